Source: an optimization exercise on an open RTL-to-GDS flow (aim: small area, a short achievable clock period and few clock cycles per item). Production flows keep margins and buffers that such runs may drop. RTL that was checked went through simulation tests only; none was proved equivalent to the original. Order is by start time. A run may have started before the one above it ended, and the first run may already hold edits. Not every run is shown, and edits may drop behaviour that the tests do not exercise. The RTL of runs 3 to 9, 11, 15, 20, 22, 27 and 30 was laid out without a check of its function. Power figures rest on the tool's default switching activity, not on a simulated workload.

`design/flow/run.sh`:
```
#!/bin/bash
# synth_recipe.tcl (not shown) runs the flow's synth.tcl, then flattens the netlist and writes it again
# the make line also repeats each setting of config.mk as NAME=value (left out here)
make -C /OpenROAD-flow-scripts/flow DESIGN_CONFIG=/design/flow/config.mk WORK_HOME=/design/flow/orfs CLKGATE_MAP_FILE= SYNTH_SCRIPT=/design/flow/synth_recipe.tcl finish
```
`design/flow/config.mk`:
```
export PLATFORM = sky130hd
export DESIGN_NAME = k_nn
export DESIGN_NICKNAME = k_nn
export VERILOG_FILES = /design/flow/design.v
export SDC_FILE = /design/flow/constraint.sdc
export NUM_CORES = 4
export LEC_CHECK = 0
export CAP_MARGIN = 20
export CORE_MARGIN = 2
export CORE_UTILIZATION = 40
export SLEW_MARGIN = 20
```
`design/flow/constraint.sdc`:
```
create_clock -name core_clock -period 9.0 [get_ports {clk}]
set_input_delay 1.8000 -clock core_clock [delete_from_list [all_inputs] [get_ports {clk}]]
set_output_delay 1.8000 -clock core_clock [all_outputs]
set_load 0.01 [all_outputs]
```
`design/flow/design.v`:
```
module knn_sqrt_pipeline #(parameter data_with=32)(
    input  wire        clk,       
    input  wire        rst,       
    input  wire        en,        
    input  wire [32:0] data_in,   
    output reg  [16:0] data_out   
);
reg [34:0] rem [0:17];
reg [16:0] quo [0:17];
reg [33:0] rad [0:17];
reg [36:0] trial;
integer i;
always @(posedge clk) begin
    if (rst) begin
        for (i = 0; i <= 17; i = i + 1) begin
            rem[i] <= 0;
            quo[i] <= 0;
            rad[i] <= 0;
        end
        data_out <= 0;
    end else if (en) begin
        rem[0] <= 0;
        quo[0] <= 0;
        rad[0] <= {1'b0, data_in};
        for (i = 0; i < 17; i = i + 1) begin
            if (rem[i][34] == 0) begin   
                trial = {rem[i], rad[i][33:32]} - {18'b0, quo[i], 2'b01};
            end else begin                
                trial = {rem[i], rad[i][33:32]} + {18'b0, quo[i], 2'b11};
            end
            rem[i+1] <= trial[34:0];
            quo[i+1] <= {quo[i][15:0], ~trial[34]};
            rad[i+1] <= {rad[i][31:0], 2'b00};
        end
        data_out <= quo[17];
    end
end
endmodule
module knn_distance #(
	parameter data_with=32
)(
    input clk,
    input rst,
    input en,
    input [data_with-1:0] x_data_df,
    input [data_with-1:0] y_data_df,
    input [data_with-1:0] new_x_data_point,
    input [data_with-1:0] new_y_data_point,
    output reg [data_with-1:0] distance 
);
reg [data_with-1:0] dx_reg, dy_reg;        
reg [data_with*2-1:0] dx_sq, dy_sq;         
reg [data_with*2-1:0] sum_sq;               
wire [16:0] sqrt_out;                       
knn_sqrt_pipeline knn_sqrt_pipeline_inst(
    .clk(clk),
    .rst(rst),
    .en(en),
    .data_in(sum_sq[32:0]), 
    .data_out(sqrt_out)
);
always @(posedge clk) begin
    if (rst) begin
        dx_reg <= 0;
        dy_reg <= 0;
    end else if (en) begin
        dx_reg <= new_x_data_point - x_data_df;
        dy_reg <= new_y_data_point - y_data_df;
    end
end
always @(posedge clk) begin
    if (rst) begin
        dx_sq <= 0;
        dy_sq <= 0;
    end else if (en) begin
        dx_sq <= dx_reg * dx_reg;
        dy_sq <= dy_reg * dy_reg;
    end
end
always @(posedge clk) begin
    if (rst) begin
        sum_sq <= 0;
    end else if (en) begin
        sum_sq <= dx_sq + dy_sq;
    end
end
always @(posedge clk) begin
    if (rst) begin
        distance <= 0;
    end else if (en) begin
        distance <= {15'b0, sqrt_out};
    end
end
endmodule
module k_nn #( 
    parameter NUMBER_ELEMENTS = 6,
    parameter DATA_WIDTH = 32,
    parameter CLASS_WIDTH = 8
)(
    input  wire                     clk,
    input  wire                     rst,  
    output reg                      m_axis_tvalid,
    input  wire                     m_axis_tready,
    output reg  [DATA_WIDTH-1:0]    m_axis_tdata,
    output reg                      m_axis_tlast,
    input  wire                     s_axis_tvalid,
    output wire                     s_axis_tready,
    input  wire [DATA_WIDTH-1:0]    s_axis_tdata,
    input  wire                     s_axis_tlast,
    output reg  [DATA_WIDTH-1:0]    distance_result
);
    localparam LAT = 23;    
    function [DATA_WIDTH-1:0] ref_x (input [2:0] k);
        case (k)
            3'd0: ref_x = 5100;  3'd1: ref_x = 4900;  3'd2: ref_x = 4700;
            3'd3: ref_x = 7000;  3'd4: ref_x = 6400;  default: ref_x = 6900;
        endcase
    endfunction
    function [DATA_WIDTH-1:0] ref_y (input [2:0] k);
        case (k)
            3'd0: ref_y = 3500;  3'd1: ref_y = 3000;  3'd2: ref_y = 3200;
            3'd3: ref_y = 3200;  3'd4: ref_y = 3200;  default: ref_y = 3100;
        endcase
    endfunction
    function [CLASS_WIDTH-1:0] ref_class (input [2:0] k);
        ref_class = (k >= 3) ? 1 : 0;
    endfunction
    wire adv = !m_axis_tvalid || m_axis_tready;
    reg                  busy;
    reg [2:0]            idx;
    reg [DATA_WIDTH-1:0] new_x_data_point;
    reg [DATA_WIDTH-1:0] new_y_data_point;
    reg [DATA_WIDTH-1:0] x_data;
    reg [DATA_WIDTH-1:0] y_data;
    assign s_axis_tready = adv && (!busy || idx == NUMBER_ELEMENTS-1);
    always @(posedge clk) begin
        if (!rst) begin
            busy <= 0;
            idx  <= 0;
        end else if (adv) begin
            if (s_axis_tvalid && s_axis_tready) begin
                busy <= 1;
                idx  <= 0;
                new_x_data_point <= {{(DATA_WIDTH-16){1'b0}}, s_axis_tdata[15:0]};
                new_y_data_point <= {{(DATA_WIDTH-16){1'b0}}, s_axis_tdata[31:16]};
            end else if (busy) begin
                if (idx == NUMBER_ELEMENTS-1)
                    busy <= 0;
                else
                    idx <= idx + 1;
            end
        end
    end
    always @(*) begin
        x_data = ref_x(idx);
        y_data = ref_y(idx);
    end
    reg [LAT-1:0] tag_v;
    reg [2:0]     tag_i [0:LAT-1];
    integer k;
    always @(posedge clk) begin
        if (!rst) begin
            tag_v <= 0;
        end else if (adv) begin
            tag_v <= {tag_v[LAT-2:0], busy};
        end
    end
    always @(posedge clk) begin
        if (adv) begin
            tag_i[0] <= idx;
            for (k = 1; k < LAT; k = k + 1)
                tag_i[k] <= tag_i[k-1];
        end
    end
    wire [DATA_WIDTH-1:0] distance_result_parallel;
    knn_distance dist_calc (
        .clk(clk),
        .rst(~rst),
        .en(adv),
        .new_x_data_point(new_x_data_point),
        .new_y_data_point(new_y_data_point),
        .x_data_df(x_data),
        .y_data_df(y_data),
        .distance(distance_result_parallel)
    );
    wire                  p_valid = tag_v[LAT-1];
    wire [2:0]            p_idx   = tag_i[LAT-1];
    wire [16:0]           p_dist  = distance_result_parallel[16:0];
    reg  [16:0]           nd0, nd1, nd2;
    reg  [CLASS_WIDTH-1:0] nc0, nc1, nc2;
    reg  [16:0]           td0, td1, td2;
    reg  [CLASS_WIDTH-1:0] tc0, tc1, tc2;
    reg  [CLASS_WIDTH-1:0] p_class;
    reg  [CLASS_WIDTH-1:0] vote;
    always @(*) begin
        p_class = ref_class(p_idx);
        if (p_idx == 0) begin
            td0 = 17'h1ffff; td1 = 17'h1ffff; td2 = 17'h1ffff;
            tc0 = 0; tc1 = 0; tc2 = 0;
        end else begin
            td0 = nd0; td1 = nd1; td2 = nd2;
            tc0 = nc0; tc1 = nc1; tc2 = nc2;
        end
        if (p_dist < td0 || p_idx == 0) begin
            td2 = td1; tc2 = tc1;
            td1 = td0; tc1 = tc0;
            td0 = p_dist; tc0 = p_class;
        end else if (p_dist < td1 || p_idx == 1) begin
            td2 = td1; tc2 = tc1;
            td1 = p_dist; tc1 = p_class;
        end else if (p_dist < td2 || p_idx == 2) begin
            td2 = p_dist; tc2 = p_class;
        end
        if (tc0 == tc1 || tc0 == tc2)
            vote = tc0;
        else if (tc1 == tc2)
            vote = tc1;
        else
            vote = tc0;
    end
    always @(posedge clk) begin
        if (adv && p_valid) begin
            nd0 <= td0; nd1 <= td1; nd2 <= td2;
            nc0 <= tc0; nc1 <= tc1; nc2 <= tc2;
        end
    end
    always @(posedge clk) begin
        if (!rst) begin
            m_axis_tvalid <= 0;
        end else if (adv) begin
            m_axis_tvalid <= p_valid;
        end
    end
    always @(posedge clk) begin
        if (adv && p_valid) begin
            m_axis_tdata <= {{(DATA_WIDTH-17){1'b0}}, p_dist};
            m_axis_tlast <= (p_idx == NUMBER_ELEMENTS-1);
            if (p_idx == NUMBER_ELEMENTS-1)
                distance_result <= {vote, {(DATA_WIDTH-CLASS_WIDTH-17){1'b0}}, td0};
        end
    end
endmodule
```
==> results of run 1 <==
## cell type report
| cell class | count | area, µm² |
|---|---|---|
| well taps | 3167 | 3960 |
| clock inverters | 68 | 1090 |
| diodes | 1 | 2.50 |
| fillers | 23300 | 133000 |
| clock buffers | 209 | 4320 |
| inverters | 1128 | 4250 |
| repair buffers | 163 | 1550 |
| multi-input cells | 8295 | 60500 |
| flip-flops and latches | 1352 | 29300 |
## cell families after synthesis
| logic type | after synthesis | synth area share [%] |
|---|---|---|
| AO/OA/AOI/OAI | 2638 | 16.6 |
| adder cells (fa/ha/maj) | 1491 | 24.5 |
| flip-flops | 1352 | 30.5 |
| AND/OR/NAND/NOR | 3440 | 15.4 |
| buffers and inverters | 1635 | 6.50 |
| multiplexers | 45 | 0.541 |
| XOR/XNOR | 659 | 6.02 |
| other | 1 | 0.00391 |
## Yosys cell counts (160+ instances only)
cell,n,share of area [%]
a21oi_1,1245,6.5
xnor2_1,479,4.4
ha_1,848,11
fa_1,643,13
edfxtp_1,219,6.9
and2_1,160,1.0
xor2_1,180,1.6
nor2_1,510,2.0
o21ai_0,451,2.4
inv_1,1126,4.4
dfxtp_1,1133,24
nand2_1,2105,8.2
clkbuf_1,442,1.7
a21o_1,245,1.9
## where the power goes
group	internal [mW]	switching, mW
Combinational	8.56	10.7
Sequential	7.38	0.855
Clock	3.88	2.72
## routing by layer
metal | vias up | part of all wire (%) | track usage [%]
met2 | 1194 | 46 | 30.3
met5 | - | 0 | 0
met1 | 35100 | 48 | 25.3
li1 | 37200 | - | -
met3 | 291 | 3.8 | 2.35
met4 | 0 | 2.6 | 5.27
## final timing paths
kind | start | to | slack, ns
worst max-delay path | dist_calc.dy_reg[7]$_SDFFE_PN0N_ | dist_calc.dy_sq[32]$_SDFFE_PN0N_ | 0.66
worst min-delay path | tag_i[10][2]$_DFFE_PN_ | tag_i[11][2]$_DFFE_PN_ | 0.39
worst max register to register | dist_calc.dy_reg[7]$_SDFFE_PN0N_ | dist_calc.dy_sq[32]$_SDFFE_PN0N_ | 0.66
worst min register to register | tag_i[10][2]$_DFFE_PN_ | tag_i[11][2]$_DFFE_PN_ | 0.39
## metrics by stage
stage          power, mW  area [µm²]  worst slack, ns  util, %
3_3_place_gp        27.0       99600            0.796     41.8
2_1_floorplan       23.5       96000             1.41        -
5_1_grt             37.3      105000            0.186     44.1
3_5_place_dp        27.5       99600            0.693     41.8
6_report            34.1      105000            0.665     44.1
4_1_cts             34.3      105000            0.675     44.1
==> flow_metrics.py, run 1 <==
metrics = {
    "clocking": {
        "cts.clk_slew.worst_paths_ns": 0.06,
        "cts_tree": "yes",
        "cts_hold_repair.buffers": 0,
        "clock_path_buffers": 3,
        "clkLatencyLatePin_ns": 0.86,
        "cts_made_buffers": 154,
        "cts_root_buf": "clkbuf_16",
        "clock_sink_count": 1352,
        "cts_resized": 0,
        "htreeDepth": 4,
        "postCtsSetupBuffers": 0,
    },
    "synthesis": {
        "synth.cell_area_um2": 95900,
        "seq_area_frac_synth_pct": 30.5,
        "synthCells": 11300,
        "synth_edf_count": 219,
        "async_flop_share_pct": 0,
        "ys_types": 96,
        "ys_ff_latch": 1352,
        "synthFlopType": "dfxtp_1",
        "ys_warn_count": 7,
        "avgSynthCellArea_um2": 8.52,
    },
    "floorplan": {
        "core-area_um2": 238000,
        "start_util_pct": 40.3,
        "io_pins": 104,
        "row_count": 179,
        "die-area_um2": 244000,
        "die_w_um": 494,
        "die_y_um": 494,
    },
    "critical_path": {
        "cp-start-kind": "flip-flop",
        "cp_data_arrival_time_ns": 9.00,
        "critPathKind": "reg2reg",
        "crit_path_max_fanout": 15,
        "cpLargestDelayFamily": "adder cells",
        "cpMostUsedCell": "fa_1",
        "required_ns": 9.66,
        "cp.depth": 25,
        "cpPeakStageDelay_ns": 0.77,
        "cp_slowest_cell": "dfxtp_1",
        "critPathCaptureType": "flip-flop",
        "cp_num_buf_inv": 4,
        "rr_worst_depth": 25,
    },
    "sta": {
        "max_slew.worst_pin.slew_ns": 1.09,
        "slew_headroom_pct": 27.1,
        "fmax_mhz": 120,
        "hold_viol": 0,
        "finClkSkew_ns": 0.0624,
        "holdWs_ns": 0.386,
        "rsz0062_at_grt": "false",
        "final-max-slew-violation-count": 0,
        "min_period_over_period_pct": 92.6,
        "setup_violations": 0,
        "min_period_ns": 8.34,
        "setup_tns_ns": 0,
    },
    "route": {
        "drt_iter0_markers": 4349,
        "wl_per_cell_um": 15.7,
        "first_pass_iters": 6,
        "finalWirelength_um": 226000,
        "vias": 73800,
        "ant_nets": 0,
        "drc_errors": 0,
        "routed_via_density": 5.13,
    },
    "grt": {
        "grt_pass1_wl_um": 377000,
        "grt_max_degree": 217,
        "first_global_vias": 73700,
        "grt_util_all_layers_pct": 18.4,
        "antenna_found_initial": 5,
        "grt_overflow": 0,
    },
    "finish": {
        "layout_commonest_cell": "nand2_1",
        "syn_to_final_growth_pct": 9.47,
        "final_cells": 14400,
        "nNetsFinal": 12600,
        "layout_common_cells": "nand2_1, a21oi_1, dfxtp_1",
        "largest_reg_flops": 482,
        "layout-drive-gt1-share_pct": 3.79,
        "top_regs": "dist_calc.knn_sqrt_pipeline_inst.rem x482, dist_calc.knn_sqrt_pipeline_inst.rad x305, dist_calc.knn_sqrt_pipeline_inst.quo x153",
        "top_register": "dist_calc.knn_sqrt_pipeline_inst.rem",
    },
    "power": {
        "worst_ir_drop_vdd_mv": 0.167,
        "p_leak_nw": 45.8,
        "power_density_nw_per_um2": 325,
    },
    "placement": {
        "numPortBuffers": 80,
        "hpwl_um": 164000,
        "placed_cells": 14100,
        "gp_congestion": 0.880,
    },
    "job": {
        "drv_cap": 0,
    },
    "worst_hold_path": {
        "holdPathStages": 0,
        "hold_path.class": "reg2reg",
    },
    "run_status": {
        "outcome": "timing/DRC/antenna clean",
    },
}
Testbench counts, summed over its fixed seeds: cycles 7,880, queries 1,280.
==> run 2, diff against run 1 <==
==> design/flow/design.v (replaced) <==
module knn_sqrt_pipeline #(
    parameter [16:0] CUT = 17'b1_0010_0100_1001_0010
)(
    input  wire        clk,
    input  wire        rst,       
    input  wire        en,        
    input  wire        vin,
    input  wire [32:0] data_in,
    output wire        vout,
    output wire [16:0] data_out
);
    wire [35:0] rem_w [0:17];
    wire [35:0] quo_w [0:17];
    wire [35:0] rad_w [0:17];
    wire        v_w   [0:17];
    assign rem_w[0] = 36'd0;
    assign quo_w[0] = 36'd0;
    assign rad_w[0] = {3'b000, data_in};
    assign v_w[0]   = vin;
    genvar j;
    generate
        for (j = 0; j < 17; j = j + 1) begin : step
            wire [j+2:0] r2 = {rem_w[j][j:0], rad_w[j][33-2*j:32-2*j]};
            wire [j+2:0] d  = {quo_w[j][j:0], 2'b01};
            wire [j+3:0] t  = {1'b0, r2} - {1'b0, d};
            wire         ok = !t[j+3];
            wire [j+1:0] rn = ok ? t[j+1:0] : r2[j+1:0];
            wire [j:0]   qn = {quo_w[j][j:0], ok};
            if (CUT[j]) begin : reg_s
                reg [j+1:0]      rr;
                reg [j:0]        qr;
                reg [35:0]       sr;
                reg              vr;
                always @(posedge clk) begin
                    if (!rst) vr <= 1'b0;
                    else if (en) vr <= v_w[j];
                end
                always @(posedge clk) begin
                    if (en) begin
                        rr <= rn;
                        qr <= qn;
                        sr <= rad_w[j];
                    end
                end
                assign rem_w[j+1] = rr;
                assign quo_w[j+1] = qr;
                assign rad_w[j+1] = sr;
                assign v_w[j+1]   = vr;
            end else begin : wire_s
                assign rem_w[j+1] = rn;
                assign quo_w[j+1] = qn;
                assign rad_w[j+1] = rad_w[j];
                assign v_w[j+1]   = v_w[j];
            end
        end
    endgenerate
    assign data_out = quo_w[17][16:0];
    assign vout     = v_w[17];
endmodule
module knn_distance (
    input  wire        clk,
    input  wire        rst,       
    input  wire        en,        
    input  wire        vin,
    input  wire [2:0]  k,
    input  wire [15:0] qx,
    input  wire [15:0] qy,
    output reg         vout,
    output reg  [32:0] sum_sq
);
    reg [15:0] rx, ry;
    always @(*) begin
        case (k)
            3'd0: begin rx = 16'd5100; ry = 16'd3500; end
            3'd1: begin rx = 16'd4900; ry = 16'd3000; end
            3'd2: begin rx = 16'd4700; ry = 16'd3200; end
            3'd3: begin rx = 16'd7000; ry = 16'd3200; end
            3'd4: begin rx = 16'd6400; ry = 16'd3200; end
            default: begin rx = 16'd6900; ry = 16'd3100; end
        endcase
    end
    wire [16:0] dx = {1'b0, qx} - {1'b0, rx};
    wire [16:0] dy = {1'b0, qy} - {1'b0, ry};
    wire [15:0] adx = dx[16] ? (rx - qx) : dx[15:0];
    wire [15:0] ady = dy[16] ? (ry - qy) : dy[15:0];
    reg        v1;
    reg [15:0] ax, ay;
    always @(posedge clk) begin
        if (!rst) begin
            v1   <= 1'b0;
            vout <= 1'b0;
        end else if (en) begin
            v1   <= vin;
            vout <= v1;
        end
    end
    always @(posedge clk) begin
        if (en) begin
            ax     <= adx;
            ay     <= ady;
            sum_sq <= ax * ax + ay * ay;
        end
    end
endmodule
module k_nn #(
    parameter NUMBER_ELEMENTS = 6,
    parameter DATA_WIDTH = 32,
    parameter CLASS_WIDTH = 8
)(
    input  wire                     clk,
    input  wire                     rst,  
    output reg                      m_axis_tvalid,
    input  wire                     m_axis_tready,
    output wire [DATA_WIDTH-1:0]    m_axis_tdata,
    output reg                      m_axis_tlast,
    input  wire                     s_axis_tvalid,
    output wire                     s_axis_tready,
    input  wire [DATA_WIDTH-1:0]    s_axis_tdata,
    input  wire                     s_axis_tlast,
    output wire [DATA_WIDTH-1:0]    distance_result
);
    reg         sk_v;
    wire        en = !sk_v;
    reg         busy;
    reg  [2:0]  idx;
    reg  [15:0] qx, qy;
    assign s_axis_tready = en && (!busy || idx == NUMBER_ELEMENTS-1);
    wire accept = s_axis_tvalid && s_axis_tready;
    always @(posedge clk) begin
        if (!rst) begin
            busy <= 1'b0;
            idx  <= 3'd0;
        end else if (accept) begin
            busy <= 1'b1;
            idx  <= 3'd0;
        end else if (en && busy) begin
            if (idx == NUMBER_ELEMENTS-1)
                busy <= 1'b0;
            else
                idx <= idx + 3'd1;
        end
    end
    always @(posedge clk) begin
        if (accept) begin
            qx <= s_axis_tdata[15:0];
            qy <= s_axis_tdata[31:16];
        end
    end
    wire        sq_v;
    wire [32:0] sum_sq;
    knn_distance dist_calc (
        .clk(clk), .rst(rst), .en(en),
        .vin(busy), .k(idx), .qx(qx), .qy(qy),
        .vout(sq_v), .sum_sq(sum_sq)
    );
    wire        p_v;
    wire [16:0] p_d;
    knn_sqrt_pipeline sqrt_calc (
        .clk(clk), .rst(rst), .en(en),
        .vin(sq_v), .data_in(sum_sq),
        .vout(p_v), .data_out(p_d)
    );
    reg  [16:0] m_d, sk_d;
    wire        take     = en && p_v;
    wire        out_free = !m_axis_tvalid || m_axis_tready;
    wire        load_m   = out_free && (sk_v || take);
    wire [16:0] din      = sk_v ? sk_d : p_d;
    always @(posedge clk) begin
        if (!rst) begin
            m_axis_tvalid <= 1'b0;
            sk_v          <= 1'b0;
        end else begin
            if (out_free)
                m_axis_tvalid <= sk_v || take;
            if (out_free)
                sk_v <= 1'b0;
            else if (take)
                sk_v <= 1'b1;
        end
    end
    always @(posedge clk) begin
        if (take && !out_free)
            sk_d <= p_d;
        if (load_m)
            m_d <= din;
    end
    assign m_axis_tdata = {{(DATA_WIDTH-17){1'b0}}, m_d};
    reg  [2:0]  ko;
    reg  [16:0] nd, sd;
    reg  [1:0]  cnt;
    wire        lt_n = din < nd;
    wire        lt_s = din < sd;
    always @(posedge clk) begin
        if (!rst)
            ko <= 3'd0;
        else if (load_m)
            ko <= (ko == NUMBER_ELEMENTS-1) ? 3'd0 : ko + 3'd1;
    end
    always @(posedge clk) begin
        if (load_m) begin
            m_axis_tlast <= (ko == NUMBER_ELEMENTS-1);
            if (ko == 3'd0) begin
                nd  <= din;
                sd  <= 17'h1ffff;
                cnt <= 2'd0;
            end else if (ko < 3'd3) begin
                if (lt_n) begin
                    nd <= din;
                    sd <= nd;
                end else if (lt_s) begin
                    sd <= din;
                end
            end else begin
                if (lt_n)
                    nd <= din;
                if (lt_s)
                    cnt <= cnt + 2'd1;
            end
        end
    end
    assign distance_result = {{(CLASS_WIDTH-1){1'b0}}, cnt[1],
                              {(DATA_WIDTH-CLASS_WIDTH-17){1'b0}}, nd};
endmodule
==> run 2 against run 1 <==
Wire length is 64% lower. Highest routed layer is now met5. First-iteration DRC count is 68% lower. Sequential cell count is 975 lower. Hold slack better by 0.0071 ns. Clock skew is 0.036 ns lower. Sequential share of layout area is 1.7 points lower. Largest cell class unchanged. Final area is 59% lower. Clock-buffer cell count is 158 lower. Critical endpoint is now dist_calc.sum_sq[31]$_DFFE_PN_. Synthesized cell count is 65% lower. Critical path depth is 6 higher. Non-clock buffer count is 38 lower. Register-to-register slack worse by 0.29 ns.
==> flow_metrics.py, run 2 <==
metrics = {
    "run_status": {
        "outcome": "timing/DRC/antenna clean",
    },
    "sta": {
        "max_slew.worst_pin.slew_ns": 1.07,
        "min_period_over_period_pct": 95.8,
        "setup_tns_ns": 0,
        "rsz0062_at_grt": "false",
        "hold_viol": 0,
        "slew_headroom_pct": 29.0,
        "final-max-slew-violation-count": 0,
        "fmax_mhz": 116,
        "min_period_ns": 8.62,
        "setup_violations": 0,
        "layout_setup_ws_ns": 0.378,
        "finClkSkew_ns": 0.0260,
    },
    "synthesis": {
        "yosysMostFrequentCell": "inv_1",
        "yosysTopAreaCellShare_pct": 27.9,
        "seq_area_frac_synth_pct": 28.7,
        "synthTopCellsByCount": "inv_1, ha_1, edfxtp_1, fa_1, nand2_1",
        "avgSynthCellArea_um2": 9.86,
        "synth.cell_area_um2": 38800,
        "yosys-top-cells-area": "edfxtp_1, fa_1, ha_1",
        "ys_types": 88,
        "synthFlopType": "edfxtp_1",
        "synth_edf_count": 360,
        "ys_warn_count": 3,
        "synthCells": 3936,
        "ys_ff_latch": 377,
        "synth_top_area_cell": "edfxtp_1",
        "async_flop_share_pct": 0,
    },
    "worst_hold_path": {
        "hold-path-endpoint": "sqrt_calc.step[1].reg_s.sr[26]$_DFFE_PN_",
        "min_from": "dist_calc.sum_sq[26]$_DFFE_PN_",
        "hold_path.class": "reg2reg",
        "holdPathStages": 0,
    },
    "critical_path": {
        "cp_num_buf_inv": 5,
        "cp-startpoint": "dist_calc.ax[8]$_DFFE_PN_",
        "rrSetupSlack_ns": 0.38,
        "rr_worst_depth": 31,
        "critPathCaptureType": "flip-flop",
        "crit_path_max_fanout": 6,
        "cp-start-kind": "flip-flop",
        "cpLargestDelayFamily": "adder cells",
        "required_ns": 9.35,
        "cpMostUsedCell": "fa_1",
        "cp_data_arrival_time_ns": 8.97,
        "cpPeakStageDelay_ns": 0.55,
        "worstReg2RegStart": "dist_calc.ax[8]$_DFFE_PN_",
        "cp_slowest_cell": "fa_1",
        "r2r-end": "dist_calc.sum_sq[31]$_DFFE_PN_",
        "critPathKind": "reg2reg",
    },
    "route": {
        "drc_errors": 0,
        "drt_iter0_markers": 1371,
        "finalWirelength_um": 81700,
        "first_pass_iters": 5,
        "routed_via_density": 4.99,
        "vias": 26600,
        "wl_per_cell_um": 15.3,
        "ant_nets": 0,
    },
    "job": {
        "drv_cap": 0,
    },
    "clocking": {
        "cts_made_buffers": 43,
        "cts.clk_slew.worst_paths_ns": 0.07,
        "cts_tree": "yes",
        "cts_root_buf": "clkbuf_16",
        "clkLatencyLatePin_ns": 0.60,
        "htreeDepth": 2,
        "clock_sink_count": 377,
        "clock_path_buffers": 3,
    },
    "floorplan": {
        "io_pins": 104,
        "die_w_um": 315,
        "die-area_um2": 99500,
        "die_y_um": 315,
        "core-area_um2": 96400,
        "row_count": 114,
        "start_util_pct": 40.2,
    },
    "grt": {
        "met3_usage_pct": 1.97,
        "met1_usage_pct": 21.9,
        "grt_pass1_wl_um": 136000,
        "grt_util_all_layers_pct": 16.8,
        "grt_max_degree": 119,
        "antenna_found_initial": 1,
        "grt_use_met2_pct": 29.7,
        "grt_overflow": 0,
        "first_global_vias": 26900,
        "grt.busiest_layer": "met2",
    },
    "finish": {
        "layout_commonest_cell": "inv_1",
        "fillers": 9375,
        "layout_common_cells": "inv_1, ha_1, edfxtp_1",
        "register_area_um2": 11200,
        "top_regs": "sqrt_calc.step.reg_s.sr x90, sqrt_calc.step.reg_s.qr x57, sqrt_calc.step.reg_s.rr x45",
        "layout-drive-gt1-share_pct": 5.84,
        "syn_to_final_growth_pct": 9.79,
        "nNetsFinal": 4849,
        "final_cells": 5335,
        "n_antenna_cell": 0,
        "top_register": "sqrt_calc.step.reg_s.sr",
        "multi_input_area_um2": 24700,
        "largest_reg_flops": 90,
    },
    "placement": {
        "pre_cts_ws_ns": 0.352,
        "numPortBuffers": 73,
        "gp_congestion": 0.849,
        "hpwl_um": 66400,
        "placed_cells": 5249,
    },
}
run 2: changes by cell type after synthesis, moves of 141 or more:
cell      delta
nor2_1     -303
o21ai_0    -312
nand2_1   -1797
clkbuf_1   -379
ha_1       -386
a21oi_1   -1028
xnor2_1    -323
edfxtp_1   +141
inv_1      -452
fa_1       -318
a21o_1     -170
dfxtp_1   -1116
run 2: logic make-up (layout without fill, tap and decap cells):
group / Yosys count / after routing / synth area share (%)
adders and majority gates: 787 / 787 / 31.7
other: 1 / 29 / 0.00966
and+or+nand+nor: 952 / 952 / 11.9
xor gates and xnor gates: 231 / 231 / 5.21
buffers and inverters: 788 / 883 / 7.97
AOI/OAI and AO/OA: 701 / 701 / 11.7
DFF: 377 / 377 / 28.7
muxes: 99 / 99 / 2.82
run 2: worst register-to-register path, delay by kind of cell, from the launching register on:
family | cells | cell delay (ns)
fa+ha+maj | 8 | 3.80
simple gates | 2 | 0.45
compound gates | 14 | 3.05
xor+xnor | 2 | 0.31
buf+inv | 5 | 0.29
flops | 1 | 0.50
run 2: layout make-up:
cell class / count / area share [%]
inverter: 679 / 6.00
clock inverter: 28 / 0.822
tap: 1276 / 3.75
multi-input combinational: 2799 / 57.9
clock buffer: 51 / 2.64
timing repair buffer: 125 / 2.69
sequential: 377 / 26.2
run 2: layer usage:
| metal | vias up | share of wire [%] |
|---|---|---|
| li1 | 13400 | - |
| met1 | 12800 | 46 |
| met2 | 392 | 49 |
| met3 | 100 | 3.4 |
| met4 | 2 | 2.2 |
| met5 | - | 0.016 |
run 2: worst max-delay path by stage:
stage / end / cells after the start
after floorplan: dist_calc.sum_sq[31]$_DFFE_PN_ / 34
after global placement: dist_calc.sum_sq[31]$_DFFE_PN_ / 31
after detailed placement: dist_calc.sum_sq[31]$_DFFE_PN_ / 31
after CTS: dist_calc.sum_sq[31]$_DFFE_PN_ / 31
after global routing: dist_calc.sum_sq[31]$_DFFE_PN_ / 31
final: dist_calc.sum_sq[31]$_DFFE_PN_ / 31
run 2: timing repair:
item                       CTS  global route
setup endpoints to repair    0             2
hold buffers                 0             0
resized for setup            0             1
setup buffers                0             7
run 2: per-stage QoR:
stage	util [%]	cell area [µm²]	hold slack (ns)
after CTS	44.1	42500	0.391
after floorplan	-	38900	0.400
after global placement	42.6	41000	0.401
after detailed placement	42.6	41000	0.405
final	44.2	42600	0.393
after global routing	44.2	42600	0.404
Testbench counts for the RTL of run 2, summed over its fixed seeds: cycles 7,760, queries 1,280.
Power of run 2 is left out: the tool's default activity adds up to more than one toggle a clock period on the data nets, which glitch-free logic cannot reach.
==> run 3, diff against run 2 <==
==> design/flow/design.v (replaced) <==
module knn_sqrt_pipeline #(
    parameter [16:0] CUT = 17'b11111111111101010
)(
    input  wire        clk,
    input  wire        rst,       
    input  wire        en,        
    input  wire        vin,
    input  wire [32:0] data_in,
    output wire        vout,
    output wire [16:0] data_out
);
    wire [35:0] rem_w [0:17];
    wire [35:0] quo_w [0:17];
    wire [35:0] rad_w [0:17];
    wire        v_w   [0:17];
    assign rem_w[0] = 36'd0;
    assign quo_w[0] = 36'd0;
    assign rad_w[0] = {3'b000, data_in};
    assign v_w[0]   = vin;
    genvar j;
    generate
        for (j = 0; j < 17; j = j + 1) begin : step
            wire [j+2:0] r2 = {rem_w[j][j:0], rad_w[j][33-2*j:32-2*j]};
            wire [j+2:0] d  = {quo_w[j][j:0], 2'b01};
            wire [j+3:0] t  = {1'b0, r2} - {1'b0, d};
            wire         ok = !t[j+3];
            wire [j+1:0] rn = ok ? t[j+1:0] : r2[j+1:0];
            wire [j:0]   qn = {quo_w[j][j:0], ok};
            if (CUT[j]) begin : reg_s
                reg [j+1:0]      rr;
                reg [j:0]        qr;
                reg [35:0]       sr;
                reg              vr;
                always @(posedge clk) begin
                    if (!rst) vr <= 1'b0;
                    else if (en) vr <= v_w[j];
                end
                always @(posedge clk) begin
                    if (en) begin
                        rr <= rn;
                        qr <= qn;
                        sr <= rad_w[j];
                    end
                end
                assign rem_w[j+1] = rr;
                assign quo_w[j+1] = qr;
                assign rad_w[j+1] = sr;
                assign v_w[j+1]   = vr;
            end else begin : wire_s
                assign rem_w[j+1] = rn;
                assign quo_w[j+1] = qn;
                assign rad_w[j+1] = rad_w[j];
                assign v_w[j+1]   = v_w[j];
            end
        end
    endgenerate
    assign data_out = quo_w[17][16:0];
    assign vout     = v_w[17];
endmodule
module knn_distance (
    input  wire        clk,
    input  wire        rst,       
    input  wire        en,        
    input  wire        vin,
    input  wire [2:0]  k,
    input  wire [15:0] qx,
    input  wire [15:0] qy,
    output wire        vout,
    output wire [32:0] sum_sq
);
    reg [15:0] rx, ry;
    always @(*) begin
        case (k)
            3'd0: begin rx = 16'd5100; ry = 16'd3500; end
            3'd1: begin rx = 16'd4900; ry = 16'd3000; end
            3'd2: begin rx = 16'd4700; ry = 16'd3200; end
            3'd3: begin rx = 16'd7000; ry = 16'd3200; end
            3'd4: begin rx = 16'd6400; ry = 16'd3200; end
            default: begin rx = 16'd6900; ry = 16'd3100; end
        endcase
    end
    wire [16:0] dx = {1'b0, qx} - {1'b0, rx};
    wire [16:0] dy = {1'b0, qy} - {1'b0, ry};
    wire [15:0] nx = rx - qx;
    wire [15:0] ny = ry - qy;
    reg        v1;
    reg [15:0] ax, ay;
    always @(posedge clk) begin
        if (!rst) v1 <= 1'b0;
        else if (en) v1 <= vin;
    end
    always @(posedge clk) begin
        if (en) begin
            ax <= dx[16] ? nx : dx[15:0];
            ay <= dy[16] ? ny : dy[15:0];
        end
    end
    wire [115:0] t4_d;
    reg  [115:0] t4;
    reg        t4_v;
    always @(posedge clk) begin
        if (!rst) t4_v <= 1'b0;
        else if (en) t4_v <= v1;
    end
    always @(posedge clk) begin
        if (en) t4 <= t4_d;
    end
    wire [61:0] t6_d;
    reg  [61:0] t6;
    reg        t6_v;
    always @(posedge clk) begin
        if (!rst) t6_v <= 1'b0;
        else if (en) t6_v <= t4_v;
    end
    always @(posedge clk) begin
        if (en) t6 <= t6_d;
    end
    wire p1;
    wire p2;
    wire p3;
    wire p4;
    wire p5;
    wire p6;
    wire p7;
    wire p8;
    wire p9;
    wire p10;
    wire p11;
    wire p12;
    wire p13;
    wire p14;
    wire p15;
    wire p16;
    wire p17;
    wire p18;
    wire p19;
    wire p20;
    wire p21;
    wire p22;
    wire p23;
    wire p24;
    wire p25;
    wire p26;
    wire p27;
    wire p28;
    wire p29;
    wire p30;
    wire p31;
    wire p32;
    wire p33;
    wire p34;
    wire p35;
    wire p36;
    wire p37;
    wire p38;
    wire p39;
    wire p40;
    wire p41;
    wire p42;
    wire p43;
    wire p44;
    wire p45;
    wire p46;
    wire p47;
    wire p48;
    wire p49;
    wire p50;
    wire p51;
    wire p52;
    wire p53;
    wire p54;
    wire p55;
    wire p56;
    wire p57;
    wire p58;
    wire p59;
    wire p60;
    wire p61;
    wire p62;
    wire p63;
    wire p64;
    wire p65;
    wire p66;
    wire p67;
    wire p68;
    wire p69;
    wire p70;
    wire p71;
    wire p72;
    wire p73;
    wire p74;
    wire p75;
    wire p76;
    wire p77;
    wire p78;
    wire p79;
    wire p80;
    wire p81;
    wire p82;
    wire p83;
    wire p84;
    wire p85;
    wire p86;
    wire p87;
    wire p88;
    wire p89;
    wire p90;
    wire p91;
    wire p92;
    wire p93;
    wire p94;
    wire p95;
    wire p96;
    wire p97;
    wire p98;
    wire p99;
    wire p100;
    wire p101;
    wire p102;
    wire p103;
    wire p104;
    wire p105;
    wire p106;
    wire p107;
    wire p108;
    wire p109;
    wire p110;
    wire p111;
    wire p112;
    wire p113;
    wire p114;
    wire p115;
    wire p116;
    wire p117;
    wire p118;
    wire p119;
    wire p120;
    wire p121;
    wire p122;
    wire p123;
    wire p124;
    wire p125;
    wire p126;
    wire p127;
    wire p128;
    wire p129;
    wire p130;
    wire p131;
    wire p132;
    wire p133;
    wire p134;
    wire p135;
    wire p136;
    wire p137;
    wire p138;
    wire p139;
    wire p140;
    wire p141;
    wire p142;
    wire p143;
    wire p144;
    wire p145;
    wire p146;
    wire p147;
    wire p148;
    wire p149;
    wire p150;
    wire p151;
    wire p152;
    wire p153;
    wire p154;
    wire p155;
    wire p156;
    wire p157;
    wire p158;
    wire p159;
    wire p160;
    wire p161;
    wire p162;
    wire p163;
    wire p164;
    wire p165;
    wire p166;
    wire p167;
    wire p168;
    wire p169;
    wire p170;
    wire p171;
    wire p172;
    wire p173;
    wire p174;
    wire p175;
    wire p176;
    wire p177;
    wire p178;
    wire p179;
    wire p180;
    wire p181;
    wire p182;
    wire p183;
    wire p184;
    wire p185;
    wire p186;
    wire p187;
    wire p188;
    wire p189;
    wire p190;
    wire p191;
    wire p192;
    wire p193;
    wire p194;
    wire p195;
    wire p196;
    wire p197;
    wire p198;
    wire p199;
    wire p200;
    wire p201;
    wire p202;
    wire p203;
    wire p204;
    wire p205;
    wire p206;
    wire p207;
    wire p208;
    wire p209;
    wire p210;
    wire p211;
    wire p212;
    wire p213;
    wire p214;
    wire p215;
    wire p216;
    wire p217;
    wire p218;
    wire p219;
    wire p220;
    wire p221;
    wire p222;
    wire p223;
    wire p224;
    wire p225;
    wire p226;
    wire p227;
    wire p228;
    wire p229;
    wire p230;
    wire p231;
    wire p232;
    wire p233;
    wire p234;
    wire p235;
    wire p236;
    wire p237;
    wire p238;
    wire p239;
    wire p240;
    wire s241;
    wire c242;
    wire s243;
    wire c244;
    wire s245;
    wire c246;
    wire s247;
    wire c248;
    wire s249;
    wire c250;
    wire s251;
    wire c252;
    wire s253;
    wire c254;
    wire s255;
    wire c256;
    wire s257;
    wire c258;
    wire s259;
    wire c260;
    wire s261;
    wire c262;
    wire s263;
    wire c264;
    wire s265;
    wire c266;
    wire s267;
    wire c268;
    wire s269;
    wire c270;
    wire s271;
    wire c272;
    wire s273;
    wire c274;
    wire s275;
    wire c276;
    wire s277;
    wire c278;
    wire s279;
    wire c280;
    wire s281;
    wire c282;
    wire s283;
    wire c284;
    wire s285;
    wire c286;
    wire s287;
    wire c288;
    wire s289;
    wire c290;
    wire s291;
    wire c292;
    wire s293;
    wire c294;
    wire s295;
    wire c296;
    wire s297;
    wire c298;
    wire s299;
    wire c300;
    wire s301;
    wire c302;
    wire s303;
    wire c304;
    wire s305;
    wire c306;
    wire s307;
    wire c308;
    wire s309;
    wire c310;
    wire s311;
    wire c312;
    wire s313;
    wire c314;
    wire s315;
    wire c316;
    wire s317;
    wire c318;
    wire s319;
    wire c320;
    wire s321;
    wire c322;
    wire s323;
    wire c324;
    wire s325;
    wire c326;
    wire s327;
    wire c328;
    wire s329;
    wire c330;
    wire s331;
    wire c332;
    wire s333;
    wire c334;
    wire s335;
    wire c336;
    wire s337;
    wire c338;
    wire s339;
    wire c340;
    wire s341;
    wire c342;
    wire s343;
    wire c344;
    wire s345;
    wire c346;
    wire s347;
    wire c348;
    wire s349;
    wire c350;
    wire s351;
    wire c352;
    wire s353;
    wire c354;
    wire s355;
    wire c356;
    wire s357;
    wire c358;
    wire s359;
    wire c360;
    wire s361;
    wire c362;
    wire s363;
    wire c364;
    wire s365;
    wire c366;
    wire s367;
    wire c368;
    wire s369;
    wire c370;
    wire s371;
    wire c372;
    wire s373;
    wire c374;
    wire s375;
    wire c376;
    wire s377;
    wire c378;
    wire s379;
    wire c380;
    wire s381;
    wire c382;
    wire s383;
    wire c384;
    wire s385;
    wire c386;
    wire s387;
    wire c388;
    wire s389;
    wire c390;
    wire s391;
    wire c392;
    wire s393;
    wire c394;
    wire s395;
    wire c396;
    wire s397;
    wire c398;
    wire s399;
    wire c400;
    wire s401;
    wire c402;
    wire s403;
    wire c404;
    wire s405;
    wire c406;
    wire s407;
    wire c408;
    wire s409;
    wire c410;
    wire s411;
    wire c412;
    wire s413;
    wire c414;
    wire s415;
    wire c416;
    wire s417;
    wire c418;
    wire s419;
    wire c420;
    wire s421;
    wire c422;
    wire s423;
    wire c424;
    wire s425;
    wire c426;
    wire s427;
    wire c428;
    wire s429;
    wire c430;
    wire s431;
    wire c432;
    wire s433;
    wire c434;
    wire s435;
    wire c436;
    wire s437;
    wire c438;
    wire s439;
    wire c440;
    wire s441;
    wire c442;
    wire s443;
    wire c444;
    wire s445;
    wire c446;
    wire s447;
    wire c448;
    wire s449;
    wire c450;
    wire s451;
    wire c452;
    wire s453;
    wire c454;
    wire s455;
    wire c456;
    wire s457;
    wire c458;
    wire s459;
    wire c460;
    wire s461;
    wire c462;
    wire s463;
    wire c464;
    wire s465;
    wire c466;
    wire s467;
    wire c468;
    wire s469;
    wire c470;
    wire s471;
    wire c472;
    wire s473;
    wire c474;
    wire s475;
    wire c476;
    wire s477;
    wire c478;
    wire s479;
    wire c480;
    wire s481;
    wire c482;
    wire s483;
    wire c484;
    wire s485;
    wire c486;
    wire s487;
    wire c488;
    wire s489;
    wire c490;
    wire s491;
    wire c492;
    wire s493;
    wire c494;
    wire s495;
    wire c496;
    wire s497;
    wire c498;
    wire s499;
    wire c500;
    wire s501;
    wire c502;
    wire s503;
    wire c504;
    wire s505;
    wire c506;
    wire s507;
    wire c508;
    wire s509;
    wire c510;
    wire s511;
    wire c512;
    wire s513;
    wire c514;
    wire s515;
    wire c516;
    wire s517;
    wire c518;
    wire s519;
    wire c520;
    wire s521;
    wire c522;
    wire s523;
    wire c524;
    wire s525;
    wire c526;
    wire s527;
    wire c528;
    wire s529;
    wire c530;
    wire s531;
    wire c532;
    wire s533;
    wire c534;
    wire s535;
    wire c536;
    wire s537;
    wire c538;
    wire s539;
    wire c540;
    wire s541;
    wire c542;
    wire s543;
    wire c544;
    wire s545;
    wire c546;
    wire s547;
    wire c548;
    wire s549;
    wire c550;
    wire s551;
    wire c552;
    wire s553;
    wire c554;
    wire s555;
    wire c556;
    wire s557;
    wire c558;
    wire s559;
    wire c560;
    wire s561;
    wire c562;
    wire s563;
    wire c564;
    wire s565;
    wire c566;
    wire s567;
    wire c568;
    wire s569;
    wire c570;
    wire s571;
    wire c572;
    wire s573;
    wire c574;
    wire s575;
    wire c576;
    wire s577;
    wire c578;
    wire s579;
    wire c580;
    wire s581;
    wire c582;
    wire s583;
    wire c584;
    wire s585;
    wire c586;
    wire s587;
    wire c588;
    wire s589;
    wire c590;
    wire s591;
    wire c592;
    wire s593;
    wire c594;
    wire s595;
    wire c596;
    wire s597;
    wire c598;
    wire s599;
    wire c600;
    wire s601;
    wire c602;
    wire s603;
    wire c604;
    wire s605;
    wire c606;
    wire s607;
    wire c608;
    wire s609;
    wire c610;
    wire s611;
    wire c612;
    wire s613;
    wire c614;
    wire s615;
    wire c616;
    wire s617;
    wire c618;
    wire s619;
    wire c620;
    wire s621;
    wire c622;
    wire s623;
    wire c624;
    wire s625;
    wire c626;
    wire s627;
    wire c628;
    wire s629;
    wire c630;
    wire s631;
    wire c632;
    wire s633;
    wire c634;
    wire s635;
    wire c636;
    wire s637;
    wire c638;
    wire s639;
    wire c640;
    wire s641;
    wire c642;
    wire s643;
    wire c644;
    wire s645;
    wire c646;
    wire s647;
    wire c648;
    wire s649;
    wire c650;
    wire s651;
    wire c652;
    wire s653;
    wire c654;
    wire s655;
    wire c656;
    wire s657;
    wire c658;
    wire s659;
    wire c660;
    wire s661;
    wire c662;
    wire s663;
    wire c664;
    wire s665;
    wire c666;
    wire s667;
    wire c668;
    wire s669;
    wire c670;
    wire s671;
    wire c672;
    wire s673;
    wire c674;
    wire s675;
    wire c676;
    wire s677;
    wire c678;
    wire s679;
    wire c680;
    wire s681;
    wire c682;
    wire s683;
    wire c684;
    wire s685;
    wire c686;
    wire s687;
    wire c688;
    wire s689;
    wire c690;
    wire s691;
    wire c692;
    assign p1 = ax[0] & ax[1];
    assign p2 = ax[0] & ax[2];
    assign p3 = ax[0] & ax[3];
    assign p4 = ax[0] & ax[4];
    assign p5 = ax[0] & ax[5];
    assign p6 = ax[0] & ax[6];
    assign p7 = ax[0] & ax[7];
    assign p8 = ax[0] & ax[8];
    assign p9 = ax[0] & ax[9];
    assign p10 = ax[0] & ax[10];
    assign p11 = ax[0] & ax[11];
    assign p12 = ax[0] & ax[12];
    assign p13 = ax[0] & ax[13];
    assign p14 = ax[0] & ax[14];
    assign p15 = ax[0] & ax[15];
    assign p16 = ax[1] & ax[2];
    assign p17 = ax[1] & ax[3];
    assign p18 = ax[1] & ax[4];
    assign p19 = ax[1] & ax[5];
    assign p20 = ax[1] & ax[6];
    assign p21 = ax[1] & ax[7];
    assign p22 = ax[1] & ax[8];
    assign p23 = ax[1] & ax[9];
    assign p24 = ax[1] & ax[10];
    assign p25 = ax[1] & ax[11];
    assign p26 = ax[1] & ax[12];
    assign p27 = ax[1] & ax[13];
    assign p28 = ax[1] & ax[14];
    assign p29 = ax[1] & ax[15];
    assign p30 = ax[2] & ax[3];
    assign p31 = ax[2] & ax[4];
    assign p32 = ax[2] & ax[5];
    assign p33 = ax[2] & ax[6];
    assign p34 = ax[2] & ax[7];
    assign p35 = ax[2] & ax[8];
    assign p36 = ax[2] & ax[9];
    assign p37 = ax[2] & ax[10];
    assign p38 = ax[2] & ax[11];
    assign p39 = ax[2] & ax[12];
    assign p40 = ax[2] & ax[13];
    assign p41 = ax[2] & ax[14];
    assign p42 = ax[2] & ax[15];
    assign p43 = ax[3] & ax[4];
    assign p44 = ax[3] & ax[5];
    assign p45 = ax[3] & ax[6];
    assign p46 = ax[3] & ax[7];
    assign p47 = ax[3] & ax[8];
    assign p48 = ax[3] & ax[9];
    assign p49 = ax[3] & ax[10];
    assign p50 = ax[3] & ax[11];
    assign p51 = ax[3] & ax[12];
    assign p52 = ax[3] & ax[13];
    assign p53 = ax[3] & ax[14];
    assign p54 = ax[3] & ax[15];
    assign p55 = ax[4] & ax[5];
    assign p56 = ax[4] & ax[6];
    assign p57 = ax[4] & ax[7];
    assign p58 = ax[4] & ax[8];
    assign p59 = ax[4] & ax[9];
    assign p60 = ax[4] & ax[10];
    assign p61 = ax[4] & ax[11];
    assign p62 = ax[4] & ax[12];
    assign p63 = ax[4] & ax[13];
    assign p64 = ax[4] & ax[14];
    assign p65 = ax[4] & ax[15];
    assign p66 = ax[5] & ax[6];
    assign p67 = ax[5] & ax[7];
    assign p68 = ax[5] & ax[8];
    assign p69 = ax[5] & ax[9];
    assign p70 = ax[5] & ax[10];
    assign p71 = ax[5] & ax[11];
    assign p72 = ax[5] & ax[12];
    assign p73 = ax[5] & ax[13];
    assign p74 = ax[5] & ax[14];
    assign p75 = ax[5] & ax[15];
    assign p76 = ax[6] & ax[7];
    assign p77 = ax[6] & ax[8];
    assign p78 = ax[6] & ax[9];
    assign p79 = ax[6] & ax[10];
    assign p80 = ax[6] & ax[11];
    assign p81 = ax[6] & ax[12];
    assign p82 = ax[6] & ax[13];
    assign p83 = ax[6] & ax[14];
    assign p84 = ax[6] & ax[15];
    assign p85 = ax[7] & ax[8];
    assign p86 = ax[7] & ax[9];
    assign p87 = ax[7] & ax[10];
    assign p88 = ax[7] & ax[11];
    assign p89 = ax[7] & ax[12];
    assign p90 = ax[7] & ax[13];
    assign p91 = ax[7] & ax[14];
    assign p92 = ax[7] & ax[15];
    assign p93 = ax[8] & ax[9];
    assign p94 = ax[8] & ax[10];
    assign p95 = ax[8] & ax[11];
    assign p96 = ax[8] & ax[12];
    assign p97 = ax[8] & ax[13];
    assign p98 = ax[8] & ax[14];
    assign p99 = ax[8] & ax[15];
    assign p100 = ax[9] & ax[10];
    assign p101 = ax[9] & ax[11];
    assign p102 = ax[9] & ax[12];
    assign p103 = ax[9] & ax[13];
    assign p104 = ax[9] & ax[14];
    assign p105 = ax[9] & ax[15];
    assign p106 = ax[10] & ax[11];
    assign p107 = ax[10] & ax[12];
    assign p108 = ax[10] & ax[13];
    assign p109 = ax[10] & ax[14];
    assign p110 = ax[10] & ax[15];
    assign p111 = ax[11] & ax[12];
    assign p112 = ax[11] & ax[13];
    assign p113 = ax[11] & ax[14];
    assign p114 = ax[11] & ax[15];
    assign p115 = ax[12] & ax[13];
    assign p116 = ax[12] & ax[14];
    assign p117 = ax[12] & ax[15];
    assign p118 = ax[13] & ax[14];
    assign p119 = ax[13] & ax[15];
    assign p120 = ax[14] & ax[15];
    assign p121 = ay[0] & ay[1];
    assign p122 = ay[0] & ay[2];
    assign p123 = ay[0] & ay[3];
    assign p124 = ay[0] & ay[4];
    assign p125 = ay[0] & ay[5];
    assign p126 = ay[0] & ay[6];
    assign p127 = ay[0] & ay[7];
    assign p128 = ay[0] & ay[8];
    assign p129 = ay[0] & ay[9];
    assign p130 = ay[0] & ay[10];
    assign p131 = ay[0] & ay[11];
    assign p132 = ay[0] & ay[12];
    assign p133 = ay[0] & ay[13];
    assign p134 = ay[0] & ay[14];
    assign p135 = ay[0] & ay[15];
    assign p136 = ay[1] & ay[2];
    assign p137 = ay[1] & ay[3];
    assign p138 = ay[1] & ay[4];
    assign p139 = ay[1] & ay[5];
    assign p140 = ay[1] & ay[6];
    assign p141 = ay[1] & ay[7];
    assign p142 = ay[1] & ay[8];
    assign p143 = ay[1] & ay[9];
    assign p144 = ay[1] & ay[10];
    assign p145 = ay[1] & ay[11];
    assign p146 = ay[1] & ay[12];
    assign p147 = ay[1] & ay[13];
    assign p148 = ay[1] & ay[14];
    assign p149 = ay[1] & ay[15];
    assign p150 = ay[2] & ay[3];
    assign p151 = ay[2] & ay[4];
    assign p152 = ay[2] & ay[5];
    assign p153 = ay[2] & ay[6];
    assign p154 = ay[2] & ay[7];
    assign p155 = ay[2] & ay[8];
    assign p156 = ay[2] & ay[9];
    assign p157 = ay[2] & ay[10];
    assign p158 = ay[2] & ay[11];
    assign p159 = ay[2] & ay[12];
    assign p160 = ay[2] & ay[13];
    assign p161 = ay[2] & ay[14];
    assign p162 = ay[2] & ay[15];
    assign p163 = ay[3] & ay[4];
    assign p164 = ay[3] & ay[5];
    assign p165 = ay[3] & ay[6];
    assign p166 = ay[3] & ay[7];
    assign p167 = ay[3] & ay[8];
    assign p168 = ay[3] & ay[9];
    assign p169 = ay[3] & ay[10];
    assign p170 = ay[3] & ay[11];
    assign p171 = ay[3] & ay[12];
    assign p172 = ay[3] & ay[13];
    assign p173 = ay[3] & ay[14];
    assign p174 = ay[3] & ay[15];
    assign p175 = ay[4] & ay[5];
    assign p176 = ay[4] & ay[6];
    assign p177 = ay[4] & ay[7];
    assign p178 = ay[4] & ay[8];
    assign p179 = ay[4] & ay[9];
    assign p180 = ay[4] & ay[10];
    assign p181 = ay[4] & ay[11];
    assign p182 = ay[4] & ay[12];
    assign p183 = ay[4] & ay[13];
    assign p184 = ay[4] & ay[14];
    assign p185 = ay[4] & ay[15];
    assign p186 = ay[5] & ay[6];
    assign p187 = ay[5] & ay[7];
    assign p188 = ay[5] & ay[8];
    assign p189 = ay[5] & ay[9];
    assign p190 = ay[5] & ay[10];
    assign p191 = ay[5] & ay[11];
    assign p192 = ay[5] & ay[12];
    assign p193 = ay[5] & ay[13];
    assign p194 = ay[5] & ay[14];
    assign p195 = ay[5] & ay[15];
    assign p196 = ay[6] & ay[7];
    assign p197 = ay[6] & ay[8];
    assign p198 = ay[6] & ay[9];
    assign p199 = ay[6] & ay[10];
    assign p200 = ay[6] & ay[11];
    assign p201 = ay[6] & ay[12];
    assign p202 = ay[6] & ay[13];
    assign p203 = ay[6] & ay[14];
    assign p204 = ay[6] & ay[15];
    assign p205 = ay[7] & ay[8];
    assign p206 = ay[7] & ay[9];
    assign p207 = ay[7] & ay[10];
    assign p208 = ay[7] & ay[11];
    assign p209 = ay[7] & ay[12];
    assign p210 = ay[7] & ay[13];
    assign p211 = ay[7] & ay[14];
    assign p212 = ay[7] & ay[15];
    assign p213 = ay[8] & ay[9];
    assign p214 = ay[8] & ay[10];
    assign p215 = ay[8] & ay[11];
    assign p216 = ay[8] & ay[12];
    assign p217 = ay[8] & ay[13];
    assign p218 = ay[8] & ay[14];
    assign p219 = ay[8] & ay[15];
    assign p220 = ay[9] & ay[10];
    assign p221 = ay[9] & ay[11];
    assign p222 = ay[9] & ay[12];
    assign p223 = ay[9] & ay[13];
    assign p224 = ay[9] & ay[14];
    assign p225 = ay[9] & ay[15];
    assign p226 = ay[10] & ay[11];
    assign p227 = ay[10] & ay[12];
    assign p228 = ay[10] & ay[13];
    assign p229 = ay[10] & ay[14];
    assign p230 = ay[10] & ay[15];
    assign p231 = ay[11] & ay[12];
    assign p232 = ay[11] & ay[13];
    assign p233 = ay[11] & ay[14];
    assign p234 = ay[11] & ay[15];
    assign p235 = ay[12] & ay[13];
    assign p236 = ay[12] & ay[14];
    assign p237 = ay[12] & ay[15];
    assign p238 = ay[13] & ay[14];
    assign p239 = ay[13] & ay[15];
    assign p240 = ay[14] & ay[15];
    assign s241 = p11 ^ p24;
    assign c242 = p11 & p24;
    assign s243 = p13 ^ p26 ^ p38;
    assign c244 = (p13 & p26) | (p13 & p38) | (p26 & p38);
    assign s245 = p49 ^ p59;
    assign c246 = p49 & p59;
    assign s247 = p14 ^ p27 ^ p39;
    assign c248 = (p14 & p27) | (p14 & p39) | (p27 & p39);
    assign s249 = p50 ^ p60;
    assign c250 = p50 & p60;
    assign s251 = p15 ^ p28 ^ p40;
    assign c252 = (p15 & p28) | (p15 & p40) | (p28 & p40);
    assign s253 = p51 ^ p61 ^ p70;
    assign c254 = (p51 & p61) | (p51 & p70) | (p61 & p70);
    assign s255 = p78 ^ p85 ^ ax[8];
    assign c256 = (p78 & p85) | (p78 & ax[8]) | (p85 & ax[8]);
    assign s257 = p135 ^ p148;
    assign c258 = p135 & p148;
    assign s259 = p29 ^ p41 ^ p52;
    assign c260 = (p29 & p41) | (p29 & p52) | (p41 & p52);
    assign s261 = p62 ^ p71 ^ p79;
    assign c262 = (p62 & p71) | (p62 & p79) | (p71 & p79);
    assign s263 = p86 ^ p149;
    assign c264 = p86 & p149;
    assign s265 = p42 ^ p53 ^ p63;
    assign c266 = (p42 & p53) | (p42 & p63) | (p53 & p63);
    assign s267 = p72 ^ p80 ^ p87;
    assign c268 = (p72 & p80) | (p72 & p87) | (p80 & p87);
    assign s269 = p93 ^ ax[9] ^ p162;
    assign c270 = (p93 & ax[9]) | (p93 & p162) | (ax[9] & p162);
    assign s271 = p54 ^ p64 ^ p73;
    assign c272 = (p54 & p64) | (p54 & p73) | (p64 & p73);
    assign s273 = p65 ^ p74 ^ p82;
    assign c274 = (p65 & p74) | (p65 & p82) | (p74 & p82);
    assign s275 = p7 ^ p20;
    assign c276 = p7 & p20;
    assign s277 = p9 ^ p22 ^ p34;
    assign c278 = (p9 & p22) | (p9 & p34) | (p22 & p34);
    assign s279 = p45 ^ p55;
    assign c280 = p45 & p55;
    assign s281 = p10 ^ p23 ^ p35;
    assign c282 = (p10 & p23) | (p10 & p35) | (p23 & p35);
    assign s283 = p46 ^ p56;
    assign c284 = p46 & p56;
    assign s285 = p36 ^ p47 ^ p57;
    assign c286 = (p36 & p47) | (p36 & p57) | (p47 & p57);
    assign s287 = p66 ^ ax[6] ^ p131;
    assign c288 = (p66 & ax[6]) | (p66 & p131) | (ax[6] & p131);
    assign s289 = p144 ^ p156 ^ p167;
    assign c290 = (p144 & p156) | (p144 & p167) | (p156 & p167);
    assign s291 = p12 ^ p25 ^ p37;
    assign c292 = (p12 & p25) | (p12 & p37) | (p25 & p37);
    assign s293 = p48 ^ p58 ^ p67;
    assign c294 = (p48 & p58) | (p48 & p67) | (p58 & p67);
    assign s295 = p132 ^ p145 ^ p157;
    assign c296 = (p132 & p145) | (p132 & p157) | (p145 & p157);
    assign s297 = p168 ^ p178;
    assign c298 = p168 & p178;
    assign s299 = p68 ^ p76 ^ ax[7];
    assign c300 = (p68 & p76) | (p68 & ax[7]) | (p76 & ax[7]);
    assign s301 = p133 ^ p146 ^ p158;
    assign c302 = (p133 & p146) | (p133 & p158) | (p146 & p158);
    assign s303 = p169 ^ p179 ^ p188;
    assign c304 = (p169 & p179) | (p169 & p188) | (p179 & p188);
    assign s305 = p196 ^ ay[7] ^ s243;
    assign c306 = (p196 & ay[7]) | (p196 & s243) | (ay[7] & s243);
    assign s307 = p69 ^ p77 ^ p134;
    assign c308 = (p69 & p77) | (p69 & p134) | (p77 & p134);
    assign s309 = p147 ^ p159 ^ p170;
    assign c310 = (p147 & p159) | (p147 & p170) | (p159 & p170);
    assign s311 = p180 ^ p189 ^ p197;
    assign c312 = (p180 & p189) | (p180 & p197) | (p189 & p197);
    assign s313 = s247 ^ s249 ^ c244;
    assign c314 = (s247 & s249) | (s247 & c244) | (s249 & c244);
    assign s315 = p160 ^ p171 ^ p181;
    assign c316 = (p160 & p171) | (p160 & p181) | (p171 & p181);
    assign s317 = p190 ^ p198 ^ p205;
    assign c318 = (p190 & p198) | (p190 & p205) | (p198 & p205);
    assign s319 = ay[8] ^ s251 ^ s253;
    assign c320 = (ay[8] & s251) | (ay[8] & s253) | (s251 & s253);
    assign s321 = s255 ^ s257 ^ c248;
    assign c322 = (s255 & s257) | (s255 & c248) | (s257 & c248);
    assign s323 = p161 ^ p172 ^ p182;
    assign c324 = (p161 & p172) | (p161 & p182) | (p172 & p182);
    assign s325 = p191 ^ p199 ^ p206;
    assign c326 = (p191 & p199) | (p191 & p206) | (p199 & p206);
    assign s327 = s259 ^ s261 ^ s263;
    assign c328 = (s259 & s261) | (s259 & s263) | (s261 & s263);
    assign s329 = c252 ^ c254 ^ c256;
    assign c330 = (c252 & c254) | (c252 & c256) | (c254 & c256);
    assign s331 = p173 ^ p183 ^ p192;
    assign c332 = (p173 & p183) | (p173 & p192) | (p183 & p192);
    assign s333 = p200 ^ p207 ^ p213;
    assign c334 = (p200 & p207) | (p200 & p213) | (p207 & p213);
    assign s335 = ay[9] ^ s265 ^ s267;
    assign c336 = (ay[9] & s265) | (ay[9] & s267) | (s265 & s267);
    assign s337 = s269 ^ c260 ^ c262;
    assign c338 = (s269 & c260) | (s269 & c262) | (c260 & c262);
    assign s339 = p81 ^ p88 ^ p94;
    assign c340 = (p81 & p88) | (p81 & p94) | (p88 & p94);
    assign s341 = p174 ^ p184 ^ p193;
    assign c342 = (p174 & p184) | (p174 & p193) | (p184 & p193);
    assign s343 = p201 ^ p208 ^ p214;
    assign c344 = (p201 & p208) | (p201 & p214) | (p208 & p214);
    assign s345 = s271 ^ c266 ^ c268;
    assign c346 = (s271 & c266) | (s271 & c268) | (c266 & c268);
    assign s347 = p89 ^ p95 ^ p100;
    assign c348 = (p89 & p95) | (p89 & p100) | (p95 & p100);
    assign s349 = ax[10] ^ p185 ^ p194;
    assign c350 = (ax[10] & p185) | (ax[10] & p194) | (p185 & p194);
    assign s351 = p202 ^ p209 ^ p215;
    assign c352 = (p202 & p209) | (p202 & p215) | (p209 & p215);
    assign s353 = p220 ^ ay[10] ^ s273;
    assign c354 = (p220 & ay[10]) | (p220 & s273) | (ay[10] & s273);
    assign s355 = p75 ^ p83 ^ p90;
    assign c356 = (p75 & p83) | (p75 & p90) | (p83 & p90);
    assign s357 = p96 ^ p101 ^ p195;
    assign c358 = (p96 & p101) | (p96 & p195) | (p101 & p195);
    assign s359 = p203 ^ p210 ^ p216;
    assign c360 = (p203 & p210) | (p203 & p216) | (p210 & p216);
    assign s361 = p84 ^ p91 ^ p97;
    assign c362 = (p84 & p91) | (p84 & p97) | (p91 & p97);
    assign s363 = p102 ^ p106 ^ ax[11];
    assign c364 = (p102 & p106) | (p102 & ax[11]) | (p106 & ax[11]);
    assign s365 = p204 ^ p211 ^ p217;
    assign c366 = (p204 & p211) | (p204 & p217) | (p211 & p217);
    assign s367 = p92 ^ p98 ^ p103;
    assign c368 = (p92 & p98) | (p92 & p103) | (p98 & p103);
    assign s369 = p99 ^ p104 ^ p108;
    assign c370 = (p99 & p104) | (p99 & p108) | (p104 & p108);
    assign s371 = p5 ^ p18 ^ p30;
    assign c372 = (p5 & p18) | (p5 & p30) | (p18 & p30);
    assign s373 = p6 ^ p19;
    assign c374 = p6 & p19;
    assign s375 = p32 ^ p43 ^ ax[4];
    assign c376 = (p32 & p43) | (p32 & ax[4]) | (p43 & ax[4]);
    assign s377 = p127 ^ p140 ^ p152;
    assign c378 = (p127 & p140) | (p127 & p152) | (p140 & p152);
    assign s379 = p8 ^ p21 ^ p33;
    assign c380 = (p8 & p21) | (p8 & p33) | (p21 & p33);
    assign s381 = p44 ^ p128 ^ p141;
    assign c382 = (p44 & p128) | (p44 & p141) | (p128 & p141);
    assign s383 = p153 ^ p164;
    assign c384 = p153 & p164;
    assign s385 = ax[5] ^ p129 ^ p142;
    assign c386 = (ax[5] & p129) | (ax[5] & p142) | (p129 & p142);
    assign s387 = p154 ^ p165 ^ p175;
    assign c388 = (p154 & p165) | (p154 & p175) | (p165 & p175);
    assign s389 = ay[5] ^ s277 ^ s279;
    assign c390 = (ay[5] & s277) | (ay[5] & s279) | (s277 & s279);
    assign s391 = p130 ^ p143 ^ p155;
    assign c392 = (p130 & p143) | (p130 & p155) | (p143 & p155);
    assign s393 = p166 ^ p176 ^ s281;
    assign c394 = (p166 & p176) | (p166 & s281) | (p176 & s281);
    assign s395 = s283 ^ c278 ^ c280;
    assign c396 = (s283 & c278) | (s283 & c280) | (c278 & c280);
    assign s397 = p177 ^ p186 ^ ay[6];
    assign c398 = (p177 & p186) | (p177 & ay[6]) | (p186 & ay[6]);
    assign s399 = s241 ^ s285 ^ s287;
    assign c400 = (s241 & s285) | (s241 & s287) | (s285 & s287);
    assign s401 = s289 ^ c282 ^ c284;
    assign c402 = (s289 & c282) | (s289 & c284) | (c282 & c284);
    assign s403 = p187 ^ c242 ^ s291;
    assign c404 = (p187 & c242) | (p187 & s291) | (c242 & s291);
    assign s405 = s293 ^ s295 ^ s297;
    assign c406 = (s293 & s295) | (s293 & s297) | (s295 & s297);
    assign s407 = c286 ^ c288 ^ c290;
    assign c408 = (c286 & c288) | (c286 & c290) | (c288 & c290);
    assign s409 = s245 ^ s299 ^ s301;
    assign c410 = (s245 & s299) | (s245 & s301) | (s299 & s301);
    assign s411 = s303 ^ s305 ^ c292;
    assign c412 = (s303 & s305) | (s303 & c292) | (s305 & c292);
    assign s413 = c294 ^ c296 ^ c298;
    assign c414 = (c294 & c296) | (c294 & c298) | (c296 & c298);
    assign s415 = c246 ^ s307 ^ s309;
    assign c416 = (c246 & s307) | (c246 & s309) | (s307 & s309);
    assign s417 = s311 ^ s313 ^ c300;
    assign c418 = (s311 & s313) | (s311 & c300) | (s313 & c300);
    assign s419 = c302 ^ c304 ^ c306;
    assign c420 = (c302 & c304) | (c302 & c306) | (c304 & c306);
    assign s421 = c250 ^ s315 ^ s317;
    assign c422 = (c250 & s315) | (c250 & s317) | (s315 & s317);
    assign s423 = s319 ^ s321 ^ c308;
    assign c424 = (s319 & s321) | (s319 & c308) | (s321 & c308);
    assign s425 = c310 ^ c312 ^ c314;
    assign c426 = (c310 & c312) | (c310 & c314) | (c312 & c314);
    assign s427 = c258 ^ s323 ^ s325;
    assign c428 = (c258 & s323) | (c258 & s325) | (s323 & s325);
    assign s429 = s327 ^ s329 ^ c316;
    assign c430 = (s327 & s329) | (s327 & c316) | (s329 & c316);
    assign s431 = c318 ^ c320 ^ c322;
    assign c432 = (c318 & c320) | (c318 & c322) | (c320 & c322);
    assign s433 = c264 ^ s331 ^ s333;
    assign c434 = (c264 & s331) | (c264 & s333) | (s331 & s333);
    assign s435 = s335 ^ s337 ^ c324;
    assign c436 = (s335 & s337) | (s335 & c324) | (s337 & c324);
    assign s437 = c326 ^ c328 ^ c330;
    assign c438 = (c326 & c328) | (c326 & c330) | (c328 & c330);
    assign s439 = c270 ^ s339 ^ s341;
    assign c440 = (c270 & s339) | (c270 & s341) | (s339 & s341);
    assign s441 = s343 ^ s345 ^ c332;
    assign c442 = (s343 & s345) | (s343 & c332) | (s345 & c332);
    assign s443 = c334 ^ c336 ^ c338;
    assign c444 = (c334 & c336) | (c334 & c338) | (c336 & c338);
    assign s445 = c272 ^ s347 ^ s349;
    assign c446 = (c272 & s347) | (c272 & s349) | (s347 & s349);
    assign s447 = s351 ^ s353 ^ c340;
    assign c448 = (s351 & s353) | (s351 & c340) | (s353 & c340);
    assign s449 = c342 ^ c344 ^ c346;
    assign c450 = (c342 & c344) | (c342 & c346) | (c344 & c346);
    assign s451 = p221 ^ c274 ^ s355;
    assign c452 = (p221 & c274) | (p221 & s355) | (c274 & s355);
    assign s453 = s357 ^ s359 ^ c348;
    assign c454 = (s357 & s359) | (s357 & c348) | (s359 & c348);
    assign s455 = c350 ^ c352 ^ c354;
    assign c456 = (c350 & c352) | (c350 & c354) | (c352 & c354);
    assign s457 = p222 ^ p226 ^ ay[11];
    assign c458 = (p222 & p226) | (p222 & ay[11]) | (p226 & ay[11]);
    assign s459 = s361 ^ s363 ^ s365;
    assign c460 = (s361 & s363) | (s361 & s365) | (s363 & s365);
    assign s461 = c356 ^ c358 ^ c360;
    assign c462 = (c356 & c358) | (c356 & c360) | (c358 & c360);
    assign s463 = p107 ^ p212 ^ p218;
    assign c464 = (p107 & p212) | (p107 & p218) | (p212 & p218);
    assign s465 = p223 ^ p227 ^ s367;
    assign c466 = (p223 & p227) | (p223 & s367) | (p227 & s367);
    assign s467 = c362 ^ c364 ^ c366;
    assign c468 = (c362 & c364) | (c362 & c366) | (c364 & c366);
    assign s469 = p111 ^ ax[12] ^ p219;
    assign c470 = (p111 & ax[12]) | (p111 & p219) | (ax[12] & p219);
    assign s471 = p224 ^ p228 ^ p231;
    assign c472 = (p224 & p228) | (p224 & p231) | (p228 & p231);
    assign s473 = ay[12] ^ s369 ^ c368;
    assign c474 = (ay[12] & s369) | (ay[12] & c368) | (s369 & c368);
    assign s475 = p105 ^ p109 ^ p112;
    assign c476 = (p105 & p109) | (p105 & p112) | (p109 & p112);
    assign s477 = p225 ^ p229 ^ p232;
    assign c478 = (p225 & p229) | (p225 & p232) | (p229 & p232);
    assign s479 = p110 ^ p113 ^ p115;
    assign c480 = (p110 & p113) | (p110 & p115) | (p113 & p115);
    assign s481 = ax[13] ^ p230 ^ p233;
    assign c482 = (ax[13] & p230) | (ax[13] & p233) | (p230 & p233);
    assign s483 = p3 ^ p16 ^ ax[2];
    assign c484 = (p3 & p16) | (p3 & ax[2]) | (p16 & ax[2]);
    assign s485 = p4 ^ p17;
    assign c486 = p4 & p17;
    assign s487 = ax[3] ^ p125 ^ p138;
    assign c488 = (ax[3] & p125) | (ax[3] & p138) | (p125 & p138);
    assign s489 = p150 ^ ay[3];
    assign c490 = p150 & ay[3];
    assign s491 = p31 ^ p126 ^ p139;
    assign c492 = (p31 & p126) | (p31 & p139) | (p126 & p139);
    assign s493 = p151 ^ s373 ^ c372;
    assign c494 = (p151 & s373) | (p151 & c372) | (s373 & c372);
    assign s495 = p163 ^ ay[4] ^ s275;
    assign c496 = (p163 & ay[4]) | (p163 & s275) | (ay[4] & s275);
    assign s497 = s375 ^ s377 ^ c374;
    assign c498 = (s375 & s377) | (s375 & c374) | (s377 & c374);
    assign s499 = c276 ^ s379 ^ s381;
    assign c500 = (c276 & s379) | (c276 & s381) | (s379 & s381);
    assign s501 = s383 ^ c376 ^ c378;
    assign c502 = (s383 & c376) | (s383 & c378) | (c376 & c378);
    assign s503 = s385 ^ s387 ^ s389;
    assign c504 = (s385 & s387) | (s385 & s389) | (s387 & s389);
    assign s505 = c380 ^ c382 ^ c384;
    assign c506 = (c380 & c382) | (c380 & c384) | (c382 & c384);
    assign s507 = s391 ^ s393 ^ s395;
    assign c508 = (s391 & s393) | (s391 & s395) | (s393 & s395);
    assign s509 = c386 ^ c388 ^ c390;
    assign c510 = (c386 & c388) | (c386 & c390) | (c388 & c390);
    assign s511 = s397 ^ s399 ^ s401;
    assign c512 = (s397 & s399) | (s397 & s401) | (s399 & s401);
    assign s513 = c392 ^ c394 ^ c396;
    assign c514 = (c392 & c394) | (c392 & c396) | (c394 & c396);
    assign s515 = s403 ^ s405 ^ s407;
    assign c516 = (s403 & s405) | (s403 & s407) | (s405 & s407);
    assign s517 = c398 ^ c400 ^ c402;
    assign c518 = (c398 & c400) | (c398 & c402) | (c400 & c402);
    assign s519 = s409 ^ s411 ^ s413;
    assign c520 = (s409 & s411) | (s409 & s413) | (s411 & s413);
    assign s521 = c404 ^ c406 ^ c408;
    assign c522 = (c404 & c406) | (c404 & c408) | (c406 & c408);
    assign s523 = s415 ^ s417 ^ s419;
    assign c524 = (s415 & s417) | (s415 & s419) | (s417 & s419);
    assign s525 = c410 ^ c412 ^ c414;
    assign c526 = (c410 & c412) | (c410 & c414) | (c412 & c414);
    assign s527 = s421 ^ s423 ^ s425;
    assign c528 = (s421 & s423) | (s421 & s425) | (s423 & s425);
    assign s529 = c416 ^ c418 ^ c420;
    assign c530 = (c416 & c418) | (c416 & c420) | (c418 & c420);
    assign s531 = s427 ^ s429 ^ s431;
    assign c532 = (s427 & s429) | (s427 & s431) | (s429 & s431);
    assign s533 = c422 ^ c424 ^ c426;
    assign c534 = (c422 & c424) | (c422 & c426) | (c424 & c426);
    assign s535 = s433 ^ s435 ^ s437;
    assign c536 = (s433 & s435) | (s433 & s437) | (s435 & s437);
    assign s537 = c428 ^ c430 ^ c432;
    assign c538 = (c428 & c430) | (c428 & c432) | (c430 & c432);
    assign s539 = s439 ^ s441 ^ s443;
    assign c540 = (s439 & s441) | (s439 & s443) | (s441 & s443);
    assign s541 = c434 ^ c436 ^ c438;
    assign c542 = (c434 & c436) | (c434 & c438) | (c436 & c438);
    assign s543 = s445 ^ s447 ^ s449;
    assign c544 = (s445 & s447) | (s445 & s449) | (s447 & s449);
    assign s545 = c440 ^ c442 ^ c444;
    assign c546 = (c440 & c442) | (c440 & c444) | (c442 & c444);
    assign s547 = s451 ^ s453 ^ s455;
    assign c548 = (s451 & s453) | (s451 & s455) | (s453 & s455);
    assign s549 = c446 ^ c448 ^ c450;
    assign c550 = (c446 & c448) | (c446 & c450) | (c448 & c450);
    assign s551 = s457 ^ s459 ^ s461;
    assign c552 = (s457 & s459) | (s457 & s461) | (s459 & s461);
    assign s553 = c452 ^ c454 ^ c456;
    assign c554 = (c452 & c454) | (c452 & c456) | (c454 & c456);
    assign s555 = s463 ^ s465 ^ s467;
    assign c556 = (s463 & s465) | (s463 & s467) | (s465 & s467);
    assign s557 = c458 ^ c460 ^ c462;
    assign c558 = (c458 & c460) | (c458 & c462) | (c460 & c462);
    assign s559 = s469 ^ s471 ^ s473;
    assign c560 = (s469 & s471) | (s469 & s473) | (s471 & s473);
    assign s561 = c464 ^ c466 ^ c468;
    assign c562 = (c464 & c466) | (c464 & c468) | (c466 & c468);
    assign s563 = c370 ^ s475 ^ s477;
    assign c564 = (c370 & s475) | (c370 & s477) | (s475 & s477);
    assign s565 = c470 ^ c472 ^ c474;
    assign c566 = (c470 & c472) | (c470 & c474) | (c472 & c474);
    assign s567 = p235 ^ ay[13] ^ s479;
    assign c568 = (p235 & ay[13]) | (p235 & s479) | (ay[13] & s479);
    assign s569 = s481 ^ c476 ^ c478;
    assign c570 = (s481 & c476) | (s481 & c478) | (c476 & c478);
    assign s571 = p114 ^ p116 ^ p234;
    assign c572 = (p114 & p116) | (p114 & p234) | (p116 & p234);
    assign s573 = p236 ^ c480 ^ c482;
    assign c574 = (p236 & c480) | (p236 & c482) | (c480 & c482);
    assign s575 = p117 ^ p118 ^ ax[14];
    assign c576 = (p117 & p118) | (p117 & ax[14]) | (p118 & ax[14]);
    assign s577 = p237 ^ p238 ^ ay[14];
    assign c578 = (p237 & p238) | (p237 & ay[14]) | (p238 & ay[14]);
    assign t4_d[0] = ax[0];
    assign t4_d[1] = ay[0];
    assign t4_d[2] = p1;
    assign t4_d[3] = ax[1];
    assign t4_d[4] = p121;
    assign t4_d[5] = ay[1];
    assign t4_d[6] = p2;
    assign t4_d[7] = p122;
    assign t4_d[8] = p123;
    assign t4_d[9] = p136;
    assign t4_d[10] = ay[2];
    assign t4_d[11] = s483;
    assign t4_d[12] = p124;
    assign t4_d[13] = p137;
    assign t4_d[14] = s485;
    assign t4_d[15] = c484;
    assign t4_d[16] = s371;
    assign t4_d[17] = s487;
    assign t4_d[18] = s489;
    assign t4_d[19] = c486;
    assign t4_d[20] = s491;
    assign t4_d[21] = s493;
    assign t4_d[22] = c488;
    assign t4_d[23] = c490;
    assign t4_d[24] = s495;
    assign t4_d[25] = s497;
    assign t4_d[26] = c492;
    assign t4_d[27] = c494;
    assign t4_d[28] = s499;
    assign t4_d[29] = s501;
    assign t4_d[30] = c496;
    assign t4_d[31] = c498;
    assign t4_d[32] = s503;
    assign t4_d[33] = s505;
    assign t4_d[34] = c500;
    assign t4_d[35] = c502;
    assign t4_d[36] = s507;
    assign t4_d[37] = s509;
    assign t4_d[38] = c504;
    assign t4_d[39] = c506;
    assign t4_d[40] = s511;
    assign t4_d[41] = s513;
    assign t4_d[42] = c508;
    assign t4_d[43] = c510;
    assign t4_d[44] = s515;
    assign t4_d[45] = s517;
    assign t4_d[46] = c512;
    assign t4_d[47] = c514;
    assign t4_d[48] = s519;
    assign t4_d[49] = s521;
    assign t4_d[50] = c516;
    assign t4_d[51] = c518;
    assign t4_d[52] = s523;
    assign t4_d[53] = s525;
    assign t4_d[54] = c520;
    assign t4_d[55] = c522;
    assign t4_d[56] = s527;
    assign t4_d[57] = s529;
    assign t4_d[58] = c524;
    assign t4_d[59] = c526;
    assign t4_d[60] = s531;
    assign t4_d[61] = s533;
    assign t4_d[62] = c528;
    assign t4_d[63] = c530;
    assign t4_d[64] = s535;
    assign t4_d[65] = s537;
    assign t4_d[66] = c532;
    assign t4_d[67] = c534;
    assign t4_d[68] = s539;
    assign t4_d[69] = s541;
    assign t4_d[70] = c536;
    assign t4_d[71] = c538;
    assign t4_d[72] = s543;
    assign t4_d[73] = s545;
    assign t4_d[74] = c540;
    assign t4_d[75] = c542;
    assign t4_d[76] = s547;
    assign t4_d[77] = s549;
    assign t4_d[78] = c544;
    assign t4_d[79] = c546;
    assign t4_d[80] = s551;
    assign t4_d[81] = s553;
    assign t4_d[82] = c548;
    assign t4_d[83] = c550;
    assign t4_d[84] = s555;
    assign t4_d[85] = s557;
    assign t4_d[86] = c552;
    assign t4_d[87] = c554;
    assign t4_d[88] = s559;
    assign t4_d[89] = s561;
    assign t4_d[90] = c556;
    assign t4_d[91] = c558;
    assign t4_d[92] = s563;
    assign t4_d[93] = s565;
    assign t4_d[94] = c560;
    assign t4_d[95] = c562;
    assign t4_d[96] = s567;
    assign t4_d[97] = s569;
    assign t4_d[98] = c564;
    assign t4_d[99] = c566;
    assign t4_d[100] = s571;
    assign t4_d[101] = s573;
    assign t4_d[102] = c568;
    assign t4_d[103] = c570;
    assign t4_d[104] = s575;
    assign t4_d[105] = s577;
    assign t4_d[106] = c572;
    assign t4_d[107] = c574;
    assign t4_d[108] = p119;
    assign t4_d[109] = p239;
    assign t4_d[110] = c576;
    assign t4_d[111] = c578;
    assign t4_d[112] = p120;
    assign t4_d[113] = ax[15];
    assign t4_d[114] = p240;
    assign t4_d[115] = ay[15];
    assign s579 = t4[2] ^ t4[3];
    assign c580 = t4[2] & t4[3];
    assign s581 = t4[8] ^ t4[9];
    assign c582 = t4[8] & t4[9];
    assign s583 = t4[12] ^ t4[13] ^ t4[14];
    assign c584 = (t4[12] & t4[13]) | (t4[12] & t4[14]) | (t4[13] & t4[14]);
    assign s585 = t4[16] ^ t4[17] ^ t4[18];
    assign c586 = (t4[16] & t4[17]) | (t4[16] & t4[18]) | (t4[17] & t4[18]);
    assign s587 = t4[20] ^ t4[21] ^ t4[22];
    assign c588 = (t4[20] & t4[21]) | (t4[20] & t4[22]) | (t4[21] & t4[22]);
    assign s589 = t4[24] ^ t4[25] ^ t4[26];
    assign c590 = (t4[24] & t4[25]) | (t4[24] & t4[26]) | (t4[25] & t4[26]);
    assign s591 = t4[28] ^ t4[29] ^ t4[30];
    assign c592 = (t4[28] & t4[29]) | (t4[28] & t4[30]) | (t4[29] & t4[30]);
    assign s593 = t4[32] ^ t4[33] ^ t4[34];
    assign c594 = (t4[32] & t4[33]) | (t4[32] & t4[34]) | (t4[33] & t4[34]);
    assign s595 = t4[36] ^ t4[37] ^ t4[38];
    assign c596 = (t4[36] & t4[37]) | (t4[36] & t4[38]) | (t4[37] & t4[38]);
    assign s597 = t4[40] ^ t4[41] ^ t4[42];
    assign c598 = (t4[40] & t4[41]) | (t4[40] & t4[42]) | (t4[41] & t4[42]);
    assign s599 = t4[44] ^ t4[45] ^ t4[46];
    assign c600 = (t4[44] & t4[45]) | (t4[44] & t4[46]) | (t4[45] & t4[46]);
    assign s601 = t4[48] ^ t4[49] ^ t4[50];
    assign c602 = (t4[48] & t4[49]) | (t4[48] & t4[50]) | (t4[49] & t4[50]);
    assign s603 = t4[52] ^ t4[53] ^ t4[54];
    assign c604 = (t4[52] & t4[53]) | (t4[52] & t4[54]) | (t4[53] & t4[54]);
    assign s605 = t4[56] ^ t4[57] ^ t4[58];
    assign c606 = (t4[56] & t4[57]) | (t4[56] & t4[58]) | (t4[57] & t4[58]);
    assign s607 = t4[60] ^ t4[61] ^ t4[62];
    assign c608 = (t4[60] & t4[61]) | (t4[60] & t4[62]) | (t4[61] & t4[62]);
    assign s609 = t4[64] ^ t4[65] ^ t4[66];
    assign c610 = (t4[64] & t4[65]) | (t4[64] & t4[66]) | (t4[65] & t4[66]);
    assign s611 = t4[68] ^ t4[69] ^ t4[70];
    assign c612 = (t4[68] & t4[69]) | (t4[68] & t4[70]) | (t4[69] & t4[70]);
    assign s613 = t4[72] ^ t4[73] ^ t4[74];
    assign c614 = (t4[72] & t4[73]) | (t4[72] & t4[74]) | (t4[73] & t4[74]);
    assign s615 = t4[76] ^ t4[77] ^ t4[78];
    assign c616 = (t4[76] & t4[77]) | (t4[76] & t4[78]) | (t4[77] & t4[78]);
    assign s617 = t4[80] ^ t4[81] ^ t4[82];
    assign c618 = (t4[80] & t4[81]) | (t4[80] & t4[82]) | (t4[81] & t4[82]);
    assign s619 = t4[84] ^ t4[85] ^ t4[86];
    assign c620 = (t4[84] & t4[85]) | (t4[84] & t4[86]) | (t4[85] & t4[86]);
    assign s621 = t4[88] ^ t4[89] ^ t4[90];
    assign c622 = (t4[88] & t4[89]) | (t4[88] & t4[90]) | (t4[89] & t4[90]);
    assign s623 = t4[92] ^ t4[93] ^ t4[94];
    assign c624 = (t4[92] & t4[93]) | (t4[92] & t4[94]) | (t4[93] & t4[94]);
    assign s625 = t4[96] ^ t4[97] ^ t4[98];
    assign c626 = (t4[96] & t4[97]) | (t4[96] & t4[98]) | (t4[97] & t4[98]);
    assign s627 = t4[100] ^ t4[101] ^ t4[102];
    assign c628 = (t4[100] & t4[101]) | (t4[100] & t4[102]) | (t4[101] & t4[102]);
    assign s629 = t4[104] ^ t4[105] ^ t4[106];
    assign c630 = (t4[104] & t4[105]) | (t4[104] & t4[106]) | (t4[105] & t4[106]);
    assign s631 = t4[108] ^ t4[109] ^ t4[110];
    assign c632 = (t4[108] & t4[109]) | (t4[108] & t4[110]) | (t4[109] & t4[110]);
    assign s633 = t4[112] ^ t4[113] ^ t4[114];
    assign c634 = (t4[112] & t4[113]) | (t4[112] & t4[114]) | (t4[113] & t4[114]);
    assign s635 = t4[4] ^ t4[5];
    assign c636 = t4[4] & t4[5];
    assign s637 = t4[6] ^ t4[7] ^ c580;
    assign c638 = (t4[6] & t4[7]) | (t4[6] & c580) | (t4[7] & c580);
    assign s639 = t4[10] ^ t4[11] ^ s581;
    assign c640 = (t4[10] & t4[11]) | (t4[10] & s581) | (t4[11] & s581);
    assign s641 = t4[15] ^ s583 ^ c582;
    assign c642 = (t4[15] & s583) | (t4[15] & c582) | (s583 & c582);
    assign s643 = t4[19] ^ s585 ^ c584;
    assign c644 = (t4[19] & s585) | (t4[19] & c584) | (s585 & c584);
    assign s645 = t4[23] ^ s587 ^ c586;
    assign c646 = (t4[23] & s587) | (t4[23] & c586) | (s587 & c586);
    assign s647 = t4[27] ^ s589 ^ c588;
    assign c648 = (t4[27] & s589) | (t4[27] & c588) | (s589 & c588);
    assign s649 = t4[31] ^ s591 ^ c590;
    assign c650 = (t4[31] & s591) | (t4[31] & c590) | (s591 & c590);
    assign s651 = t4[35] ^ s593 ^ c592;
    assign c652 = (t4[35] & s593) | (t4[35] & c592) | (s593 & c592);
    assign s653 = t4[39] ^ s595 ^ c594;
    assign c654 = (t4[39] & s595) | (t4[39] & c594) | (s595 & c594);
    assign s655 = t4[43] ^ s597 ^ c596;
    assign c656 = (t4[43] & s597) | (t4[43] & c596) | (s597 & c596);
    assign s657 = t4[47] ^ s599 ^ c598;
    assign c658 = (t4[47] & s599) | (t4[47] & c598) | (s599 & c598);
    assign s659 = t4[51] ^ s601 ^ c600;
    assign c660 = (t4[51] & s601) | (t4[51] & c600) | (s601 & c600);
    assign s661 = t4[55] ^ s603 ^ c602;
    assign c662 = (t4[55] & s603) | (t4[55] & c602) | (s603 & c602);
    assign s663 = t4[59] ^ s605 ^ c604;
    assign c664 = (t4[59] & s605) | (t4[59] & c604) | (s605 & c604);
    assign s665 = t4[63] ^ s607 ^ c606;
    assign c666 = (t4[63] & s607) | (t4[63] & c606) | (s607 & c606);
    assign s667 = t4[67] ^ s609 ^ c608;
    assign c668 = (t4[67] & s609) | (t4[67] & c608) | (s609 & c608);
    assign s669 = t4[71] ^ s611 ^ c610;
    assign c670 = (t4[71] & s611) | (t4[71] & c610) | (s611 & c610);
    assign s671 = t4[75] ^ s613 ^ c612;
    assign c672 = (t4[75] & s613) | (t4[75] & c612) | (s613 & c612);
    assign s673 = t4[79] ^ s615 ^ c614;
    assign c674 = (t4[79] & s615) | (t4[79] & c614) | (s615 & c614);
    assign s675 = t4[83] ^ s617 ^ c616;
    assign c676 = (t4[83] & s617) | (t4[83] & c616) | (s617 & c616);
    assign s677 = t4[87] ^ s619 ^ c618;
    assign c678 = (t4[87] & s619) | (t4[87] & c618) | (s619 & c618);
    assign s679 = t4[91] ^ s621 ^ c620;
    assign c680 = (t4[91] & s621) | (t4[91] & c620) | (s621 & c620);
    assign s681 = t4[95] ^ s623 ^ c622;
    assign c682 = (t4[95] & s623) | (t4[95] & c622) | (s623 & c622);
    assign s683 = t4[99] ^ s625 ^ c624;
    assign c684 = (t4[99] & s625) | (t4[99] & c624) | (s625 & c624);
    assign s685 = t4[103] ^ s627 ^ c626;
    assign c686 = (t4[103] & s627) | (t4[103] & c626) | (s627 & c626);
    assign s687 = t4[107] ^ s629 ^ c628;
    assign c688 = (t4[107] & s629) | (t4[107] & c628) | (s629 & c628);
    assign s689 = t4[111] ^ s631 ^ c630;
    assign c690 = (t4[111] & s631) | (t4[111] & c630) | (s631 & c630);
    assign s691 = t4[115] ^ s633 ^ c632;
    assign c692 = (t4[115] & s633) | (t4[115] & c632) | (s633 & c632);
    assign t6_d[0] = t4[0];
    assign t6_d[1] = t4[1];
    assign t6_d[2] = s579;
    assign t6_d[3] = s635;
    assign t6_d[4] = s637;
    assign t6_d[5] = c636;
    assign t6_d[6] = s639;
    assign t6_d[7] = c638;
    assign t6_d[8] = s641;
    assign t6_d[9] = c640;
    assign t6_d[10] = s643;
    assign t6_d[11] = c642;
    assign t6_d[12] = s645;
    assign t6_d[13] = c644;
    assign t6_d[14] = s647;
    assign t6_d[15] = c646;
    assign t6_d[16] = s649;
    assign t6_d[17] = c648;
    assign t6_d[18] = s651;
    assign t6_d[19] = c650;
    assign t6_d[20] = s653;
    assign t6_d[21] = c652;
    assign t6_d[22] = s655;
    assign t6_d[23] = c654;
    assign t6_d[24] = s657;
    assign t6_d[25] = c656;
    assign t6_d[26] = s659;
    assign t6_d[27] = c658;
    assign t6_d[28] = s661;
    assign t6_d[29] = c660;
    assign t6_d[30] = s663;
    assign t6_d[31] = c662;
    assign t6_d[32] = s665;
    assign t6_d[33] = c664;
    assign t6_d[34] = s667;
    assign t6_d[35] = c666;
    assign t6_d[36] = s669;
    assign t6_d[37] = c668;
    assign t6_d[38] = s671;
    assign t6_d[39] = c670;
    assign t6_d[40] = s673;
    assign t6_d[41] = c672;
    assign t6_d[42] = s675;
    assign t6_d[43] = c674;
    assign t6_d[44] = s677;
    assign t6_d[45] = c676;
    assign t6_d[46] = s679;
    assign t6_d[47] = c678;
    assign t6_d[48] = s681;
    assign t6_d[49] = c680;
    assign t6_d[50] = s683;
    assign t6_d[51] = c682;
    assign t6_d[52] = s685;
    assign t6_d[53] = c684;
    assign t6_d[54] = s687;
    assign t6_d[55] = c686;
    assign t6_d[56] = s689;
    assign t6_d[57] = c688;
    assign t6_d[58] = s691;
    assign t6_d[59] = c690;
    assign t6_d[60] = c634;
    assign t6_d[61] = c692;
    wire [32:0] row_a = {1'b0, t6[60], t6[58], t6[56], t6[54], t6[52], t6[50], t6[48], t6[46], t6[44], t6[42], t6[40], t6[38], t6[36], t6[34], t6[32], t6[30], t6[28], t6[26], t6[24], t6[22], t6[20], t6[18], t6[16], t6[14], t6[12], t6[10], t6[8], t6[6], t6[4], t6[2], 1'b0, t6[0]};
    wire [32:0] row_b = {1'b0, t6[61], t6[59], t6[57], t6[55], t6[53], t6[51], t6[49], t6[47], t6[45], t6[43], t6[41], t6[39], t6[37], t6[35], t6[33], t6[31], t6[29], t6[27], t6[25], t6[23], t6[21], t6[19], t6[17], t6[15], t6[13], t6[11], t6[9], t6[7], t6[5], t6[3], 1'b0, t6[1]};
    wire [32:0] sum = row_a + row_b;
    assign sum_sq = sum;
    assign vout = t6_v;
endmodule
module k_nn #(
    parameter NUMBER_ELEMENTS = 6,
    parameter DATA_WIDTH = 32,
    parameter CLASS_WIDTH = 8
)(
    input  wire                     clk,
    input  wire                     rst,  
    output reg                      m_axis_tvalid,
    input  wire                     m_axis_tready,
    output wire [DATA_WIDTH-1:0]    m_axis_tdata,
    output wire                     m_axis_tlast,
    input  wire                     s_axis_tvalid,
    output wire                     s_axis_tready,
    input  wire [DATA_WIDTH-1:0]    s_axis_tdata,
    input  wire                     s_axis_tlast,
    output wire [DATA_WIDTH-1:0]    distance_result
);
    reg         full;
    wire        en = !full;
    reg         busy;
    reg  [2:0]  idx;
    reg  [15:0] qx, qy;
    assign s_axis_tready = en && (!busy || idx == NUMBER_ELEMENTS-1);
    wire accept = s_axis_tvalid && s_axis_tready;
    always @(posedge clk) begin
        if (!rst) begin
            busy <= 1'b0;
            idx  <= 3'd0;
        end else if (accept) begin
            busy <= 1'b1;
            idx  <= 3'd0;
        end else if (en && busy) begin
            if (idx == NUMBER_ELEMENTS-1)
                busy <= 1'b0;
            else
                idx <= idx + 3'd1;
        end
    end
    always @(posedge clk) begin
        if (s_axis_tready) begin
            qx <= s_axis_tdata[15:0];
            qy <= s_axis_tdata[31:16];
        end
    end
    wire        sq_v;
    wire [32:0] sum_sq;
    knn_distance dist_calc (
        .clk(clk), .rst(rst), .en(en),
        .vin(busy), .k(idx), .qx(qx), .qy(qy),
        .vout(sq_v), .sum_sq(sum_sq)
    );
    wire        p_v;
    wire [16:0] p_d;
    knn_sqrt_pipeline sqrt_calc (
        .clk(clk), .rst(rst), .en(en),
        .vin(sq_v), .data_in(sum_sq),
        .vout(p_v), .data_out(p_d)
    );
    wire take = en && p_v;
    reg  [2:0]  ko;
    reg  [16:0] nd, sd;
    reg  [1:0]  cnt;
    reg  [16:0] res_d;
    reg         res_c;
    wire        lt_n = p_d < nd;
    wire        lt_s = p_d < sd;
    wire        last = (ko == NUMBER_ELEMENTS-1);
    always @(posedge clk) begin
        if (!rst)
            ko <= 3'd0;
        else if (take)
            ko <= last ? 3'd0 : ko + 3'd1;
    end
    always @(posedge clk) begin
        if (take) begin
            if (ko == 3'd0) begin
                nd  <= p_d;
                sd  <= 17'h1ffff;
                cnt <= 2'd0;
            end else if (ko < 3'd3) begin
                if (lt_n) begin
                    nd <= p_d;
                    sd <= nd;
                end else if (lt_s) begin
                    sd <= p_d;
                end
            end else begin
                if (lt_n)
                    nd <= p_d;
                if (lt_s)
                    cnt <= cnt + 2'd1;
            end
            if (last) begin
                res_d <= lt_n ? p_d : nd;
                res_c <= (cnt + lt_s) >= 2'd2;
            end
        end
    end
    assign distance_result = {{(CLASS_WIDTH-1){1'b0}}, res_c,
                              {(DATA_WIDTH-CLASS_WIDTH-17){1'b0}}, res_d};
    reg  [16:0] q0_d, q1_d;
    reg         q0_l, q1_l;
    reg         wp;
    reg         rd0, rd1;
    reg  [1:0]  qn;
    wire        pop = m_axis_tvalid && m_axis_tready;
    wire [1:0]  qn_next = qn + {1'b0, take} - {1'b0, pop};
    always @(posedge clk) begin
        if (!rst) begin
            wp            <= 1'b0;
            rd0           <= 1'b1;
            rd1           <= 1'b0;
            qn            <= 2'd0;
            full          <= 1'b0;
            m_axis_tvalid <= 1'b0;
        end else begin
            if (take)
                wp <= !wp;
            if (pop) begin
                rd0 <= !rd0;
                rd1 <= !rd1;
            end
            qn            <= qn_next;
            full          <= qn_next[1];
            m_axis_tvalid <= qn_next != 2'd0;
        end
    end
    always @(posedge clk) begin
        if (take && !wp) begin
            q0_d <= p_d;
            q0_l <= last;
        end
        if (take && wp) begin
            q1_d <= p_d;
            q1_l <= last;
        end
    end
    assign m_axis_tdata = {{(DATA_WIDTH-17){1'b0}},
                           ({17{rd0}} & q0_d) | ({17{rd1}} & q1_d)};
    assign m_axis_tlast = (rd0 & q0_l) | (rd1 & q1_l);
endmodule
--- a/design/flow/config.mk
+++ b/design/flow/config.mk
@@ -5,6 +5,7 @@
 export SDC_FILE = /design/flow/constraint.sdc
 export NUM_CORES = 4
 export LEC_CHECK = 0
+export ABC_CLOCK_PERIOD_IN_PS = 1900
 export CAP_MARGIN = 20
 export CORE_MARGIN = 2
 export CORE_UTILIZATION = 40
==> run 3 against run 2 <==
Still clean. Sequential share of layout area is 23 points higher. Clock skew is 0.025 ns higher. Maximum frequency grew 84%. Synthesized area is 17% higher. Register-to-register slack improved by 4.2 ns. Clock-buffer cell count grew 61. Worst setup slack improved by 3.9 ns. Final area up 19%. Critical endpoint is now s_axis_tready.
==> flow_metrics.py, run 3 <==
metrics = {
    "run_status": {
        "outcome": "timing/DRC/antenna clean",
    },
    "grt": {
        "grt_overflow": 0,
        "grt_util_all_layers_pct": 13.9,
        "grt_pass1_wl_um": 132000,
        "antenna_found_initial": 0,
        "first_global_vias": 26200,
        "grt_max_degree": 144,
    },
    "worst_hold_path": {
        "hold_path.class": "reg2reg",
    },
    "synthesis": {
        "synth.area.mux_share_pct": 2.93,
        "synthFlopType": "edfxtp_1",
        "synthTopCellsByCount": "edfxtp_1, inv_1, ha_1, and2_1, fa_1",
        "synthAdderAreaFrac_pct": 16.4,
        "ys_ff_latch": 834,
        "synth_edf_count": 804,
        "ys_warn_count": 3,
        "yosysMostFrequentCell": "edfxtp_1",
        "synthCells": 3545,
        "async_flop_share_pct": 0,
        "synth-simple-area-share_pct": 8.93,
        "yosysTopAreaCellShare_pct": 53.3,
        "synth_xor_area_share_pct": 3.25,
        "synth.cell_area_um2": 45300,
        "synth-compound-area-share_pct": 9.02,
        "ys_types": 83,
        "seq_area_frac_synth_pct": 54.7,
        "yosys-top-cells-area": "edfxtp_1, fa_1, ha_1",
        "synth_top_family_by_area": "adder cells",
        "synth_top_area_cell": "edfxtp_1",
        "avgSynthCellArea_um2": 12.8,
    },
    "critical_path": {
        "cp_data_arrival_time_ns": 2.88,
        "worstReg2RegStart": "idx[1]$_SDFFE_PP0P_",
        "cp.depth": 6,
        "critPathCaptureType": "output port",
        "endpoint": "s_axis_tready",
        "cp_num_buf_inv": 3,
        "cp_slowest_cell": "clkdlybuf4s50_1",
        "critPathKind": "reg2out",
        "cpLargestDelayFamily": "buffers and inverters",
        "cp-startpoint": "idx[1]$_SDFFE_PP0P_",
        "r2r-end": "dist_calc.ax[5]$_DFFE_PN_",
        "cp-start-kind": "flip-flop",
        "crit_path_max_fanout": 34,
        "crit_chain": "inv_1 > ha_1 > nand2_1 > a21oi_4 > buf_4 > clkdlybuf4s50_1",
        "required_ns": 7.20,
        "cpPeakStageDelay_ns": 0.62,
        "rr_worst_depth": 17,
        "rrSetupSlack_ns": 4.53,
    },
    "route": {
        "drt_iter0_markers": 1310,
        "drc_errors": 0,
        "wl_per_cell_um": 15.3,
        "routed_via_density": 4.93,
        "vias": 25700,
        "first_pass_iters": 6,
        "finalWirelength_um": 79800,
        "ant_nets": 0,
    },
    "sta": {
        "max_slew.worst_pin.slew_ns": 1.02,
        "setup_violations": 0,
        "rsz0062_at_grt": "false",
        "final-max-slew-violation-count": 0,
        "finClkSkew_ns": 0.0513,
        "min_period_over_period_pct": 52.0,
        "fmax_mhz": 214,
        "hold_viol": 0,
        "slew_headroom_pct": 32.0,
        "min_period_ns": 4.68,
        "setup_tns_ns": 0,
    },
    "finish": {
        "register_area_um2": 24700,
        "top_regs": "sqrt_calc.step.reg_s.sr x188, sqrt_calc.step.reg_s.qr x144, sqrt_calc.step.reg_s.rr x140",
        "utilization_pct": 45.0,
        "layout_commonest_cell": "edfxtp_1",
        "largest_reg_flops": 188,
        "top_register": "sqrt_calc.step.reg_s.sr",
        "layout_common_cells": "edfxtp_1, inv_1, ha_1",
        "n_antenna_cell": 0,
        "nNetsFinal": 4155,
        "multi_input_area_um2": 18500,
        "syn_to_final_growth_pct": 11.7,
        "fillers": 10200,
        "layout-drive-gt1-share_pct": 6.89,
    },
    "floorplan": {
        "core-area_um2": 112000,
        "die_w_um": 340,
        "row_count": 123,
        "start_util_pct": 40.3,
        "die_y_um": 340,
        "io_pins": 104,
        "die-area_um2": 116000,
    },
    "clocking": {
        "htreeDepth": 3,
        "cts_tree": "yes",
        "cts_resized": 0,
        "cts_made_buffers": 89,
        "cts_root_buf": "clkbuf_16",
        "clock_sink_count": 834,
        "clkLatencyLatePin_ns": 0.67,
        "cts.clk_slew.worst_paths_ns": 0.06,
        "cts_hold_repair.buffers": 0,
        "postCtsSetupBuffers": 0,
        "clock_path_buffers": 3,
    },
    "placement": {
        "gp_congestion": 0.848,
        "hpwl_um": 55900,
        "numPortBuffers": 73,
    },
    "job": {
        "drv_cap": 0,
    },
}
[run 3: changes by cell type in the layout (fill, tap and decap cells not counted), moves of 23 or more]
cell and delta:
edfxtp_1 +444, inv_1 -252, ha_1 -182, nand2_1 -140
fa_1 -128, and2_1 +86, xnor2_1 -47, clkbuf_16 +46
a21oi_1 -39, nor2_1 -37, buf_4 -34, mux2_2 +28
o21ai_0 -28, nand3_1 -23
[run 3: kinds of logic (layout without fill, tap and decap cells)]
| family | Yosys count | after routing |
|---|---|---|
| flops | 834 | 834 |
| fa+ha+maj | 477 | 477 |
| buf+inv | 534 | 674 |
| simple gates | 787 | 787 |
| xor+xnor | 167 | 167 |
| mux | 122 | 122 |
| compound gates | 623 | 623 |
| other cells | 1 | 29 |
[run 3: layout make-up]
class / instances / area share (%)
clock inverter: 51 / 1.25
inverter: 421 / 3.13
timing repair buffer: 90 / 1.72
sequential: 834 / 48.9
tap: 1500 / 3.71
multi-input combinational: 2205 / 36.6
clock buffer: 112 / 4.67
[run 3: how the worst min path moves through the flow]
stage                                                   startpoint  depth (start not counted)                                        to
final                     sqrt_calc.step[1].reg_s.sr[12]$_DFFE_PN_                          0  sqrt_calc.step[3].reg_s.sr[12]$_DFFE_PN_
after global routing      sqrt_calc.step[1].reg_s.sr[12]$_DFFE_PN_                          0  sqrt_calc.step[3].reg_s.sr[12]$_DFFE_PN_
after CTS                  sqrt_calc.step[3].reg_s.sr[1]$_DFFE_PN_                          0   sqrt_calc.step[5].reg_s.sr[1]$_DFFE_PN_
after detailed placement   sqrt_calc.step[9].reg_s.sr[4]$_DFFE_PN_                          0  sqrt_calc.step[10].reg_s.sr[4]$_DFFE_PN_
after global placement     sqrt_calc.step[3].reg_s.sr[6]$_DFFE_PN_                          0   sqrt_calc.step[5].reg_s.sr[6]$_DFFE_PN_
after floorplan                          dist_calc.t4[0]$_DFFE_PN_                          0                 dist_calc.t6[0]$_DFFE_PN_
[run 3: per-stage QoR]
step | cell area, µm² | std cells | setup WS (ns) | hold WS [ns]
final | 50600 | 5213 | 4.32 | 0.367
after global placement | 47600 | 5050 | 4.67 | 0.400
after floorplan | 45400 | 3573 | -2.92 | 0.400
after CTS | 50600 | 5213 | 4.24 | 0.364
after detailed placement | 47600 | 5050 | 4.61 | 0.405
after global routing | 50600 | 5213 | 4.09 | 0.374
[run 3: metal layers]
| layer | GRT usage [%] | up-vias | part of all wire (%) |
|---|---|---|---|
| met4 | 4.86 | 0 | 3.2 |
| met2 | 25.0 | 413 | 51 |
| met5 | 0 | - | 0 |
| met3 | 2.36 | 181 | 3.6 |
| met1 | 16.7 | 12500 | 42 |
| li1 | - | 12600 | - |
Power of run 3 is not shown: the default activity estimate is doubtful for this run.
==> run 4, diff against run 3 <==
--- a/design/flow/config.mk
+++ b/design/flow/config.mk
@@ -8,5 +8,6 @@
 export ABC_CLOCK_PERIOD_IN_PS = 1900
 export CAP_MARGIN = 20
 export CORE_MARGIN = 2
-export CORE_UTILIZATION = 40
+export CORE_UTILIZATION = 60
+export PLACE_DENSITY = 0.7
 export SLEW_MARGIN = 20
==> run 4 against run 3 <==
Highest routed layer unchanged. Cell count shrank 10%. Critical path type unchanged. Via count grew 2.8%. Still clean. Sequential cell count is the same. Largest cell class unchanged. Critical path depth shrank 1. Synthesized area is the same.
==> flow_metrics.py, run 4 <==
metrics = {
    "route": {
        "drc_errors": 0,
        "wl_per_cell_um": 18.0,
        "first_pass_iters": 8,
        "ant_nets": 0,
        "finalWirelength_um": 84200,
        "routed_via_density": 5.65,
        "drt_iter0_markers": 1772,
        "vias": 26400,
    },
    "finish": {
        "top_regs": "sqrt_calc.step.reg_s.sr x188, sqrt_calc.step.reg_s.qr x144, sqrt_calc.step.reg_s.rr x140",
        "fillers": 5375,
        "multi_input_area_um2": 18500,
        "nNetsFinal": 4156,
        "register_area_um2": 24700,
        "utilization_pct": 66.8,
        "n_antenna_cell": 0,
        "syn_to_final_growth_pct": 9.96,
        "layout_common_cells": "edfxtp_1, inv_1, ha_1",
        "layout-drive-gt1-share_pct": 7.11,
        "layout_commonest_cell": "edfxtp_1",
        "largest_reg_flops": 188,
        "top_register": "sqrt_calc.step.reg_s.sr",
    },
    "critical_path": {
        "critPathCaptureType": "output port",
        "crit_path_max_fanout": 34,
        "cp-start-kind": "flip-flop",
        "cp_data_arrival_time_ns": 2.88,
        "required_ns": 7.20,
        "critPathKind": "reg2out",
    },
    "sta": {
        "final-max-slew-violation-count": 0,
        "min_period_ns": 4.68,
        "finClkSkew_ns": 0.0211,
        "max_slew.worst_pin.slew_ns": 1.02,
        "rsz0062_at_grt": "false",
        "layout_setup_ws_ns": 4.32,
        "setup_tns_ns": 0,
        "hold_viol": 0,
        "slew_headroom_pct": 31.4,
        "fmax_mhz": 214,
        "min_period_over_period_pct": 52.0,
        "setup_violations": 0,
    },
    "placement": {
        "pre_cts_ws_ns": 4.60,
        "hpwl_um": 60400,
        "gp_congestion": 0.891,
        "numPortBuffers": 73,
    },
    "clocking": {
        "clock_path_buffers": 3,
        "cts_tree": "yes",
        "postCtsSetupBuffers": 0,
        "cts_made_buffers": 89,
        "clkLatencyLatePin_ns": 0.62,
        "cts.clk_slew.worst_paths_ns": 0.06,
        "cts_root_buf": "clkbuf_16",
        "htreeDepth": 3,
        "cts_resized": 0,
        "clock_sink_count": 834,
        "cts_hold_repair.buffers": 0,
    },
    "synthesis": {
        "synth.area.mux_share_pct": 2.93,
        "seq_area_frac_synth_pct": 54.7,
        "yosysTopAreaCellShare_pct": 53.3,
        "synthTopCellsByCount": "edfxtp_1, inv_1, ha_1, and2_1, fa_1",
        "synth_xor_area_share_pct": 3.25,
        "ys_ff_latch": 834,
        "synthCells": 3545,
        "synth_top_area_cell": "edfxtp_1",
        "synth-compound-area-share_pct": 9.02,
        "ys_warn_count": 3,
        "yosys-top-cells-area": "edfxtp_1, fa_1, ha_1",
        "avgSynthCellArea_um2": 12.8,
        "synth.cell_area_um2": 45300,
        "yosysMostFrequentCell": "edfxtp_1",
        "synth-simple-area-share_pct": 8.93,
        "ys_types": 83,
        "synthFlopType": "edfxtp_1",
        "async_flop_share_pct": 0,
        "synth_top_family_by_area": "adder cells",
        "synthAdderAreaFrac_pct": 16.4,
        "synth_edf_count": 804,
    },
    "floorplan": {
        "core-area_um2": 74600,
        "die_w_um": 279,
        "start_util_pct": 60.7,
        "io_pins": 104,
        "die_y_um": 279,
        "die-area_um2": 77700,
        "row_count": 100,
    },
    "run_status": {
        "outcome": "timing/DRC/antenna clean",
    },
    "grt": {
        "grt_max_degree": 177,
        "grt_util_all_layers_pct": 22.2,
        "antenna_found_initial": 0,
        "grt_overflow": 0,
        "grt_pass1_wl_um": 139000,
        "first_global_vias": 27900,
    },
    "worst_hold_path": {
        "hold_path.class": "reg2reg",
    },
    "job": {
        "drv_cap": 0,
    },
}
[run 4: changes by cell type in the layout (fill, tap and decap cells not counted), sizes merged]
cell and change:
bufinv -6, clkinvlp +3, inv -1, buf +1
clkbuf +5, clkinv -3
[run 4: critical path: stages (launching register included)]
cell             delay [ns]
dfxtp_1                0.45
ha_1                   0.37
nand2_1                0.21
a21oi_4                0.19
buf_4                  0.39
clkdlybuf4s50_1        0.62
[run 4: cells by family after synthesis]
logic type                 after synthesis
buffers and inverters                  534
and+or+nand+nor                        787
other                                    1
muxes                                  122
AOI/OAI and AO/OA                      623
adders and majority gates              477
DFF                                    834
xor gates and xnor gates               167
[run 4: worst paths after layout]
path / end / start / slack (ns) / cells past startpoint
setup / recovery: s_axis_tready / idx[0]$_SDFFE_PP0P_ / 4.32 / 5
setup reg to reg: dist_calc.ax[5]$_DFFE_PN_ / idx[0]$_SDFFE_PP0P_ / 4.50 / 17
hold / removal: sqrt_calc.step[7].reg_s.sr[10]$_DFFE_PN_ / sqrt_calc.step[6].reg_s.sr[10]$_DFFE_PN_ / 0.41 / 0
hold reg to reg: sqrt_calc.step[7].reg_s.sr[10]$_DFFE_PN_ / sqrt_calc.step[6].reg_s.sr[10]$_DFFE_PN_ / 0.41 / 0
[run 4: area by class of cell]
cell class / instances / share of cell area [%]
Inverter: 421 / 3.18
Tap cell: 969 / 2.44
Multi-Input combinational cell: 2205 / 37.2
Sequential cell: 834 / 49.7
Timing Repair Buffer: 91 / 1.81
Clock inverter: 44 / 0.684
Clock buffer: 117 / 5.02
[run 4: layer usage]
layer / GRT usage, % / vias up / part of all wire [%] / routed length (µm)
li1: - / 12600 / - / -
met2: 41.3 / 547 / 53 / 44700
met1: 25.8 / 13000 / 40 / 33300
met5: 0 / - / 0 / 0
met4: 8.95 / 0 / 3.9 / 3290
met3: 3.12 / 214 / 3.4 / 2900
[run 4: stage by stage]
stage                     instances  hold slack (ns)  cell area [µm²]
after floorplan                3573            0.400            45400
after global placement         4519            0.400            46900
after detailed placement       4519            0.405            46900
after CTS                      4680            0.409            49800
after global routing           4681            0.416            49800
final                          4681            0.412            49800
Power of run 4 is left out: the tool's default activity adds up to more than one toggle a clock period on the data nets, which glitch-free logic cannot reach.
==> run 5, diff against run 4 <==
--- a/design/flow/config.mk
+++ b/design/flow/config.mk
@@ -8,6 +8,6 @@
 export ABC_CLOCK_PERIOD_IN_PS = 1900
 export CAP_MARGIN = 20
 export CORE_MARGIN = 2
-export CORE_UTILIZATION = 60
-export PLACE_DENSITY = 0.7
+export CORE_UTILIZATION = 40
+export SETUP_SLACK_MARGIN = 5
 export SLEW_MARGIN = 20
==> run 5 against run 4 <==
First-iteration DRC count is 29% lower. Critical path depth is 3 lower. Critical path type unchanged. Wire length is 5.6% lower. Highest routed layer unchanged. Via count is 2.9% lower. Clock-buffer cell count is 12 lower. Synthesized cell count stayed put.
==> flow_metrics.py, run 5 <==
metrics = {
    "finish": {
        "top_regs": "sqrt_calc.step.reg_s.sr x188, sqrt_calc.step.reg_s.qr x144, sqrt_calc.step.reg_s.rr x140",
        "syn_to_final_growth_pct": 11.7,
        "n_antenna_cell": 0,
        "layout_common_cells": "edfxtp_1, inv_1, ha_1",
        "layout_commonest_cell": "edfxtp_1",
        "top_register": "sqrt_calc.step.reg_s.sr",
        "layout-drive-gt1-share_pct": 7.62,
        "utilization_pct": 45.0,
        "largest_reg_flops": 188,
        "nNetsFinal": 4164,
    },
    "placement": {
        "numPortBuffers": 73,
        "hpwl_um": 55100,
        "pre_cts_ws_ns": 4.58,
        "gp_congestion": 0.837,
    },
    "floorplan": {
        "die-area_um2": 116000,
        "io_pins": 104,
        "start_util_pct": 40.3,
        "die_y_um": 340,
        "row_count": 123,
        "die_w_um": 340,
        "core-area_um2": 112000,
    },
    "clocking": {
        "clkLatencyLatePin_ns": 0.65,
        "clock_sink_count": 834,
        "cts_tree": "yes",
        "cts_hold_repair.buffers": 0,
        "cts.clk_slew.worst_paths_ns": 0.06,
        "cts_made_buffers": 89,
        "clock_path_buffers": 3,
        "cts_root_buf": "clkbuf_16",
        "htreeDepth": 3,
    },
    "route": {
        "wl_per_cell_um": 15.2,
        "drt_iter0_markers": 1258,
        "ant_nets": 0,
        "drc_errors": 0,
        "vias": 25600,
        "first_pass_iters": 5,
        "finalWirelength_um": 79500,
        "routed_via_density": 4.92,
    },
    "synthesis": {
        "yosysTopAreaCellShare_pct": 53.3,
        "ys_types": 83,
        "synthCells": 3545,
        "synth.area.mux_share_pct": 2.93,
        "async_flop_share_pct": 0,
        "synth-compound-area-share_pct": 9.02,
        "seq_area_frac_synth_pct": 54.7,
        "ys_ff_latch": 834,
        "synthTopCellsByCount": "edfxtp_1, inv_1, ha_1, and2_1, fa_1",
        "synth_xor_area_share_pct": 3.25,
        "ys_warn_count": 3,
        "synthFlopType": "edfxtp_1",
        "synthAdderAreaFrac_pct": 16.4,
        "synth_top_area_cell": "edfxtp_1",
        "yosys-top-cells-area": "edfxtp_1, fa_1, ha_1",
        "synth.cell_area_um2": 45300,
        "synth-simple-area-share_pct": 8.93,
        "avgSynthCellArea_um2": 12.8,
        "synth_top_family_by_area": "adder cells",
        "synth_edf_count": 804,
        "yosysMostFrequentCell": "edfxtp_1",
    },
    "critical_path": {
        "cp_slowest_cell": "dfxtp_2",
        "cp-start-kind": "flip-flop",
        "cp_data_arrival_time_ns": 2.01,
        "cp_num_buf_inv": 1,
        "cpPeakStageDelay_ns": 0.57,
        "cpLargestDelayFamily": "flip-flops",
        "crit_chain": "a22o_1 > clkdlybuf4s50_1",
        "crit_path_max_fanout": 19,
        "required_ns": 7.20,
        "critPathKind": "reg2out",
        "critPathCaptureType": "output port",
    },
    "sta": {
        "min_period_over_period_pct": 42.4,
        "final-max-slew-violation-count": 0,
        "setup_violations": 0,
        "fmax_mhz": 262,
        "finClkSkew_ns": 0.0277,
        "max_slew.worst_pin.slew_ns": 0.981,
        "min_period_ns": 3.81,
        "layout_setup_ws_ns": 5.19,
        "slew_headroom_pct": 34.6,
        "rsz0062_at_grt": "true",
        "hold_viol": 0,
    },
    "grt": {
        "grt_max_degree": 215,
        "grt_overflow": 0,
        "grt_pass1_wl_um": 131000,
        "first_global_vias": 26200,
        "antenna_found_initial": 0,
        "grt_util_all_layers_pct": 13.8,
    },
    "run_status": {
        "outcome": "timing/DRC/antenna clean",
    },
    "job": {
        "drv_cap": 0,
    },
    "worst_hold_path": {
        "hold_path.class": "reg2reg",
    },
}
run 5: cell types whose count changed in the layout (fill, tap and decap cells not counted), moves of 4 or more:
cell       change
clkbuf_16      -5
clkbuf_8       -4
dfxtp_2        +4
dfxtp_1        -4
clkinv_1       +5
ha_1           -4
buf_4          +6
run 5: area by class of cell:
type / instances / area, µm²
fillers: 10100 / 61800
repair buffers: 98 / 978
clock inverters: 52 / 489
inverters: 421 / 1580
well taps: 1500 / 1880
multi-input cells: 2206 / 18600
flip-flops and latches: 834 / 24800
clock buffers: 105 / 2310
run 5: path summary, 6_finish.rpt:
check / from / to / slack (ns) / depth (start not counted)
setup reg to reg: dist_calc.t6[3]$_DFFE_PN_ / sqrt_calc.step[1].reg_s.rr[2]$_DFFE_PN_ / 5.21 / 14
setup / recovery: rd0$_SDFFE_PN1P_ / m_axis_tdata[1] / 5.19 / 2
hold / removal: sqrt_calc.step[3].reg_s.sr[1]$_DFFE_PN_ / sqrt_calc.step[5].reg_s.sr[1]$_DFFE_PN_ / 0.41 / 0
hold reg to reg: sqrt_calc.step[3].reg_s.sr[1]$_DFFE_PN_ / sqrt_calc.step[5].reg_s.sr[1]$_DFFE_PN_ / 0.41 / 0
run 5: what timing repair did:
action | in CTS | in global routing
buffers inserted | 5 | 3
pin swaps | 2 | 3
resized for setup | 9 | 17
endpoints found under the setup margin | 35 | 27
gates cloned | 1 | 0
run 5: cells by family after synthesis:
group / count (synthesis)
AO/OA/AOI/OAI: 623
XOR/XNOR: 167
adder cells (fa/ha/maj): 477
buffers and inverters: 534
flip-flops: 834
multiplexers: 122
other: 1
AND/OR/NAND/NOR: 787
run 5: per-layer routing:
layer	up-vias	global-route usage (%)	routed length [µm]	share of wire [%]
li1	12700	-	-	-
met1	12400	16.7	33800	42
met2	408	24.9	40700	51
met3	182	2.26	2610	3.3
met4	0	4.99	2480	3.1
met5	-	0	0	0
run 5: per-stage QoR:
stage | hold slack [ns] | cell area [µm²] | TNS, ns | cells
after floorplan | 0.400 | 45400 | -1601.48 | 3573
after global placement | 0.400 | 47600 | 0 | 5049
after detailed placement | 0.405 | 47600 | 0 | 5049
after CTS | 0.408 | 50500 | 0 | 5212
after global routing | 0.419 | 50600 | 0 | 5216
final | 0.405 | 50600 | 0 | 5216
Power of run 5 is not shown: the default activity estimate is doubtful for this run.
==> run 6, diff against run 5 <==
--- a/design/flow/design.v
+++ b/design/flow/design.v
@@ -1,5 +1,5 @@
 module knn_sqrt_pipeline #(
-    parameter [16:0] CUT = 17'b11111111111101010
+    parameter [16:0] CUT = 17'b10101010101010100
 )(
     input  wire        clk,
     input  wire        rst,       
@@ -95,22 +95,12 @@
             ay <= dy[16] ? ny : dy[15:0];
         end
     end
-    wire [115:0] t4_d;
-    reg  [115:0] t4;
-    reg        t4_v;
-    always @(posedge clk) begin
-        if (!rst) t4_v <= 1'b0;
-        else if (en) t4_v <= v1;
-    end
-    always @(posedge clk) begin
-        if (en) t4 <= t4_d;
-    end
     wire [61:0] t6_d;
     reg  [61:0] t6;
     reg        t6_v;
     always @(posedge clk) begin
         if (!rst) t6_v <= 1'b0;
-        else if (en) t6_v <= t4_v;
+        else if (en) t6_v <= v1;
     end
     always @(posedge clk) begin
         if (en) t6 <= t6_d;
@@ -1385,238 +1375,122 @@
     assign c576 = (p117 & p118) | (p117 & ax[14]) | (p118 & ax[14]);
     assign s577 = p237 ^ p238 ^ ay[14];
     assign c578 = (p237 & p238) | (p237 & ay[14]) | (p238 & ay[14]);
-    assign t4_d[0] = ax[0];
-    assign t4_d[1] = ay[0];
-    assign t4_d[2] = p1;
-    assign t4_d[3] = ax[1];
-    assign t4_d[4] = p121;
-    assign t4_d[5] = ay[1];
-    assign t4_d[6] = p2;
-    assign t4_d[7] = p122;
-    assign t4_d[8] = p123;
-    assign t4_d[9] = p136;
-    assign t4_d[10] = ay[2];
-    assign t4_d[11] = s483;
-    assign t4_d[12] = p124;
-    assign t4_d[13] = p137;
-    assign t4_d[14] = s485;
-    assign t4_d[15] = c484;
-    assign t4_d[16] = s371;
-    assign t4_d[17] = s487;
-    assign t4_d[18] = s489;
-    assign t4_d[19] = c486;
-    assign t4_d[20] = s491;
-    assign t4_d[21] = s493;
-    assign t4_d[22] = c488;
-    assign t4_d[23] = c490;
-    assign t4_d[24] = s495;
-    assign t4_d[25] = s497;
-    assign t4_d[26] = c492;
-    assign t4_d[27] = c494;
-    assign t4_d[28] = s499;
-    assign t4_d[29] = s501;
-    assign t4_d[30] = c496;
-    assign t4_d[31] = c498;
-    assign t4_d[32] = s503;
-    assign t4_d[33] = s505;
-    assign t4_d[34] = c500;
-    assign t4_d[35] = c502;
-    assign t4_d[36] = s507;
-    assign t4_d[37] = s509;
-    assign t4_d[38] = c504;
-    assign t4_d[39] = c506;
-    assign t4_d[40] = s511;
-    assign t4_d[41] = s513;
-    assign t4_d[42] = c508;
-    assign t4_d[43] = c510;
-    assign t4_d[44] = s515;
-    assign t4_d[45] = s517;
-    assign t4_d[46] = c512;
-    assign t4_d[47] = c514;
-    assign t4_d[48] = s519;
-    assign t4_d[49] = s521;
-    assign t4_d[50] = c516;
-    assign t4_d[51] = c518;
-    assign t4_d[52] = s523;
-    assign t4_d[53] = s525;
-    assign t4_d[54] = c520;
-    assign t4_d[55] = c522;
-    assign t4_d[56] = s527;
-    assign t4_d[57] = s529;
-    assign t4_d[58] = c524;
-    assign t4_d[59] = c526;
-    assign t4_d[60] = s531;
-    assign t4_d[61] = s533;
-    assign t4_d[62] = c528;
-    assign t4_d[63] = c530;
-    assign t4_d[64] = s535;
-    assign t4_d[65] = s537;
-    assign t4_d[66] = c532;
-    assign t4_d[67] = c534;
-    assign t4_d[68] = s539;
-    assign t4_d[69] = s541;
-    assign t4_d[70] = c536;
-    assign t4_d[71] = c538;
-    assign t4_d[72] = s543;
-    assign t4_d[73] = s545;
-    assign t4_d[74] = c540;
-    assign t4_d[75] = c542;
-    assign t4_d[76] = s547;
-    assign t4_d[77] = s549;
-    assign t4_d[78] = c544;
-    assign t4_d[79] = c546;
-    assign t4_d[80] = s551;
-    assign t4_d[81] = s553;
-    assign t4_d[82] = c548;
-    assign t4_d[83] = c550;
-    assign t4_d[84] = s555;
-    assign t4_d[85] = s557;
-    assign t4_d[86] = c552;
-    assign t4_d[87] = c554;
-    assign t4_d[88] = s559;
-    assign t4_d[89] = s561;
-    assign t4_d[90] = c556;
-    assign t4_d[91] = c558;
-    assign t4_d[92] = s563;
-    assign t4_d[93] = s565;
-    assign t4_d[94] = c560;
-    assign t4_d[95] = c562;
-    assign t4_d[96] = s567;
-    assign t4_d[97] = s569;
-    assign t4_d[98] = c564;
-    assign t4_d[99] = c566;
-    assign t4_d[100] = s571;
-    assign t4_d[101] = s573;
-    assign t4_d[102] = c568;
-    assign t4_d[103] = c570;
-    assign t4_d[104] = s575;
-    assign t4_d[105] = s577;
-    assign t4_d[106] = c572;
-    assign t4_d[107] = c574;
-    assign t4_d[108] = p119;
-    assign t4_d[109] = p239;
-    assign t4_d[110] = c576;
-    assign t4_d[111] = c578;
-    assign t4_d[112] = p120;
-    assign t4_d[113] = ax[15];
-    assign t4_d[114] = p240;
-    assign t4_d[115] = ay[15];
-    assign s579 = t4[2] ^ t4[3];
-    assign c580 = t4[2] & t4[3];
-    assign s581 = t4[8] ^ t4[9];
-    assign c582 = t4[8] & t4[9];
-    assign s583 = t4[12] ^ t4[13] ^ t4[14];
-    assign c584 = (t4[12] & t4[13]) | (t4[12] & t4[14]) | (t4[13] & t4[14]);
-    assign s585 = t4[16] ^ t4[17] ^ t4[18];
-    assign c586 = (t4[16] & t4[17]) | (t4[16] & t4[18]) | (t4[17] & t4[18]);
-    assign s587 = t4[20] ^ t4[21] ^ t4[22];
-    assign c588 = (t4[20] & t4[21]) | (t4[20] & t4[22]) | (t4[21] & t4[22]);
-    assign s589 = t4[24] ^ t4[25] ^ t4[26];
-    assign c590 = (t4[24] & t4[25]) | (t4[24] & t4[26]) | (t4[25] & t4[26]);
-    assign s591 = t4[28] ^ t4[29] ^ t4[30];
-    assign c592 = (t4[28] & t4[29]) | (t4[28] & t4[30]) | (t4[29] & t4[30]);
-    assign s593 = t4[32] ^ t4[33] ^ t4[34];
-    assign c594 = (t4[32] & t4[33]) | (t4[32] & t4[34]) | (t4[33] & t4[34]);
-    assign s595 = t4[36] ^ t4[37] ^ t4[38];
-    assign c596 = (t4[36] & t4[37]) | (t4[36] & t4[38]) | (t4[37] & t4[38]);
-    assign s597 = t4[40] ^ t4[41] ^ t4[42];
-    assign c598 = (t4[40] & t4[41]) | (t4[40] & t4[42]) | (t4[41] & t4[42]);
-    assign s599 = t4[44] ^ t4[45] ^ t4[46];
-    assign c600 = (t4[44] & t4[45]) | (t4[44] & t4[46]) | (t4[45] & t4[46]);
-    assign s601 = t4[48] ^ t4[49] ^ t4[50];
-    assign c602 = (t4[48] & t4[49]) | (t4[48] & t4[50]) | (t4[49] & t4[50]);
-    assign s603 = t4[52] ^ t4[53] ^ t4[54];
-    assign c604 = (t4[52] & t4[53]) | (t4[52] & t4[54]) | (t4[53] & t4[54]);
-    assign s605 = t4[56] ^ t4[57] ^ t4[58];
-    assign c606 = (t4[56] & t4[57]) | (t4[56] & t4[58]) | (t4[57] & t4[58]);
-    assign s607 = t4[60] ^ t4[61] ^ t4[62];
-    assign c608 = (t4[60] & t4[61]) | (t4[60] & t4[62]) | (t4[61] & t4[62]);
-    assign s609 = t4[64] ^ t4[65] ^ t4[66];
-    assign c610 = (t4[64] & t4[65]) | (t4[64] & t4[66]) | (t4[65] & t4[66]);
-    assign s611 = t4[68] ^ t4[69] ^ t4[70];
-    assign c612 = (t4[68] & t4[69]) | (t4[68] & t4[70]) | (t4[69] & t4[70]);
-    assign s613 = t4[72] ^ t4[73] ^ t4[74];
-    assign c614 = (t4[72] & t4[73]) | (t4[72] & t4[74]) | (t4[73] & t4[74]);
-    assign s615 = t4[76] ^ t4[77] ^ t4[78];
-    assign c616 = (t4[76] & t4[77]) | (t4[76] & t4[78]) | (t4[77] & t4[78]);
-    assign s617 = t4[80] ^ t4[81] ^ t4[82];
-    assign c618 = (t4[80] & t4[81]) | (t4[80] & t4[82]) | (t4[81] & t4[82]);
-    assign s619 = t4[84] ^ t4[85] ^ t4[86];
-    assign c620 = (t4[84] & t4[85]) | (t4[84] & t4[86]) | (t4[85] & t4[86]);
-    assign s621 = t4[88] ^ t4[89] ^ t4[90];
-    assign c622 = (t4[88] & t4[89]) | (t4[88] & t4[90]) | (t4[89] & t4[90]);
-    assign s623 = t4[92] ^ t4[93] ^ t4[94];
-    assign c624 = (t4[92] & t4[93]) | (t4[92] & t4[94]) | (t4[93] & t4[94]);
-    assign s625 = t4[96] ^ t4[97] ^ t4[98];
-    assign c626 = (t4[96] & t4[97]) | (t4[96] & t4[98]) | (t4[97] & t4[98]);
-    assign s627 = t4[100] ^ t4[101] ^ t4[102];
-    assign c628 = (t4[100] & t4[101]) | (t4[100] & t4[102]) | (t4[101] & t4[102]);
-    assign s629 = t4[104] ^ t4[105] ^ t4[106];
-    assign c630 = (t4[104] & t4[105]) | (t4[104] & t4[106]) | (t4[105] & t4[106]);
-    assign s631 = t4[108] ^ t4[109] ^ t4[110];
-    assign c632 = (t4[108] & t4[109]) | (t4[108] & t4[110]) | (t4[109] & t4[110]);
-    assign s633 = t4[112] ^ t4[113] ^ t4[114];
-    assign c634 = (t4[112] & t4[113]) | (t4[112] & t4[114]) | (t4[113] & t4[114]);
-    assign s635 = t4[4] ^ t4[5];
-    assign c636 = t4[4] & t4[5];
-    assign s637 = t4[6] ^ t4[7] ^ c580;
-    assign c638 = (t4[6] & t4[7]) | (t4[6] & c580) | (t4[7] & c580);
-    assign s639 = t4[10] ^ t4[11] ^ s581;
-    assign c640 = (t4[10] & t4[11]) | (t4[10] & s581) | (t4[11] & s581);
-    assign s641 = t4[15] ^ s583 ^ c582;
-    assign c642 = (t4[15] & s583) | (t4[15] & c582) | (s583 & c582);
-    assign s643 = t4[19] ^ s585 ^ c584;
-    assign c644 = (t4[19] & s585) | (t4[19] & c584) | (s585 & c584);
-    assign s645 = t4[23] ^ s587 ^ c586;
-    assign c646 = (t4[23] & s587) | (t4[23] & c586) | (s587 & c586);
-    assign s647 = t4[27] ^ s589 ^ c588;
-    assign c648 = (t4[27] & s589) | (t4[27] & c588) | (s589 & c588);
-    assign s649 = t4[31] ^ s591 ^ c590;
-    assign c650 = (t4[31] & s591) | (t4[31] & c590) | (s591 & c590);
-    assign s651 = t4[35] ^ s593 ^ c592;
-    assign c652 = (t4[35] & s593) | (t4[35] & c592) | (s593 & c592);
-    assign s653 = t4[39] ^ s595 ^ c594;
-    assign c654 = (t4[39] & s595) | (t4[39] & c594) | (s595 & c594);
-    assign s655 = t4[43] ^ s597 ^ c596;
-    assign c656 = (t4[43] & s597) | (t4[43] & c596) | (s597 & c596);
-    assign s657 = t4[47] ^ s599 ^ c598;
-    assign c658 = (t4[47] & s599) | (t4[47] & c598) | (s599 & c598);
-    assign s659 = t4[51] ^ s601 ^ c600;
-    assign c660 = (t4[51] & s601) | (t4[51] & c600) | (s601 & c600);
-    assign s661 = t4[55] ^ s603 ^ c602;
-    assign c662 = (t4[55] & s603) | (t4[55] & c602) | (s603 & c602);
-    assign s663 = t4[59] ^ s605 ^ c604;
-    assign c664 = (t4[59] & s605) | (t4[59] & c604) | (s605 & c604);
-    assign s665 = t4[63] ^ s607 ^ c606;
-    assign c666 = (t4[63] & s607) | (t4[63] & c606) | (s607 & c606);
-    assign s667 = t4[67] ^ s609 ^ c608;
-    assign c668 = (t4[67] & s609) | (t4[67] & c608) | (s609 & c608);
-    assign s669 = t4[71] ^ s611 ^ c610;
-    assign c670 = (t4[71] & s611) | (t4[71] & c610) | (s611 & c610);
-    assign s671 = t4[75] ^ s613 ^ c612;
-    assign c672 = (t4[75] & s613) | (t4[75] & c612) | (s613 & c612);
-    assign s673 = t4[79] ^ s615 ^ c614;
-    assign c674 = (t4[79] & s615) | (t4[79] & c614) | (s615 & c614);
-    assign s675 = t4[83] ^ s617 ^ c616;
-    assign c676 = (t4[83] & s617) | (t4[83] & c616) | (s617 & c616);
-    assign s677 = t4[87] ^ s619 ^ c618;
-    assign c678 = (t4[87] & s619) | (t4[87] & c618) | (s619 & c618);
-    assign s679 = t4[91] ^ s621 ^ c620;
-    assign c680 = (t4[91] & s621) | (t4[91] & c620) | (s621 & c620);
-    assign s681 = t4[95] ^ s623 ^ c622;
-    assign c682 = (t4[95] & s623) | (t4[95] & c622) | (s623 & c622);
-    assign s683 = t4[99] ^ s625 ^ c624;
-    assign c684 = (t4[99] & s625) | (t4[99] & c624) | (s625 & c624);
-    assign s685 = t4[103] ^ s627 ^ c626;
-    assign c686 = (t4[103] & s627) | (t4[103] & c626) | (s627 & c626);
-    assign s687 = t4[107] ^ s629 ^ c628;
-    assign c688 = (t4[107] & s629) | (t4[107] & c628) | (s629 & c628);
-    assign s689 = t4[111] ^ s631 ^ c630;
-    assign c690 = (t4[111] & s631) | (t4[111] & c630) | (s631 & c630);
-    assign s691 = t4[115] ^ s633 ^ c632;
-    assign c692 = (t4[115] & s633) | (t4[115] & c632) | (s633 & c632);
-    assign t6_d[0] = t4[0];
-    assign t6_d[1] = t4[1];
+    assign s579 = p1 ^ ax[1];
+    assign c580 = p1 & ax[1];
+    assign s581 = p123 ^ p136;
+    assign c582 = p123 & p136;
+    assign s583 = p124 ^ p137 ^ s485;
+    assign c584 = (p124 & p137) | (p124 & s485) | (p137 & s485);
+    assign s585 = s371 ^ s487 ^ s489;
+    assign c586 = (s371 & s487) | (s371 & s489) | (s487 & s489);
+    assign s587 = s491 ^ s493 ^ c488;
+    assign c588 = (s491 & s493) | (s491 & c488) | (s493 & c488);
+    assign s589 = s495 ^ s497 ^ c492;
+    assign c590 = (s495 & s497) | (s495 & c492) | (s497 & c492);
+    assign s591 = s499 ^ s501 ^ c496;
+    assign c592 = (s499 & s501) | (s499 & c496) | (s501 & c496);
+    assign s593 = s503 ^ s505 ^ c500;
+    assign c594 = (s503 & s505) | (s503 & c500) | (s505 & c500);
+    assign s595 = s507 ^ s509 ^ c504;
+    assign c596 = (s507 & s509) | (s507 & c504) | (s509 & c504);
+    assign s597 = s511 ^ s513 ^ c508;
+    assign c598 = (s511 & s513) | (s511 & c508) | (s513 & c508);
+    assign s599 = s515 ^ s517 ^ c512;
+    assign c600 = (s515 & s517) | (s515 & c512) | (s517 & c512);
+    assign s601 = s519 ^ s521 ^ c516;
+    assign c602 = (s519 & s521) | (s519 & c516) | (s521 & c516);
+    assign s603 = s523 ^ s525 ^ c520;
+    assign c604 = (s523 & s525) | (s523 & c520) | (s525 & c520);
+    assign s605 = s527 ^ s529 ^ c524;
+    assign c606 = (s527 & s529) | (s527 & c524) | (s529 & c524);
+    assign s607 = s531 ^ s533 ^ c528;
+    assign c608 = (s531 & s533) | (s531 & c528) | (s533 & c528);
+    assign s609 = s535 ^ s537 ^ c532;
+    assign c610 = (s535 & s537) | (s535 & c532) | (s537 & c532);
+    assign s611 = s539 ^ s541 ^ c536;
+    assign c612 = (s539 & s541) | (s539 & c536) | (s541 & c536);
+    assign s613 = s543 ^ s545 ^ c540;
+    assign c614 = (s543 & s545) | (s543 & c540) | (s545 & c540);
+    assign s615 = s547 ^ s549 ^ c544;
+    assign c616 = (s547 & s549) | (s547 & c544) | (s549 & c544);
+    assign s617 = s551 ^ s553 ^ c548;
+    assign c618 = (s551 & s553) | (s551 & c548) | (s553 & c548);
+    assign s619 = s555 ^ s557 ^ c552;
+    assign c620 = (s555 & s557) | (s555 & c552) | (s557 & c552);
+    assign s621 = s559 ^ s561 ^ c556;
+    assign c622 = (s559 & s561) | (s559 & c556) | (s561 & c556);
+    assign s623 = s563 ^ s565 ^ c560;
+    assign c624 = (s563 & s565) | (s563 & c560) | (s565 & c560);
+    assign s625 = s567 ^ s569 ^ c564;
+    assign c626 = (s567 & s569) | (s567 & c564) | (s569 & c564);
+    assign s627 = s571 ^ s573 ^ c568;
+    assign c628 = (s571 & s573) | (s571 & c568) | (s573 & c568);
+    assign s629 = s575 ^ s577 ^ c572;
+    assign c630 = (s575 & s577) | (s575 & c572) | (s577 & c572);
+    assign s631 = p119 ^ p239 ^ c576;
+    assign c632 = (p119 & p239) | (p119 & c576) | (p239 & c576);
+    assign s633 = p120 ^ ax[15] ^ p240;
+    assign c634 = (p120 & ax[15]) | (p120 & p240) | (ax[15] & p240);
+    assign s635 = p121 ^ ay[1];
+    assign c636 = p121 & ay[1];
+    assign s637 = p2 ^ p122 ^ c580;
+    assign c638 = (p2 & p122) | (p2 & c580) | (p122 & c580);
+    assign s639 = ay[2] ^ s483 ^ s581;
+    assign c640 = (ay[2] & s483) | (ay[2] & s581) | (s483 & s581);
+    assign s641 = c484 ^ s583 ^ c582;
+    assign c642 = (c484 & s583) | (c484 & c582) | (s583 & c582);
+    assign s643 = c486 ^ s585 ^ c584;
+    assign c644 = (c486 & s585) | (c486 & c584) | (s585 & c584);
+    assign s645 = c490 ^ s587 ^ c586;
+    assign c646 = (c490 & s587) | (c490 & c586) | (s587 & c586);
+    assign s647 = c494 ^ s589 ^ c588;
+    assign c648 = (c494 & s589) | (c494 & c588) | (s589 & c588);
+    assign s649 = c498 ^ s591 ^ c590;
+    assign c650 = (c498 & s591) | (c498 & c590) | (s591 & c590);
+    assign s651 = c502 ^ s593 ^ c592;
+    assign c652 = (c502 & s593) | (c502 & c592) | (s593 & c592);
+    assign s653 = c506 ^ s595 ^ c594;
+    assign c654 = (c506 & s595) | (c506 & c594) | (s595 & c594);
+    assign s655 = c510 ^ s597 ^ c596;
+    assign c656 = (c510 & s597) | (c510 & c596) | (s597 & c596);
+    assign s657 = c514 ^ s599 ^ c598;
+    assign c658 = (c514 & s599) | (c514 & c598) | (s599 & c598);
+    assign s659 = c518 ^ s601 ^ c600;
+    assign c660 = (c518 & s601) | (c518 & c600) | (s601 & c600);
+    assign s661 = c522 ^ s603 ^ c602;
+    assign c662 = (c522 & s603) | (c522 & c602) | (s603 & c602);
+    assign s663 = c526 ^ s605 ^ c604;
+    assign c664 = (c526 & s605) | (c526 & c604) | (s605 & c604);
+    assign s665 = c530 ^ s607 ^ c606;
+    assign c666 = (c530 & s607) | (c530 & c606) | (s607 & c606);
+    assign s667 = c534 ^ s609 ^ c608;
+    assign c668 = (c534 & s609) | (c534 & c608) | (s609 & c608);
+    assign s669 = c538 ^ s611 ^ c610;
+    assign c670 = (c538 & s611) | (c538 & c610) | (s611 & c610);
+    assign s671 = c542 ^ s613 ^ c612;
+    assign c672 = (c542 & s613) | (c542 & c612) | (s613 & c612);
+    assign s673 = c546 ^ s615 ^ c614;
+    assign c674 = (c546 & s615) | (c546 & c614) | (s615 & c614);
+    assign s675 = c550 ^ s617 ^ c616;
+    assign c676 = (c550 & s617) | (c550 & c616) | (s617 & c616);
+    assign s677 = c554 ^ s619 ^ c618;
+    assign c678 = (c554 & s619) | (c554 & c618) | (s619 & c618);
+    assign s679 = c558 ^ s621 ^ c620;
+    assign c680 = (c558 & s621) | (c558 & c620) | (s621 & c620);
+    assign s681 = c562 ^ s623 ^ c622;
+    assign c682 = (c562 & s623) | (c562 & c622) | (s623 & c622);
+    assign s683 = c566 ^ s625 ^ c624;
+    assign c684 = (c566 & s625) | (c566 & c624) | (s625 & c624);
+    assign s685 = c570 ^ s627 ^ c626;
+    assign c686 = (c570 & s627) | (c570 & c626) | (s627 & c626);
+    assign s687 = c574 ^ s629 ^ c628;
+    assign c688 = (c574 & s629) | (c574 & c628) | (s629 & c628);
+    assign s689 = c578 ^ s631 ^ c630;
+    assign c690 = (c578 & s631) | (c578 & c630) | (s631 & c630);
+    assign s691 = ay[15] ^ s633 ^ c632;
+    assign c692 = (ay[15] & s633) | (ay[15] & c632) | (s633 & c632);
+    assign t6_d[0] = ax[0];
+    assign t6_d[1] = ay[0];
     assign t6_d[2] = s579;
     assign t6_d[3] = s635;
     assign t6_d[4] = s637;
@@ -1693,36 +1567,74 @@
     output reg                      m_axis_tvalid,
     input  wire                     m_axis_tready,
     output wire [DATA_WIDTH-1:0]    m_axis_tdata,
-    output wire                     m_axis_tlast,
+    output reg                      m_axis_tlast,
     input  wire                     s_axis_tvalid,
     output wire                     s_axis_tready,
     input  wire [DATA_WIDTH-1:0]    s_axis_tdata,
     input  wire                     s_axis_tlast,
     output wire [DATA_WIDTH-1:0]    distance_result
 );
-    reg         full;
-    wire        en = !full;
+    reg         sk_v;
+    wire        en = !sk_v;
+    wire        p_v;
+    wire [16:0] p_d;
+    reg  [16:0] m_d, sk_d;
+    wire        take     = en && p_v;
+    wire        out_free = !m_axis_tvalid || m_axis_tready;
+    wire        load_m   = out_free && (sk_v || take);
+    wire [16:0] din      = sk_v ? sk_d : p_d;
+    wire        sk_v_n   = out_free ? 1'b0 : (sk_v || take);
+    always @(posedge clk) begin
+        if (!rst) begin
+            m_axis_tvalid <= 1'b0;
+            sk_v          <= 1'b0;
+        end else begin
+            if (out_free)
+                m_axis_tvalid <= sk_v || take;
+            sk_v <= sk_v_n;
+        end
+    end
+    always @(posedge clk) begin
+        if (take && !out_free)
+            sk_d <= p_d;
+        if (load_m)
+            m_d <= din;
+    end
+    assign m_axis_tdata = {{(DATA_WIDTH-17){1'b0}}, m_d};
     reg         busy;
     reg  [2:0]  idx;
     reg  [15:0] qx, qy;
-    assign s_axis_tready = en && (!busy || idx == NUMBER_ELEMENTS-1);
-    wire accept = s_axis_tvalid && s_axis_tready;
-    always @(posedge clk) begin
-        if (!rst) begin
-            busy <= 1'b0;
-            idx  <= 3'd0;
-        end else if (accept) begin
-            busy <= 1'b1;
-            idx  <= 3'd0;
+    reg         s_rdy;
+    wire        accept = s_axis_tvalid && s_rdy;
+    reg         busy_n;
+    reg  [2:0]  idx_n;
+    always @(*) begin
+        busy_n = busy;
+        idx_n  = idx;
+        if (accept) begin
+            busy_n = 1'b1;
+            idx_n  = 3'd0;
         end else if (en && busy) begin
             if (idx == NUMBER_ELEMENTS-1)
-                busy <= 1'b0;
+                busy_n = 1'b0;
             else
-                idx <= idx + 3'd1;
+                idx_n = idx + 3'd1;
+        end
+    end
+    always @(posedge clk) begin
+        if (!rst) begin
+            busy  <= 1'b0;
+            idx   <= 3'd0;
+            s_rdy <= 1'b0;
+        end else begin
+            busy  <= busy_n;
+            idx   <= idx_n;
+            s_rdy <= !sk_v_n && (!busy_n || idx_n == NUMBER_ELEMENTS-1);
         end
     end
+    assign s_axis_tready = s_rdy;
     always @(posedge clk) begin
-        if (s_axis_tready) begin
+        if (s_rdy) begin
             qx <= s_axis_tdata[15:0];
             qy <= s_axis_tdata[31:16];
         end
@@ -1734,93 +1646,44 @@
         .vin(busy), .k(idx), .qx(qx), .qy(qy),
         .vout(sq_v), .sum_sq(sum_sq)
     );
-    wire        p_v;
-    wire [16:0] p_d;
     knn_sqrt_pipeline sqrt_calc (
         .clk(clk), .rst(rst), .en(en),
         .vin(sq_v), .data_in(sum_sq),
         .vout(p_v), .data_out(p_d)
     );
-    wire take = en && p_v;
     reg  [2:0]  ko;
     reg  [16:0] nd, sd;
     reg  [1:0]  cnt;
-    reg  [16:0] res_d;
-    reg         res_c;
-    wire        lt_n = p_d < nd;
-    wire        lt_s = p_d < sd;
-    wire        last = (ko == NUMBER_ELEMENTS-1);
+    wire        lt_n = din < nd;
+    wire        lt_s = din < sd;
     always @(posedge clk) begin
         if (!rst)
             ko <= 3'd0;
-        else if (take)
-            ko <= last ? 3'd0 : ko + 3'd1;
+        else if (load_m)
+            ko <= (ko == NUMBER_ELEMENTS-1) ? 3'd0 : ko + 3'd1;
     end
     always @(posedge clk) begin
-        if (take) begin
+        if (load_m) begin
+            m_axis_tlast <= (ko == NUMBER_ELEMENTS-1);
             if (ko == 3'd0) begin
-                nd  <= p_d;
+                nd  <= din;
                 sd  <= 17'h1ffff;
                 cnt <= 2'd0;
             end else if (ko < 3'd3) begin
                 if (lt_n) begin
-                    nd <= p_d;
+                    nd <= din;
                     sd <= nd;
                 end else if (lt_s) begin
-                    sd <= p_d;
+                    sd <= din;
                 end
             end else begin
                 if (lt_n)
-                    nd <= p_d;
+                    nd <= din;
                 if (lt_s)
                     cnt <= cnt + 2'd1;
             end
-            if (last) begin
-                res_d <= lt_n ? p_d : nd;
-                res_c <= (cnt + lt_s) >= 2'd2;
-            end
-        end
-    end
-    assign distance_result = {{(CLASS_WIDTH-1){1'b0}}, res_c,
-                              {(DATA_WIDTH-CLASS_WIDTH-17){1'b0}}, res_d};
-    reg  [16:0] q0_d, q1_d;
-    reg         q0_l, q1_l;
-    reg         wp;
-    reg         rd0, rd1;
-    reg  [1:0]  qn;
-    wire        pop = m_axis_tvalid && m_axis_tready;
-    wire [1:0]  qn_next = qn + {1'b0, take} - {1'b0, pop};
-    always @(posedge clk) begin
-        if (!rst) begin
-            wp            <= 1'b0;
-            rd0           <= 1'b1;
-            rd1           <= 1'b0;
-            qn            <= 2'd0;
-            full          <= 1'b0;
-            m_axis_tvalid <= 1'b0;
-        end else begin
-            if (take)
-                wp <= !wp;
-            if (pop) begin
-                rd0 <= !rd0;
-                rd1 <= !rd1;
-            end
-            qn            <= qn_next;
-            full          <= qn_next[1];
-            m_axis_tvalid <= qn_next != 2'd0;
-        end
-    end
-    always @(posedge clk) begin
-        if (take && !wp) begin
-            q0_d <= p_d;
-            q0_l <= last;
-        end
-        if (take && wp) begin
-            q1_d <= p_d;
-            q1_l <= last;
         end
     end
-    assign m_axis_tdata = {{(DATA_WIDTH-17){1'b0}},
-                           ({17{rd0}} & q0_d) | ({17{rd1}} & q1_d)};
-    assign m_axis_tlast = (rd0 & q0_l) | (rd1 & q1_l);
+    assign distance_result = {{(CLASS_WIDTH-1){1'b0}}, cnt[1],
+                              {(DATA_WIDTH-CLASS_WIDTH-17){1'b0}}, nd};
 endmodule
--- a/design/flow/config.mk
+++ b/design/flow/config.mk
@@ -5,7 +5,7 @@
 export SDC_FILE = /design/flow/constraint.sdc
 export NUM_CORES = 4
 export LEC_CHECK = 0
-export ABC_CLOCK_PERIOD_IN_PS = 1900
+export ABC_CLOCK_PERIOD_IN_PS = 3000
 export CAP_MARGIN = 20
 export CORE_MARGIN = 2
 export CORE_UTILIZATION = 40
==> run 6 against run 5 <==
Still clean. Critical path depth is 18 higher. First-iteration DRC count is 11% lower. Global-route usage is 3.0 points higher. Wire length is 7.4% lower. Clock-buffer cell count is 48 lower. Non-clock buffer count is 242 higher. Synthesized area is 25% lower. Cell count is 12% lower. Core utilization is 4.8 points higher. Sequential share of layout area is 15 points lower. Via count is 9.7% lower. Hold slack worse by 0.0065 ns. Highest routed layer unchanged.
==> flow_metrics.py, run 6 <==
metrics = {
    "clocking": {
        "cts_hold_repair.buffers": 0,
        "clock_sink_count": 479,
        "htreeDepth": 2,
        "cts_made_buffers": 54,
        "cts.clk_slew.worst_paths_ns": 0.06,
        "clock_path_buffers": 3,
        "cts_root_buf": "clkbuf_16",
        "clkLatencyLatePin_ns": 0.63,
        "cts_tree": "yes",
    },
    "run_status": {
        "outcome": "timing/DRC/antenna clean",
    },
    "grt": {
        "grt_pass1_wl_um": 119000,
        "first_global_vias": 23500,
        "grt_max_degree": 171,
        "grt_overflow": 0,
        "antenna_found_initial": 0,
        "grt_util_all_layers_pct": 16.8,
    },
    "synthesis": {
        "yosysMostFrequentCell": "edfxtp_1",
        "synth_edf_count": 459,
        "synth_top_area_cell": "edfxtp_1",
        "ys_warn_count": 3,
        "ys_types": 91,
        "avgSynthCellArea_um2": 10.9,
        "async_flop_share_pct": 0,
        "synthTopCellsByCount": "edfxtp_1, inv_1, ha_1, nand2_1, fa_1",
        "synth.cell_area_um2": 34000,
        "synthFlopType": "edfxtp_1",
        "synthCells": 3108,
        "seq_area_frac_synth_pct": 41.7,
        "yosysTopAreaCellShare_pct": 40.5,
        "yosys-top-cells-area": "edfxtp_1, fa_1, ha_1",
        "ys_ff_latch": 479,
    },
    "route": {
        "drt_iter0_markers": 1123,
        "routed_via_density": 5.02,
        "wl_per_cell_um": 15.9,
        "first_pass_iters": 5,
        "ant_nets": 0,
        "finalWirelength_um": 73600,
        "drc_errors": 0,
        "vias": 23200,
    },
    "floorplan": {
        "io_pins": 104,
        "row_count": 106,
        "start_util_pct": 40.5,
        "die_w_um": 296,
        "core-area_um2": 84000,
        "die_y_um": 296,
        "die-area_um2": 87400,
    },
    "critical_path": {
        "cp_data_arrival_time_ns": 5.10,
        "cpPeakStageDelay_ns": 0.54,
        "cp_slowest_cell": "or4_4",
        "critPathCaptureType": "flip-flop",
        "required_ns": 9.38,
        "critPathKind": "reg2reg",
        "crit_path_max_fanout": 6,
        "cp_num_buf_inv": 3,
        "crit_chain": "ha_4 > or4_4 > o21ai_4 > a2111oi_4 > or3b_4 > inv_12 > nand2_4 > o21ai_4 > ha_4 > a21oi_4 > o21bai_1 > a21o_1 > a211o_1 > a2111oi_4 > nor3_2 > o21a_1 > a21boi_2 > buf_6 > inv_8 > mux2_4",
        "cp-start-kind": "flip-flop",
        "cpLargestDelayFamily": "compound AO/OA/AOI/OAI gates",
    },
    "sta": {
        "slew_headroom_pct": 19.3,
        "finClkSkew_ns": 0.0359,
        "hold_viol": 0,
        "final-max-slew-violation-count": 0,
        "setup_tns_ns": 0,
        "fmax_mhz": 212,
        "min_period_ns": 4.72,
        "rsz0062_at_grt": "true",
        "min_period_over_period_pct": 52.4,
        "setup_violations": 0,
        "max_slew.worst_pin.slew_ns": 1.20,
    },
    "job": {
        "drv_cap": 0,
    },
    "placement": {
        "numPortBuffers": 73,
        "placed_cells": 4257,
        "gp_congestion": 0.827,
        "hpwl_um": 50300,
    },
    "finish": {
        "final_cells": 4616,
        "n_antenna_cell": 0,
        "syn_to_final_growth_pct": 22.9,
        "top_register": "sqrt_calc.step.reg_s.sr",
        "fillers": 7406,
        "layout_common_cells": "edfxtp_1, inv_1, ha_1",
        "layout-drive-gt1-share_pct": 20.7,
        "largest_reg_flops": 112,
        "nNetsFinal": 3944,
        "top_regs": "sqrt_calc.step.reg_s.sr x112, sqrt_calc.step.reg_s.qr x80, sqrt_calc.step.reg_s.rr x70",
        "layout_commonest_cell": "edfxtp_1",
    },
    "worst_hold_path": {
        "hold_path.class": "reg2reg",
    },
}
[run 6: cell count changes after synthesis, moves of 12 or more]
cell      change
mux2_2       -19
a21oi_1      -35
edfxtp_1    -345
a22o_1       -18
buf_2        -12
nand2_1      +47
nor2_1       -27
o21ai_0      +28
o21a_1       -15
a21o_1       -13
[run 6: worst reg2reg max path, cell delays in order (launching register included)]
cell,delay [ns]
edfxtp_1,0.43
ha_4,0.26
or4_4,0.54
o21ai_4,0.10
a2111oi_4,0.07
or3b_4,0.49
inv_12,0.12
nand2_4,0.06
o21ai_4,0.07
ha_4,0.23
a21oi_4,0.13
o21bai_1,0.09
a21o_1,0.15
a211o_1,0.36
a2111oi_4,0.36
nor3_2,0.10
o21a_1,0.23
a21boi_2,0.17
buf_6,0.17
inv_8,0.05
mux2_4,0.29
[run 6: final timing paths]
check	startpoint	endpoint	cells after the start	slack (ns)
hold reg to reg	sqrt_calc.step[2].reg_s.sr[0]$_DFFE_PN_	sqrt_calc.step[4].reg_s.sr[0]$_DFFE_PN_	0	0.40
hold / removal	sqrt_calc.step[2].reg_s.sr[0]$_DFFE_PN_	sqrt_calc.step[4].reg_s.sr[0]$_DFFE_PN_	0	0.40
setup / recovery	sqrt_calc.step[12].reg_s.rr[3]$_DFFE_PN_	sqrt_calc.step[14].reg_s.rr[8]$_DFFE_PN_	20	4.28
setup reg to reg	sqrt_calc.step[12].reg_s.rr[3]$_DFFE_PN_	sqrt_calc.step[14].reg_s.rr[8]$_DFFE_PN_	20	4.28
[run 6: final cells by class]
type                       count  area (µm²)  share of cell area, %
clock buffer                  57        1360                   3.26
sequential                   479       14200                   33.9
tap                         1134        1420                   3.39
clock inverter                44         537                   1.28
multi-input combinational   2145       19700                   47.0
timing repair buffer         340        3040                   7.28
timing repair inverter         3        22.5                 0.0538
inverter                     414        1600                   3.82
[run 6: layer usage]
layer  share of wire (%)  vias up  global-route usage, %
met5                   0        -                      0
met4                 4.1        0                   7.07
met3                 2.9      179                   2.04
met2                  51      364                   30.9
met1                  42    11300                   19.7
li1                    -    11300                      -
[run 6: repair_timing]
action / CTS / global route
pin swaps: 119 / 116
buffers inserted: 167 / 84
gates resized for setup: 202 / 173
setup endpoints to repair: 142 / 233
cloned: 6 / 1
[run 6: cells by family after synthesis]
family / count (synthesis) / synth area share [%]
adders and majority gates: 470 / 21.6
DFF: 479 / 41.7
xor gates and xnor gates: 168 / 4.40
muxes: 103 / 3.25
AOI/OAI and AO/OA: 568 / 10.9
buffers and inverters: 514 / 6.10
other: 1 / 0.0110
and+or+nand+nor: 805 / 12.0
[run 6: per-stage QoR]
step | cell area [µm²] | hold slack [ns] | utilization (%) | setup slack [ns]
CTS | 40400 | 0.385 | 48.1 | 4.31
floorplan | 34600 | 0.400 | - | 2.81
finish | 41800 | 0.399 | 49.8 | 4.28
global placement | 36200 | 0.400 | 43.1 | 3.28
global route | 41800 | 0.416 | 49.8 | 4.17
detailed placement | 36200 | 0.405 | 43.2 | 3.24
Power of run 6 is not shown: default switching activity piles up to over one toggle a cycle in this logic, so the estimate is an artifact.
==> run 7, diff against run 6 <==
==> design/flow/design.v: back to that of run 3 <==
==> design/flow/flow/run.sh (new file) <==
#!/bin/bash
# Standard ORFS layout (standard.sh, unchanged synthesis), with the
# resizer's setup repair aimed below the 9 ns clock: repair_timing keeps
# working until setup slack reaches SETUP_SLACK_MARGIN.
set -euo pipefail
bash standard.sh SETUP_SLACK_MARGIN=${MARGIN:-6.2} finish > standard.log 2>&1
==> design/flow/standard.sh (new file) <==
#!/bin/bash
# synth_recipe.tcl (not shown) runs the flow's synth.tcl, then flattens the netlist and writes it again
# the make line also repeats each setting of config.mk as NAME=value (left out here)
make -C /OpenROAD-flow-scripts/flow DESIGN_CONFIG=/design/flow/config.mk WORK_HOME=/design/flow/orfs CLKGATE_MAP_FILE= SYNTH_SCRIPT=/design/flow/synth_recipe.tcl "${@:-finish}"
==> design/flow/config.mk (replaced) <==
export PLATFORM = sky130hd
export DESIGN_NAME = k_nn
export DESIGN_NICKNAME = k_nn
export VERILOG_FILES = /design/flow/design.v
export SDC_FILE = /design/flow/constraint.sdc
export NUM_CORES = 4
export LEC_CHECK = 0
export ABC_CLOCK_PERIOD_IN_PS = 1900
export CAP_MARGIN = 20
export CORE_MARGIN = 2
export CORE_UTILIZATION = 40
export SLEW_MARGIN = 20
removed: design/flow/run.sh
==> run 7 against run 6 <==
Worst setup slack improved by 1.3 ns. Sequential cell count increased by 355. First-iteration DRC count increased by 19%. Synthesized cell count increased by 14%. Global-route usage decreased by 2.0 points. Core utilization decreased by 1.7 points. Cell count increased by 18%. Final area increased by 29%. Die area increased by 33%. Synthesized area increased by 33%. Critical path type unchanged. Critical endpoint is now dist_calc.ax[10]$_DFFE_PN_.
==> flow_metrics.py, run 7 <==
metrics = {
    "finish": {
        "fillers": 9793,
        "nNetsFinal": 4393,
        "final_cells": 5453,
        "layout-drive-gt1-share_pct": 19.6,
        "largest_reg_flops": 188,
        "layout_common_cells": "edfxtp_1, inv_1, ha_1",
        "syn_to_final_growth_pct": 19.5,
        "layout_commonest_cell": "edfxtp_1",
        "top_regs": "sqrt_calc.step.reg_s.sr x188, sqrt_calc.step.reg_s.qr x144, sqrt_calc.step.reg_s.rr x140",
        "top_register": "sqrt_calc.step.reg_s.sr",
        "utilization_pct": 48.2,
        "n_antenna_cell": 0,
    },
    "synthesis": {
        "synthCells": 3545,
        "yosysMostFrequentCell": "edfxtp_1",
        "seq_area_frac_synth_pct": 54.7,
        "synth.cell_area_um2": 45300,
        "synthFlopType": "edfxtp_1",
        "async_flop_share_pct": 0,
        "synth_edf_count": 804,
        "yosysTopAreaCellShare_pct": 53.3,
        "ys_warn_count": 3,
        "yosys-top-cells-area": "edfxtp_1, fa_1, ha_1",
        "ys_types": 83,
        "synth_top_area_cell": "edfxtp_1",
        "ys_ff_latch": 834,
        "synthTopCellsByCount": "edfxtp_1, inv_1, ha_1, and2_1, fa_1",
        "avgSynthCellArea_um2": 12.8,
    },
    "sta": {
        "fmax_mhz": 291,
        "finClkSkew_ns": 0.0280,
        "slew_headroom_pct": 18.6,
        "setup_violations": 0,
        "min_period_over_period_pct": 38.2,
        "final-max-slew-violation-count": 0,
        "layout_setup_ws_ns": 5.56,
        "max_slew.worst_pin.slew_ns": 1.22,
        "min_period_ns": 3.44,
        "rsz0062_at_grt": "true",
        "hold_viol": 0,
    },
    "route": {
        "routed_via_density": 4.96,
        "finalWirelength_um": 88100,
        "m1WireLength_um": 36000,
        "vias": 27000,
        "wl_met3_um": 2860,
        "wl_per_cell_um": 16.2,
        "first_pass_iters": 6,
        "topRoutingLayerUsed": "met4",
        "met2_wirelength_um": 46100,
        "drt_iter0_markers": 1339,
        "drc_errors": 0,
        "ant_nets": 0,
    },
    "grt": {
        "grt_util_all_layers_pct": 14.9,
        "first_global_vias": 27600,
        "antenna_found_initial": 0,
        "grt_max_degree": 173,
        "grt_pass1_wl_um": 140000,
        "grt_overflow": 0,
    },
    "clocking": {
        "cts_made_buffers": 87,
        "clock_path_buffers": 3,
        "cts_root_buf": "clkbuf_16",
        "cts_tree": "yes",
        "clkLatencyLatePin_ns": 0.67,
        "htreeDepth": 3,
        "cts.clk_slew.worst_paths_ns": 0.06,
        "clock_sink_count": 834,
    },
    "floorplan": {
        "row_count": 123,
        "io_pins": 104,
        "core-area_um2": 112000,
        "die_y_um": 340,
        "die-area_um2": 116000,
        "start_util_pct": 40.3,
        "die_w_um": 340,
    },
    "placement": {
        "pre_cts_ws_ns": 4.83,
        "gp_congestion": 0.852,
        "placed_cells": 5051,
        "numPortBuffers": 73,
        "hpwl_um": 56000,
    },
    "critical_path": {
        "crit_path_max_fanout": 5,
        "critPathCaptureType": "flip-flop",
        "cp_data_arrival_time_ns": 3.83,
        "cp-start-kind": "flip-flop",
        "required_ns": 9.39,
        "critPathKind": "reg2reg",
    },
    "job": {
        "drv_cap": 0,
    },
    "run_status": {
        "outcome": "timing/DRC/antenna clean",
    },
    "worst_hold_path": {
        "hold_path.class": "reg2reg",
    },
}
## run 7: cell types whose count changed in the layout (fill, tap and decap cells not counted), sizes merged, moves of 28 or more
cell           delta
a21oi            +37
clkbuf           +54
clkdlybuf4s50    -40
edfxtp          +345
mux2             +28
nand2            -43
nor2             +29
## run 7: what timing repair did
item | CTS | global route
resized for setup | 402 | 160
hold buffers | 0 | 0
gates cloned | 12 | 7
endpoints found under the setup margin | 762 | 625
pin swaps | 96 | 76
buffers inserted | 175 | 45
## run 7: critical path, stage by stage (launching register included)
cell and delay (ns):
dfxtp_4 0.36, buf_6 0.12, ha_4 0.18, nor3_4 0.18, nor3_2 0.06, a21oi_2 0.18
inv_2 0.08, o21ai_2 0.07, ha_2 0.21, fa_2 0.21, nor2b_2 0.05, o21ai_2 0.16
a21oi_2 0.09, o31a_1 0.28, o221a_4 0.25, buf_4 0.14, or3_1 0.31, o31a_1 0.12
xnor2_1 0.12
## run 7: routing by layer
layer	vias up	global-route usage [%]
met4	0	6.00
met1	13300	17.6
met5	-	0
met3	179	2.07
met2	446	27.0
li1	13100	-
## run 7: area by class of cell
class	instances	area [µm²]	share of cell area, %
clock buffers	109	2290	4.23
flip-flops and latches	834	24800	45.8
clock inverters	54	706	1.30
repair inverters	2	10.0	0.0185
repair buffers	322	3120	5.77
multi-input cells	2211	19800	36.5
well taps	1500	1880	3.47
inverters	421	1600	2.95
## run 7: path summary, 6_finish.rpt
| kind | from | to | slack (ns) | cells after the start |
|---|---|---|---|---|
| worst max-delay path | idx[1]$_SDFFE_PP0P_ | dist_calc.ax[10]$_DFFE_PN_ | 5.56 | 18 |
| worst min-delay path | sqrt_calc.step[5].reg_s.sr[17]$_DFFE_PN_ | sqrt_calc.step[6].reg_s.sr[17]$_DFFE_PN_ | 0.39 | 0 |
| worst min register to register | sqrt_calc.step[5].reg_s.sr[17]$_DFFE_PN_ | sqrt_calc.step[6].reg_s.sr[17]$_DFFE_PN_ | 0.39 | 0 |
| worst max register to register | idx[1]$_SDFFE_PP0P_ | dist_calc.ax[10]$_DFFE_PN_ | 5.56 | 18 |
## run 7: cell families (layout without fill, tap and decap cells)
logic type      after synthesis  in the layout  share of synthesized area (%)
buf+inv                     534            908                           4.76
simple gates                787            791                           8.93
fa+ha+maj                   477            477                           16.4
compound gates              623            625                           9.02
flops                       834            834                           54.7
mux                         122            122                           2.93
other cells                   1             29                        0.00828
xor+xnor                    167            167                           3.25
## run 7: through the flow
stage | hold WS (ns) | TNS [ns] | area (µm²)
after floorplan | 0.400 | -1601.48 | 45500
after global placement | 0.400 | 0 | 47700
after detailed placement | 0.405 | 0 | 47700
after CTS | 0.391 | 0 | 53100
after global routing | 0.406 | 0 | 54100
final | 0.389 | 0 | 54100
Power of run 7 is not shown: the default activity estimate is doubtful for this run.
==> run 8, diff against run 7 <==
--- a/design/flow/design.v
+++ b/design/flow/design.v
@@ -1693,36 +1693,74 @@
     output reg                      m_axis_tvalid,
     input  wire                     m_axis_tready,
     output wire [DATA_WIDTH-1:0]    m_axis_tdata,
-    output wire                     m_axis_tlast,
+    output reg                      m_axis_tlast,
     input  wire                     s_axis_tvalid,
     output wire                     s_axis_tready,
     input  wire [DATA_WIDTH-1:0]    s_axis_tdata,
     input  wire                     s_axis_tlast,
     output wire [DATA_WIDTH-1:0]    distance_result
 );
-    reg         full;
-    wire        en = !full;
+    reg         sk_v;
+    wire        en = !sk_v;
+    wire        p_v;
+    wire [16:0] p_d;
+    reg  [16:0] m_d, sk_d;
+    wire        take     = en && p_v;
+    wire        out_free = !m_axis_tvalid || m_axis_tready;
+    wire        load_m   = out_free && (sk_v || take);
+    wire [16:0] din      = sk_v ? sk_d : p_d;
+    wire        sk_v_n   = out_free ? 1'b0 : (sk_v || take);
+    always @(posedge clk) begin
+        if (!rst) begin
+            m_axis_tvalid <= 1'b0;
+            sk_v          <= 1'b0;
+        end else begin
+            if (out_free)
+                m_axis_tvalid <= sk_v || take;
+            sk_v <= sk_v_n;
+        end
+    end
+    always @(posedge clk) begin
+        if (take && !out_free)
+            sk_d <= p_d;
+        if (load_m)
+            m_d <= din;
+    end
+    assign m_axis_tdata = {{(DATA_WIDTH-17){1'b0}}, m_d};
     reg         busy;
     reg  [2:0]  idx;
     reg  [15:0] qx, qy;
-    assign s_axis_tready = en && (!busy || idx == NUMBER_ELEMENTS-1);
-    wire accept = s_axis_tvalid && s_axis_tready;
-    always @(posedge clk) begin
-        if (!rst) begin
-            busy <= 1'b0;
-            idx  <= 3'd0;
-        end else if (accept) begin
-            busy <= 1'b1;
-            idx  <= 3'd0;
+    reg         s_rdy;
+    wire        accept = s_axis_tvalid && s_rdy;
+    reg         busy_n;
+    reg  [2:0]  idx_n;
+    always @(*) begin
+        busy_n = busy;
+        idx_n  = idx;
+        if (accept) begin
+            busy_n = 1'b1;
+            idx_n  = 3'd0;
         end else if (en && busy) begin
             if (idx == NUMBER_ELEMENTS-1)
-                busy <= 1'b0;
+                busy_n = 1'b0;
             else
-                idx <= idx + 3'd1;
+                idx_n = idx + 3'd1;
         end
     end
     always @(posedge clk) begin
-        if (s_axis_tready) begin
+        if (!rst) begin
+            busy  <= 1'b0;
+            idx   <= 3'd0;
+            s_rdy <= 1'b0;
+        end else begin
+            busy  <= busy_n;
+            idx   <= idx_n;
+            s_rdy <= !sk_v_n && (!busy_n || idx_n == NUMBER_ELEMENTS-1);
+        end
+    end
+    assign s_axis_tready = s_rdy;
+    always @(posedge clk) begin
+        if (s_rdy) begin
             qx <= s_axis_tdata[15:0];
             qy <= s_axis_tdata[31:16];
         end
@@ -1734,93 +1772,44 @@
         .vin(busy), .k(idx), .qx(qx), .qy(qy),
         .vout(sq_v), .sum_sq(sum_sq)
     );
-    wire        p_v;
-    wire [16:0] p_d;
     knn_sqrt_pipeline sqrt_calc (
         .clk(clk), .rst(rst), .en(en),
         .vin(sq_v), .data_in(sum_sq),
         .vout(p_v), .data_out(p_d)
     );
-    wire take = en && p_v;
     reg  [2:0]  ko;
     reg  [16:0] nd, sd;
     reg  [1:0]  cnt;
-    reg  [16:0] res_d;
-    reg         res_c;
-    wire        lt_n = p_d < nd;
-    wire        lt_s = p_d < sd;
-    wire        last = (ko == NUMBER_ELEMENTS-1);
+    wire        lt_n = din < nd;
+    wire        lt_s = din < sd;
     always @(posedge clk) begin
         if (!rst)
             ko <= 3'd0;
-        else if (take)
-            ko <= last ? 3'd0 : ko + 3'd1;
+        else if (load_m)
+            ko <= (ko == NUMBER_ELEMENTS-1) ? 3'd0 : ko + 3'd1;
     end
     always @(posedge clk) begin
-        if (take) begin
+        if (load_m) begin
+            m_axis_tlast <= (ko == NUMBER_ELEMENTS-1);
             if (ko == 3'd0) begin
-                nd  <= p_d;
+                nd  <= din;
                 sd  <= 17'h1ffff;
                 cnt <= 2'd0;
             end else if (ko < 3'd3) begin
                 if (lt_n) begin
-                    nd <= p_d;
+                    nd <= din;
                     sd <= nd;
                 end else if (lt_s) begin
-                    sd <= p_d;
+                    sd <= din;
                 end
             end else begin
                 if (lt_n)
-                    nd <= p_d;
+                    nd <= din;
                 if (lt_s)
                     cnt <= cnt + 2'd1;
             end
-            if (last) begin
-                res_d <= lt_n ? p_d : nd;
-                res_c <= (cnt + lt_s) >= 2'd2;
-            end
-        end
-    end
-    assign distance_result = {{(CLASS_WIDTH-1){1'b0}}, res_c,
-                              {(DATA_WIDTH-CLASS_WIDTH-17){1'b0}}, res_d};
-    reg  [16:0] q0_d, q1_d;
-    reg         q0_l, q1_l;
-    reg         wp;
-    reg         rd0, rd1;
-    reg  [1:0]  qn;
-    wire        pop = m_axis_tvalid && m_axis_tready;
-    wire [1:0]  qn_next = qn + {1'b0, take} - {1'b0, pop};
-    always @(posedge clk) begin
-        if (!rst) begin
-            wp            <= 1'b0;
-            rd0           <= 1'b1;
-            rd1           <= 1'b0;
-            qn            <= 2'd0;
-            full          <= 1'b0;
-            m_axis_tvalid <= 1'b0;
-        end else begin
-            if (take)
-                wp <= !wp;
-            if (pop) begin
-                rd0 <= !rd0;
-                rd1 <= !rd1;
-            end
-            qn            <= qn_next;
-            full          <= qn_next[1];
-            m_axis_tvalid <= qn_next != 2'd0;
-        end
-    end
-    always @(posedge clk) begin
-        if (take && !wp) begin
-            q0_d <= p_d;
-            q0_l <= last;
-        end
-        if (take && wp) begin
-            q1_d <= p_d;
-            q1_l <= last;
         end
     end
-    assign m_axis_tdata = {{(DATA_WIDTH-17){1'b0}},
-                           ({17{rd0}} & q0_d) | ({17{rd1}} & q1_d)};
-    assign m_axis_tlast = (rd0 & q0_l) | (rd1 & q1_l);
+    assign distance_result = {{(CLASS_WIDTH-1){1'b0}}, cnt[1],
+                              {(DATA_WIDTH-CLASS_WIDTH-17){1'b0}}, nd};
 endmodule
==> run 8 against run 7 <==
Register-to-register slack improved by 0.02 ns. First-iteration DRC count rose by 21%. Sequential cell count decreased by 22. Critical path depth is 2 higher. Core utilization grew 1.6 points. Maximum frequency up 0.46%. Hold slack improved by 0.022 ns. Largest cell class unchanged. Synthesized area fell by 2.4%. Clock skew decreased by 0.0029 ns. Sequential share of layout area decreased by 1.3 points.
==> flow_metrics.py, run 8 <==
metrics = {
    "run_status": {
        "outcome": "timing/DRC/antenna clean",
    },
    "finish": {
        "utilization_pct": 49.8,
        "top_regs": "sqrt_calc.step.reg_s.sr x188, sqrt_calc.step.reg_s.qr x144, sqrt_calc.step.reg_s.rr x140",
        "n_antenna_cell": 0,
        "top_register": "sqrt_calc.step.reg_s.sr",
        "layout_commonest_cell": "edfxtp_1",
        "fillers": 9275,
        "layout-drive-gt1-share_pct": 22.9,
        "layout_common_cells": "edfxtp_1, inv_1, ha_1",
        "syn_to_final_growth_pct": 23.0,
        "largest_reg_flops": 188,
        "nNetsFinal": 4389,
    },
    "clocking": {
        "htreeDepth": 3,
        "cts_tree": "yes",
        "cts_hold_repair.buffers": 0,
        "clock_sink_count": 812,
        "clkLatencyLatePin_ns": 0.65,
        "clock_path_buffers": 3,
        "cts.clk_slew.worst_paths_ns": 0.06,
        "cts_root_buf": "clkbuf_16",
        "cts_made_buffers": 85,
    },
    "synthesis": {
        "yosys-top-cells-area": "edfxtp_1, fa_1, ha_1",
        "ys_warn_count": 3,
        "synth_edf_count": 785,
        "ys_ff_latch": 812,
        "synth_top_area_cell": "edfxtp_1",
        "yosysMostFrequentCell": "edfxtp_1",
        "async_flop_share_pct": 0,
        "synthCells": 3489,
        "synthFlopType": "edfxtp_1",
        "synth.cell_area_um2": 44200,
        "avgSynthCellArea_um2": 12.7,
        "seq_area_frac_synth_pct": 54.6,
        "synthTopCellsByCount": "edfxtp_1, inv_1, ha_1, and2_1, fa_1",
        "yosysTopAreaCellShare_pct": 53.3,
        "ys_types": 79,
    },
    "floorplan": {
        "die_w_um": 336,
        "die-area_um2": 113000,
        "row_count": 121,
        "start_util_pct": 40.5,
        "die_y_um": 336,
        "io_pins": 104,
        "core-area_um2": 109000,
    },
    "grt": {
        "first_global_vias": 27700,
        "grt_max_degree": 195,
        "grt_pass1_wl_um": 144000,
        "antenna_found_initial": 0,
        "grt_util_all_layers_pct": 16.1,
        "grt_overflow": 0,
    },
    "sta": {
        "min_period_over_period_pct": 38.1,
        "setup_violations": 0,
        "finClkSkew_ns": 0.0250,
        "slew_headroom_pct": 28.9,
        "holdWs_ns": 0.411,
        "setup_tns_ns": 0,
        "layout_setup_ws_ns": 5.58,
        "max_slew.worst_pin.slew_ns": 1.07,
        "rsz0062_at_grt": "true",
        "min_period_ns": 3.42,
        "fmax_mhz": 292,
        "final-max-slew-violation-count": 0,
        "hold_viol": 0,
    },
    "job": {
        "drv_cap": 0,
    },
    "placement": {
        "hpwl_um": 58000,
        "numPortBuffers": 73,
        "gp_congestion": 0.828,
        "pre_cts_ws_ns": 4.36,
    },
    "critical_path": {
        "crit_path_max_fanout": 5,
        "worstReg2RegStart": "idx[0]$_SDFF_PN0_",
        "rrSetupSlack_ns": 5.58,
        "cp_data_arrival_time_ns": 3.92,
        "cp-start-kind": "flip-flop",
        "critPathCaptureType": "flip-flop",
        "required_ns": 9.50,
        "cp-startpoint": "idx[0]$_SDFF_PN0_",
        "critPathKind": "reg2reg",
    },
    "worst_hold_path": {
        "min_from": "sqrt_calc.step[8].reg_s.sr[0]$_DFFE_PN_",
        "hold_path.class": "reg2reg",
    },
    "route": {
        "drt_iter0_markers": 1615,
        "wl_per_cell_um": 17.1,
        "routed_via_density": 5.01,
        "vias": 27200,
        "first_pass_iters": 5,
        "finalWirelength_um": 92900,
        "drc_errors": 0,
        "ant_nets": 0,
    },
}
[run 8: worst max-delay path, cell delays in order, from the launching register on]
cell and delay, ns:
dfxtp_4 0.40, inv_4 0.06, ha_4 0.17, nor2_4 0.14, nor2_4 0.06, nor2_1 0.09, nor2_1 0.07, nor2_2 0.14
inv_2 0.07, o21ai_4 0.10, ha_4 0.18, fa_2 0.20, nor2b_1 0.05, o21a_1 0.19, o21ai_2 0.21, a21oi_4 0.11
o41ai_4 0.24, buf_6 0.19, buf_8 0.13, or3b_1 0.36, o21ai_2 0.08
[run 8: final cells by class]
cell class	instances	area, µm²	area share [%]
inverters	423	1610	2.96
well taps	1476	1850	3.40
repair inverters	1	7.51	0.0138
clock inverters	54	691	1.27
flip-flops and latches	812	24100	44.4
clock buffers	103	2220	4.08
multi-input cells	2174	20100	37.0
repair buffers	380	3730	6.87
[run 8: final timing paths]
| check | to | cells after the start |
|---|---|---|
| worst min-delay path | sqrt_calc.step[9].reg_s.sr[0]$_DFFE_PN_ | 0 |
| worst max-delay path | dist_calc.ax[3]$_DFFE_PN_ | 20 |
| worst min register to register | sqrt_calc.step[9].reg_s.sr[0]$_DFFE_PN_ | 0 |
| worst max register to register | dist_calc.ax[3]$_DFFE_PN_ | 20 |
[run 8: stage by stage]
stage	cell area (µm²)	std cells
after global placement	46600	4979
after floorplan	44300	3517
after CTS	53000	5364
final	54300	5423
after global routing	54300	5423
after detailed placement	46600	4979
[run 8: repair_timing]
action                     in CTS  in global routing
setup endpoints to repair     295                268
gates cloned                   16                  4
buffers inserted              212                 55
resized for setup             553                215
pin swaps                     183                139
[run 8: logic make-up after synthesis]
| group | synth area share [%] |
|---|---|
| flops | 54.6 |
| other cells | 0.00849 |
| compound gates | 9.18 |
| fa+ha+maj | 16.8 |
| xor+xnor | 3.29 |
| buf+inv | 4.88 |
| simple gates | 9.12 |
| mux | 2.16 |
[run 8: per-layer routing]
layer | vias to the layer above | track usage [%] | wire length (µm) | share of wire, %
li1 | 13000 | - | - | -
met2 | 532 | 29.4 | 48800 | 53
met4 | 0 | 5.14 | 2890 | 3.1
met5 | - | 0 | 0 | 0
met3 | 209 | 2.68 | 3930 | 4.2
met1 | 13400 | 19.2 | 37300 | 40
Power of run 8 is not shown: the default activity estimate is doubtful for this run.
==> run 9, diff against run 8 <==
--- a/design/flow/design.v
+++ b/design/flow/design.v
@@ -1,5 +1,5 @@
 module knn_sqrt_pipeline #(
-    parameter [16:0] CUT = 17'b11111111111101010
+    parameter [16:0] CUT = 17'b11111111111111101
 )(
     input  wire        clk,
     input  wire        rst,       
@@ -62,23 +62,26 @@
     input  wire        rst,       
     input  wire        en,        
     input  wire        vin,
-    input  wire [2:0]  k,
+    input  wire [5:0]  k,         
     input  wire [15:0] qx,
     input  wire [15:0] qy,
     output wire        vout,
     output wire [32:0] sum_sq
 );
-    reg [15:0] rx, ry;
-    always @(*) begin
-        case (k)
-            3'd0: begin rx = 16'd5100; ry = 16'd3500; end
-            3'd1: begin rx = 16'd4900; ry = 16'd3000; end
-            3'd2: begin rx = 16'd4700; ry = 16'd3200; end
-            3'd3: begin rx = 16'd7000; ry = 16'd3200; end
-            3'd4: begin rx = 16'd6400; ry = 16'd3200; end
-            default: begin rx = 16'd6900; ry = 16'd3100; end
-        endcase
-    end
+    wire [15:0] rx =
+        ({16{k[0]}} & 16'd5100) |
+        ({16{k[1]}} & 16'd4900) |
+        ({16{k[2]}} & 16'd4700) |
+        ({16{k[3]}} & 16'd7000) |
+        ({16{k[4]}} & 16'd6400) |
+        ({16{k[5]}} & 16'd6900);
+    wire [15:0] ry =
+        ({16{k[0]}} & 16'd3500) |
+        ({16{k[1]}} & 16'd3000) |
+        ({16{k[2]}} & 16'd3200) |
+        ({16{k[3]}} & 16'd3200) |
+        ({16{k[4]}} & 16'd3200) |
+        ({16{k[5]}} & 16'd3100);
     wire [16:0] dx = {1'b0, qx} - {1'b0, rx};
     wire [16:0] dy = {1'b0, qy} - {1'b0, ry};
     wire [15:0] nx = rx - qx;
@@ -1704,11 +1707,11 @@
     wire        en = !sk_v;
     wire        p_v;
     wire [16:0] p_d;
+    reg  [5:0]  ko;           
     reg  [16:0] m_d, sk_d;
+    reg         sk_l;
     wire        take     = en && p_v;
     wire        out_free = !m_axis_tvalid || m_axis_tready;
-    wire        load_m   = out_free && (sk_v || take);
-    wire [16:0] din      = sk_v ? sk_d : p_d;
     wire        sk_v_n   = out_free ? 1'b0 : (sk_v || take);
     always @(posedge clk) begin
         if (!rst) begin
@@ -1721,41 +1724,50 @@
         end
     end
     always @(posedge clk) begin
-        if (take && !out_free)
+        if (take && !out_free) begin
             sk_d <= p_d;
-        if (load_m)
-            m_d <= din;
+            sk_l <= ko[5];
+        end
+        if (out_free) begin
+            if (sk_v) begin
+                m_d          <= sk_d;
+                m_axis_tlast <= sk_l;
+            end else if (take) begin
+                m_d          <= p_d;
+                m_axis_tlast <= ko[5];
+            end
+        end
     end
     assign m_axis_tdata = {{(DATA_WIDTH-17){1'b0}}, m_d};
     reg         busy;
-    reg  [2:0]  idx;
+    reg  [5:0]  kx;
     reg  [15:0] qx, qy;
     reg         s_rdy;
     wire        accept = s_axis_tvalid && s_rdy;
     reg         busy_n;
-    reg  [2:0]  idx_n;
+    reg  [5:0]  kx_n;
     always @(*) begin
         busy_n = busy;
-        idx_n  = idx;
+        kx_n   = kx;
         if (accept) begin
             busy_n = 1'b1;
-            idx_n  = 3'd0;
+            kx_n   = 6'b000001;
         end else if (en && busy) begin
-            if (idx == NUMBER_ELEMENTS-1)
+            if (kx[5])
                 busy_n = 1'b0;
             else
-                idx_n = idx + 3'd1;
+                kx_n = {kx[4:0], 1'b0};
         end
     end
     always @(posedge clk) begin
         if (!rst) begin
             busy  <= 1'b0;
-            idx   <= 3'd0;
+            kx    <= 6'b000001;
             s_rdy <= 1'b0;
         end else begin
             busy  <= busy_n;
-            idx   <= idx_n;
-            s_rdy <= !sk_v_n && (!busy_n || idx_n == NUMBER_ELEMENTS-1);
+            kx    <= kx_n;
+            s_rdy <= !sk_v_n && (!busy_n || kx_n[5]);
         end
     end
     assign s_axis_tready = s_rdy;
@@ -1769,7 +1781,7 @@
     wire [32:0] sum_sq;
     knn_distance dist_calc (
         .clk(clk), .rst(rst), .en(en),
-        .vin(busy), .k(idx), .qx(qx), .qy(qy),
+        .vin(busy), .k(kx), .qx(qx), .qy(qy),
         .vout(sq_v), .sum_sq(sum_sq)
     );
     knn_sqrt_pipeline sqrt_calc (
@@ -1777,39 +1789,43 @@
         .vin(sq_v), .data_in(sum_sq),
         .vout(p_v), .data_out(p_d)
     );
-    reg  [2:0]  ko;
     reg  [16:0] nd, sd;
     reg  [1:0]  cnt;
-    wire        lt_n = din < nd;
-    wire        lt_s = din < sd;
+    reg  [16:0] res_d;
+    reg         res_c;
+    wire        lt_n = p_d < nd;
+    wire        lt_s = p_d < sd;
     always @(posedge clk) begin
         if (!rst)
-            ko <= 3'd0;
-        else if (load_m)
-            ko <= (ko == NUMBER_ELEMENTS-1) ? 3'd0 : ko + 3'd1;
+            ko <= 6'b000001;
+        else if (take)
+            ko <= {ko[4:0], ko[5]};
     end
     always @(posedge clk) begin
-        if (load_m) begin
-            m_axis_tlast <= (ko == NUMBER_ELEMENTS-1);
-            if (ko == 3'd0) begin
-                nd  <= din;
+        if (take) begin
+            if (ko[0]) begin
+                nd  <= p_d;
                 sd  <= 17'h1ffff;
                 cnt <= 2'd0;
-            end else if (ko < 3'd3) begin
+            end else if (ko[1] || ko[2]) begin
                 if (lt_n) begin
-                    nd <= din;
+                    nd <= p_d;
                     sd <= nd;
                 end else if (lt_s) begin
-                    sd <= din;
+                    sd <= p_d;
                 end
             end else begin
                 if (lt_n)
-                    nd <= din;
+                    nd <= p_d;
                 if (lt_s)
                     cnt <= cnt + 2'd1;
             end
+            if (ko[5]) begin
+                res_d <= lt_n ? p_d : nd;
+                res_c <= cnt[1] || (cnt[0] && lt_s);
+            end
         end
     end
-    assign distance_result = {{(CLASS_WIDTH-1){1'b0}}, cnt[1],
-                              {(DATA_WIDTH-CLASS_WIDTH-17){1'b0}}, nd};
+    assign distance_result = {{(CLASS_WIDTH-1){1'b0}}, res_c,
+                              {(DATA_WIDTH-CLASS_WIDTH-17){1'b0}}, res_d};
 endmodule
==> run 9 against run 8 <==
Synthesized area rose by 7.4%. Die area rose by 7.3%. Worst setup slack improved by 0.15 ns. Largest cell class unchanged.
==> flow_metrics.py, run 9 <==
metrics = {
    "synthesis": {
        "async_flop_share_pct": 0,
        "synth_top_area_cell": "edfxtp_1",
        "synth.cell_area_um2": 47400,
        "ys_types": 93,
        "ys_warn_count": 3,
        "yosysTopAreaCellShare_pct": 55.2,
        "synthCells": 3591,
        "synth_edf_count": 873,
        "ys_ff_latch": 908,
        "yosysMostFrequentCell": "edfxtp_1",
        "avgSynthCellArea_um2": 13.2,
        "synthFlopType": "edfxtp_1",
        "synthTopCellsByCount": "edfxtp_1, inv_1, ha_1, fa_1, and2_1",
        "seq_area_frac_synth_pct": 56.7,
        "yosys-top-cells-area": "edfxtp_1, fa_1, ha_1",
    },
    "finish": {
        "final_cells": 5529,
        "top_register": "sqrt_calc.step.reg_s.sr",
        "multi_input_area_um2": 19800,
        "register_area_um2": 26900,
        "largest_reg_flops": 242,
        "syn_to_final_growth_pct": 18.7,
        "top_regs": "sqrt_calc.step.reg_s.sr x242, sqrt_calc.step.reg_s.qr x151, sqrt_calc.step.reg_s.rr x148",
        "nNetsFinal": 4422,
        "layout-drive-gt1-share_pct": 19.7,
        "utilization_pct": 47.8,
        "layout_common_cells": "edfxtp_1, inv_1, ha_1",
        "layout_commonest_cell": "edfxtp_1",
        "n_antenna_cell": 0,
        "fillers": 10200,
    },
    "sta": {
        "layout_setup_ws_ns": 5.73,
        "min_period_over_period_pct": 36.4,
        "rsz0062_at_grt": "true",
        "min_period_ns": 3.27,
        "finClkSkew_ns": 0.0374,
        "setup_violations": 0,
        "hold_viol": 0,
        "slew_headroom_pct": 31.6,
        "max_slew.worst_pin.slew_ns": 1.03,
        "fmax_mhz": 306,
        "final-max-slew-violation-count": 0,
    },
    "grt": {
        "met1_usage_pct": 17.2,
        "first_global_vias": 28600,
        "grt_max_degree": 102,
        "grt.busiest_layer": "met2",
        "grt_overflow": 0,
        "grt_pass1_wl_um": 144000,
        "grt_use_met2_pct": 26.4,
        "met3_usage_pct": 2.03,
        "grt_util_all_layers_pct": 14.5,
        "antenna_found_initial": 0,
    },
    "route": {
        "vias": 27500,
        "first_pass_iters": 5,
        "drt_iter0_markers": 1515,
        "drc_errors": 0,
        "ant_nets": 0,
        "finalWirelength_um": 88700,
        "routed_via_density": 4.97,
        "wl_per_cell_um": 16.0,
    },
    "power": {
        "p_leak_nw": 23.3,
        "power_density_nw_per_um2": 377,
        "worst_ir_drop_vdd_mv": 0.179,
    },
    "critical_path": {
        "worstReg2RegStart": "kx[5]$_SDFF_PN0_",
        "cpLargestDelayFamily": "compound AO/OA/AOI/OAI gates",
        "crit_path_max_fanout": 4,
        "rrSetupSlack_ns": 5.73,
        "crit_chain": "or4_4 > or2_4 > nor2_4 > ha_4 > a2111oi_4 > o21a_4 > mux2_4 > o211a_1 > o21ai_2 > o31ai_1",
        "cpPeakStageDelay_ns": 0.55,
        "cp_data_arrival_time_ns": 3.68,
        "required_ns": 9.41,
        "cp-start-kind": "flip-flop",
        "critPathCaptureType": "flip-flop",
        "rr_worst_depth": 10,
        "cp_num_buf_inv": 0,
        "cp_slowest_cell": "or4_4",
        "critPathKind": "reg2reg",
        "r2r-end": "dist_calc.ay[15]$_DFFE_PN_",
    },
    "clocking": {
        "clkLatencyLatePin_ns": 0.66,
        "cts_hold_repair.buffers": 0,
        "clock_path_buffers": 3,
        "cts_root_buf": "clkbuf_16",
        "htreeDepth": 3,
        "cts_made_buffers": 95,
        "cts.clk_slew.worst_paths_ns": 0.06,
        "cts_tree": "yes",
        "clock_sink_count": 908,
    },
    "floorplan": {
        "die-area_um2": 121000,
        "core-area_um2": 118000,
        "start_util_pct": 40.2,
        "row_count": 126,
        "die_w_um": 348,
        "die_y_um": 348,
        "io_pins": 104,
    },
    "worst_hold_path": {
        "hold_path.class": "reg2reg",
        "holdPathStages": 0,
        "hold-path-endpoint": "sqrt_calc.step[5].reg_s.sr[13]$_DFFE_PN_",
        "min_from": "sqrt_calc.step[4].reg_s.sr[13]$_DFFE_PN_",
    },
    "placement": {
        "gp_congestion": 0.815,
        "placed_cells": 5130,
        "hpwl_um": 55300,
        "numPortBuffers": 73,
        "pre_cts_ws_ns": 5.16,
    },
    "run_status": {
        "outcome": "timing/DRC/antenna clean",
    },
    "job": {
        "drv_cap": 0,
    },
}
run 9: cell types whose count changed after synthesis, moves of 16 or more:
cell / previous run / this run
edfxtp_1: 785 / 873
a211o_1: 6 / 29
a31oi_1: 39 / 17
and2_1: 204 / 187
nand2_1: 161 / 182
mux2_4: 0 / 16
nor2b_1: 55 / 79
o21ai_0: 149 / 126
mux2_2: 50 / 87
run 9: worst max path at each step:
stage | startpoint | end | cells past startpoint
detailed placement | kx[2]$_SDFFE_PP0P_ | dist_calc.ay[15]$_DFFE_PN_ | 10
floorplan | sk_v$_SDFF_PN0_ | ko[0]$_SDFFE_PN1P_ | 6
finish | kx[5]$_SDFF_PN0_ | dist_calc.ay[15]$_DFFE_PN_ | 10
global placement | kx[2]$_SDFFE_PP0P_ | dist_calc.ay[15]$_DFFE_PN_ | 10
global route | kx[5]$_SDFF_PN0_ | dist_calc.ay[15]$_DFFE_PN_ | 12
CTS | kx[5]$_SDFF_PN0_ | dist_calc.ay[15]$_DFFE_PN_ | 10
run 9: where the power goes:
group	internal [mW]	switching (mW)	total (mW)
combinational	4.60	4.78	9.38
clock	2.31	1.65	3.96
sequential	7.17	0.746	7.92
run 9: layout make-up:
type                            count  share of cell area (%)
Sequential cell                   908                    47.8
Multi-Input combinational cell   2174                    35.1
Timing Repair Buffer              310                    5.21
Clock buffer                      111                    4.37
Tap cell                         1536                    3.41
Inverter                          425                    2.86
Clock inverter                     65                    1.27
run 9: metal layers:
metal / part of all wire (%) / wire [µm]
met4: 3.6 / 3210
met3: 3.3 / 2910
met5: 0 / 0
met2: 52 / 46000
met1: 41 / 36700
run 9: cell families after synthesis:
group,share of synthesized area [%]
xor+xnor,3.05
compound gates,8.13
simple gates,8.45
flops,56.7
fa+ha+maj,15.5
buf+inv,4.68
mux,3.43
other cells,0.00790
run 9: stage by stage:
step	hold WS [ns]	TNS [ns]	cell area, µm²	power [mW]
after detailed placement	0.405	0	49900	16.2
after global routing	0.409	0	56300	22.9
after floorplan	0.400	-2719.47	47800	14.2
after global placement	0.401	0	49900	15.9
after CTS	0.394	0	55200	21.0
final	0.396	0	56300	21.3
run 9: what timing repair did:
action                     4_1_cts  5_1_grt
pin swaps                       97       91
gates resized for setup        360      151
buffers inserted               153       58
gates cloned                     9        3
setup endpoints to repair      689      254
==> run 10, diff against run 9 <==
--- a/design/flow/design.v
+++ b/design/flow/design.v
@@ -1,5 +1,5 @@
 module knn_sqrt_pipeline #(
-    parameter [16:0] CUT = 17'b11111111111111101
+    parameter [16:0] CUT = 17'b11111111111110101
 )(
     input  wire        clk,
     input  wire        rst,       
==> run 10 against run 9 <==
Global-route usage is 0.65 points higher. Final area is 0.72% lower. Worst setup slack improved by 0.16 ns. Core utilization rose by 0.55 points. Via count fell by 0.20%. Sequential share of layout area down 1.5 points. Register-to-register slack improved by 0.16 ns. Critical path type unchanged. Critical endpoint is now dist_calc.ax[11]$_DFFE_PN_.
==> flow_metrics.py, run 10 <==
metrics = {
    "clocking": {
        "cts_root_buf": "clkbuf_16",
        "cts_hold_repair.buffers": 0,
        "cts_tree": "yes",
        "clkLatencyLatePin_ns": 0.70,
        "clock_sink_count": 872,
        "clock_path_buffers": 3,
        "cts_made_buffers": 97,
        "htreeDepth": 3,
        "cts.clk_slew.worst_paths_ns": 0.06,
    },
    "grt": {
        "grt_util_all_layers_pct": 15.1,
        "grt_pass1_wl_um": 145000,
        "grt_overflow": 0,
        "first_global_vias": 27600,
        "grt_max_degree": 179,
        "antenna_found_initial": 0,
    },
    "finish": {
        "layout_commonest_cell": "edfxtp_1",
        "n_antenna_cell": 0,
        "layout_common_cells": "edfxtp_1, inv_1, ha_1",
        "top_register": "sqrt_calc.step.reg_s.sr",
        "layout-drive-gt1-share_pct": 21.5,
        "largest_reg_flops": 216,
        "final_area_um2": 55900,
        "register_area_um2": 25900,
        "top_regs": "sqrt_calc.step.reg_s.sr x216, sqrt_calc.step.reg_s.qr x147, sqrt_calc.step.reg_s.rr x143",
        "syn_to_final_growth_pct": 20.4,
        "multi_input_area_um2": 20000,
        "fillers": 10000,
        "nNetsFinal": 4442,
    },
    "placement": {
        "hpwl_um": 58100,
        "placed_area_um2": 49000,
        "gp_congestion": 0.827,
        "pre_cts_ws_ns": 5.05,
        "numPortBuffers": 73,
    },
    "synthesis": {
        "seq_area_frac_synth_pct": 55.6,
        "synth_top_area_cell": "edfxtp_1",
        "ys_warn_count": 3,
        "synthCells": 3560,
        "yosys-top-cells-area": "edfxtp_1, fa_1, ha_1",
        "synth_edf_count": 838,
        "yosysMostFrequentCell": "edfxtp_1",
        "synth.cell_area_um2": 46500,
        "ys_ff_latch": 872,
        "avgSynthCellArea_um2": 13.0,
        "synthFlopType": "edfxtp_1",
        "synthTopCellsByCount": "edfxtp_1, inv_1, ha_1, fa_1, and2_1",
        "ys_types": 105,
        "async_flop_share_pct": 0,
        "yosysTopAreaCellShare_pct": 54.2,
    },
    "sta": {
        "hold_viol": 0,
        "holdWs_ns": 0.367,
        "final-max-slew-violation-count": 0,
        "layout_setup_ws_ns": 5.89,
        "fmax_mhz": 321,
        "min_period_ns": 3.11,
        "finClkSkew_ns": 0.0843,
        "slew_headroom_pct": 34.1,
        "max_slew.worst_pin.slew_ns": 0.989,
        "setup_violations": 0,
        "rsz0062_at_grt": "true",
        "min_period_over_period_pct": 34.6,
    },
    "floorplan": {
        "die_y_um": 345,
        "start_util_pct": 40.1,
        "core-area_um2": 116000,
        "die-area_um2": 119000,
        "die_w_um": 345,
        "io_pins": 104,
        "row_count": 125,
    },
    "route": {
        "finalWirelength_um": 90400,
        "routed_via_density": 4.95,
        "vias": 27400,
        "wl_per_cell_um": 16.3,
        "first_pass_iters": 5,
        "ant_nets": 0,
        "drt_iter0_markers": 1443,
        "drc_errors": 0,
    },
    "job": {
        "drv_cap": 0,
    },
    "critical_path": {
        "cp_data_arrival_time_ns": 3.55,
        "critPathKind": "reg2reg",
        "critPathCaptureType": "flip-flop",
        "crit_path_max_fanout": 5,
        "required_ns": 9.44,
        "cp-start-kind": "flip-flop",
    },
    "run_status": {
        "outcome": "timing/DRC/antenna clean",
    },
    "worst_hold_path": {
        "hold_path.class": "reg2reg",
    },
}
[run 10: changes by cell type in the layout (fill, tap and decap cells not counted), moves of 12 or more]
cell      previous run  this run
a211o_1             28         8
buf_4              162       204
clkinv_1            29        15
edfxtp_1           873       838
mux2_4              29        12
nand2_1            166       143
nand3_1             22        60
nor2b_1             72        50
o21ai_0            108       121
xor2_1              59        47
[run 10: path summary, 6_finish.rpt]
path                                           start                                       to  slack, ns  depth (start not counted)
max                               kx[1]$_SDFFE_PP0P_               dist_calc.ax[11]$_DFFE_PN_       5.89                         16
min          sqrt_calc.step[2].reg_s.sr[6]$_DFFE_PN_  sqrt_calc.step[4].reg_s.sr[6]$_DFFE_PN_       0.37                          0
max reg2reg                       kx[1]$_SDFFE_PP0P_               dist_calc.ax[11]$_DFFE_PN_       5.89                         16
min reg2reg  sqrt_calc.step[2].reg_s.sr[6]$_DFFE_PN_  sqrt_calc.step[4].reg_s.sr[6]$_DFFE_PN_       0.37                          0
[run 10: cell type report]
type | count | area share, %
multi-input combinational | 2183 | 35.7
clock inverter | 54 | 1.18
sequential | 872 | 46.3
tap | 1524 | 3.41
clock buffer | 125 | 4.64
timing repair buffer | 356 | 5.91
inverter | 424 | 2.91
[run 10: per-stage QoR]
stage | utilization, % | TNS (ns) | cells
2_1_floorplan | - | -2209.76 | 3589
3_3_place_gp | 42.4 | 0 | 5090
3_5_place_dp | 42.4 | 0 | 5090
4_1_cts | 47.2 | 0 | 5462
5_1_grt | 48.3 | 0 | 5538
6_report | 48.3 | 0 | 5538
[run 10: routing by layer]
| layer | vias to the layer above | track usage [%] | part of all wire [%] |
|---|---|---|---|
| li1 | 13300 | - | - |
| met1 | 13500 | 18.9 | 43 |
| met2 | 484 | 26.7 | 50 |
| met3 | 188 | 2.52 | 3.8 |
| met4 | 0 | 5.02 | 3.1 |
| met5 | - | 0 | 0 |
[run 10: timing repair]
action                                  in CTS  in global routing
resized for setup                          343                160
setup buffers                              184                 74
endpoints found under the setup margin     443                353
pin swaps                                   91                105
cloned                                       9                  2
[run 10: worst max-delay path, stage by stage, from the launching register on]
cell and delay, ns:
dfxtp_4 0.37, nor2_4 0.14, nand2_4 0.08, or2_4 0.25
ha_4 0.17, fa_2 0.35, nor2b_2 0.14, o21ai_2 0.08
o21ai_4 0.20, a311oi_4 0.14, buf_6 0.17, buf_6 0.11
buf_6 0.11, nand2_4 0.06, o31ai_4 0.07, o221ai_2 0.20
xor2_1 0.23
[run 10: logic make-up after synthesis]
kind of cell             count (synthesis)  synth area share [%]
flip-flops                             872                  55.6
AND/OR/NAND/NOR                        775                  8.63
AO/OA/AOI/OAI                          596                  8.60
buffers and inverters                  537                  4.70
adder cells (fa/ha/maj)                471                  15.9
XOR/XNOR                               162                  3.05
multiplexers                           146                  3.49
other                                    1               0.00807
Testbench counts for the RTL of run 10, summed over its fixed seeds: cycles 7,840, queries 1,280.
Power of run 10 is not shown: the default activity estimate is doubtful for this run.
==> run 11, diff against run 10 <==
--- a/design/flow/design.v
+++ b/design/flow/design.v
@@ -1,5 +1,5 @@
 module knn_sqrt_pipeline #(
-    parameter [16:0] CUT = 17'b11111111111110101
+    parameter [16:0] CUT = 17'b11111111111110100
 )(
     input  wire        clk,
     input  wire        rst,       
@@ -108,16 +108,6 @@
     always @(posedge clk) begin
         if (en) t4 <= t4_d;
     end
-    wire [61:0] t6_d;
-    reg  [61:0] t6;
-    reg        t6_v;
-    always @(posedge clk) begin
-        if (!rst) t6_v <= 1'b0;
-        else if (en) t6_v <= t4_v;
-    end
-    always @(posedge clk) begin
-        if (en) t6 <= t6_d;
-    end
     wire p1;
     wire p2;
     wire p3;
@@ -1618,73 +1608,20 @@
     assign c690 = (t4[111] & s631) | (t4[111] & c630) | (s631 & c630);
     assign s691 = t4[115] ^ s633 ^ c632;
     assign c692 = (t4[115] & s633) | (t4[115] & c632) | (s633 & c632);
-    assign t6_d[0] = t4[0];
-    assign t6_d[1] = t4[1];
-    assign t6_d[2] = s579;
-    assign t6_d[3] = s635;
-    assign t6_d[4] = s637;
-    assign t6_d[5] = c636;
-    assign t6_d[6] = s639;
-    assign t6_d[7] = c638;
-    assign t6_d[8] = s641;
-    assign t6_d[9] = c640;
-    assign t6_d[10] = s643;
-    assign t6_d[11] = c642;
-    assign t6_d[12] = s645;
-    assign t6_d[13] = c644;
-    assign t6_d[14] = s647;
-    assign t6_d[15] = c646;
-    assign t6_d[16] = s649;
-    assign t6_d[17] = c648;
-    assign t6_d[18] = s651;
-    assign t6_d[19] = c650;
-    assign t6_d[20] = s653;
-    assign t6_d[21] = c652;
-    assign t6_d[22] = s655;
-    assign t6_d[23] = c654;
-    assign t6_d[24] = s657;
-    assign t6_d[25] = c656;
-    assign t6_d[26] = s659;
-    assign t6_d[27] = c658;
-    assign t6_d[28] = s661;
-    assign t6_d[29] = c660;
-    assign t6_d[30] = s663;
-    assign t6_d[31] = c662;
-    assign t6_d[32] = s665;
-    assign t6_d[33] = c664;
-    assign t6_d[34] = s667;
-    assign t6_d[35] = c666;
-    assign t6_d[36] = s669;
-    assign t6_d[37] = c668;
-    assign t6_d[38] = s671;
-    assign t6_d[39] = c670;
-    assign t6_d[40] = s673;
-    assign t6_d[41] = c672;
-    assign t6_d[42] = s675;
-    assign t6_d[43] = c674;
-    assign t6_d[44] = s677;
-    assign t6_d[45] = c676;
-    assign t6_d[46] = s679;
-    assign t6_d[47] = c678;
-    assign t6_d[48] = s681;
-    assign t6_d[49] = c680;
-    assign t6_d[50] = s683;
-    assign t6_d[51] = c682;
-    assign t6_d[52] = s685;
-    assign t6_d[53] = c684;
-    assign t6_d[54] = s687;
-    assign t6_d[55] = c686;
-    assign t6_d[56] = s689;
-    assign t6_d[57] = c688;
-    assign t6_d[58] = s691;
-    assign t6_d[59] = c690;
-    assign t6_d[60] = c634;
-    assign t6_d[61] = c692;
-    wire [32:0] row_a = {1'b0, t6[60], t6[58], t6[56], t6[54], t6[52], t6[50], t6[48], t6[46], t6[44], t6[42], t6[40], t6[38], t6[36], t6[34], t6[32], t6[30], t6[28], t6[26], t6[24], t6[22], t6[20], t6[18], t6[16], t6[14], t6[12], t6[10], t6[8], t6[6], t6[4], t6[2], 1'b0, t6[0]};
-    wire [32:0] row_b = {1'b0, t6[61], t6[59], t6[57], t6[55], t6[53], t6[51], t6[49], t6[47], t6[45], t6[43], t6[41], t6[39], t6[37], t6[35], t6[33], t6[31], t6[29], t6[27], t6[25], t6[23], t6[21], t6[19], t6[17], t6[15], t6[13], t6[11], t6[9], t6[7], t6[5], t6[3], 1'b0, t6[1]};
+    wire [32:0] row_a = {1'b0, c634, s691, s689, s687, s685, s683, s681, s679, s677, s675, s673, s671, s669, s667, s665, s663, s661, s659, s657, s655, s653, s651, s649, s647, s645, s643, s641, s639, s637, s579, 1'b0, t4[0]};
+    wire [32:0] row_b = {1'b0, c692, c690, c688, c686, c684, c682, c680, c678, c676, c674, c672, c670, c668, c666, c664, c662, c660, c658, c656, c654, c652, c650, c648, c646, c644, c642, c640, c638, c636, s635, 1'b0, t4[1]};
     wire [32:0] sum = row_a + row_b;
-    assign sum_sq = sum;
-    assign vout = t6_v;
+    reg  [32:0] sum_r;
+    reg         sum_v;
+    always @(posedge clk) begin
+        if (!rst) sum_v <= 1'b0;
+        else if (en) sum_v <= t4_v;
+    end
+    always @(posedge clk) begin
+        if (en) sum_r <= sum;
+    end
+    assign sum_sq = sum_r;
+    assign vout = sum_v;
 endmodule
 module k_nn #(
     parameter NUMBER_ELEMENTS = 6,
==> design/flow/flow/run.sh (replaced) <==
#!/bin/bash
# Standard ORFS layout (standard.sh, unchanged synthesis), with the
# resizer's setup repair aimed below the 9 ns clock: repair_timing keeps
# working until setup slack reaches SETUP_SLACK_MARGIN.
set -euo pipefail
bash standard.sh SETUP_SLACK_MARGIN=${MARGIN:-5.9} finish > standard.log 2>&1
==> run 11 against run 10 <==
First-iteration DRC count grew 6.9%. Synthesized area decreased by 1.1%. Cell count up 0.54%. Global-route usage is essentially flat. Core utilization decreased by 1.5 points. Clock-buffer cell count decreased by 11. Hold slack better by 0.041 ns. Critical endpoint is now dist_calc.sum_r[31]$_DFFE_PN_.
==> flow_metrics.py, run 11 <==
metrics = {
    "synthesis": {
        "synthFlopType": "edfxtp_1",
        "async_flop_share_pct": 0,
        "synth.area.mux_share_pct": 4.23,
        "synthAdderAreaFrac_pct": 16.1,
        "ys_warn_count": 3,
        "synthTopCellsByCount": "edfxtp_1, inv_1, ha_1, and2_1, fa_1",
        "yosys-top-cells-area": "edfxtp_1, fa_1, ha_1",
        "synth_top_family_by_area": "adder cells",
        "synth-compound-area-share_pct": 9.38,
        "ys_ff_latch": 808,
        "synth.cell_area_um2": 45900,
        "yosysMostFrequentCell": "edfxtp_1",
        "synth-simple-area-share_pct": 9.32,
        "synth_top_area_cell": "edfxtp_1",
        "ys_types": 89,
        "synth_edf_count": 775,
        "yosysTopAreaCellShare_pct": 50.7,
        "synth_xor_area_share_pct": 2.95,
        "synthCells": 3755,
        "seq_area_frac_synth_pct": 52.1,
        "avgSynthCellArea_um2": 12.2,
    },
    "grt": {
        "grt_pass1_wl_um": 144000,
        "first_global_vias": 28400,
        "grt.busiest_layer": "met2",
        "grt_overflow": 0,
        "grt_util_all_layers_pct": 15.1,
        "met1_usage_pct": 18.4,
        "grt_max_degree": 193,
        "antenna_found_initial": 0,
        "met3_usage_pct": 2.61,
        "grt_use_met2_pct": 27.0,
    },
    "placement": {
        "hpwl_um": 59600,
        "gp_congestion": 0.850,
        "numPortBuffers": 73,
    },
    "sta": {
        "rsz0062_at_grt": "true",
        "fmax_mhz": 275,
        "finClkSkew_ns": 0.0340,
        "final-max-slew-violation-count": 0,
        "max_slew.worst_pin.slew_ns": 0.930,
        "min_period_ns": 3.64,
        "hold_viol": 0,
        "slew_headroom_pct": 37.9,
        "min_period_over_period_pct": 40.4,
        "setup_violations": 0,
        "holdWs_ns": 0.408,
    },
    "floorplan": {
        "die-area_um2": 118000,
        "core-area_um2": 114000,
        "row_count": 124,
        "die_y_um": 343,
        "start_util_pct": 40.2,
        "io_pins": 104,
        "die_w_um": 343,
    },
    "critical_path": {
        "rrSetupSlack_ns": 5.36,
        "critPathKind": "reg2reg",
        "cp_data_arrival_time_ns": 4.16,
        "r2r-end": "dist_calc.sum_r[31]$_DFFE_PN_",
        "worstReg2RegStart": "dist_calc.t4[12]$_DFFE_PN_",
        "required_ns": 9.52,
        "critPathCaptureType": "flip-flop",
        "crit_path_max_fanout": 2,
        "rr_worst_depth": 13,
        "cp-start-kind": "flip-flop",
    },
    "finish": {
        "top_regs": "sqrt_calc.step.reg_s.sr x184, sqrt_calc.step.reg_s.qr x146, sqrt_calc.step.reg_s.rr x142",
        "n_antenna_cell": 0,
        "nNetsFinal": 4497,
        "layout-drive-gt1-share_pct": 16.9,
        "largest_reg_flops": 184,
        "layout_common_cells": "edfxtp_1, inv_1, ha_1",
        "syn_to_final_growth_pct": 16.5,
        "top_register": "sqrt_calc.step.reg_s.sr",
        "layout_commonest_cell": "edfxtp_1",
    },
    "clocking": {
        "cts_tree": "yes",
        "cts.clk_slew.worst_paths_ns": 0.06,
        "cts_root_buf": "clkbuf_16",
        "cts_made_buffers": 89,
        "clkLatencyLatePin_ns": 0.66,
        "clock_path_buffers": 3,
        "htreeDepth": 3,
        "clock_sink_count": 808,
    },
    "route": {
        "drt_iter0_markers": 1543,
        "finalWirelength_um": 88800,
        "vias": 27600,
        "routed_via_density": 4.95,
        "wl_per_cell_um": 15.9,
        "first_pass_iters": 5,
        "ant_nets": 0,
        "drc_errors": 0,
    },
    "worst_hold_path": {
        "hold_path.class": "reg2reg",
        "min_from": "sqrt_calc.step[5].reg_s.sr[14]$_DFFE_PN_",
        "hold-path-endpoint": "sqrt_calc.step[6].reg_s.sr[14]$_DFFE_PN_",
        "holdPathStages": 0,
    },
    "run_status": {
        "outcome": "timing/DRC/antenna clean",
    },
    "job": {
        "drv_cap": 0,
    },
}
run 11: area by class of cell:
cell class / instances / area [µm²]
multi-input cells: 2292 / 20600
repair buffers: 232 / 1910
clock buffers: 114 / 2390
fillers: 10300 / 60700
well taps: 1512 / 1890
flip-flops and latches: 808 / 23900
inverters: 564 / 2130
clock inverters: 46 / 583
run 11: critical path: stages (launching register included):
cell and delay (ns):
edfxtp_1 0.38, inv_2 0.07, fa_1 0.43, fa_1 0.51, inv_2 0.04, ha_4 0.28, o21ai_4 0.07, nor4_4 0.36
nor3_4 0.10, a2111oi_4 0.30, buf_4 0.20, o2111ai_4 0.14, or4b_1 0.54, nand3b_1 0.09
run 11: worst max path at each step:
stage / start / end / slack, ns / cells after the start
after floorplan: sk_v$_SDFF_PN0_ / sk_d[0]$_DFFE_PP_ / -3.11 / 3
after detailed placement: dist_calc.t4[22]$_DFFE_PN_ / dist_calc.sum_r[31]$_DFFE_PN_ / 4.84 / 12
final: dist_calc.t4[12]$_DFFE_PN_ / dist_calc.sum_r[31]$_DFFE_PN_ / 5.36 / 13
after global routing: dist_calc.t4[12]$_DFFE_PN_ / dist_calc.sum_r[31]$_DFFE_PN_ / 5.21 / 13
after global placement: dist_calc.t4[22]$_DFFE_PN_ / dist_calc.sum_r[31]$_DFFE_PN_ / 4.86 / 12
after CTS: dist_calc.t4[13]$_DFFE_PN_ / dist_calc.sum_r[31]$_DFFE_PN_ / 5.38 / 13
run 11: metal layers:
metal  share of wire, %  up-vias
met3                3.7      183
met4                3.2        0
met2                 51      464
met5                  0        -
li1                   -    13500
met1                 43    13400
run 11: what timing repair did:
item,4_1_cts,5_1_grt
pin swaps,63,62
setup buffers,90,42
resized for setup,273,120
endpoints found under the setup margin,296,290
hold buffers,0,0
gates cloned,1,1
run 11: through the flow:
| stage | setup slack, ns | setup TNS [ns] | cell area, µm² | std cells | utilization (%) |
|---|---|---|---|---|---|
| 3_3_place_gp | 4.86 | 0 | 48600 | 5274 | 42.6 |
| 6_report | 5.36 | 0 | 53500 | 5568 | 46.9 |
| 3_5_place_dp | 4.84 | 0 | 48600 | 5274 | 42.6 |
| 5_1_grt | 5.21 | 0 | 53500 | 5568 | 46.9 |
| 2_1_floorplan | -3.11 | -1263.36 | 46400 | 3783 | - |
| 4_1_cts | 5.38 | 0 | 52800 | 5525 | 46.2 |
run 11: cells by family (layout without fill, tap and decap cells):
group	Yosys count	count (layout)
simple gates	815	815
flops	808	808
buf+inv	683	956
compound gates	643	643
fa+ha+maj	473	473
mux	177	177
xor+xnor	155	155
other cells	1	29
Power of run 11 is not shown: the default activity estimate is doubtful for this run.
==> run 12, diff against run 11 <==
==> design/flow/design.v: back to that of run 10 <==
==> design/flow/flow/run.sh (replaced) <==
#!/bin/bash
# Standard ORFS layout (standard.sh, unchanged synthesis), with the
# resizer's setup repair aimed below the 9 ns clock: repair_timing keeps
# working until setup slack reaches SETUP_SLACK_MARGIN.
set -euo pipefail
bash standard.sh SETUP_SLACK_MARGIN=${MARGIN:-5.5} finish > standard.log 2>&1
==> run 12 against run 11 <==
Still clean. Maximum frequency increased by 6.7%. Via count fell by 6.0%. Synthesized area up 1.1%. Global-route usage shrank 1.2 points. Die area up 1.1%. Cell count fell by 5.3%. Wire length is 8.0% lower. Worst setup slack gained 0.23 ns. Core utilization is 2.0 points lower. Critical path depth unchanged. Clock-buffer cell count is 7 higher. Hold slack worse by 0.0013 ns.
==> flow_metrics.py, run 12 <==
metrics = {
    "synthesis": {
        "seq_area_frac_synth_pct": 55.6,
        "synth.cell_area_um2": 46500,
        "synthTopCellsByCount": "edfxtp_1, inv_1, ha_1, fa_1, and2_1",
        "yosys-top-cells-area": "edfxtp_1, fa_1, ha_1",
        "avgSynthCellArea_um2": 13.0,
        "async_flop_share_pct": 0,
        "synth_edf_count": 838,
        "ys_types": 105,
        "synth_top_area_cell": "edfxtp_1",
        "ys_warn_count": 3,
        "yosysTopAreaCellShare_pct": 54.2,
        "synthFlopType": "edfxtp_1",
        "ys_ff_latch": 872,
        "yosysMostFrequentCell": "edfxtp_1",
        "synthCells": 3560,
    },
    "floorplan": {
        "row_count": 125,
        "io_pins": 104,
        "die-area_um2": 119000,
        "core-area_um2": 116000,
        "die_w_um": 345,
        "start_util_pct": 40.1,
        "die_y_um": 345,
    },
    "route": {
        "routed_via_density": 4.92,
        "wl_per_cell_um": 15.5,
        "first_pass_iters": 5,
        "vias": 25900,
        "drt_iter0_markers": 1340,
        "finalWirelength_um": 81700,
        "ant_nets": 0,
        "drc_errors": 0,
    },
    "clocking": {
        "cts.clk_slew.worst_paths_ns": 0.06,
        "cts_hold_repair.buffers": 0,
        "cts_root_buf": "clkbuf_16",
        "cts_tree": "yes",
        "cts_made_buffers": 93,
        "htreeDepth": 3,
        "clock_path_buffers": 3,
        "clkLatencyLatePin_ns": 0.64,
        "clock_sink_count": 872,
    },
    "finish": {
        "n_antenna_cell": 0,
        "top_register": "sqrt_calc.step.reg_s.sr",
        "register_area_um2": 25900,
        "syn_to_final_growth_pct": 11.9,
        "layout-drive-gt1-share_pct": 9.30,
        "layout_common_cells": "edfxtp_1, inv_1, ha_1",
        "top_regs": "sqrt_calc.step.reg_s.sr x216, sqrt_calc.step.reg_s.qr x147, sqrt_calc.step.reg_s.rr x143",
        "multi_input_area_um2": 18700,
        "largest_reg_flops": 216,
        "layout_commonest_cell": "edfxtp_1",
        "nNetsFinal": 4188,
        "fillers": 10400,
    },
    "critical_path": {
        "cpPeakStageDelay_ns": 0.46,
        "cp.depth": 13,
        "r2r-end": "dist_calc.ax[13]$_DFFE_PN_",
        "cp_slowest_cell": "fa_1",
        "required_ns": 9.37,
        "endpoint": "dist_calc.ax[13]$_DFFE_PN_",
        "cp-start-kind": "flip-flop",
        "critPathCaptureType": "flip-flop",
        "cp_data_arrival_time_ns": 3.79,
        "cp-startpoint": "kx[2]$_SDFFE_PP0P_",
        "critPathKind": "reg2reg",
        "crit_path_max_fanout": 7,
        "crit_chain": "or2_2 > nor2_1 > inv_1 > fa_1 > nor2b_1 > o21ai_0 > o21ai_2 > a311oi_4 > buf_6 > nand3b_1 > a31oi_4 > o21ai_1 > xnor2_1",
        "cp_num_buf_inv": 2,
        "rr_worst_depth": 13,
        "cpLargestDelayFamily": "simple AND/OR/NAND/NOR gates",
        "rrSetupSlack_ns": 5.59,
        "worstReg2RegStart": "kx[2]$_SDFFE_PP0P_",
    },
    "sta": {
        "final-max-slew-violation-count": 0,
        "max_slew.worst_pin.slew_ns": 1.22,
        "hold_viol": 0,
        "fmax_mhz": 293,
        "min_period_over_period_pct": 37.9,
        "setup_tns_ns": 0,
        "slew_headroom_pct": 18.5,
        "finClkSkew_ns": 0.0285,
        "min_period_ns": 3.41,
        "setup_violations": 0,
        "rsz0062_at_grt": "true",
    },
    "run_status": {
        "outcome": "timing/DRC/antenna clean",
    },
    "grt": {
        "first_global_vias": 26600,
        "grt_overflow": 0,
        "grt_pass1_wl_um": 134000,
        "grt_util_all_layers_pct": 13.9,
        "antenna_found_initial": 1,
        "grt_max_degree": 192,
    },
    "placement": {
        "gp_congestion": 0.843,
        "numPortBuffers": 73,
        "hpwl_um": 56700,
    },
    "worst_hold_path": {
        "hold_path.class": "reg2reg",
    },
    "job": {
        "drv_cap": 0,
    },
}
## run 12: area by class of cell
type,instances,area share (%)
clock buffer,121,4.80
tap,1524,3.67
timing repair buffer,109,2.11
clock inverter,45,0.667
multi-input combinational,2180,35.9
inverter,424,3.08
sequential,872,49.7
## run 12: how the worst min path moves through the flow
| stage | start | cells after the start | to |
|---|---|---|---|
| after floorplan | dist_calc.t4[0]$_DFFE_PN_ | 0 | dist_calc.t6[0]$_DFFE_PN_ |
| after global placement | sqrt_calc.step[0].reg_s.sr[10]$_DFFE_PN_ | 0 | sqrt_calc.step[2].reg_s.sr[10]$_DFFE_PN_ |
| after detailed placement | sqrt_calc.step[9].reg_s.sr[10]$_DFFE_PN_ | 0 | sqrt_calc.step[10].reg_s.sr[10]$_DFFE_PN_ |
| after CTS | dist_calc.t4[1]$_DFFE_PN_ | 0 | dist_calc.t6[1]$_DFFE_PN_ |
| after global routing | dist_calc.t4[1]$_DFFE_PN_ | 0 | dist_calc.t6[1]$_DFFE_PN_ |
| final | sqrt_calc.step[12].reg_s.sr[5]$_DFFE_PN_ | 0 | sqrt_calc.step[13].reg_s.sr[5]$_DFFE_PN_ |
## run 12: worst reg2reg max path: cells and delay by family, from the launching register on
kind | cells | cell delay (ns)
fa+ha+maj | 1 | 0.46
flops | 1 | 0.36
simple gates | 4 | 0.99
compound gates | 5 | 0.90
buf+inv | 2 | 0.34
xor+xnor | 1 | 0.13
## run 12: per-stage QoR
stage	hold WS, ns	setup WS [ns]	utilization [%]	instance area (µm²)	cells
3_3_place_gp	0.400	5.06	42.1	48800	5085
6_report	0.407	5.59	44.9	52000	5275
4_1_cts	0.404	5.53	44.7	51700	5258
3_5_place_dp	0.405	5.06	42.1	48800	5085
5_1_grt	0.416	5.41	44.9	52000	5275
2_1_floorplan	0.400	-4.19	-	46600	3589
## run 12: cells by family after synthesis
kind of cell	count (synthesis)	synth area share [%]
AOI/OAI and AO/OA	596	8.60
xor gates and xnor gates	162	3.05
adders and majority gates	471	15.9
buffers and inverters	537	4.70
DFF	872	55.6
muxes	146	3.49
other	1	0.00807
and+or+nand+nor	775	8.63
## run 12: routing by layer
layer / wire length, µm / vias up / track usage (%)
met3: 2720 / 175 / 1.99
met1: 34600 / 12600 / 16.9
met4: 2990 / 0 / 5.59
met5: 0 / - / 0
li1: - / 12800 / -
met2: 41300 / 411 / 24.9
## run 12: what timing repair did
item / 4_1_cts / 5_1_grt
pin swaps: 3 / 6
resized for setup: 18 / 15
setup buffers: 7 / 17
endpoints found under the hold margin: 0 / 0
endpoints found under the setup margin: 57 / 99
Testbench counts for the RTL of run 12, summed over its fixed seeds: cycles 7,840, queries 1,280.
Power of run 12 is not shown: the default activity estimate is doubtful for this run.
==> run 13, diff against run 12 <==
==> design/flow/flow/run.sh (replaced) <==
#!/bin/bash
# Standard ORFS layout (standard.sh, unchanged synthesis), with the
# resizer's setup repair aimed below the 9 ns clock: repair_timing keeps
# working until setup slack reaches SETUP_SLACK_MARGIN.
set -euo pipefail
bash standard.sh SETUP_SLACK_MARGIN=${MARGIN:-5.9} finish > standard.log 2>&1
==> run 13 against run 12 <==
Synthesized cell count stayed put. Final area is 2.2% higher. Hold slack better by 0.0056 ns. First-iteration DRC count is 8.9% higher. Wire length is 4.2% higher. Critical path type unchanged. Largest cell class unchanged.
==> flow_metrics.py, run 13 <==
metrics = {
    "run_status": {
        "outcome": "timing/DRC/antenna clean",
    },
    "sta": {
        "min_period_over_period_pct": 34.6,
        "min_period_ns": 3.11,
        "max_slew.worst_pin.slew_ns": 1.05,
        "rsz0062_at_grt": "true",
        "fmax_mhz": 321,
        "slew_headroom_pct": 30.0,
        "layout_setup_ws_ns": 5.89,
        "setup_violations": 0,
        "hold_viol": 0,
        "final-max-slew-violation-count": 0,
        "finClkSkew_ns": 0.0264,
    },
    "floorplan": {
        "die_w_um": 345,
        "row_count": 125,
        "core-area_um2": 116000,
        "die_y_um": 345,
        "die-area_um2": 119000,
        "io_pins": 104,
        "start_util_pct": 40.1,
    },
    "placement": {
        "numPortBuffers": 73,
        "gp_congestion": 0.850,
        "hpwl_um": 58000,
        "placed_cells": 5090,
        "pre_cts_ws_ns": 4.79,
    },
    "worst_hold_path": {
        "hold-path-endpoint": "sqrt_calc.step[6].reg_s.sr[13]$_DFFE_PN_",
        "min_from": "sqrt_calc.step[5].reg_s.sr[13]$_DFFE_PN_",
        "holdPathStages": 0,
        "hold_path.class": "reg2reg",
    },
    "finish": {
        "layout-drive-gt1-share_pct": 13.8,
        "utilization_pct": 45.9,
        "syn_to_final_growth_pct": 14.3,
        "layout_common_cells": "edfxtp_1, inv_1, ha_1",
        "largest_reg_flops": 216,
        "nNetsFinal": 4277,
        "final_cells": 5364,
        "layout_commonest_cell": "edfxtp_1",
        "top_regs": "sqrt_calc.step.reg_s.sr x216, sqrt_calc.step.reg_s.qr x147, sqrt_calc.step.reg_s.rr x143",
        "top_register": "sqrt_calc.step.reg_s.sr",
        "n_antenna_cell": 0,
    },
    "grt": {
        "first_global_vias": 26800,
        "grt_util_all_layers_pct": 14.4,
        "grt_pass1_wl_um": 138000,
        "antenna_found_initial": 0,
        "grt_max_degree": 87,
        "grt_overflow": 0,
    },
    "clocking": {
        "htreeDepth": 3,
        "cts.clk_slew.worst_paths_ns": 0.06,
        "cts_root_buf": "clkbuf_16",
        "clock_sink_count": 872,
        "cts_tree": "yes",
        "cts_made_buffers": 92,
        "clkLatencyLatePin_ns": 0.65,
        "clock_path_buffers": 3,
    },
    "synthesis": {
        "seq_area_frac_synth_pct": 55.6,
        "synth_top_area_cell": "edfxtp_1",
        "synthFlopType": "edfxtp_1",
        "avgSynthCellArea_um2": 13.0,
        "yosysTopAreaCellShare_pct": 54.2,
        "ys_types": 105,
        "synth_edf_count": 838,
        "synthCells": 3560,
        "yosys-top-cells-area": "edfxtp_1, fa_1, ha_1",
        "synth.cell_area_um2": 46500,
        "synthTopCellsByCount": "edfxtp_1, inv_1, ha_1, fa_1, and2_1",
        "ys_warn_count": 3,
        "ys_ff_latch": 872,
        "yosysMostFrequentCell": "edfxtp_1",
        "async_flop_share_pct": 0,
    },
    "route": {
        "routed_via_density": 4.90,
        "finalWirelength_um": 85100,
        "vias": 26300,
        "drc_errors": 0,
        "wl_per_cell_um": 15.9,
        "ant_nets": 0,
        "drt_iter0_markers": 1459,
        "first_pass_iters": 5,
    },
    "critical_path": {
        "critPathKind": "reg2reg",
        "cp_data_arrival_time_ns": 3.50,
        "rrSetupSlack_ns": 5.89,
        "crit_path_max_fanout": 8,
        "r2r-end": "dist_calc.ax[13]$_DFFE_PN_",
        "rr_worst_depth": 14,
        "cp-start-kind": "flip-flop",
        "worstReg2RegStart": "kx[5]$_SDFF_PN0_",
        "required_ns": 9.39,
        "critPathCaptureType": "flip-flop",
    },
    "job": {
        "drv_cap": 0,
    },
}
-- run 13: cell types whose count changed in the layout (fill, tap and decap cells not counted), moves of 9 or more --
| cell | delta |
|---|---|
| clkbuf_1 | -17 |
| clkdlybuf4s50_1 | -38 |
| clkinv_1 | +17 |
| bufinv_16 | +10 |
| buf_4 | +78 |
| ha_1 | -10 |
| clkbuf_2 | +9 |
| buf_2 | +29 |
-- run 13: kinds of logic after synthesis --
logic type	after synthesis	share of synthesized area (%)
mux	146	3.49
buf+inv	537	4.70
fa+ha+maj	471	15.9
simple gates	775	8.63
xor+xnor	162	3.05
flops	872	55.6
other cells	1	0.00807
compound gates	596	8.60
-- run 13: worst max path at each step --
stage,cells after the start,to,slack [ns],startpoint
2_1_floorplan,6,ko[0]$_SDFFE_PN1P_,-4.19,sk_v$_SDFF_PN0_
3_3_place_gp,5,sqrt_calc.step[13].reg_s.rr[12]$_DFFE_PN_,4.86,sk_v$_SDFF_PN0_
3_5_place_dp,5,sqrt_calc.step[13].reg_s.qr[11]$_DFFE_PN_,4.79,sk_v$_SDFF_PN0_
4_1_cts,11,sd[8]$_SDFFCE_PP1P_,5.88,sqrt_calc.step[16].reg_s.qr[14]$_DFFE_PN_
5_1_grt,14,dist_calc.ax[14]$_DFFE_PN_,5.78,kx[5]$_SDFF_PN0_
6_report,14,dist_calc.ax[13]$_DFFE_PN_,5.89,kx[5]$_SDFF_PN0_
-- run 13: final cells by class --
cell class                 count  area, µm²
multi-input combinational   2181      19000
sequential                   872      25900
clock inverter                65        701
timing repair inverter         1       5.00
inverter                     424       1610
fill                       10300      62600
timing repair buffer         197       1690
tap                         1524       1910
clock buffer                 100       2370
-- run 13: metal layers --
layer,global-route usage (%),wire [µm],up-vias
met5,0,0,-
met4,5.10,2740,0
met3,2.44,3350,178
met2,25.5,42800,466
met1,17.6,36200,12700
li1,-,-,12900
-- run 13: critical path, cell delays in order, from the launching register on --
cell      delay (ns)
dfxtp_4         0.37
nor2_4          0.15
nand2_4         0.08
or2_4           0.30
ha_4            0.18
fa_2            0.35
nor2b_2         0.13
o21ai_2         0.08
o21ai_2         0.21
a311oi_2        0.14
buf_6           0.18
mux2_4          0.31
a31oi_4         0.17
o21ai_2         0.07
xnor2_1         0.13
-- run 13: stage by stage --
| step | TNS, ns | area, µm² | hold WS, ns |
|---|---|---|---|
| after floorplan | -2209.75 | 46600 | 0.400 |
| after global routing | 0 | 53100 | 0.423 |
| final | 0 | 53100 | 0.412 |
| after detailed placement | 0 | 48800 | 0.405 |
| after global placement | 0 | 48800 | 0.400 |
| after CTS | 0 | 52700 | 0.408 |
-- run 13: repair_timing --
item	in CTS	in global routing
gates resized for setup	203	55
setup buffers	62	42
hold buffers	0	0
cloned	5	0
pin swaps	17	41
endpoints found under the hold margin	0	0
setup endpoints to repair	732	509
Power of run 13 is not shown: the default activity estimate is doubtful for this run.
==> run 14, diff against run 13 <==
--- a/design/flow/config.mk
+++ b/design/flow/config.mk
@@ -5,7 +5,7 @@
 export SDC_FILE = /design/flow/constraint.sdc
 export NUM_CORES = 4
 export LEC_CHECK = 0
-export ABC_CLOCK_PERIOD_IN_PS = 1900
+export ABC_CLOCK_PERIOD_IN_PS = 2500
 export CAP_MARGIN = 20
 export CORE_MARGIN = 2
 export CORE_UTILIZATION = 40
==> run 14 against run 13 <==
Clock-buffer cell count unchanged. First-iteration DRC count did not move. Non-clock buffer count unchanged. Cell count unchanged. Global-route usage unchanged. Die area stayed put. Clock skew unchanged. Register-to-register slack about the same. Synthesized cell count did not move. Synthesized area unchanged. Via count is the same. Sequential cell count stayed put.
==> flow_metrics.py, run 14 <==
metrics = {
    "sta": {
        "rsz0062_at_grt": "true",
        "max_slew.worst_pin.slew_ns": 1.05,
        "hold_viol": 0,
        "fmax_mhz": 321,
        "final-max-slew-violation-count": 0,
        "min_period_ns": 3.11,
        "finClkSkew_ns": 0.0264,
        "setup_violations": 0,
        "min_period_over_period_pct": 34.6,
        "slew_headroom_pct": 30.0,
    },
    "clocking": {
        "cts.clk_slew.worst_paths_ns": 0.06,
        "htreeDepth": 3,
        "clock_path_buffers": 3,
        "clkLatencyLatePin_ns": 0.65,
        "clock_sink_count": 872,
        "cts_tree": "yes",
        "cts_made_buffers": 92,
        "cts_root_buf": "clkbuf_16",
    },
    "job": {
        "drv_cap": 0,
    },
    "route": {
        "routed_via_density": 4.90,
        "ant_nets": 0,
        "wl_per_cell_um": 15.9,
        "vias": 26300,
        "first_pass_iters": 5,
        "drc_errors": 0,
        "drt_iter0_markers": 1459,
        "finalWirelength_um": 85100,
    },
    "synthesis": {
        "synthFlopType": "edfxtp_1",
        "synthCells": 3560,
        "seq_area_frac_synth_pct": 55.6,
        "yosysMostFrequentCell": "edfxtp_1",
        "async_flop_share_pct": 0,
        "synthTopCellsByCount": "edfxtp_1, inv_1, ha_1, fa_1, and2_1",
        "ys_warn_count": 3,
        "avgSynthCellArea_um2": 13.0,
        "ys_ff_latch": 872,
        "yosysTopAreaCellShare_pct": 54.2,
        "synth.cell_area_um2": 46500,
        "synth_edf_count": 838,
        "synth_top_area_cell": "edfxtp_1",
        "ys_types": 105,
        "yosys-top-cells-area": "edfxtp_1, fa_1, ha_1",
    },
    "grt": {
        "first_global_vias": 26800,
        "met1_usage_pct": 17.6,
        "grt_use_met2_pct": 25.5,
        "grt_util_all_layers_pct": 14.4,
        "grt_max_degree": 87,
        "grt.busiest_layer": "met2",
        "grt_overflow": 0,
        "grt_pass1_wl_um": 138000,
        "met3_usage_pct": 2.44,
        "antenna_found_initial": 0,
    },
    "critical_path": {
        "critPathCaptureType": "flip-flop",
        "critPathKind": "reg2reg",
        "cp-start-kind": "flip-flop",
        "rr_worst_depth": 14,
        "cp_data_arrival_time_ns": 3.50,
        "required_ns": 9.39,
        "crit_path_max_fanout": 8,
    },
    "finish": {
        "layout_common_cells": "edfxtp_1, inv_1, ha_1",
        "top_regs": "sqrt_calc.step.reg_s.sr x216, sqrt_calc.step.reg_s.qr x147, sqrt_calc.step.reg_s.rr x143",
        "largest_reg_flops": 216,
        "nNetsFinal": 4277,
        "layout-drive-gt1-share_pct": 13.8,
        "top_register": "sqrt_calc.step.reg_s.sr",
        "utilization_pct": 45.9,
        "layout_commonest_cell": "edfxtp_1",
        "n_antenna_cell": 0,
        "syn_to_final_growth_pct": 14.3,
    },
    "placement": {
        "hpwl_um": 58000,
        "numPortBuffers": 73,
        "gp_congestion": 0.850,
    },
    "run_status": {
        "outcome": "timing/DRC/antenna clean",
    },
    "floorplan": {
        "io_pins": 104,
        "die_y_um": 345,
        "row_count": 125,
        "start_util_pct": 40.1,
        "core-area_um2": 116000,
        "die-area_um2": 119000,
        "die_w_um": 345,
    },
    "worst_hold_path": {
        "hold_path.class": "reg2reg",
        "holdPathStages": 0,
    },
}
## run 14: cell counts after synthesis
Identical to the previous run, type by type.
## run 14: through the flow
| step | hold WS (ns) | instance area [µm²] | TNS (ns) | setup slack, ns | instances |
|---|---|---|---|---|---|
| after floorplan | 0.400 | 46600 | -2209.75 | -4.19 | 3589 |
| after global placement | 0.400 | 48800 | 0 | 4.86 | 5090 |
| after detailed placement | 0.405 | 48800 | 0 | 4.79 | 5090 |
| after CTS | 0.408 | 52700 | 0 | 5.88 | 5322 |
| after global routing | 0.423 | 53100 | 0 | 5.78 | 5364 |
| final | 0.412 | 53100 | 0 | 5.89 | 5364 |
## run 14: cell families after synthesis
kind of cell	after synthesis	share of synthesized area, %
adder cells (fa/ha/maj)	471	15.9
other	1	0.00807
multiplexers	146	3.49
buffers and inverters	537	4.70
flip-flops	872	55.6
AND/OR/NAND/NOR	775	8.63
XOR/XNOR	162	3.05
AO/OA/AOI/OAI	596	8.60
## run 14: worst paths after layout
kind | end | slack (ns) | from
max | dist_calc.ax[13]$_DFFE_PN_ | 5.89 | kx[5]$_SDFF_PN0_
min | sqrt_calc.step[6].reg_s.sr[13]$_DFFE_PN_ | 0.41 | sqrt_calc.step[5].reg_s.sr[13]$_DFFE_PN_
max reg2reg | dist_calc.ax[13]$_DFFE_PN_ | 5.89 | kx[5]$_SDFF_PN0_
min reg2reg | sqrt_calc.step[6].reg_s.sr[13]$_DFFE_PN_ | 0.41 | sqrt_calc.step[5].reg_s.sr[13]$_DFFE_PN_
## run 14: cell type report
class,instances,area (µm²)
Clock buffer,100,2370
Multi-Input combinational cell,2181,19000
Fill cell,10300,62600
Sequential cell,872,25900
Clock inverter,65,701
Timing Repair Buffer,197,1690
Tap cell,1524,1910
Timing Repair inverter,1,5.00
Inverter,424,1610
## run 14: worst max-delay path, stage by stage (launching register included)
cell and delay, ns:
dfxtp_4 0.37, nor2_4 0.15, nand2_4 0.08, or2_4 0.30
ha_4 0.18, fa_2 0.35, nor2b_2 0.13, o21ai_2 0.08
o21ai_2 0.21, a311oi_2 0.14, buf_6 0.18, mux2_4 0.31
a31oi_4 0.17, o21ai_2 0.07, xnor2_1 0.13
## run 14: per-layer routing
metal,share of wire [%],vias up,wire length (µm)
met3,3.9,178,3350
met5,0,-,0
met2,50,466,42800
met4,3.2,0,2740
met1,43,12700,36200
li1,-,12900,-
## run 14: timing repair
action	CTS	global route
resized for setup	203	55
buffers inserted	62	42
setup endpoints to repair	732	509
gates cloned	5	0
hold buffers	0	0
pin swaps	17	41
Power of run 14 is not shown: the default activity estimate is doubtful for this run.
## Run 15: large edit since run 14, in outline
design/flow/design.v: 1831 -> 2027 lines; modules unchanged: 2
  knn_distance: edited, 1629 -> 1825 lines, shown in part
==> module knn_distance, changes in run 15, first 85 of 1856 lines <==
@@ -25,22 +25,20 @@
         ({16{k[5]}} & 16'd3100);
     wire [16:0] dx = {1'b0, qx} - {1'b0, rx};
     wire [16:0] dy = {1'b0, qy} - {1'b0, ry};
-    wire [15:0] nx = rx - qx;
-    wire [15:0] ny = ry - qy;
     reg        v1;
-    reg [15:0] ax, ay;
+    reg [16:0] ax, ay;      
     always @(posedge clk) begin
         if (!rst) v1 <= 1'b0;
         else if (en) v1 <= vin;
     end
     always @(posedge clk) begin
         if (en) begin
-            ax <= dx[16] ? nx : dx[15:0];
-            ay <= dy[16] ? ny : dy[15:0];
+            ax <= dx;
+            ay <= dy;
         end
     end
-    wire [115:0] t4_d;
-    reg  [115:0] t4;
+    wire [123:0] t4_d;
+    reg  [123:0] t4;
     reg        t4_v;
     always @(posedge clk) begin
         if (!rst) t4_v <= 1'b0;
@@ -49,8 +47,8 @@
     always @(posedge clk) begin
         if (en) t4 <= t4_d;
     end
-    wire [61:0] t6_d;
-    reg  [61:0] t6;
+    wire [63:0] t6_d;
+    reg  [63:0] t6;
     reg        t6_v;
     always @(posedge clk) begin
         if (!rst) t6_v <= 1'b0;
@@ -179,22 +177,22 @@
     wire p118;
     wire p119;
     wire p120;
-    wire p121;
-    wire p122;
-    wire p123;
-    wire p124;
-    wire p125;
-    wire p126;
-    wire p127;
-    wire p128;
-    wire p129;
-    wire p130;
-    wire p131;
-    wire p132;
-    wire p133;
-    wire p134;
-    wire p135;
-    wire p136;
+    wire n121;
+    wire n122;
+    wire n123;
+    wire n124;
+    wire n125;
+    wire n126;
+    wire n127;
+    wire n128;
+    wire n129;
+    wire n130;
+    wire n131;
+    wire n132;
+    wire n133;
+    wire n134;
+    wire n135;
+    wire n136;
     wire p137;
     wire p138;
     wire p139;
@@ -299,38 +297,38 @@
     wire p238;
     wire p239;
     wire p240;
-    wire s241;
-    wire c242;
-    wire s243;
--- a/design/flow/config.mk
+++ b/design/flow/config.mk
@@ -5,7 +5,7 @@
 export SDC_FILE = /design/flow/constraint.sdc
 export NUM_CORES = 4
 export LEC_CHECK = 0
-export ABC_CLOCK_PERIOD_IN_PS = 2500
+export ABC_CLOCK_PERIOD_IN_PS = 1900
 export CAP_MARGIN = 20
 export CORE_MARGIN = 2
 export CORE_UTILIZATION = 40
==> run 15 against run 14 <==
Still clean on timing, DRC and antenna. Sequential cell count rose by 12. Synthesized cell count down 0.51%. Sequential share of layout area is 0.24 points higher. Final area grew 0.85%. Maximum frequency down 0.23%. First-iteration DRC count up 0.34%. Worst setup slack got worse by 0.0070 ns. Cell count increased by 0.19%. Wire length increased by 1.7%. Clock-buffer cell count is 18 higher. Global-route usage up 0.23 points. Critical path type unchanged. Largest cell class unchanged.
==> flow_metrics.py, run 15 <==
metrics = {
    "sta": {
        "max_slew.worst_pin.slew_ns": 1.12,
        "finClkSkew_ns": 0.0347,
        "hold_viol": 0,
        "slew_headroom_pct": 25.5,
        "min_period_over_period_pct": 34.7,
        "setup_violations": 0,
        "layout_setup_ws_ns": 5.88,
        "rsz0062_at_grt": "true",
        "min_period_ns": 3.12,
        "fmax_mhz": 320,
        "final-max-slew-violation-count": 0,
    },
    "route": {
        "first_pass_iters": 5,
        "routed_via_density": 4.97,
        "ant_nets": 0,
        "drt_iter0_markers": 1464,
        "drc_errors": 0,
        "vias": 26700,
        "wl_per_cell_um": 16.1,
        "finalWirelength_um": 86600,
    },
    "clocking": {
        "clock_sink_count": 884,
        "cts_root_buf": "clkbuf_16",
        "cts_made_buffers": 94,
        "clock_path_buffers": 3,
        "cts.clk_slew.worst_paths_ns": 0.06,
        "htreeDepth": 3,
        "cts_tree": "yes",
        "clkLatencyLatePin_ns": 0.67,
        "cts_hold_repair.buffers": 0,
    },
    "synthesis": {
        "ys_types": 84,
        "synthFlopType": "edfxtp_1",
        "ys_ff_latch": 884,
        "yosys-top-cells-area": "edfxtp_1, fa_1, ha_1",
        "synth_top_area_cell": "edfxtp_1",
        "avgSynthCellArea_um2": 13.2,
        "yosysMostFrequentCell": "edfxtp_1",
        "synthCells": 3542,
        "synthTopCellsByCount": "edfxtp_1, inv_1, ha_1, fa_1, nand2_1",
        "yosysTopAreaCellShare_pct": 54.6,
        "ys_warn_count": 3,
        "synth_edf_count": 850,
        "seq_area_frac_synth_pct": 56.0,
        "async_flop_share_pct": 0,
        "synth.cell_area_um2": 46800,
    },
    "critical_path": {
        "crit_path_max_fanout": 4,
        "critPathCaptureType": "flip-flop",
        "critPathKind": "reg2reg",
        "cp_data_arrival_time_ns": 3.51,
        "required_ns": 9.39,
        "cp-start-kind": "flip-flop",
    },
    "finish": {
        "nNetsFinal": 4287,
        "largest_reg_flops": 216,
        "top_register": "sqrt_calc.step.reg_s.sr",
        "layout_commonest_cell": "edfxtp_1",
        "fillers": 10300,
        "top_regs": "sqrt_calc.step.reg_s.sr x216, sqrt_calc.step.reg_s.qr x147, sqrt_calc.step.reg_s.rr x143",
        "layout_common_cells": "edfxtp_1, inv_1, ha_1",
        "n_antenna_cell": 0,
        "layout-drive-gt1-share_pct": 14.2,
        "syn_to_final_growth_pct": 14.5,
    },
    "job": {
        "drv_cap": 0,
    },
    "run_status": {
        "outcome": "timing/DRC/antenna clean",
    },
    "grt": {
        "grt_max_degree": 202,
        "first_global_vias": 27800,
        "grt_pass1_wl_um": 142000,
        "grt_util_all_layers_pct": 14.6,
        "grt_overflow": 0,
        "antenna_found_initial": 1,
    },
    "floorplan": {
        "start_util_pct": 40.3,
        "die_y_um": 346,
        "core-area_um2": 116000,
        "io_pins": 104,
        "die_w_um": 346,
        "row_count": 125,
        "die-area_um2": 120000,
    },
    "placement": {
        "gp_congestion": 0.805,
        "hpwl_um": 57600,
        "numPortBuffers": 73,
        "pre_cts_ws_ns": 5.15,
    },
    "worst_hold_path": {
        "hold_path.class": "reg2reg",
    },
}
[run 15: cell types whose count changed in the layout (fill, tap and decap cells not counted), moves of 14 or more]
cell	delta
nand2_1	+27
buf_4	+15
a211o_1	+16
mux2_2	+28
nand3_1	-32
a211oi_1	+14
o21ai_0	-22
clkinv_1	-14
a21o_1	-18
fa_1	+25
[run 15: cells by family (layout without fill, tap and decap cells)]
family | after synthesis | after routing | share of synthesized area (%)
buf+inv | 526 | 804 | 4.51
other cells | 1 | 30 | 0.00802
xor+xnor | 153 | 153 | 2.86
simple gates | 781 | 781 | 8.50
mux | 154 | 154 | 3.70
compound gates | 564 | 565 | 8.00
flops | 884 | 884 | 56.0
fa+ha+maj | 479 | 479 | 16.4
[run 15: path summary, 6_finish.rpt]
path	startpoint	end	slack, ns	depth (start not counted)
worst min register to register	sqrt_calc.step[5].reg_s.sr[12]$_DFFE_PN_	sqrt_calc.step[6].reg_s.sr[12]$_DFFE_PN_	0.40	0
worst max register to register	dist_calc.ax[10]$_DFFE_PN_	dist_calc.t4[68]$_DFFE_PN_	5.88	8
worst max-delay path	dist_calc.ax[10]$_DFFE_PN_	dist_calc.t4[68]$_DFFE_PN_	5.88	8
worst min-delay path	sqrt_calc.step[5].reg_s.sr[12]$_DFFE_PN_	sqrt_calc.step[6].reg_s.sr[12]$_DFFE_PN_	0.40	0
[run 15: metal layers]
metal  routed length [µm]  vias to the layer above  GRT usage, %
met2                44600                      380          26.5
met4                 2910                        0          5.45
met1                36500                    13200          17.6
met3                 2550                      182          2.08
met5                    0                        -             0
li1                     -                    13000             -
[run 15: critical path, stage by stage, from the launching register on]
cell and delay, ns:
edfxtp_1 0.45, buf_4 0.17, and2_1 0.16, fa_1 0.48, inv_1 0.05, fa_1 0.47, fa_1 0.55, inv_1 0.06
fa_1 0.45
[run 15: what timing repair did]
action | CTS | global route
setup buffers | 96 | 23
gates resized for setup | 200 | 60
gates cloned | 2 | 1
setup endpoints to repair | 664 | 467
pin swaps | 30 | 28
[run 15: final cells by class]
| cell class | count | area, µm² | area share, % |
|---|---|---|---|
| clock buffer | 118 | 2510 | 4.70 |
| clock inverter | 57 | 642 | 1.20 |
| inverter | 414 | 1570 | 2.93 |
| multi-input combinational | 2162 | 18900 | 35.3 |
| sequential | 884 | 26200 | 48.9 |
| tap | 1524 | 1910 | 3.56 |
| timing repair buffer | 213 | 1770 | 3.30 |
| timing repair inverter | 2 | 10.0 | 0.0187 |
[run 15: metrics by stage]
stage | utilization, % | setup TNS (ns) | hold WS, ns | instances | area, µm²
finish | 46.1 | 0 | 0.395 | 5374 | 53500
global route | 46.1 | 0 | 0.394 | 5374 | 53500
CTS | 45.8 | 0 | 0.389 | 5350 | 53200
detailed placement | 42.4 | 0 | 0.405 | 5077 | 49200
global placement | 42.4 | 0 | 0.401 | 5077 | 49200
floorplan | - | -2366.02 | 0.400 | 3571 | 46900
Power of run 15 is not shown: the default activity estimate is doubtful for this run.
==> run 16, diff against run 15 <==
==> design/flow/design.v: back to that of run 10 <==
--- a/design/flow/config.mk
+++ b/design/flow/config.mk
@@ -8,5 +8,6 @@
 export ABC_CLOCK_PERIOD_IN_PS = 1900
 export CAP_MARGIN = 20
 export CORE_MARGIN = 2
-export CORE_UTILIZATION = 40
+export CORE_UTILIZATION = 60
+export PLACE_DENSITY = 0.75
 export SLEW_MARGIN = 20
==> run 16 against run 15 <==
Maximum frequency is 0.26% lower. Sequential share of layout area rose by 0.26 points. Final area fell by 1.8%. Non-clock buffer count is 27 lower. Via count rose by 0.97%. First-iteration DRC count increased by 7.2%. Wire length shrank 0.86%. Cell count shrank 9.3%. Clock skew shrank 0.019 ns. Synthesized area fell by 0.68%. Register-to-register slack barely moved. Core utilization up 22 points. Highest routed layer unchanged.
==> flow_metrics.py, run 16 <==
metrics = {
    "run_status": {
        "outcome": "timing/DRC/antenna clean",
    },
    "finish": {
        "syn_to_final_growth_pct": 13.1,
        "top_regs": "sqrt_calc.step.reg_s.sr x216, sqrt_calc.step.reg_s.qr x147, sqrt_calc.step.reg_s.rr x143",
        "largest_reg_flops": 216,
        "nNetsFinal": 4265,
        "layout-drive-gt1-share_pct": 14.0,
        "layout_commonest_cell": "edfxtp_1",
        "top_register": "sqrt_calc.step.reg_s.sr",
        "final_area_um2": 52600,
        "layout_common_cells": "edfxtp_1, inv_1, ha_1",
        "fillers": 5467,
    },
    "grt": {
        "grt_pass1_wl_um": 137000,
        "met3_usage_pct": 3.11,
        "grt_max_degree": 194,
        "grt_util_all_layers_pct": 21.8,
        "antenna_found_initial": 0,
        "first_global_vias": 27400,
        "grt_use_met2_pct": 39.9,
        "met1_usage_pct": 25.8,
        "grt.busiest_layer": "met2",
        "grt_overflow": 0,
    },
    "sta": {
        "min_period_over_period_pct": 34.8,
        "fmax_mhz": 320,
        "rsz0062_at_grt": "true",
        "slew_headroom_pct": 36.1,
        "final-max-slew-violation-count": 0,
        "max_slew.worst_pin.slew_ns": 0.958,
        "min_period_ns": 3.13,
        "setup_tns_ns": 0,
        "layout_setup_ws_ns": 5.87,
        "finClkSkew_ns": 0.0160,
        "hold_viol": 0,
        "setup_violations": 0,
    },
    "synthesis": {
        "yosysMostFrequentCell": "edfxtp_1",
        "synthCells": 3560,
        "synth_edf_count": 838,
        "synth.cell_area_um2": 46500,
        "yosysTopAreaCellShare_pct": 54.2,
        "yosys-top-cells-area": "edfxtp_1, fa_1, ha_1",
        "ys_ff_latch": 872,
        "ys_warn_count": 3,
        "synthFlopType": "edfxtp_1",
        "avgSynthCellArea_um2": 13.0,
        "seq_area_frac_synth_pct": 55.6,
        "synthTopCellsByCount": "edfxtp_1, inv_1, ha_1, fa_1, and2_1",
        "async_flop_share_pct": 0,
        "ys_types": 105,
        "synth_top_area_cell": "edfxtp_1",
    },
    "route": {
        "ant_nets": 0,
        "finalWirelength_um": 85800,
        "routed_via_density": 5.54,
        "first_pass_iters": 5,
        "drt_iter0_markers": 1570,
        "drc_errors": 0,
        "vias": 27000,
        "wl_per_cell_um": 17.6,
    },
    "critical_path": {
        "cpLargestDelayFamily": "adder cells",
        "cp_num_buf_inv": 2,
        "critPathCaptureType": "flip-flop",
        "cp_slowest_cell": "fa_1",
        "rrSetupSlack_ns": 5.87,
        "cp_data_arrival_time_ns": 3.51,
        "crit_path_max_fanout": 6,
        "cp-start-kind": "flip-flop",
        "cpPeakStageDelay_ns": 0.59,
        "critPathKind": "reg2reg",
        "crit_chain": "and2_4 > fa_1 > inv_2 > fa_1 > fa_1 > inv_2 > fa_2",
        "required_ns": 9.38,
        "cpMostUsedCell": "fa_1",
    },
    "clocking": {
        "htreeDepth": 3,
        "cts_root_buf": "clkbuf_16",
        "cts_made_buffers": 92,
        "clock_sink_count": 872,
        "cts_hold_repair.buffers": 0,
        "cts_tree": "yes",
        "clock_path_buffers": 3,
        "cts.clk_slew.worst_paths_ns": 0.06,
        "clkLatencyLatePin_ns": 0.65,
    },
    "floorplan": {
        "io_pins": 104,
        "start_util_pct": 60.3,
        "die-area_um2": 79700,
        "row_count": 102,
        "die_w_um": 282,
        "core-area_um2": 77100,
        "die_y_um": 282,
    },
    "placement": {
        "gp_congestion": 0.861,
        "hpwl_um": 56900,
        "placed_area_um2": 48200,
        "numPortBuffers": 73,
        "pre_cts_ws_ns": 4.88,
    },
    "worst_hold_path": {
        "hold_path.class": "reg2reg",
    },
    "job": {
        "drv_cap": 0,
    },
}
[run 16: changes by cell type after synthesis, moves of 14 or more]
| cell | before | now |
|---|---|---|
| a211o_1 | 25 | 10 |
| a211oi_1 | 29 | 14 |
| a21o_1 | 46 | 64 |
| fa_1 | 223 | 197 |
| ha_1 | 256 | 274 |
| mux2_2 | 111 | 85 |
| nand2_1 | 193 | 166 |
| nand3_1 | 29 | 61 |
| o21ai_0 | 109 | 130 |
| o21ai_1 | 1 | 15 |
[run 16: metal layers]
layer / part of all wire [%] / vias up / routed length (µm)
li1: - / 12900 / -
met1: 40 / 13200 / 34400
met2: 52 / 595 / 45000
met3: 3.6 / 206 / 3080
met4: 3.9 / 0 / 3360
met5: 0 / - / 0
[run 16: logic make-up (layout without fill, tap and decap cells)]
group | count (synthesis) | count (layout) | synth area share [%]
XOR/XNOR | 162 | 162 | 3.05
other | 1 | 31 | 0.00807
adder cells (fa/ha/maj) | 471 | 471 | 15.9
flip-flops | 872 | 872 | 55.6
AO/OA/AOI/OAI | 596 | 597 | 8.60
AND/OR/NAND/NOR | 775 | 775 | 8.63
multiplexers | 146 | 146 | 3.49
buffers and inverters | 537 | 779 | 4.70
[run 16: repair_timing]
| action | in CTS | in global routing |
|---|---|---|
| resized for setup | 161 | 108 |
| endpoints found under the setup margin | 350 | 295 |
| pin swaps | 22 | 52 |
| buffers inserted | 58 | 36 |
| cloned | 4 | 1 |
[run 16: area by class of cell]
type	count	area (µm²)	share of cell area (%)
clock inverter	52	568	1.08
sequential	872	25900	49.2
multi-input combinational	2181	19100	36.3
tap	1040	1300	2.48
inverter	424	1610	3.06
timing repair buffer	186	1660	3.17
antenna	1	2.50	0.00476
clock buffer	117	2480	4.72
[run 16: path summary, 6_finish.rpt]
check                                                               from                                       end  cells after the start
worst max-delay path                          dist_calc.ax[12]$_DFFE_PN_                dist_calc.t4[52]$_DFFE_PN_                      7
worst min-delay path            sqrt_calc.step[10].reg_s.sr[8]$_DFFE_PN_  sqrt_calc.step[11].reg_s.sr[8]$_DFFE_PN_                      0
worst max register to register                dist_calc.ax[12]$_DFFE_PN_                dist_calc.t4[52]$_DFFE_PN_                      7
worst min register to register  sqrt_calc.step[10].reg_s.sr[8]$_DFFE_PN_  sqrt_calc.step[11].reg_s.sr[8]$_DFFE_PN_                      0
[run 16: stage by stage]
stage               hold slack [ns]  std cells  utilization (%)
finish                        0.412       4873             68.2
global route                  0.418       4872             68.2
CTS                           0.412       4835             67.5
detailed placement            0.405       4604             62.5
global placement              0.401       4604             62.5
floorplan                     0.400       3589                -
Testbench counts for the RTL of run 16, summed over its fixed seeds: cycles 7,840, queries 1,280.
Power of run 16 is not shown: the default activity estimate is doubtful for this run.
==> run 17, diff against run 16 <==
--- a/design/flow/config.mk
+++ b/design/flow/config.mk
@@ -8,6 +8,7 @@
 export ABC_CLOCK_PERIOD_IN_PS = 1900
 export CAP_MARGIN = 20
 export CORE_MARGIN = 2
-export CORE_UTILIZATION = 60
-export PLACE_DENSITY = 0.75
+export CORE_UTILIZATION = 40
+export CTS_CLUSTER_DIAMETER = 120
+export CTS_CLUSTER_SIZE = 26
 export SLEW_MARGIN = 20
==> run 17 against run 16 <==
Largest cell class unchanged. Maximum frequency increased by 0.84%. Critical endpoint is now dist_calc.ax[13]$_DFFE_PN_. Via count decreased by 3.8%. Register-to-register slack improved by 0.03 ns. First-iteration DRC count decreased by 2.7%. Highest routed layer unchanged. Core utilization decreased by 24 points. Hold slack about the same. Final area decreased by 2.7%. Clock-buffer cell count decreased by 63. Sequential share of layout area increased by 1.3 points. Sequential cell count unchanged. Clock skew increased by 0.0053 ns.
==> flow_metrics.py, run 17 <==
metrics = {
    "finish": {
        "n_antenna_cell": 0,
        "nNetsFinal": 4221,
        "final_area_um2": 51200,
        "largest_reg_flops": 216,
        "layout-drive-gt1-share_pct": 11.7,
        "syn_to_final_growth_pct": 10.1,
        "top_register": "sqrt_calc.step.reg_s.sr",
        "layout_common_cells": "edfxtp_1, inv_1, ha_1",
        "top_regs": "sqrt_calc.step.reg_s.sr x216, sqrt_calc.step.reg_s.qr x147, sqrt_calc.step.reg_s.rr x143",
        "final_cells": 5254,
        "layout_commonest_cell": "edfxtp_1",
    },
    "synthesis": {
        "ys_warn_count": 3,
        "synthFlopType": "edfxtp_1",
        "ys_types": 105,
        "synthCells": 3560,
        "yosysMostFrequentCell": "edfxtp_1",
        "synth_top_area_cell": "edfxtp_1",
        "yosysTopAreaCellShare_pct": 54.2,
        "avgSynthCellArea_um2": 13.0,
        "yosys-top-cells-area": "edfxtp_1, fa_1, ha_1",
        "synth_edf_count": 838,
        "async_flop_share_pct": 0,
        "ys_ff_latch": 872,
        "seq_area_frac_synth_pct": 55.6,
        "synth.cell_area_um2": 46500,
        "synthTopCellsByCount": "edfxtp_1, inv_1, ha_1, fa_1, and2_1",
    },
    "worst_hold_path": {
        "hold-path-endpoint": "sqrt_calc.step[5].reg_s.sr[4]$_DFFE_PN_",
        "hold_path.class": "reg2reg",
        "min_from": "sqrt_calc.step[4].reg_s.sr[4]$_DFFE_PN_",
        "holdPathStages": 0,
    },
    "critical_path": {
        "rrSetupSlack_ns": 5.90,
        "r2r-end": "dist_calc.ax[13]$_DFFE_PN_",
        "critPathCaptureType": "flip-flop",
        "cp-startpoint": "kx[5]$_SDFF_PN0_",
        "cp-start-kind": "flip-flop",
        "cp_data_arrival_time_ns": 3.46,
        "crit_path_max_fanout": 8,
        "required_ns": 9.36,
        "worstReg2RegStart": "kx[5]$_SDFF_PN0_",
        "rr_worst_depth": 14,
        "critPathKind": "reg2reg",
    },
    "floorplan": {
        "die-area_um2": 119000,
        "start_util_pct": 40.1,
        "core-area_um2": 116000,
        "io_pins": 104,
        "die_y_um": 345,
        "row_count": 125,
        "die_w_um": 345,
    },
    "sta": {
        "fmax_mhz": 322,
        "min_period_over_period_pct": 34.5,
        "max_slew.worst_pin.slew_ns": 1.04,
        "setup_violations": 0,
        "final-max-slew-violation-count": 0,
        "slew_headroom_pct": 30.8,
        "hold_viol": 0,
        "min_period_ns": 3.10,
        "rsz0062_at_grt": "true",
        "finClkSkew_ns": 0.0212,
    },
    "clocking": {
        "cts_root_buf": "clkbuf_16",
        "clock_path_buffers": 3,
        "htreeDepth": 2,
        "cts_tree": "yes",
        "cts_hold_repair.buffers": 0,
        "cts_made_buffers": 40,
        "clock_sink_count": 872,
        "cts.clk_slew.worst_paths_ns": 0.10,
        "clkLatencyLatePin_ns": 0.61,
    },
    "run_status": {
        "outcome": "timing/DRC/antenna clean",
    },
    "route": {
        "wl_per_cell_um": 16.0,
        "ant_nets": 0,
        "finalWirelength_um": 83900,
        "drc_errors": 0,
        "routed_via_density": 4.94,
        "drt_iter0_markers": 1527,
        "vias": 26000,
        "first_pass_iters": 6,
    },
    "grt": {
        "grt_util_all_layers_pct": 14.1,
        "first_global_vias": 26200,
        "grt_overflow": 0,
        "grt_max_degree": 87,
        "antenna_found_initial": 0,
        "grt_pass1_wl_um": 136000,
    },
    "placement": {
        "placed_area_um2": 48800,
        "placed_cells": 5090,
        "gp_congestion": 0.850,
        "hpwl_um": 58000,
        "numPortBuffers": 73,
    },
    "job": {
        "drv_cap": 0,
    },
}
run 17: cell types whose count changed in the layout (fill, tap and decap cells not counted), sizes merged:
| cell | delta |
|---|---|
| nor3 | +1 |
| clkbuf | -68 |
| buf | +9 |
| clkdlybuf4s15 | +2 |
| clkinv | -33 |
| inv | -2 |
| bufinv | -11 |
| diode | -1 |
run 17: worst max path at each step:
stage,to,slack [ns],depth (start not counted)
floorplan,ko[0]$_SDFFE_PN1P_,-4.19,6
global placement,sqrt_calc.step[13].reg_s.rr[12]$_DFFE_PN_,4.86,5
detailed placement,sqrt_calc.step[13].reg_s.qr[11]$_DFFE_PN_,4.79,5
CTS,sd[9]$_SDFFCE_PP1P_,5.89,10
global route,dist_calc.ax[13]$_DFFE_PN_,5.76,14
finish,dist_calc.ax[13]$_DFFE_PN_,5.90,14
run 17: stage by stage:
step / utilization [%] / setup slack, ns / setup TNS, ns / hold slack (ns)
2_1_floorplan: - / -4.19 / -2209.75 / 0.400
3_3_place_gp: 42.2 / 4.86 / 0 / 0.400
4_1_cts: 43.9 / 5.89 / 0 / 0.418
3_5_place_dp: 42.2 / 4.79 / 0 / 0.405
6_report: 44.2 / 5.90 / 0 / 0.412
5_1_grt: 44.2 / 5.76 / 0 / 0.428
run 17: final cells by class:
cell class | count | area (µm²)
Fill cell | 10500 | 64600
Clock buffer | 54 | 1050
Timing Repair Buffer | 192 | 1670
Multi-Input combinational cell | 2182 | 19000
Timing Repair inverter | 1 | 5.00
Inverter | 424 | 1610
Sequential cell | 872 | 25900
Tap cell | 1524 | 1910
Clock inverter | 5 | 66.3
run 17: repair_timing:
| item | in CTS | in global routing |
|---|---|---|
| gates cloned | 6 | 0 |
| gates resized for setup | 172 | 66 |
| pin swaps | 22 | 49 |
| endpoints found under the setup margin | 734 | 111 |
| buffers inserted | 67 | 32 |
run 17: critical path: stages (launching register included):
cell and delay [ns]:
dfxtp_4 0.38, nor2_4 0.14, nand2_4 0.08, or2_4 0.27
ha_2 0.21, fa_2 0.36, nor2b_2 0.13, o21ai_2 0.08
o21ai_2 0.21, a311oi_2 0.14, buf_6 0.18, mux2_2 0.29
a31oi_4 0.16, o21ai_1 0.09, xnor2_1 0.13
run 17: cell families (layout without fill, tap and decap cells):
kind of cell             count (synthesis)  after routing  share of synthesized area [%]
AO/OA/AOI/OAI                          596            597                           8.60
XOR/XNOR                               162            162                           3.05
adder cells (fa/ha/maj)                471            471                           15.9
buffers and inverters                  537            676                           4.70
flip-flops                             872            872                           55.6
multiplexers                           146            146                           3.49
other                                    1             30                        0.00807
AND/OR/NAND/NOR                        775            776                           8.63
run 17: routing by layer:
metal / track usage [%] / up-vias / wire, µm
met1: 17.7 / 12700 / 36300
li1: - / 12700 / -
met4: 4.44 / 0 / 2400
met5: 0 / - / 0
met3: 1.65 / 116 / 2770
met2: 25.4 / 385 / 42400
Power of run 17 is not shown: the default activity estimate is doubtful for this run.
==> run 18, diff against run 17 <==
==> design/flow/flow/run.sh (replaced) <==
#!/bin/bash
# Standard ORFS layout (standard.sh, unchanged synthesis), with the
# resizer's setup repair aimed below the 9 ns clock: repair_timing keeps
# working until setup slack reaches SETUP_SLACK_MARGIN.
set -euo pipefail
bash standard.sh SETUP_SLACK_MARGIN=${MARGIN:-6.05} finish > standard.log 2>&1
==> run 18 against run 17 <==
Hold slack lost 0.0071 ns. Register-to-register slack about the same. Critical path depth did not move. Die area is the same. Via count rose by 0.76%. Maximum frequency barely moved. Non-clock buffer count up 37. Sequential cell count unchanged. Final area is 1.4% higher. Critical path type unchanged. Core utilization increased by 0.61 points. Clock skew grew 0.016 ns. Synthesized cell count stayed put. Critical endpoint unchanged.
==> flow_metrics.py, run 18 <==
metrics = {
    "run_status": {
        "outcome": "timing/DRC/antenna clean",
    },
    "finish": {
        "layout_common_cells": "edfxtp_1, inv_1, ha_1",
        "syn_to_final_growth_pct": 11.7,
        "top_register": "sqrt_calc.step.reg_s.sr",
        "largest_reg_flops": 216,
        "n_antenna_cell": 0,
        "top_regs": "sqrt_calc.step.reg_s.sr x216, sqrt_calc.step.reg_s.qr x147, sqrt_calc.step.reg_s.rr x143",
        "layout_commonest_cell": "edfxtp_1",
        "final_area_um2": 51900,
        "nNetsFinal": 4257,
        "final_cells": 5292,
        "utilization_pct": 44.8,
        "layout-drive-gt1-share_pct": 14.4,
    },
    "sta": {
        "holdWs_ns": 0.405,
        "min_period_over_period_pct": 34.5,
        "rsz0062_at_grt": "true",
        "setup_violations": 0,
        "fmax_mhz": 322,
        "max_slew.worst_pin.slew_ns": 1.10,
        "slew_headroom_pct": 26.3,
        "final-max-slew-violation-count": 0,
        "finClkSkew_ns": 0.0373,
        "hold_viol": 0,
        "min_period_ns": 3.10,
    },
    "clocking": {
        "cts_made_buffers": 40,
        "clock_sink_count": 872,
        "clock_path_buffers": 3,
        "clkLatencyLatePin_ns": 0.62,
        "htreeDepth": 2,
        "cts_root_buf": "clkbuf_16",
        "cts_tree": "yes",
        "cts.clk_slew.worst_paths_ns": 0.11,
    },
    "synthesis": {
        "synth_edf_count": 838,
        "synthCells": 3560,
        "synthAdderAreaFrac_pct": 15.9,
        "synth-simple-area-share_pct": 8.63,
        "async_flop_share_pct": 0,
        "ys_types": 105,
        "ys_ff_latch": 872,
        "yosys-top-cells-area": "edfxtp_1, fa_1, ha_1",
        "avgSynthCellArea_um2": 13.0,
        "yosysTopAreaCellShare_pct": 54.2,
        "synthTopCellsByCount": "edfxtp_1, inv_1, ha_1, fa_1, and2_1",
        "yosysMostFrequentCell": "edfxtp_1",
        "synth_top_area_cell": "edfxtp_1",
        "synth.cell_area_um2": 46500,
        "synth-compound-area-share_pct": 8.60,
        "synth_xor_area_share_pct": 3.05,
        "synthFlopType": "edfxtp_1",
        "synth_top_family_by_area": "adder cells",
        "synth.area.mux_share_pct": 3.49,
        "seq_area_frac_synth_pct": 55.6,
        "ys_warn_count": 3,
    },
    "floorplan": {
        "row_count": 125,
        "io_pins": 104,
        "die-area_um2": 119000,
        "die_y_um": 345,
        "start_util_pct": 40.1,
        "die_w_um": 345,
        "core-area_um2": 116000,
    },
    "grt": {
        "grt_overflow": 0,
        "first_global_vias": 26700,
        "grt_max_degree": 190,
        "grt_util_all_layers_pct": 14.1,
        "grt_pass1_wl_um": 137000,
        "antenna_found_initial": 1,
    },
    "critical_path": {
        "required_ns": 9.37,
        "critPathKind": "reg2reg",
        "rrSetupSlack_ns": 5.90,
        "critPathCaptureType": "flip-flop",
        "rr_worst_depth": 14,
        "cp-start-kind": "flip-flop",
        "crit_path_max_fanout": 7,
        "r2r-end": "dist_calc.ax[13]$_DFFE_PN_",
        "worstReg2RegStart": "kx[1]$_SDFFE_PP0P_",
        "cp_data_arrival_time_ns": 3.47,
    },
    "route": {
        "ant_nets": 0,
        "first_pass_iters": 7,
        "routed_via_density": 4.94,
        "vias": 26100,
        "drt_iter0_markers": 1477,
        "finalWirelength_um": 84100,
        "wl_per_cell_um": 15.9,
        "drc_errors": 0,
    },
    "job": {
        "drv_cap": 0,
    },
    "placement": {
        "gp_congestion": 0.847,
        "numPortBuffers": 73,
        "placed_cells": 5088,
        "hpwl_um": 58300,
        "placed_area_um2": 48900,
    },
    "worst_hold_path": {
        "min_from": "sqrt_calc.step[5].reg_s.sr[0]$_DFFE_PN_",
        "holdPathStages": 0,
        "hold-path-endpoint": "sqrt_calc.step[6].reg_s.sr[0]$_DFFE_PN_",
        "hold_path.class": "reg2reg",
    },
}
[run 18: cell counts after synthesis]
No cell type changed its count.
[run 18: how the worst max path moves through the flow]
stage / from / end / slack, ns / cells past startpoint
floorplan: sk_v$_SDFF_PN0_ / ko[0]$_SDFFE_PN1P_ / -4.19 / 6
global placement: sqrt_calc.step[16].reg_s.qr[14]$_DFFE_PN_ / sd[9]$_SDFFCE_PP1P_ / 5.09 / 9
detailed placement: sqrt_calc.step[16].reg_s.qr[14]$_DFFE_PN_ / sd[10]$_SDFFCE_PP1P_ / 5.02 / 9
CTS: kx[5]$_SDFF_PN0_ / dist_calc.ax[13]$_DFFE_PN_ / 5.87 / 14
global route: kx[1]$_SDFFE_PP0P_ / dist_calc.ax[13]$_DFFE_PN_ / 5.78 / 14
finish: kx[1]$_SDFFE_PP0P_ / dist_calc.ax[13]$_DFFE_PN_ / 5.90 / 14
[run 18: critical path, cell delays in order, from the launching register on]
cell and delay (ns):
dfxtp_4 0.38, nor2_4 0.15, nand2_4 0.06, or2_4 0.28, ha_4 0.17, fa_2 0.37
nor2b_4 0.14, o21ai_4 0.08, o21ai_4 0.18, a311oi_2 0.14, buf_6 0.18, mux2_4 0.32
a31oi_4 0.19, o21ai_2 0.09, xnor2_1 0.13
[run 18: cells by family after synthesis]
family / after synthesis
flip-flops: 872
AND/OR/NAND/NOR: 775
AO/OA/AOI/OAI: 596
buffers and inverters: 537
adder cells (fa/ha/maj): 471
XOR/XNOR: 162
multiplexers: 146
other: 1
[run 18: repair_timing]
action	CTS	global route
hold buffers	0	0
setup buffers	93	46
resized for setup	249	109
gates cloned	2	2
endpoints found under the setup margin	379	369
hold endpoints to repair	0	0
pin swaps	43	52
[run 18: routing by layer]
layer	GRT usage, %	routed length [µm]
met1	17.4	35900
met2	25.6	43200
met3	1.53	2630
met4	4.70	2350
met5	0	0
[run 18: cell type report]
cell class / count / area [µm²]
flip-flops and latches: 872 / 25900
well taps: 1524 / 1910
clock buffers: 55 / 1080
repair buffers: 229 / 2000
multi-input cells: 2182 / 19300
clock inverters: 6 / 67.6
fillers: 10300 / 63900
inverters: 424 / 1610
[run 18: metrics by stage]
stage | setup slack, ns | setup TNS (ns)
2_1_floorplan | -4.19 | -2209.75
4_1_cts | 5.87 | 0
3_5_place_dp | 5.02 | 0
6_report | 5.90 | 0
5_1_grt | 5.78 | 0
3_3_place_gp | 5.09 | 0
Power of run 18 is not shown: the default activity estimate is doubtful for this run.
==> run 19, diff against run 18 <==
--- a/design/flow/design.v
+++ b/design/flow/design.v
@@ -3,7 +3,7 @@
 )(
     input  wire        clk,
     input  wire        rst,       
-    input  wire        en,        
+    input  wire        flush,     
     input  wire        vin,
     input  wire [32:0] data_in,
     output wire        vout,
@@ -33,14 +33,12 @@
                 reg              vr;
                 always @(posedge clk) begin
                     if (!rst) vr <= 1'b0;
-                    else if (en) vr <= v_w[j];
+                    else vr <= v_w[j] & !flush;
                 end
                 always @(posedge clk) begin
-                    if (en) begin
-                        rr <= rn;
-                        qr <= qn;
-                        sr <= rad_w[j];
-                    end
+                    rr <= rn;
+                    qr <= qn;
+                    sr <= rad_w[j];
                 end
                 assign rem_w[j+1] = rr;
                 assign quo_w[j+1] = qr;
@@ -60,7 +58,7 @@
 module knn_distance (
     input  wire        clk,
     input  wire        rst,       
-    input  wire        en,        
+    input  wire        flush,     
     input  wire        vin,
     input  wire [5:0]  k,         
     input  wire [15:0] qx,
@@ -90,10 +88,10 @@
     reg [15:0] ax, ay;
     always @(posedge clk) begin
         if (!rst) v1 <= 1'b0;
-        else if (en) v1 <= vin;
+        else v1 <= vin & !flush;
     end
     always @(posedge clk) begin
-        if (en) begin
+        begin
             ax <= dx[16] ? nx : dx[15:0];
             ay <= dy[16] ? ny : dy[15:0];
         end
@@ -103,20 +101,20 @@
     reg        t4_v;
     always @(posedge clk) begin
         if (!rst) t4_v <= 1'b0;
-        else if (en) t4_v <= v1;
+        else t4_v <= v1 & !flush;
     end
     always @(posedge clk) begin
-        if (en) t4 <= t4_d;
+        t4 <= t4_d;
     end
     wire [61:0] t6_d;
     reg  [61:0] t6;
     reg        t6_v;
     always @(posedge clk) begin
         if (!rst) t6_v <= 1'b0;
-        else if (en) t6_v <= t4_v;
+        else t6_v <= t4_v & !flush;
     end
     always @(posedge clk) begin
-        if (en) t6 <= t6_d;
+        t6 <= t6_d;
     end
     wire p1;
     wire p2;
@@ -1689,7 +1687,8 @@
 module k_nn #(
     parameter NUMBER_ELEMENTS = 6,
     parameter DATA_WIDTH = 32,
-    parameter CLASS_WIDTH = 8
+    parameter CLASS_WIDTH = 8,
+    parameter NS = 5
 )(
     input  wire                     clk,
     input  wire                     rst,  
@@ -1703,106 +1702,119 @@
     input  wire                     s_axis_tlast,
     output wire [DATA_WIDTH-1:0]    distance_result
 );
-    reg         sk_v;
-    wire        en = !sk_v;
+    function [2:0] inc (input [2:0] p);
+        inc = (p == NS-1) ? 3'd0 : p + 3'd1;
+    endfunction
     wire        p_v;
     wire [16:0] p_d;
+    reg  [16:0] m_d;
     reg  [5:0]  ko;           
-    reg  [16:0] m_d, sk_d;
-    reg         sk_l;
-    wire        take     = en && p_v;
     wire        out_free = !m_axis_tvalid || m_axis_tready;
-    wire        sk_v_n   = out_free ? 1'b0 : (sk_v || take);
+    wire        commit   = p_v && out_free;
+    wire        flush    = p_v && !out_free;
     always @(posedge clk) begin
-        if (!rst) begin
+        if (!rst)
             m_axis_tvalid <= 1'b0;
-            sk_v          <= 1'b0;
-        end else begin
-            if (out_free)
-                m_axis_tvalid <= sk_v || take;
-            sk_v <= sk_v_n;
-        end
+        else if (out_free)
+            m_axis_tvalid <= p_v;
     end
     always @(posedge clk) begin
-        if (take && !out_free) begin
-            sk_d <= p_d;
-            sk_l <= ko[5];
-        end
-        if (out_free) begin
-            if (sk_v) begin
-                m_d          <= sk_d;
-                m_axis_tlast <= sk_l;
-            end else if (take) begin
-                m_d          <= p_d;
-                m_axis_tlast <= ko[5];
-            end
+        if (commit) begin
+            m_d          <= p_d;
+            m_axis_tlast <= ko[5];
         end
     end
     assign m_axis_tdata = {{(DATA_WIDTH-17){1'b0}}, m_d};
-    reg         busy;
-    reg  [5:0]  kx;
-    reg  [15:0] qx, qy;
+    reg  [31:0] slot [0:NS-1];
+    reg  [2:0]  wr, com, iss, ia, used;
+    reg  [5:0]  ik;
     reg         s_rdy;
-    wire        accept = s_axis_tvalid && s_rdy;
-    reg         busy_n;
-    reg  [5:0]  kx_n;
+    reg  [31:0] cur;          
+    wire        accept   = s_axis_tvalid && s_rdy;
+    wire        can_iss  = ia < used;
+    wire        issue    = can_iss && !flush;
+    wire        q_done   = commit && ko[5];
+    reg  [2:0]  iss_n, ia_n, used_n;
+    wire [2:0]  iss_nf = (can_iss && ik[5]) ? inc(iss) : iss;
+    reg  [5:0]  ik_n;
     always @(*) begin
-        busy_n = busy;
-        kx_n   = kx;
-        if (accept) begin
-            busy_n = 1'b1;
-            kx_n   = 6'b000001;
-        end else if (en && busy) begin
-            if (kx[5])
-                busy_n = 1'b0;
-            else
-                kx_n = {kx[4:0], 1'b0};
+        iss_n  = iss;
+        ia_n   = ia;
+        ik_n   = ik;
+        if (flush) begin
+            iss_n = com;
+            ia_n  = 3'd0;
+            ik_n  = ko;
+        end else begin
+            if (issue) begin
+                if (ik[5]) begin
+                    iss_n = inc(iss);
+                    ia_n  = ia + 3'd1;
+                    ik_n  = 6'b000001;
+                end else begin
+                    ik_n  = {ik[4:0], 1'b0};
+                end
+            end
+            if (q_done)
+                ia_n = ia_n - 3'd1;
         end
+        used_n = used + {2'b00, accept} - {2'b00, q_done};
     end
     always @(posedge clk) begin
         if (!rst) begin
-            busy  <= 1'b0;
-            kx    <= 6'b000001;
+            wr    <= 3'd0;
+            com   <= 3'd0;
+            iss   <= 3'd0;
+            ia    <= 3'd0;
+            used  <= 3'd0;
+            ik    <= 6'b000001;
+            ko    <= 6'b000001;
             s_rdy <= 1'b0;
         end else begin
-            busy  <= busy_n;
-            kx    <= kx_n;
-            s_rdy <= !sk_v_n && (!busy_n || kx_n[5]);
+            if (accept)
+                wr <= inc(wr);
+            if (q_done)
+                com <= inc(com);
+            if (commit)
+                ko <= {ko[4:0], ko[5]};
+            iss   <= iss_n;
+            ia    <= ia_n;
+            ik    <= ik_n;
+            used  <= used_n;
+            s_rdy <= q_done || (accept ? (used < NS-1) : (used < NS));
         end
     end
     assign s_axis_tready = s_rdy;
+    integer i;
     always @(posedge clk) begin
-        if (s_rdy) begin
-            qx <= s_axis_tdata[15:0];
-            qy <= s_axis_tdata[31:16];
-        end
+        for (i = 0; i < NS; i = i + 1)
+            if (s_rdy && wr == i)
+                slot[i] <= s_axis_tdata;
+        if (flush)
+            cur <= slot[com];
+        else if (s_rdy && iss_nf == wr)
+            cur <= s_axis_tdata;
+        else
+            cur <= slot[iss_nf];
     end
     wire        sq_v;
     wire [32:0] sum_sq;
     knn_distance dist_calc (
-        .clk(clk), .rst(rst), .en(en),
-        .vin(busy), .k(kx), .qx(qx), .qy(qy),
+        .clk(clk), .rst(rst), .flush(flush),
+        .vin(issue), .k(ik), .qx(cur[15:0]), .qy(cur[31:16]),
         .vout(sq_v), .sum_sq(sum_sq)
     );
     knn_sqrt_pipeline sqrt_calc (
-        .clk(clk), .rst(rst), .en(en),
+        .clk(clk), .rst(rst), .flush(flush),
         .vin(sq_v), .data_in(sum_sq),
         .vout(p_v), .data_out(p_d)
     );
     reg  [16:0] nd, sd;
     reg  [1:0]  cnt;
-    reg  [16:0] res_d;
-    reg         res_c;
     wire        lt_n = p_d < nd;
     wire        lt_s = p_d < sd;
     always @(posedge clk) begin
-        if (!rst)
-            ko <= 6'b000001;
-        else if (take)
-            ko <= {ko[4:0], ko[5]};
-    end
-    always @(posedge clk) begin
-        if (take) begin
+        if (commit) begin
             if (ko[0]) begin
                 nd  <= p_d;
                 sd  <= 17'h1ffff;
@@ -1820,12 +1832,8 @@
                 if (lt_s)
                     cnt <= cnt + 2'd1;
             end
-            if (ko[5]) begin
-                res_d <= lt_n ? p_d : nd;
-                res_c <= cnt[1] || (cnt[0] && lt_s);
-            end
         end
     end
-    assign distance_result = {{(CLASS_WIDTH-1){1'b0}}, res_c,
-                              {(DATA_WIDTH-CLASS_WIDTH-17){1'b0}}, res_d};
+    assign distance_result = {{(CLASS_WIDTH-1){1'b0}}, cnt[1],
+                              {(DATA_WIDTH-CLASS_WIDTH-17){1'b0}}, nd};
 endmodule
==> design/flow/flow/run.sh (replaced) <==
#!/bin/bash
# Standard ORFS layout (standard.sh, unchanged synthesis), with the
# resizer's setup repair aimed below the 9 ns clock: repair_timing keeps
# working until setup slack reaches SETUP_SLACK_MARGIN.
set -euo pipefail
bash standard.sh SETUP_SLACK_MARGIN=${MARGIN:-5.9} finish > standard.log 2>&1
==> run 19 against run 18 <==
Still clean. Maximum frequency up 0.79%. Sequential cell count up 137. Via count is 11% higher. Clock-buffer cell count increased by 4. Synthesized cell count grew 16%. Register-to-register slack better by 0.05 ns. Wire length increased by 16%. Hold slack got worse by 0.098 ns. Cell count rose by 8.5%. Non-clock buffer count decreased by 51. Synthesized area shrank 3.2%. Critical path type is now reg2out. Largest cell class unchanged.
==> flow_metrics.py, run 19 <==
metrics = {
    "clocking": {
        "htreeDepth": 2,
        "cts_made_buffers": 45,
        "cts_tree": "yes",
        "clkLatencyLatePin_ns": 0.66,
        "clock_path_buffers": 3,
        "cts_root_buf": "clkbuf_16",
        "clock_sink_count": 1009,
        "cts.clk_slew.worst_paths_ns": 0.11,
    },
    "synthesis": {
        "yosysTopAreaCellShare_pct": 35.4,
        "ys_warn_count": 4,
        "synth_edf_count": 214,
        "ys_types": 94,
        "async_flop_share_pct": 0,
        "yosysMostFrequentCell": "dfxtp_1",
        "synth-simple-area-share_pct": 10.3,
        "seq_area_frac_synth_pct": 49.7,
        "synth_xor_area_share_pct": 3.41,
        "synthCells": 4123,
        "synthTopCellsByCount": "dfxtp_1, inv_1, ha_1, nor2_1, nand2_1",
        "yosys-top-cells-area": "dfxtp_1, edfxtp_1, fa_1",
        "synth_top_area_cell": "dfxtp_1",
        "synth_top_family_by_area": "adder cells",
        "synthFlopType": "dfxtp_1",
        "synth-compound-area-share_pct": 11.8,
        "avgSynthCellArea_um2": 10.9,
        "synthAdderAreaFrac_pct": 17.0,
        "synth.cell_area_um2": 45000,
        "synth.area.mux_share_pct": 2.45,
        "ys_ff_latch": 1009,
    },
    "sta": {
        "final-max-slew-violation-count": 0,
        "setup_tns_ns": 0,
        "slew_headroom_pct": 27.8,
        "fmax_mhz": 325,
        "hold_viol": 0,
        "setup_violations": 0,
        "rsz0062_at_grt": "true",
        "finClkSkew_ns": 0.0526,
        "min_period_over_period_pct": 34.2,
        "min_period_ns": 3.08,
        "max_slew.worst_pin.slew_ns": 1.08,
    },
    "critical_path": {
        "critPathCaptureType": "output port",
        "cpPeakStageDelay_ns": 0.47,
        "critPathKind": "reg2out",
        "cp_data_arrival_time_ns": 1.28,
        "cpLargestDelayFamily": "flip-flops",
        "cp-start-kind": "flip-flop",
        "cp_slowest_cell": "edfxtp_1",
        "crit_chain": "buf_6",
        "crit_path_max_fanout": 2,
        "cp_num_buf_inv": 1,
        "required_ns": 7.20,
    },
    "route": {
        "m1WireLength_um": 43100,
        "drc_errors": 0,
        "wl_per_cell_um": 17.0,
        "drt_iter0_markers": 2034,
        "finalWirelength_um": 97800,
        "met2_wirelength_um": 46800,
        "vias": 28900,
        "topRoutingLayerUsed": "met4",
        "ant_nets": 0,
        "first_pass_iters": 6,
        "wl_met3_um": 5830,
        "routed_via_density": 5.04,
    },
    "job": {
        "drv_cap": 0,
    },
    "grt": {
        "grt_overflow": 0,
        "first_global_vias": 28700,
        "grt_util_all_layers_pct": 16.6,
        "grt_pass1_wl_um": 155000,
        "grt_max_degree": 71,
        "antenna_found_initial": 0,
    },
    "floorplan": {
        "io_pins": 104,
        "die_w_um": 339,
        "die-area_um2": 115000,
        "die_y_um": 339,
        "core-area_um2": 112000,
        "row_count": 123,
        "start_util_pct": 40.2,
    },
    "placement": {
        "numPortBuffers": 73,
        "hpwl_um": 65300,
        "gp_congestion": 0.832,
    },
    "finish": {
        "syn_to_final_growth_pct": 10.3,
        "layout-drive-gt1-share_pct": 9.38,
        "layout_common_cells": "dfxtp_1, inv_1, ha_1",
        "largest_reg_flops": 216,
        "top_register": "sqrt_calc.step.reg_s.sr",
        "top_regs": "sqrt_calc.step.reg_s.sr x216, slot x160, sqrt_calc.step.reg_s.qr x147",
        "fillers": 10500,
        "nNetsFinal": 4754,
        "n_antenna_cell": 0,
        "layout_commonest_cell": "dfxtp_1",
    },
    "run_status": {
        "outcome": "timing/DRC/antenna clean",
    },
    "worst_hold_path": {
        "hold_path.class": "reg2reg",
    },
}
[run 19: cell count changes after synthesis, moves of 33 or more]
cell,before,now
dfxtp_1,34,795
edfxtp_1,838,214
nor2_1,152,237
a21oi_1,146,218
a22oi_1,0,65
nand2_1,166,230
a211oi_1,14,62
clkbuf_1,60,98
o22ai_1,3,37
a31oi_1,17,50
[run 19: area by class of cell]
type | instances | area (µm²) | share of cell area, %
Sequential cell | 1009 | 22400 | 45.1
Multi-Input combinational cell | 2547 | 20900 | 42.1
Tap cell | 1500 | 1880 | 3.78
Inverter | 442 | 1690 | 3.41
Timing Repair Buffer | 178 | 1510 | 3.04
Clock buffer | 59 | 1180 | 2.37
Clock inverter | 5 | 77.6 | 0.156
Timing Repair inverter | 2 | 13.8 | 0.0277
[run 19: routing by layer]
layer	vias up	global-route usage (%)
met2	736	28.6
li1	14100	-
met3	135	2.68
met1	14000	21.8
met4	0	4.23
met5	-	0
[run 19: path summary, 6_finish.rpt]
kind	startpoint	endpoint	slack (ns)	cells past startpoint
max	nd[16]$_DFFE_PP_	distance_result[16]	5.92	1
min	sqrt_calc.step[0].reg_s.sr[23]$_DFF_P_	sqrt_calc.step[2].reg_s.sr[23]$_DFF_P_	0.31	0
max reg2reg	ik[0]$_SDFFE_PN1P_	dist_calc.ax[11]$_DFF_P_	5.95	11
min reg2reg	sqrt_calc.step[0].reg_s.sr[23]$_DFF_P_	sqrt_calc.step[2].reg_s.sr[23]$_DFF_P_	0.31	0
[run 19: cells by family after synthesis]
family | after synthesis
flip-flops | 1009
AND/OR/NAND/NOR | 936
AO/OA/AOI/OAI | 812
buffers and inverters | 599
adder cells (fa/ha/maj) | 492
XOR/XNOR | 175
multiplexers | 99
other | 1
[run 19: what timing repair did]
item	4_1_cts	5_1_grt
gates resized for setup	222	86
hold buffers	0	0
cloned	4	3
setup buffers	40	29
setup endpoints to repair	191	146
hold endpoints to repair	0	0
pin swaps	18	23
[run 19: per-stage QoR]
| stage | area (µm²) | instances | util (%) | hold WS [ns] | worst slack, ns |
|---|---|---|---|---|---|
| 4_1_cts | 49100 | 5710 | 43.9 | 0.304 | 5.86 |
| 2_1_floorplan | 45200 | 4152 | - | 0.310 | 5.52 |
| 3_3_place_gp | 47300 | 5602 | 42.2 | 0.310 | 4.28 |
| 5_1_grt | 49600 | 5742 | 44.3 | 0.323 | 5.85 |
| 3_5_place_dp | 47300 | 5602 | 42.2 | 0.312 | 4.24 |
| 6_report | 49600 | 5742 | 44.3 | 0.307 | 5.92 |
Testbench counts for the RTL of run 19, summed over its fixed seeds: cycles 7,840, queries 1,280.
Power of run 19 is not shown: the default activity estimate is doubtful for this run.
==> run 20: too many edits to list; what changed since run 19 <==
design/flow/design.v: 1839 -> 2028 lines; modules unchanged: 1
  knn_distance: edited, 1629 -> 1825 lines, shown in part
  k_nn: edited, 153 -> 146 lines
==> module knn_distance, changes in run 20, first 72 of 1856 lines <==
@@ -25,22 +25,20 @@
         ({16{k[5]}} & 16'd3100);
     wire [16:0] dx = {1'b0, qx} - {1'b0, rx};
     wire [16:0] dy = {1'b0, qy} - {1'b0, ry};
-    wire [15:0] nx = rx - qx;
-    wire [15:0] ny = ry - qy;
     reg        v1;
-    reg [15:0] ax, ay;
+    reg [16:0] ax, ay;      
     always @(posedge clk) begin
         if (!rst) v1 <= 1'b0;
         else v1 <= vin & !flush;
     end
     always @(posedge clk) begin
         begin
-            ax <= dx[16] ? nx : dx[15:0];
-            ay <= dy[16] ? ny : dy[15:0];
+            ax <= dx;
+            ay <= dy;
         end
     end
-    wire [115:0] t4_d;
-    reg  [115:0] t4;
+    wire [123:0] t4_d;
+    reg  [123:0] t4;
     reg        t4_v;
     always @(posedge clk) begin
         if (!rst) t4_v <= 1'b0;
@@ -49,8 +47,8 @@
     always @(posedge clk) begin
         t4 <= t4_d;
     end
-    wire [61:0] t6_d;
-    reg  [61:0] t6;
+    wire [63:0] t6_d;
+    reg  [63:0] t6;
     reg        t6_v;
     always @(posedge clk) begin
         if (!rst) t6_v <= 1'b0;
@@ -179,22 +177,22 @@
     wire p118;
     wire p119;
     wire p120;
-    wire p121;
-    wire p122;
-    wire p123;
-    wire p124;
-    wire p125;
-    wire p126;
-    wire p127;
-    wire p128;
-    wire p129;
-    wire p130;
-    wire p131;
-    wire p132;
-    wire p133;
-    wire p134;
-    wire p135;
-    wire p136;
+    wire n121;
+    wire n122;
+    wire n123;
+    wire n124;
+    wire n125;
+    wire n126;
+    wire n127;
+    wire n128;
+    wire n129;
+    wire n130;
+    wire n131;
+    wire n132;
+    wire n133;
==> module k_nn, changes in run 20 <==
@@ -43,13 +43,12 @@
     reg  [2:0]  wr, com, iss, ia, used;
     reg  [5:0]  ik;
     reg         s_rdy;
-    reg  [31:0] cur;          
+    wire [31:0] cur = slot[iss];
     wire        accept   = s_axis_tvalid && s_rdy;
     wire        can_iss  = ia < used;
     wire        issue    = can_iss && !flush;
     wire        q_done   = commit && ko[5];
     reg  [2:0]  iss_n, ia_n, used_n;
-    wire [2:0]  iss_nf = (can_iss && ik[5]) ? inc(iss) : iss;
     reg  [5:0]  ik_n;
     always @(*) begin
         iss_n  = iss;
@@ -104,12 +103,6 @@
         for (i = 0; i < NS; i = i + 1)
             if (s_rdy && wr == i)
                 slot[i] <= s_axis_tdata;
-        if (flush)
-            cur <= slot[com];
-        else if (s_rdy && iss_nf == wr)
-            cur <= s_axis_tdata;
-        else
-            cur <= slot[iss_nf];
     end
     wire        sq_v;
     wire [32:0] sum_sq;
==> run 20 against run 19 <==
Global-route usage decreased by 1.4 points. Core utilization increased by 0.57 points. Cell count decreased by 7.9%. Critical path type is now reg2reg. Critical endpoint is now dist_calc.ax[14]$_DFF_P_. Largest cell class unchanged.
==> flow_metrics.py, run 20 <==
metrics = {
    "sta": {
        "fmax_mhz": 281,
        "setup_tns_ns": 0,
        "rsz0062_at_grt": "true",
        "setup_violations": 0,
        "final-max-slew-violation-count": 0,
        "slew_headroom_pct": 37.5,
        "min_period_over_period_pct": 39.5,
        "finClkSkew_ns": 0.0561,
        "hold_viol": 0,
        "max_slew.worst_pin.slew_ns": 0.930,
        "holdWs_ns": 0.300,
        "min_period_ns": 3.56,
    },
    "finish": {
        "final_cells": 5291,
        "layout_commonest_cell": "dfxtp_1",
        "top_register": "sqrt_calc.step.reg_s.sr",
        "layout_common_cells": "dfxtp_1, inv_1, ha_1",
        "layout-drive-gt1-share_pct": 9.93,
        "top_regs": "sqrt_calc.step.reg_s.sr x216, slot x160, sqrt_calc.step.reg_s.qr x147",
        "largest_reg_flops": 216,
        "syn_to_final_growth_pct": 10.9,
        "final_area_um2": 47400,
        "nNetsFinal": 4420,
    },
    "job": {
        "drv_cap": 0,
    },
    "clocking": {
        "cts_hold_repair.buffers": 0,
        "cts.clk_slew.worst_paths_ns": 0.10,
        "clock_sink_count": 989,
        "htreeDepth": 2,
        "cts_made_buffers": 44,
        "clock_path_buffers": 3,
        "cts_root_buf": "clkbuf_16",
        "clkLatencyLatePin_ns": 0.65,
        "cts_tree": "yes",
    },
    "placement": {
        "hpwl_um": 57500,
        "gp_congestion": 0.824,
        "placed_area_um2": 45100,
        "numPortBuffers": 73,
        "placed_cells": 5143,
    },
    "critical_path": {
        "critPathCaptureType": "flip-flop",
        "required_ns": 9.58,
        "crit_path_max_fanout": 6,
        "cp-startpoint": "iss[0]$_SDFFE_PN0P_",
        "rrSetupSlack_ns": 5.44,
        "cp_data_arrival_time_ns": 4.13,
        "critPathKind": "reg2reg",
        "cp-start-kind": "flip-flop",
        "worstReg2RegStart": "iss[0]$_SDFFE_PN0P_",
    },
    "synthesis": {
        "ys_ff_latch": 989,
        "synthCells": 3756,
        "yosysMostFrequentCell": "dfxtp_1",
        "synth_top_area_cell": "dfxtp_1",
        "synth.cell_area_um2": 42700,
        "synthTopCellsByCount": "dfxtp_1, inv_1, ha_1, fa_1, edfxtp_1",
        "avgSynthCellArea_um2": 11.4,
        "seq_area_frac_synth_pct": 51.4,
        "ys_types": 80,
        "synthFlopType": "dfxtp_1",
        "yosys-top-cells-area": "dfxtp_1, edfxtp_1, fa_1",
        "yosysTopAreaCellShare_pct": 36.3,
        "ys_warn_count": 4,
        "async_flop_share_pct": 0,
        "synth_edf_count": 214,
    },
    "worst_hold_path": {
        "hold_path.class": "reg2reg",
        "min_from": "sqrt_calc.step[2].reg_s.sr[21]$_DFF_P_",
    },
    "route": {
        "ant_nets": 0,
        "finalWirelength_um": 83200,
        "routed_via_density": 4.82,
        "vias": 25500,
        "wl_per_cell_um": 15.7,
        "drt_iter0_markers": 1265,
        "first_pass_iters": 6,
        "drc_errors": 0,
    },
    "floorplan": {
        "start_util_pct": 40.4,
        "die_w_um": 331,
        "io_pins": 104,
        "core-area_um2": 106000,
        "die_y_um": 331,
        "row_count": 119,
        "die-area_um2": 109000,
    },
    "grt": {
        "first_global_vias": 25800,
        "grt_pass1_wl_um": 134000,
        "grt_overflow": 0,
        "grt_util_all_layers_pct": 15.2,
        "antenna_found_initial": 0,
        "grt_max_degree": 46,
    },
    "run_status": {
        "outcome": "timing/DRC/antenna clean",
    },
}
[run 20: changes by cell type in the layout (fill, tap and decap cells not counted), moves of 25 or more]
| cell | previous run | this run |
|---|---|---|
| a211oi_1 | 58 | 12 |
| fa_1 | 195 | 221 |
| o31ai_1 | 41 | 7 |
| mux2_2 | 74 | 31 |
| o22ai_1 | 37 | 4 |
| nand2_1 | 221 | 196 |
| a21oi_1 | 215 | 168 |
| nor2_1 | 230 | 171 |
[run 20: final cells by class]
cell class | instances | area (µm²)
antenna | 1 | 2.50
clock buffer | 59 | 1180
clock inverter | 4 | 67.6
fill | 9718 | 58200
inverter | 415 | 1580
multi-input combinational | 2248 | 19200
sequential | 989 | 22000
tap | 1391 | 1740
timing repair buffer | 183 | 1580
timing repair inverter | 1 | 8.76
[run 20: cell families (layout without fill, tap and decap cells)]
group	Yosys count	after routing	share of synthesized area [%]
compound gates	649	650	10.0
xor+xnor	172	172	3.53
fa+ha+maj	501	501	18.6
buf+inv	549	662	5.17
flops	989	989	51.4
mux	44	44	1.20
other cells	1	31	0.00878
simple gates	851	851	10.1
[run 20: layer usage]
layer,track usage (%),vias to the layer above,wire [µm]
met4,3.93,0,1740
met5,0,-,0
met1,19.0,12400,37100
met2,27.9,311,42100
li1,-,12700,-
met3,1.63,103,2330
[run 20: worst paths after layout]
kind                                                  to  depth (start not counted)
setup / recovery                dist_calc.ax[14]$_DFF_P_                         17
hold / removal    sqrt_calc.step[4].reg_s.sr[21]$_DFF_P_                          0
setup reg to reg                dist_calc.ax[14]$_DFF_P_                         17
hold reg to reg   sqrt_calc.step[4].reg_s.sr[21]$_DFF_P_                          0
[run 20: worst max-delay path, stage by stage, from the launching register on]
cell and delay (ns):
dfxtp_4 0.41, inv_4 0.05, ha_4 0.16, or3_4 0.38, a21o_4 0.24, buf_12 0.14
buf_4 0.17, a31oi_4 0.20, ha_4 0.25, nor2b_1 0.13, o21ai_1 0.18, a21boi_1 0.12
o21ai_2 0.18, a21boi_2 0.10, o21ai_2 0.17, nand2_2 0.11, a311oi_2 0.30, xor2_1 0.16
[run 20: repair_timing]
item,in CTS,in global routing
gates cloned,3,4
endpoints found under the setup margin,148,128
setup buffers,63,14
pin swaps,30,27
resized for setup,201,80
[run 20: per-stage QoR]
stage / utilization [%] / worst slack [ns]
floorplan: - / 5.48
global placement: 42.7 / 4.54
detailed placement: 42.7 / 4.52
CTS: 44.5 / 5.45
global route: 44.9 / 5.34
finish: 44.9 / 5.44
Power of run 20 is not shown: the default activity estimate is doubtful for this run.
==> run 21, diff against run 20 <==
--- a/design/flow/design.v
+++ b/design/flow/design.v
@@ -1898,8 +1898,8 @@
     input  wire                     s_axis_tlast,
     output wire [DATA_WIDTH-1:0]    distance_result
 );
-    function [2:0] inc (input [2:0] p);
-        inc = (p == NS-1) ? 3'd0 : p + 3'd1;
+    function [NS-1:0] rot (input [NS-1:0] p);
+        rot = {p[NS-2:0], p[NS-1]};
     endfunction
     wire        p_v;
     wire [16:0] p_d;
@@ -1922,15 +1922,23 @@
     end
     assign m_axis_tdata = {{(DATA_WIDTH-17){1'b0}}, m_d};
     reg  [31:0] slot [0:NS-1];
-    reg  [2:0]  wr, com, iss, ia, used;
+    reg  [NS-1:0] wr, com, iss;
+    reg  [2:0]  ia, used;
     reg  [5:0]  ik;
     reg         s_rdy;
-    wire [31:0] cur = slot[iss];
+    reg  [31:0] cur;
+    integer c;
+    always @(*) begin
+        cur = 32'd0;
+        for (c = 0; c < NS; c = c + 1)
+            cur = cur | ({32{iss[c]}} & slot[c]);
+    end
     wire        accept   = s_axis_tvalid && s_rdy;
     wire        can_iss  = ia < used;
     wire        issue    = can_iss && !flush;
     wire        q_done   = commit && ko[5];
-    reg  [2:0]  iss_n, ia_n, used_n;
+    reg  [NS-1:0] iss_n;
+    reg  [2:0]  ia_n, used_n;
     reg  [5:0]  ik_n;
     always @(*) begin
         iss_n  = iss;
@@ -1943,7 +1951,7 @@
         end else begin
             if (issue) begin
                 if (ik[5]) begin
-                    iss_n = inc(iss);
+                    iss_n = rot(iss);
                     ia_n  = ia + 3'd1;
                     ik_n  = 6'b000001;
                 end else begin
@@ -1957,9 +1965,9 @@
     end
     always @(posedge clk) begin
         if (!rst) begin
-            wr    <= 3'd0;
-            com   <= 3'd0;
-            iss   <= 3'd0;
+            wr    <= {{(NS-1){1'b0}}, 1'b1};
+            com   <= {{(NS-1){1'b0}}, 1'b1};
+            iss   <= {{(NS-1){1'b0}}, 1'b1};
             ia    <= 3'd0;
             used  <= 3'd0;
             ik    <= 6'b000001;
@@ -1967,9 +1975,9 @@
             s_rdy <= 1'b0;
         end else begin
             if (accept)
-                wr <= inc(wr);
+                wr <= rot(wr);
             if (q_done)
-                com <= inc(com);
+                com <= rot(com);
             if (commit)
                 ko <= {ko[4:0], ko[5]};
             iss   <= iss_n;
@@ -1983,7 +1991,7 @@
     integer i;
     always @(posedge clk) begin
         for (i = 0; i < NS; i = i + 1)
-            if (s_rdy && wr == i)
+            if (s_rdy && wr[i])
                 slot[i] <= s_axis_tdata;
     end
     wire        sq_v;
==> run 21 against run 20 <==
Worst setup slack better by 0.49 ns. Synthesized cell count is 1.1% lower. Largest cell class unchanged. Non-clock buffer count decreased by 39. First-iteration DRC count increased by 8.5%. Die area increased by 0.18%. Still clean.
==> flow_metrics.py, run 21 <==
metrics = {
    "critical_path": {
        "worstReg2RegStart": "dist_calc.ax[14]$_DFF_P_",
        "cp-startpoint": "m_axis_tready",
        "r2r-end": "dist_calc.t4[52]$_DFF_P_",
        "critPathCaptureType": "flip-flop",
        "endpoint": "used[2]$_SDFF_PN0_",
        "cpPeakStageDelay_ns": 0.34,
        "cp_data_arrival_time_ns": 3.60,
        "rr_worst_depth": 8,
        "required_ns": 9.54,
        "rrSetupSlack_ns": 5.98,
        "cp-start-kind": "primary input",
        "critPathKind": "in2reg",
        "crit_path_max_fanout": 8,
        "crit_chain": "dlygate4sd2_1 > nor2b_4 > nand2b_4 > inv_16 > nand2_8 > clkinv_8 > ha_4 > inv_2 > ha_4 > inv_2 > fa_2 > xnor2_1 > and2_1",
        "cp_slowest_cell": "fa_2",
    },
    "sta": {
        "setup_violations": 0,
        "finClkSkew_ns": 0.0316,
        "slew_headroom_pct": 42.7,
        "min_period_ns": 3.06,
        "max_slew.worst_pin.slew_ns": 0.858,
        "setup_tns_ns": 0,
        "layout_setup_ws_ns": 5.94,
        "min_period_over_period_pct": 34.0,
        "final-max-slew-violation-count": 0,
        "hold_viol": 0,
        "fmax_mhz": 326,
        "rsz0062_at_grt": "true",
    },
    "floorplan": {
        "die_w_um": 331,
        "core-area_um2": 106000,
        "die_y_um": 331,
        "io_pins": 104,
        "die-area_um2": 110000,
        "row_count": 119,
        "start_util_pct": 40.5,
    },
    "synthesis": {
        "synth_xor_area_share_pct": 3.38,
        "ys_ff_latch": 995,
        "synth-compound-area-share_pct": 9.94,
        "synth.area.mux_share_pct": 2.02,
        "seq_area_frac_synth_pct": 51.6,
        "async_flop_share_pct": 0,
        "ys_warn_count": 4,
        "synth-simple-area-share_pct": 9.73,
        "synth_top_area_cell": "dfxtp_1",
        "synthCells": 3715,
        "yosysMostFrequentCell": "dfxtp_1",
        "ys_types": 89,
        "synth.cell_area_um2": 42800,
        "synth_top_family_by_area": "adder cells",
        "synthAdderAreaFrac_pct": 18.2,
        "avgSynthCellArea_um2": 11.5,
        "yosysTopAreaCellShare_pct": 36.6,
        "synthFlopType": "dfxtp_1",
        "synth_edf_count": 214,
        "synthTopCellsByCount": "dfxtp_1, inv_1, ha_1, nand2_1, fa_1",
        "yosys-top-cells-area": "dfxtp_1, edfxtp_1, fa_1",
    },
    "finish": {
        "n_antenna_cell": 0,
        "top_regs": "sqrt_calc.step.reg_s.sr x216, slot x160, sqrt_calc.step.reg_s.qr x147",
        "layout_commonest_cell": "dfxtp_1",
        "syn_to_final_growth_pct": 9.50,
        "nNetsFinal": 4327,
        "top_register": "sqrt_calc.step.reg_s.sr",
        "layout-drive-gt1-share_pct": 8.38,
        "layout_common_cells": "dfxtp_1, inv_1, ha_1",
        "largest_reg_flops": 216,
        "final_cells": 5209,
        "fillers": 9892,
        "final_area_um2": 46800,
    },
    "route": {
        "first_pass_iters": 5,
        "finalWirelength_um": 82300,
        "vias": 25300,
        "drc_errors": 0,
        "routed_via_density": 4.85,
        "wl_per_cell_um": 15.8,
        "drt_iter0_markers": 1373,
        "ant_nets": 0,
    },
    "clocking": {
        "cts_made_buffers": 44,
        "cts_root_buf": "clkbuf_16",
        "cts_tree": "yes",
        "clock_sink_count": 995,
        "cts.clk_slew.worst_paths_ns": 0.10,
        "clkLatencyLatePin_ns": 0.64,
        "htreeDepth": 2,
        "clock_path_buffers": 3,
        "cts_hold_repair.buffers": 0,
    },
    "placement": {
        "placed_cells": 5104,
        "hpwl_um": 57600,
        "numPortBuffers": 73,
        "placed_area_um2": 45000,
        "pre_cts_ws_ns": 4.89,
        "gp_congestion": 0.829,
    },
    "grt": {
        "grt_util_all_layers_pct": 15.1,
        "grt_max_degree": 52,
        "first_global_vias": 25500,
        "grt_overflow": 0,
        "antenna_found_initial": 0,
        "grt_pass1_wl_um": 133000,
    },
    "worst_hold_path": {
        "hold_path.class": "reg2reg",
    },
    "run_status": {
        "outcome": "timing/DRC/antenna clean",
    },
    "job": {
        "drv_cap": 0,
    },
}
[run 21: metrics by stage]
| stage | util [%] | hold WS, ns |
|---|---|---|
| CTS | 44.1 | 0.306 |
| floorplan | - | 0.310 |
| finish | 44.3 | 0.308 |
| global route | 44.3 | 0.315 |
| detailed placement | 42.6 | 0.312 |
| global placement | 42.6 | 0.310 |
[run 21: critical path, delay by kind of cell]
family	cells	cell delay, ns
fa+ha+maj	3	0.66
simple gates	4	0.54
xor+xnor	1	0.12
buf+inv	5	0.47
[run 21: timing repair]
item	4_1_cts	5_1_grt
buffers inserted	28	10
gates cloned	4	0
endpoints found under the setup margin	119	62
resized for setup	189	54
pin swaps	12	17
[run 21: layout make-up]
| type | count | area, µm² | share of cell area [%] |
|---|---|---|---|
| Sequential cell | 995 | 22100 | 47.2 |
| Multi-Input combinational cell | 2210 | 18900 | 40.3 |
| Tap cell | 1391 | 1740 | 3.72 |
| Inverter | 406 | 1560 | 3.32 |
| Timing Repair Buffer | 144 | 1260 | 2.69 |
| Clock buffer | 58 | 1170 | 2.51 |
| Clock inverter | 4 | 92.6 | 0.198 |
| Timing Repair inverter | 1 | 8.76 | 0.0187 |
[run 21: layer usage]
layer	vias up	global-route usage [%]	share of wire, %	routed length [µm]
met3	129	1.64	3.5	2900
met1	12200	19.6	45	36800
met5	-	0	0	0
met2	419	26.6	49	40400
li1	12500	-	-	-
met4	0	4.48	2.7	2260
[run 21: kinds of logic (layout without fill, tap and decap cells)]
| logic type | count (synthesis) | after routing |
|---|---|---|
| AND/OR/NAND/NOR | 839 | 839 |
| AO/OA/AOI/OAI | 612 | 612 |
| buffers and inverters | 539 | 613 |
| adder cells (fa/ha/maj) | 488 | 488 |
| flip-flops | 995 | 995 |
| other | 1 | 30 |
| XOR/XNOR | 165 | 165 |
| multiplexers | 76 | 76 |
[run 21: worst min path at each step]
stage | slack, ns | end | cells after the start | start
2_1_floorplan | 0.31 | dist_calc.t6[0]$_DFF_P_ | 0 | dist_calc.t4[0]$_DFF_P_
3_3_place_gp | 0.31 | sqrt_calc.step[8].reg_s.sr[15]$_DFF_P_ | 0 | sqrt_calc.step[7].reg_s.sr[15]$_DFF_P_
3_5_place_dp | 0.31 | sqrt_calc.step[10].reg_s.sr[0]$_DFF_P_ | 0 | sqrt_calc.step[9].reg_s.sr[0]$_DFF_P_
4_1_cts | 0.31 | sqrt_calc.step[5].reg_s.sr[21]$_DFF_P_ | 0 | sqrt_calc.step[4].reg_s.sr[21]$_DFF_P_
5_1_grt | 0.32 | sqrt_calc.step[2].reg_s.sr[27]$_DFF_P_ | 0 | sqrt_calc.step[0].reg_s.sr[27]$_DFF_P_
6_report | 0.31 | sqrt_calc.step[5].reg_s.sr[21]$_DFF_P_ | 0 | sqrt_calc.step[4].reg_s.sr[21]$_DFF_P_
Testbench counts for the RTL of run 21, summed over its fixed seeds: cycles 7,840, queries 1,280.
Power of run 21 is not shown: the default activity estimate is doubtful for this run.
==> run 22, diff against run 21 <==
--- a/design/flow/design.v
+++ b/design/flow/design.v
@@ -14,18 +14,20 @@
     wire [35:0] rad_w [0:17];
     wire        v_w   [0:17];
     assign rem_w[0] = 36'd0;
-    assign quo_w[0] = 36'd0;
+    assign quo_w[0] = 36'd0;          
     assign rad_w[0] = {3'b000, data_in};
     assign v_w[0]   = vin;
     genvar j;
     generate
         for (j = 0; j < 17; j = j + 1) begin : step
             wire [j+2:0] r2 = {rem_w[j][j:0], rad_w[j][33-2*j:32-2*j]};
-            wire [j+2:0] d  = {quo_w[j][j:0], 2'b01};
+            localparam [35:0] QMASK = (36'd1 << j) - 36'd1;    
+            wire [j:0]   qp = ~quo_w[j][j:0] & QMASK[j:0];
+            wire [j+2:0] d  = {qp, 2'b01};
             wire [j+3:0] t  = {1'b0, r2} - {1'b0, d};
             wire         ok = !t[j+3];
             wire [j+1:0] rn = ok ? t[j+1:0] : r2[j+1:0];
-            wire [j:0]   qn = {quo_w[j][j:0], ok};
+            wire [j:0]   qn = {quo_w[j][j:0], !ok};
             if (CUT[j]) begin : reg_s
                 reg [j+1:0]      rr;
                 reg [j:0]        qr;
@@ -52,7 +54,7 @@
             end
         end
     endgenerate
-    assign data_out = quo_w[17][16:0];
+    assign data_out = ~quo_w[17][16:0];
     assign vout     = v_w[17];
 endmodule
 module knn_distance (
==> run 22 against run 21 <==
Final area decreased by 0.64%. Cell count decreased by 0.94%. Global-route usage increased by 0.12 points.
==> flow_metrics.py, run 22 <==
metrics = {
    "synthesis": {
        "synthTopCellsByCount": "dfxtp_1, nand2_1, inv_1, ha_1, fa_1",
        "seq_area_frac_synth_pct": 51.8,
        "synthFlopType": "dfxtp_1",
        "synth_top_area_cell": "dfxtp_1",
        "yosysMostFrequentCell": "dfxtp_1",
        "synth_edf_count": 214,
        "yosysTopAreaCellShare_pct": 36.7,
        "ys_types": 78,
        "avgSynthCellArea_um2": 11.6,
        "ys_warn_count": 4,
        "yosys-top-cells-area": "dfxtp_1, edfxtp_1, fa_1",
        "synth.cell_area_um2": 42600,
        "ys_ff_latch": 995,
        "async_flop_share_pct": 0,
        "synthCells": 3675,
    },
    "clocking": {
        "cts_tree": "yes",
        "clkLatencyLatePin_ns": 0.64,
        "clock_sink_count": 995,
        "cts_root_buf": "clkbuf_16",
        "clock_path_buffers": 3,
        "htreeDepth": 2,
        "cts_hold_repair.buffers": 0,
        "cts_made_buffers": 44,
        "cts.clk_slew.worst_paths_ns": 0.11,
    },
    "critical_path": {
        "crit_chain": "buf_6 > buf_6",
        "rr_worst_depth": 9,
        "crit_path_max_fanout": 2,
        "required_ns": 7.20,
        "cp_slowest_cell": "edfxtp_1",
        "cp.depth": 2,
        "cpPeakStageDelay_ns": 0.42,
        "cpMostUsedCell": "buf_6",
        "cp-start-kind": "flip-flop",
        "cpLargestDelayFamily": "flip-flops",
        "cp_data_arrival_time_ns": 1.31,
        "critPathCaptureType": "output port",
        "critPathKind": "reg2out",
        "cp_num_buf_inv": 2,
    },
    "route": {
        "vias": 25300,
        "first_pass_iters": 26,
        "ant_nets": 0,
        "drc_errors": 0,
        "routed_via_density": 4.90,
        "finalWirelength_um": 82300,
        "drt_iter0_markers": 1532,
        "wl_per_cell_um": 16.0,
    },
    "sta": {
        "fmax_mhz": 322,
        "rsz0062_at_grt": "true",
        "hold_viol": 0,
        "setup_violations": 0,
        "final-max-slew-violation-count": 0,
        "holdWs_ns": 0.315,
        "finClkSkew_ns": 0.0326,
        "min_period_ns": 3.11,
        "min_period_over_period_pct": 34.5,
        "max_slew.worst_pin.slew_ns": 1.00,
        "setup_tns_ns": 0,
        "layout_setup_ws_ns": 5.89,
        "slew_headroom_pct": 33.2,
    },
    "finish": {
        "top_register": "sqrt_calc.step.reg_s.sr",
        "n_antenna_cell": 0,
        "largest_reg_flops": 216,
        "layout-drive-gt1-share_pct": 7.69,
        "top_regs": "sqrt_calc.step.reg_s.sr x216, slot x160, sqrt_calc.step.reg_s.qr x147",
        "nNetsFinal": 4278,
        "utilization_pct": 44.1,
        "layout_commonest_cell": "dfxtp_1",
        "layout_common_cells": "dfxtp_1, nand2_1, inv_1",
        "syn_to_final_growth_pct": 9.32,
    },
    "floorplan": {
        "die-area_um2": 109000,
        "start_util_pct": 40.4,
        "core-area_um2": 105000,
        "io_pins": 104,
        "row_count": 119,
        "die_w_um": 330,
        "die_y_um": 330,
    },
    "worst_hold_path": {
        "holdPathStages": 0,
        "hold_path.class": "reg2reg",
    },
    "run_status": {
        "outcome": "timing/DRC/antenna clean",
    },
    "grt": {
        "grt_pass1_wl_um": 134000,
        "grt_util_all_layers_pct": 15.2,
        "antenna_found_initial": 1,
        "grt_overflow": 0,
        "first_global_vias": 25500,
        "grt_max_degree": 52,
    },
    "placement": {
        "gp_congestion": 0.821,
        "numPortBuffers": 73,
        "pre_cts_ws_ns": 4.78,
        "hpwl_um": 58300,
    },
    "job": {
        "drv_cap": 0,
    },
}
## run 22: timing repair
action                     4_1_cts  5_1_grt
buffers inserted                25       10
resized for setup              165       70
cloned                           1        1
pin swaps                        2       18
setup endpoints to repair      120      104
## run 22: final timing paths
| kind | start | endpoint | slack, ns |
|---|---|---|---|
| setup / recovery | nd[4]$_DFFE_PP_ | distance_result[4] | 5.89 |
| hold / removal | sqrt_calc.step[4].reg_s.sr[21]$_DFF_P_ | sqrt_calc.step[5].reg_s.sr[21]$_DFF_P_ | 0.31 |
| setup reg to reg | dist_calc.ax[12]$_DFF_P_ | dist_calc.t4[56]$_DFF_P_ | 6.01 |
| hold reg to reg | sqrt_calc.step[4].reg_s.sr[21]$_DFF_P_ | sqrt_calc.step[5].reg_s.sr[21]$_DFF_P_ | 0.31 |
## run 22: area by class of cell
cell class / instances / area, µm²
fillers: 9784 / 58900
flip-flops and latches: 995 / 22100
multi-input cells: 2275 / 19100
well taps: 1391 / 1740
clock buffers: 58 / 1150
inverters: 299 / 1150
repair buffers: 137 / 1140
clock inverters: 4 / 86.3
repair inverters: 1 / 8.76
## run 22: cell families after synthesis
group,Yosys count,synth area share (%)
buf+inv,434,4.14
flops,995,51.8
compound gates,592,9.42
xor+xnor,170,3.50
other cells,1,0.00881
simple gates,903,10.5
fa+ha+maj,488,18.3
mux,92,2.34
## run 22: metrics by stage
| stage | cells | area, µm² |
|---|---|---|
| 2_1_floorplan | 3704 | 42800 |
| 3_3_place_gp | 5061 | 44800 |
| 3_5_place_dp | 5061 | 44800 |
| 4_1_cts | 5149 | 46300 |
| 5_1_grt | 5160 | 46500 |
| 6_report | 5160 | 46500 |
## run 22: routing by layer
layer	up-vias	track usage [%]	routed length [µm]
li1	12600	-	-
met2	429	26.6	40200
met1	12200	19.4	36500
met4	0	5.19	2510
met3	118	1.89	3180
met5	-	0	0
Power of run 22 is not shown: the default activity estimate is doubtful for this run.
==> run 23, diff against run 22 <==
--- a/design/flow/design.v
+++ b/design/flow/design.v
@@ -1,5 +1,5 @@
 module knn_sqrt_pipeline #(
-    parameter [16:0] CUT = 17'b11111111111110101
+    parameter [16:0] CUT = 17'b11111111111101010
 )(
     input  wire        clk,
     input  wire        rst,       
==> run 23 against run 22 <==
Register-to-register slack worse by 0.12 ns. Still clean on timing, DRC and antenna. Sequential share of layout area is 0.73 points lower. Clock skew is 0.015 ns higher.
==> flow_metrics.py, run 23 <==
metrics = {
    "sta": {
        "setup_violations": 0,
        "final-max-slew-violation-count": 0,
        "holdWs_ns": 0.318,
        "fmax_mhz": 322,
        "slew_headroom_pct": 29.7,
        "setup_tns_ns": 0,
        "min_period_over_period_pct": 34.5,
        "hold_viol": 0,
        "finClkSkew_ns": 0.0479,
        "rsz0062_at_grt": "true",
        "min_period_ns": 3.11,
        "max_slew.worst_pin.slew_ns": 1.05,
    },
    "clocking": {
        "htreeDepth": 2,
        "cts.clk_slew.worst_paths_ns": 0.10,
        "clock_sink_count": 960,
        "cts_made_buffers": 43,
        "cts_tree": "yes",
        "cts_root_buf": "clkbuf_16",
        "clock_path_buffers": 3,
        "clkLatencyLatePin_ns": 0.64,
    },
    "grt": {
        "grt_max_degree": 51,
        "grt_util_all_layers_pct": 14.9,
        "antenna_found_initial": 0,
        "first_global_vias": 25000,
        "grt_pass1_wl_um": 130000,
        "grt_overflow": 0,
    },
    "synthesis": {
        "synthTopCellsByCount": "dfxtp_1, nand2_1, inv_1, ha_1, fa_1",
        "seq_area_frac_synth_pct": 51.5,
        "yosys-top-cells-area": "dfxtp_1, edfxtp_1, fa_1",
        "synth_edf_count": 214,
        "synth.cell_area_um2": 41500,
        "avgSynthCellArea_um2": 11.6,
        "ys_ff_latch": 960,
        "async_flop_share_pct": 0,
        "yosysTopAreaCellShare_pct": 36.0,
        "yosysMostFrequentCell": "dfxtp_1",
        "synthFlopType": "dfxtp_1",
        "ys_types": 79,
        "synth_top_area_cell": "dfxtp_1",
        "synthCells": 3583,
        "ys_warn_count": 4,
    },
    "job": {
        "drv_cap": 0,
    },
    "finish": {
        "layout_commonest_cell": "dfxtp_1",
        "top_regs": "sqrt_calc.step.reg_s.sr x188, slot x160, sqrt_calc.step.reg_s.qr x144",
        "syn_to_final_growth_pct": 10.4,
        "utilization_pct": 44.4,
        "layout_common_cells": "dfxtp_1, nand2_1, inv_1",
        "nNetsFinal": 4211,
        "layout-drive-gt1-share_pct": 9.14,
        "largest_reg_flops": 188,
        "n_antenna_cell": 0,
        "top_register": "sqrt_calc.step.reg_s.sr",
        "final_cells": 5079,
    },
    "critical_path": {
        "cp_data_arrival_time_ns": 3.61,
        "rr_worst_depth": 17,
        "r2r-end": "sqrt_calc.step[1].reg_s.rr[0]$_DFF_P_",
        "cp-startpoint": "dist_calc.t6[2]$_DFF_P_",
        "critPathKind": "reg2reg",
        "crit_path_max_fanout": 2,
        "required_ns": 9.51,
        "critPathCaptureType": "flip-flop",
        "cp-start-kind": "flip-flop",
        "rrSetupSlack_ns": 5.89,
        "worstReg2RegStart": "dist_calc.t6[2]$_DFF_P_",
    },
    "floorplan": {
        "die_y_um": 326,
        "io_pins": 104,
        "core-area_um2": 103000,
        "row_count": 118,
        "die-area_um2": 106000,
        "start_util_pct": 40.2,
        "die_w_um": 326,
    },
    "route": {
        "vias": 24800,
        "first_pass_iters": 5,
        "ant_nets": 0,
        "drc_errors": 0,
        "wl_per_cell_um": 15.8,
        "finalWirelength_um": 80100,
        "drt_iter0_markers": 1312,
        "routed_via_density": 4.88,
    },
    "placement": {
        "numPortBuffers": 73,
        "hpwl_um": 55300,
        "gp_congestion": 0.828,
        "placed_cells": 4953,
    },
    "worst_hold_path": {
        "hold-path-endpoint": "sqrt_calc.step[9].reg_s.sr[6]$_DFF_P_",
        "min_from": "sqrt_calc.step[8].reg_s.sr[6]$_DFF_P_",
        "hold_path.class": "reg2reg",
        "holdPathStages": 0,
    },
    "run_status": {
        "outcome": "timing/DRC/antenna clean",
    },
}
[run 23: changes by cell type in the layout (fill, tap and decap cells not counted), sizes merged, moves of 15 or more]
cell   change
nor3      -17
buf       +22
a21oi     +15
dfxtp     -35
o21ai     +16
mux2i     -21
nand3     -15
[run 23: worst max-delay path, stage by stage, from the launching register on]
cell and delay [ns]:
dfxtp_2 0.34, ha_4 0.16, fa_2 0.34, a21o_1 0.18
nand4_1 0.14, a21oi_2 0.11, o21ai_4 0.19, o31ai_4 0.10
a21oi_2 0.16, o21ai_2 0.08, buf_4 0.15, buf_4 0.12
buf_4 0.12, buf_4 0.12, buf_4 0.12, buf_6 0.10
buf_6 0.10, xnor3_1 0.34
[run 23: layer usage]
layer  vias to the layer above  track usage (%)  share of wire, %
met5                         -                0                 0
met4                         0             4.08               2.4
met3                       115             2.00               4.2
met2                       430             25.8                48
met1                     12000             19.6                45
li1                      12300                -                 -
[run 23: cells by family (layout without fill, tap and decap cells)]
kind of cell / Yosys count / count (layout) / share of synthesized area [%]
adder cells (fa/ha/maj): 490 / 490 / 18.8
AND/OR/NAND/NOR: 863 / 864 / 10.3
buffers and inverters: 422 / 509 / 4.17
XOR/XNOR: 169 / 169 / 3.60
AO/OA/AOI/OAI: 619 / 619 / 10.0
multiplexers: 59 / 59 / 1.62
flip-flops: 960 / 960 / 51.5
other: 1 / 29 / 0.00904
[run 23: worst max path at each step]
stage / endpoint / slack, ns / cells past startpoint
after CTS: dist_calc.ay[15]$_DFF_P_ / 5.90 / 11
after global routing: sqrt_calc.step[1].reg_s.rr[0]$_DFF_P_ / 5.78 / 17
after floorplan: used[2]$_SDFF_PN0_ / 5.44 / 13
after global placement: ia[2]$_SDFF_PP0_ / 4.51 / 10
final: sqrt_calc.step[1].reg_s.rr[0]$_DFF_P_ / 5.89 / 17
after detailed placement: ia[1]$_SDFF_PP0_ / 4.49 / 8
[run 23: final cells by class]
type | instances | area [µm²]
multi-input cells | 2230 | 18900
flip-flops and latches | 960 | 21400
repair buffers | 160 | 1350
fillers | 9570 | 57400
well taps | 1380 | 1730
repair inverters | 1 | 8.76
clock inverters | 3 | 61.3
clock buffers | 57 | 1150
inverters | 288 | 1110
[run 23: metrics by stage]
step	cell area [µm²]	worst slack [ns]
global route	45800	5.78
global placement	43700	4.51
CTS	45500	5.90
detailed placement	43700	4.49
floorplan	41700	5.44
finish	45800	5.89
[run 23: what timing repair did]
item	in CTS	in global routing
pin swaps	19	17
setup buffers	50	13
hold buffers	0	0
gates cloned	2	1
resized for setup	211	56
hold endpoints to repair	0	0
setup endpoints to repair	143	80
Testbench counts for the RTL of run 23, summed over its fixed seeds: cycles 7,832, queries 1,280.
Power of run 23 is not shown: the default activity estimate is doubtful for this run.
==> run 24, diff against run 23 <==
==> design/flow/flow/run.sh (replaced) <==
#!/bin/bash
# Standard ORFS layout (standard.sh, unchanged synthesis), with the
# resizer's setup repair aimed below the 9 ns clock: repair_timing keeps
# working until setup slack reaches SETUP_SLACK_MARGIN.
set -euo pipefail
bash standard.sh SETUP_SLACK_MARGIN=${MARGIN:-6.15} finish > standard.log 2>&1
==> run 24 against run 23 <==
Register-to-register slack improved by 0.04 ns. Sequential share of layout area fell by 1.6 points. Clock-buffer cell count did not move. Die area did not move. Synthesized area did not move. Wire length rose by 5.6%. First-iteration DRC count rose by 9.9%. Sequential cell count did not move. Via count rose by 3.2%. Critical path type is now reg2out.
==> flow_metrics.py, run 24 <==
metrics = {
    "floorplan": {
        "start_util_pct": 40.2,
        "row_count": 118,
        "core-area_um2": 103000,
        "die-area_um2": 106000,
        "die_w_um": 326,
        "io_pins": 104,
        "die_y_um": 326,
    },
    "finish": {
        "nNetsFinal": 4327,
        "syn_to_final_growth_pct": 14.5,
        "layout_commonest_cell": "dfxtp_1",
        "top_register": "sqrt_calc.step.reg_s.sr",
        "n_antenna_cell": 0,
        "layout_common_cells": "dfxtp_1, nand2_1, inv_1",
        "largest_reg_flops": 188,
        "layout-drive-gt1-share_pct": 14.5,
        "top_regs": "sqrt_calc.step.reg_s.sr x188, slot x160, sqrt_calc.step.reg_s.qr x144",
    },
    "clocking": {
        "cts_hold_repair.buffers": 0,
        "cts_made_buffers": 43,
        "cts_root_buf": "clkbuf_16",
        "cts_tree": "yes",
        "clock_sink_count": 960,
        "htreeDepth": 2,
        "clkLatencyLatePin_ns": 0.64,
        "cts.clk_slew.worst_paths_ns": 0.10,
        "clock_path_buffers": 3,
    },
    "sta": {
        "min_period_ns": 3.09,
        "final-max-slew-violation-count": 0,
        "setup_violations": 0,
        "holdWs_ns": 0.316,
        "rsz0062_at_grt": "true",
        "setup_tns_ns": 0,
        "finClkSkew_ns": 0.0518,
        "min_period_over_period_pct": 34.3,
        "slew_headroom_pct": 40.5,
        "max_slew.worst_pin.slew_ns": 0.883,
        "hold_viol": 0,
        "fmax_mhz": 324,
    },
    "critical_path": {
        "cp_num_buf_inv": 1,
        "critPathCaptureType": "output port",
        "cpPeakStageDelay_ns": 0.49,
        "cp-start-kind": "flip-flop",
        "cp_slowest_cell": "edfxtp_1",
        "critPathKind": "reg2out",
        "crit_path_max_fanout": 2,
        "required_ns": 7.20,
        "cp_data_arrival_time_ns": 1.29,
        "crit_chain": "buf_6",
        "cpLargestDelayFamily": "flip-flops",
    },
    "placement": {
        "numPortBuffers": 73,
        "hpwl_um": 55700,
        "gp_congestion": 0.822,
    },
    "synthesis": {
        "synth.cell_area_um2": 41500,
        "synth.area.mux_share_pct": 1.62,
        "ys_types": 79,
        "yosysMostFrequentCell": "dfxtp_1",
        "synthAdderAreaFrac_pct": 18.8,
        "synth_edf_count": 214,
        "synth-compound-area-share_pct": 10.0,
        "yosysTopAreaCellShare_pct": 36.0,
        "ys_warn_count": 4,
        "synth_xor_area_share_pct": 3.60,
        "async_flop_share_pct": 0,
        "yosys-top-cells-area": "dfxtp_1, edfxtp_1, fa_1",
        "synthTopCellsByCount": "dfxtp_1, nand2_1, inv_1, ha_1, fa_1",
        "synth_top_area_cell": "dfxtp_1",
        "synth_top_family_by_area": "adder cells",
        "avgSynthCellArea_um2": 11.6,
        "synthCells": 3583,
        "synth-simple-area-share_pct": 10.3,
        "ys_ff_latch": 960,
        "seq_area_frac_synth_pct": 51.5,
        "synthFlopType": "dfxtp_1",
    },
    "route": {
        "first_pass_iters": 5,
        "ant_nets": 0,
        "finalWirelength_um": 84600,
        "vias": 25600,
        "drt_iter0_markers": 1442,
        "routed_via_density": 4.92,
        "drc_errors": 0,
        "wl_per_cell_um": 16.3,
    },
    "grt": {
        "grt_pass1_wl_um": 135000,
        "antenna_found_initial": 0,
        "grt_util_all_layers_pct": 15.6,
        "grt_overflow": 0,
        "grt_max_degree": 51,
        "first_global_vias": 25700,
    },
    "run_status": {
        "outcome": "timing/DRC/antenna clean",
    },
    "job": {
        "drv_cap": 0,
    },
    "worst_hold_path": {
        "hold_path.class": "reg2reg",
    },
}
[run 24: layer usage]
metal	share of wire [%]	GRT usage [%]	up-vias	wire, µm
li1	-	-	12500	-
met2	48	26.8	480	40600
met5	0	0	-	0
met4	3.0	4.68	0	2580
met3	4.1	1.97	138	3490
met1	45	20.6	12500	38000
[run 24: logic make-up (layout without fill, tap and decap cells)]
family	count (synthesis)	after routing
compound gates	619	621
flops	960	960
simple gates	863	864
fa+ha+maj	490	490
buf+inv	422	623
mux	59	59
xor+xnor	169	169
other cells	1	29
[run 24: path summary, 6_finish.rpt]
| check | cells after the start | slack [ns] | from | endpoint |
|---|---|---|---|---|
| worst min-delay path | 0 | 0.32 | sqrt_calc.step[8].reg_s.sr[6]$_DFF_P_ | sqrt_calc.step[9].reg_s.sr[6]$_DFF_P_ |
| worst max-delay path | 1 | 5.91 | nd[7]$_DFFE_PP_ | distance_result[7] |
| worst min register to register | 0 | 0.32 | sqrt_calc.step[8].reg_s.sr[6]$_DFF_P_ | sqrt_calc.step[9].reg_s.sr[6]$_DFF_P_ |
| worst max register to register | 15 | 5.93 | iss[1]$_SDFFE_PN0P_ | dist_calc.ay[14]$_DFF_P_ |
[run 24: area by class of cell]
cell class | instances | area (µm²)
Timing Repair Buffer | 274 | 2510
Clock buffer | 57 | 1170
Tap cell | 1380 | 1730
Timing Repair inverter | 1 | 8.76
Inverter | 288 | 1120
Fill cell | 9324 | 55700
Multi-Input combinational cell | 2232 | 19400
Clock inverter | 3 | 90.1
Sequential cell | 960 | 21500
[run 24: through the flow]
| step | util [%] | instances | instance area, µm² | setup WS, ns |
|---|---|---|---|---|
| floorplan | - | 3611 | 41900 | 5.44 |
| global placement | 42.5 | 4956 | 43800 | 4.75 |
| detailed placement | 42.5 | 4956 | 43800 | 4.75 |
| CTS | 45.2 | 5147 | 46600 | 5.89 |
| global route | 46.0 | 5195 | 47500 | 5.72 |
| finish | 46.0 | 5195 | 47500 | 5.91 |
[run 24: what timing repair did]
| action | in CTS | in global routing |
|---|---|---|
| resized for setup | 341 | 126 |
| setup endpoints to repair | 199 | 160 |
| gates cloned | 7 | 1 |
| setup buffers | 124 | 46 |
| pin swaps | 50 | 82 |
Power of run 24 is not shown: the default activity estimate is doubtful for this run.
==> run 25, diff against run 24 <==
--- a/design/flow/design.v
+++ b/design/flow/design.v
@@ -1886,7 +1886,7 @@
     parameter NUMBER_ELEMENTS = 6,
     parameter DATA_WIDTH = 32,
     parameter CLASS_WIDTH = 8,
-    parameter NS = 5
+    parameter NS = 4
 )(
     input  wire                     clk,
     input  wire                     rst,  
==> design/flow/flow/run.sh (replaced) <==
#!/bin/bash
# Standard ORFS layout (standard.sh, unchanged synthesis), with the
# resizer's setup repair aimed below the 9 ns clock: repair_timing keeps
# working until setup slack reaches SETUP_SLACK_MARGIN.
set -euo pipefail
bash standard.sh SETUP_SLACK_MARGIN=${MARGIN:-5.9} finish > standard.log 2>&1
==> run 25 against run 24 <==
Still clean on timing, DRC and antenna. Maximum frequency rose by 0.88%. Wire length fell by 6.6%. Via count fell by 5.3%. Clock-buffer cell count fell by 2. Synthesized cell count fell by 1.4%. Die area fell by 1.5%. First-iteration DRC count fell by 12%. Core utilization fell by 1.8 points. Final area fell by 5.3%. Global-route usage fell by 0.49 points. Critical endpoint is now used[2]$_SDFF_PN0_. Largest cell class unchanged.
==> flow_metrics.py, run 25 <==
metrics = {
    "sta": {
        "slew_headroom_pct": 39.3,
        "min_period_ns": 3.06,
        "min_period_over_period_pct": 34.0,
        "hold_viol": 0,
        "setup_violations": 0,
        "finClkSkew_ns": 0.0354,
        "holdWs_ns": 0.327,
        "rsz0062_at_grt": "true",
        "max_slew.worst_pin.slew_ns": 0.906,
        "final-max-slew-violation-count": 0,
        "setup_tns_ns": 0,
        "fmax_mhz": 327,
    },
    "job": {
        "drv_cap": 0,
    },
    "grt": {
        "grt_overflow": 0,
        "first_global_vias": 24400,
        "grt_max_degree": 48,
        "grt_pass1_wl_um": 128000,
        "grt_util_all_layers_pct": 15.1,
        "antenna_found_initial": 0,
    },
    "synthesis": {
        "ys_ff_latch": 925,
        "async_flop_share_pct": 0,
        "yosysTopAreaCellShare_pct": 36.4,
        "ys_types": 98,
        "yosysMostFrequentCell": "dfxtp_1",
        "avgSynthCellArea_um2": 11.6,
        "yosys-top-cells-area": "dfxtp_1, edfxtp_1, fa_1",
        "synth_top_area_cell": "dfxtp_1",
        "synth_edf_count": 182,
        "synth.cell_area_um2": 40900,
        "ys_warn_count": 4,
        "seq_area_frac_synth_pct": 49.8,
        "synthCells": 3533,
        "synthFlopType": "dfxtp_1",
        "synthTopCellsByCount": "dfxtp_1, inv_1, ha_1, nand2_1, fa_1",
    },
    "floorplan": {
        "die_y_um": 324,
        "die-area_um2": 105000,
        "core-area_um2": 102000,
        "die_w_um": 324,
        "start_util_pct": 40.2,
        "row_count": 117,
        "io_pins": 104,
    },
    "finish": {
        "final_cells": 5003,
        "layout-drive-gt1-share_pct": 9.93,
        "layout_commonest_cell": "dfxtp_1",
        "top_regs": "sqrt_calc.step.reg_s.sr x188, sqrt_calc.step.reg_s.qr x144, sqrt_calc.step.reg_s.rr x140",
        "nNetsFinal": 4145,
        "top_register": "sqrt_calc.step.reg_s.sr",
        "n_antenna_cell": 0,
        "layout_common_cells": "dfxtp_1, inv_1, ha_1",
        "syn_to_final_growth_pct": 10.1,
        "largest_reg_flops": 188,
        "fillers": 9497,
    },
    "route": {
        "drc_errors": 0,
        "drt_iter0_markers": 1270,
        "vias": 24200,
        "ant_nets": 0,
        "routed_via_density": 4.84,
        "wl_per_cell_um": 15.8,
        "finalWirelength_um": 79100,
        "first_pass_iters": 4,
    },
    "clocking": {
        "htreeDepth": 2,
        "cts_tree": "yes",
        "clock_path_buffers": 3,
        "cts_root_buf": "clkbuf_16",
        "clock_sink_count": 925,
        "clkLatencyLatePin_ns": 0.63,
        "cts_made_buffers": 41,
        "cts.clk_slew.worst_paths_ns": 0.10,
    },
    "worst_hold_path": {
        "hold_path.class": "reg2reg",
        "min_from": "sqrt_calc.step[7].reg_s.sr[0]$_DFF_P_",
        "hold-path-endpoint": "sqrt_calc.step[8].reg_s.sr[0]$_DFF_P_",
        "holdPathStages": 0,
    },
    "critical_path": {
        "required_ns": 9.52,
        "critPathCaptureType": "flip-flop",
        "worstReg2RegStart": "nd[6]$_DFFE_PP_",
        "r2r-end": "sd[15]$_SDFFCE_PP1P_",
        "critPathKind": "in2reg",
        "crit_path_max_fanout": 8,
        "rrSetupSlack_ns": 5.97,
        "rr_worst_depth": 12,
        "cp_data_arrival_time_ns": 3.58,
        "cp-start-kind": "primary input",
    },
    "placement": {
        "gp_congestion": 0.835,
        "numPortBuffers": 73,
        "placed_cells": 4901,
        "hpwl_um": 56800,
    },
    "run_status": {
        "outcome": "timing/DRC/antenna clean",
    },
}
[run 25: how the worst max path moves through the flow]
stage | startpoint | end | slack (ns) | cells after the start
after floorplan | m_axis_tready | used[2]$_SDFF_PN0_ | 5.45 | 13
after global routing | nd[6]$_DFFE_PP_ | sd[15]$_SDFFCE_PP1P_ | 5.85 | 12
after CTS | m_d[9]$_DFFE_PP_ | m_axis_tdata[9] | 5.90 | 1
after global placement | m_axis_tready | ia[2]$_SDFF_PP0_ | 4.59 | 10
after detailed placement | m_axis_tready | ia[2]$_SDFF_PP0_ | 4.50 | 10
final | m_axis_tready | used[2]$_SDFF_PN0_ | 5.94 | 13
[run 25: logic make-up after synthesis]
group | Yosys count | share of synthesized area, %
xor gates and xnor gates | 166 | 3.56
AOI/OAI and AO/OA | 572 | 9.65
other | 1 | 0.00918
DFF | 925 | 49.8
adders and majority gates | 489 | 19.1
and+or+nand+nor | 849 | 10.5
buffers and inverters | 414 | 4.22
muxes | 117 | 3.19
[run 25: repair_timing]
action,CTS,global route
pin swaps,13,35
setup buffers,28,12
resized for setup,196,79
gates cloned,1,2
endpoints found under the setup margin,119,75
hold buffers,0,0
[run 25: layout make-up]
class	instances	area (µm²)	area share [%]
Clock buffer	55	1100	2.45
Timing Repair Buffer	138	1180	2.63
Inverter	290	1120	2.48
Timing Repair inverter	1	8.76	0.0195
Multi-Input combinational cell	2222	19400	43.1
Sequential cell	925	20400	45.4
Clock inverter	4	52.6	0.117
Tap cell	1368	1710	3.81
[run 25: per-layer routing]
layer	routed length (µm)	vias to the layer above	global-route usage, %	share of wire [%]
li1	-	12100	-	-
met1	35100	11700	19.3	44
met2	39100	356	27.1	49
met3	2950	111	1.75	3.7
met4	1860	0	4.25	2.3
met5	0	-	0	0
[run 25: stage by stage]
stage	worst slack (ns)	instance area, µm²	util, %
after floorplan	5.45	41100	-
final	5.94	45000	44.3
after global routing	5.85	45000	44.3
after CTS	5.90	44600	43.9
after detailed placement	4.50	43000	42.4
after global placement	4.59	43000	42.4
[run 25: worst max-delay path: stages]
cell,delay (ns)
dlygate4sd2_1,0.25
nor2b_4,0.11
nand2b_4,0.17
clkinv_8,0.07
nand2_8,0.07
clkinv_8,0.07
ha_4,0.21
inv_2,0.06
ha_4,0.12
inv_2,0.03
fa_2,0.34
xnor2_1,0.12
and2_1,0.14
Testbench counts for the RTL of run 25, summed over its fixed seeds: cycles 7,832, queries 1,280.
Power of run 25 is not shown: the default activity estimate is doubtful for this run.
==> run 26, diff against run 25 <==
==> design/flow/flow/run.sh (replaced) <==
#!/bin/bash
# Standard ORFS layout (standard.sh, unchanged synthesis), with the
# resizer's setup repair aimed below the 9 ns clock: repair_timing keeps
# working until setup slack reaches SETUP_SLACK_MARGIN.
set -euo pipefail
bash standard.sh SETUP_SLACK_MARGIN=${MARGIN:-5.75} finish > standard.log 2>&1
==> run 26 against run 25 <==
Critical path depth fell by 4. Still clean on timing, DRC and antenna. Worst setup slack got worse by 0.12 ns. Critical path type unchanged. Highest routed layer unchanged. Critical endpoint unchanged. Synthesized area did not move.
==> flow_metrics.py, run 26 <==
metrics = {
    "worst_hold_path": {
        "hold_path.class": "reg2reg",
    },
    "route": {
        "first_pass_iters": 5,
        "drc_errors": 0,
        "drt_iter0_markers": 1222,
        "routed_via_density": 4.85,
        "ant_nets": 0,
        "vias": 24200,
        "finalWirelength_um": 78000,
        "wl_per_cell_um": 15.7,
    },
    "finish": {
        "top_register": "sqrt_calc.step.reg_s.sr",
        "fillers": 9556,
        "final_cells": 4981,
        "layout-drive-gt1-share_pct": 7.78,
        "syn_to_final_growth_pct": 9.23,
        "largest_reg_flops": 188,
        "n_antenna_cell": 0,
        "nNetsFinal": 4125,
        "top_regs": "sqrt_calc.step.reg_s.sr x188, sqrt_calc.step.reg_s.qr x144, sqrt_calc.step.reg_s.rr x140",
        "layout_commonest_cell": "dfxtp_1",
        "layout_common_cells": "dfxtp_1, inv_1, ha_1",
    },
    "floorplan": {
        "die-area_um2": 105000,
        "die_w_um": 324,
        "core-area_um2": 102000,
        "die_y_um": 324,
        "start_util_pct": 40.2,
        "row_count": 117,
        "io_pins": 104,
    },
    "synthesis": {
        "synth_edf_count": 182,
        "synthTopCellsByCount": "dfxtp_1, inv_1, ha_1, nand2_1, fa_1",
        "synth_top_area_cell": "dfxtp_1",
        "yosysTopAreaCellShare_pct": 36.4,
        "seq_area_frac_synth_pct": 49.8,
        "ys_warn_count": 4,
        "synthCells": 3533,
        "yosys-top-cells-area": "dfxtp_1, edfxtp_1, fa_1",
        "synth.cell_area_um2": 40900,
        "ys_ff_latch": 925,
        "ys_types": 98,
        "async_flop_share_pct": 0,
        "synthFlopType": "dfxtp_1",
        "yosysMostFrequentCell": "dfxtp_1",
        "avgSynthCellArea_um2": 11.6,
    },
    "placement": {
        "pre_cts_ws_ns": 4.81,
        "gp_congestion": 0.831,
        "numPortBuffers": 73,
        "placed_cells": 4903,
        "hpwl_um": 56400,
    },
    "critical_path": {
        "cp-start-kind": "primary input",
        "critPathKind": "in2reg",
        "crit_path_max_fanout": 6,
        "critPathCaptureType": "flip-flop",
        "cp_data_arrival_time_ns": 3.70,
        "required_ns": 9.52,
    },
    "run_status": {
        "outcome": "timing/DRC/antenna clean",
    },
    "clocking": {
        "htreeDepth": 2,
        "cts_tree": "yes",
        "clkLatencyLatePin_ns": 0.61,
        "clock_path_buffers": 3,
        "cts_hold_repair.buffers": 0,
        "cts_root_buf": "clkbuf_16",
        "cts_made_buffers": 41,
        "cts.clk_slew.worst_paths_ns": 0.11,
        "clock_sink_count": 925,
    },
    "sta": {
        "finClkSkew_ns": 0.0373,
        "fmax_mhz": 314,
        "min_period_over_period_pct": 35.4,
        "slew_headroom_pct": 38.2,
        "final-max-slew-violation-count": 0,
        "setup_tns_ns": 0,
        "setup_violations": 0,
        "min_period_ns": 3.18,
        "layout_setup_ws_ns": 5.82,
        "hold_viol": 0,
        "rsz0062_at_grt": "true",
        "max_slew.worst_pin.slew_ns": 0.922,
    },
    "grt": {
        "grt_max_degree": 48,
        "antenna_found_initial": 1,
        "grt_pass1_wl_um": 126000,
        "grt_overflow": 0,
        "first_global_vias": 24100,
        "grt_util_all_layers_pct": 15.0,
    },
    "job": {
        "drv_cap": 0,
    },
}
[run 26: final cells by class]
| cell class | count | area [µm²] | area share, % |
|---|---|---|---|
| clock inverter | 4 | 47.5 | 0.107 |
| clock buffer | 53 | 1090 | 2.45 |
| timing repair buffer | 118 | 1060 | 2.37 |
| tap | 1368 | 1710 | 3.83 |
| inverter | 290 | 1120 | 2.50 |
| multi-input combinational | 2222 | 19200 | 43.1 |
| sequential | 925 | 20400 | 45.6 |
| timing repair inverter | 1 | 8.76 | 0.0196 |
[run 26: cells by family (layout without fill, tap and decap cells)]
group | after synthesis | in the layout | synth area share (%)
xor gates and xnor gates | 166 | 166 | 3.56
buffers and inverters | 414 | 466 | 4.22
muxes | 117 | 117 | 3.19
AOI/OAI and AO/OA | 572 | 572 | 9.65
adders and majority gates | 489 | 489 | 19.1
DFF | 925 | 925 | 49.8
other | 1 | 29 | 0.00918
and+or+nand+nor | 849 | 849 | 10.5
[run 26: path summary, 6_finish.rpt]
path / start / endpoint / slack [ns] / depth (start not counted)
worst max-delay path: s_axis_tvalid / used[2]$_SDFF_PN0_ / 5.82 / 9
worst min-delay path: sqrt_calc.step[1].reg_s.sr[22]$_DFF_P_ / sqrt_calc.step[3].reg_s.sr[22]$_DFF_P_ / 0.32 / 0
worst max register to register: iss[1]$_SDFFE_PN0P_ / dist_calc.ax[16]$_DFF_P_ / 5.90 / 13
worst min register to register: sqrt_calc.step[1].reg_s.sr[22]$_DFF_P_ / sqrt_calc.step[3].reg_s.sr[22]$_DFF_P_ / 0.32 / 0
[run 26: through the flow]
| stage | hold WS, ns | cell area, µm² | utilization [%] |
|---|---|---|---|
| global route | 0.321 | 44600 | 43.9 |
| floorplan | 0.310 | 41100 | - |
| detailed placement | 0.312 | 43100 | 42.4 |
| finish | 0.322 | 44600 | 43.9 |
| CTS | 0.316 | 44400 | 43.7 |
| global placement | 0.310 | 43100 | 42.4 |
[run 26: critical path, cell delays in order]
cell,delay [ns]
clkdlybuf4s50_1,0.59
nand2_1,0.21
ha_4,0.28
inv_2,0.06
ha_4,0.12
inv_2,0.03
fa_2,0.34
xnor2_1,0.12
and2_1,0.14
[run 26: timing repair]
action,in CTS,in global routing
endpoints found under the setup margin,83,29
buffers inserted,11,9
resized for setup,79,41
pin swaps,0,11
gates cloned,1,0
[run 26: layer usage]
metal  share of wire (%)  global-route usage, %  vias up  routed length, µm
met5                   0                      0        -                  0
met4                 2.6                   4.47        0               2060
met3                 3.0                   1.57      116               2350
met2                  50                   26.9      320              38700
met1                  45                   19.2    11700              34900
li1                    -                      -    12000                  -
Power of run 26 is not shown: the default activity estimate is doubtful for this run.
==> run 27, diff against run 26 <==
--- a/design/flow/design.v
+++ b/design/flow/design.v
@@ -1,5 +1,5 @@
 module knn_sqrt_pipeline #(
-    parameter [16:0] CUT = 17'b11111111111101010
+    parameter [16:0] CUT = 17'b11111111110101010
 )(
     input  wire        clk,
     input  wire        rst,       
==> design/flow/flow/run.sh (replaced) <==
#!/bin/bash
# Standard ORFS layout (standard.sh, unchanged synthesis), with the
# resizer's setup repair aimed below the 9 ns clock: repair_timing keeps
# working until setup slack reaches SETUP_SLACK_MARGIN.
set -euo pipefail
bash standard.sh SETUP_SLACK_MARGIN=${MARGIN:-5.9} finish > standard.log 2>&1
==> run 27 against run 26 <==
Sequential cell count is 36 lower. Die area is 2.4% lower. Non-clock buffer count is 58 higher. Clock skew is 0.0073 ns higher. Critical endpoint is now sqrt_calc.step[7].reg_s.rr[8]$_DFF_P_. Maximum frequency is 5.1% lower. Core utilization is 1.2 points higher.
==> flow_metrics.py, run 27 <==
metrics = {
    "placement": {
        "hpwl_um": 55300,
        "placed_cells": 4793,
        "numPortBuffers": 73,
        "gp_congestion": 0.844,
    },
    "clocking": {
        "cts_hold_repair.buffers": 0,
        "clock_path_buffers": 3,
        "cts_tree": "yes",
        "htreeDepth": 2,
        "cts_made_buffers": 40,
        "clkLatencyLatePin_ns": 0.62,
        "cts.clk_slew.worst_paths_ns": 0.10,
        "cts_root_buf": "clkbuf_16",
        "clock_sink_count": 889,
    },
    "sta": {
        "min_period_over_period_pct": 37.2,
        "setup_violations": 0,
        "setup_tns_ns": 0,
        "hold_viol": 0,
        "holdWs_ns": 0.316,
        "max_slew.worst_pin.slew_ns": 0.970,
        "slew_headroom_pct": 35.4,
        "final-max-slew-violation-count": 0,
        "rsz0062_at_grt": "true",
        "finClkSkew_ns": 0.0446,
        "fmax_mhz": 298,
        "min_period_ns": 3.35,
    },
    "grt": {
        "grt_pass1_wl_um": 125000,
        "grt_max_degree": 47,
        "first_global_vias": 23900,
        "grt_overflow": 0,
        "antenna_found_initial": 1,
        "grt_util_all_layers_pct": 15.1,
    },
    "floorplan": {
        "die-area_um2": 102000,
        "core-area_um2": 98600,
        "row_count": 115,
        "die_y_um": 320,
        "start_util_pct": 40.5,
        "die_w_um": 320,
        "io_pins": 104,
    },
    "route": {
        "ant_nets": 0,
        "routed_via_density": 4.87,
        "first_pass_iters": 5,
        "drt_iter0_markers": 1022,
        "vias": 24000,
        "drc_errors": 0,
        "wl_per_cell_um": 15.8,
        "finalWirelength_um": 78100,
    },
    "job": {
        "drv_cap": 0,
    },
    "finish": {
        "utilization_pct": 45.1,
        "final_cells": 4932,
        "nNetsFinal": 4155,
        "top_regs": "sqrt_calc.step.reg_s.sr x168, sqrt_calc.step.reg_s.qr x137, sqrt_calc.step.reg_s.rr x132",
        "largest_reg_flops": 168,
        "layout_common_cells": "dfxtp_1, inv_1, ha_1",
        "fillers": 9034,
        "top_register": "sqrt_calc.step.reg_s.sr",
        "layout-drive-gt1-share_pct": 11.5,
        "syn_to_final_growth_pct": 11.5,
        "layout_commonest_cell": "dfxtp_1",
    },
    "synthesis": {
        "ys_warn_count": 4,
        "synthTopCellsByCount": "dfxtp_1, inv_1, ha_1, fa_1, and2_1",
        "avgSynthCellArea_um2": 11.4,
        "synthCells": 3504,
        "yosys-top-cells-area": "dfxtp_1, edfxtp_1, fa_1",
        "seq_area_frac_synth_pct": 49.2,
        "ys_ff_latch": 889,
        "yosysMostFrequentCell": "dfxtp_1",
        "synth.cell_area_um2": 39900,
        "synth_top_area_cell": "dfxtp_1",
        "async_flop_share_pct": 0,
        "yosysTopAreaCellShare_pct": 35.5,
        "synth_edf_count": 182,
        "ys_types": 79,
        "synthFlopType": "dfxtp_1",
    },
    "critical_path": {
        "crit_chain": "ha_4 > o211ai_1 > a21o_1 > nand2_2 > o21a_1 > nand2b_4 > buf_6 > mux2_4 > ha_4 > nor2b_4 > a311o_1 > and2_4 > o31a_1 > o221a_2",
        "cp_num_buf_inv": 1,
        "crit_path_max_fanout": 5,
        "cp-start-kind": "flip-flop",
        "cp_data_arrival_time_ns": 3.86,
        "cpLargestDelayFamily": "compound AO/OA/AOI/OAI gates",
        "cpMostUsedCell": "ha_4",
        "cpPeakStageDelay_ns": 0.38,
        "critPathCaptureType": "flip-flop",
        "critPathKind": "reg2reg",
        "required_ns": 9.51,
        "cp_slowest_cell": "a311o_1",
    },
    "worst_hold_path": {
        "hold_path.class": "reg2reg",
    },
    "run_status": {
        "outcome": "timing/DRC/antenna clean",
    },
}
run 27: changes by cell type after synthesis, sizes merged, moves of 7 or more:
cell and delta:
dfxtp -36, nand2 -32, nor2 +30, mux2 -23, and2 +19, nand2b +17
a21oi +13, inv +9, o21a -8, o21ai -8, o211ai -7, or3 +7
run 27: cell type report:
type | instances | area, µm² | share of cell area, %
tap | 1287 | 1610 | 3.62
sequential | 889 | 19700 | 44.4
inverter | 298 | 1160 | 2.60
multi-input combinational | 2223 | 19300 | 43.5
timing repair buffer | 176 | 1470 | 3.31
antenna | 1 | 2.50 | 0.00563
clock inverter | 5 | 97.6 | 0.219
clock buffer | 52 | 1050 | 2.35
timing repair inverter | 1 | 16.3 | 0.0366
run 27: logic make-up (layout without fill, tap and decap cells):
kind of cell	after synthesis	in the layout	synth area share, %
buffers and inverters	421	532	4.32
muxes	88	88	2.48
DFF	889	889	49.2
xor gates and xnor gates	170	170	3.73
and+or+nand+nor	885	886	11.2
AOI/OAI and AO/OA	561	561	9.49
adders and majority gates	489	489	19.6
other	1	30	0.00940
run 27: worst paths after layout:
path                                          startpoint                                     end  slack, ns  cells after the start
setup / recovery   sqrt_calc.step[5].reg_s.qr[1]$_DFF_P_   sqrt_calc.step[7].reg_s.rr[8]$_DFF_P_       5.65                     14
hold / removal    sqrt_calc.step[1].reg_s.sr[13]$_DFF_P_  sqrt_calc.step[3].reg_s.sr[13]$_DFF_P_       0.32                      0
setup reg to reg   sqrt_calc.step[5].reg_s.qr[1]$_DFF_P_   sqrt_calc.step[7].reg_s.rr[8]$_DFF_P_       5.65                     14
hold reg to reg   sqrt_calc.step[1].reg_s.sr[13]$_DFF_P_  sqrt_calc.step[3].reg_s.sr[13]$_DFF_P_       0.32                      0
run 27: routing by layer:
| layer | up-vias | GRT usage (%) | wire [µm] | share of wire (%) |
|---|---|---|---|---|
| met2 | 341 | 26.4 | 38200 | 49 |
| met5 | - | 0 | 0 | 0 |
| li1 | 12000 | - | - | - |
| met1 | 11600 | 19.7 | 35500 | 45 |
| met3 | 100 | 1.91 | 2680 | 3.4 |
| met4 | 0 | 3.95 | 1680 | 2.2 |
run 27: what timing repair did:
item / CTS / global route
pin swaps: 33 / 42
setup buffers: 45 / 32
resized for setup: 207 / 93
setup endpoints to repair: 174 / 114
cloned: 2 / 2
run 27: metrics by stage:
| step | worst slack (ns) | cell area [µm²] |
|---|---|---|
| detailed placement | 4.86 | 42200 |
| global route | 5.54 | 44500 |
| CTS | 5.67 | 43900 |
| floorplan | 5.48 | 40300 |
| global placement | 4.88 | 42200 |
| finish | 5.65 | 44500 |
Power of run 27 is not shown: the default activity estimate is doubtful for this run.
==> run 28, diff against run 27 <==
--- a/design/flow/design.v
+++ b/design/flow/design.v
@@ -1,5 +1,5 @@
 module knn_sqrt_pipeline #(
-    parameter [16:0] CUT = 17'b11111111110101010
+    parameter [16:0] CUT = 17'b11111111111101010
 )(
     input  wire        clk,
     input  wire        rst,       
--- a/design/flow/config.mk
+++ b/design/flow/config.mk
@@ -10,5 +10,5 @@
 export CORE_MARGIN = 2
 export CORE_UTILIZATION = 40
 export CTS_CLUSTER_DIAMETER = 120
-export CTS_CLUSTER_SIZE = 26
+export CTS_CLUSTER_SIZE = 29
 export SLEW_MARGIN = 20
==> run 28 against run 27 <==
Register-to-register slack improved by 0.36 ns. Critical path type is now in2reg. Wire length rose by 0.89%. Clock skew fell by 0.019 ns. Core utilization fell by 0.97 points. Synthesized cell count rose by 0.83%. Cell count rose by 1.3%. Worst setup slack improved by 0.30 ns. Via count rose by 0.41%. Still clean on timing, DRC and antenna. Hold slack improved by 0.012 ns.
==> flow_metrics.py, run 28 <==
metrics = {
    "run_status": {
        "outcome": "timing/DRC/antenna clean",
    },
    "sta": {
        "finClkSkew_ns": 0.0257,
        "setup_violations": 0,
        "fmax_mhz": 328,
        "layout_setup_ws_ns": 5.95,
        "rsz0062_at_grt": "true",
        "slew_headroom_pct": 39.0,
        "max_slew.worst_pin.slew_ns": 0.910,
        "final-max-slew-violation-count": 0,
        "min_period_over_period_pct": 33.9,
        "hold_viol": 0,
        "setup_tns_ns": 0,
        "min_period_ns": 3.05,
    },
    "finish": {
        "layout_commonest_cell": "dfxtp_1",
        "top_register": "sqrt_calc.step.reg_s.sr",
        "layout_common_cells": "dfxtp_1, inv_1, ha_1",
        "nNetsFinal": 4139,
        "fillers": 9493,
        "utilization_pct": 44.2,
        "largest_reg_flops": 188,
        "multi_input_area_um2": 19400,
        "n_antenna_cell": 0,
        "final_area_um2": 44900,
        "syn_to_final_growth_pct": 9.77,
        "layout-drive-gt1-share_pct": 9.83,
        "top_regs": "sqrt_calc.step.reg_s.sr x188, sqrt_calc.step.reg_s.qr x144, sqrt_calc.step.reg_s.rr x140",
        "register_area_um2": 20400,
    },
    "critical_path": {
        "rr_worst_depth": 13,
        "required_ns": 9.53,
        "critPathKind": "in2reg",
        "critPathCaptureType": "flip-flop",
        "cp_data_arrival_time_ns": 3.58,
        "crit_path_max_fanout": 8,
        "cp-start-kind": "primary input",
    },
    "route": {
        "routed_via_density": 4.82,
        "drc_errors": 0,
        "first_pass_iters": 5,
        "finalWirelength_um": 78800,
        "drt_iter0_markers": 1282,
        "ant_nets": 0,
        "wl_per_cell_um": 15.8,
        "vias": 24100,
    },
    "grt": {
        "grt_overflow": 0,
        "grt_util_all_layers_pct": 15.1,
        "first_global_vias": 24400,
        "grt_pass1_wl_um": 127000,
        "antenna_found_initial": 0,
        "grt_max_degree": 48,
    },
    "worst_hold_path": {
        "hold_path.class": "reg2reg",
        "holdPathStages": 0,
    },
    "synthesis": {
        "ys_types": 98,
        "seq_area_frac_synth_pct": 49.8,
        "async_flop_share_pct": 0,
        "synthCells": 3533,
        "synth.cell_area_um2": 40900,
        "synth_edf_count": 182,
        "avgSynthCellArea_um2": 11.6,
        "yosys-top-cells-area": "dfxtp_1, edfxtp_1, fa_1",
        "yosysTopAreaCellShare_pct": 36.4,
        "ys_ff_latch": 925,
        "yosysMostFrequentCell": "dfxtp_1",
        "ys_warn_count": 4,
        "synthTopCellsByCount": "dfxtp_1, inv_1, ha_1, nand2_1, fa_1",
        "synthFlopType": "dfxtp_1",
        "synth_top_area_cell": "dfxtp_1",
    },
    "clocking": {
        "clkLatencyLatePin_ns": 0.63,
        "cts_tree": "yes",
        "clock_sink_count": 925,
        "cts.clk_slew.worst_paths_ns": 0.11,
        "htreeDepth": 2,
        "cts_root_buf": "clkbuf_16",
        "clock_path_buffers": 3,
        "cts_made_buffers": 38,
    },
    "floorplan": {
        "start_util_pct": 40.2,
        "die_y_um": 324,
        "io_pins": 104,
        "row_count": 117,
        "die_w_um": 324,
        "core-area_um2": 102000,
        "die-area_um2": 105000,
    },
    "job": {
        "drv_cap": 0,
    },
    "placement": {
        "placed_area_um2": 43000,
        "numPortBuffers": 73,
        "pre_cts_ws_ns": 4.50,
        "hpwl_um": 56800,
        "gp_congestion": 0.835,
    },
}
-- run 28: cell types whose count changed after synthesis, moves of 9 or more --
cell	before	now
a21oi_1	137	125
mux2_2	57	68
inv_1	297	288
dfxtp_1	707	743
nor2_1	187	156
nand2_1	206	237
mux2_1	0	13
nand2b_1	41	23
and2_1	220	202
-- run 28: area by class of cell --
type / instances / area share (%)
inverter: 290 / 2.49
clock buffer: 51 / 2.23
tap: 1368 / 3.82
sequential: 925 / 45.5
clock inverter: 6 / 0.226
multi-input combinational: 2222 / 43.2
timing repair inverter: 1 / 0.0195
timing repair buffer: 135 / 2.49
-- run 28: final timing paths --
kind | start | endpoint | slack [ns]
setup reg to reg | iss[0]$_SDFFE_PN1P_ | dist_calc.ax[14]$_DFF_P_ | 6.01
hold / removal | sqrt_calc.step[6].reg_s.sr[9]$_DFF_P_ | sqrt_calc.step[7].reg_s.sr[9]$_DFF_P_ | 0.33
hold reg to reg | sqrt_calc.step[6].reg_s.sr[9]$_DFF_P_ | sqrt_calc.step[7].reg_s.sr[9]$_DFF_P_ | 0.33
setup / recovery | m_axis_tready | used[2]$_SDFF_PN0_ | 5.95
-- run 28: repair_timing --
| action | CTS | global route |
|---|---|---|
| setup buffers | 28 | 9 |
| resized for setup | 192 | 82 |
| cloned | 1 | 2 |
| endpoints found under the setup margin | 121 | 78 |
| pin swaps | 12 | 35 |
| hold buffers | 0 | 0 |
-- run 28: cells by family (layout without fill, tap and decap cells) --
group / count (synthesis) / after routing / synth area share [%]
flops: 925 / 925 / 49.8
mux: 117 / 117 / 3.19
compound gates: 572 / 572 / 9.65
buf+inv: 414 / 483 / 4.22
other cells: 1 / 29 / 0.00918
simple gates: 849 / 849 / 10.5
fa+ha+maj: 489 / 489 / 19.1
xor+xnor: 166 / 166 / 3.56
-- run 28: worst max-delay path, cell delays in order --
cell and delay, ns:
dlygate4sd2_1 0.25, nor2b_4 0.11, nand2b_4 0.17, clkinv_8 0.07, nand2_8 0.07, clkinv_8 0.07, ha_4 0.21, inv_2 0.06
ha_4 0.12, inv_2 0.03, fa_2 0.34, xnor2_1 0.12, and2_1 0.14
-- run 28: per-layer routing --
layer	routed length (µm)	global-route usage [%]	part of all wire, %	vias to the layer above
met5	0	0	0	-
met4	2010	4.31	2.5	0
met3	2810	1.84	3.6	108
met2	38700	27.0	49	344
met1	35300	19.2	45	11600
li1	-	-	-	12100
-- run 28: metrics by stage --
step           instances  hold slack [ns]
3_3_place_gp        4901            0.311
3_5_place_dp        4901            0.312
6_report            4998            0.328
2_1_floorplan       3561            0.310
4_1_cts             4987            0.329
5_1_grt             4998            0.334
Testbench counts for the RTL of run 28, summed over its fixed seeds: cycles 7,832, queries 1,280.
Power of run 28 is not shown: the default activity estimate is doubtful for this run.
==> run 29, diff against run 28 <==
--- a/design/flow/design.v
+++ b/design/flow/design.v
@@ -106,16 +106,6 @@
     always @(posedge clk) begin
         t4 <= t4_d;
     end
-    wire [63:0] t6_d;
-    reg  [63:0] t6;
-    reg        t6_v;
-    always @(posedge clk) begin
-        if (!rst) t6_v <= 1'b0;
-        else t6_v <= t4_v & !flush;
-    end
-    always @(posedge clk) begin
-        t6 <= t6_d;
-    end
     wire p1;
     wire p2;
     wire p3;
@@ -1812,75 +1802,25 @@
     assign c784 = (t4[119] & s721) | (t4[119] & c720) | (s721 & c720);
     assign s785 = t4[123] ^ s723 ^ c722;
     assign c786 = (t4[123] & s723) | (t4[123] & c722) | (s723 & c722);
-    assign t6_d[0] = t4[0];
-    assign t6_d[1] = t4[1];
-    assign t6_d[2] = s665;
-    assign t6_d[3] = s725;
-    assign t6_d[4] = s727;
-    assign t6_d[5] = c726;
-    assign t6_d[6] = s729;
-    assign t6_d[7] = c728;
-    assign t6_d[8] = s731;
-    assign t6_d[9] = c730;
-    assign t6_d[10] = s733;
-    assign t6_d[11] = c732;
-    assign t6_d[12] = s735;
-    assign t6_d[13] = c734;
-    assign t6_d[14] = s737;
-    assign t6_d[15] = c736;
-    assign t6_d[16] = s739;
-    assign t6_d[17] = c738;
-    assign t6_d[18] = s741;
-    assign t6_d[19] = c740;
-    assign t6_d[20] = s743;
-    assign t6_d[21] = c742;
-    assign t6_d[22] = s745;
-    assign t6_d[23] = c744;
-    assign t6_d[24] = s747;
-    assign t6_d[25] = c746;
-    assign t6_d[26] = s749;
-    assign t6_d[27] = c748;
-    assign t6_d[28] = s751;
-    assign t6_d[29] = c750;
-    assign t6_d[30] = s753;
-    assign t6_d[31] = c752;
-    assign t6_d[32] = s755;
-    assign t6_d[33] = c754;
-    assign t6_d[34] = s757;
-    assign t6_d[35] = c756;
-    assign t6_d[36] = s759;
-    assign t6_d[37] = c758;
-    assign t6_d[38] = s761;
-    assign t6_d[39] = c760;
-    assign t6_d[40] = s763;
-    assign t6_d[41] = c762;
-    assign t6_d[42] = s765;
-    assign t6_d[43] = c764;
-    assign t6_d[44] = s767;
-    assign t6_d[45] = c766;
-    assign t6_d[46] = s769;
-    assign t6_d[47] = c768;
-    assign t6_d[48] = s771;
-    assign t6_d[49] = c770;
-    assign t6_d[50] = s773;
-    assign t6_d[51] = c772;
-    assign t6_d[52] = s775;
-    assign t6_d[53] = c774;
-    assign t6_d[54] = s777;
-    assign t6_d[55] = c776;
-    assign t6_d[56] = s779;
-    assign t6_d[57] = c778;
-    assign t6_d[58] = s781;
-    assign t6_d[59] = c780;
-    assign t6_d[60] = s783;
-    assign t6_d[61] = c782;
-    assign t6_d[62] = s785;
-    assign t6_d[63] = c784;
-    wire [32:0] row_a = {t6[62], t6[60], t6[58], t6[56], t6[54], t6[52], t6[50], t6[48], t6[46], t6[44], t6[42], t6[40], t6[38], t6[36], t6[34], t6[32], t6[30], t6[28], t6[26], t6[24], t6[22], t6[20], t6[18], t6[16], t6[14], t6[12], t6[10], t6[8], t6[6], t6[4], t6[2], 1'b0, t6[0]};
-    wire [32:0] row_b = {t6[63], t6[61], t6[59], t6[57], t6[55], t6[53], t6[51], t6[49], t6[47], t6[45], t6[43], t6[41], t6[39], t6[37], t6[35], t6[33], t6[31], t6[29], t6[27], t6[25], t6[23], t6[21], t6[19], t6[17], t6[15], t6[13], t6[11], t6[9], t6[7], t6[5], t6[3], 1'b0, t6[1]};
-    wire [32:0] sum = row_a + row_b;
+    wire [32:0] row_a = {s785, s783, s781, s779, s777, s775, s773, s771, s769, s767, s765, s763, s761, s759, s757, s755, s753, s751, s749, s747, s745, s743, s741, s739, s737, s735, s733, s731, s729, s727, s665, 1'b0, t4[0]};
+    wire [32:0] row_b = {c784, c782, c780, c778, c776, c774, c772, c770, c768, c766, c764, c762, c760, c758, c756, c754, c752, c750, c748, c746, c744, c742, c740, c738, c736, c734, c732, c730, c728, c726, s725, 1'b0, t4[1]};
+    wire [18:0] lo = {1'b0, row_a[17:0]} + {1'b0, row_b[17:0]};
+    reg  [18:0] lo_r;
+    reg  [14:0] ha_r, hb_r;
+    reg         sp_v;
+    always @(posedge clk) begin
+        if (!rst) sp_v <= 1'b0;
+        else sp_v <= t4_v & !flush;
+    end
+    always @(posedge clk) begin
+        lo_r <= lo;
+        ha_r <= row_a[32:18];
+        hb_r <= row_b[32:18];
+    end
+    wire [14:0] hi = ha_r + hb_r + {{(14){1'b0}}, lo_r[18]};
+    wire [32:0] sum = {hi, lo_r[17:0]};
     assign sum_sq = sum;
-    assign vout = t6_v;
+    assign vout = sp_v;
 endmodule
 module k_nn #(
     parameter NUMBER_ELEMENTS = 6,
--- a/design/flow/config.mk
+++ b/design/flow/config.mk
@@ -10,5 +10,5 @@
 export CORE_MARGIN = 2
 export CORE_UTILIZATION = 40
 export CTS_CLUSTER_DIAMETER = 120
-export CTS_CLUSTER_SIZE = 29
+export CTS_CLUSTER_SIZE = 26
 export SLEW_MARGIN = 20
==> run 29 against run 28 <==
Critical path type unchanged. Hold slack got worse by 0.0034 ns. Core utilization rose by 0.19 points. Synthesized cell count rose by 1.5%. Still clean. Critical endpoint unchanged. Worst setup slack got worse by 0.017 ns. Sequential share of layout area fell by 0.093 points. Largest cell class unchanged.
==> flow_metrics.py, run 29 <==
metrics = {
    "run_status": {
        "outcome": "timing/DRC/antenna clean",
    },
    "route": {
        "first_pass_iters": 5,
        "vias": 24100,
        "routed_via_density": 4.84,
        "ant_nets": 0,
        "wl_per_cell_um": 15.1,
        "drc_errors": 0,
        "drt_iter0_markers": 1231,
        "finalWirelength_um": 75200,
    },
    "grt": {
        "grt_util_all_layers_pct": 14.6,
        "grt_max_degree": 48,
        "grt_pass1_wl_um": 123000,
        "grt_overflow": 0,
        "antenna_found_initial": 0,
        "first_global_vias": 24200,
    },
    "sta": {
        "final-max-slew-violation-count": 0,
        "hold_viol": 0,
        "rsz0062_at_grt": "true",
        "fmax_mhz": 326,
        "finClkSkew_ns": 0.0257,
        "setup_violations": 0,
        "min_period_ns": 3.07,
        "setup_tns_ns": 0,
        "slew_headroom_pct": 33.1,
        "max_slew.worst_pin.slew_ns": 1.00,
        "min_period_over_period_pct": 34.1,
    },
    "placement": {
        "hpwl_um": 52900,
        "numPortBuffers": 73,
        "gp_congestion": 0.827,
    },
    "synthesis": {
        "ys_types": 77,
        "yosysMostFrequentCell": "dfxtp_1",
        "synthCells": 3585,
        "yosys-top-cells-area": "dfxtp_1, edfxtp_1, fa_1",
        "ys_warn_count": 4,
        "synth-simple-area-share_pct": 10.5,
        "async_flop_share_pct": 0,
        "synthTopCellsByCount": "dfxtp_1, inv_1, nand2_1, ha_1, fa_1",
        "synth_xor_area_share_pct": 3.94,
        "synth.area.mux_share_pct": 1.38,
        "synthFlopType": "dfxtp_1",
        "ys_ff_latch": 910,
        "yosysTopAreaCellShare_pct": 36.2,
        "synth-compound-area-share_pct": 9.96,
        "synth_edf_count": 182,
        "synth.cell_area_um2": 40200,
        "synth_top_family_by_area": "adder cells",
        "seq_area_frac_synth_pct": 49.8,
        "avgSynthCellArea_um2": 11.2,
        "synth_top_area_cell": "dfxtp_1",
        "synthAdderAreaFrac_pct": 19.5,
    },
    "finish": {
        "n_antenna_cell": 0,
        "layout_commonest_cell": "dfxtp_1",
        "layout_common_cells": "dfxtp_1, inv_1, nand2_1",
        "top_regs": "sqrt_calc.step.reg_s.sr x188, sqrt_calc.step.reg_s.qr x144, sqrt_calc.step.reg_s.rr x140",
        "nNetsFinal": 4192,
        "syn_to_final_growth_pct": 10.1,
        "largest_reg_flops": 188,
        "layout-drive-gt1-share_pct": 8.04,
        "fillers": 9389,
        "top_register": "sqrt_calc.step.reg_s.sr",
    },
    "floorplan": {
        "io_pins": 104,
        "die_y_um": 321,
        "start_util_pct": 40.3,
        "die_w_um": 321,
        "core-area_um2": 99900,
        "die-area_um2": 103000,
        "row_count": 116,
    },
    "critical_path": {
        "cp_data_arrival_time_ns": 3.59,
        "critPathCaptureType": "flip-flop",
        "cp-startpoint": "m_axis_tready",
        "critPathKind": "in2reg",
        "required_ns": 9.52,
        "crit_path_max_fanout": 5,
        "rrSetupSlack_ns": 5.94,
        "rr_worst_depth": 12,
        "cpLargestDelayFamily": "adder cells",
        "cpPeakStageDelay_ns": 0.34,
        "cp_num_buf_inv": 5,
        "crit_chain": "clkdlybuf4s15_1 > nor2b_4 > nand2b_4 > clkinv_8 > nand2_8 > clkinv_8 > ha_4 > inv_4 > ha_4 > inv_2 > fa_2 > xnor2_1 > and2_1",
        "r2r-end": "sqrt_calc.step[5].reg_s.rr[5]$_DFF_P_",
        "worstReg2RegStart": "sqrt_calc.step[3].reg_s.rr[0]$_DFF_P_",
        "cp-start-kind": "primary input",
        "cp_slowest_cell": "fa_2",
    },
    "clocking": {
        "clkLatencyLatePin_ns": 0.62,
        "clock_sink_count": 910,
        "cts_tree": "yes",
        "clock_path_buffers": 3,
        "htreeDepth": 2,
        "cts_root_buf": "clkbuf_16",
        "cts_hold_repair.buffers": 0,
        "cts.clk_slew.worst_paths_ns": 0.10,
        "cts_made_buffers": 41,
    },
    "worst_hold_path": {
        "hold-path-endpoint": "sqrt_calc.step[6].reg_s.sr[18]$_DFF_P_",
        "min_from": "sqrt_calc.step[5].reg_s.sr[18]$_DFF_P_",
        "hold_path.class": "reg2reg",
        "holdPathStages": 0,
    },
    "job": {
        "drv_cap": 0,
    },
}
[run 29: cell types whose count changed in the layout (fill, tap and decap cells not counted), moves of 20 or more]
cell      before  now
inv_1        284  344
a21oi_1      116  145
mux2_2        68   23
nand2_1      233  268
o21ai_0       86  125
nand2b_1      20   50
o21a_1        57   37
[run 29: layout make-up]
cell class	instances	area [µm²]	area share, %
multi-input combinational	2225	18900	42.6
sequential	910	20100	45.4
timing repair inverter	1	8.76	0.0198
timing repair buffer	136	1140	2.58
inverter	350	1340	3.03
clock inverter	6	95.1	0.215
tap	1298	1620	3.67
clock buffer	52	1070	2.41
[run 29: per-layer routing]
layer	wire (µm)	GRT usage [%]	vias to the layer above	part of all wire [%]
li1	-	-	12100	-
met1	34900	19.6	11600	46
met2	35800	24.9	356	48
met3	2900	2.13	105	3.9
met4	1530	3.74	0	2.0
met5	0	0	-	0
[run 29: logic make-up (layout without fill, tap and decap cells)]
logic type,count (synthesis),in the layout
AOI/OAI and AO/OA,615,616
DFF,910,910
buffers and inverters,479,545
and+or+nand+nor,857,857
adders and majority gates,490,490
xor gates and xnor gates,181,181
muxes,52,52
other,1,29
[run 29: repair_timing]
item / 4_1_cts / 5_1_grt
buffers inserted: 31 / 10
endpoints found under the setup margin: 123 / 60
gates resized for setup: 190 / 77
pin swaps: 18 / 31
gates cloned: 2 / 0
[run 29: worst max-delay path by stage]
stage                                             to  depth (start not counted)  slack (ns)
2_1_floorplan                     used[2]$_SDFF_PN0_                         13        5.45
3_3_place_gp                        ia[2]$_SDFF_PP0_                         10        4.56
3_5_place_dp                        ia[2]$_SDFF_PP0_                         10        4.52
4_1_cts                   dist_calc.lo_r[17]$_DFF_P_                         13        5.90
5_1_grt        sqrt_calc.step[5].reg_s.rr[2]$_DFF_P_                         14        5.78
6_report                          used[2]$_SDFF_PN0_                         13        5.93
[run 29: per-stage QoR]
stage / cells / hold WS [ns] / utilization [%] / area [µm²] / setup WS [ns]
5_1_grt: 4978 / 0.338 / 44.3 / 44300 / 5.78
4_1_cts: 4968 / 0.328 / 44.0 / 43900 / 5.90
2_1_floorplan: 3613 / 0.310 / - / 40400 / 5.45
3_3_place_gp: 4876 / 0.310 / 42.4 / 42300 / 4.56
6_report: 4978 / 0.325 / 44.3 / 44300 / 5.93
3_5_place_dp: 4877 / 0.312 / 42.4 / 42300 / 4.52
[run 29: worst register-to-register path, delay by kind of cell, from the launching register on]
| kind | cells | cell delay [ns] |
|---|---|---|
| flip-flops | 1 | 0.35 |
| AND/OR/NAND/NOR | 2 | 0.60 |
| AO/OA/AOI/OAI | 5 | 0.74 |
| adder cells (fa/ha/maj) | 2 | 0.46 |
| buffers and inverters | 1 | 0.15 |
| multiplexers | 2 | 0.67 |
Testbench counts for the RTL of run 29, summed over its fixed seeds: cycles 7,832, queries 1,280.
Power of run 29 is not shown: the default activity estimate is doubtful for this run.
==> run 30, diff against run 29 <==
--- a/design/flow/design.v
+++ b/design/flow/design.v
@@ -1,5 +1,5 @@
 module knn_sqrt_pipeline #(
-    parameter [16:0] CUT = 17'b11111111111101010
+    parameter [16:0] CUT = 17'b11111111111010100
 )(
     input  wire        clk,
     input  wire        rst,       
==> run 30 against run 29 <==
Still clean. Sequential cell count decreased by 36. Synthesized cell count down 3.9%. Final area decreased by 0.90%. Hold slack got worse by 0.049 ns. Global-route usage increased by 0.89 points. Synthesized area is 2.5% lower. Non-clock buffer count rose by 53. Register-to-register slack got worse by 0.72 ns. Clock-buffer cell count unchanged. Critical endpoint is now sqrt_calc.step[2].reg_s.rr[2]$_DFF_P_. Highest routed layer is now met5.
==> flow_metrics.py, run 30 <==
metrics = {
    "run_status": {
        "outcome": "timing/DRC/antenna clean",
    },
    "synthesis": {
        "synth_top_area_cell": "dfxtp_1",
        "yosys-top-cells-area": "dfxtp_1, edfxtp_1, fa_1",
        "synthAdderAreaFrac_pct": 19.9,
        "synth_edf_count": 182,
        "synth-compound-area-share_pct": 9.83,
        "synth.area.mux_share_pct": 1.67,
        "synthCells": 3444,
        "synth_top_family_by_area": "adder cells",
        "yosysMostFrequentCell": "dfxtp_1",
        "seq_area_frac_synth_pct": 49.3,
        "ys_ff_latch": 874,
        "ys_warn_count": 4,
        "synth.cell_area_um2": 39200,
        "ys_types": 88,
        "synth_xor_area_share_pct": 3.80,
        "synthFlopType": "dfxtp_1",
        "synth-simple-area-share_pct": 11.0,
        "yosysTopAreaCellShare_pct": 35.4,
        "avgSynthCellArea_um2": 11.4,
        "synthTopCellsByCount": "dfxtp_1, inv_1, ha_1, fa_1, nand2_1",
        "async_flop_share_pct": 0,
    },
    "finish": {
        "n_antenna_cell": 0,
        "fillers": 8887,
        "layout_commonest_cell": "dfxtp_1",
        "top_regs": "sqrt_calc.step.reg_s.sr x162, sqrt_calc.step.reg_s.qr x140, sqrt_calc.step.reg_s.rr x135",
        "largest_reg_flops": 162,
        "nNetsFinal": 4105,
        "layout-drive-gt1-share_pct": 11.4,
        "top_register": "sqrt_calc.step.reg_s.sr",
        "final_cells": 4871,
        "syn_to_final_growth_pct": 12.0,
        "layout_common_cells": "dfxtp_1, inv_1, ha_1",
    },
    "clocking": {
        "clock_sink_count": 874,
        "cts_made_buffers": 40,
        "cts.clk_slew.worst_paths_ns": 0.10,
        "cts_tree": "yes",
        "clock_path_buffers": 3,
        "cts_root_buf": "clkbuf_16",
        "clkLatencyLatePin_ns": 0.64,
        "cts_hold_repair.buffers": 0,
        "htreeDepth": 2,
    },
    "grt": {
        "grt_pass1_wl_um": 125000,
        "first_global_vias": 24000,
        "grt_max_degree": 39,
        "grt_overflow": 0,
        "grt_util_all_layers_pct": 15.5,
        "antenna_found_initial": 2,
    },
    "route": {
        "drc_errors": 0,
        "routed_via_density": 4.87,
        "vias": 23700,
        "wl_per_cell_um": 15.9,
        "drt_iter0_markers": 1245,
        "finalWirelength_um": 77600,
        "ant_nets": 0,
        "first_pass_iters": 5,
    },
    "sta": {
        "final-max-slew-violation-count": 0,
        "rsz0062_at_grt": "true",
        "layout_setup_ws_ns": 5.22,
        "setup_violations": 0,
        "slew_headroom_pct": 38.6,
        "max_slew.worst_pin.slew_ns": 0.919,
        "hold_viol": 0,
        "finClkSkew_ns": 0.0640,
        "min_period_over_period_pct": 41.9,
        "min_period_ns": 3.78,
        "fmax_mhz": 265,
        "setup_tns_ns": 0,
    },
    "critical_path": {
        "cpPeakStageDelay_ns": 0.39,
        "crit_path_max_fanout": 3,
        "crit_chain": "fa_2 > inv_2 > fa_2 > nor2b_4 > o31ai_4 > a21oi_2 > nand2b_4 > a41o_4 > o21ai_2 > nor2b_4 > xnor2_4 > ha_4 > inv_4 > mux2_4 > inv_2 > ha_4 > a21oi_4 > nand2_2 > nor4b_4 > a31oi_1 > o211ai_1",
        "cp_slowest_cell": "fa_2",
        "required_ns": 9.50,
        "critPathCaptureType": "flip-flop",
        "cp-start-kind": "flip-flop",
        "critPathKind": "reg2reg",
        "cp_data_arrival_time_ns": 4.27,
    },
    "floorplan": {
        "die-area_um2": 100000,
        "row_count": 114,
        "die_w_um": 317,
        "core-area_um2": 96900,
        "die_y_um": 317,
        "start_util_pct": 40.5,
        "io_pins": 104,
    },
    "placement": {
        "hpwl_um": 54000,
        "numPortBuffers": 73,
        "placed_cells": 4723,
        "pre_cts_ws_ns": 4.75,
        "gp_congestion": 0.798,
    },
    "job": {
        "drv_cap": 0,
    },
    "worst_hold_path": {
        "hold_path.class": "reg2reg",
    },
}
run 30: changes by cell type after synthesis, sizes merged, moves of 13 or more:
cell    before  now
mux2i       26   12
nor3        41   68
dfxtp      728  692
o21a        37   56
a21oi      156  121
and2       196  218
nand2b      52   38
inv        348  298
nand2      275  225
o21ai      143  119
mux2        26   47
a21o        53   40
run 30: cell families after synthesis:
kind of cell / after synthesis
buffers and inverters: 425
multiplexers: 59
XOR/XNOR: 170
AND/OR/NAND/NOR: 855
flip-flops: 874
adder cells (fa/ha/maj): 489
AO/OA/AOI/OAI: 571
other: 1
run 30: metrics by stage:
step	util (%)	hold slack, ns	area (µm²)
after global placement	42.8	0.310	41500
after floorplan	-	0.310	39600
after detailed placement	42.8	0.312	41500
after CTS	44.7	0.266	43300
after global routing	45.3	0.281	43900
final	45.3	0.276	43900
run 30: cell type report:
cell class | instances | area (µm²) | area share, %
clock buffers | 52 | 1050 | 2.38
clock inverters | 6 | 103 | 0.234
inverters | 299 | 1150 | 2.62
multi-input cells | 2174 | 19000 | 43.2
flip-flops and latches | 874 | 19400 | 44.2
well taps | 1276 | 1600 | 3.64
repair buffers | 189 | 1590 | 3.63
repair inverters | 1 | 8.76 | 0.0200
run 30: metal layers:
layer,up-vias,share of wire (%),GRT usage (%)
li1,11800,-,-
met1,11500,44,19.8
met2,351,49,27.6
met3,119,3.7,2.12
met4,2,2.6,4.17
met5,-,0.0090,0
run 30: worst paths after layout:
| kind | startpoint | to | slack (ns) | cells after the start |
|---|---|---|---|---|
| max | dist_calc.lo_r[18]$_DFF_P_ | sqrt_calc.step[2].reg_s.rr[2]$_DFF_P_ | 5.22 | 21 |
| min | sqrt_calc.step[2].reg_s.sr[20]$_DFF_P_ | sqrt_calc.step[4].reg_s.sr[20]$_DFF_P_ | 0.28 | 0 |
| max reg2reg | dist_calc.lo_r[18]$_DFF_P_ | sqrt_calc.step[2].reg_s.rr[2]$_DFF_P_ | 5.22 | 21 |
| min reg2reg | sqrt_calc.step[2].reg_s.sr[20]$_DFF_P_ | sqrt_calc.step[4].reg_s.sr[20]$_DFF_P_ | 0.28 | 0 |
run 30: critical path, delay by kind of cell, from the launching register on:
kind	cells	cell delay, ns
AO/OA/AOI/OAI	7	1.22
buffers and inverters	3	0.14
AND/OR/NAND/NOR	5	0.63
adder cells (fa/ha/maj)	4	0.95
XOR/XNOR	1	0.16
multiplexers	1	0.20
flip-flops	1	0.33
run 30: repair_timing:
item,CTS,global route
pin swaps,28,46
resized for setup,192,106
gates cloned,3,1
setup buffers,59,27
setup endpoints to repair,128,112
hold endpoints to repair,0,0
Power of run 30 is not shown: default switching activity piles up to over one toggle a cycle in this logic, so the estimate is an artifact.
==> run 31, diff against run 30 <==
--- a/design/flow/design.v
+++ b/design/flow/design.v
@@ -1,5 +1,5 @@
 module knn_sqrt_pipeline #(
-    parameter [16:0] CUT = 17'b11111111111010100
+    parameter [16:0] CUT = 17'b11111111111101010
 )(
     input  wire        clk,
     input  wire        rst,       
--- a/design/flow/config.mk
+++ b/design/flow/config.mk
@@ -10,5 +10,5 @@
 export CORE_MARGIN = 2
 export CORE_UTILIZATION = 40
 export CTS_CLUSTER_DIAMETER = 120
-export CTS_CLUSTER_SIZE = 26
+export CTS_CLUSTER_SIZE = 29
 export SLEW_MARGIN = 20
==> run 31 against run 30 <==
Still clean on timing, DRC and antenna. Largest cell class unchanged. Clock-buffer cell count fell by 3. Final area increased by 0.61%. Cell count rose by 2.2%. Wire length fell by 3.4%. First-iteration DRC count rose by 2.6%. Hold slack better by 0.045 ns. Via count rose by 1.3%. Maximum frequency increased by 23%.
==> flow_metrics.py, run 31 <==
metrics = {
    "clocking": {
        "htreeDepth": 2,
        "cts.clk_slew.worst_paths_ns": 0.11,
        "cts_made_buffers": 37,
        "cts_tree": "yes",
        "clkLatencyLatePin_ns": 0.62,
        "clock_sink_count": 910,
        "clock_path_buffers": 3,
        "cts_root_buf": "clkbuf_16",
    },
    "placement": {
        "pre_cts_ws_ns": 4.52,
        "hpwl_um": 52900,
        "gp_congestion": 0.827,
        "numPortBuffers": 73,
    },
    "finish": {
        "utilization_pct": 44.2,
        "nNetsFinal": 4192,
        "layout_commonest_cell": "dfxtp_1",
        "syn_to_final_growth_pct": 9.79,
        "top_register": "sqrt_calc.step.reg_s.sr",
        "largest_reg_flops": 188,
        "top_regs": "sqrt_calc.step.reg_s.sr x188, sqrt_calc.step.reg_s.qr x144, sqrt_calc.step.reg_s.rr x140",
        "n_antenna_cell": 0,
        "layout_common_cells": "dfxtp_1, inv_1, nand2_1",
        "multi_input_area_um2": 18900,
        "fillers": 9409,
        "layout-drive-gt1-share_pct": 8.02,
        "register_area_um2": 20100,
    },
    "floorplan": {
        "die_y_um": 321,
        "die_w_um": 321,
        "core-area_um2": 99900,
        "start_util_pct": 40.3,
        "io_pins": 104,
        "row_count": 116,
        "die-area_um2": 103000,
    },
    "synthesis": {
        "yosysMostFrequentCell": "dfxtp_1",
        "synth_edf_count": 182,
        "yosysTopAreaCellShare_pct": 36.2,
        "async_flop_share_pct": 0,
        "synth.cell_area_um2": 40200,
        "synth_top_area_cell": "dfxtp_1",
        "ys_warn_count": 4,
        "synthCells": 3585,
        "ys_ff_latch": 910,
        "seq_area_frac_synth_pct": 49.8,
        "yosys-top-cells-area": "dfxtp_1, edfxtp_1, fa_1",
        "synthTopCellsByCount": "dfxtp_1, inv_1, nand2_1, ha_1, fa_1",
        "ys_types": 77,
        "synthFlopType": "dfxtp_1",
        "avgSynthCellArea_um2": 11.2,
    },
    "critical_path": {
        "cp_data_arrival_time_ns": 1.27,
        "crit_path_max_fanout": 2,
        "rr_worst_depth": 13,
        "critPathKind": "reg2out",
        "critPathCaptureType": "output port",
        "required_ns": 7.20,
        "cp-start-kind": "flip-flop",
    },
    "grt": {
        "grt_overflow": 0,
        "antenna_found_initial": 0,
        "grt_pass1_wl_um": 123000,
        "grt_util_all_layers_pct": 14.6,
        "grt_max_degree": 48,
        "first_global_vias": 24200,
    },
    "sta": {
        "min_period_over_period_pct": 34.1,
        "max_slew.worst_pin.slew_ns": 1.01,
        "final-max-slew-violation-count": 0,
        "fmax_mhz": 326,
        "rsz0062_at_grt": "true",
        "layout_setup_ws_ns": 5.93,
        "finClkSkew_ns": 0.0311,
        "slew_headroom_pct": 32.8,
        "setup_violations": 0,
        "min_period_ns": 3.07,
        "setup_tns_ns": 0,
        "hold_viol": 0,
    },
    "route": {
        "drt_iter0_markers": 1277,
        "vias": 24000,
        "wl_per_cell_um": 15.1,
        "finalWirelength_um": 75000,
        "drc_errors": 0,
        "routed_via_density": 4.83,
        "first_pass_iters": 5,
        "ant_nets": 0,
    },
    "run_status": {
        "outcome": "timing/DRC/antenna clean",
    },
    "worst_hold_path": {
        "hold_path.class": "reg2reg",
        "holdPathStages": 0,
    },
    "job": {
        "drv_cap": 0,
    },
}
-- run 31: changes by cell type in the layout (fill, tap and decap cells not counted), moves of 14 or more --
cell      change
inv_1        +60
nand2_1      +53
a21oi_1      +37
buf_4        -37
dfxtp_1      +33
nor3_1       -26
and2_1       -22
mux2_2       -19
o21ai_0      +19
o21a_1       -17
mux2i_1      +14
nand2b_1     +14
-- run 31: final cells by class --
type,count,share of cell area [%]
sequential,910,45.6
multi-input combinational,2225,42.7
tap,1298,3.68
inverter,350,3.04
timing repair buffer,140,2.62
clock buffer,49,2.20
clock inverter,5,0.142
timing repair inverter,1,0.0198
-- run 31: timing repair --
item,in CTS,in global routing
hold buffers,0,0
resized for setup,180,86
pin swaps,19,39
endpoints found under the setup margin,123,87
cloned,2,0
buffers inserted,31,14
-- run 31: stage by stage --
stage          hold slack [ns]  cell area [µm²]  instances
3_5_place_dp             0.312            42300       4877
4_1_cts                  0.318            43800       4964
6_report                 0.321            44100       4978
5_1_grt                  0.328            44100       4978
3_3_place_gp             0.310            42300       4876
2_1_floorplan            0.310            40400       3613
-- run 31: critical path, cell delays in order (launching register included) --
cell and delay, ns:
edfxtp_1 0.43, buf_6 0.14, buf_6 0.11
-- run 31: logic make-up after synthesis --
| kind of cell | Yosys count | synth area share [%] |
|---|---|---|
| other cells | 1 | 0.00933 |
| simple gates | 857 | 10.5 |
| flops | 910 | 49.8 |
| fa+ha+maj | 490 | 19.5 |
| compound gates | 615 | 9.96 |
| xor+xnor | 181 | 3.94 |
| buf+inv | 479 | 4.87 |
| mux | 52 | 1.38 |
-- run 31: metal layers --
layer | track usage [%] | routed length, µm | up-vias
met5 | 0 | 0 | -
met4 | 3.64 | 1520 | 0
met3 | 1.99 | 2460 | 96
met2 | 24.9 | 35700 | 332
met1 | 19.6 | 35200 | 11600
li1 | - | - | 12100
-- run 31: path summary, 6_finish.rpt --
check,from,slack [ns],endpoint
worst min register to register,sqrt_calc.step[1].reg_s.sr[22]$_DFF_P_,0.32,sqrt_calc.step[3].reg_s.sr[22]$_DFF_P_
worst max register to register,dist_calc.t4[24]$_DFF_P_,5.93,dist_calc.lo_r[17]$_DFF_P_
worst min-delay path,sqrt_calc.step[1].reg_s.sr[22]$_DFF_P_,0.32,sqrt_calc.step[3].reg_s.sr[22]$_DFF_P_
worst max-delay path,nd[3]$_DFFE_PP_,5.93,distance_result[3]
Testbench counts for the RTL of run 31, summed over its fixed seeds: cycles 7,832, queries 1,280.
Power of run 31 is not shown: the default activity estimate is doubtful for this run.
==> run 32, diff against run 31 <==
==> design/flow/design.v (replaced) <==
module knn_sqrt_pipeline #(
    parameter [16:0] CUT = 17'b11111111111101010
)(
    input  wire        clk,
    input  wire        rst,       
    input  wire        flush,     
    input  wire        vin,
    input  wire [32:0] data_in,
    output wire        vout,
    output wire [16:0] data_out
);
    wire [35:0] rem_w [0:17];
    wire [35:0] quo_w [0:17];
    wire [35:0] rad_w [0:17];
    wire        v_w   [0:17];
    assign rem_w[0] = 36'd0;
    assign quo_w[0] = 36'd0;          
    assign rad_w[0] = {3'b000, data_in};
    assign v_w[0]   = vin;
    genvar j;
    generate
        for (j = 0; j < 17; j = j + 1) begin : step
            wire [j+2:0] r2 = {rem_w[j][j:0], rad_w[j][33-2*j:32-2*j]};
            localparam [35:0] QMASK = (36'd1 << j) - 36'd1;    
            wire [j:0]   qp = ~quo_w[j][j:0] & QMASK[j:0];
            wire [j+2:0] d  = {qp, 2'b01};
            wire [j+3:0] t  = {1'b0, r2} - {1'b0, d};
            wire         ok = !t[j+3];
            wire [j+1:0] rn = ok ? t[j+1:0] : r2[j+1:0];
            wire [j:0]   qn = {quo_w[j][j:0], !ok};
            if (CUT[j]) begin : reg_s
                reg [j+1:0]      rr;
                reg [j:0]        qr;
                reg [35:0]       sr;
                reg              vr;
                always @(posedge clk) begin
                    if (!rst) vr <= 1'b0;
                    else vr <= v_w[j] & !flush;
                end
                always @(posedge clk) begin
                    rr <= rn;
                    qr <= qn;
                    sr <= rad_w[j];
                end
                assign rem_w[j+1] = rr;
                assign quo_w[j+1] = qr;
                assign rad_w[j+1] = sr;
                assign v_w[j+1]   = vr;
            end else begin : wire_s
                assign rem_w[j+1] = rn;
                assign quo_w[j+1] = qn;
                assign rad_w[j+1] = rad_w[j];
                assign v_w[j+1]   = v_w[j];
            end
        end
    endgenerate
    assign data_out = ~quo_w[17][16:0];
    assign vout     = v_w[17];
endmodule
module knn_distance (
    input  wire        clk,
    input  wire        rst,       
    input  wire        flush,     
    input  wire        vin,
    input  wire [5:0]  k,         
    input  wire [15:0] qx,
    input  wire [15:0] qy,
    output wire        vout,
    output wire [32:0] sum_sq
);
    wire [15:0] rx =
        ({16{k[0]}} & 16'd5100) |
        ({16{k[1]}} & 16'd4900) |
        ({16{k[2]}} & 16'd4700) |
        ({16{k[3]}} & 16'd7000) |
        ({16{k[4]}} & 16'd6400) |
        ({16{k[5]}} & 16'd6900);
    wire [15:0] ry =
        ({16{k[0]}} & 16'd3500) |
        ({16{k[1]}} & 16'd3000) |
        ({16{k[2]}} & 16'd3200) |
        ({16{k[3]}} & 16'd3200) |
        ({16{k[4]}} & 16'd3200) |
        ({16{k[5]}} & 16'd3100);
    wire [16:0] dx = {1'b0, qx} - {1'b0, rx};
    wire [16:0] dy = {1'b0, qy} - {1'b0, ry};
    reg        v1;
    reg [16:0] ax, ay;      
    always @(posedge clk) begin
        if (!rst) v1 <= 1'b0;
        else v1 <= vin & !flush;
    end
    always @(posedge clk) begin
        begin
            ax <= dx;
            ay <= dy;
        end
    end
    wire [86:0] t4_d;
    reg  [86:0] t4;
    reg        t4_v;
    always @(posedge clk) begin
        if (!rst) t4_v <= 1'b0;
        else t4_v <= v1 & !flush;
    end
    always @(posedge clk) begin
        t4 <= t4_d;
    end
    wire p1;
    wire p2;
    wire p3;
    wire p4;
    wire p5;
    wire p6;
    wire p7;
    wire p8;
    wire p9;
    wire p10;
    wire p11;
    wire p12;
    wire p13;
    wire p14;
    wire p15;
    wire p16;
    wire p17;
    wire p18;
    wire p19;
    wire p20;
    wire p21;
    wire p22;
    wire p23;
    wire p24;
    wire p25;
    wire p26;
    wire p27;
    wire p28;
    wire p29;
    wire p30;
    wire p31;
    wire p32;
    wire p33;
    wire p34;
    wire p35;
    wire p36;
    wire p37;
    wire p38;
    wire p39;
    wire p40;
    wire p41;
    wire p42;
    wire p43;
    wire p44;
    wire p45;
    wire p46;
    wire p47;
    wire p48;
    wire p49;
    wire p50;
    wire p51;
    wire p52;
    wire p53;
    wire p54;
    wire p55;
    wire p56;
    wire p57;
    wire p58;
    wire p59;
    wire p60;
    wire p61;
    wire p62;
    wire p63;
    wire p64;
    wire p65;
    wire p66;
    wire p67;
    wire p68;
    wire p69;
    wire p70;
    wire p71;
    wire p72;
    wire p73;
    wire p74;
    wire p75;
    wire p76;
    wire p77;
    wire p78;
    wire p79;
    wire p80;
    wire p81;
    wire p82;
    wire p83;
    wire p84;
    wire p85;
    wire p86;
    wire p87;
    wire p88;
    wire p89;
    wire p90;
    wire p91;
    wire p92;
    wire p93;
    wire p94;
    wire p95;
    wire p96;
    wire p97;
    wire p98;
    wire p99;
    wire p100;
    wire p101;
    wire p102;
    wire p103;
    wire p104;
    wire p105;
    wire p106;
    wire p107;
    wire p108;
    wire p109;
    wire p110;
    wire p111;
    wire p112;
    wire p113;
    wire p114;
    wire p115;
    wire p116;
    wire p117;
    wire p118;
    wire p119;
    wire p120;
    wire n121;
    wire n122;
    wire n123;
    wire n124;
    wire n125;
    wire n126;
    wire n127;
    wire n128;
    wire n129;
    wire n130;
    wire n131;
    wire n132;
    wire n133;
    wire n134;
    wire n135;
    wire n136;
    wire p137;
    wire p138;
    wire p139;
    wire p140;
    wire p141;
    wire p142;
    wire p143;
    wire p144;
    wire p145;
    wire p146;
    wire p147;
    wire p148;
    wire p149;
    wire p150;
    wire p151;
    wire p152;
    wire p153;
    wire p154;
    wire p155;
    wire p156;
    wire p157;
    wire p158;
    wire p159;
    wire p160;
    wire p161;
    wire p162;
    wire p163;
    wire p164;
    wire p165;
    wire p166;
    wire p167;
    wire p168;
    wire p169;
    wire p170;
    wire p171;
    wire p172;
    wire p173;
    wire p174;
    wire p175;
    wire p176;
    wire p177;
    wire p178;
    wire p179;
    wire p180;
    wire p181;
    wire p182;
    wire p183;
    wire p184;
    wire p185;
    wire p186;
    wire p187;
    wire p188;
    wire p189;
    wire p190;
    wire p191;
    wire p192;
    wire p193;
    wire p194;
    wire p195;
    wire p196;
    wire p197;
    wire p198;
    wire p199;
    wire p200;
    wire p201;
    wire p202;
    wire p203;
    wire p204;
    wire p205;
    wire p206;
    wire p207;
    wire p208;
    wire p209;
    wire p210;
    wire p211;
    wire p212;
    wire p213;
    wire p214;
    wire p215;
    wire p216;
    wire p217;
    wire p218;
    wire p219;
    wire p220;
    wire p221;
    wire p222;
    wire p223;
    wire p224;
    wire p225;
    wire p226;
    wire p227;
    wire p228;
    wire p229;
    wire p230;
    wire p231;
    wire p232;
    wire p233;
    wire p234;
    wire p235;
    wire p236;
    wire p237;
    wire p238;
    wire p239;
    wire p240;
    wire p241;
    wire p242;
    wire p243;
    wire p244;
    wire p245;
    wire p246;
    wire p247;
    wire p248;
    wire p249;
    wire p250;
    wire p251;
    wire p252;
    wire p253;
    wire p254;
    wire p255;
    wire p256;
    wire n257;
    wire n258;
    wire n259;
    wire n260;
    wire n261;
    wire n262;
    wire n263;
    wire n264;
    wire n265;
    wire n266;
    wire n267;
    wire n268;
    wire n269;
    wire n270;
    wire n271;
    wire n272;
    wire s273;
    wire c274;
    wire s275;
    wire c276;
    wire s277;
    wire c278;
    wire s279;
    wire c280;
    wire s281;
    wire c282;
    wire s283;
    wire c284;
    wire s285;
    wire c286;
    wire s287;
    wire c288;
    wire s289;
    wire c290;
    wire s291;
    wire c292;
    wire s293;
    wire c294;
    wire s295;
    wire c296;
    wire s297;
    wire c298;
    wire s299;
    wire c300;
    wire s301;
    wire c302;
    wire s303;
    wire c304;
    wire s305;
    wire c306;
    wire s307;
    wire c308;
    wire s309;
    wire c310;
    wire s311;
    wire c312;
    wire s313;
    wire c314;
    wire s315;
    wire c316;
    wire s317;
    wire c318;
    wire s319;
    wire c320;
    wire s321;
    wire c322;
    wire s323;
    wire c324;
    wire s325;
    wire c326;
    wire s327;
    wire c328;
    wire s329;
    wire c330;
    wire s331;
    wire c332;
    wire s333;
    wire c334;
    wire s335;
    wire c336;
    wire s337;
    wire c338;
    wire s339;
    wire c340;
    wire s341;
    wire c342;
    wire s343;
    wire c344;
    wire s345;
    wire c346;
    wire s347;
    wire c348;
    wire s349;
    wire c350;
    wire s351;
    wire c352;
    wire s353;
    wire c354;
    wire s355;
    wire c356;
    wire s357;
    wire c358;
    wire s359;
    wire c360;
    wire s361;
    wire c362;
    wire s363;
    wire c364;
    wire s365;
    wire c366;
    wire s367;
    wire c368;
    wire s369;
    wire c370;
    wire s371;
    wire c372;
    wire s373;
    wire c374;
    wire s375;
    wire c376;
    wire s377;
    wire c378;
    wire s379;
    wire c380;
    wire s381;
    wire c382;
    wire s383;
    wire c384;
    wire s385;
    wire c386;
    wire s387;
    wire c388;
    wire s389;
    wire c390;
    wire s391;
    wire c392;
    wire s393;
    wire c394;
    wire s395;
    wire c396;
    wire s397;
    wire c398;
    wire s399;
    wire c400;
    wire s401;
    wire c402;
    wire s403;
    wire c404;
    wire s405;
    wire c406;
    wire s407;
    wire c408;
    wire s409;
    wire c410;
    wire s411;
    wire c412;
    wire s413;
    wire c414;
    wire s415;
    wire c416;
    wire s417;
    wire c418;
    wire s419;
    wire c420;
    wire s421;
    wire c422;
    wire s423;
    wire c424;
    wire s425;
    wire c426;
    wire s427;
    wire c428;
    wire s429;
    wire c430;
    wire s431;
    wire c432;
    wire s433;
    wire c434;
    wire s435;
    wire c436;
    wire s437;
    wire c438;
    wire s439;
    wire c440;
    wire s441;
    wire c442;
    wire s443;
    wire c444;
    wire s445;
    wire c446;
    wire s447;
    wire c448;
    wire s449;
    wire c450;
    wire s451;
    wire c452;
    wire s453;
    wire c454;
    wire s455;
    wire c456;
    wire s457;
    wire c458;
    wire s459;
    wire c460;
    wire s461;
    wire c462;
    wire s463;
    wire c464;
    wire s465;
    wire c466;
    wire s467;
    wire c468;
    wire s469;
    wire c470;
    wire s471;
    wire c472;
    wire s473;
    wire c474;
    wire s475;
    wire c476;
    wire s477;
    wire c478;
    wire s479;
    wire c480;
    wire s481;
    wire c482;
    wire s483;
    wire c484;
    wire s485;
    wire c486;
    wire s487;
    wire c488;
    wire s489;
    wire c490;
    wire s491;
    wire c492;
    wire s493;
    wire c494;
    wire s495;
    wire c496;
    wire s497;
    wire c498;
    wire s499;
    wire c500;
    wire s501;
    wire c502;
    wire s503;
    wire c504;
    wire s505;
    wire c506;
    wire s507;
    wire c508;
    wire s509;
    wire c510;
    wire s511;
    wire c512;
    wire s513;
    wire c514;
    wire s515;
    wire c516;
    wire s517;
    wire c518;
    wire s519;
    wire c520;
    wire s521;
    wire c522;
    wire s523;
    wire c524;
    wire s525;
    wire c526;
    wire s527;
    wire c528;
    wire s529;
    wire c530;
    wire s531;
    wire c532;
    wire s533;
    wire c534;
    wire s535;
    wire c536;
    wire s537;
    wire c538;
    wire s539;
    wire c540;
    wire s541;
    wire c542;
    wire s543;
    wire c544;
    wire s545;
    wire c546;
    wire s547;
    wire c548;
    wire s549;
    wire c550;
    wire s551;
    wire c552;
    wire s553;
    wire c554;
    wire s555;
    wire c556;
    wire s557;
    wire c558;
    wire s559;
    wire c560;
    wire s561;
    wire c562;
    wire s563;
    wire c564;
    wire s565;
    wire c566;
    wire s567;
    wire c568;
    wire s569;
    wire c570;
    wire s571;
    wire c572;
    wire s573;
    wire c574;
    wire s575;
    wire c576;
    wire s577;
    wire c578;
    wire s579;
    wire c580;
    wire s581;
    wire c582;
    wire s583;
    wire c584;
    wire s585;
    wire c586;
    wire s587;
    wire c588;
    wire s589;
    wire c590;
    wire s591;
    wire c592;
    wire s593;
    wire c594;
    wire s595;
    wire c596;
    wire s597;
    wire c598;
    wire s599;
    wire c600;
    wire s601;
    wire c602;
    wire s603;
    wire c604;
    wire s605;
    wire c606;
    wire s607;
    wire c608;
    wire s609;
    wire c610;
    wire s611;
    wire c612;
    wire s613;
    wire c614;
    wire s615;
    wire c616;
    wire s617;
    wire c618;
    wire s619;
    wire c620;
    wire s621;
    wire c622;
    wire s623;
    wire c624;
    wire s625;
    wire c626;
    wire s627;
    wire c628;
    wire s629;
    wire c630;
    wire s631;
    wire c632;
    wire s633;
    wire c634;
    wire s635;
    wire c636;
    wire s637;
    wire c638;
    wire s639;
    wire c640;
    wire s641;
    wire c642;
    wire s643;
    wire c644;
    wire s645;
    wire c646;
    wire s647;
    wire c648;
    wire s649;
    wire c650;
    wire s651;
    wire c652;
    wire s653;
    wire c654;
    wire s655;
    wire c656;
    wire s657;
    wire c658;
    wire s659;
    wire c660;
    wire s661;
    wire c662;
    wire s663;
    wire c664;
    wire s665;
    wire c666;
    wire s667;
    wire c668;
    wire s669;
    wire c670;
    wire s671;
    wire c672;
    wire s673;
    wire c674;
    wire s675;
    wire c676;
    wire s677;
    wire c678;
    wire s679;
    wire c680;
    wire s681;
    wire c682;
    wire s683;
    wire c684;
    wire s685;
    wire c686;
    wire s687;
    wire c688;
    wire s689;
    wire c690;
    wire s691;
    wire c692;
    wire s693;
    wire c694;
    wire s695;
    wire c696;
    wire s697;
    wire c698;
    wire s699;
    wire c700;
    wire s701;
    wire c702;
    wire s703;
    wire c704;
    wire s705;
    wire c706;
    wire s707;
    wire c708;
    wire s709;
    wire c710;
    wire s711;
    wire c712;
    wire s713;
    wire c714;
    wire s715;
    wire c716;
    wire s717;
    wire c718;
    wire s719;
    wire c720;
    wire s721;
    wire c722;
    wire s723;
    wire c724;
    wire s725;
    wire c726;
    wire s727;
    wire c728;
    wire s729;
    wire c730;
    wire s731;
    wire c732;
    wire s733;
    wire c734;
    wire s735;
    wire c736;
    wire s737;
    wire c738;
    wire s739;
    wire c740;
    wire s741;
    wire c742;
    wire s743;
    wire c744;
    wire s745;
    wire c746;
    wire s747;
    wire c748;
    wire s749;
    wire c750;
    wire s751;
    wire c752;
    wire s753;
    wire c754;
    wire s755;
    wire c756;
    wire s757;
    wire c758;
    wire s759;
    wire c760;
    wire s761;
    wire c762;
    wire s763;
    wire c764;
    wire s765;
    wire c766;
    wire s767;
    wire c768;
    wire s769;
    wire c770;
    wire s771;
    wire c772;
    wire s773;
    wire c774;
    wire s775;
    wire c776;
    wire s777;
    wire c778;
    wire s779;
    wire c780;
    wire s781;
    wire c782;
    wire s783;
    wire c784;
    assign p1 = ax[0] & ax[1];
    assign p2 = ax[0] & ax[2];
    assign p3 = ax[0] & ax[3];
    assign p4 = ax[0] & ax[4];
    assign p5 = ax[0] & ax[5];
    assign p6 = ax[0] & ax[6];
    assign p7 = ax[0] & ax[7];
    assign p8 = ax[0] & ax[8];
    assign p9 = ax[0] & ax[9];
    assign p10 = ax[0] & ax[10];
    assign p11 = ax[0] & ax[11];
    assign p12 = ax[0] & ax[12];
    assign p13 = ax[0] & ax[13];
    assign p14 = ax[0] & ax[14];
    assign p15 = ax[0] & ax[15];
    assign p16 = ax[1] & ax[2];
    assign p17 = ax[1] & ax[3];
    assign p18 = ax[1] & ax[4];
    assign p19 = ax[1] & ax[5];
    assign p20 = ax[1] & ax[6];
    assign p21 = ax[1] & ax[7];
    assign p22 = ax[1] & ax[8];
    assign p23 = ax[1] & ax[9];
    assign p24 = ax[1] & ax[10];
    assign p25 = ax[1] & ax[11];
    assign p26 = ax[1] & ax[12];
    assign p27 = ax[1] & ax[13];
    assign p28 = ax[1] & ax[14];
    assign p29 = ax[1] & ax[15];
    assign p30 = ax[2] & ax[3];
    assign p31 = ax[2] & ax[4];
    assign p32 = ax[2] & ax[5];
    assign p33 = ax[2] & ax[6];
    assign p34 = ax[2] & ax[7];
    assign p35 = ax[2] & ax[8];
    assign p36 = ax[2] & ax[9];
    assign p37 = ax[2] & ax[10];
    assign p38 = ax[2] & ax[11];
    assign p39 = ax[2] & ax[12];
    assign p40 = ax[2] & ax[13];
    assign p41 = ax[2] & ax[14];
    assign p42 = ax[2] & ax[15];
    assign p43 = ax[3] & ax[4];
    assign p44 = ax[3] & ax[5];
    assign p45 = ax[3] & ax[6];
    assign p46 = ax[3] & ax[7];
    assign p47 = ax[3] & ax[8];
    assign p48 = ax[3] & ax[9];
    assign p49 = ax[3] & ax[10];
    assign p50 = ax[3] & ax[11];
    assign p51 = ax[3] & ax[12];
    assign p52 = ax[3] & ax[13];
    assign p53 = ax[3] & ax[14];
    assign p54 = ax[3] & ax[15];
    assign p55 = ax[4] & ax[5];
    assign p56 = ax[4] & ax[6];
    assign p57 = ax[4] & ax[7];
    assign p58 = ax[4] & ax[8];
    assign p59 = ax[4] & ax[9];
    assign p60 = ax[4] & ax[10];
    assign p61 = ax[4] & ax[11];
    assign p62 = ax[4] & ax[12];
    assign p63 = ax[4] & ax[13];
    assign p64 = ax[4] & ax[14];
    assign p65 = ax[4] & ax[15];
    assign p66 = ax[5] & ax[6];
    assign p67 = ax[5] & ax[7];
    assign p68 = ax[5] & ax[8];
    assign p69 = ax[5] & ax[9];
    assign p70 = ax[5] & ax[10];
    assign p71 = ax[5] & ax[11];
    assign p72 = ax[5] & ax[12];
    assign p73 = ax[5] & ax[13];
    assign p74 = ax[5] & ax[14];
    assign p75 = ax[5] & ax[15];
    assign p76 = ax[6] & ax[7];
    assign p77 = ax[6] & ax[8];
    assign p78 = ax[6] & ax[9];
    assign p79 = ax[6] & ax[10];
    assign p80 = ax[6] & ax[11];
    assign p81 = ax[6] & ax[12];
    assign p82 = ax[6] & ax[13];
    assign p83 = ax[6] & ax[14];
    assign p84 = ax[6] & ax[15];
    assign p85 = ax[7] & ax[8];
    assign p86 = ax[7] & ax[9];
    assign p87 = ax[7] & ax[10];
    assign p88 = ax[7] & ax[11];
    assign p89 = ax[7] & ax[12];
    assign p90 = ax[7] & ax[13];
    assign p91 = ax[7] & ax[14];
    assign p92 = ax[7] & ax[15];
    assign p93 = ax[8] & ax[9];
    assign p94 = ax[8] & ax[10];
    assign p95 = ax[8] & ax[11];
    assign p96 = ax[8] & ax[12];
    assign p97 = ax[8] & ax[13];
    assign p98 = ax[8] & ax[14];
    assign p99 = ax[8] & ax[15];
    assign p100 = ax[9] & ax[10];
    assign p101 = ax[9] & ax[11];
    assign p102 = ax[9] & ax[12];
    assign p103 = ax[9] & ax[13];
    assign p104 = ax[9] & ax[14];
    assign p105 = ax[9] & ax[15];
    assign p106 = ax[10] & ax[11];
    assign p107 = ax[10] & ax[12];
    assign p108 = ax[10] & ax[13];
    assign p109 = ax[10] & ax[14];
    assign p110 = ax[10] & ax[15];
    assign p111 = ax[11] & ax[12];
    assign p112 = ax[11] & ax[13];
    assign p113 = ax[11] & ax[14];
    assign p114 = ax[11] & ax[15];
    assign p115 = ax[12] & ax[13];
    assign p116 = ax[12] & ax[14];
    assign p117 = ax[12] & ax[15];
    assign p118 = ax[13] & ax[14];
    assign p119 = ax[13] & ax[15];
    assign p120 = ax[14] & ax[15];
    assign n121 = ~(ax[16] & ax[0]);
    assign n122 = ~(ax[16] & ax[1]);
    assign n123 = ~(ax[16] & ax[2]);
    assign n124 = ~(ax[16] & ax[3]);
    assign n125 = ~(ax[16] & ax[4]);
    assign n126 = ~(ax[16] & ax[5]);
    assign n127 = ~(ax[16] & ax[6]);
    assign n128 = ~(ax[16] & ax[7]);
    assign n129 = ~(ax[16] & ax[8]);
    assign n130 = ~(ax[16] & ax[9]);
    assign n131 = ~(ax[16] & ax[10]);
    assign n132 = ~(ax[16] & ax[11]);
    assign n133 = ~(ax[16] & ax[12]);
    assign n134 = ~(ax[16] & ax[13]);
    assign n135 = ~(ax[16] & ax[14]);
    assign n136 = ~(ax[16] & ax[15]);
    assign p137 = ay[0] & ay[1];
    assign p138 = ay[0] & ay[2];
    assign p139 = ay[0] & ay[3];
    assign p140 = ay[0] & ay[4];
    assign p141 = ay[0] & ay[5];
    assign p142 = ay[0] & ay[6];
    assign p143 = ay[0] & ay[7];
    assign p144 = ay[0] & ay[8];
    assign p145 = ay[0] & ay[9];
    assign p146 = ay[0] & ay[10];
    assign p147 = ay[0] & ay[11];
    assign p148 = ay[0] & ay[12];
    assign p149 = ay[0] & ay[13];
    assign p150 = ay[0] & ay[14];
    assign p151 = ay[0] & ay[15];
    assign p152 = ay[1] & ay[2];
    assign p153 = ay[1] & ay[3];
    assign p154 = ay[1] & ay[4];
    assign p155 = ay[1] & ay[5];
    assign p156 = ay[1] & ay[6];
    assign p157 = ay[1] & ay[7];
    assign p158 = ay[1] & ay[8];
    assign p159 = ay[1] & ay[9];
    assign p160 = ay[1] & ay[10];
    assign p161 = ay[1] & ay[11];
    assign p162 = ay[1] & ay[12];
    assign p163 = ay[1] & ay[13];
    assign p164 = ay[1] & ay[14];
    assign p165 = ay[1] & ay[15];
    assign p166 = ay[2] & ay[3];
    assign p167 = ay[2] & ay[4];
    assign p168 = ay[2] & ay[5];
    assign p169 = ay[2] & ay[6];
    assign p170 = ay[2] & ay[7];
    assign p171 = ay[2] & ay[8];
    assign p172 = ay[2] & ay[9];
    assign p173 = ay[2] & ay[10];
    assign p174 = ay[2] & ay[11];
    assign p175 = ay[2] & ay[12];
    assign p176 = ay[2] & ay[13];
    assign p177 = ay[2] & ay[14];
    assign p178 = ay[2] & ay[15];
    assign p179 = ay[3] & ay[4];
    assign p180 = ay[3] & ay[5];
    assign p181 = ay[3] & ay[6];
    assign p182 = ay[3] & ay[7];
    assign p183 = ay[3] & ay[8];
    assign p184 = ay[3] & ay[9];
    assign p185 = ay[3] & ay[10];
    assign p186 = ay[3] & ay[11];
    assign p187 = ay[3] & ay[12];
    assign p188 = ay[3] & ay[13];
    assign p189 = ay[3] & ay[14];
    assign p190 = ay[3] & ay[15];
    assign p191 = ay[4] & ay[5];
    assign p192 = ay[4] & ay[6];
    assign p193 = ay[4] & ay[7];
    assign p194 = ay[4] & ay[8];
    assign p195 = ay[4] & ay[9];
    assign p196 = ay[4] & ay[10];
    assign p197 = ay[4] & ay[11];
    assign p198 = ay[4] & ay[12];
    assign p199 = ay[4] & ay[13];
    assign p200 = ay[4] & ay[14];
    assign p201 = ay[4] & ay[15];
    assign p202 = ay[5] & ay[6];
    assign p203 = ay[5] & ay[7];
    assign p204 = ay[5] & ay[8];
    assign p205 = ay[5] & ay[9];
    assign p206 = ay[5] & ay[10];
    assign p207 = ay[5] & ay[11];
    assign p208 = ay[5] & ay[12];
    assign p209 = ay[5] & ay[13];
    assign p210 = ay[5] & ay[14];
    assign p211 = ay[5] & ay[15];
    assign p212 = ay[6] & ay[7];
    assign p213 = ay[6] & ay[8];
    assign p214 = ay[6] & ay[9];
    assign p215 = ay[6] & ay[10];
    assign p216 = ay[6] & ay[11];
    assign p217 = ay[6] & ay[12];
    assign p218 = ay[6] & ay[13];
    assign p219 = ay[6] & ay[14];
    assign p220 = ay[6] & ay[15];
    assign p221 = ay[7] & ay[8];
    assign p222 = ay[7] & ay[9];
    assign p223 = ay[7] & ay[10];
    assign p224 = ay[7] & ay[11];
    assign p225 = ay[7] & ay[12];
    assign p226 = ay[7] & ay[13];
    assign p227 = ay[7] & ay[14];
    assign p228 = ay[7] & ay[15];
    assign p229 = ay[8] & ay[9];
    assign p230 = ay[8] & ay[10];
    assign p231 = ay[8] & ay[11];
    assign p232 = ay[8] & ay[12];
    assign p233 = ay[8] & ay[13];
    assign p234 = ay[8] & ay[14];
    assign p235 = ay[8] & ay[15];
    assign p236 = ay[9] & ay[10];
    assign p237 = ay[9] & ay[11];
    assign p238 = ay[9] & ay[12];
    assign p239 = ay[9] & ay[13];
    assign p240 = ay[9] & ay[14];
    assign p241 = ay[9] & ay[15];
    assign p242 = ay[10] & ay[11];
    assign p243 = ay[10] & ay[12];
    assign p244 = ay[10] & ay[13];
    assign p245 = ay[10] & ay[14];
    assign p246 = ay[10] & ay[15];
    assign p247 = ay[11] & ay[12];
    assign p248 = ay[11] & ay[13];
    assign p249 = ay[11] & ay[14];
    assign p250 = ay[11] & ay[15];
    assign p251 = ay[12] & ay[13];
    assign p252 = ay[12] & ay[14];
    assign p253 = ay[12] & ay[15];
    assign p254 = ay[13] & ay[14];
    assign p255 = ay[13] & ay[15];
    assign p256 = ay[14] & ay[15];
    assign n257 = ~(ay[16] & ay[0]);
    assign n258 = ~(ay[16] & ay[1]);
    assign n259 = ~(ay[16] & ay[2]);
    assign n260 = ~(ay[16] & ay[3]);
    assign n261 = ~(ay[16] & ay[4]);
    assign n262 = ~(ay[16] & ay[5]);
    assign n263 = ~(ay[16] & ay[6]);
    assign n264 = ~(ay[16] & ay[7]);
    assign n265 = ~(ay[16] & ay[8]);
    assign n266 = ~(ay[16] & ay[9]);
    assign n267 = ~(ay[16] & ay[10]);
    assign n268 = ~(ay[16] & ay[11]);
    assign n269 = ~(ay[16] & ay[12]);
    assign n270 = ~(ay[16] & ay[13]);
    assign n271 = ~(ay[16] & ay[14]);
    assign n272 = ~(ay[16] & ay[15]);
    assign s273 = p1 ^ ax[1] ^ p137;
    assign c274 = (p1 & ax[1]) | (p1 & p137) | (ax[1] & p137);
    assign s275 = p3 ^ p16 ^ ax[2];
    assign c276 = (p3 & p16) | (p3 & ax[2]) | (p16 & ax[2]);
    assign s277 = p139 ^ p152 ^ ay[2];
    assign c278 = (p139 & p152) | (p139 & ay[2]) | (p152 & ay[2]);
    assign s279 = p4 ^ p17 ^ p140;
    assign c280 = (p4 & p17) | (p4 & p140) | (p17 & p140);
    assign s281 = p5 ^ p18 ^ p30;
    assign c282 = (p5 & p18) | (p5 & p30) | (p18 & p30);
    assign s283 = ax[3] ^ p141 ^ p154;
    assign c284 = (ax[3] & p141) | (ax[3] & p154) | (p141 & p154);
    assign s285 = p6 ^ p19 ^ p31;
    assign c286 = (p6 & p19) | (p6 & p31) | (p19 & p31);
    assign s287 = p142 ^ p155 ^ p167;
    assign c288 = (p142 & p155) | (p142 & p167) | (p155 & p167);
    assign s289 = p7 ^ p20 ^ p32;
    assign c290 = (p7 & p20) | (p7 & p32) | (p20 & p32);
    assign s291 = p43 ^ ax[4] ^ p143;
    assign c292 = (p43 & ax[4]) | (p43 & p143) | (ax[4] & p143);
    assign s293 = p156 ^ p168 ^ p179;
    assign c294 = (p156 & p168) | (p156 & p179) | (p168 & p179);
    assign s295 = p8 ^ p21 ^ p33;
    assign c296 = (p8 & p21) | (p8 & p33) | (p21 & p33);
    assign s297 = p44 ^ p144 ^ p157;
    assign c298 = (p44 & p144) | (p44 & p157) | (p144 & p157);
    assign s299 = p9 ^ p22 ^ p34;
    assign c300 = (p9 & p22) | (p9 & p34) | (p22 & p34);
    assign s301 = p45 ^ p55 ^ ax[5];
    assign c302 = (p45 & p55) | (p45 & ax[5]) | (p55 & ax[5]);
    assign s303 = p145 ^ p158 ^ p170;
    assign c304 = (p145 & p158) | (p145 & p170) | (p158 & p170);
    assign s305 = p181 ^ p191 ^ ay[5];
    assign c306 = (p181 & p191) | (p181 & ay[5]) | (p191 & ay[5]);
    assign s307 = p10 ^ p23 ^ p35;
    assign c308 = (p10 & p23) | (p10 & p35) | (p23 & p35);
    assign s309 = p46 ^ p56 ^ p146;
    assign c310 = (p46 & p56) | (p46 & p146) | (p56 & p146);
    assign s311 = p159 ^ p171 ^ p182;
    assign c312 = (p159 & p171) | (p159 & p182) | (p171 & p182);
    assign s313 = p11 ^ p24 ^ p36;
    assign c314 = (p11 & p24) | (p11 & p36) | (p24 & p36);
    assign s315 = p47 ^ p57 ^ p66;
    assign c316 = (p47 & p57) | (p47 & p66) | (p57 & p66);
    assign s317 = ax[6] ^ p147 ^ p160;
    assign c318 = (ax[6] & p147) | (ax[6] & p160) | (p147 & p160);
    assign s319 = p172 ^ p183 ^ p193;
    assign c320 = (p172 & p183) | (p172 & p193) | (p183 & p193);
    assign s321 = p12 ^ p25 ^ p37;
    assign c322 = (p12 & p25) | (p12 & p37) | (p25 & p37);
    assign s323 = p48 ^ p58 ^ p67;
    assign c324 = (p48 & p58) | (p48 & p67) | (p58 & p67);
    assign s325 = p148 ^ p161 ^ p173;
    assign c326 = (p148 & p161) | (p148 & p173) | (p161 & p173);
    assign s327 = p184 ^ p194 ^ p203;
    assign c328 = (p184 & p194) | (p184 & p203) | (p194 & p203);
    assign s329 = p13 ^ p26 ^ p38;
    assign c330 = (p13 & p26) | (p13 & p38) | (p26 & p38);
    assign s331 = p49 ^ p59 ^ p68;
    assign c332 = (p49 & p59) | (p49 & p68) | (p59 & p68);
    assign s333 = p76 ^ ax[7] ^ p149;
    assign c334 = (p76 & ax[7]) | (p76 & p149) | (ax[7] & p149);
    assign s335 = p162 ^ p174 ^ p185;
    assign c336 = (p162 & p174) | (p162 & p185) | (p174 & p185);
    assign s337 = p195 ^ p204 ^ p212;
    assign c338 = (p195 & p204) | (p195 & p212) | (p204 & p212);
    assign s339 = p14 ^ p27 ^ p39;
    assign c340 = (p14 & p27) | (p14 & p39) | (p27 & p39);
    assign s341 = p50 ^ p60 ^ p69;
    assign c342 = (p50 & p60) | (p50 & p69) | (p60 & p69);
    assign s343 = p77 ^ p150 ^ p163;
    assign c344 = (p77 & p150) | (p77 & p163) | (p150 & p163);
    assign s345 = p175 ^ p186 ^ p196;
    assign c346 = (p175 & p186) | (p175 & p196) | (p186 & p196);
    assign s347 = p15 ^ p28 ^ p40;
    assign c348 = (p15 & p28) | (p15 & p40) | (p28 & p40);
    assign s349 = p51 ^ p61 ^ p70;
    assign c350 = (p51 & p61) | (p51 & p70) | (p61 & p70);
    assign s351 = p78 ^ p85 ^ ax[8];
    assign c352 = (p78 & p85) | (p78 & ax[8]) | (p85 & ax[8]);
    assign s353 = p151 ^ p164 ^ p176;
    assign c354 = (p151 & p164) | (p151 & p176) | (p164 & p176);
    assign s355 = p187 ^ p197 ^ p206;
    assign c356 = (p187 & p197) | (p187 & p206) | (p197 & p206);
    assign s357 = p214 ^ p221 ^ ay[8];
    assign c358 = (p214 & p221) | (p214 & ay[8]) | (p221 & ay[8]);
    assign s359 = p29 ^ p41 ^ p52;
    assign c360 = (p29 & p41) | (p29 & p52) | (p41 & p52);
    assign s361 = p62 ^ p71 ^ p79;
    assign c362 = (p62 & p71) | (p62 & p79) | (p71 & p79);
    assign s363 = p86 ^ n121 ^ p165;
    assign c364 = (p86 & n121) | (p86 & p165) | (n121 & p165);
    assign s365 = p177 ^ p188 ^ p198;
    assign c366 = (p177 & p188) | (p177 & p198) | (p188 & p198);
    assign s367 = p207 ^ p215 ^ p222;
    assign c368 = (p207 & p215) | (p207 & p222) | (p215 & p222);
    assign s369 = p42 ^ p53 ^ p63;
    assign c370 = (p42 & p53) | (p42 & p63) | (p53 & p63);
    assign s371 = p72 ^ p80 ^ p87;
    assign c372 = (p72 & p80) | (p72 & p87) | (p80 & p87);
    assign s373 = p93 ^ ax[9] ^ n122;
    assign c374 = (p93 & ax[9]) | (p93 & n122) | (ax[9] & n122);
    assign s375 = p178 ^ p189 ^ p199;
    assign c376 = (p178 & p189) | (p178 & p199) | (p189 & p199);
    assign s377 = p208 ^ p216 ^ p223;
    assign c378 = (p208 & p216) | (p208 & p223) | (p216 & p223);
    assign s379 = p229 ^ ay[9] ^ n258;
    assign c380 = (p229 & ay[9]) | (p229 & n258) | (ay[9] & n258);
    assign s381 = p54 ^ p64 ^ p73;
    assign c382 = (p54 & p64) | (p54 & p73) | (p64 & p73);
    assign s383 = p81 ^ p88 ^ p94;
    assign c384 = (p81 & p88) | (p81 & p94) | (p88 & p94);
    assign s385 = n123 ^ p190 ^ p200;
    assign c386 = (n123 & p190) | (n123 & p200) | (p190 & p200);
    assign s387 = p209 ^ p217 ^ p224;
    assign c388 = (p209 & p217) | (p209 & p224) | (p217 & p224);
    assign s389 = p65 ^ p74 ^ p82;
    assign c390 = (p65 & p74) | (p65 & p82) | (p74 & p82);
    assign s391 = p89 ^ p95 ^ p100;
    assign c392 = (p89 & p95) | (p89 & p100) | (p95 & p100);
    assign s393 = ax[10] ^ n124 ^ p201;
    assign c394 = (ax[10] & n124) | (ax[10] & p201) | (n124 & p201);
    assign s395 = p210 ^ p218 ^ p225;
    assign c396 = (p210 & p218) | (p210 & p225) | (p218 & p225);
    assign s397 = p231 ^ p236 ^ ay[10];
    assign c398 = (p231 & p236) | (p231 & ay[10]) | (p236 & ay[10]);
    assign s399 = p75 ^ p83 ^ p90;
    assign c400 = (p75 & p83) | (p75 & p90) | (p83 & p90);
    assign s401 = p96 ^ p101 ^ n125;
    assign c402 = (p96 & p101) | (p96 & n125) | (p101 & n125);
    assign s403 = p211 ^ p219 ^ p226;
    assign c404 = (p211 & p219) | (p211 & p226) | (p219 & p226);
    assign s405 = p232 ^ p237 ^ n261;
    assign c406 = (p232 & p237) | (p232 & n261) | (p237 & n261);
    assign s407 = p84 ^ p91 ^ p97;
    assign c408 = (p84 & p91) | (p84 & p97) | (p91 & p97);
    assign s409 = p102 ^ p106 ^ ax[11];
    assign c410 = (p102 & p106) | (p102 & ax[11]) | (p106 & ax[11]);
    assign s411 = n126 ^ p220 ^ p227;
    assign c412 = (n126 & p220) | (n126 & p227) | (p220 & p227);
    assign s413 = p233 ^ p238 ^ p242;
    assign c414 = (p233 & p238) | (p233 & p242) | (p238 & p242);
    assign s415 = p92 ^ p98 ^ p103;
    assign c416 = (p92 & p98) | (p92 & p103) | (p98 & p103);
    assign s417 = p107 ^ n127 ^ p228;
    assign c418 = (p107 & n127) | (p107 & p228) | (n127 & p228);
    assign s419 = p234 ^ p239 ^ p243;
    assign c420 = (p234 & p239) | (p234 & p243) | (p239 & p243);
    assign s421 = p99 ^ p104 ^ p108;
    assign c422 = (p99 & p104) | (p99 & p108) | (p104 & p108);
    assign s423 = p111 ^ ax[12] ^ n128;
    assign c424 = (p111 & ax[12]) | (p111 & n128) | (ax[12] & n128);
    assign s425 = p235 ^ p240 ^ p244;
    assign c426 = (p235 & p240) | (p235 & p244) | (p240 & p244);
    assign s427 = p247 ^ ay[12] ^ n264;
    assign c428 = (p247 & ay[12]) | (p247 & n264) | (ay[12] & n264);
    assign s429 = p105 ^ p109 ^ p112;
    assign c430 = (p105 & p109) | (p105 & p112) | (p109 & p112);
    assign s431 = n129 ^ p241 ^ p245;
    assign c432 = (n129 & p241) | (n129 & p245) | (p241 & p245);
    assign s433 = p110 ^ p113 ^ p115;
    assign c434 = (p110 & p113) | (p110 & p115) | (p113 & p115);
    assign s435 = ax[13] ^ n130 ^ p246;
    assign c436 = (ax[13] & n130) | (ax[13] & p246) | (n130 & p246);
    assign s437 = p249 ^ p251 ^ ay[13];
    assign c438 = (p249 & p251) | (p249 & ay[13]) | (p251 & ay[13]);
    assign s439 = p114 ^ p116 ^ n131;
    assign c440 = (p114 & p116) | (p114 & n131) | (p116 & n131);
    assign s441 = p250 ^ p252 ^ n267;
    assign c442 = (p250 & p252) | (p250 & n267) | (p252 & n267);
    assign s443 = p117 ^ p118 ^ ax[14];
    assign c444 = (p117 & p118) | (p117 & ax[14]) | (p118 & ax[14]);
    assign s445 = n132 ^ p253 ^ p254;
    assign c446 = (n132 & p253) | (n132 & p254) | (p253 & p254);
    assign s447 = p119 ^ n133 ^ p255;
    assign c448 = (p119 & n133) | (p119 & p255) | (n133 & p255);
    assign s449 = p120 ^ ax[15] ^ n134;
    assign c450 = (p120 & ax[15]) | (p120 & n134) | (ax[15] & n134);
    assign s451 = p256 ^ ay[15] ^ n270;
    assign c452 = (p256 & ay[15]) | (p256 & n270) | (ay[15] & n270);
    assign s453 = n136 ^ ax[16] ^ n272;
    assign c454 = (n136 & ax[16]) | (n136 & n272) | (ax[16] & n272);
    assign s455 = p2 ^ p138 ^ c274;
    assign c456 = (p2 & p138) | (p2 & c274) | (p138 & c274);
    assign s457 = p153 ^ s279 ^ c276;
    assign c458 = (p153 & s279) | (p153 & c276) | (s279 & c276);
    assign s459 = p166 ^ ay[3] ^ s281;
    assign c460 = (p166 & ay[3]) | (p166 & s281) | (ay[3] & s281);
    assign s461 = s285 ^ s287 ^ c282;
    assign c462 = (s285 & s287) | (s285 & c282) | (s287 & c282);
    assign s463 = ay[4] ^ s289 ^ s291;
    assign c464 = (ay[4] & s289) | (ay[4] & s291) | (s289 & s291);
    assign s465 = s293 ^ c286 ^ c288;
    assign c466 = (s293 & c286) | (s293 & c288) | (c286 & c288);
    assign s467 = p169 ^ p180 ^ s295;
    assign c468 = (p169 & p180) | (p169 & s295) | (p180 & s295);
    assign s469 = s297 ^ c290 ^ c292;
    assign c470 = (s297 & c290) | (s297 & c292) | (c290 & c292);
    assign s471 = s299 ^ s301 ^ s303;
    assign c472 = (s299 & s301) | (s299 & s303) | (s301 & s303);
    assign s473 = s305 ^ c296 ^ c298;
    assign c474 = (s305 & c296) | (s305 & c298) | (c296 & c298);
    assign s475 = p192 ^ s307 ^ s309;
    assign c476 = (p192 & s307) | (p192 & s309) | (s307 & s309);
    assign s477 = s311 ^ c300 ^ c302;
    assign c478 = (s311 & c300) | (s311 & c302) | (c300 & c302);
    assign s479 = p202 ^ ay[6] ^ s313;
    assign c480 = (p202 & ay[6]) | (p202 & s313) | (ay[6] & s313);
    assign s481 = s315 ^ s317 ^ s319;
    assign c482 = (s315 & s317) | (s315 & s319) | (s317 & s319);
    assign s483 = c308 ^ c310 ^ c312;
    assign c484 = (c308 & c310) | (c308 & c312) | (c310 & c312);
    assign s485 = s321 ^ s323 ^ s325;
    assign c486 = (s321 & s323) | (s321 & s325) | (s323 & s325);
    assign s487 = s327 ^ c314 ^ c316;
    assign c488 = (s327 & c314) | (s327 & c316) | (c314 & c316);
    assign s489 = ay[7] ^ s329 ^ s331;
    assign c490 = (ay[7] & s329) | (ay[7] & s331) | (s329 & s331);
    assign s491 = s333 ^ s335 ^ s337;
    assign c492 = (s333 & s335) | (s333 & s337) | (s335 & s337);
    assign s493 = c322 ^ c324 ^ c326;
    assign c494 = (c322 & c324) | (c322 & c326) | (c324 & c326);
    assign s495 = p205 ^ p213 ^ s339;
    assign c496 = (p205 & p213) | (p205 & s339) | (p213 & s339);
    assign s497 = s341 ^ s343 ^ s345;
    assign c498 = (s341 & s343) | (s341 & s345) | (s343 & s345);
    assign s499 = c330 ^ c332 ^ c334;
    assign c500 = (c330 & c332) | (c330 & c334) | (c332 & c334);
    assign s501 = s347 ^ s349 ^ s351;
    assign c502 = (s347 & s349) | (s347 & s351) | (s349 & s351);
    assign s503 = s353 ^ s355 ^ s357;
    assign c504 = (s353 & s355) | (s353 & s357) | (s355 & s357);
    assign s505 = c340 ^ c342 ^ c344;
    assign c506 = (c340 & c342) | (c340 & c344) | (c342 & c344);
    assign s507 = n257 ^ s359 ^ s361;
    assign c508 = (n257 & s359) | (n257 & s361) | (s359 & s361);
    assign s509 = s363 ^ s365 ^ s367;
    assign c510 = (s363 & s365) | (s363 & s367) | (s365 & s367);
    assign s511 = c348 ^ c350 ^ c352;
    assign c512 = (c348 & c350) | (c348 & c352) | (c350 & c352);
    assign s513 = c354 ^ c356 ^ c358;
    assign c514 = (c354 & c356) | (c354 & c358) | (c356 & c358);
    assign s515 = 1'b1 ^ s369 ^ s371;
    assign c516 = (1'b1 & s369) | (1'b1 & s371) | (s369 & s371);
    assign s517 = s373 ^ s375 ^ s377;
    assign c518 = (s373 & s375) | (s373 & s377) | (s375 & s377);
    assign s519 = s379 ^ c360 ^ c362;
    assign c520 = (s379 & c360) | (s379 & c362) | (c360 & c362);
    assign s521 = c364 ^ c366 ^ c368;
    assign c522 = (c364 & c366) | (c364 & c368) | (c366 & c368);
    assign s523 = p230 ^ n259 ^ s381;
    assign c524 = (p230 & n259) | (p230 & s381) | (n259 & s381);
    assign s525 = s383 ^ s385 ^ s387;
    assign c526 = (s383 & s385) | (s383 & s387) | (s385 & s387);
    assign s527 = c370 ^ c372 ^ c374;
    assign c528 = (c370 & c372) | (c370 & c374) | (c372 & c374);
    assign s529 = c376 ^ c378 ^ c380;
    assign c530 = (c376 & c378) | (c376 & c380) | (c378 & c380);
    assign s531 = n260 ^ s389 ^ s391;
    assign c532 = (n260 & s389) | (n260 & s391) | (s389 & s391);
    assign s533 = s393 ^ s395 ^ s397;
    assign c534 = (s393 & s395) | (s393 & s397) | (s395 & s397);
    assign s535 = c382 ^ c384 ^ c386;
    assign c536 = (c382 & c384) | (c382 & c386) | (c384 & c386);
    assign s537 = s399 ^ s401 ^ s403;
    assign c538 = (s399 & s401) | (s399 & s403) | (s401 & s403);
    assign s539 = s405 ^ c390 ^ c392;
    assign c540 = (s405 & c390) | (s405 & c392) | (c390 & c392);
    assign s541 = c394 ^ c396 ^ c398;
    assign c542 = (c394 & c396) | (c394 & c398) | (c396 & c398);
    assign s543 = ay[11] ^ n262 ^ s407;
    assign c544 = (ay[11] & n262) | (ay[11] & s407) | (n262 & s407);
    assign s545 = s409 ^ s411 ^ s413;
    assign c546 = (s409 & s411) | (s409 & s413) | (s411 & s413);
    assign s547 = c400 ^ c402 ^ c404;
    assign c548 = (c400 & c402) | (c400 & c404) | (c402 & c404);
    assign s549 = n263 ^ s415 ^ s417;
    assign c550 = (n263 & s415) | (n263 & s417) | (s415 & s417);
    assign s551 = s419 ^ c408 ^ c410;
    assign c552 = (s419 & c408) | (s419 & c410) | (c408 & c410);
    assign s553 = s421 ^ s423 ^ s425;
    assign c554 = (s421 & s423) | (s421 & s425) | (s423 & s425);
    assign s555 = s427 ^ c416 ^ c418;
    assign c556 = (s427 & c416) | (s427 & c418) | (c416 & c418);
    assign s557 = p248 ^ n265 ^ s429;
    assign c558 = (p248 & n265) | (p248 & s429) | (n265 & s429);
    assign s559 = s431 ^ c422 ^ c424;
    assign c560 = (s431 & c422) | (s431 & c424) | (c422 & c424);
    assign s561 = n266 ^ s433 ^ s435;
    assign c562 = (n266 & s433) | (n266 & s435) | (s433 & s435);
    assign s563 = s437 ^ c430 ^ c432;
    assign c564 = (s437 & c430) | (s437 & c432) | (c430 & c432);
    assign s565 = s439 ^ s441 ^ c434;
    assign c566 = (s439 & s441) | (s439 & c434) | (s441 & c434);
    assign s567 = ay[14] ^ n268 ^ s443;
    assign c568 = (ay[14] & n268) | (ay[14] & s443) | (n268 & s443);
    assign s569 = s445 ^ c440 ^ c442;
    assign c570 = (s445 & c440) | (s445 & c442) | (c440 & c442);
    assign s571 = n269 ^ s447 ^ c444;
    assign c572 = (n269 & s447) | (n269 & c444) | (s447 & c444);
    assign s573 = s449 ^ s451 ^ c448;
    assign c574 = (s449 & s451) | (s449 & c448) | (s451 & c448);
    assign s575 = n135 ^ n271 ^ c450;
    assign c576 = (n135 & n271) | (n135 & c450) | (n271 & c450);
    assign s577 = s275 ^ s277 ^ c456;
    assign c578 = (s275 & s277) | (s275 & c456) | (s277 & c456);
    assign s579 = s283 ^ c280 ^ s459;
    assign c580 = (s283 & c280) | (s283 & s459) | (c280 & s459);
    assign s581 = c284 ^ s461 ^ c460;
    assign c582 = (c284 & s461) | (c284 & c460) | (s461 & c460);
    assign s583 = s463 ^ s465 ^ c462;
    assign c584 = (s463 & s465) | (s463 & c462) | (s465 & c462);
    assign s585 = c294 ^ s467 ^ s469;
    assign c586 = (c294 & s467) | (c294 & s469) | (s467 & s469);
    assign s587 = s471 ^ s473 ^ c468;
    assign c588 = (s471 & s473) | (s471 & c468) | (s473 & c468);
    assign s589 = c304 ^ c306 ^ s475;
    assign c590 = (c304 & c306) | (c304 & s475) | (c306 & s475);
    assign s591 = s477 ^ c472 ^ c474;
    assign c592 = (s477 & c472) | (s477 & c474) | (c472 & c474);
    assign s593 = s479 ^ s481 ^ s483;
    assign c594 = (s479 & s481) | (s479 & s483) | (s481 & s483);
    assign s595 = c318 ^ c320 ^ s485;
    assign c596 = (c318 & c320) | (c318 & s485) | (c320 & s485);
    assign s597 = s487 ^ c480 ^ c482;
    assign c598 = (s487 & c480) | (s487 & c482) | (c480 & c482);
    assign s599 = c328 ^ s489 ^ s491;
    assign c600 = (c328 & s489) | (c328 & s491) | (s489 & s491);
    assign s601 = s493 ^ c486 ^ c488;
    assign c602 = (s493 & c486) | (s493 & c488) | (c486 & c488);
    assign s603 = c336 ^ c338 ^ s495;
    assign c604 = (c336 & c338) | (c336 & s495) | (c338 & s495);
    assign s605 = s497 ^ s499 ^ c490;
    assign c606 = (s497 & s499) | (s497 & c490) | (s499 & c490);
    assign s607 = c346 ^ s501 ^ s503;
    assign c608 = (c346 & s501) | (c346 & s503) | (s501 & s503);
    assign s609 = s505 ^ c496 ^ c498;
    assign c610 = (s505 & c496) | (s505 & c498) | (c496 & c498);
    assign s611 = s507 ^ s509 ^ s511;
    assign c612 = (s507 & s509) | (s507 & s511) | (s509 & s511);
    assign s613 = s513 ^ c502 ^ c504;
    assign c614 = (s513 & c502) | (s513 & c504) | (c502 & c504);
    assign s615 = s515 ^ s517 ^ s519;
    assign c616 = (s515 & s517) | (s515 & s519) | (s517 & s519);
    assign s617 = s521 ^ c508 ^ c510;
    assign c618 = (s521 & c508) | (s521 & c510) | (c508 & c510);
    assign s619 = s523 ^ s525 ^ s527;
    assign c620 = (s523 & s525) | (s523 & s527) | (s525 & s527);
    assign s621 = s529 ^ c516 ^ c518;
    assign c622 = (s529 & c516) | (s529 & c518) | (c516 & c518);
    assign s623 = c388 ^ s531 ^ s533;
    assign c624 = (c388 & s531) | (c388 & s533) | (s531 & s533);
    assign s625 = s535 ^ c524 ^ c526;
    assign c626 = (s535 & c524) | (s535 & c526) | (c524 & c526);
    assign s627 = s537 ^ s539 ^ s541;
    assign c628 = (s537 & s539) | (s537 & s541) | (s539 & s541);
    assign s629 = c532 ^ c534 ^ c536;
    assign c630 = (c532 & c534) | (c532 & c536) | (c534 & c536);
    assign s631 = c406 ^ s543 ^ s545;
    assign c632 = (c406 & s543) | (c406 & s545) | (s543 & s545);
    assign s633 = s547 ^ c538 ^ c540;
    assign c634 = (s547 & c538) | (s547 & c540) | (c538 & c540);
    assign s635 = c412 ^ c414 ^ s549;
    assign c636 = (c412 & c414) | (c412 & s549) | (c414 & s549);
    assign s637 = s551 ^ c544 ^ c546;
    assign c638 = (s551 & c544) | (s551 & c546) | (c544 & c546);
    assign s639 = c420 ^ s553 ^ s555;
    assign c640 = (c420 & s553) | (c420 & s555) | (s553 & s555);
    assign s641 = c426 ^ c428 ^ s557;
    assign c642 = (c426 & c428) | (c426 & s557) | (c428 & s557);
    assign s643 = s559 ^ c554 ^ c556;
    assign c644 = (s559 & c554) | (s559 & c556) | (c554 & c556);
    assign s645 = s561 ^ s563 ^ c558;
    assign c646 = (s561 & s563) | (s561 & c558) | (s563 & c558);
    assign s647 = c436 ^ c438 ^ s565;
    assign c648 = (c436 & c438) | (c436 & s565) | (c438 & s565);
    assign s649 = s567 ^ s569 ^ c566;
    assign c650 = (s567 & s569) | (s567 & c566) | (s569 & c566);
    assign s651 = c446 ^ s571 ^ c568;
    assign c652 = (c446 & s571) | (c446 & c568) | (s571 & c568);
    assign s653 = c452 ^ s575 ^ c574;
    assign c654 = (c452 & s575) | (c452 & c574) | (s575 & c574);
    assign s655 = ay[16] ^ s453 ^ c576;
    assign c656 = (ay[16] & s453) | (ay[16] & c576) | (s453 & c576);
    assign s657 = c278 ^ s457 ^ c578;
    assign c658 = (c278 & s457) | (c278 & c578) | (s457 & c578);
    assign s659 = c464 ^ c466 ^ s585;
    assign c660 = (c464 & c466) | (c464 & s585) | (c466 & s585);
    assign s661 = c470 ^ s587 ^ c586;
    assign c662 = (c470 & s587) | (c470 & c586) | (s587 & c586);
    assign s663 = s589 ^ s591 ^ c588;
    assign c664 = (s589 & s591) | (s589 & c588) | (s591 & c588);
    assign s665 = c476 ^ c478 ^ s593;
    assign c666 = (c476 & c478) | (c476 & s593) | (c478 & s593);
    assign s667 = c484 ^ s595 ^ s597;
    assign c668 = (c484 & s595) | (c484 & s597) | (s595 & s597);
    assign s669 = s599 ^ s601 ^ c596;
    assign c670 = (s599 & s601) | (s599 & c596) | (s601 & c596);
    assign s671 = c492 ^ c494 ^ s603;
    assign c672 = (c492 & c494) | (c492 & s603) | (c494 & s603);
    assign s673 = s605 ^ c600 ^ c602;
    assign c674 = (s605 & c600) | (s605 & c602) | (c600 & c602);
    assign s675 = c500 ^ s607 ^ s609;
    assign c676 = (c500 & s607) | (c500 & s609) | (s607 & s609);
    assign s677 = c604 ^ c606;
    assign c678 = c604 & c606;
    assign s679 = c506 ^ s611 ^ s613;
    assign c680 = (c506 & s611) | (c506 & s613) | (s611 & s613);
    assign s681 = c608 ^ c610;
    assign c682 = c608 & c610;
    assign s683 = c512 ^ c514 ^ s615;
    assign c684 = (c512 & c514) | (c512 & s615) | (c514 & s615);
    assign s685 = s617 ^ c612 ^ c614;
    assign c686 = (s617 & c612) | (s617 & c614) | (c612 & c614);
    assign s687 = c520 ^ c522 ^ s619;
    assign c688 = (c520 & c522) | (c520 & s619) | (c522 & s619);
    assign s689 = s621 ^ c616 ^ c618;
    assign c690 = (s621 & c616) | (s621 & c618) | (c616 & c618);
    assign s691 = c528 ^ c530 ^ s623;
    assign c692 = (c528 & c530) | (c528 & s623) | (c530 & s623);
    assign s693 = s625 ^ c620 ^ c622;
    assign c694 = (s625 & c620) | (s625 & c622) | (c620 & c622);
    assign s695 = s627 ^ s629 ^ c624;
    assign c696 = (s627 & s629) | (s627 & c624) | (s629 & c624);
    assign s697 = c542 ^ s631 ^ s633;
    assign c698 = (c542 & s631) | (c542 & s633) | (s631 & s633);
    assign s699 = c548 ^ s635 ^ s637;
    assign c700 = (c548 & s635) | (c548 & s637) | (s635 & s637);
    assign s701 = c550 ^ c552 ^ s639;
    assign c702 = (c550 & c552) | (c550 & s639) | (c552 & s639);
    assign s703 = s641 ^ s643 ^ c640;
    assign c704 = (s641 & s643) | (s641 & c640) | (s643 & c640);
    assign s705 = c560 ^ s645 ^ c642;
    assign c706 = (c560 & s645) | (c560 & c642) | (s645 & c642);
    assign s707 = c562 ^ c564 ^ s647;
    assign c708 = (c562 & c564) | (c562 & s647) | (c564 & s647);
    assign s709 = c570 ^ s651 ^ c650;
    assign c710 = (c570 & s651) | (c570 & c650) | (s651 & c650);
    assign s711 = s573 ^ c572 ^ c652;
    assign c712 = (s573 & c572) | (s573 & c652) | (c572 & c652);
    assign t4_d[0] = ax[0];
    assign t4_d[1] = ay[0];
    assign t4_d[2] = ay[1];
    assign t4_d[3] = s273;
    assign t4_d[4] = s455;
    assign t4_d[5] = s577;
    assign t4_d[6] = s657;
    assign t4_d[7] = c458;
    assign t4_d[8] = s579;
    assign t4_d[9] = c658;
    assign t4_d[10] = s581;
    assign t4_d[11] = c580;
    assign t4_d[12] = s583;
    assign t4_d[13] = c582;
    assign t4_d[14] = c584;
    assign t4_d[15] = s659;
    assign t4_d[16] = s661;
    assign t4_d[17] = c660;
    assign t4_d[18] = s663;
    assign t4_d[19] = c662;
    assign t4_d[20] = c590;
    assign t4_d[21] = c592;
    assign t4_d[22] = s665;
    assign t4_d[23] = c664;
    assign t4_d[24] = c594;
    assign t4_d[25] = s667;
    assign t4_d[26] = c666;
    assign t4_d[27] = c598;
    assign t4_d[28] = s669;
    assign t4_d[29] = c668;
    assign t4_d[30] = s671;
    assign t4_d[31] = s673;
    assign t4_d[32] = c670;
    assign t4_d[33] = s675;
    assign t4_d[34] = s677;
    assign t4_d[35] = c672;
    assign t4_d[36] = c674;
    assign t4_d[37] = s679;
    assign t4_d[38] = s681;
    assign t4_d[39] = c676;
    assign t4_d[40] = c678;
    assign t4_d[41] = s683;
    assign t4_d[42] = s685;
    assign t4_d[43] = c680;
    assign t4_d[44] = c682;
    assign t4_d[45] = s687;
    assign t4_d[46] = s689;
    assign t4_d[47] = c684;
    assign t4_d[48] = c686;
    assign t4_d[49] = s691;
    assign t4_d[50] = s693;
    assign t4_d[51] = c688;
    assign t4_d[52] = c690;
    assign t4_d[53] = c626;
    assign t4_d[54] = s695;
    assign t4_d[55] = c692;
    assign t4_d[56] = c694;
    assign t4_d[57] = c628;
    assign t4_d[58] = c630;
    assign t4_d[59] = s697;
    assign t4_d[60] = c696;
    assign t4_d[61] = c632;
    assign t4_d[62] = c634;
    assign t4_d[63] = s699;
    assign t4_d[64] = c698;
    assign t4_d[65] = c636;
    assign t4_d[66] = c638;
    assign t4_d[67] = s701;
    assign t4_d[68] = c700;
    assign t4_d[69] = s703;
    assign t4_d[70] = c702;
    assign t4_d[71] = c644;
    assign t4_d[72] = s705;
    assign t4_d[73] = c704;
    assign t4_d[74] = c646;
    assign t4_d[75] = s707;
    assign t4_d[76] = c706;
    assign t4_d[77] = s649;
    assign t4_d[78] = c648;
    assign t4_d[79] = c708;
    assign t4_d[80] = s709;
    assign t4_d[81] = s711;
    assign t4_d[82] = c710;
    assign t4_d[83] = s653;
    assign t4_d[84] = c712;
    assign t4_d[85] = s655;
    assign t4_d[86] = c654;
    assign s713 = t4[20] ^ t4[21];
    assign c714 = t4[20] & t4[21];
    assign s715 = t4[24] ^ t4[25];
    assign c716 = t4[24] & t4[25];
    assign s717 = t4[27] ^ t4[28];
    assign c718 = t4[27] & t4[28];
    assign s719 = t4[30] ^ t4[31];
    assign c720 = t4[30] & t4[31];
    assign s721 = t4[33] ^ t4[34] ^ t4[35];
    assign c722 = (t4[33] & t4[34]) | (t4[33] & t4[35]) | (t4[34] & t4[35]);
    assign s723 = t4[37] ^ t4[38] ^ t4[39];
    assign c724 = (t4[37] & t4[38]) | (t4[37] & t4[39]) | (t4[38] & t4[39]);
    assign s725 = t4[41] ^ t4[42] ^ t4[43];
    assign c726 = (t4[41] & t4[42]) | (t4[41] & t4[43]) | (t4[42] & t4[43]);
    assign s727 = t4[45] ^ t4[46] ^ t4[47];
    assign c728 = (t4[45] & t4[46]) | (t4[45] & t4[47]) | (t4[46] & t4[47]);
    assign s729 = t4[49] ^ t4[50] ^ t4[51];
    assign c730 = (t4[49] & t4[50]) | (t4[49] & t4[51]) | (t4[50] & t4[51]);
    assign s731 = t4[53] ^ t4[54] ^ t4[55];
    assign c732 = (t4[53] & t4[54]) | (t4[53] & t4[55]) | (t4[54] & t4[55]);
    assign s733 = t4[57] ^ t4[58] ^ t4[59];
    assign c734 = (t4[57] & t4[58]) | (t4[57] & t4[59]) | (t4[58] & t4[59]);
    assign s735 = t4[61] ^ t4[62] ^ t4[63];
    assign c736 = (t4[61] & t4[62]) | (t4[61] & t4[63]) | (t4[62] & t4[63]);
    assign s737 = t4[65] ^ t4[66] ^ t4[67];
    assign c738 = (t4[65] & t4[66]) | (t4[65] & t4[67]) | (t4[66] & t4[67]);
    assign s739 = t4[7] ^ t4[8];
    assign c740 = t4[7] & t4[8];
    assign s741 = t4[10] ^ t4[11];
    assign c742 = t4[10] & t4[11];
    assign s743 = t4[12] ^ t4[13];
    assign c744 = t4[12] & t4[13];
    assign s745 = t4[14] ^ t4[15];
    assign c746 = t4[14] & t4[15];
    assign s747 = t4[16] ^ t4[17];
    assign c748 = t4[16] & t4[17];
    assign s749 = t4[18] ^ t4[19];
    assign c750 = t4[18] & t4[19];
    assign s751 = t4[22] ^ t4[23] ^ s713;
    assign c752 = (t4[22] & t4[23]) | (t4[22] & s713) | (t4[23] & s713);
    assign s753 = t4[26] ^ s715 ^ c714;
    assign c754 = (t4[26] & s715) | (t4[26] & c714) | (s715 & c714);
    assign s755 = t4[29] ^ s717 ^ c716;
    assign c756 = (t4[29] & s717) | (t4[29] & c716) | (s717 & c716);
    assign s757 = t4[32] ^ s719 ^ c718;
    assign c758 = (t4[32] & s719) | (t4[32] & c718) | (s719 & c718);
    assign s759 = t4[36] ^ s721 ^ c720;
    assign c760 = (t4[36] & s721) | (t4[36] & c720) | (s721 & c720);
    assign s761 = t4[40] ^ s723 ^ c722;
    assign c762 = (t4[40] & s723) | (t4[40] & c722) | (s723 & c722);
    assign s763 = t4[44] ^ s725 ^ c724;
    assign c764 = (t4[44] & s725) | (t4[44] & c724) | (s725 & c724);
    assign s765 = t4[48] ^ s727 ^ c726;
    assign c766 = (t4[48] & s727) | (t4[48] & c726) | (s727 & c726);
    assign s767 = t4[52] ^ s729 ^ c728;
    assign c768 = (t4[52] & s729) | (t4[52] & c728) | (s729 & c728);
    assign s769 = t4[56] ^ s731 ^ c730;
    assign c770 = (t4[56] & s731) | (t4[56] & c730) | (s731 & c730);
    assign s771 = t4[60] ^ s733 ^ c732;
    assign c772 = (t4[60] & s733) | (t4[60] & c732) | (s733 & c732);
    assign s773 = t4[64] ^ s735 ^ c734;
    assign c774 = (t4[64] & s735) | (t4[64] & c734) | (s735 & c734);
    assign s775 = t4[68] ^ s737 ^ c736;
    assign c776 = (t4[68] & s737) | (t4[68] & c736) | (s737 & c736);
    assign s777 = t4[69] ^ t4[70] ^ c738;
    assign c778 = (t4[69] & t4[70]) | (t4[69] & c738) | (t4[70] & c738);
    assign s779 = t4[71] ^ t4[72] ^ t4[73];
    assign c780 = (t4[71] & t4[72]) | (t4[71] & t4[73]) | (t4[72] & t4[73]);
    assign s781 = t4[74] ^ t4[75] ^ t4[76];
    assign c782 = (t4[74] & t4[75]) | (t4[74] & t4[76]) | (t4[75] & t4[76]);
    assign s783 = t4[77] ^ t4[78] ^ t4[79];
    assign c784 = (t4[77] & t4[78]) | (t4[77] & t4[79]) | (t4[78] & t4[79]);
    wire [32:0] row_a = {t4[85], t4[83], t4[81], t4[80], s783, s781, s779, s777, s775, s773, s771, s769, s767, s765, s763, s761, s759, s757, s755, s753, s751, s749, s747, s745, s743, s741, t4[9], t4[6], t4[5], t4[4], t4[2], 1'b0, t4[0]};
    wire [32:0] row_b = {t4[86], t4[84], t4[82], c784, c782, c780, c778, c776, c774, c772, c770, c768, c766, c764, c762, c760, c758, c756, c754, c752, c750, c748, c746, c744, c742, c740, s739, 1'b0, 1'b0, 1'b0, t4[3], 1'b0, t4[1]};
    wire [18:0] lo = {1'b0, row_a[17:0]} + {1'b0, row_b[17:0]};
    reg  [18:0] lo_r;
    reg  [14:0] ha_r, hb_r;
    reg         sp_v;
    always @(posedge clk) begin
        if (!rst) sp_v <= 1'b0;
        else sp_v <= t4_v & !flush;
    end
    always @(posedge clk) begin
        lo_r <= lo;
        ha_r <= row_a[32:18];
        hb_r <= row_b[32:18];
    end
    wire [14:0] hi = ha_r + hb_r + {{(14){1'b0}}, lo_r[18]};
    wire [32:0] sum = {hi, lo_r[17:0]};
    assign sum_sq = sum;
    assign vout = sp_v;
endmodule
module k_nn #(
    parameter NUMBER_ELEMENTS = 6,
    parameter DATA_WIDTH = 32,
    parameter CLASS_WIDTH = 8,
    parameter NS = 4
)(
    input  wire                     clk,
    input  wire                     rst,  
    output reg                      m_axis_tvalid,
    input  wire                     m_axis_tready,
    output wire [DATA_WIDTH-1:0]    m_axis_tdata,
    output reg                      m_axis_tlast,
    input  wire                     s_axis_tvalid,
    output wire                     s_axis_tready,
    input  wire [DATA_WIDTH-1:0]    s_axis_tdata,
    input  wire                     s_axis_tlast,
    output wire [DATA_WIDTH-1:0]    distance_result
);
    function [NS-1:0] rot (input [NS-1:0] p);
        rot = {p[NS-2:0], p[NS-1]};
    endfunction
    wire        p_v;
    wire [16:0] p_d;
    reg  [16:0] m_d;
    reg  [5:0]  ko;           
    wire        out_free = !m_axis_tvalid || m_axis_tready;
    wire        commit   = p_v && out_free;
    wire        flush    = p_v && !out_free;
    always @(posedge clk) begin
        if (!rst)
            m_axis_tvalid <= 1'b0;
        else if (out_free)
            m_axis_tvalid <= p_v;
    end
    always @(posedge clk) begin
        if (commit) begin
            m_d          <= p_d;
            m_axis_tlast <= ko[5];
        end
    end
    assign m_axis_tdata = {{(DATA_WIDTH-17){1'b0}}, m_d};
    reg  [31:0] slot [0:NS-1];
    reg  [NS-1:0] wr, com, iss;
    reg  [2:0]  ia, used;
    reg  [5:0]  ik;
    reg         s_rdy;
    reg  [31:0] cur;
    integer c;
    always @(*) begin
        cur = 32'd0;
        for (c = 0; c < NS; c = c + 1)
            cur = cur | ({32{iss[c]}} & slot[c]);
    end
    wire        accept   = s_axis_tvalid && s_rdy;
    wire        can_iss  = ia < used;
    wire        issue    = can_iss && !flush;
    wire        q_done   = commit && ko[5];
    reg  [NS-1:0] iss_n;
    reg  [2:0]  ia_n, used_n;
    reg  [5:0]  ik_n;
    always @(*) begin
        iss_n  = iss;
        ia_n   = ia;
        ik_n   = ik;
        if (flush) begin
            iss_n = com;
            ia_n  = 3'd0;
            ik_n  = ko;
        end else begin
            if (issue) begin
                if (ik[5]) begin
                    iss_n = rot(iss);
                    ia_n  = ia + 3'd1;
                    ik_n  = 6'b000001;
                end else begin
                    ik_n  = {ik[4:0], 1'b0};
                end
            end
            if (q_done)
                ia_n = ia_n - 3'd1;
        end
        used_n = used + {2'b00, accept} - {2'b00, q_done};
    end
    always @(posedge clk) begin
        if (!rst) begin
            wr    <= {{(NS-1){1'b0}}, 1'b1};
            com   <= {{(NS-1){1'b0}}, 1'b1};
            iss   <= {{(NS-1){1'b0}}, 1'b1};
            ia    <= 3'd0;
            used  <= 3'd0;
            ik    <= 6'b000001;
            ko    <= 6'b000001;
            s_rdy <= 1'b0;
        end else begin
            if (accept)
                wr <= rot(wr);
            if (q_done)
                com <= rot(com);
            if (commit)
                ko <= {ko[4:0], ko[5]};
            iss   <= iss_n;
            ia    <= ia_n;
            ik    <= ik_n;
            used  <= used_n;
            s_rdy <= q_done || (accept ? (used < NS-1) : (used < NS));
        end
    end
    assign s_axis_tready = s_rdy;
    integer i;
    always @(posedge clk) begin
        for (i = 0; i < NS; i = i + 1)
            if (s_rdy && wr[i])
                slot[i] <= s_axis_tdata;
    end
    wire        sq_v;
    wire [32:0] sum_sq;
    knn_distance dist_calc (
        .clk(clk), .rst(rst), .flush(flush),
        .vin(issue), .k(ik), .qx(cur[15:0]), .qy(cur[31:16]),
        .vout(sq_v), .sum_sq(sum_sq)
    );
    knn_sqrt_pipeline sqrt_calc (
        .clk(clk), .rst(rst), .flush(flush),
        .vin(sq_v), .data_in(sum_sq),
        .vout(p_v), .data_out(p_d)
    );
    reg  [16:0] nd, sd;
    reg  [1:0]  cnt;
    wire        lt_n = p_d < nd;
    wire        lt_s = p_d < sd;
    always @(posedge clk) begin
        if (commit) begin
            if (ko[0]) begin
                nd  <= p_d;
                sd  <= 17'h1ffff;
                cnt <= 2'd0;
            end else if (ko[1] || ko[2]) begin
                if (lt_n) begin
                    nd <= p_d;
                    sd <= nd;
                end else if (lt_s) begin
                    sd <= p_d;
                end
            end else begin
                if (lt_n)
                    nd <= p_d;
                if (lt_s)
                    cnt <= cnt + 2'd1;
            end
        end
    end
    assign distance_result = {{(CLASS_WIDTH-1){1'b0}}, cnt[1],
                              {(DATA_WIDTH-CLASS_WIDTH-17){1'b0}}, nd};
endmodule
--- a/design/flow/config.mk
+++ b/design/flow/config.mk
@@ -10,5 +10,5 @@
 export CORE_MARGIN = 2
 export CORE_UTILIZATION = 40
 export CTS_CLUSTER_DIAMETER = 120
-export CTS_CLUSTER_SIZE = 29
+export CTS_CLUSTER_SIZE = 26
 export SLEW_MARGIN = 20
==> run 32 against run 31 <==
Die area is 1.2% lower. Global-route usage is 0.29 points higher. Clock-buffer cell count is 2 higher. Sequential share of layout area is 1.1 points lower. Synthesized cell count is 2.1% lower. Critical path depth is 5 higher. Worst setup slack worse by 0.021 ns. Cell count is 1.8% lower. Non-clock buffer count is 9 lower. Still clean. Wire length is 1.6% higher. Critical path type is now reg2reg. Hold slack worse by 0.0059 ns.
==> flow_metrics.py, run 32 <==
metrics = {
    "finish": {
        "layout_commonest_cell": "dfxtp_1",
        "layout-drive-gt1-share_pct": 9.56,
        "top_register": "sqrt_calc.step.reg_s.sr",
        "nNetsFinal": 4107,
        "layout_common_cells": "dfxtp_1, inv_1, ha_1",
        "syn_to_final_growth_pct": 9.82,
        "top_regs": "sqrt_calc.step.reg_s.sr x188, sqrt_calc.step.reg_s.qr x144, sqrt_calc.step.reg_s.rr x140",
        "n_antenna_cell": 0,
        "largest_reg_flops": 188,
    },
    "sta": {
        "min_period_over_period_pct": 34.3,
        "finClkSkew_ns": 0.0352,
        "rsz0062_at_grt": "true",
        "setup_tns_ns": 0,
        "slew_headroom_pct": 48.1,
        "final-max-slew-violation-count": 0,
        "fmax_mhz": 324,
        "hold_viol": 0,
        "min_period_ns": 3.09,
        "layout_setup_ws_ns": 5.91,
        "max_slew.worst_pin.slew_ns": 0.779,
        "setup_violations": 0,
    },
    "critical_path": {
        "cp-start-kind": "flip-flop",
        "cp_num_buf_inv": 2,
        "required_ns": 9.49,
        "cpMostUsedCell": "fa_1",
        "endpoint": "dist_calc.t4[69]$_DFF_P_",
        "cp.depth": 7,
        "rr_worst_depth": 7,
        "worstReg2RegStart": "dist_calc.ay[10]$_DFF_P_",
        "r2r-end": "dist_calc.t4[69]$_DFF_P_",
        "cpLargestDelayFamily": "adder cells",
        "cp_data_arrival_time_ns": 3.58,
        "rrSetupSlack_ns": 5.91,
        "cpPeakStageDelay_ns": 0.66,
        "cp-startpoint": "dist_calc.ay[10]$_DFF_P_",
        "critPathKind": "reg2reg",
        "crit_chain": "and2_1 > fa_1 > fa_1 > inv_1 > fa_1 > inv_1 > fa_1",
        "critPathCaptureType": "flip-flop",
        "crit_path_max_fanout": 17,
        "cp_slowest_cell": "dfxtp_2",
    },
    "job": {
        "drv_cap": 0,
    },
    "synthesis": {
        "synthTopCellsByCount": "dfxtp_1, inv_1, ha_1, nand2_1, fa_1",
        "yosysTopAreaCellShare_pct": 34.8,
        "seq_area_frac_synth_pct": 48.6,
        "yosysMostFrequentCell": "dfxtp_1",
        "async_flop_share_pct": 0,
        "synth.cell_area_um2": 39700,
        "avgSynthCellArea_um2": 11.3,
        "yosys-top-cells-area": "dfxtp_1, edfxtp_1, fa_1",
        "synth_edf_count": 182,
        "ys_types": 91,
        "synthCells": 3509,
        "synthFlopType": "dfxtp_1",
        "ys_warn_count": 4,
        "synth_top_area_cell": "dfxtp_1",
        "ys_ff_latch": 873,
    },
    "floorplan": {
        "core-area_um2": 98400,
        "io_pins": 104,
        "die_y_um": 319,
        "start_util_pct": 40.3,
        "die_w_um": 319,
        "row_count": 115,
        "die-area_um2": 102000,
    },
    "placement": {
        "pre_cts_ws_ns": 4.54,
        "gp_congestion": 0.816,
        "numPortBuffers": 73,
        "hpwl_um": 54200,
    },
    "grt": {
        "antenna_found_initial": 0,
        "grt_util_all_layers_pct": 14.9,
        "first_global_vias": 24300,
        "grt_overflow": 0,
        "grt_max_degree": 48,
        "grt_pass1_wl_um": 124000,
    },
    "clocking": {
        "htreeDepth": 2,
        "cts_hold_repair.buffers": 0,
        "cts.clk_slew.worst_paths_ns": 0.11,
        "cts_tree": "yes",
        "clock_path_buffers": 3,
        "clkLatencyLatePin_ns": 0.63,
        "cts_root_buf": "clkbuf_16",
        "cts_made_buffers": 40,
        "clock_sink_count": 873,
    },
    "run_status": {
        "outcome": "timing/DRC/antenna clean",
    },
    "worst_hold_path": {
        "holdPathStages": 0,
        "hold_path.class": "reg2reg",
    },
    "route": {
        "finalWirelength_um": 76200,
        "routed_via_density": 4.88,
        "drc_errors": 0,
        "drt_iter0_markers": 976,
        "wl_per_cell_um": 15.6,
        "vias": 23800,
        "first_pass_iters": 5,
        "ant_nets": 0,
    },
}
[run 32: area by class of cell]
| cell class | instances | area (µm²) |
|---|---|---|
| Clock buffer | 51 | 1040 |
| Clock inverter | 6 | 120 |
| Fill cell | 9236 | 54800 |
| Inverter | 344 | 1320 |
| Multi-Input combinational cell | 2194 | 19000 |
| Sequential cell | 873 | 19400 |
| Tap cell | 1287 | 1610 |
| Timing Repair Buffer | 131 | 1110 |
| Timing Repair inverter | 1 | 8.76 |
[run 32: logic make-up (layout without fill, tap and decap cells)]
kind of cell / after synthesis / in the layout / synth area share [%]
fa+ha+maj: 485 / 485 / 19.5
other cells: 1 / 29 / 0.00944
mux: 121 / 121 / 3.33
flops: 873 / 873 / 48.6
simple gates: 847 / 847 / 10.4
compound gates: 549 / 549 / 9.64
buf+inv: 470 / 533 / 4.80
xor+xnor: 163 / 163 / 3.63
[run 32: how the worst min path moves through the flow]
stage	start	to	slack (ns)
2_1_floorplan	dist_calc.t4[80]$_DFF_P_	dist_calc.ha_r[11]$_DFF_P_	0.31
3_3_place_gp	dist_calc.lo_r[15]$_DFF_P_	sqrt_calc.step[1].reg_s.sr[15]$_DFF_P_	0.31
3_5_place_dp	sqrt_calc.step[9].reg_s.sr[6]$_DFF_P_	sqrt_calc.step[10].reg_s.sr[6]$_DFF_P_	0.31
4_1_cts	sqrt_calc.step[5].reg_s.sr[19]$_DFF_P_	sqrt_calc.step[6].reg_s.sr[19]$_DFF_P_	0.32
5_1_grt	dist_calc.t4[82]$_DFF_P_	dist_calc.hb_r[12]$_DFF_P_	0.33
6_report	sqrt_calc.step[5].reg_s.sr[19]$_DFF_P_	sqrt_calc.step[6].reg_s.sr[19]$_DFF_P_	0.32
[run 32: timing repair]
item / 4_1_cts / 5_1_grt
gates resized for setup: 204 / 67
cloned: 1 / 1
pin swaps: 13 / 28
setup endpoints to repair: 149 / 87
buffers inserted: 25 / 16
[run 32: layer usage]
layer | global-route usage [%] | wire, µm | up-vias | share of wire [%]
met2 | 26.4 | 36900 | 333 | 48
met1 | 19.3 | 35300 | 11500 | 46
li1 | - | - | 11900 | -
met5 | 0 | 0 | - | 0
met4 | 3.46 | 1440 | 0 | 1.9
met3 | 1.86 | 2560 | 90 | 3.4
[run 32: stage by stage]
stage	cells	util, %	cell area, µm²	hold WS (ns)
after floorplan	3537	-	39900	0.310
after global placement	4787	42.4	41800	0.310
after detailed placement	4787	42.4	41800	0.312
after CTS	4870	44.0	43300	0.317
after global routing	4887	44.3	43600	0.332
final	4887	44.3	43600	0.315
Testbench counts for the RTL of run 32, summed over its fixed seeds: cycles 7,832, queries 1,280.
Power of run 32 is not shown: the default activity estimate is doubtful for this run.
==> run 33, diff against run 32 <==
--- a/design/flow/config.mk
+++ b/design/flow/config.mk
@@ -7,6 +7,8 @@
 export LEC_CHECK = 0
 export ABC_CLOCK_PERIOD_IN_PS = 1900
 export CAP_MARGIN = 20
+export CELL_PAD_IN_SITES_DETAIL_PLACEMENT = 0
+export CELL_PAD_IN_SITES_GLOBAL_PLACEMENT = 0
 export CORE_MARGIN = 2
 export CORE_UTILIZATION = 40
 export CTS_CLUSTER_DIAMETER = 120
==> run 33 against run 32 <==
Synthesized area stayed put. Sequential cell count is the same. Cell count unchanged. Die area unchanged. Synthesized cell count unchanged. Global-route usage unchanged. Via count stayed put. Critical path type unchanged. Critical endpoint unchanged. Highest routed layer unchanged.
==> flow_metrics.py, run 33 <==
metrics = {
    "run_status": {
        "outcome": "timing/DRC/antenna clean",
    },
    "route": {
        "wl_per_cell_um": 15.6,
        "drt_iter0_markers": 976,
        "routed_via_density": 4.88,
        "vias": 23800,
        "finalWirelength_um": 76200,
        "ant_nets": 0,
        "first_pass_iters": 5,
        "drc_errors": 0,
    },
    "clocking": {
        "htreeDepth": 2,
        "clock_sink_count": 873,
        "clkLatencyLatePin_ns": 0.63,
        "cts_root_buf": "clkbuf_16",
        "cts.clk_slew.worst_paths_ns": 0.11,
        "cts_made_buffers": 40,
        "clock_path_buffers": 3,
        "cts_tree": "yes",
    },
    "synthesis": {
        "async_flop_share_pct": 0,
        "avgSynthCellArea_um2": 11.3,
        "synth_top_family_by_area": "adder cells",
        "synthTopCellsByCount": "dfxtp_1, inv_1, ha_1, nand2_1, fa_1",
        "ys_types": 91,
        "yosysMostFrequentCell": "dfxtp_1",
        "synth_xor_area_share_pct": 3.63,
        "synth_edf_count": 182,
        "yosys-top-cells-area": "dfxtp_1, edfxtp_1, fa_1",
        "ys_ff_latch": 873,
        "synth.cell_area_um2": 39700,
        "synth-simple-area-share_pct": 10.4,
        "synthAdderAreaFrac_pct": 19.5,
        "ys_warn_count": 4,
        "synth.area.mux_share_pct": 3.33,
        "seq_area_frac_synth_pct": 48.6,
        "synth_top_area_cell": "dfxtp_1",
        "yosysTopAreaCellShare_pct": 34.8,
        "synth-compound-area-share_pct": 9.64,
        "synthFlopType": "dfxtp_1",
        "synthCells": 3509,
    },
    "floorplan": {
        "row_count": 115,
        "die_w_um": 319,
        "die-area_um2": 102000,
        "io_pins": 104,
        "die_y_um": 319,
        "core-area_um2": 98400,
        "start_util_pct": 40.3,
    },
    "sta": {
        "fmax_mhz": 324,
        "min_period_ns": 3.09,
        "setup_violations": 0,
        "rsz0062_at_grt": "true",
        "final-max-slew-violation-count": 0,
        "holdWs_ns": 0.315,
        "hold_viol": 0,
        "setup_tns_ns": 0,
        "finClkSkew_ns": 0.0352,
        "min_period_over_period_pct": 34.3,
        "slew_headroom_pct": 48.1,
        "max_slew.worst_pin.slew_ns": 0.779,
    },
    "finish": {
        "largest_reg_flops": 188,
        "final_cells": 4887,
        "layout_common_cells": "dfxtp_1, inv_1, ha_1",
        "layout-drive-gt1-share_pct": 9.56,
        "top_register": "sqrt_calc.step.reg_s.sr",
        "top_regs": "sqrt_calc.step.reg_s.sr x188, sqrt_calc.step.reg_s.qr x144, sqrt_calc.step.reg_s.rr x140",
        "layout_commonest_cell": "dfxtp_1",
        "nNetsFinal": 4107,
        "syn_to_final_growth_pct": 9.82,
        "n_antenna_cell": 0,
    },
    "grt": {
        "antenna_found_initial": 0,
        "grt_util_all_layers_pct": 14.9,
        "first_global_vias": 24300,
        "grt_pass1_wl_um": 124000,
        "grt_overflow": 0,
        "grt_max_degree": 48,
    },
    "placement": {
        "numPortBuffers": 73,
        "gp_congestion": 0.816,
        "hpwl_um": 54200,
        "placed_cells": 4787,
    },
    "worst_hold_path": {
        "hold_path.class": "reg2reg",
    },
    "critical_path": {
        "critPathCaptureType": "flip-flop",
        "crit_path_max_fanout": 17,
        "required_ns": 9.49,
        "cp-start-kind": "flip-flop",
        "critPathKind": "reg2reg",
        "cp_data_arrival_time_ns": 3.58,
    },
    "job": {
        "drv_cap": 0,
    },
}
-- run 33: cell counts after synthesis --
No cell type changed its count.
-- run 33: stage by stage --
stage | utilization (%) | instance area [µm²] | setup WS (ns)
2_1_floorplan | - | 39900 | 5.45
3_3_place_gp | 42.4 | 41800 | 4.58
3_5_place_dp | 42.4 | 41800 | 4.54
4_1_cts | 44.0 | 43300 | 5.85
5_1_grt | 44.3 | 43600 | 5.78
6_report | 44.3 | 43600 | 5.91
-- run 33: logic make-up (layout without fill, tap and decap cells) --
group,count (synthesis),count (layout)
flip-flops,873,873
AND/OR/NAND/NOR,847,847
AO/OA/AOI/OAI,549,549
adder cells (fa/ha/maj),485,485
buffers and inverters,470,533
XOR/XNOR,163,163
multiplexers,121,121
other,1,29
-- run 33: final timing paths --
| kind | start | to | slack, ns | cells after the start |
|---|---|---|---|---|
| setup reg to reg | dist_calc.ay[10]$_DFF_P_ | dist_calc.t4[69]$_DFF_P_ | 5.91 | 7 |
| hold reg to reg | sqrt_calc.step[5].reg_s.sr[19]$_DFF_P_ | sqrt_calc.step[6].reg_s.sr[19]$_DFF_P_ | 0.32 | 0 |
| setup / recovery | dist_calc.ay[10]$_DFF_P_ | dist_calc.t4[69]$_DFF_P_ | 5.91 | 7 |
| hold / removal | sqrt_calc.step[5].reg_s.sr[19]$_DFF_P_ | sqrt_calc.step[6].reg_s.sr[19]$_DFF_P_ | 0.32 | 0 |
-- run 33: critical path, stage by stage, from the launching register on --
cell and delay [ns]:
dfxtp_2 0.66, and2_1 0.22, fa_1 0.44, fa_1 0.55, inv_1 0.06, fa_1 0.52, inv_1 0.05, fa_1 0.45
-- run 33: what timing repair did --
item | CTS | global route
endpoints found under the hold margin | 0 | 0
buffers inserted | 25 | 16
setup endpoints to repair | 149 | 87
gates resized for setup | 204 | 67
pin swaps | 13 | 28
cloned | 1 | 1
hold buffers | 0 | 0
-- run 33: per-layer routing --
| metal | global-route usage, % | share of wire (%) | vias to the layer above |
|---|---|---|---|
| met3 | 1.86 | 3.4 | 90 |
| met4 | 3.46 | 1.9 | 0 |
| met1 | 19.3 | 46 | 11500 |
| met2 | 26.4 | 48 | 333 |
| li1 | - | - | 11900 |
| met5 | 0 | 0 | - |
-- run 33: final cells by class --
type / count / area, µm²
fill: 9236 / 54800
sequential: 873 / 19400
multi-input combinational: 2194 / 19000
tap: 1287 / 1610
inverter: 344 / 1320
timing repair buffer: 131 / 1110
clock buffer: 51 / 1040
clock inverter: 6 / 120
timing repair inverter: 1 / 8.76
Power of run 33 is not shown: the default activity estimate is doubtful for this run.
==> run 34, diff against run 33 <==
==> design/flow/config.mk (replaced) <==
export PLATFORM = sky130hd
export DESIGN_NAME = k_nn
export DESIGN_NICKNAME = k_nn
export VERILOG_FILES = /design/flow/design.v
export SDC_FILE = /design/flow/constraint.sdc
export NUM_CORES = 4
export LEC_CHECK = 0
export ABC_CLOCK_PERIOD_IN_PS = 1900
export CAP_MARGIN = 20
export CORE_MARGIN = 2
export CORE_UTILIZATION = 55
export CTS_CLUSTER_DIAMETER = 120
export CTS_CLUSTER_SIZE = 26
export SLEW_MARGIN = 20
==> run 34 against run 33 <==
Largest cell class unchanged. Critical path depth fell by 6. Synthesized area did not move. Die area shrank 27%. Critical path type is now reg2out. Still clean on timing, DRC and antenna.
==> flow_metrics.py, run 34 <==
metrics = {
    "run_status": {
        "outcome": "timing/DRC/antenna clean",
    },
    "finish": {
        "largest_reg_flops": 188,
        "syn_to_final_growth_pct": 9.41,
        "layout_commonest_cell": "dfxtp_1",
        "layout_common_cells": "dfxtp_1, inv_1, ha_1",
        "n_antenna_cell": 0,
        "top_register": "sqrt_calc.step.reg_s.sr",
        "final_area_um2": 43400,
        "nNetsFinal": 4130,
        "final_cells": 4571,
        "layout-drive-gt1-share_pct": 9.86,
        "top_regs": "sqrt_calc.step.reg_s.sr x188, sqrt_calc.step.reg_s.qr x144, sqrt_calc.step.reg_s.rr x140",
    },
    "synthesis": {
        "synthCells": 3509,
        "synth_top_area_cell": "dfxtp_1",
        "synthFlopType": "dfxtp_1",
        "synth_edf_count": 182,
        "yosysTopAreaCellShare_pct": 34.8,
        "avgSynthCellArea_um2": 11.3,
        "ys_types": 91,
        "yosys-top-cells-area": "dfxtp_1, edfxtp_1, fa_1",
        "synthTopCellsByCount": "dfxtp_1, inv_1, ha_1, nand2_1, fa_1",
        "yosysMostFrequentCell": "dfxtp_1",
        "ys_warn_count": 4,
        "async_flop_share_pct": 0,
        "seq_area_frac_synth_pct": 48.6,
        "synth.cell_area_um2": 39700,
        "ys_ff_latch": 873,
    },
    "sta": {
        "max_slew.worst_pin.slew_ns": 0.814,
        "slew_headroom_pct": 44.3,
        "rsz0062_at_grt": "true",
        "min_period_over_period_pct": 34.0,
        "setup_violations": 0,
        "finClkSkew_ns": 0.0242,
        "setup_tns_ns": 0,
        "final-max-slew-violation-count": 0,
        "min_period_ns": 3.06,
        "fmax_mhz": 327,
        "holdWs_ns": 0.322,
        "hold_viol": 0,
    },
    "clocking": {
        "cts_root_buf": "clkbuf_16",
        "clock_sink_count": 873,
        "clock_path_buffers": 3,
        "cts_hold_repair.buffers": 0,
        "cts_made_buffers": 39,
        "cts_tree": "yes",
        "clkLatencyLatePin_ns": 0.60,
        "cts.clk_slew.worst_paths_ns": 0.10,
        "htreeDepth": 2,
    },
    "floorplan": {
        "row_count": 98,
        "die_y_um": 273,
        "start_util_pct": 55.5,
        "io_pins": 104,
        "die-area_um2": 74400,
        "core-area_um2": 71500,
        "die_w_um": 273,
    },
    "critical_path": {
        "rrSetupSlack_ns": 5.97,
        "crit_path_max_fanout": 2,
        "r2r-end": "dist_calc.ay[12]$_DFF_P_",
        "crit_chain": "clkdlybuf4s15_2",
        "worstReg2RegStart": "iss[1]$_SDFFE_PN0P_",
        "cp_num_buf_inv": 1,
        "required_ns": 7.20,
        "cp_data_arrival_time_ns": 1.26,
        "cpLargestDelayFamily": "flip-flops",
        "cp_slowest_cell": "edfxtp_1",
        "critPathCaptureType": "output port",
        "critPathKind": "reg2out",
        "cp-startpoint": "nd[15]$_DFFE_PP_",
        "cpPeakStageDelay_ns": 0.43,
        "rr_worst_depth": 13,
        "cp.depth": 1,
        "cp-start-kind": "flip-flop",
        "endpoint": "distance_result[15]",
    },
    "placement": {
        "gp_congestion": 0.855,
        "numPortBuffers": 73,
        "hpwl_um": 55900,
        "placed_cells": 4450,
        "placed_area_um2": 41300,
    },
    "grt": {
        "antenna_found_initial": 0,
        "grt_util_all_layers_pct": 21.3,
        "grt_max_degree": 48,
        "first_global_vias": 25200,
        "grt_pass1_wl_um": 128000,
        "grt_overflow": 0,
    },
    "job": {
        "drv_cap": 0,
    },
    "route": {
        "wl_per_cell_um": 17.3,
        "finalWirelength_um": 78900,
        "routed_via_density": 5.37,
        "vias": 24500,
        "drt_iter0_markers": 1238,
        "ant_nets": 0,
        "drc_errors": 0,
        "first_pass_iters": 6,
    },
    "worst_hold_path": {
        "min_from": "dist_calc.t4[80]$_DFF_P_",
        "hold_path.class": "reg2reg",
    },
}
run 34: cell counts after synthesis:
No cell type changed its count.
run 34: layout make-up:
class	instances	area (µm²)
fillers	5796	28000
repair inverters	1	8.76
multi-input cells	2194	19000
flip-flops and latches	873	19400
inverters	344	1320
clock buffers	52	1070
clock inverters	2	15.0
well taps	950	1190
repair buffers	155	1420
run 34: how the worst min path moves through the flow:
stage                                             endpoint  depth (start not counted)
global placement    sqrt_calc.step[7].reg_s.sr[11]$_DFF_P_                          0
CTS                 sqrt_calc.step[13].reg_s.sr[0]$_DFF_P_                          0
floorplan                       dist_calc.ha_r[11]$_DFF_P_                          0
detailed placement              dist_calc.ha_r[13]$_DFF_P_                          0
finish                          dist_calc.ha_r[11]$_DFF_P_                          0
global route         sqrt_calc.step[6].reg_s.sr[9]$_DFF_P_                          0
run 34: cells by family after synthesis:
| group | count (synthesis) | synth area share [%] |
|---|---|---|
| DFF | 873 | 48.6 |
| and+or+nand+nor | 847 | 10.4 |
| AOI/OAI and AO/OA | 549 | 9.64 |
| adders and majority gates | 485 | 19.5 |
| buffers and inverters | 470 | 4.80 |
| xor gates and xnor gates | 163 | 3.63 |
| muxes | 121 | 3.33 |
| other | 1 | 0.00944 |
run 34: routing by layer:
| layer | global-route usage [%] | wire length [µm] |
|---|---|---|
| met1 | 27.4 | 34400 |
| met5 | 0 | 0 |
| met3 | 2.19 | 2940 |
| met4 | 6.03 | 1760 |
| met2 | 38.0 | 39800 |
run 34: per-stage QoR:
| step | utilization, % | setup slack (ns) |
|---|---|---|
| after floorplan | - | 5.45 |
| after global placement | 57.8 | 4.59 |
| after detailed placement | 57.8 | 4.47 |
| after CTS | 60.0 | 5.90 |
| after global routing | 60.8 | 5.83 |
| final | 60.8 | 5.94 |
run 34: what timing repair did:
item                       CTS  global route
gates resized for setup    179            82
pin swaps                   12            25
setup endpoints to repair  152            97
cloned                       1             4
buffers inserted            29            33
Power of run 34 is not shown: the default activity estimate is doubtful for this run.

[afterwards: timing with drivers on the ports]
How much do the figures lean on ideal ports? The routed layouts below were timed once more, with nothing changed but the port constraints. Step 1 assumes that a clkbuf_16 drives the clock port and a buf_2 every other input. Step 2, shift: input delay + t, output delay - t, t = (earliest + latest rising clock arrival at the registers) / 2. This alone moves slack from input paths to output paths. Three values: no drivers, after step 1, after step 2; two values: the first two.
| run | t, ns | setup slack, ns | latest minus earliest clock arrival (ns) | slew at the worst register clock pin (ns) |
|---|---|---|---|---|
| run 1 | 0.915 | 0.665 / 0.665 / 0.665 | 0.088 / 0.087 | 0.07 / 0.07 |
| run 2 | 0.654 | 0.378 / 0.378 / 0.378 | 0.027 / 0.026 | 0.07 / 0.07 |
| run 3 | 0.715 | 4.321 / 4.254 / 4.535 | 0.061 / 0.061 | 0.06 / 0.06 |
| run 4 | 0.676 | 4.323 / 4.262 / 4.498 | 0.026 / 0.026 | 0.06 / 0.06 |
| run 5 | 0.715 | 5.186 / 5.116 / 5.206 | 0.038 / 0.038 | 0.06 / 0.06 |
| run 6 | 0.679 | 4.284 / 4.284 / 4.284 | 0.039 / 0.039 | 0.07 / 0.07 |
| run 7 | 0.719 | 5.560 / 5.521 / 5.560 | 0.037 / 0.038 | 0.07 / 0.07 |
| run 8 | 0.704 | 5.575 / 5.575 / 5.575 | 0.033 / 0.033 | 0.07 / 0.07 |
| run 9 | 0.721 | 5.727 / 5.727 / 5.622 | 0.044 / 0.044 | 0.06 / 0.06 |
| run 10 | 0.727 | 5.886 / 5.880 / 5.642 | 0.089 / 0.090 | 0.06 / 0.06 |
| run 11 | 0.710 | 5.360 / 5.360 / 5.360 | 0.035 / 0.035 | 0.06 / 0.06 |
| run 12 | 0.698 | 5.588 / 5.563 / 5.375 | 0.034 / 0.034 | 0.07 / 0.07 |
| run 13 | 0.704 | 5.886 / 5.886 / 5.388 | 0.029 / 0.029 | 0.07 / 0.07 |
| run 14 | 0.704 | 5.886 / 5.886 / 5.388 | 0.029 / 0.029 | 0.07 / 0.07 |
| run 15 | 0.720 | 5.879 / 5.879 / 5.482 | 0.039 / 0.039 | 0.07 / 0.07 |
| run 16 | 0.702 | 5.871 / 5.871 / 5.390 | 0.018 / 0.018 | 0.07 / 0.07 |
| run 17 | 0.665 | 5.897 / 5.897 / 5.388 | 0.031 / 0.031 | 0.11 / 0.11 |
| run 18 | 0.674 | 5.895 / 5.895 / 5.657 | 0.044 / 0.043 | 0.11 / 0.11 |
| run 19 | 0.709 | 5.920 / 5.849 / 5.311 | 0.053 / 0.054 | 0.11 / 0.11 |
| run 20 | 0.692 | 5.443 / 5.443 / 5.312 | 0.060 / 0.059 | 0.11 / 0.11 |
| run 21 | 0.684 | 5.936 / 5.898 / 5.297 | 0.033 / 0.033 | 0.11 / 0.11 |
| run 22 | 0.685 | 5.895 / 5.831 / 5.312 | 0.035 / 0.035 | 0.11 / 0.11 |
| run 23 | 0.676 | 5.894 / 5.892 / 5.287 | 0.051 / 0.052 | 0.11 / 0.11 |
| run 24 | 0.676 | 5.910 / 5.846 / 5.490 | 0.054 / 0.054 | 0.10 / 0.10 |
| run 25 | 0.673 | 5.937 / 5.893 / 5.308 | 0.044 / 0.044 | 0.11 / 0.11 |
| run 26 | 0.665 | 5.818 / 5.764 / 5.193 | 0.044 / 0.044 | 0.11 / 0.11 |
| run 27 | 0.668 | 5.648 / 5.648 / 5.449 | 0.046 / 0.046 | 0.11 / 0.11 |
| run 28 | 0.676 | 5.950 / 5.897 / 5.317 | 0.029 / 0.029 | 0.11 / 0.11 |
| run 29 | 0.678 | 5.933 / 5.888 / 5.305 | 0.038 / 0.037 | 0.11 / 0.11 |
| run 30 | 0.670 | 5.225 / 5.225 / 5.225 | 0.068 / 0.067 | 0.11 / 0.11 |
| run 31 | 0.664 | 5.930 / 5.863 / 5.430 | 0.040 / 0.040 | 0.12 / 0.12 |
| run 32 | 0.672 | 5.910 / 5.869 / 5.335 | 0.039 / 0.040 | 0.11 / 0.11 |
| run 33 | 0.672 | 5.910 / 5.869 / 5.335 | 0.039 / 0.040 | 0.11 / 0.11 |
| run 34 | 0.655 | 5.944 / 5.878 / 5.411 | 0.030 / 0.030 | 0.11 / 0.11 |
After both steps every run listed still meets setup and hold. For run 21, which loses most, drivers alone change the setup slack by -0.038 ns; drivers and shift together by -0.639 ns.
